Source: an optimization exercise on an open RTL-to-GDS flow (aim: small area, a short achievable clock period and few clock cycles per item). Production flows keep margins and buffers that such runs may drop.
Where RTL was checked, it was by simulation tests only, not by an equivalence proof against the original.
Runs are listed by start time; runs that overlapped did not see each other's results, and the first one shown may already differ from the original design.
Not every run is shown, and edits may drop behaviour that the tests do not exercise.
Function not checked in runs 2, 3, 6 to 13, 17 to 24, 29 to 31 and 36: the RTL went through the layout flow alone.
Power figures rest on the tool's default switching activity, not on a simulated workload.

==> run.sh <==
#!/bin/bash
# synth_recipe.tcl (not shown) runs the flow's synth.tcl, then flattens the netlist and writes it again
# the make line also repeats each setting of config.mk as NAME=value (left out here)
make -C /OpenROAD-flow-scripts/flow DESIGN_CONFIG=/design/flow/config.mk WORK_HOME=/design/flow/orfs CLKGATE_MAP_FILE= SYNTH_SCRIPT=/design/flow/synth_recipe.tcl finish
==> constraint.sdc <==
create_clock -name core_clock -period 5.0 [get_ports {clk}]
set_input_delay 1.0000 -clock core_clock [delete_from_list [all_inputs] [get_ports {clk}]]
set_output_delay 1.0000 -clock core_clock [all_outputs]
set_load 0.01 [all_outputs]
==> design.v <==
module div(
    input                               clk,
    input                               resetn,
    input                               signed_div_i,
    input   [31:0]                   operand1_i,
    input   [31:0]                   operand2_i,
    input                               start_i,
    input                               annul_i,
    output  reg[63:0]          result_o,
    output  reg                         ready_o
);
wire[32:0] div_temp;
reg[64:0] dividend;
reg[5:0] cnt;
reg[1:0] state;
reg[31:0] divisor;
assign div_temp = {1'b0, dividend[63:32]} - {1'b0, divisor};
always @(posedge clk) begin
    if (resetn == 1'b0) begin
        state <= 2'b00;
        ready_o <= 1'b0;
        result_o <= {32'd0, 32'd0};
    end else begin
        case (state)
            2'b00: begin
                if ((start_i == 1'b1) && (annul_i == 1'b0)) begin
                    if (operand2_i == 32'd0) begin
                        state <= 2'b01;
                    end else begin
                        state <= 2'b10;
                        cnt <= 6'b000000;
                        dividend[63:33] <= 31'b0;
                        dividend[0] <= 1'b0;
                        if ((signed_div_i == 1'b1) && (operand1_i[31] == 1'b1)) begin
                            dividend[32:1] <= ~operand1_i + 1;
                        end else begin
                            dividend[32:1] <= operand1_i;
                        end
                        if ((signed_div_i == 1'b1) && (operand2_i[31] == 1'b1)) begin
                            divisor <= ~operand2_i + 1;
                        end else begin
                            divisor <= operand2_i;
                        end
                    end
                end else begin
                    ready_o <= 1'b0;
                    result_o <= {32'd0, 32'd0};
                end
            end
            2'b01: begin
                dividend <= {32'd0, 32'd0};
                state <= 2'b11;
            end
            2'b10: begin
                if (annul_i == 1'b0) begin
                    if (cnt != 6'b100000) begin
                        if (div_temp[32] == 1'b1) begin
                            dividend <= {dividend[63:0], 1'b0};
                        end else begin
                            dividend <= {div_temp[31:0], dividend[31:0], 1'b1};
                        end
                        cnt <= cnt + 1;
                    end else begin
                        if ((signed_div_i == 1'b1) && ((operand1_i[31] ^ operand2_i[31]) == 1'b1)) begin
                            dividend[31:0] <= (~dividend[31:0] + 1);
                        end
                        if ((signed_div_i == 1'b1) && ((operand1_i[31] ^ dividend[64]) == 1'b1)) begin
                            dividend[64:33] <= (~dividend[64:33] + 1);
                        end
                        state <= 2'b11;
                        cnt <= 6'b000000;
                    end
                end else begin
                    state <= 2'b00;
                end
            end
            2'b11: begin
                result_o <= {dividend[64:33], dividend[31:0]};
                ready_o <= 1'b1;
                if (start_i == 1'b0) begin
                    state <= 2'b00;
                    ready_o <= 1'b0;
                    result_o <= {32'd0, 32'd0};
                end
            end
        endcase
    end
end
endmodule
==> config.mk <==
export PLATFORM = sky130hd
export DESIGN_NAME = div
export DESIGN_NICKNAME = div
export VERILOG_FILES = /design/flow/design.v
export SDC_FILE = /design/flow/constraint.sdc
export NUM_CORES = 8
export LEC_CHECK = 0
export CAP_MARGIN = 20
export CORE_MARGIN = 2
export CORE_UTILIZATION = 40
export SLEW_MARGIN = 20
==> reports/results.tsv, run 1 <==
stage	metric	value	unit
setup_path	CP Cell Sequence	clkdlybuf4s50_1 -> inv_1 -> ha_1 -> and4bb_2 -> nand4_1 -> o21ai_0 -> a21oi_1 -> nor2_1 -> or3b_2 -> a21oi_2 -> buf_4	
layout	Final Util	48.2	%
timing	Final Max Tran Viols	0	
global_route	GRT Util Overall	21.6	%
setup_path	r2r endpoint	dividend[54]	
synth	ys async rst share	0	%
setup_path	CP endpoint kind	flop	
timing	worst clock skew	13.6	ps
clock_network	CTS max path bufs	2	
layout	Area Growth Syn to Fin	18.9	%
timing	final setup vio count	0	
synth	dominant cell by count in the synthesized netlist	edfxtp_1	
clock_network	# resized after CTS	0	
die	Starting Density	40.5	%
die	DIE HEIGHT	175	µm
worst_hold_path	Hold Path Stages	2	
route	Avg WL per Cell	18.6	µm
route	DRT iter0 DRCs	778	
setup_path	worst r2r src	dividend[33]	
timing	final-report hold violation count	0	
clock_network	# H-tree levels	4	
setup_path	critical path launch point type	input port	
synth	top cell type by total area after synthesis	edfxtp_1	
die	Die Wd	175	µm
place	routability congestion estimate	0.914	
setup_path	Worst Setup SP	operand2_i[0]	
synth	Mapped Cells	1266	
clock_network	clock insertion delay at the later pin of the skew report	450	ps
setup_path	signal arrival time at the worst endpoint	3870	ps
route	first-pass detailed-route iteration total	6	
global_route	initial antenna violation count	5	
setup_path	crit path kind	input port to flop	
route	via count	9974	
die	core region area	28700	µm²
setup_path	max incr delay on CP	550	ps
route	DR vias/cell	5.65	
timing	fin worst setup slack	1220	ps
synth	Yosys top cell area share	26.6	%
timing	setup TNS	0	ps
pwr	Total Power	5.94	mW
place	dpl hpwl	24200	µm
die	Ports	134	
synth	EDFF count, synth	103	
setup_path	Crit Path Max Fanout	31	
run	MaxCap Viol Count	0	
layout	layout cells sized above 1	6.25	%
timing	Max Clk Rate	264	MHz
layout	number of nets in the final layout	1476	
pwr	leakage power	4.72	nW
layout	Multi-input gate area	6680	µm²
global_route	GRT overflow	0	
setup_path	Worst EP required	5090	ps
synth	Seq/Total Area, Yosys	38.1	%
timing	RSZ-0062 raised after global routing	false	
layout	Storage cell area	4430	µm²
clock_network	clk slew on worst S/H paths	70	ps
global_route	largest net degree at the start of global routing	66	
timing	period utilisation layout	75.7	%
place	I/O Buffers	133	
clock_network	# Post-CTS Setup Buffers	0	
setup_path	cell family with most CP delay	simple AND/OR/NAND/NOR gates	
outcome	outcome	finished clean	
setup_path	Critical path buffers and inverters	3	
pwr	Peak supply drop	0.264	mV
global_route	first-pass GRT wire length	52100	µm
clock_network	# hold bufs at CTS	0	
worst_hold_path	Hold Path Class	flop to flop	
place	DP Area	13200	µm²
setup_path	total stage count of the critical path	11	
synth	Synth Register Bits	170	
synth	Netlist cell types	87	
synth	Post-Syn Area	11600	µm²
clock_network	CTS tree	done	
route	DRC violations left	0	
route	final antenna-violating net count	0	
synth	ranking of synthesized cells by area	edfxtp_1 27%, dfxtp_1 12%, xor2_1 4.8%, a22oi_1 4.7%, xnor2_1 4.6%	
setup_path	Worst R2R Path Depth	10	
synth	dominant synthesized flop cell	edfxtp_1	
global_route	number of global-route vias before repair	9659	
clock_network	CTS root buffer	clkbuf_16	
pwr	power per cell area	429	nW/µm²
route	final WL	32900	µm
setup_path	Max stage delay cell, worst path	clkdlybuf4s50_1	
timing	slew of the pin with the lowest slew margin	1100	ps
setup_path	R2R setup slack	1320	ps
synth	Syn Area/Cell	9.19	µm²
layout	Fillers	2754	
die	full die area	30500	µm²
synth	synthesized netlist net count	1378	
place	Setup WS pre-CTS	771	ps
synth	Synth Warn #	1	
clock_network	CTS Sinks	170	
timing	Rel. slew slack	26.5	%
clock_network	Num CTS Buffers	17	
timing	min cycle time layout	3780	ps
setup_path	worst setup path endpoint	dividend[61]	
layout	Finished Cell Area	13800	µm²
synth	Commonest cells post-synth	103 x edfxtp_1, 91 x nor2_1, 82 x nand2_1	
die	Rows	62	
layer usage:
| layer | wire [µm] | vias to the layer above | share of wire (%) | track usage (%) |
|---|---|---|---|---|
| li1 | - | 4929 | - | - |
| met1 | 14400 | 4736 | 44 | 27.6 |
| met2 | 15900 | 269 | 48 | 37.1 |
| met3 | 1900 | 40 | 5.8 | 4.07 |
| met4 | 626 | 0 | 1.9 | 6.39 |
| met5 | 0 | - | 0 | 0 |
power by group:
part | total, mW | switching, mW | leakage [nW] | internal, mW
sequential | 2.19 | 0.355 | 1.51 | 1.84
combinational | 2.36 | 1.48 | 2.92 | 0.880
clock | 1.38 | 0.666 | 0.292 | 0.717
flip-flops by register name (all words and copies together) (netlist names):
signal and flops:
dividend 65, divisor 32, cnt 6, state 2, ready_o 1, result_o 64
layout by cell type (no fill, tap or decap), drive strengths merged, types with 10 or more instances in the layout:
cell type / n
clkbuf: 17
nor2b: 70
a21oi: 72
nor2: 92
nand2b: 12
dfxtp: 67
o21ai: 64
or4: 17
xor2: 64
and3: 11
a31oi: 11
and2: 13
nand3: 26
inv: 63
mux2i: 20
edfxtp: 103
ha: 42
o31ai: 12
o41ai: 10
nand2: 85
o22ai: 32
clkdlybuf4s50: 132
a211oi: 11
nor4: 22
a22oi: 73
xnor2: 61
buf: 13
nor3: 36
how the worst min path moves through the flow:
stage                     startpoint        to  slack [ps]
after floorplan             state[0]  state[0]         460
after global placement      state[0]  state[0]         490
after detailed placement    state[0]  state[0]         490
after CTS                   state[0]  state[0]         500
after global routing        state[0]  state[0]         540
final                       state[0]  state[0]         510
area by class of cell:
class / instances / area share, %
Antenna cell: 5 / 0.0904
Clock buffer: 17 / 3.07
Inverter: 56 / 1.52
Multi-Input combinational cell: 974 / 48.3
Clock inverter: 15 / 1.29
Sequential cell: 170 / 32.0
Tap cell: 384 / 3.47
Timing Repair Buffer: 145 / 10.2
cells by family (layout without fill, tap and decap cells):
group | Yosys count | count (layout) | share of synthesized area (%)
AND/OR/NAND/NOR | 421 | 421 | 20.2
multiplexers | 21 | 21 | 1.82
adder cells (fa/ha/maj) | 43 | 43 | 4.69
AO/OA/AOI/OAI | 364 | 364 | 21.2
buffers and inverters | 122 | 233 | 4.61
flip-flops | 170 | 170 | 38.1
other | 0 | 5 | 0
XOR/XNOR | 125 | 125 | 9.41
worst register-to-register path, stage by stage, from the launching register on:
cell and delay (ps):
edfxtp_1 530, inv_1 140, fa_1 470, nand2b_1 190
a21o_1 200, a31oi_1 340, o21a_1 260, a31oi_4 200
nor2_8 450, nand2_1 380, o21ai_0 330
stage by stage:
step | hold slack, ps | cells
2_1_floorplan | 465 | 1266
3_3_place_gp | 489 | 1729
3_5_place_dp | 490 | 1729
4_1_cts | 505 | 1761
5_1_grt | 538 | 1762
6_report | 510 | 1766
==> run 2, diff against run 1 <==
==> design.v (replaced) <==
module div(
    input                               clk,
    input                               resetn,
    input                               signed_div_i,
    input   [31:0]                   operand1_i,
    input   [31:0]                   operand2_i,
    input                               start_i,
    input                               annul_i,
    output  reg[63:0]          result_o,
    output  reg                         ready_o
);
localparam S_IDLE = 3'd0;
localparam S_NEG  = 3'd1;
localparam S_NORM = 3'd2;
localparam S_ITER = 3'd3;
localparam S_DONE = 3'd4;
reg [2:0]  state;
reg [32:0] rem;
reg [32:0] dsr;
reg [31:0] quo;
reg [4:0]  cnt;
wire sa_in = signed_div_i & operand1_i[31];
wire sb_in = signed_div_i & operand2_i[31];
reg  sa;       
reg  neg_q;    
wire b_zero = ~|operand2_i;
wire [32:0] a_ext = {sa_in, operand1_i};
wire [32:0] b_ext = {sb_in, operand2_i};
wire sd = dsr[32];
wire do_add = ~sa & sd;
wire [33:0] x = {rem[32], rem};
wire [33:0] y = do_add ? {dsr[32], dsr} : ~{dsr[32], dsr};
wire [33:0] sum = x + y + {33'd0, ~do_add};
wire eq = (rem == dsr);
wire take = sa ? (sum[33] | eq) : ~sum[33];
function [5:0] lzc32;
    input [31:0] v;
    reg [15:0] v16;
    reg [7:0]  v8;
    reg [3:0]  v4;
    reg [1:0]  v2;
    reg [4:0]  n;
    begin
        n[4] = ~|v[31:16];
        v16  = n[4] ? v[15:0] : v[31:16];
        n[3] = ~|v16[15:8];
        v8   = n[3] ? v16[7:0] : v16[15:8];
        n[2] = ~|v8[7:4];
        v4   = n[2] ? v8[3:0] : v8[7:4];
        n[1] = ~|v4[3:2];
        v2   = n[1] ? v4[1:0] : v4[3:2];
        n[0] = ~v2[1];
        lzc32 = {~|v, n & {5{|v}}};
    end
endfunction
wire [5:0] lz_r = lzc32(rem[31:0] ^ {32{sa}});
wire [5:0] lz_d = lzc32((dsr[31:0] ^ {32{sd}}) | 32'd1);
wire [5:0] first = lz_d - lz_r + {5'd0, sa};
always @(*) begin
    result_o = {rem[31:0], quo};
end
always @(posedge clk) begin
    if (resetn == 1'b0) begin
        state   <= S_IDLE;
        ready_o <= 1'b0;
    end else begin
        case (state)
            S_IDLE: begin
                ready_o <= 1'b0;
                quo     <= 32'd0;
                dsr     <= b_ext;
                sa      <= sa_in;
                neg_q   <= sa_in ^ sb_in;
                if (sa_in & ~sb_in | b_zero) rem <= 33'd0;
                else                   rem <= a_ext;
                if (start_i && !annul_i) begin
                    if (b_zero) begin
                        state   <= S_DONE;
                        ready_o <= 1'b1;
                    end else if (sa_in & ~sb_in) begin
                        state <= S_NEG;
                    end else begin
                        state <= S_NORM;
                    end
                end
            end
            S_NEG: begin
                rem <= a_ext;
                dsr <= sum[32:0];
                state <= annul_i ? S_IDLE : S_NORM;
            end
            S_NORM: begin
                if (annul_i) begin
                    state <= S_IDLE;
                end else if (!take) begin
                    state   <= S_DONE;
                    ready_o <= 1'b1;
                end else begin
                    if (neg_q) rem <= sum[32:0];
                    quo   <= {32{neg_q}};
                    dsr   <= dsr << first[4:0];
                    cnt   <= first[4:0];
                    state <= S_ITER;
                end
            end
            S_ITER: begin
                if (annul_i) begin
                    state <= S_IDLE;
                end else begin
                    if (take) rem <= sum[32:0];
                    quo <= {quo[30:0], take ^ neg_q};
                    dsr <= {dsr[32], dsr[32:1]};
                    cnt <= cnt - 5'd1;
                    if (cnt == 5'd0) begin
                        state   <= S_DONE;
                        ready_o <= 1'b1;
                    end
                end
            end
            default: begin
                state   <= S_IDLE;
                ready_o <= 1'b0;
            end
        endcase
    end
end
endmodule
==> reports/results.tsv, run 2 <==
stage	metric	value	unit	change
setup_path	Crit Path Max Fanout	7		-77%
synth	Yosys top cell area share	27.8	%	+1.2 points
setup_path	max incr delay on CP	630	ps	+80 ps
global_route	initial antenna violation count	0		-5
synth	Post-Syn Area	11300	µm²	-2.6%
synth	Synth Warn #	1		unchanged
setup_path	critical path launch point type	flop		
global_route	GRT Util Overall	33.5	%	+12 points
setup_path	cell family with most CP delay	compound AO/OA/AOI/OAI gates		
synth	Commonest cells post-synth	138 x nand2_1, 105 x edfxtp_1, 89 x o21ai_0		
place	dpl hpwl	38700	µm	+60%
timing	Final Max Tran Viols	0		unchanged
synth	EDFF count, synth	105		+1.9%
synth	Syn Area/Cell	8.55	µm²	-7.0%
timing	final setup vio count	34		+34
setup_path	CP endpoint kind	flop		
timing	fin worst setup slack	-908	ps	-2120 ps
timing	RSZ-0062 raised after global routing	true		
layout	commonest non-fill, non-tap cell in the layout	buf_4		
timing	Max Clk Rate	169	MHz	-36%
synth	ranking of synthesized cells by area	edfxtp_1 28%, xnor2_1 5.5%, ha_1 4.7%, nand2_1 4.6%, mux2i_1 4.1%		
route	DR vias/cell	6.10		+8.0%
die	core region area	27900	µm²	-2.9%
clock_network	CTS tree	done		
place	routability congestion estimate	1.01		+11%
clock_network	clock insertion delay at the later pin of the skew report	380	ps	-70 ps
global_route	first-pass GRT wire length	73100	µm	+40%
run	MaxCap Viol Count	0		unchanged
global_route	GRT overflow	0		unchanged
setup_path	crit path kind	flop to flop		
route	DRT iter0 DRCs	1341		+72%
synth	dominant cell by count in the synthesized netlist	nand2_1		
layout	Fillers	2505		-9.0%
die	DIE HEIGHT	172	µm	-1.3%
setup_path	Worst EP required	5210	ps	+120 ps
layout	number of nets in the final layout	1770		+20%
setup_path	signal arrival time at the worst endpoint	6120	ps	+2250 ps
clock_network	CTS Sinks	109		-36%
route	Avg WL per Cell	24.8	µm	+33%
timing	worst clock skew	14.6	ps	+1.04 ps
clock_network	CTS root buffer	clkbuf_16		
layout	most frequent cells in the layout	285 x buf_4, 133 x clkdlybuf4s50_1, 126 x nand2_1		
layout	Final Util	59.0	%	+11 points
route	final WL	50600	µm	+54%
layout	Top Registers	dsr x33, rem x33, quo x32		
setup_path	CP most frequent cell	buf_6		
timing	period utilisation layout	118	%	+42 points
layout	Post-Layout Cell Count	2039		+15%
clock_network	CTS max path bufs	2		unchanged
die	Starting Density	40.7	%	+0.14 points
die	Ports	134		unchanged
synth	Synth Register Bits	109		-36%
global_route	largest net degree at the start of global routing	43		-35%
clock_network	clk slew on worst S/H paths	100	ps	+30 ps
synth	post-synthesis simple-gate area fraction	17.1	%	-3.1 points
timing	final-report hold violation count	0		unchanged
clock_network	# H-tree levels	3		-1
synth	Netlist cell types	89		+2.3%
synth	largest family of logic cells by synthesized area	compound AO/OA/AOI/OAI gates		
worst_hold_path	Hold Path Class	flop to flop		
global_route	number of global-route vias before repair	11600		+20%
synth	complex-gate fraction of the synthesized area	26.3	%	+5.1 points
synth	Post-Synth Adder-Cell Area	5.10	%	+0.41 points
synth	dominant synthesized flop cell	edfxtp_1		
route	via count	12400		+25%
layout	n_diodes	0		-5
outcome	Failing Checks	negative setup slack		
place	Cells after DPL	1973		+14%
timing	min cycle time layout	5910	ps	+2120 ps
setup_path	Max stage delay cell, worst path	fa_2		
layout	Storage cell area	3230	µm²	-27%
synth	synthesized netlist net count	1440		+4.5%
synth	top cell type by total area after synthesis	edfxtp_1		
timing	slew of the pin with the lowest slew margin	814	ps	-288 ps
die	Rows	61		-1.6%
synth	multiplexer share of the synthesized area	7.34	%	+5.5 points
route	first-pass detailed-route iteration total	5		-1
layout	layout cells sized above 1	31.7	%	+25 points
place	I/O Buffers	133		unchanged
clock_network	Num CTS Buffers	9		-8
die	full die area	29700	µm²	-2.6%
route	final antenna-violating net count	0		unchanged
die	Die Wd	172	µm	-1.3%
timing	Rel. slew slack	45.5	%	+19 points
synth	ys async rst share	0	%	unchanged
route	DRC violations left	0		unchanged
layout	Multi-input gate area	8210	µm²	+23%
outcome	outcome	complete, but fails checks		
synth	Mapped Cells	1326		+4.7%
synth	Seq/Total Area, Yosys	28.5	%	-9.6 points
timing	Hold Worst Slack	533	ps	+22.9 ps
layout	Area Growth Syn to Fin	45.1	%	
synth	Post-Synth XOR/XNOR Area	8.58	%	-0.83 points
setup_path	Critical path buffers and inverters	11		+8
[run 2: layout make-up]
cell class	count	area share, %
timing repair buffer	458	24.8
multi-input combinational	1048	49.9
inverter	30	0.746
clock inverter	7	0.586
clock buffer	9	1.37
tap	378	2.88
sequential	109	19.7
[run 2: path summary, 6_finish.rpt]
check,depth (start not counted),slack (ps),startpoint,endpoint
setup / recovery,30,-910,sa,dsr[30]
hold / removal,1,530,ready_o,ready_o
setup reg to reg,30,-910,sa,dsr[30]
hold reg to reg,1,530,ready_o,ready_o
[run 2: metal layers]
layer / global-route usage, % / routed length (µm)
met5: 0 / 0
met4: 14.2 / 2360
met3: 4.67 / 4480
met2: 51.2 / 22200
met1: 47.2 / 21500
[run 2: metrics by stage]
| stage | TNS [ps] | area [µm²] | setup WS [ps] |
|---|---|---|---|
| after floorplan | -24690 | 11500 | -562 |
| after global routing | -32750 | 16400 | -1130 |
| final | -23690 | 16400 | -908 |
| after detailed placement | -29810 | 14900 | -1140 |
| after global placement | -28220 | 14900 | -1120 |
| after CTS | -24870 | 15800 | -889 |
[run 2: worst reg2reg max path, delay by kind of cell, from the launching register on]
family	cells	cell delay (ps)
mux	1	150
buf+inv	11	1250
simple gates	6	530
compound gates	9	2350
flops	1	470
fa+ha+maj	3	1010
[run 2: logic make-up (layout without fill, tap and decap cells)]
family / count (synthesis) / in the layout
simple gates: 391 / 392
mux: 68 / 68
flops: 109 / 109
compound gates: 432 / 432
xor+xnor: 111 / 111
fa+ha+maj: 45 / 45
buf+inv: 170 / 504
[run 2: repair_timing]
action	in CTS	in global routing
pin swaps	48	70
buffers inserted	31	23
resized for setup	80	122
cloned	2	0
endpoints found under the setup margin	35	134
hold buffers	0	0
Power of run 2 is left out: the tool's default activity adds up to more than one toggle a clock period on the data nets, which glitch-free logic cannot reach.
==> run 3, diff against run 2 <==
--- a/design.v
+++ b/design.v
@@ -19,20 +19,15 @@
 reg [32:0] dsr;
 reg [31:0] quo;
 reg [4:0]  cnt;
+reg [5:0]  lz_a;      
+reg [5:0]  lz_b;      
+reg        sa;        
+reg        neg_q;     
 wire sa_in = signed_div_i & operand1_i[31];
 wire sb_in = signed_div_i & operand2_i[31];
-reg  sa;       
-reg  neg_q;    
 wire b_zero = ~|operand2_i;
 wire [32:0] a_ext = {sa_in, operand1_i};
 wire [32:0] b_ext = {sb_in, operand2_i};
-wire sd = dsr[32];
-wire do_add = ~sa & sd;
-wire [33:0] x = {rem[32], rem};
-wire [33:0] y = do_add ? {dsr[32], dsr} : ~{dsr[32], dsr};
-wire [33:0] sum = x + y + {33'd0, ~do_add};
-wire eq = (rem == dsr);
-wire take = sa ? (sum[33] | eq) : ~sum[33];
 function [5:0] lzc32;
     input [31:0] v;
     reg [15:0] v16;
@@ -53,9 +48,40 @@
         lzc32 = {~|v, n & {5{|v}}};
     end
 endfunction
-wire [5:0] lz_r = lzc32(rem[31:0] ^ {32{sa}});
-wire [5:0] lz_d = lzc32((dsr[31:0] ^ {32{sd}}) | 32'd1);
-wire [5:0] first = lz_d - lz_r + {5'd0, sa};
+wire [5:0] lz_a_in = lzc32(operand1_i ^ {32{sa_in}});
+wire [5:0] lz_b_in = lzc32((operand2_i ^ {32{sb_in}}) | 32'd1);
+wire small_in = (lz_b_in + {5'd0, sa_in}) < lz_a_in;
+wire sd = dsr[32];
+wire sub = sa | ~sd;
+wire [33:0] x = {rem[32], rem};
+wire [33:0] y = {dsr[32], dsr} ^ {34{sub}};
+wire [33:0] g0 = x & y;
+wire [33:0] p0 = x ^ y;
+wire [33:0] gg [0:6];
+wire [33:0] pp [0:6];
+assign gg[0] = g0;
+assign pp[0] = p0;
+genvar k, i;
+generate
+    for (k = 0; k < 6; k = k + 1) begin : ks
+        for (i = 0; i < 34; i = i + 1) begin : kb
+            if (i >= (1 << k)) begin : comb
+                assign gg[k+1][i] = gg[k][i] | (pp[k][i] & gg[k][i - (1 << k)]);
+                assign pp[k+1][i] = pp[k][i] & pp[k][i - (1 << k)];
+            end else begin : pass
+                assign gg[k+1][i] = gg[k][i];
+                assign pp[k+1][i] = pp[k][i];
+            end
+        end
+    end
+endgenerate
+wire [33:0] gt = gg[6];
+wire [33:0] pt = pp[6];
+wire [33:0] carry = {gt[32:0] | (pt[32:0] & {33{sub}}), sub};
+wire [33:0] sum = p0 ^ carry;
+wire neg_le = p0[33] ^ gt[32];
+wire take = sa ? neg_le : ~sum[33];
+wire [5:0] first = lz_b - lz_a + {5'd0, sa};
 always @(*) begin
     result_o = {rem[31:0], quo};
 end
@@ -69,12 +95,14 @@
                 ready_o <= 1'b0;
                 quo     <= 32'd0;
                 dsr     <= b_ext;
+                lz_a    <= lz_a_in;
+                lz_b    <= lz_b_in;
                 sa      <= sa_in;
                 neg_q   <= sa_in ^ sb_in;
-                if (sa_in & ~sb_in | b_zero) rem <= 33'd0;
-                else                   rem <= a_ext;
+                if (b_zero | ~small_in & sa_in & ~sb_in) rem <= 33'd0;
+                else                                    rem <= a_ext;
                 if (start_i && !annul_i) begin
-                    if (b_zero) begin
+                    if (b_zero | small_in) begin
                         state   <= S_DONE;
                         ready_o <= 1'b1;
                     end else if (sa_in & ~sb_in) begin
==> reports/results.tsv, run 3 <==
stage	metric	value	unit	change
outcome	outcome	complete, but fails checks		
outcome	Failing Checks	negative setup slack		
synth	Mapped Cells	1263		-4.8%
die	Die Wd	171	µm	-0.91%
route	final WL	43700	µm	-14%
timing	min cycle time layout	5590	ps	-316 ps
place	routability congestion estimate	0.996		-1.9%
route	via count	11400		-8.3%
timing	Max Clk Rate	179	MHz	+5.7%
pwr	Peak supply drop	0.241	mV	
global_route	met1 GRT Util	41.0	%	-6.2 points
global_route	GRT Util Overall	29.9	%	-3.6 points
synth	top cell type by total area after synthesis	edfxtp_1		
pwr	power per cell area	484	nW/µm²	
die	full die area	29200	µm²	-1.8%
place	dpl hpwl	33300	µm	-14%
synth	Synth Register Bits	119		+9.2%
route	final antenna-violating net count	0		unchanged
global_route	number of global-route vias before repair	11000		-5.4%
clock_network	CTS root buffer	clkbuf_16		
die	Ports	134		unchanged
synth	ranking of synthesized cells by area	edfxtp_1 31%, ha_1 5.7%, xnor2_1 5.1%, mux2i_1 4.3%, a21oi_1 4.2%		
pwr	switch share	47.7	%	
die	core region area	27600	µm²	-1.1%
clock_network	# hold bufs at CTS	0		unchanged
layout	number of nets in the final layout	1625		-8.2%
timing	RSZ-0062 raised after global routing	true		
timing	Hold Worst Slack	542	ps	+9.34 ps
setup_path	CP most frequent cell	buf_12		
timing	slew of the pin with the lowest slew margin	1080	ps	+268 ps
layout	Area Growth Syn to Fin	35.5	%	
timing	Rel. slew slack	27.7	%	-18 points
pwr	clock share of power	17.6	%	
place	I/O Buffers	133		unchanged
synth	ys async rst share	0	%	unchanged
synth	Seq/Total Area, Yosys	31.8	%	+3.2 points
clock_network	clk slew on worst S/H paths	70	ps	-30 ps
synth	synthesized netlist net count	1384		-3.9%
synth	Syn Area/Cell	8.81	µm²	+3.1%
global_route	GRT overflow	0		unchanged
setup_path	crit path kind	input port to flop		
layout	n_diodes	0		unchanged
die	DIE HEIGHT	171	µm	-0.91%
setup_path	Crit Path Max Fanout	8		+1
route	DRC violations left	0		unchanged
route	DR vias/cell	6.02		-1.3%
timing	final setup vio count	37		+8.8%
synth	Yosys top cell area share	31.0	%	+3.2 points
clock_network	CTS max path bufs	2		unchanged
setup_path	signal arrival time at the worst endpoint	5870	ps	-250 ps
pwr	sequential share of power	20.7	%	
layout	most frequent cells in the layout	186 x buf_4, 116 x clkdlybuf4s50_1, 115 x edfxtp_1		
synth	EDFF count, synth	115		+9.5%
die	Rows	61		unchanged
synth	Netlist cell types	83		-6.7%
synth	Post-Syn Area	11100	µm²	-1.8%
global_route	met2 GRT Util	47.6	%	-3.6 points
global_route	initial antenna violation count	0		unchanged
synth	dominant cell by count in the synthesized netlist	edfxtp_1		
clock_network	CTS Sinks	119		+9.2%
layout	Top Registers	dsr x33, rem x33, quo x32		
synth	dominant synthesized flop cell	edfxtp_1		
route	first-pass detailed-route iteration total	7		+2
clock_network	Num CTS Buffers	17		+8
pwr	Total Power	7.29	mW	
global_route	most used routing layer	met2		
pwr	Psw	3.48	mW	
global_route	GR Util met3	4.49	%	-0.18 points
timing	fin worst setup slack	-592	ps	+316 ps
pwr	internal power	3.81	mW	
run	MaxCap Viol Count	0		unchanged
pwr	Comb pwr share	61.7	%	
timing	Final Max Tran Viols	0		unchanged
setup_path	CP endpoint kind	flop		
setup_path	max incr delay on CP	540	ps	-90 ps
timing	final-report hold violation count	0		unchanged
layout	layout cells sized above 1	22.8	%	-8.9 points
setup_path	Worst EP required	5280	ps	+70 ps
route	Avg WL per Cell	23.1	µm	-6.9%
clock_network	# H-tree levels	4		+1
synth	Commonest cells post-synth	115 x edfxtp_1, 112 x nand2_1, 105 x nor2_1		
clock_network	clock insertion delay at the later pin of the skew report	440	ps	+60 ps
clock_network	CTS tree	done		
setup_path	Max stage delay cell, worst path	or4_4		
layout	commonest non-fill, non-tap cell in the layout	buf_4		
global_route	first-pass GRT wire length	65700	µm	-10%
setup_path	critical path launch point type	input port		
die	Starting Density	40.4	%	-0.31 points
route	DRT iter0 DRCs	1220		-9.0%
timing	period utilisation layout	112	%	-6.3 points
global_route	largest net degree at the start of global routing	47		+9.3%
worst_hold_path	Hold Path Class	flop to flop		
timing	worst clock skew	15.9	ps	+1.28 ps
synth	Synth Warn #	1		unchanged
pwr	leakage power	6.25	nW	
## run 3: cell count changes after synthesis, sizes merged, moves of 19 or more
cell,previous run,this run
o21ai,103,68
nor2,76,105
clkbuf,80,54
nand2,138,113
o2bb2ai,0,25
nand3,19,38
## run 3: logic make-up after synthesis
| group | after synthesis | share of synthesized area, % |
|---|---|---|
| multiplexers | 63 | 6.45 |
| adder cells (fa/ha/maj) | 52 | 5.92 |
| AO/OA/AOI/OAI | 428 | 27.1 |
| flip-flops | 119 | 31.8 |
| AND/OR/NAND/NOR | 365 | 15.4 |
| buffers and inverters | 147 | 6.45 |
| XOR/XNOR | 89 | 7.01 |
## run 3: per-layer routing
| layer | wire length, µm | part of all wire [%] |
|---|---|---|
| met1 | 18200 | 42 |
| met2 | 20200 | 46 |
| met3 | 3760 | 8.6 |
| met4 | 1550 | 3.5 |
| met5 | 0 | 0 |
## run 3: layout make-up
| type | instances | area, µm² |
|---|---|---|
| fillers | 2569 | 12500 |
| clock buffers | 17 | 425 |
| flip-flops and latches | 119 | 3530 |
| inverters | 34 | 133 |
| repair buffers | 335 | 2980 |
| multi-input cells | 997 | 7350 |
| clock inverters | 15 | 175 |
| well taps | 378 | 473 |
## run 3: per-stage QoR
step / instances / cell area (µm²) / setup WS, ps / utilization, % / TNS (ps)
after floorplan: 1263 / 11300 / -448 / - / -15290
after CTS: 1894 / 15000 / -542 / 54.3 / -16590
after detailed placement: 1841 / 13900 / -1280 / 50.6 / -45650
after global placement: 1841 / 13900 / -1160 / 50.6 / -41490
after global routing: 1895 / 15100 / -776 / 54.7 / -26740
final: 1895 / 15100 / -592 / 54.7 / -19630
## run 3: path summary, 6_finish.rpt
path,slack (ps),startpoint,endpoint,cells after the start
hold reg to reg,540,quo[13],quo[14],1
setup / recovery,-590,operand2_i[26],rem[16],26
hold / removal,540,quo[13],quo[14],1
setup reg to reg,360,dsr[32],dsr[2],14
## run 3: what timing repair did
action / CTS / global route
buffers inserted: 22 / 4
gates resized for setup: 87 / 27
pin swaps: 24 / 29
setup endpoints to repair: 37 / 37
gates cloned: 3 / 0
## run 3: power by group through the flow
stage	combinational (mW)	sequential [mW]	clock, mW
6_report	4.50	1.51	1.28
3_5_place_dp	4.22	1.52	0
3_3_place_gp	4.21	1.52	0
2_1_floorplan	2.85	1.46	0
5_1_grt	4.83	1.52	1.33
4_1_cts	4.36	1.50	1.29
## run 3: worst max-delay path: cells and delay by family
family | cells | cell delay (ps)
AOI/OAI and AO/OA | 15 | 2780
adders and majority gates | 2 | 500
buffers and inverters | 5 | 660
and+or+nand+nor | 4 | 920
==> run 4, diff against run 3 <==
==> design.v (replaced) <==
module div(
    input                               clk,
    input                               resetn,
    input                               signed_div_i,
    input   [31:0]                   operand1_i,
    input   [31:0]                   operand2_i,
    input                               start_i,
    input                               annul_i,
    output  reg[63:0]          result_o,
    output  reg                         ready_o
);
localparam S_IDLE = 3'd0;
localparam S_NEG  = 3'd1;
localparam S_NORM = 3'd2;
localparam S_ITER = 3'd3;
localparam S_DONE = 3'd4;
reg [2:0]  state;
reg [32:0] rem;
reg [32:0] dsr;       
reg [31:0] quo;
reg [4:0]  cnt;
reg [5:0]  lz_a;      
reg [5:0]  lz_b;      
reg        sa;        
reg        sub;       
reg        neg_q;     
reg        is_small;     
wire sa_in = signed_div_i & operand1_i[31];
wire sb_in = signed_div_i & operand2_i[31];
wire b_zero = ~|operand2_i;
wire [32:0] a_ext = {sa_in, operand1_i};
wire [32:0] b_ext = {sb_in, operand2_i};
wire neg_first = sa_in & ~sb_in;      
wire [31:0] ua = operand1_i ^ {32{sa_in}};
wire [31:0] ub = (operand2_i ^ {32{sb_in}}) | 32'd1;
wire [7:0] nz_a, nz_b;
genvar k, i;
generate
    for (k = 0; k < 8; k = k + 1) begin : nib
        assign nz_a[k] = |ua[4*k+3:4*k];
        assign nz_b[k] = |ub[4*k+3:4*k];
    end
endgenerate
function [5:0] lzc32;
    input [31:0] v;
    input [7:0]  nz;
    reg [2:0] hn;
    reg [3:0] nb;
    begin
        casez (nz)
            8'b1???????: hn = 3'd0;
            8'b01??????: hn = 3'd1;
            8'b001?????: hn = 3'd2;
            8'b0001????: hn = 3'd3;
            8'b00001???: hn = 3'd4;
            8'b000001??: hn = 3'd5;
            8'b0000001?: hn = 3'd6;
            default:     hn = 3'd7;
        endcase
        nb = v[31 - 4*hn -: 4];
        casez (nb)
            4'b1???: lzc32 = {1'b0, hn, 2'd0};
            4'b01??: lzc32 = {1'b0, hn, 2'd1};
            4'b001?: lzc32 = {1'b0, hn, 2'd2};
            4'b0001: lzc32 = {1'b0, hn, 2'd3};
            default: lzc32 = 6'd32;
        endcase
    end
endfunction
wire [7:0] nz_b_above;    
assign nz_b_above[7] = 1'b0;
generate
    for (k = 0; k < 7; k = k + 1) begin : above
        assign nz_b_above[k] = |nz_b[7:k+1];
    end
endgenerate
wire small_in = ~sa_in & ~|(nz_a & ~nz_b_above);
wire [33:0] x = {rem[32], rem};
wire [33:0] y = {dsr[32], dsr};
wire [33:0] g0 = x & y;
wire [33:0] p0 = x ^ y;
wire [33:0] gg [0:6];
wire [33:0] pp [0:6];
assign gg[0] = g0;
assign pp[0] = p0;
generate
    for (k = 0; k < 6; k = k + 1) begin : ks
        for (i = 0; i < 34; i = i + 1) begin : kb
            if (i >= (1 << k)) begin : comb
                assign gg[k+1][i] = gg[k][i] | (pp[k][i] & gg[k][i - (1 << k)]);
                assign pp[k+1][i] = pp[k][i] & pp[k][i - (1 << k)];
            end else begin : pass
                assign gg[k+1][i] = gg[k][i];
                assign pp[k+1][i] = pp[k][i];
            end
        end
    end
endgenerate
wire [33:0] gt = gg[6];
wire [33:0] pt = pp[6];
wire [33:0] carry = {gt[32:0] | (pt[32:0] & {33{sub}}), sub};
wire [33:0] sum = p0 ^ carry;
wire neg_le = p0[33] ^ gt[32];
wire take = sa ? neg_le : ~sum[33];
wire [5:0] first = lz_b - lz_a + {5'd0, sa};
always @(*) begin
    result_o = {rem[31:0], quo};
end
always @(posedge clk) begin
    if (resetn == 1'b0) begin
        state   <= S_IDLE;
        ready_o <= 1'b0;
    end else begin
        case (state)
            S_IDLE: begin
                ready_o <= 1'b0;
                quo     <= 32'd0;
                dsr     <= b_ext ^ {33{sa_in | ~sb_in}};
                lz_a    <= lzc32(ua, nz_a);
                lz_b    <= lzc32(ub, nz_b);
                sa      <= sa_in;
                sub     <= sa_in | ~sb_in;
                neg_q   <= sa_in ^ sb_in;
                is_small   <= small_in;
                if (b_zero | neg_first) rem <= 33'd0;
                else                    rem <= a_ext;
                if (start_i && !annul_i) begin
                    if (b_zero | small_in) begin
                        state   <= S_DONE;
                        ready_o <= 1'b1;
                    end else if (neg_first) begin
                        state <= S_NEG;
                    end else begin
                        state <= S_NORM;
                    end
                end
            end
            S_NEG: begin
                rem   <= a_ext;
                dsr   <= ~sum[32:0];
                state <= annul_i ? S_IDLE : S_NORM;
            end
            S_NORM: begin
                dsr <= (dsr << first[4:0]) | ~({33{1'b1}} << first[4:0]) & {33{sub}};
                cnt <= first[4:0];
                quo <= {32{neg_q & take}};
                if (take & neg_q) rem <= sum[32:0];
                if (annul_i) begin
                    state <= S_IDLE;
                end else if (!take) begin
                    state   <= S_DONE;
                    ready_o <= 1'b1;
                end else begin
                    state <= S_ITER;
                end
            end
            S_ITER: begin
                if (take) rem <= sum[32:0];
                quo <= {quo[30:0], take ^ neg_q};
                dsr <= {dsr[32], dsr[32:1]};
                cnt <= cnt - 5'd1;
                if (annul_i) begin
                    state <= S_IDLE;
                end else if (cnt == 5'd0) begin
                    state   <= S_DONE;
                    ready_o <= 1'b1;
                end
            end
            default: begin
                state   <= S_IDLE;
                ready_o <= 1'b0;
            end
        endcase
    end
end
endmodule
==> reports/results.tsv, run 4 <==
stage	metric	value	unit	change
place	dpl hpwl	32500	µm	-2.2%
timing	RSZ-0062 raised after global routing	false		
synth	EDFF count, synth	116		+0.87%
die	core region area	28000	µm²	+1.7%
clock_network	Num CTS Buffers	17		unchanged
outcome	outcome	finished clean		
synth	Mapped Cells	1270		+0.55%
layout	Final Util	50.2	%	-4.5 points
pwr	Total Power	5.83	mW	-20%
synth	Post-Syn Area	11500	µm²	+3.0%
route	Avg WL per Cell	23.6	µm	+2.1%
layout	n_diodes	0		unchanged
timing	final-report hold violation count	0		unchanged
timing	Hold Worst Slack	545	ps	+2.53 ps
timing	setup TNS	0	ps	+19,630 ps
route	DR vias/cell	6.15		+2.2%
route	DRT iter0 DRCs	1225		+0.41%
timing	fin worst setup slack	426	ps	+1020 ps
die	Die Wd	173	µm	+1.4%
global_route	largest net degree at the start of global routing	42		-11%
synth	Yosys top cell area share	30.4	%	-0.63 points
layout	commonest non-fill, non-tap cell in the layout	clkdlybuf4s50_1		
setup_path	max incr delay on CP	490	ps	-50 ps
run	MaxCap Viol Count	0		unchanged
clock_network	# H-tree levels	4		unchanged
place	Setup WS pre-CTS	95.1	ps	+1380 ps
pwr	leakage power	5.76	nW	-7.8%
timing	period utilisation layout	91.5	%	-20 points
pwr	Peak supply drop	0.254	mV	+5.1%
timing	slew of the pin with the lowest slew margin	1100	ps	+20.7 ps
synth	Seq/Total Area, Yosys	31.1	%	-0.65 points
setup_path	crit path kind	input port to flop		
setup_path	CP Cell Sequence	clkdlybuf4s50_1 -> nor4_1 -> mux2i_1 -> or2_2 -> o211ai_1 -> ha_1 -> buf_4 -> inv_1 -> nor2_1 -> nand3_1 -> mux2i_1 -> a2111oi_4 -> o221ai_1 -> a21oi_2 -> a21oi_1		
clock_network	# hold bufs at CTS	0		unchanged
layout	most frequent cells in the layout	133 x clkdlybuf4s50_1, 118 x nand2_1, 116 x edfxtp_1		
pwr	power per cell area	414	nW/µm²	-14%
route	final WL	41900	µm	-4.2%
clock_network	CTS max path bufs	2		unchanged
place	routability congestion estimate	1.01		+1.4%
clock_network	CTS root buffer	clkbuf_16		
setup_path	CP most frequent cell	mux2i_1		
clock_network	CTS tree	done		
global_route	number of global-route vias before repair	10400		-4.9%
timing	min cycle time layout	4570	ps	-1020 ps
setup_path	CP endpoint kind	flop		
synth	synthesized netlist net count	1390		+0.43%
clock_network	clk slew on worst S/H paths	60	ps	about the same
route	first-pass detailed-route iteration total	5		-2
timing	Final Max Tran Viols	0		unchanged
timing	Max Clk Rate	219	MHz	+22%
synth	Synth Warn #	1		unchanged
synth	Syn Area/Cell	9.02	µm²	+2.4%
synth	dominant cell by count in the synthesized netlist	nand2_1		
clock_network	# Post-CTS Setup Buffers	0		-100%
clock_network	CTS Sinks	120		+0.84%
synth	Netlist cell types	97		+17%
global_route	GRT overflow	0		unchanged
setup_path	critical path launch point type	input port		
layout	Finished Cell Area	14100	µm²	-6.7%
layout	Post-Layout Cell Count	1778		-6.2%
clock_network	clock insertion delay at the later pin of the skew report	430	ps	about the same
die	Ports	134		unchanged
die	full die area	30000	µm²	+2.9%
place	Cells after DPL	1746		-5.2%
die	DIE HEIGHT	173	µm	+1.4%
clock_network	# resized after CTS	0		-100%
synth	ys async rst share	0	%	unchanged
timing	worst clock skew	9.52	ps	-6.39 ps
setup_path	signal arrival time at the worst endpoint	4750	ps	-1120 ps
layout	layout cells sized above 1	12.6	%	-10 points
worst_hold_path	Hold Path Class	flop to flop		
die	Rows	61		unchanged
die	Starting Density	40.9	%	+0.52 points
setup_path	Crit Path Max Fanout	11		+3
layout	Top Registers	dsr x33, rem x33, quo x32		
route	DRC violations left	0		unchanged
setup_path	Max stage delay cell, worst path	clkdlybuf4s50_1		
synth	dominant synthesized flop cell	edfxtp_1		
global_route	first-pass GRT wire length	63300	µm	-3.6%
layout	number of nets in the final layout	1507		-7.3%
synth	ranking of synthesized cells by area	edfxtp_1 30%, mux2i_1 6.5%, ha_1 5.4%, xnor2_1 4.9%, a21oi_1 4.3%		
route	final antenna-violating net count	0		unchanged
layout	Storage cell area	3560	µm²	+0.85%
setup_path	Worst EP required	5170	ps	-110 ps
layout	Fillers	2686		+4.6%
place	I/O Buffers	133		unchanged
synth	Commonest cells post-synth	118 x nand2_1, 116 x edfxtp_1, 99 x a21oi_1		
timing	Rel. slew slack	26.4	%	-1.3 points
place	DP Area	13400	µm²	-3.9%
global_route	initial antenna violation count	0		unchanged
synth	Synth Register Bits	120		+0.84%
timing	final setup vio count	0		-100%
layout	Area Growth Syn to Fin	22.8	%	
layout	Multi-input gate area	7280	µm²	-0.92%
route	via count	10900		-4.1%
global_route	GRT Util Overall	27.6	%	-2.4 points
synth	top cell type by total area after synthesis	edfxtp_1		
run 4: kinds of logic (layout without fill, tap and decap cells):
family / Yosys count / in the layout / share of synthesized area (%)
adder cells (fa/ha/maj): 51 / 51 / 5.70
buffers and inverters: 145 / 275 / 6.23
AO/OA/AOI/OAI: 421 / 421 / 24.8
AND/OR/NAND/NOR: 334 / 334 / 14.1
XOR/XNOR: 98 / 98 / 7.49
multiplexers: 101 / 101 / 10.6
flip-flops: 120 / 120 / 31.1
run 4: path summary, 6_finish.rpt:
check                                    start      end  slack (ps)  depth (start not counted)
worst max register to register          dsr[1]   rem[2]         740                         13
worst max-delay path            operand1_i[23]  lz_a[3]         430                         15
worst min register to register         quo[12]  quo[13]         540                          1
worst min-delay path                   quo[12]  quo[13]         540                          1
run 4: critical path, delay by kind of cell:
kind / cells / cell delay, ps
AO/OA/AOI/OAI: 5 / 1310
adder cells (fa/ha/maj): 1 / 290
buffers and inverters: 3 / 860
AND/OR/NAND/NOR: 4 / 960
multiplexers: 2 / 320
run 4: cell type report:
type	count	area share [%]
multi-input cells	1005	51.8
clock inverters	13	1.53
well taps	378	3.36
inverters	31	0.828
flip-flops and latches	120	25.3
clock buffers	19	3.22
repair buffers	212	13.9
run 4: where the power goes:
group	leakage, nW	switching, mW	internal, mW
Clock	0.325	0.505	0.917
Sequential	1.18	0.106	1.24
Combinational	4.26	1.90	1.15
Total	5.76	2.51	3.31
run 4: per-layer routing:
layer	GRT usage [%]	vias up	share of wire (%)
met4	11.5	0	3.9
met1	37.6	5244	42
met5	0	-	0
met3	5.34	91	9.1
met2	42.8	561	45
li1	-	5042	-
Testbench counts for the RTL of run 4, summed over its fixed seeds: cycles 72,428, divisions 8,000.
==> run 5, diff against run 4 <==
--- a/config.mk
+++ b/config.mk
@@ -8,4 +8,5 @@
 export CAP_MARGIN = 20
 export CORE_MARGIN = 2
 export CORE_UTILIZATION = 40
+export SETUP_SLACK_MARGIN = 2.0
 export SLEW_MARGIN = 20
==> reports/results.tsv, run 5 <==
stage	metric	value	unit	change
pwr	power per cell area	440	nW/µm²	+6.1%
layout	Area Growth Syn to Fin	56.2	%	
global_route	initial antenna violation count	2		+2
clock_network	CTS max path bufs	2		unchanged
place	DP Area	13500	µm²	+1.1%
setup_path	CP most frequent cell	buf_6		
timing	final setup vio count	0		unchanged
timing	setup TNS	0	ps	unchanged
clock_network	Num CTS Buffers	17		unchanged
timing	Final Max Tran Viols	0		unchanged
timing	Hold Worst Slack	552	ps	+7.15 ps
clock_network	clk slew on worst S/H paths	60	ps	about the same
timing	period utilisation layout	80.1	%	-11 points
synth	dominant cell by count in the synthesized netlist	nand2_1		
layout	Finished Cell Area	17900	µm²	+27%
run	MaxCap Viol Count	0		unchanged
synth	Post-Syn Area	11500	µm²	unchanged
clock_network	# H-tree levels	4		unchanged
route	Avg WL per Cell	26.2	µm	+11%
setup_path	Max stage delay cell, worst path	or4_4		
clock_network	CTS root buffer	clkbuf_16		
timing	Max Clk Rate	250	MHz	+14%
timing	RSZ-0062 raised after global routing	true		
layout	Top Registers	dsr x33, rem x33, quo x32		
synth	Commonest cells post-synth	118 x nand2_1, 116 x edfxtp_1, 99 x a21oi_1		
synth	synthesized netlist net count	1390		unchanged
synth	EDFF count, synth	116		unchanged
synth	ranking of synthesized cells by area	edfxtp_1 30%, mux2i_1 6.5%, ha_1 5.4%, xnor2_1 4.9%, a21oi_1 4.3%		
timing	final-report hold violation count	0		unchanged
layout	commonest non-fill, non-tap cell in the layout	buf_4		
place	routability congestion estimate	0.942		-6.7%
timing	worst clock skew	11.3	ps	+1.75 ps
setup_path	crit path kind	input port to flop		
route	DRT iter0 DRCs	1774		+45%
die	core region area	28000	µm²	unchanged
route	final antenna-violating net count	0		unchanged
route	first-pass detailed-route iteration total	8		+3
synth	dominant synthesized flop cell	edfxtp_1		
setup_path	CP Cell Sequence	buf_8 -> or4_4 -> mux2_4 -> or2_4 -> o21ai_4 -> ha_4 -> buf_6 -> buf_6 -> a311o_2 -> a211o_1 -> nor3_4 -> o221ai_4 -> a21oi_4 -> a21oi_2		
route	DR vias/cell	6.37		+3.6%
clock_network	clock insertion delay at the later pin of the skew report	440	ps	about the same
layout	Multi-input gate area	9190	µm²	+26%
synth	ys async rst share	0	%	unchanged
die	Ports	134		unchanged
layout	most frequent cells in the layout	198 x buf_4, 116 x edfxtp_1, 95 x nand2_1		
die	DIE HEIGHT	173	µm	unchanged
synth	Synth Warn #	1		unchanged
synth	Synth Register Bits	120		unchanged
die	Die Wd	173	µm	unchanged
worst_hold_path	Hold Path Class	flop to flop		
timing	Rel. slew slack	20.5	%	-5.9 points
setup_path	critical path launch point type	input port		
layout	Fillers	2181		-19%
place	I/O Buffers	133		unchanged
setup_path	CP endpoint kind	flop		
setup_path	max incr delay on CP	520	ps	+30 ps
layout	Storage cell area	3560	µm²	unchanged
global_route	GRT Util Overall	32.2	%	+4.6 points
timing	min cycle time layout	4010	ps	-568 ps
global_route	number of global-route vias before repair	11700		+13%
pwr	Peak supply drop	0.341	mV	+34%
global_route	first-pass GRT wire length	73700	µm	+16%
pwr	leakage power	7.22	nW	+25%
outcome	outcome	finished clean		
die	Rows	61		unchanged
synth	Mapped Cells	1270		unchanged
route	via count	12600		+15%
route	final WL	51800	µm	+24%
clock_network	CTS tree	done		
place	dpl hpwl	32700	µm	+0.64%
die	Starting Density	40.9	%	unchanged
setup_path	Worst EP required	5180	ps	about the same
die	full die area	30000	µm²	unchanged
layout	number of nets in the final layout	1706		+13%
setup_path	signal arrival time at the worst endpoint	4180	ps	-570 ps
synth	Seq/Total Area, Yosys	31.1	%	unchanged
synth	Netlist cell types	97		unchanged
route	DRC violations left	0		unchanged
synth	top cell type by total area after synthesis	edfxtp_1		
clock_network	CTS Sinks	120		unchanged
global_route	largest net degree at the start of global routing	51		+21%
global_route	GRT overflow	0		unchanged
synth	Syn Area/Cell	9.02	µm²	unchanged
timing	slew of the pin with the lowest slew margin	1180	ps	+80.9 ps
setup_path	Crit Path Max Fanout	7		-4
synth	Yosys top cell area share	30.4	%	unchanged
layout	layout cells sized above 1	41.4	%	+29 points
layout	n_diodes	0		unchanged
==> run 5: what timing repair did <==
action | 4_1_cts | 5_1_grt
setup endpoints to repair | 151 | 129
cloned | 17 | 0
resized for setup | 446 | 196
hold buffers | 0 | 0
pin swaps | 150 | 155
buffers inserted | 135 | 55
==> run 5: final cells by class <==
| cell class | instances | area share [%] |
|---|---|---|
| tap | 378 | 2.64 |
| clock inverter | 15 | 0.790 |
| timing repair buffer | 407 | 22.0 |
| multi-input combinational | 1008 | 51.3 |
| inverter | 31 | 0.832 |
| sequential | 120 | 19.9 |
| timing repair inverter | 1 | 0.0490 |
| clock buffer | 17 | 2.38 |
==> run 5: layer usage <==
metal	wire (µm)	share of wire, %	GRT usage (%)	up-vias
li1	-	-	-	5455
met1	19700	38	42.1	6106
met3	5280	10	6.84	220
met4	3290	6.4	15.5	2
met2	23500	45	50.8	812
met5	13	0.025	0	-
==> run 5: where the power goes <==
group          switching (mW)  internal, mW  total [mW]
Combinational            2.88          2.40        5.28
Clock                   0.539         0.693        1.23
Sequential              0.106          1.24        1.35
Total                    3.53          4.34        7.87
==> run 5: path summary, 6_finish.rpt <==
path | slack (ps) | startpoint | cells after the start | end
setup / recovery | 990 | operand1_i[26] | 14 | lz_a[2]
hold / removal | 550 | quo[4] | 1 | quo[5]
setup reg to reg | 1200 | dsr[30] | 16 | rem[19]
hold reg to reg | 550 | quo[4] | 1 | quo[5]
==> run 5: logic make-up (layout without fill, tap and decap cells) <==
logic type	after synthesis	after routing	share of synthesized area, %
buf+inv	145	471	6.23
simple gates	334	335	14.1
xor+xnor	98	100	7.49
flops	120	120	31.1
fa+ha+maj	51	51	5.70
compound gates	421	421	24.8
mux	101	101	10.6
==> run 5: worst max-delay path, delay by kind of cell <==
| family | cells | cell delay [ps] |
|---|---|---|
| AOI/OAI and AO/OA | 6 | 1290 |
| buffers and inverters | 3 | 320 |
| and+or+nand+nor | 3 | 1050 |
| muxes | 1 | 270 |
| adders and majority gates | 1 | 240 |
==> run 5: through the flow <==
stage / util, % / cells / total power, mW / worst slack [ps]
after floorplan: - / 1270 / 3.46 / 666
after global placement: 48.3 / 1737 / 4.40 / 204
after detailed placement: 48.3 / 1737 / 4.40 / 139
after CTS: 59.8 / 1921 / 7.10 / 966
after global routing: 63.9 / 1977 / 8.13 / 901
final: 63.9 / 1977 / 7.87 / 994
==> run 6, diff against run 5 <==
==> design.v (replaced) <==
module div(
    input                               clk,
    input                               resetn,
    input                               signed_div_i,
    input   [31:0]                   operand1_i,
    input   [31:0]                   operand2_i,
    input                               start_i,
    input                               annul_i,
    output  reg[63:0]          result_o,
    output  reg                         ready_o
);
localparam S_IDLE = 3'd0;
localparam S_NEG  = 3'd1;
localparam S_NORM = 3'd2;
localparam S_ITER = 3'd3;
localparam S_DONE = 3'd4;
reg [2:0]  state;
reg [32:0] rem;
reg [32:0] dsr;       
reg [31:0] quo;
reg [4:0]  cnt;
reg [5:0]  lz_a;      
reg [5:0]  lz_b;      
reg        sa;        
reg        sub;       
reg        neg_q;     
wire sa_in = signed_div_i & operand1_i[31];
wire sb_in = signed_div_i & operand2_i[31];
wire b_zero = ~|operand2_i;
wire [32:0] a_ext = {sa_in, operand1_i};
wire [32:0] b_ext = {sb_in, operand2_i};
wire neg_first = sa_in & ~sb_in;      
wire [31:0] ua = operand1_i ^ {32{sa_in}};
wire [31:0] ub = (operand2_i ^ {32{sb_in}}) | 32'd1;
genvar k, i;
function [5:0] lzc32;
    input [31:0] v;
    reg [7:0] nz;
    reg [7:0] oh;
    reg [1:0] lo;
    reg [2:0] hi;
    integer n;
    begin
        for (n = 0; n < 8; n = n + 1)
            nz[n] = |v[4*n +: 4];
        for (n = 0; n < 8; n = n + 1)
            oh[n] = nz[n] & ~|(nz >> (n + 1));
        lo = 2'd0;
        hi = 3'd0;
        for (n = 0; n < 8; n = n + 1) begin
            lo = lo | ({2{oh[n]}} & {~v[4*n+3] & ~v[4*n+2],
                                     ~v[4*n+3] & (v[4*n+2] | ~v[4*n+1])});
            hi = hi | ({3{oh[n]}} & (3'd7 - n[2:0]));
        end
        lzc32 = {~|nz, hi, lo};
    end
endfunction
wire [7:0] nz_a, nz_b, nz_b_above;
generate
    for (k = 0; k < 8; k = k + 1) begin : nib
        assign nz_a[k] = |ua[4*k+3:4*k];
        assign nz_b[k] = |ub[4*k+3:4*k];
        if (k == 7) begin : top
            assign nz_b_above[k] = 1'b0;
        end else begin : below
            assign nz_b_above[k] = |nz_b[7:k+1];
        end
    end
endgenerate
wire small_in = ~sa_in & ~|(nz_a & ~nz_b_above);
wire [33:0] x = {rem[32], rem};
wire [33:0] y = {dsr[32], dsr};
wire [33:0] g0 = x & y;
wire [33:0] p0 = x ^ y;
wire [33:0] gg [0:6];
wire [33:0] pp [0:6];
assign gg[0] = g0;
assign pp[0] = p0;
generate
    for (k = 0; k < 6; k = k + 1) begin : ks
        for (i = 0; i < 34; i = i + 1) begin : kb
            if (i >= (1 << k)) begin : comb
                assign gg[k+1][i] = gg[k][i] | (pp[k][i] & gg[k][i - (1 << k)]);
                assign pp[k+1][i] = pp[k][i] & pp[k][i - (1 << k)];
            end else begin : pass
                assign gg[k+1][i] = gg[k][i];
                assign pp[k+1][i] = pp[k][i];
            end
        end
    end
endgenerate
wire [33:0] gt = gg[6];
wire [33:0] pt = pp[6];
wire [33:0] carry = {gt[32:0] | (pt[32:0] & {33{sub}}), sub};
wire [33:0] sum = p0 ^ carry;
wire neg_le = p0[33] ^ gt[32];
wire take = sa ? neg_le : ~sum[33];
wire [5:0] first = lz_b - lz_a + {5'd0, sa};
always @(*) begin
    result_o = {rem[31:0], quo};
    ready_o  = (state == S_DONE);
end
always @(posedge clk) begin
    lz_a  <= lzc32(ua);
    lz_b  <= lzc32(ub);
    sa    <= sa_in;
    sub   <= sa_in | ~sb_in;
    neg_q <= sa_in ^ sb_in;
    case (state)
        S_IDLE:  dsr <= b_ext ^ {33{sa_in | ~sb_in}};
        S_NEG:   dsr <= ~sum[32:0];     
        S_NORM:  dsr <= (dsr << first[4:0]) | ~({33{1'b1}} << first[4:0]) & {33{sub}};
        default: dsr <= {dsr[32], dsr[32:1]};
    endcase
    if (state == S_NORM) cnt <= first[4:0];
    else                 cnt <= cnt - 5'd1;
    case (state)
        S_IDLE:  quo <= 32'd0;
        S_NEG:   quo <= 32'd0;
        S_NORM:  quo <= {32{neg_q & take}};
        default: quo <= {quo[30:0], take ^ neg_q};
    endcase
    case (state)
        S_IDLE:  rem <= (b_zero | neg_first) ? 33'd0 : a_ext;
        S_NEG:   rem <= a_ext;
        S_NORM:  if (take & neg_q) rem <= sum[32:0];
        S_ITER:  if (take) rem <= sum[32:0];
        default: ;
    endcase
    if (resetn == 1'b0) begin
        state <= S_IDLE;
    end else begin
        case (state)
            S_IDLE: begin
                if (start_i && !annul_i) begin
                    if (b_zero | small_in) state <= S_DONE;
                    else if (neg_first)    state <= S_NEG;
                    else                   state <= S_NORM;
                end
            end
            S_NEG:  state <= annul_i ? S_IDLE : S_NORM;
            S_NORM: begin
                if (annul_i)    state <= S_IDLE;
                else if (!take) state <= S_DONE;     
                else            state <= S_ITER;
            end
            S_ITER: begin
                if (annul_i)           state <= S_IDLE;
                else if (cnt == 5'd0)  state <= S_DONE;
            end
            default: state <= S_IDLE;
        endcase
    end
end
endmodule
--- a/config.mk
+++ b/config.mk
@@ -8,5 +8,4 @@
 export CAP_MARGIN = 20
 export CORE_MARGIN = 2
 export CORE_UTILIZATION = 40
-export SETUP_SLACK_MARGIN = 2.0
 export SLEW_MARGIN = 20
==> reports/results.tsv, run 6 <==
stage	metric	value	unit	change
outcome	outcome	finished clean		
timing	setup TNS	0	ps	unchanged
global_route	number of global-route vias before repair	9904		-16%
layout	Area Growth Syn to Fin	19.7	%	
route	final WL	41100	µm	-21%
synth	Seq/Total Area, Yosys	26.4	%	-4.7 points
route	final antenna-violating net count	0		unchanged
layout	Top Registers	dsr x33, rem x33, quo x32		
setup_path	Max stage delay cell, worst path	fa_2		
synth	top cell type by total area after synthesis	dfxtp_1		
global_route	first-pass GRT wire length	60800	µm	-18%
clock_network	# Post-CTS Setup Buffers	0		-100%
clock_network	clk slew on worst S/H paths	60	ps	about the same
clock_network	# resized after CTS	0		-100%
setup_path	Critical path buffers and inverters	2		-1
layout	Multi-input gate area	6940	µm²	-24%
die	Ports	134		unchanged
synth	ranking of synthesized cells by area	dfxtp_1 16%, edfxtp_1 9.9%, nand2_1 6.6%, ha_1 5.6%, mux2i_1 4.6%		
layout	number of nets in the final layout	1477		-13%
setup_path	cell family with most CP delay	adder cells		
clock_network	CTS tree	done		
synth	EDFF count, synth	34		-71%
clock_network	# hold bufs at CTS	0		unchanged
setup_path	Worst EP required	5290	ps	+110 ps
layout	Storage cell area	2720	µm²	-24%
worst_hold_path	Hold Path Stages	2		+1
synth	Commonest cells post-synth	182 x nand2_1, 85 x dfxtp_1, 83 x a21oi_1		
timing	final setup vio count	0		unchanged
synth	Post-Syn Area	10300	µm²	-9.9%
clock_network	CTS Sinks	119		-0.83%
die	core region area	25300	µm²	-9.8%
worst_hold_path	Hold Path Class	flop to flop		
run	MaxCap Viol Count	0		unchanged
die	full die area	27100	µm²	-9.7%
timing	period utilisation layout	80.2	%	+0.097 points
clock_network	# H-tree levels	4		unchanged
route	DRC violations left	0		unchanged
route	Avg WL per Cell	24.1	µm	-7.8%
setup_path	max incr delay on CP	1080	ps	+560 ps
synth	Mapped Cells	1284		+1.1%
route	first-pass detailed-route iteration total	7		-1
timing	final-report hold violation count	0		unchanged
timing	Final Max Tran Viols	0		unchanged
synth	Synth Warn #	1		unchanged
global_route	GRT overflow	0		unchanged
pwr	power per cell area	517	nW/µm²	+17%
setup_path	Crit Path Max Fanout	30		+23
route	via count	10700		-15%
timing	RSZ-0062 raised after global routing	false		
setup_path	crit path kind	flop to flop		
place	dpl hpwl	32200	µm	-1.6%
timing	min cycle time layout	4010	ps	+4.87 ps
global_route	GRT Util Overall	30.3	%	-2.0 points
pwr	Total Power	6.38	mW	-19%
synth	Syn Area/Cell	8.04	µm²	-11%
clock_network	clock insertion delay at the later pin of the skew report	430	ps	about the same
place	routability congestion estimate	0.990		+5.1%
synth	Yosys top cell area share	16.5	%	-14 points
setup_path	Worst R2R Path Depth	12		-4
timing	worst clock skew	14.9	ps	+3.66 ps
pwr	leakage power	4.89	nW	-32%
synth	dominant synthesized flop cell	dfxtp_1		
setup_path	signal arrival time at the worst endpoint	4300	ps	+120 ps
setup_path	CP endpoint kind	flop		
die	Starting Density	40.9	%	about the same
synth	Netlist cell types	84		-13%
die	DIE HEIGHT	165	µm	-5.0%
synth	Synth Register Bits	119		-0.83%
layout	Finished Cell Area	12400	µm²	-31%
route	DRT iter0 DRCs	1104		-38%
layout	commonest non-fill, non-tap cell in the layout	nand2_1		
place	DP Area	11800	µm²	-13%
clock_network	Num CTS Buffers	17		unchanged
global_route	largest net degree at the start of global routing	59		+16%
layout	layout cells sized above 1	8.45	%	-33 points
synth	ys async rst share	0	%	unchanged
global_route	initial antenna violation count	0		-2
synth	dominant cell by count in the synthesized netlist	nand2_1		
timing	Rel. slew slack	39.9	%	+19 points
layout	most frequent cells in the layout	181 x nand2_1, 133 x clkdlybuf4s50_1, 85 x dfxtp_1		
layout	Fillers	2483		+14%
synth	synthesized netlist net count	1401		+0.79%
die	Rows	58		-4.9%
pwr	Peak supply drop	0.219	mV	-36%
setup_path	CP Cell Sequence	inv_1 -> ha_1 -> inv_1 -> ha_2 -> fa_2 -> mux4_2 -> nand2_1 -> a21oi_1 -> o31ai_1 -> o21ai_0 -> nor3_1 -> a21oi_1		
timing	slew of the pin with the lowest slew margin	892	ps	-292 ps
route	DR vias/cell	6.29		-1.2%
setup_path	critical path launch point type	flop		
die	Die Wd	165	µm	-5.0%
setup_path	total stage count of the critical path	12		-2
clock_network	CTS max path bufs	2		unchanged
clock_network	CTS root buffer	clkbuf_16		
place	I/O Buffers	133		unchanged
timing	Max Clk Rate	249	MHz	-0.12%
## run 6: cell types whose count changed in the layout (fill, tap and decap cells not counted), sizes merged, moves of 28 or more
cell	change
a21o	-48
mux2i	-28
buf	-271
nand2	+63
edfxtp	-82
dfxtp	+81
clkdlybuf4s50	+55
## run 6: per-stage QoR
stage	instances	hold WS, ps	worst slack (ps)	util (%)
finish	1704	432	989	48.9
global route	1703	445	797	48.9
CTS	1702	432	1050	48.8
detailed placement	1670	432	654	46.6
global placement	1670	428	613	46.6
floorplan	1284	429	684	-
## run 6: area by class of cell
cell class	instances	area share [%]
timing repair buffer	160	12.5
tap	330	3.34
multi-input combinational	1017	56.2
clock buffer	19	3.85
antenna	1	0.0202
inverter	45	1.37
sequential	119	22.0
clock inverter	13	0.769
## run 6: worst paths after layout
check,start,endpoint,slack (ps)
min reg2reg,quo[25],quo[26],430
max,sa,dsr[27],990
min,quo[25],quo[26],430
max reg2reg,sa,dsr[27],990
## run 6: tightest hold or removal path: cells and delay by family, from the launching register on
family	cells	cell delay, ps
flops	1	310
simple gates	2	90
## run 6: cell families after synthesis
| kind of cell | after synthesis | synth area share [%] |
|---|---|---|
| adders and majority gates | 48 | 5.96 |
| and+or+nand+nor | 438 | 19.7 |
| muxes | 69 | 8.70 |
| buffers and inverters | 148 | 6.98 |
| xor gates and xnor gates | 67 | 5.83 |
| DFF | 119 | 26.4 |
| AOI/OAI and AO/OA | 395 | 26.4 |
## run 6: power breakdown
part	leakage [nW]	switching, mW	internal [mW]
Sequential	1.07	0.275	1.23
Clock	0.272	0.505	0.694
Combinational	3.55	2.25	1.43
## run 6: routing by layer
layer	global-route usage (%)	vias to the layer above	share of wire [%]
li1	-	4961	-
met1	41.4	5093	43
met2	44.6	584	43
met3	7.96	87	9.9
met4	13.5	0	3.9
met5	0	-	0
==> run 7, diff against run 6 <==
--- a/config.mk
+++ b/config.mk
@@ -8,4 +8,5 @@
 export CAP_MARGIN = 20
 export CORE_MARGIN = 2
 export CORE_UTILIZATION = 40
+export SETUP_SLACK_MARGIN = 0.6
 export SLEW_MARGIN = 20
==> reports/results.tsv, run 7 <==
stage	metric	value	unit	change
die	Die Wd	165	µm	unchanged
place	Setup WS pre-CTS	654	ps	unchanged
synth	Netlist cell types	84		unchanged
synth	Seq/Total Area, Yosys	26.4	%	unchanged
outcome	outcome	finished clean		
pwr	switch share	47.5	%	unchanged
timing	worst clock skew	14.9	ps	unchanged
clock_network	# resized after CTS	0		unchanged
place	I/O Buffers	133		unchanged
die	Rows	58		unchanged
pwr	clock share of power	18.8	%	about the same
setup_path	critical path launch point type	flop		
layout	Top Registers	dsr x33, rem x33, quo x32		
die	Starting Density	40.9	%	unchanged
die	core region area	25300	µm²	unchanged
route	Avg WL per Cell	24.1	µm	unchanged
global_route	initial antenna violation count	0		unchanged
timing	Final Max Tran Viols	0		unchanged
place	routability congestion estimate	0.990		unchanged
synth	dominant cell by count in the synthesized netlist	nand2_1		
run	MaxCap Viol Count	0		unchanged
synth	Mapped Cells	1284		unchanged
clock_network	CTS max path bufs	2		unchanged
timing	slew of the pin with the lowest slew margin	892	ps	unchanged
global_route	met2 GRT Util	44.6	%	unchanged
layout	layout cells sized above 1	8.45	%	unchanged
pwr	sequential share of power	23.5	%	about the same
global_route	number of global-route vias before repair	9904		unchanged
clock_network	clk slew on worst S/H paths	60	ps	about the same
die	Ports	134		unchanged
timing	setup TNS	0	ps	unchanged
layout	most frequent cells in the layout	181 x nand2_1, 133 x clkdlybuf4s50_1, 85 x dfxtp_1		
layout	number of nets in the final layout	1477		unchanged
timing	period utilisation layout	80.2	%	unchanged
timing	min cycle time layout	4010	ps	unchanged
pwr	Psw	3.03	mW	unchanged
timing	final setup vio count	0		unchanged
route	final WL	41100	µm	unchanged
clock_network	# hold bufs at CTS	0		unchanged
clock_network	# Post-CTS Setup Buffers	0		unchanged
timing	Hold Worst Slack	432	ps	unchanged
setup_path	CP endpoint kind	flop		
die	full die area	27100	µm²	unchanged
setup_path	Crit Path Max Fanout	30		unchanged
layout	commonest non-fill, non-tap cell in the layout	nand2_1		
clock_network	# H-tree levels	4		unchanged
place	dpl hpwl	32200	µm	unchanged
global_route	GRT Util Overall	30.3	%	unchanged
timing	RSZ-0062 raised after global routing	false		
synth	Syn Area/Cell	8.04	µm²	unchanged
clock_network	clock insertion delay at the later pin of the skew report	430	ps	about the same
synth	EDFF count, synth	34		unchanged
die	DIE HEIGHT	165	µm	unchanged
timing	Rel. slew slack	39.9	%	unchanged
clock_network	Num CTS Buffers	17		unchanged
timing	fin worst setup slack	989	ps	unchanged
timing	final-report hold violation count	0		unchanged
layout	Area Growth Syn to Fin	19.7	%	unchanged
route	DRC violations left	0		unchanged
pwr	Peak supply drop	0.219	mV	unchanged
synth	dominant synthesized flop cell	dfxtp_1		
synth	Yosys top cell area share	16.5	%	unchanged
global_route	most used routing layer	met2		
synth	Post-Syn Area	10300	µm²	unchanged
setup_path	R2R setup slack	990	ps	about the same
route	final antenna-violating net count	0		unchanged
clock_network	CTS Sinks	119		unchanged
route	first-pass detailed-route iteration total	7		unchanged
timing	Max Clk Rate	249	MHz	unchanged
synth	ranking of synthesized cells by area	dfxtp_1 16%, edfxtp_1 9.9%, nand2_1 6.6%, ha_1 5.6%, mux2i_1 4.6%		
pwr	Comb pwr share	57.7	%	about the same
route	DR vias/cell	6.29		unchanged
global_route	GR Util met3	7.96	%	unchanged
global_route	largest net degree at the start of global routing	59		unchanged
synth	ys async rst share	0	%	unchanged
setup_path	crit path kind	flop to flop		
setup_path	signal arrival time at the worst endpoint	4300	ps	about the same
global_route	GRT overflow	0		unchanged
route	via count	10700		unchanged
synth	synthesized netlist net count	1401		unchanged
layout	Fillers	2483		unchanged
global_route	first-pass GRT wire length	60800	µm	unchanged
pwr	power per cell area	517	nW/µm²	unchanged
synth	Synth Register Bits	119		unchanged
clock_network	CTS tree	done		
pwr	internal power	3.35	mW	unchanged
synth	Synth Warn #	1		unchanged
synth	Commonest cells post-synth	182 x nand2_1, 85 x dfxtp_1, 83 x a21oi_1		
worst_hold_path	Hold Path Class	flop to flop		
pwr	leakage power	4.89	nW	unchanged
clock_network	CTS root buffer	clkbuf_16		
synth	top cell type by total area after synthesis	dfxtp_1		
setup_path	Worst EP required	5290	ps	about the same
global_route	met1 GRT Util	41.4	%	unchanged
route	DRT iter0 DRCs	1104		unchanged
==> run 7: layer usage <==
layer,vias to the layer above,share of wire (%)
met5,-,0
li1,4961,-
met4,0,3.9
met3,87,9.9
met1,5093,43
met2,584,43
==> run 7: final timing paths <==
kind                               from  endpoint  depth (start not counted)
worst max-delay path                 sa   dsr[27]                         12
worst min-delay path            quo[25]   quo[26]                          2
worst max register to register       sa   dsr[27]                         12
worst min register to register  quo[25]   quo[26]                          2
==> run 7: metrics by stage <==
stage	cells	total power [mW]	utilization [%]	instance area (µm²)
finish	1704	6.38	48.9	12400
floorplan	1284	3.91	-	10300
global placement	1670	5.08	46.6	11800
detailed placement	1670	5.09	46.6	11800
global route	1703	6.70	48.9	12400
CTS	1702	6.30	48.8	12300
==> run 7: power groups by stage <==
stage | logic [mW] | clock network, mW | registers, mW
2_1_floorplan | 2.54 | 0 | 1.38
3_3_place_gp | 3.57 | 0 | 1.51
6_report | 3.68 | 1.20 | 1.50
3_5_place_dp | 3.58 | 0 | 1.51
4_1_cts | 3.60 | 1.21 | 1.49
5_1_grt | 3.93 | 1.26 | 1.51
==> run 7: kinds of logic after synthesis <==
| group | after synthesis | share of synthesized area [%] |
|---|---|---|
| multiplexers | 69 | 8.70 |
| buffers and inverters | 148 | 6.98 |
| AO/OA/AOI/OAI | 395 | 26.4 |
| adder cells (fa/ha/maj) | 48 | 5.96 |
| flip-flops | 119 | 26.4 |
| XOR/XNOR | 67 | 5.83 |
| AND/OR/NAND/NOR | 438 | 19.7 |
==> run 7: critical path, cell delays in order, from the launching register on <==
cell     delay [ps]
dfxtp_1         370
inv_1            70
ha_1            330
inv_1            60
ha_2            180
fa_2           1080
mux4_2          620
nand2_1         110
a21oi_1          70
o31ai_1         470
o21ai_0         250
nor3_1          170
a21oi_1          90
==> run 7: layout make-up <==
type	instances	area, µm²	area share [%]
Multi-Input combinational cell	1017	6940	56.2
Sequential cell	119	2720	22.0
Timing Repair Buffer	160	1540	12.5
Clock buffer	19	475	3.85
Tap cell	330	413	3.34
Inverter	45	169	1.37
Clock inverter	13	95.1	0.769
Antenna cell	1	2.50	0.0202
==> run 8, diff against run 7 <==
--- a/config.mk
+++ b/config.mk
@@ -8,5 +8,5 @@
 export CAP_MARGIN = 20
 export CORE_MARGIN = 2
 export CORE_UTILIZATION = 40
-export SETUP_SLACK_MARGIN = 0.6
+export SETUP_SLACK_MARGIN = 1.2
 export SLEW_MARGIN = 20
==> reports/results.tsv, run 8 <==
stage	metric	value	unit	change
setup_path	CP endpoint kind	output pin		
layout	n_diodes	0		-1
route	final antenna-violating net count	0		unchanged
setup_path	cell family with most CP delay	buffers and inverters		
timing	setup TNS	0	ps	unchanged
synth	Post-Synth Adder-Cell Area	5.96	%	unchanged
route	Avg WL per Cell	24.7	µm	+2.1%
place	I/O Buffers	133		unchanged
route	DR vias/cell	6.36		+1.1%
setup_path	max incr delay on CP	770	ps	-310 ps
route	DRT iter0 DRCs	1276		+16%
place	dpl hpwl	32500	µm	+0.77%
clock_network	clk slew on worst S/H paths	70	ps	about the same
timing	Rel. slew slack	27.7	%	-12 points
global_route	initial antenna violation count	1		+1
synth	dominant synthesized flop cell	dfxtp_1		
pwr	power per cell area	524	nW/µm²	+1.4%
timing	Max Clk Rate	271	MHz	+8.7%
layout	most frequent cells in the layout	181 x nand2_1, 131 x clkdlybuf4s50_1, 85 x dfxtp_1		
layout	Area Growth Syn to Fin	21.2	%	
die	full die area	27100	µm²	unchanged
layout	Final Util	49.5	%	+0.60 points
synth	multiplexer share of the synthesized area	8.70	%	unchanged
synth	ys async rst share	0	%	unchanged
route	DRC violations left	0		unchanged
timing	Final Max Tran Viols	0		unchanged
layout	layout cells sized above 1	9.49	%	+1.0 points
die	Die Wd	165	µm	unchanged
layout	commonest non-fill, non-tap cell in the layout	nand2_1		
setup_path	Crit Path Max Fanout	12		-60%
global_route	number of global-route vias before repair	9966		+0.63%
clock_network	clock insertion delay at the later pin of the skew report	440	ps	about the same
setup_path	Worst EP required	4000	ps	-1290 ps
run	MaxCap Viol Count	0		unchanged
die	Starting Density	40.9	%	unchanged
synth	dominant cell by count in the synthesized netlist	nand2_1		
synth	Syn Area/Cell	8.04	µm²	unchanged
outcome	outcome	finished clean		
timing	final setup vio count	0		unchanged
synth	ranking of synthesized cells by area	dfxtp_1 16%, edfxtp_1 9.9%, nand2_1 6.6%, ha_1 5.6%, mux2i_1 4.6%		
clock_network	# H-tree levels	4		unchanged
setup_path	Max stage delay cell, worst path	dfxtp_1		
global_route	first-pass GRT wire length	61900	µm	+1.8%
pwr	Peak supply drop	0.247	mV	+13%
route	final WL	42200	µm	+2.5%
place	routability congestion estimate	0.989		about the same
synth	Synth Warn #	1		unchanged
clock_network	CTS Sinks	119		unchanged
clock_network	CTS tree	done		
synth	Synth Register Bits	119		unchanged
timing	period utilisation layout	73.8	%	-6.5 points
synth	top cell type by total area after synthesis	dfxtp_1		
synth	Post-Synth XOR/XNOR Area	5.83	%	unchanged
clock_network	# hold bufs at CTS	0		unchanged
clock_network	CTS max path bufs	2		unchanged
timing	RSZ-0062 raised after global routing	false		
global_route	largest net degree at the start of global routing	59		unchanged
timing	min cycle time layout	3690	ps	-323 ps
die	Ports	134		unchanged
setup_path	CP Cell Sequence	clkinv_1 -> nor3_1 -> clkdlybuf4s50_1		
synth	EDFF count, synth	34		unchanged
setup_path	critical path launch point type	flop		
timing	final-report hold violation count	0		unchanged
timing	worst clock skew	16.2	ps	+1.28 ps
clock_network	Num CTS Buffers	17		unchanged
synth	post-synthesis simple-gate area fraction	19.7	%	unchanged
timing	slew of the pin with the lowest slew margin	1080	ps	+191 ps
die	DIE HEIGHT	165	µm	unchanged
synth	largest family of logic cells by synthesized area	compound AO/OA/AOI/OAI gates		
setup_path	signal arrival time at the worst endpoint	2690	ps	-1610 ps
global_route	GRT overflow	0		unchanged
synth	complex-gate fraction of the synthesized area	26.4	%	unchanged
synth	Post-Syn Area	10300	µm²	unchanged
synth	synthesized netlist net count	1401		unchanged
clock_network	CTS root buffer	clkbuf_16		
synth	Commonest cells post-synth	182 x nand2_1, 85 x dfxtp_1, 83 x a21oi_1		
synth	Mapped Cells	1284		unchanged
pwr	leakage power	4.94	nW	+1.2%
setup_path	Critical path buffers and inverters	2		unchanged
synth	Yosys top cell area share	16.5	%	unchanged
route	first-pass detailed-route iteration total	7		unchanged
synth	Seq/Total Area, Yosys	26.4	%	unchanged
route	via count	10900		+1.4%
die	Rows	58		unchanged
setup_path	R2R setup slack	1350	ps	+360 ps
global_route	GRT Util Overall	30.9	%	+0.67 points
worst_hold_path	Hold Path Class	flop to flop		
setup_path	crit path kind	flop to output pin		
die	core region area	25300	µm²	unchanged
layout	Top Registers	dsr x33, rem x33, quo x32		
synth	Netlist cell types	84		unchanged
layout	number of nets in the final layout	1484		+0.47%
-- run 8: repair_timing --
action | 4_1_cts | 5_1_grt
gates resized for setup | 2 | 17
buffers inserted | 1 | 8
cloned | 0 | 0
pin swaps | 1 | 3
endpoints found under the setup margin | 42 | 52
-- run 8: power by group --
part           internal (mW)  leakage [nW]  total (mW)  switching, mW
clock                  0.693         0.276        1.21          0.521
combinational           1.49          3.60        3.84           2.34
sequential              1.23          1.07        1.51          0.279
total                   3.41          4.94        6.56           3.14
-- run 8: worst register-to-register path, stage by stage (launching register included) --
cell and delay (ps):
dfxtp_1 370, inv_1 70, ha_1 270, inv_1 90
ha_4 180, fa_2 460, xnor2_4 480, buf_12 250
mux2i_1 380, mux2i_1 170, a311oi_1 260, a21oi_1 140
a222oi_1 240, o21ai_1 110
-- run 8: stage by stage --
stage          cells  power (mW)  area, µm²  hold slack [ps]  setup slack, ps
6_report        1710        6.56      12500              436             1310
5_1_grt         1710        6.85      12500              451             1200
4_1_cts         1702        6.36      12400              440             1220
3_5_place_dp    1669        5.12      11800              437              794
3_3_place_gp    1669        5.13      11800              429              839
2_1_floorplan   1284        3.91      10300              429             1390
-- run 8: area by class of cell --
class	count	area [µm²]
Fill cell	2425	12700
Sequential cell	119	2720
Clock inverter	15	141
Tap cell	330	413
Timing Repair Buffer	167	1630
Multi-Input combinational cell	1017	7000
Inverter	45	176
Clock buffer	17	425
-- run 8: worst paths after layout --
kind              startpoint  cells after the start  endpoint
setup / recovery    state[2]                      3   ready_o
hold / removal       quo[30]                      2   quo[31]
setup reg to reg          sa                     13   dsr[30]
hold reg to reg      quo[30]                      2   quo[31]
-- run 8: layer usage --
metal  vias to the layer above  global-route usage [%]  wire length [µm]
li1                       4981                       -                 -
met3                       112                    7.58              4470
met1                      5129                    42.3             17700
met4                         2                    13.0              1750
met2                       652                    46.4             18300
met5                         -                       0                13
-- run 8: cells by family (layout without fill, tap and decap cells) --
logic type / Yosys count / in the layout
muxes: 69 / 69
xor gates and xnor gates: 67 / 67
DFF: 119 / 119
AOI/OAI and AO/OA: 395 / 395
adders and majority gates: 48 / 48
and+or+nand+nor: 438 / 438
buffers and inverters: 148 / 244
==> run 9, diff against run 8 <==
--- a/config.mk
+++ b/config.mk
@@ -8,5 +8,5 @@
 export CAP_MARGIN = 20
 export CORE_MARGIN = 2
 export CORE_UTILIZATION = 40
-export SETUP_SLACK_MARGIN = 1.2
+export SETUP_SLACK_MARGIN = 1.6
 export SLEW_MARGIN = 20
==> reports/results.tsv, run 9 <==
stage	metric	value	unit	change
route	final antenna-violating net count	0		unchanged
synth	Yosys top cell area share	16.5	%	unchanged
layout	Fillers	2391		-1.4%
clock_network	# H-tree levels	4		unchanged
pwr	Peak supply drop	0.201	mV	-19%
worst_hold_path	Endpoint, Worst Hold	quo[13]		
place	dpl hpwl	31700	µm	-2.2%
die	Rows	58		unchanged
layout	Final Util	52.8	%	+3.3 points
route	DRC violations left	0		unchanged
synth	ys async rst share	0	%	unchanged
synth	EDFF count, synth	34		unchanged
die	core region area	25300	µm²	unchanged
synth	Synth Register Bits	119		unchanged
setup_path	signal arrival time at the worst endpoint	3720	ps	+1030 ps
synth	Netlist cell types	84		unchanged
clock_network	CTS tree	done		
place	I/O Buffers	133		unchanged
clock_network	clk slew on worst S/H paths	70	ps	about the same
die	Die Wd	165	µm	unchanged
clock_network	CTS root buffer	clkbuf_16		
timing	Rel. slew slack	22.4	%	-5.2 points
synth	Synth Warn #	1		unchanged
global_route	GRT Util Overall	30.8	%	-0.087 points
die	DIE HEIGHT	165	µm	unchanged
setup_path	R2R setup slack	1590	ps	+240 ps
timing	worst clock skew	11.3	ps	-4.92 ps
route	via count	11300		+3.7%
timing	period utilisation layout	68.3	%	-5.5 points
route	Avg WL per Cell	24.8	µm	+0.60%
place	DP Area	11700	µm²	-0.23%
layout	Area Growth Syn to Fin	29.2	%	
clock_network	# hold bufs at CTS	0		unchanged
global_route	initial antenna violation count	1		unchanged
timing	final-report hold violation count	0		unchanged
setup_path	critical path launch point type	flop		
die	Starting Density	40.9	%	unchanged
layout	Finished Cell Area	13300	µm²	+6.6%
layout	Storage cell area	2740	µm²	+0.55%
synth	ranking of synthesized cells by area	dfxtp_1 16%, edfxtp_1 9.9%, nand2_1 6.6%, ha_1 5.6%, mux2i_1 4.6%		
clock_network	CTS Sinks	119		unchanged
timing	slew of the pin with the lowest slew margin	1130	ps	+51.9 ps
synth	Commonest cells post-synth	182 x nand2_1, 85 x dfxtp_1, 83 x a21oi_1		
synth	dominant synthesized flop cell	dfxtp_1		
timing	final setup vio count	0		unchanged
timing	min cycle time layout	3410	ps	-274 ps
setup_path	crit path kind	flop to flop		
layout	Top Registers	dsr x33, rem x33, quo x32		
route	DRT iter0 DRCs	1324		+3.8%
timing	Final Max Tran Viols	0		unchanged
setup_path	worst r2r src	sa		
layout	most frequent cells in the layout	180 x nand2_1, 129 x clkdlybuf4s50_1, 79 x nor2_1		
layout	Multi-input gate area	7410	µm²	+5.9%
timing	RSZ-0062 raised after global routing	true		
timing	setup TNS	0	ps	unchanged
run	MaxCap Viol Count	0		unchanged
route	first-pass detailed-route iteration total	9		+2
route	DR vias/cell	6.47		+1.8%
timing	fin worst setup slack	1590	ps	+274 ps
setup_path	CP endpoint kind	flop		
outcome	outcome	finished clean		
synth	Mapped Cells	1284		unchanged
route	final WL	43200	µm	+2.5%
synth	Seq/Total Area, Yosys	26.4	%	unchanged
setup_path	Worst EP required	5300	ps	+1300 ps
place	routability congestion estimate	1.04		+5.1%
place	Setup WS pre-CTS	735	ps	-59.1 ps
die	Ports	134		unchanged
clock_network	CTS max path bufs	2		unchanged
synth	synthesized netlist net count	1401		unchanged
layout	layout cells sized above 1	15.4	%	+5.9 points
setup_path	Worst R2R Path Depth	12		-1
pwr	leakage power	5.22	nW	+5.6%
global_route	largest net degree at the start of global routing	59		unchanged
timing	Max Clk Rate	293	MHz	+8.0%
setup_path	r2r endpoint	dsr[23]		
clock_network	clock insertion delay at the later pin of the skew report	440	ps	about the same
setup_path	Crit Path Max Fanout	6		-6
worst_hold_path	min-delay src	quo[12]		
synth	dominant cell by count in the synthesized netlist	nand2_1		
synth	top cell type by total area after synthesis	dfxtp_1		
synth	Post-Syn Area	10300	µm²	unchanged
global_route	number of global-route vias before repair	10100		+1.4%
synth	Syn Area/Cell	8.04	µm²	unchanged
clock_network	Num CTS Buffers	17		unchanged
pwr	power per cell area	535	nW/µm²	+2.1%
layout	number of nets in the final layout	1515		+2.1%
global_route	GRT overflow	0		unchanged
global_route	first-pass GRT wire length	62400	µm	+0.74%
worst_hold_path	Hold Path Class	flop to flop		
die	full die area	27100	µm²	unchanged
worst_hold_path	Hold Path Stages	2		unchanged
layout	commonest non-fill, non-tap cell in the layout	nand2_1		
[run 9: cell families (layout without fill, tap and decap cells)]
family	Yosys count	count (layout)	share of synthesized area, %
XOR/XNOR	67	68	5.83
other	0	1	0
flip-flops	119	119	26.4
AND/OR/NAND/NOR	438	438	19.7
adder cells (fa/ha/maj)	48	48	5.96
multiplexers	69	69	8.70
buffers and inverters	148	274	6.98
AO/OA/AOI/OAI	395	395	26.4
[run 9: final cells by class]
cell class              instances  area share (%)
well taps                     330            3.10
clock inverters                12            1.21
clock buffers                  20            3.67
repair inverters                2          0.0938
flip-flops and latches        119            20.5
repair buffers                195            14.5
diodes                          1          0.0188
inverters                      45            1.36
multi-input cells            1018            55.6
[run 9: worst max path at each step]
stage | from | end | cells after the start
floorplan | sa | dsr[32] | 11
global placement | operand1_i[31] | state[1] | 10
detailed placement | operand1_i[31] | state[1] | 10
CTS | sa | dsr[32] | 11
global route | sa | dsr[23] | 12
finish | sa | dsr[23] | 12
[run 9: power breakdown]
group          total [mW]  switching (mW)  internal, mW
combinational        4.25            2.51          1.74
clock                1.36           0.501         0.862
sequential           1.53           0.294          1.23
[run 9: routing by layer]
layer,vias up,wire (µm),track usage [%],share of wire (%)
met3,160,4920,7.31,11
met4,2,2380,14.9,5.5
li1,5021,-,-,-
met1,5323,17500,42.5,41
met5,-,11,0,0.025
met2,773,18400,45.2,43
[run 9: critical path, stage by stage (launching register included)]
cell,delay (ps)
dfxtp_4,370
inv_4,50
ha_4,260
inv_2,40
ha_4,160
fa_2,650
buf_6,180
mux4_2,520
nand2_1,90
nand2_1,70
mux4_2,460
a222oi_1,300
o21ai_1,110
[run 9: through the flow]
stage | total power, mW | hold WS [ps] | cells
3_5_place_dp | 5.09 | 432 | 1667
2_1_floorplan | 3.91 | 429 | 1284
6_report | 7.13 | 431 | 1742
3_3_place_gp | 5.09 | 427 | 1667
5_1_grt | 7.43 | 448 | 1741
4_1_cts | 6.61 | 435 | 1710
[run 9: what timing repair did]
item                                   in CTS  in global routing
setup buffers                               9                 26
cloned                                      2                  5
resized for setup                          44                 87
pin swaps                                   5                 16
endpoints found under the hold margin       0                  0
setup endpoints to repair                 133                125
==> run 10, diff against run 9 <==
--- a/config.mk
+++ b/config.mk
@@ -8,5 +8,5 @@
 export CAP_MARGIN = 20
 export CORE_MARGIN = 2
 export CORE_UTILIZATION = 40
-export SETUP_SLACK_MARGIN = 1.6
+export SETUP_SLACK_MARGIN = 2.0
 export SLEW_MARGIN = 20
==> reports/results.tsv, run 10 <==
stage	metric	value	unit	change
route	DRC violations left	0		unchanged
global_route	initial antenna violation count	0		-1
pwr	leakage power	5.66	nW	+8.4%
layout	Area Growth Syn to Fin	37.5	%	
global_route	GRT overflow	0		unchanged
pwr	Total Power	7.56	mW	+6.0%
synth	ranking of synthesized cells by area	dfxtp_1 16%, edfxtp_1 9.9%, nand2_1 6.6%, ha_1 5.6%, mux2i_1 4.6%		
route	via count	11300		+0.23%
setup_path	CP endpoint kind	flop		
setup_path	Worst R2R Path Depth	17		+5
synth	Syn Area/Cell	8.04	µm²	unchanged
synth	ys async rst share	0	%	unchanged
synth	Synth Warn #	1		unchanged
setup_path	CP Cell Sequence	inv_4 -> ha_4 -> inv_2 -> ha_4 -> fa_2 -> buf_12 -> buf_8 -> buf_4 -> buf_4 -> nand2_1 -> o22ai_2 -> mux2i_1 -> mux2i_1 -> a311oi_1 -> a21oi_2 -> a222oi_1 -> o21ai_1		
setup_path	worst r2r src	sa		
die	Die Wd	165	µm	unchanged
pwr	power per cell area	533	nW/µm²	-0.39%
worst_hold_path	Hold Path Class	flop to flop		
layout	Fillers	2319		-3.0%
outcome	outcome	finished clean		
die	Starting Density	40.9	%	unchanged
synth	EDFF count, synth	34		unchanged
place	DP Area	11900	µm²	+1.5%
timing	final-report hold violation count	0		unchanged
timing	RSZ-0062 raised after global routing	true		
clock_network	CTS root buffer	clkbuf_16		
timing	min cycle time layout	3460	ps	+50.1 ps
timing	Max Clk Rate	289	MHz	-1.4%
clock_network	clock insertion delay at the later pin of the skew report	440	ps	about the same
layout	Top Registers	dsr x33, rem x33, quo x32		
layout	layout cells sized above 1	22.9	%	+7.5 points
layout	number of nets in the final layout	1539		+1.6%
synth	synthesized netlist net count	1401		unchanged
synth	post-synthesis simple-gate area fraction	19.7	%	unchanged
route	final antenna-violating net count	0		unchanged
setup_path	critical path launch point type	flop		
synth	Post-Synth XOR/XNOR Area	5.83	%	unchanged
synth	top cell type by total area after synthesis	dfxtp_1		
clock_network	# H-tree levels	4		unchanged
die	full die area	27100	µm²	unchanged
synth	dominant synthesized flop cell	dfxtp_1		
die	Ports	134		unchanged
worst_hold_path	Hold Path Stages	2		unchanged
run	MaxCap Viol Count	0		unchanged
setup_path	Critical path buffers and inverters	6		+3
synth	Seq/Total Area, Yosys	26.4	%	unchanged
route	final WL	44100	µm	+2.1%
setup_path	crit path kind	flop to flop		
synth	Netlist cell types	84		unchanged
setup_path	r2r endpoint	dsr[30]		
timing	worst clock skew	11.9	ps	+0.556 ps
place	dpl hpwl	31700	µm	-0.21%
global_route	GRT Util Overall	31.9	%	+1.1 points
synth	Post-Synth Adder-Cell Area	5.96	%	unchanged
clock_network	clk slew on worst S/H paths	70	ps	about the same
global_route	number of global-route vias before repair	10500		+4.1%
setup_path	Max stage delay cell, worst path	fa_2		
synth	largest family of logic cells by synthesized area	compound AO/OA/AOI/OAI gates		
synth	Mapped Cells	1284		unchanged
setup_path	cell family with most CP delay	compound AO/OA/AOI/OAI gates		
worst_hold_path	Endpoint, Worst Hold	quo[26]		
layout	commonest non-fill, non-tap cell in the layout	nand2_1		
timing	Rel. slew slack	47.5	%	+25 points
route	DRT iter0 DRCs	1563		+18%
synth	complex-gate fraction of the synthesized area	26.4	%	unchanged
worst_hold_path	min-delay src	quo[25]		
layout	most frequent cells in the layout	166 x nand2_1, 103 x clkdlybuf4s50_1, 73 x nor2_1		
route	DR vias/cell	6.41		-1.1%
timing	period utilisation layout	69.3	%	+1.0 points
clock_network	CTS max path bufs	2		unchanged
die	Rows	58		unchanged
global_route	largest net degree at the start of global routing	59		unchanged
timing	setup TNS	0	ps	unchanged
route	Avg WL per Cell	25.0	µm	+0.79%
synth	multiplexer share of the synthesized area	8.70	%	unchanged
layout	n_diodes	0		-1
place	I/O Buffers	133		unchanged
clock_network	CTS Sinks	119		unchanged
timing	final setup vio count	0		unchanged
setup_path	Worst EP required	5310	ps	about the same
setup_path	signal arrival time at the worst endpoint	3780	ps	+60 ps
die	DIE HEIGHT	165	µm	unchanged
synth	Post-Syn Area	10300	µm²	unchanged
timing	slew of the pin with the lowest slew margin	780	ps	-355 ps
pwr	Peak supply drop	0.224	mV	+12%
clock_network	CTS tree	done		
setup_path	R2R setup slack	1540	ps	-50 ps
timing	Final Max Tran Viols	0		unchanged
place	routability congestion estimate	0.965		-7.2%
global_route	first-pass GRT wire length	64300	µm	+3.0%
synth	Commonest cells post-synth	182 x nand2_1, 85 x dfxtp_1, 83 x a21oi_1		
synth	Yosys top cell area share	16.5	%	unchanged
setup_path	Crit Path Max Fanout	6		unchanged
clock_network	Num CTS Buffers	17		unchanged
synth	Synth Register Bits	119		unchanged
route	first-pass detailed-route iteration total	8		-1
layout	Finished Cell Area	14200	µm²	+6.4%
synth	dominant cell by count in the synthesized netlist	nand2_1		
setup_path	max incr delay on CP	440	ps	-210 ps
die	core region area	25300	µm²	unchanged
run 10: timing repair:
item                       in CTS  in global routing
hold buffers                    0                  0
buffers inserted               40                 24
setup endpoints to repair     144                135
resized for setup             153                120
pin swaps                      40                 43
gates cloned                    4                  1
run 10: worst min-delay path: cells and delay by family, from the launching register on:
family           cells  cell delay, ps
flip-flops           1             310
AND/OR/NAND/NOR      2              90
run 10: power breakdown:
group          internal [mW]  switching, mW  total, mW
Combinational           2.07           2.73       4.81
Sequential              1.23          0.298       1.53
Clock                  0.689          0.535       1.22
run 10: cells by family (layout without fill, tap and decap cells):
group	after synthesis	in the layout
xor+xnor	67	67
compound gates	395	395
fa+ha+maj	48	48
simple gates	438	439
buf+inv	148	298
mux	69	69
flops	119	119
run 10: worst max path at each step:
stage            startpoint      end  slack [ps]  depth (start not counted)
2_1_floorplan       rem[24]   rem[0]        1980                          9
3_3_place_gp   signed_div_i  lz_a[1]         800                         10
3_5_place_dp   signed_div_i  lz_a[1]         670                         10
4_1_cts                  sa  dsr[23]        1720                         13
5_1_grt                  sa  dsr[30]        1480                         16
6_report                 sa  dsr[30]        1540                         17
run 10: final cells by class:
type | count | area, µm² | share of cell area, %
Inverter | 45 | 181 | 1.28
Timing Repair Buffer | 220 | 2300 | 16.2
Timing Repair inverter | 1 | 7.51 | 0.0529
Clock inverter | 13 | 106 | 0.749
Multi-Input combinational cell | 1018 | 7980 | 56.2
Tap cell | 330 | 413 | 2.91
Sequential cell | 119 | 2750 | 19.3
Clock buffer | 19 | 464 | 3.27
run 10: metal layers:
layer	up-vias	GRT usage (%)	share of wire, %
li1	5082	-	-
met1	5353	43.6	41
met2	728	47.5	43
met3	142	6.81	11
met4	0	15.8	5.4
met5	-	0	0
run 10: stage by stage:
stage	hold slack, ps	setup slack [ps]	std cells	util, %
4_1_cts	441	1720	1740	53.5
6_report	436	1540	1765	56.2
3_3_place_gp	427	797	1664	47.2
2_1_floorplan	429	1980	1284	-
5_1_grt	453	1480	1765	56.2
3_5_place_dp	432	674	1664	47.2
==> run 11, diff against run 10 <==
==> flow/run.sh (new file) <==
#!/bin/bash
# The standard layout, with the ports buffered by buf_2 cells.
set -euo pipefail
bash standard.sh "BUFFER_PORTS_ARGS=-buffer_cell sky130_fd_sc_hd__buf_2" finish > standard_flow.log 2>&1
==> standard.sh (new file) <==
#!/bin/bash
# synth_recipe.tcl (not shown) runs the flow's synth.tcl, then flattens the netlist and writes it again
# the make line also repeats each setting of config.mk as NAME=value (left out here)
make -C /OpenROAD-flow-scripts/flow DESIGN_CONFIG=/design/flow/config.mk WORK_HOME=/design/flow/orfs CLKGATE_MAP_FILE= SYNTH_SCRIPT=/design/flow/synth_recipe.tcl "${@:-finish}"
--- a/config.mk
+++ b/config.mk
@@ -8,5 +8,5 @@
 export CAP_MARGIN = 20
 export CORE_MARGIN = 2
 export CORE_UTILIZATION = 40
-export SETUP_SLACK_MARGIN = 2.0
+export SETUP_SLACK_MARGIN = 1.2
 export SLEW_MARGIN = 20
removed: run.sh
==> reports/results.tsv, run 11 <==
stage	metric	value	unit	change
synth	Yosys top cell area share	16.5	%	unchanged
setup_path	r2r endpoint	dsr[8]		
route	first-pass detailed-route iteration total	6		-2
layout	most frequent cells in the layout	181 x nand2_1, 133 x buf_2, 85 x dfxtp_1		
setup_path	Worst Setup SP	lz_a[1]		
die	Starting Density	40.9	%	unchanged
synth	Seq/Total Area, Yosys	26.4	%	unchanged
global_route	GRT overflow	0		unchanged
global_route	GRT Util Overall	30.2	%	-1.7 points
timing	min cycle time layout	3710	ps	+249 ps
setup_path	Worst R2R Path Depth	12		-5
global_route	first-pass GRT wire length	61200	µm	-4.7%
pwr	power per cell area	543	nW/µm²	+1.9%
route	DRC violations left	0		unchanged
synth	Synth Register Bits	119		unchanged
setup_path	CP endpoint kind	flop		
timing	slew of the pin with the lowest slew margin	918	ps	+138 ps
setup_path	Crit Path Max Fanout	11		+5
synth	Synth Warn #	1		unchanged
worst_hold_path	Hold Path Stages	2		unchanged
clock_network	Num CTS Buffers	17		unchanged
setup_path	CP Cell Sequence	inv_1 -> ha_1 -> ha_1 -> a21o_1 -> a21oi_2 -> xor2_2 -> buf_4 -> nand2_1 -> nand3_1 -> a31oi_1 -> a211oi_1 -> a21oi_1		
synth	ys async rst share	0	%	unchanged
pwr	switch share	48.6	%	+1.5 points
route	DR vias/cell	6.38		-0.35%
layout	n_diodes	0		unchanged
layout	layout cells sized above 1	18.6	%	-4.2 points
timing	period utilisation layout	74.2	%	+5.0 points
synth	dominant synthesized flop cell	dfxtp_1		
clock_network	CTS Sinks	119		unchanged
clock_network	clock insertion delay at the later pin of the skew report	440	ps	about the same
global_route	met1 GRT Util	41.8	%	-1.8 points
outcome	outcome	finished clean		
pwr	Comb pwr share	57.1	%	-6.4 points
place	I/O Buffers	133		unchanged
timing	Rel. slew slack	38.6	%	-8.9 points
route	via count	10900		-3.5%
clock_network	CTS max path bufs	2		unchanged
clock_network	CTS root buffer	clkbuf_16		
layout	Fillers	2555		+10%
global_route	GR Util met3	5.50	%	-1.3 points
global_route	number of global-route vias before repair	9916		-5.7%
route	DRT iter0 DRCs	1469		-6.0%
place	dpl hpwl	31500	µm	-0.43%
route	final antenna-violating net count	0		unchanged
route	Avg WL per Cell	24.1	µm	-3.7%
worst_hold_path	min-delay src	quo[28]		
die	Ports	134		unchanged
setup_path	max incr delay on CP	550	ps	+110 ps
timing	final setup vio count	0		unchanged
setup_path	Worst EP required	5300	ps	about the same
synth	Netlist cell types	84		unchanged
timing	Max Clk Rate	269	MHz	-6.7%
die	Die Wd	165	µm	unchanged
layout	number of nets in the final layout	1484		-3.6%
timing	Final Max Tran Viols	0		unchanged
synth	top cell type by total area after synthesis	dfxtp_1		
timing	worst clock skew	15.9	ps	+4.05 ps
pwr	clock share of power	19.3	%	+3.1 points
pwr	internal power	3.29	mW	-18%
pwr	sequential share of power	23.6	%	+3.3 points
timing	setup TNS	0	ps	unchanged
layout	Top Registers	dsr x33, rem x33, quo x32		
die	full die area	27100	µm²	unchanged
clock_network	CTS tree	done		
pwr	Peak supply drop	0.251	mV	+12%
synth	synthesized netlist net count	1401		unchanged
timing	RSZ-0062 raised after global routing	false		
synth	ranking of synthesized cells by area	dfxtp_1 16%, edfxtp_1 9.9%, nand2_1 6.6%, ha_1 5.6%, mux2i_1 4.6%		
setup_path	R2R setup slack	1290	ps	-250 ps
route	final WL	41200	µm	-6.7%
synth	dominant cell by count in the synthesized netlist	nand2_1		
place	routability congestion estimate	0.985		+2.1%
setup_path	CP most frequent cell	ha_1		
setup_path	worst setup path endpoint	dsr[8]		
setup_path	Max stage delay cell, worst path	xor2_2		
global_route	initial antenna violation count	0		unchanged
setup_path	crit path kind	flop to flop		
synth	Post-Syn Area	10300	µm²	unchanged
timing	Hold Worst Slack	434	ps	-1.91 ps
global_route	largest net degree at the start of global routing	59		unchanged
synth	Mapped Cells	1284		unchanged
layout	commonest non-fill, non-tap cell in the layout	nand2_1		
setup_path	worst r2r src	lz_a[1]		
pwr	Psw	3.11	mW	-13%
worst_hold_path	Hold Path Class	flop to flop		
synth	EDFF count, synth	34		unchanged
die	Rows	58		unchanged
clock_network	# H-tree levels	4		unchanged
die	DIE HEIGHT	165	µm	unchanged
global_route	met2 GRT Util	45.7	%	-1.9 points
synth	Syn Area/Cell	8.04	µm²	unchanged
run	MaxCap Viol Count	0		unchanged
synth	Commonest cells post-synth	182 x nand2_1, 85 x dfxtp_1, 83 x a21oi_1		
pwr	leakage power	5.02	nW	-11%
timing	final-report hold violation count	0		unchanged
setup_path	critical path launch point type	flop		
setup_path	signal arrival time at the worst endpoint	4010	ps	+230 ps
layout	Area Growth Syn to Fin	14.2	%	
die	core region area	25300	µm²	unchanged
clock_network	clk slew on worst S/H paths	70	ps	about the same
global_route	most used routing layer	met2		
-- run 11: worst min path at each step --
stage	end	slack (ps)
3_3_place_gp	quo[26]	420
6_report	quo[29]	430
2_1_floorplan	cnt[0]	430
3_5_place_dp	quo[17]	430
4_1_cts	quo[17]	440
5_1_grt	quo[17]	450
-- run 11: what timing repair did --
item / 4_1_cts / 5_1_grt
gates resized for setup: 2 / 3
pin swaps: 1 / 2
hold buffers: 0 / 0
buffers inserted: 1 / 10
setup endpoints to repair: 31 / 37
-- run 11: cells by family after synthesis --
logic type / Yosys count / share of synthesized area, %
AND/OR/NAND/NOR: 438 / 19.7
AO/OA/AOI/OAI: 395 / 26.4
buffers and inverters: 148 / 6.98
flip-flops: 119 / 26.4
multiplexers: 69 / 8.70
XOR/XNOR: 67 / 5.83
adder cells (fa/ha/maj): 48 / 5.96
-- run 11: worst max-delay path: cells and delay by family, from the launching register on --
kind | cells | cell delay [ps]
xor gates and xnor gates | 1 | 550
buffers and inverters | 2 | 390
AOI/OAI and AO/OA | 5 | 1150
adders and majority gates | 2 | 660
and+or+nand+nor | 2 | 510
DFF | 1 | 310
-- run 11: layer usage --
layer / wire length (µm) / up-vias
li1: - / 4972
met1: 17500 / 5163
met2: 17900 / 665
met3: 3860 / 114
met4: 1870 / 0
met5: 0 / -
-- run 11: layout make-up --
class                   instances  area (µm²)  share of cell area [%]
clock buffers                  19         475                    4.03
clock inverters                13         111                   0.945
inverters                      45         169                    1.43
multi-input cells            1017        6960                    59.1
flip-flops and latches        119        2720                    23.1
well taps                     330         413                    3.50
repair buffers                167         928                    7.88
-- run 11: through the flow --
step	cell area [µm²]	std cells	power (mW)	utilization, %	setup slack, ps
final	11800	1710	6.40	46.7	1290
after floorplan	10300	1284	3.91	-	1390
after global placement	11100	1667	4.98	43.9	1170
after detailed placement	11100	1667	4.97	43.9	1050
after global routing	11800	1710	6.70	46.7	1230
after CTS	11700	1700	6.24	46.3	1240
-- run 11: power by group through the flow --
stage	logic [mW]	clock network [mW]	registers, mW
6_report	3.65	1.24	1.51
5_1_grt	3.90	1.28	1.52
4_1_cts	3.50	1.25	1.50
3_5_place_dp	3.46	0	1.52
3_3_place_gp	3.47	0	1.52
2_1_floorplan	2.54	0	1.37
==> run 12, diff against run 11 <==
--- a/design.v
+++ b/design.v
@@ -19,8 +19,7 @@
 reg [32:0] dsr;       
 reg [31:0] quo;
 reg [4:0]  cnt;
-reg [5:0]  lz_a;      
-reg [5:0]  lz_b;      
+reg [4:0]  first;     
 reg        sa;        
 reg        sub;       
 reg        neg_q;     
@@ -30,36 +29,41 @@
 wire [32:0] a_ext = {sa_in, operand1_i};
 wire [32:0] b_ext = {sb_in, operand2_i};
 wire neg_first = sa_in & ~sb_in;      
-wire [31:0] ua = operand1_i ^ {32{sa_in}};
-wire [31:0] ub = (operand2_i ^ {32{sb_in}}) | 32'd1;
 genvar k, i;
 function [5:0] lzc32;
     input [31:0] v;
+    input        s;
     reg [7:0] nz;
     reg [7:0] oh;
-    reg [1:0] lo;
+    reg [3:0] nb;
     reg [2:0] hi;
     integer n;
     begin
         for (n = 0; n < 8; n = n + 1)
-            nz[n] = |v[4*n +: 4];
+            nz[n] = s ? ~&v[4*n +: 4] : |v[4*n +: 4];
         for (n = 0; n < 8; n = n + 1)
             oh[n] = nz[n] & ~|(nz >> (n + 1));
-        lo = 2'd0;
+        nb = 4'd0;
         hi = 3'd0;
         for (n = 0; n < 8; n = n + 1) begin
-            lo = lo | ({2{oh[n]}} & {~v[4*n+3] & ~v[4*n+2],
-                                     ~v[4*n+3] & (v[4*n+2] | ~v[4*n+1])});
+            nb = nb | ({4{oh[n]}} & v[4*n +: 4]);
             hi = hi | ({3{oh[n]}} & (3'd7 - n[2:0]));
         end
-        lzc32 = {~|nz, hi, lo};
+        nb = nb ^ {4{s}};
+        lzc32 = {~|nz, hi, ~nb[3] & ~nb[2], ~nb[3] & (nb[2] | ~nb[1])};
     end
 endfunction
+wire [5:0] lz_a = lzc32(operand1_i, sa_in);
+wire [5:0] lz_b = lzc32({operand2_i[31:1], ~sb_in}, sb_in);
 wire [7:0] nz_a, nz_b, nz_b_above;
 generate
     for (k = 0; k < 8; k = k + 1) begin : nib
-        assign nz_a[k] = |ua[4*k+3:4*k];
-        assign nz_b[k] = |ub[4*k+3:4*k];
+        assign nz_a[k] = |operand1_i[4*k+3:4*k];
+        if (k == 0) begin : low
+            assign nz_b[k] = 1'b1;
+        end else begin : high
+            assign nz_b[k] = sb_in ? ~&operand2_i[4*k+3:4*k] : |operand2_i[4*k+3:4*k];
+        end
         if (k == 7) begin : top
             assign nz_b_above[k] = 1'b0;
         end else begin : below
@@ -95,24 +99,22 @@
 wire [33:0] sum = p0 ^ carry;
 wire neg_le = p0[33] ^ gt[32];
 wire take = sa ? neg_le : ~sum[33];
-wire [5:0] first = lz_b - lz_a + {5'd0, sa};
 always @(*) begin
     result_o = {rem[31:0], quo};
     ready_o  = (state == S_DONE);
 end
 always @(posedge clk) begin
-    lz_a  <= lzc32(ua);
-    lz_b  <= lzc32(ub);
+    first <= lz_b[4:0] - lz_a[4:0] + {4'd0, sa_in};
     sa    <= sa_in;
     sub   <= sa_in | ~sb_in;
     neg_q <= sa_in ^ sb_in;
     case (state)
         S_IDLE:  dsr <= b_ext ^ {33{sa_in | ~sb_in}};
         S_NEG:   dsr <= ~sum[32:0];     
-        S_NORM:  dsr <= (dsr << first[4:0]) | ~({33{1'b1}} << first[4:0]) & {33{sub}};
+        S_NORM:  dsr <= (dsr << first) | ~({33{1'b1}} << first) & {33{sub}};
         default: dsr <= {dsr[32], dsr[32:1]};
     endcase
-    if (state == S_NORM) cnt <= first[4:0];
+    if (state == S_NORM) cnt <= first;
     else                 cnt <= cnt - 5'd1;
     case (state)
         S_IDLE:  quo <= 32'd0;
==> reports/results.tsv, run 12 <==
stage	metric	value	unit	change
global_route	number of global-route vias before repair	9142		-7.8%
die	Ports	134		unchanged
setup_path	cell family with most CP delay	simple AND/OR/NAND/NOR gates		
timing	worst clock skew	8.65	ps	-7.26 ps
global_route	GRT overflow	0		unchanged
route	DRT iter0 DRCs	1067		-27%
global_route	initial antenna violation count	0		unchanged
place	I/O Buffers	133		unchanged
clock_network	# H-tree levels	4		unchanged
die	Die Wd	161	µm	-2.0%
die	full die area	26000	µm²	-4.0%
synth	Syn Area/Cell	8.57	µm²	+6.6%
clock_network	# hold bufs at CTS	0		unchanged
route	first-pass detailed-route iteration total	8		+2
worst_hold_path	Hold Path Class	flop to flop		
setup_path	Max stage delay cell, worst path	or4_4		
clock_network	CTS root buffer	clkbuf_16		
layout	n_diodes	0		unchanged
place	Setup WS pre-CTS	-0.193	ps	-1050 ps
layout	commonest non-fill, non-tap cell in the layout	buf_2		
global_route	GRT Util Overall	27.9	%	-2.2 points
route	via count	9829		-9.9%
setup_path	worst setup path endpoint	first[4]		
timing	final setup vio count	0		unchanged
global_route	largest net degree at the start of global routing	58		-1.7%
clock_network	clk slew on worst S/H paths	50	ps	-20 ps
synth	EDFF count, synth	34		unchanged
layout	most frequent cells in the layout	129 x buf_2, 92 x nand2_1, 81 x nor2_1		
synth	dominant cell by count in the synthesized netlist	nand2_1		
setup_path	CP most frequent cell	xnor2_1		
setup_path	CP Cell Sequence	buf_8 -> or4_4 -> mux2_4 -> nor4_4 -> buf_4 -> buf_4 -> and3_1 -> nand2_1 -> nand4_1 -> xnor2_1 -> a21boi_2 -> ha_1 -> inv_1 -> ha_2 -> inv_2 -> fa_2 -> inv_2 -> a21o_1 -> a21oi_2 -> xor2_1 -> xnor2_1 -> xnor2_1		
setup_path	critical path launch point type	input port		
timing	Rel. slew slack	39.1	%	+0.53 points
synth	dominant synthesized flop cell	dfxtp_1		
clock_network	Num CTS Buffers	17		unchanged
pwr	clock share of power	16.2	%	-3.1 points
pwr	leakage power	5.11	nW	+1.7%
clock_network	CTS tree	done		
setup_path	Crit Path Max Fanout	4		-7
pwr	Peak supply drop	0.217	mV	-13%
clock_network	CTS Sinks	114		-4.2%
setup_path	R2R setup slack	1380	ps	+90 ps
global_route	first-pass GRT wire length	55400	µm	-9.6%
setup_path	total stage count of the critical path	22		+10
route	final WL	36800	µm	-11%
timing	Max Clk Rate	223	MHz	-17%
route	DR vias/cell	6.19		-3.1%
pwr	power per cell area	617	nW/µm²	+14%
timing	min cycle time layout	4490	ps	+778 ps
layout	layout cells sized above 1	23.8	%	+5.2 points
timing	fin worst setup slack	510	ps	-778 ps
pwr	Psw	3.47	mW	+12%
die	core region area	24300	µm²	-3.7%
place	DP Area	10800	µm²	-2.9%
setup_path	Worst EP required	5280	ps	-20 ps
synth	Commonest cells post-synth	93 x nand2_1, 81 x nor2_1, 80 x dfxtp_1		
die	Starting Density	40.7	%	-0.16 points
layout	Finished Cell Area	11500	µm²	-2.1%
synth	ranking of synthesized cells by area	dfxtp_1 16%, edfxtp_1 10%, ha_1 5.9%, mux4_2 5.2%, mux2i_1 4.0%		
route	DRC violations left	0		unchanged
setup_path	r2r endpoint	rem[9]		
synth	ys async rst share	0	%	unchanged
pwr	Comb pwr share	60.5	%	+3.4 points
pwr	switch share	48.8	%	+0.11 points
place	Cells after DPL	1544		-7.4%
timing	slew of the pin with the lowest slew margin	890	ps	-27.6 ps
timing	final-report hold violation count	0		unchanged
setup_path	max incr delay on CP	530	ps	-20 ps
place	routability congestion estimate	0.940		-4.6%
setup_path	signal arrival time at the worst endpoint	4770	ps	+760 ps
synth	synthesized netlist net count	1273		-9.1%
synth	Synth Register Bits	114		-4.2%
pwr	sequential share of power	23.3	%	-0.3 points
setup_path	Worst R2R Path Depth	14		+2
timing	Final Max Tran Viols	0		unchanged
setup_path	CP endpoint kind	flop		
setup_path	worst r2r src	dsr[8]		
layout	Area Growth Syn to Fin	16.6	%	
synth	Yosys top cell area share	16.2	%	-0.31 points
die	DIE HEIGHT	161	µm	-2.0%
synth	Post-Syn Area	9900	µm²	-4.1%
setup_path	crit path kind	input port to flop		
setup_path	Critical path buffers and inverters	6		+4
run	MaxCap Viol Count	0		unchanged
clock_network	clock insertion delay at the later pin of the skew report	420	ps	-20 ps
synth	top cell type by total area after synthesis	dfxtp_1		
synth	Netlist cell types	73		-13%
timing	RSZ-0062 raised after global routing	true		
setup_path	Worst Setup SP	operand1_i[24]		
timing	period utilisation layout	89.8	%	+16 points
synth	Mapped Cells	1155		-10%
pwr	internal power	3.65	mW	+11%
route	Avg WL per Cell	23.2	µm	-3.7%
die	Rows	57		-1.7%
layout	number of nets in the final layout	1370		-7.7%
synth	Synth Warn #	1		unchanged
layout	Top Registers	dsr x33, rem x33, quo x32		
route	final antenna-violating net count	0		unchanged
clock_network	CTS max path bufs	2		unchanged
synth	Seq/Total Area, Yosys	26.5	%	+0.11 points
outcome	outcome	finished clean		
place	dpl hpwl	28400	µm	-9.9%
layout	Post-Layout Cell Count	1589		-7.1%
==> run 12: cell count changes in the layout (fill, tap and decap cells not counted), moves of 15 or more <==
cell / before / now
nor3_1: 37 / 17
mux2_2: 6 / 21
o21ai_0: 76 / 53
a21o_1: 9 / 49
o21ai_1: 4 / 23
nand2_1: 181 / 92
a31oi_1: 30 / 13
==> run 12: metrics by stage <==
| stage | setup TNS, ps | power [mW] | hold WS [ps] | util (%) |
|---|---|---|---|---|
| finish | 0 | 7.12 | 441 | 47.5 |
| global route | 0 | 7.51 | 460 | 47.5 |
| CTS | 0 | 6.99 | 443 | 46.9 |
| detailed placement | -0.193 | 5.80 | 430 | 44.2 |
| global placement | 0 | 5.78 | 427 | 44.2 |
| floorplan | 0 | 4.59 | 429 | - |
==> run 12: worst min path at each step <==
| stage | startpoint | end | slack [ps] | cells past startpoint |
|---|---|---|---|---|
| 6_report | quo[21] | quo[22] | 440 | 1 |
| 5_1_grt | quo[30] | quo[31] | 460 | 1 |
| 4_1_cts | quo[21] | quo[22] | 440 | 1 |
| 3_5_place_dp | quo[21] | quo[22] | 430 | 1 |
| 3_3_place_gp | quo[16] | quo[17] | 430 | 1 |
| 2_1_floorplan | cnt[0] | cnt[0] | 430 | 1 |
==> run 12: layer usage <==
layer | track usage [%] | vias to the layer above | part of all wire (%)
li1 | - | 4545 | -
met1 | 38.9 | 4697 | 43
met2 | 42.7 | 517 | 44
met3 | 5.65 | 70 | 9.5
met4 | 10.5 | 0 | 3.8
met5 | 0 | - | 0
==> run 12: area by class of cell <==
cell class,count,area (µm²)
fill,2398,12800
clock buffer,20,478
timing repair buffer,181,1070
multi-input combinational,900,6740
sequential,114,2630
tap,324,405
inverter,38,143
clock inverter,12,75.1
==> run 12: power by group through the flow <==
stage	sequential (mW)	clock (mW)	combinational (mW)
after floorplan	1.44	0	3.15
final	1.66	1.15	4.31
after global placement	1.66	0	4.12
after detailed placement	1.66	0	4.13
after global routing	1.69	1.20	4.61
after CTS	1.65	1.16	4.18
==> run 12: logic make-up (layout without fill, tap and decap cells) <==
logic type | Yosys count | count (layout) | synth area share (%)
multiplexers | 88 | 88 | 12.2
XOR/XNOR | 69 | 69 | 6.10
AO/OA/AOI/OAI | 372 | 372 | 25.6
adder cells (fa/ha/maj) | 49 | 49 | 6.34
buffers and inverters | 141 | 251 | 6.76
AND/OR/NAND/NOR | 322 | 322 | 16.5
flip-flops | 114 | 114 | 26.5
==> run 12: repair_timing <==
action,CTS,global route
pin swaps,12,12
gates resized for setup,15,19
setup endpoints to repair,69,69
setup buffers,6,7
==> run 13, diff against run 12 <==
--- a/config.mk
+++ b/config.mk
@@ -8,5 +8,5 @@
 export CAP_MARGIN = 20
 export CORE_MARGIN = 2
 export CORE_UTILIZATION = 40
-export SETUP_SLACK_MARGIN = 1.2
+export SETUP_SLACK_MARGIN = 1.6
 export SLEW_MARGIN = 20
==> reports/results.tsv, run 13 <==
stage	metric	value	unit	change
outcome	outcome	finished clean		
synth	Post-Syn Area	9900	µm²	unchanged
clock_network	Num CTS Buffers	17		unchanged
place	routability congestion estimate	0.946		+0.69%
layout	number of nets in the final layout	1391		+1.5%
clock_network	CTS tree	done		
die	DIE HEIGHT	161	µm	unchanged
setup_path	crit path kind	input port to flop		
place	dpl hpwl	28200	µm	-0.92%
clock_network	clock insertion delay at the later pin of the skew report	440	ps	+20 ps
timing	final setup vio count	0		unchanged
layout	Finished Cell Area	12200	µm²	+5.8%
timing	Final Max Tran Viols	0		unchanged
worst_hold_path	Hold Path Class	flop to flop		
setup_path	r2r endpoint	rem[29]		
clock_network	CTS Sinks	114		unchanged
synth	Yosys top cell area share	16.2	%	unchanged
timing	Rel. slew slack	34.6	%	-4.5 points
route	first-pass detailed-route iteration total	5		-3
global_route	GRT overflow	0		unchanged
synth	top cell type by total area after synthesis	dfxtp_1		
setup_path	CP endpoint kind	flop		
clock_network	CTS max path bufs	2		unchanged
pwr	leakage power	5.31	nW	+4.1%
route	DRT iter0 DRCs	1215		+14%
setup_path	worst setup path endpoint	first[4]		
synth	EDFF count, synth	34		unchanged
layout	n_diodes	0		unchanged
clock_network	CTS root buffer	clkbuf_16		
route	Avg WL per Cell	24.1	µm	+4.0%
die	Ports	134		unchanged
setup_path	Worst R2R Path Depth	16		+2
global_route	first-pass GRT wire length	57000	µm	+2.9%
clock_network	clk slew on worst S/H paths	70	ps	+20 ps
synth	dominant synthesized flop cell	dfxtp_1		
timing	min cycle time layout	4430	ps	-58.0 ps
route	DR vias/cell	6.29		+1.7%
setup_path	critical path launch point type	input port		
setup_path	Crit Path Max Fanout	5		+1
layout	most frequent cells in the layout	128 x buf_2, 90 x nand2_1, 80 x nor2_1		
pwr	power per cell area	636	nW/µm²	+3.1%
setup_path	Worst Setup SP	operand1_i[24]		
synth	dominant cell by count in the synthesized netlist	nand2_1		
synth	Commonest cells post-synth	93 x nand2_1, 81 x nor2_1, 80 x dfxtp_1		
route	final WL	38800	µm	+5.3%
synth	Seq/Total Area, Yosys	26.5	%	unchanged
timing	slew of the pin with the lowest slew margin	979	ps	+88.2 ps
die	full die area	26000	µm²	unchanged
synth	Synth Register Bits	114		unchanged
place	I/O Buffers	133		unchanged
die	Die Wd	161	µm	unchanged
timing	final-report hold violation count	0		unchanged
synth	ys async rst share	0	%	unchanged
layout	layout cells sized above 1	27.9	%	+4.1 points
global_route	initial antenna violation count	1		+1
synth	ranking of synthesized cells by area	dfxtp_1 16%, edfxtp_1 10%, ha_1 5.9%, mux4_2 5.2%, mux2i_1 4.0%		
layout	Post-Layout Cell Count	1610		+1.3%
global_route	largest net degree at the start of global routing	58		unchanged
die	core region area	24300	µm²	unchanged
route	via count	10100		+3.0%
synth	Syn Area/Cell	8.57	µm²	unchanged
global_route	number of global-route vias before repair	9537		+4.3%
route	final antenna-violating net count	0		unchanged
pwr	Peak supply drop	0.230	mV	+6.1%
setup_path	worst r2r src	rem[7]		
timing	setup TNS	0	ps	unchanged
timing	RSZ-0062 raised after global routing	true		
global_route	GRT Util Overall	28.9	%	+0.94 points
route	DRC violations left	0		unchanged
synth	Netlist cell types	73		unchanged
synth	Synth Warn #	1		unchanged
clock_network	# hold bufs at CTS	0		unchanged
setup_path	Worst EP required	5300	ps	+20 ps
place	DP Area	10700	µm²	-0.14%
synth	synthesized netlist net count	1273		unchanged
setup_path	signal arrival time at the worst endpoint	4730	ps	-40 ps
clock_network	# H-tree levels	4		unchanged
layout	Top Registers	dsr x33, rem x33, quo x32		
run	MaxCap Viol Count	0		unchanged
die	Starting Density	40.7	%	unchanged
setup_path	R2R setup slack	1490	ps	+110 ps
die	Rows	57		unchanged
layout	commonest non-fill, non-tap cell in the layout	buf_2		
timing	worst clock skew	13.8	ps	+5.13 ps
layout	Area Growth Syn to Fin	23.3	%	
place	Cells after DPL	1539		-0.32%
timing	Max Clk Rate	226	MHz	+1.3%
synth	Mapped Cells	1155		unchanged
timing	period utilisation layout	88.6	%	-1.2 points
[run 13: final cells by class]
| class | instances | area (µm²) |
|---|---|---|
| clock buffer | 18 | 450 |
| clock inverter | 14 | 164 |
| fill | 2323 | 12100 |
| inverter | 38 | 145 |
| multi-input combinational | 903 | 7090 |
| sequential | 114 | 2630 |
| tap | 324 | 405 |
| timing repair buffer | 199 | 1320 |
[run 13: what timing repair did]
action	CTS	global route
gates cloned	4	3
resized for setup	58	38
pin swaps	29	11
setup buffers	24	8
endpoints found under the setup margin	70	49
[run 13: metal layers]
layer | routed length [µm] | vias up | global-route usage [%]
met3 | 3810 | 97 | 6.81
met2 | 17300 | 566 | 44.2
met1 | 16000 | 4830 | 38.8
met4 | 1660 | 2 | 12.6
met5 | 16 | - | 0
li1 | - | 4630 | -
[run 13: worst min path at each step]
stage                     endpoint  slack [ps]     from  cells after the start
after floorplan             cnt[0]         430   cnt[0]                      1
after global placement     quo[22]         430  quo[21]                      1
after detailed placement   quo[24]         430  quo[23]                      1
after CTS                  quo[24]         450  quo[23]                      1
after global routing       quo[11]         460  quo[10]                      1
final                       quo[4]         440   quo[3]                      1
[run 13: where the power goes]
part           switching, mW  leakage (nW)  total (mW)  internal [mW]
Clock                  0.527         0.301        1.31          0.780
Combinational           2.78          3.99        4.76           1.99
Sequential             0.436          1.03        1.70           1.26
Total                   3.74          5.31        7.77           4.03
[run 13: stage by stage]
stage	utilization (%)	hold WS, ps	setup WS [ps]	power [mW]
2_1_floorplan	-	429	399	4.62
3_3_place_gp	44.2	426	102	5.78
3_5_place_dp	44.2	432	60.2	5.79
4_1_cts	48.9	446	601	7.40
5_1_grt	50.2	461	424	8.16
6_report	50.2	444	568	7.77
[run 13: worst max-delay path, cell delays in order]
cell and delay, ps:
buf_6 90, or4_4 530, mux2_4 310, nor4_4 390, buf_4 190, and3_4 200
nand2_1 60, nand4_1 150, xnor2_2 150, a21boi_2 80, ha_1 310, inv_2 70
ha_4 130, inv_2 40, fa_2 380, inv_1 60, a21o_1 120, a21oi_2 50
xor2_1 150, xnor2_1 190, xnor2_1 90
[run 13: cells by family after synthesis]
logic type / count (synthesis) / share of synthesized area [%]
AOI/OAI and AO/OA: 372 / 25.6
xor gates and xnor gates: 69 / 6.10
adders and majority gates: 49 / 6.34
buffers and inverters: 141 / 6.76
DFF: 114 / 26.5
muxes: 88 / 12.2
and+or+nand+nor: 322 / 16.5
==> run 14, diff against run 13 <==
--- a/design.v
+++ b/design.v
@@ -19,7 +19,8 @@
 reg [32:0] dsr;       
 reg [31:0] quo;
 reg [4:0]  cnt;
-reg [4:0]  first;     
+reg [4:0]  lz_a;      
+reg [4:0]  lz_b;      
 reg        sa;        
 reg        sub;       
 reg        neg_q;     
@@ -30,7 +31,7 @@
 wire [32:0] b_ext = {sb_in, operand2_i};
 wire neg_first = sa_in & ~sb_in;      
 genvar k, i;
-function [5:0] lzc32;
+function [4:0] lzc32;
     input [31:0] v;
     input        s;
     reg [7:0] nz;
@@ -50,20 +51,16 @@
             hi = hi | ({3{oh[n]}} & (3'd7 - n[2:0]));
         end
         nb = nb ^ {4{s}};
-        lzc32 = {~|nz, hi, ~nb[3] & ~nb[2], ~nb[3] & (nb[2] | ~nb[1])};
+        lzc32 = {hi, ~nb[3] & ~nb[2], ~nb[3] & (nb[2] | ~nb[1])};
     end
 endfunction
-wire [5:0] lz_a = lzc32(operand1_i, sa_in);
-wire [5:0] lz_b = lzc32({operand2_i[31:1], ~sb_in}, sb_in);
+wire [31:0] wa = sa_in ? {~operand1_i[30:0], 1'b1} : operand1_i;
+wire [31:0] wb = {operand2_i[31:1], ~sb_in};
 wire [7:0] nz_a, nz_b, nz_b_above;
 generate
     for (k = 0; k < 8; k = k + 1) begin : nib
         assign nz_a[k] = |operand1_i[4*k+3:4*k];
-        if (k == 0) begin : low
-            assign nz_b[k] = 1'b1;
-        end else begin : high
-            assign nz_b[k] = sb_in ? ~&operand2_i[4*k+3:4*k] : |operand2_i[4*k+3:4*k];
-        end
+        assign nz_b[k] = sb_in ? ~&wb[4*k+3:4*k] : |wb[4*k+3:4*k];
         if (k == 7) begin : top
             assign nz_b_above[k] = 1'b0;
         end else begin : below
@@ -72,10 +69,20 @@
     end
 endgenerate
 wire small_in = ~sa_in & ~|(nz_a & ~nz_b_above);
+wire [4:0] sg = lz_b & ~lz_a;
+wire [4:0] sp = lz_b | ~lz_a;
+wire [4:0] sc;      
+assign sc[0] = 1'b1;
+assign sc[1] = sg[0] | sp[0];
+assign sc[2] = sg[1] | sp[1] & (sg[0] | sp[0]);
+assign sc[3] = sg[2] | sp[2] & sg[1] | sp[2] & sp[1] & (sg[0] | sp[0]);
+assign sc[4] = sg[3] | sp[3] & sg[2] | sp[3] & sp[2] & sg[1]
+             | sp[3] & sp[2] & sp[1] & (sg[0] | sp[0]);
+wire [4:0] first = (lz_b ^ sc) ^ ~lz_a;
 wire [33:0] x = {rem[32], rem};
 wire [33:0] y = {dsr[32], dsr};
 wire [33:0] g0 = x & y;
-wire [33:0] p0 = x ^ y;
+wire [33:0] p0 = x | y;
 wire [33:0] gg [0:6];
 wire [33:0] pp [0:6];
 assign gg[0] = g0;
@@ -96,15 +103,16 @@
 wire [33:0] gt = gg[6];
 wire [33:0] pt = pp[6];
 wire [33:0] carry = {gt[32:0] | (pt[32:0] & {33{sub}}), sub};
-wire [33:0] sum = p0 ^ carry;
-wire neg_le = p0[33] ^ gt[32];
+wire [33:0] sum = (x ^ carry) ^ y;
+wire neg_le = (x[33] ^ gt[32]) ^ y[33];
 wire take = sa ? neg_le : ~sum[33];
 always @(*) begin
     result_o = {rem[31:0], quo};
     ready_o  = (state == S_DONE);
 end
 always @(posedge clk) begin
-    first <= lz_b[4:0] - lz_a[4:0] + {4'd0, sa_in};
+    lz_a  <= lzc32(wa, 1'b0);
+    lz_b  <= lzc32(wb, sb_in);
     sa    <= sa_in;
     sub   <= sa_in | ~sb_in;
     neg_q <= sa_in ^ sb_in;
==> reports/results.tsv, run 14 <==
stage	metric	value	unit	change
synth	ranking of synthesized cells by area	dfxtp_1 17%, edfxtp_1 10%, xnor2_1 7.9%, nand2_1 7.3%, a21oi_1 4.9%		
synth	Mapped Cells	1339		+16%
clock_network	Num CTS Buffers	17		unchanged
layout	Post-Layout Cell Count	1775		+10%
route	final antenna-violating net count	0		unchanged
layout	Area Growth Syn to Fin	20.9	%	
worst_hold_path	min-delay src	quo[1]		
route	Avg WL per Cell	22.5	µm	-6.5%
synth	Netlist cell types	79		+8.2%
run	MaxCap Viol Count	0		unchanged
synth	Yosys top cell area share	16.7	%	+0.55 points
worst_hold_path	Hold Path Class	flop to flop		
place	Setup WS pre-CTS	1020	ps	+960 ps
setup_path	critical path launch point type	flop		
pwr	Comb pwr share	57.6	%	-3.7 points
setup_path	cell family with most CP delay	compound AO/OA/AOI/OAI gates		
global_route	most used routing layer	met2		
timing	period utilisation layout	67.9	%	-21 points
route	via count	11000		+8.2%
synth	Syn Area/Cell	7.60	µm²	-11%
pwr	leakage power	4.94	nW	-7.1%
setup_path	Crit Path Max Fanout	8		+3
layout	n_diodes	0		unchanged
synth	Seq/Total Area, Yosys	26.8	%	+0.28 points
global_route	first-pass GRT wire length	58500	µm	+2.7%
setup_path	Worst EP required	5200	ps	-100 ps
route	final WL	40000	µm	+3.1%
global_route	initial antenna violation count	0		-1
setup_path	Max stage delay cell, worst path	or3_4		
setup_path	worst r2r src	rem[15]		
synth	Synth Warn #	1		unchanged
setup_path	R2R setup slack	1610	ps	+120 ps
layout	number of nets in the final layout	1509		+8.5%
setup_path	Critical path buffers and inverters	0		-5
route	DR vias/cell	6.17		-1.9%
global_route	GR Util met3	7.97	%	+1.2 points
timing	Hold Worst Slack	433	ps	-11.1 ps
pwr	power per cell area	566	nW/µm²	-11%
layout	most frequent cells in the layout	195 x nand2_1, 134 x buf_2, 105 x nor2_1		
die	DIE HEIGHT	163	µm	+1.3%
setup_path	signal arrival time at the worst endpoint	3590	ps	-1140 ps
die	Starting Density	40.5	%	-0.20 points
global_route	met2 GRT Util	45.0	%	+0.76 points
place	I/O Buffers	133		unchanged
place	dpl hpwl	29500	µm	+4.7%
setup_path	CP Cell Sequence	o22ai_1 -> nor4_2 -> nand3_2 -> or3_4 -> a221oi_4 -> a2111oi_4 -> o31ai_2 -> maj3_2 -> xnor2_2 -> a22o_1		
timing	min cycle time layout	3390	ps	-1040 ps
timing	Final Max Tran Viols	0		unchanged
die	Rows	58		+1.8%
synth	ys async rst share	0	%	unchanged
timing	final-report hold violation count	0		unchanged
setup_path	CP endpoint kind	flop		
layout	Final Util	49.0	%	-1.2 points
pwr	Psw	3.27	mW	-13%
synth	Post-Syn Area	10200	µm²	+2.7%
timing	final setup vio count	0		unchanged
die	Ports	134		unchanged
clock_network	clk slew on worst S/H paths	70	ps	about the same
pwr	switch share	46.9	%	-1.2 points
timing	fin worst setup slack	1610	ps	+1040 ps
route	DRC violations left	0		unchanged
timing	worst clock skew	18.4	ps	+4.59 ps
synth	dominant cell by count in the synthesized netlist	nand2_1		
global_route	GRT Util Overall	29.0	%	+0.16 points
layout	Top Registers	dsr x33, rem x33, quo x32		
die	Die Wd	163	µm	+1.3%
timing	setup TNS	0	ps	unchanged
setup_path	crit path kind	flop to flop		
pwr	clock share of power	17.8	%	+1.0 points
route	DRT iter0 DRCs	1386		+14%
timing	Rel. slew slack	37.3	%	+2.7 points
synth	dominant synthesized flop cell	dfxtp_1		
place	routability congestion estimate	0.991		+4.7%
setup_path	Worst Setup SP	rem[15]		
synth	Synth Register Bits	119		+4.4%
clock_network	CTS tree	done		
die	full die area	26700	µm²	+2.7%
pwr	internal power	3.69	mW	-8.3%
global_route	GRT overflow	0		unchanged
global_route	met1 GRT Util	37.9	%	-0.91 points
pwr	Peak supply drop	0.230	mV	about the same
outcome	outcome	finished clean		
route	first-pass detailed-route iteration total	8		+3
layout	commonest non-fill, non-tap cell in the layout	nand2_1		
clock_network	CTS Sinks	119		+4.4%
synth	Commonest cells post-synth	199 x nand2_1, 112 x nor2_1, 99 x a21oi_1		
pwr	sequential share of power	24.6	%	+2.7 points
clock_network	# H-tree levels	4		unchanged
synth	top cell type by total area after synthesis	dfxtp_1		
timing	RSZ-0062 raised after global routing	true		
layout	layout cells sized above 1	25.4	%	-2.5 points
clock_network	CTS root buffer	clkbuf_16		
clock_network	# hold bufs at CTS	0		unchanged
synth	synthesized netlist net count	1416		+11%
die	core region area	25100	µm²	+3.2%
global_route	number of global-route vias before repair	9857		+3.4%
timing	Max Clk Rate	295	MHz	+31%
setup_path	max incr delay on CP	510	ps	-20 ps
clock_network	CTS max path bufs	2		unchanged
clock_network	clock insertion delay at the later pin of the skew report	440	ps	about the same
synth	EDFF count, synth	34		unchanged
timing	slew of the pin with the lowest slew margin	937	ps	-42.0 ps
global_route	largest net degree at the start of global routing	42		-28%
place	Cells after DPL	1683		+9.4%
[run 14: repair_timing]
action                                  4_1_cts  5_1_grt
buffers inserted                             22       35
pin swaps                                    16       37
resized for setup                            29       68
gates cloned                                  2        1
endpoints found under the setup margin       60      104
[run 14: final cells by class]
type                       count  area (µm²)
timing repair buffer         215        1380
clock inverter                12         105
timing repair inverter         1        7.51
fill                        2536       12800
sequential                   119        2750
tap                          330         413
inverter                      43         169
clock buffer                  20         479
multi-input combinational   1035        6990
[run 14: kinds of logic (layout without fill, tap and decap cells)]
| group | Yosys count | in the layout | share of synthesized area (%) |
|---|---|---|---|
| AOI/OAI and AO/OA | 425 | 425 | 28.4 |
| buffers and inverters | 185 | 291 | 8.38 |
| xor gates and xnor gates | 108 | 108 | 9.37 |
| and+or+nand+nor | 426 | 426 | 18.2 |
| adders and majority gates | 31 | 31 | 3.47 |
| DFF | 119 | 119 | 26.8 |
| muxes | 45 | 45 | 5.38 |
[run 14: metrics by stage]
stage | total power [mW] | cell area (µm²)
final | 6.96 | 12300
after detailed placement | 5.09 | 10800
after global routing | 7.35 | 12300
after floorplan | 4.19 | 10200
after global placement | 5.07 | 10800
after CTS | 6.56 | 11700
[run 14: worst paths after layout]
| kind | cells after the start | end |
|---|---|---|
| hold reg to reg | 2 | quo[2] |
| setup reg to reg | 10 | rem[32] |
| hold / removal | 2 | quo[2] |
| setup / recovery | 10 | rem[32] |
[run 14: worst reg2reg max path, cell delays in order, from the launching register on]
cell and delay, ps:
edfxtp_1 500, o22ai_1 190, nor4_2 400, nand3_2 240, or3_4 510, a221oi_4 340, a2111oi_4 90, o31ai_2 330
maj3_2 260, xnor2_2 80, a22o_1 210
[run 14: layer usage]
layer	up-vias	wire, µm
li1	5053	-
met1	5259	16800
met2	531	17800
met3	110	3640
met4	0	1760
met5	-	0
[run 14: power groups by stage]
stage	logic (mW)	clock network (mW)	registers, mW
2_1_floorplan	2.74	0	1.45
3_3_place_gp	3.37	0	1.71
3_5_place_dp	3.36	0	1.72
4_1_cts	3.61	1.26	1.70
5_1_grt	4.30	1.29	1.76
6_report	4.01	1.24	1.71
Testbench counts for the RTL of run 14, summed over its fixed seeds: cycles 72,428, divisions 8,000.
==> run 15, diff against run 14 <==
--- a/config.mk
+++ b/config.mk
@@ -8,5 +8,5 @@
 export CAP_MARGIN = 20
 export CORE_MARGIN = 2
 export CORE_UTILIZATION = 40
-export SETUP_SLACK_MARGIN = 1.6
+export SETUP_SLACK_MARGIN = 1.2
 export SLEW_MARGIN = 20
==> reports/results.tsv, run 15 <==
stage	metric	value	unit	change
synth	Post-Syn Area	10200	µm²	unchanged
synth	dominant cell by count in the synthesized netlist	nand2_1		
clock_network	CTS root buffer	clkbuf_16		
clock_network	CTS tree	done		
global_route	GRT overflow	0		unchanged
place	Setup WS pre-CTS	879	ps	-142 ps
layout	Storage cell area	2730	µm²	-0.82%
synth	Synth Warn #	1		unchanged
die	Ports	134		unchanged
synth	synthesized netlist net count	1416		unchanged
setup_path	Max stage delay cell, worst path	edfxtp_1		
timing	Max Clk Rate	277	MHz	-6.1%
timing	setup TNS	0	ps	unchanged
die	DIE HEIGHT	163	µm	unchanged
setup_path	max incr delay on CP	470	ps	-40 ps
pwr	power per cell area	568	nW/µm²	+0.25%
setup_path	cell family with most CP delay	compound AO/OA/AOI/OAI gates		
layout	Area Growth Syn to Fin	13.4	%	
synth	dominant synthesized flop cell	dfxtp_1		
synth	EDFF count, synth	34		unchanged
die	Starting Density	40.5	%	unchanged
clock_network	# H-tree levels	4		unchanged
synth	Mapped Cells	1339		unchanged
global_route	number of global-route vias before repair	9804		-0.54%
die	Rows	58		unchanged
timing	Rel. slew slack	30.3	%	-7.0 points
setup_path	signal arrival time at the worst endpoint	3750	ps	+160 ps
synth	Yosys top cell area share	16.7	%	unchanged
setup_path	CP endpoint kind	flop		
route	final WL	39700	µm	-0.68%
layout	Multi-input gate area	6710	µm²	-4.1%
timing	fin worst setup slack	1390	ps	-220 ps
synth	Commonest cells post-synth	199 x nand2_1, 112 x nor2_1, 99 x a21oi_1		
layout	commonest non-fill, non-tap cell in the layout	nand2_1		
timing	min cycle time layout	3610	ps	+220 ps
route	final antenna-violating net count	0		unchanged
clock_network	CTS max path bufs	2		unchanged
die	Die Wd	163	µm	unchanged
synth	Seq/Total Area, Yosys	26.8	%	unchanged
route	Avg WL per Cell	23.1	µm	+2.6%
route	DR vias/cell	6.22		+0.87%
synth	ys async rst share	0	%	unchanged
route	DRT iter0 DRCs	1177		-15%
timing	worst clock skew	14.5	ps	-3.91 ps
layout	Post-Layout Cell Count	1718		-3.2%
clock_network	clk slew on worst S/H paths	60	ps	about the same
layout	number of nets in the final layout	1452		-3.8%
clock_network	# hold bufs at CTS	0		unchanged
outcome	outcome	finished clean		
place	I/O Buffers	133		unchanged
timing	period utilisation layout	72.3	%	+4.4 points
clock_network	clock insertion delay at the later pin of the skew report	440	ps	about the same
timing	slew of the pin with the lowest slew margin	1040	ps	+108 ps
setup_path	CP Cell Sequence	and2_1 -> maj3_1 -> a21o_1 -> o211a_1 -> o31ai_1 -> a311oi_2 -> o31a_1 -> nor3_4 -> xnor2_2 -> o21ai_1 -> a21oi_4 -> clkbuf_16		
setup_path	Worst EP required	5140	ps	-60 ps
pwr	leakage power	4.63	nW	-6.3%
clock_network	Num CTS Buffers	17		unchanged
synth	Syn Area/Cell	7.60	µm²	unchanged
layout	Fillers	2557		+0.83%
synth	ranking of synthesized cells by area	dfxtp_1 17%, edfxtp_1 10%, xnor2_1 7.9%, nand2_1 7.3%, a21oi_1 4.9%		
setup_path	Crit Path Max Fanout	16		+8
synth	Synth Register Bits	119		unchanged
setup_path	crit path kind	flop to flop		
run	MaxCap Viol Count	0		unchanged
global_route	initial antenna violation count	0		unchanged
global_route	largest net degree at the start of global routing	41		-2.4%
setup_path	Critical path buffers and inverters	1		+1
route	DRC violations left	0		unchanged
layout	n_diodes	0		unchanged
clock_network	CTS Sinks	119		unchanged
place	dpl hpwl	30000	µm	+1.7%
worst_hold_path	Hold Path Class	flop to flop		
global_route	GRT Util Overall	29.5	%	+0.44 points
timing	RSZ-0062 raised after global routing	false		
place	routability congestion estimate	0.973		-1.8%
die	full die area	26700	µm²	unchanged
pwr	Total Power	6.55	mW	-5.9%
layout	layout cells sized above 1	18.2	%	-7.2 points
timing	Final Max Tran Viols	0		unchanged
die	core region area	25100	µm²	unchanged
global_route	first-pass GRT wire length	59200	µm	+1.2%
timing	final-report hold violation count	0		unchanged
timing	final setup vio count	0		unchanged
setup_path	critical path launch point type	flop		
layout	most frequent cells in the layout	198 x nand2_1, 133 x buf_2, 110 x nor2_1		
layout	Top Registers	dsr x33, rem x33, quo x32		
place	Cells after DPL	1683		unchanged
synth	top cell type by total area after synthesis	dfxtp_1		
route	via count	10700		-2.4%
pwr	Peak supply drop	0.223	mV	-3.1%
synth	Netlist cell types	79		unchanged
route	first-pass detailed-route iteration total	6		-2
timing	Hold Worst Slack	432	ps	-0.681 ps
run 15: cell counts after synthesis:
Identical to the previous run, type by type.
run 15: kinds of logic (layout without fill, tap and decap cells):
kind of cell | count (synthesis) | in the layout | synth area share (%)
AOI/OAI and AO/OA | 425 | 425 | 28.4
xor gates and xnor gates | 108 | 108 | 9.37
adders and majority gates | 31 | 31 | 3.47
buffers and inverters | 185 | 234 | 8.38
DFF | 119 | 119 | 26.8
muxes | 45 | 45 | 5.38
and+or+nand+nor | 426 | 426 | 18.2
run 15: worst paths after layout:
path | from | endpoint | slack (ps) | cells past startpoint
worst max-delay path | rem[9] | rem[14] | 1390 | 12
worst max register to register | rem[9] | rem[14] | 1390 | 12
worst min-delay path | quo[2] | quo[3] | 430 | 2
worst min register to register | quo[2] | quo[3] | 430 | 2
run 15: stage by stage:
step	area [µm²]	utilization, %
after floorplan	10200	-
after global placement	10800	43.0
after detailed placement	10800	43.0
after CTS	11500	45.6
after global routing	11500	45.9
final	11500	45.9
run 15: tightest hold or removal path: stages, from the launching register on:
cell and delay [ps]:
dfxtp_1 300, nand2_1 50, nand2_1 40
run 15: cell type report:
class	count	area share, %
clock buffer	22	4.68
clock inverter	10	0.846
inverter	43	1.40
multi-input combinational	1035	58.1
sequential	119	23.6
tap	330	3.58
timing repair buffer	159	7.72
run 15: report_power, final:
group          internal [mW]  switching [mW]  total [mW]
Combinational           1.38            2.11        3.49
Clock                  0.823           0.505        1.33
Sequential              1.27           0.460        1.73
Total                   3.47            3.08        6.55
run 15: layer usage:
| metal | GRT usage (%) | part of all wire (%) | up-vias | wire length, µm |
|---|---|---|---|---|
| met5 | 0 | 0 | - | 0 |
| met4 | 11.6 | 3.8 | 0 | 1520 |
| met3 | 11.6 | 13 | 88 | 5180 |
| met2 | 43.1 | 42 | 577 | 16800 |
| met1 | 38.8 | 41 | 5107 | 16300 |
| li1 | - | - | 4922 | - |
run 15: timing repair:
action                     4_1_cts  5_1_grt
setup buffers                    0        2
setup endpoints to repair       33       38
resized for setup                5        9
gates cloned                     0        1
pin swaps                        0        2
==> run 16, diff against run 15 <==
--- a/config.mk
+++ b/config.mk
@@ -8,5 +8,6 @@
 export CAP_MARGIN = 20
 export CORE_MARGIN = 2
 export CORE_UTILIZATION = 40
+export CTS_BUF_LIST = sky130_fd_sc_hd__clkbuf_4 sky130_fd_sc_hd__clkbuf_8
 export SETUP_SLACK_MARGIN = 1.2
 export SLEW_MARGIN = 20
==> reports/results.tsv, run 16 <==
stage	metric	value	unit	change
timing	Rel. slew slack	28.3	%	-2.0 points
die	Die Wd	163	µm	unchanged
synth	Commonest cells post-synth	199 x nand2_1, 112 x nor2_1, 99 x a21oi_1		
layout	Post-Layout Cell Count	1722		+0.23%
setup_path	critical path launch point type	flop		
route	via count	10700		-0.14%
run	MaxCap Viol Count	0		unchanged
setup_path	signal arrival time at the worst endpoint	3870	ps	+120 ps
route	DRC violations left	0		unchanged
clock_network	CTS tree	done		
place	Setup WS pre-CTS	879	ps	unchanged
route	Avg WL per Cell	23.2	µm	+0.16%
clock_network	Num CTS Buffers	17		unchanged
clock_network	clock insertion delay at the later pin of the skew report	470	ps	+30 ps
layout	Fillers	2579		+0.86%
global_route	number of global-route vias before repair	9810		+0.061%
pwr	clock share of power	17.1	%	-3.2 points
die	DIE HEIGHT	163	µm	unchanged
clock_network	# H-tree levels	4		unchanged
synth	Netlist cell types	79		unchanged
pwr	switch share	48.1	%	+1.2 points
die	Rows	58		unchanged
synth	synthesized netlist net count	1416		unchanged
layout	layout cells sized above 1	18.5	%	+0.38 points
setup_path	Worst EP required	5170	ps	+30 ps
synth	Mapped Cells	1339		unchanged
pwr	internal power	3.27	mW	-5.8%
timing	min cycle time layout	3700	ps	+82.6 ps
layout	most frequent cells in the layout	198 x nand2_1, 133 x buf_2, 110 x nor2_1		
layout	Top Registers	dsr x33, rem x33, quo x32		
synth	dominant synthesized flop cell	dfxtp_1		
place	routability congestion estimate	0.973		unchanged
synth	Yosys top cell area share	16.7	%	unchanged
setup_path	Worst R2R Path Depth	12		unchanged
layout	number of nets in the final layout	1456		+0.28%
synth	Seq/Total Area, Yosys	26.8	%	unchanged
global_route	initial antenna violation count	0		unchanged
timing	slew of the pin with the lowest slew margin	1070	ps	+29.7 ps
setup_path	r2r endpoint	rem[28]		
die	Ports	134		unchanged
timing	worst clock skew	15.2	ps	+0.721 ps
clock_network	CTS max path bufs	2		unchanged
route	DRT iter0 DRCs	1251		+6.3%
die	core region area	25100	µm²	unchanged
timing	Max Clk Rate	271	MHz	-2.2%
clock_network	CTS root buffer	clkbuf_8		
pwr	Comb pwr share	55.6	%	+2.3 points
synth	ranking of synthesized cells by area	dfxtp_1 17%, edfxtp_1 10%, xnor2_1 7.9%, nand2_1 7.3%, a21oi_1 4.9%		
timing	setup TNS	0	ps	unchanged
route	DR vias/cell	6.20		-0.37%
timing	Final Max Tran Viols	0		unchanged
route	final WL	39900	µm	+0.39%
global_route	first-pass GRT wire length	59200	µm	about the same
die	Starting Density	40.5	%	unchanged
clock_network	# hold bufs at CTS	0		unchanged
global_route	largest net degree at the start of global routing	41		unchanged
synth	ys async rst share	0	%	unchanged
worst_hold_path	Hold Path Class	flop to flop		
die	full die area	26700	µm²	unchanged
synth	dominant cell by count in the synthesized netlist	nand2_1		
global_route	GRT Util Overall	29.4	%	about the same
worst_hold_path	Hold Path Stages	2		unchanged
setup_path	Crit Path Max Fanout	16		unchanged
setup_path	crit path kind	flop to flop		
pwr	Peak supply drop	0.222	mV	-0.55%
outcome	outcome	finished clean		
synth	Syn Area/Cell	7.60	µm²	unchanged
setup_path	R2R setup slack	1300	ps	-80 ps
worst_hold_path	min-delay src	quo[2]		
setup_path	worst r2r src	dsr[23]		
pwr	sequential share of power	27.3	%	+0.9 points
pwr	leakage power	4.56	nW	-1.4%
worst_hold_path	Endpoint, Worst Hold	quo[3]		
layout	n_diodes	0		unchanged
synth	Post-Syn Area	10200	µm²	unchanged
pwr	power per cell area	554	nW/µm²	-2.5%
timing	RSZ-0062 raised after global routing	false		
pwr	Total Power	6.30	mW	-3.7%
synth	top cell type by total area after synthesis	dfxtp_1		
timing	period utilisation layout	73.9	%	+1.7 points
clock_network	clk slew on worst S/H paths	80	ps	+20 ps
timing	final setup vio count	0		unchanged
synth	Synth Register Bits	119		unchanged
setup_path	CP endpoint kind	flop		
global_route	GRT overflow	0		unchanged
layout	Area Growth Syn to Fin	11.9	%	
route	final antenna-violating net count	0		unchanged
clock_network	CTS Sinks	119		unchanged
synth	Synth Warn #	1		unchanged
place	dpl hpwl	30000	µm	unchanged
place	I/O Buffers	133		unchanged
route	first-pass detailed-route iteration total	9		+3
synth	EDFF count, synth	34		unchanged
timing	final-report hold violation count	0		unchanged
pwr	Psw	3.03	mW	-1.4%
place	Cells after DPL	1683		unchanged
timing	fin worst setup slack	1300	ps	-82.6 ps
layout	commonest non-fill, non-tap cell in the layout	nand2_1		
[run 16: cell counts after synthesis]
No cell type changed its count.
[run 16: power groups by stage]
stage	Clock, mW	Sequential, mW	Combinational, mW
floorplan	0	1.45	2.72
global placement	0	1.71	3.33
detailed placement	0	1.73	3.33
CTS	1.09	1.71	3.36
global route	1.13	1.77	3.79
finish	1.08	1.72	3.50
[run 16: cell families (layout without fill, tap and decap cells)]
group / Yosys count / in the layout / synth area share, %
AO/OA/AOI/OAI: 425 / 425 / 28.4
XOR/XNOR: 108 / 108 / 9.37
adder cells (fa/ha/maj): 31 / 31 / 3.47
buffers and inverters: 185 / 238 / 8.38
flip-flops: 119 / 119 / 26.8
multiplexers: 45 / 45 / 5.38
AND/OR/NAND/NOR: 426 / 426 / 18.2
[run 16: final cells by class]
class                      count  area, µm²  share of cell area (%)
sequential                   119       2730                    24.0
tap                          330        413                    3.63
clock buffer                  18        248                    2.18
clock inverter                14        218                    1.91
inverter                      43        161                    1.42
timing repair buffer         163        921                    8.09
multi-input combinational   1035       6690                    58.8
[run 16: worst max-delay path by stage]
stage | startpoint | to | depth (start not counted)
2_1_floorplan | operand1_i[31] | dsr[30] | 12
3_3_place_gp | dsr[19] | rem[23] | 12
3_5_place_dp | dsr[19] | rem[23] | 12
4_1_cts | rem[9] | rem[7] | 12
5_1_grt | dsr[11] | rem[4] | 12
6_report | dsr[23] | rem[28] | 12
[run 16: metal layers]
metal | wire length, µm | up-vias | GRT usage [%]
met4 | 1350 | 0 | 11.4
li1 | - | 4941 | -
met3 | 4970 | 84 | 11.0
met1 | 16500 | 5092 | 39.1
met2 | 17000 | 562 | 43.1
met5 | 0 | - | 0
[run 16: timing repair]
item	in CTS	in global routing
gates cloned	0	1
resized for setup	4	11
buffers inserted	0	6
pin swaps	0	2
endpoints found under the setup margin	33	38
[run 16: stage by stage]
step	hold WS [ps]	cell area [µm²]	utilization [%]
after global placement	422	10800	43.0
after CTS	435	11300	44.9
after floorplan	467	10200	-
after detailed placement	428	10800	43.0
final	434	11400	45.3
after global routing	451	11400	45.3
[run 16: worst max-delay path, cell delays in order (launching register included)]
cell,delay [ps]
dfxtp_1,510
nor2_1,160
nor4_4,440
nand3_1,280
nor4_1,500
nand3_1,130
nand3_1,110
nor3_1,60
nor3_2,300
xnor2_2,210
o21ai_1,170
a21oi_4,260
clkbuf_16,250
==> run 17, diff against run 16 <==
--- a/design.v
+++ b/design.v
@@ -59,7 +59,7 @@
 wire [7:0] nz_a, nz_b, nz_b_above;
 generate
     for (k = 0; k < 8; k = k + 1) begin : nib
-        assign nz_a[k] = |operand1_i[4*k+3:4*k];
+        assign nz_a[k] = |wa[4*k+3:4*k];
         assign nz_b[k] = sb_in ? ~&wb[4*k+3:4*k] : |wb[4*k+3:4*k];
         if (k == 7) begin : top
             assign nz_b_above[k] = 1'b0;
@@ -68,7 +68,7 @@
         end
     end
 endgenerate
-wire small_in = ~sa_in & ~|(nz_a & ~nz_b_above);
+wire small_in = ~|(nz_a & ~nz_b_above);
 wire [4:0] sg = lz_b & ~lz_a;
 wire [4:0] sp = lz_b | ~lz_a;
 wire [4:0] sc;      
@@ -143,12 +143,17 @@
         case (state)
             S_IDLE: begin
                 if (start_i && !annul_i) begin
-                    if (b_zero | small_in) state <= S_DONE;
-                    else if (neg_first)    state <= S_NEG;
+                    if (b_zero)         state <= S_DONE;
+                    else if (neg_first) state <= S_NEG;
+                    else if (small_in)  state <= S_DONE;
                     else                   state <= S_NORM;
                 end
             end
-            S_NEG:  state <= annul_i ? S_IDLE : S_NORM;
+            S_NEG: begin
+                if (annul_i)       state <= S_IDLE;
+                else if (small_in) state <= S_DONE;     
+                else               state <= S_NORM;
+            end
             S_NORM: begin
                 if (annul_i)    state <= S_IDLE;
                 else if (!take) state <= S_DONE;     
--- a/config.mk
+++ b/config.mk
@@ -8,6 +8,5 @@
 export CAP_MARGIN = 20
 export CORE_MARGIN = 2
 export CORE_UTILIZATION = 40
-export CTS_BUF_LIST = sky130_fd_sc_hd__clkbuf_4 sky130_fd_sc_hd__clkbuf_8
 export SETUP_SLACK_MARGIN = 1.2
 export SLEW_MARGIN = 20
==> reports/results.tsv, run 17 <==
stage	metric	value	unit	change
synth	Post-Syn Area	10300	µm²	+0.87%
timing	setup TNS	0	ps	unchanged
clock_network	# H-tree levels	4		unchanged
place	I/O Buffers	133		unchanged
die	Starting Density	40.7	%	+0.24 points
setup_path	signal arrival time at the worst endpoint	3750	ps	-120 ps
timing	fin worst setup slack	1400	ps	+93.1 ps
synth	Seq/Total Area, Yosys	26.5	%	-0.23 points
synth	synthesized netlist net count	1419		+0.21%
clock_network	Num CTS Buffers	17		unchanged
die	Ports	134		unchanged
global_route	number of global-route vias before repair	9756		-0.55%
pwr	leakage power	4.68	nW	+2.7%
route	final WL	39700	µm	-0.56%
layout	most frequent cells in the layout	177 x nand2_1, 133 x buf_2, 118 x nor2_1		
clock_network	clk slew on worst S/H paths	70	ps	about the same
layout	Post-Layout Cell Count	1731		+0.52%
synth	Mapped Cells	1342		+0.22%
setup_path	CP Cell Sequence	o22ai_1 -> or2_1 -> nor3_2 -> o2111ai_1 -> o311a_1 -> o2111ai_1 -> mux2i_1 -> xor2_2 -> o21ai_1 -> a21oi_4 -> buf_12		
setup_path	Max stage delay cell, worst path	edfxtp_1		
die	Rows	58		unchanged
global_route	GRT overflow	0		unchanged
layout	Final Util	46.2	%	+0.84 points
synth	ys async rst share	0	%	unchanged
pwr	Total Power	6.13	mW	-2.7%
synth	EDFF count, synth	34		unchanged
synth	Synth Register Bits	119		unchanged
synth	Commonest cells post-synth	178 x nand2_1, 119 x nor2_1, 96 x a21oi_1		
layout	Multi-input gate area	6820	µm²	+1.9%
timing	Hold Worst Slack	437	ps	+2.19 ps
pwr	Peak supply drop	0.212	mV	-4.4%
timing	Max Clk Rate	278	MHz	+2.6%
route	DR vias/cell	6.23		+0.52%
timing	worst clock skew	14.0	ps	-1.13 ps
clock_network	CTS max path bufs	2		unchanged
pwr	power per cell area	527	nW/µm²	-4.8%
place	Cells after DPL	1691		+0.48%
place	routability congestion estimate	1.03		+5.7%
setup_path	CP most frequent cell	o2111ai_1		
timing	RSZ-0062 raised after global routing	false		
synth	Netlist cell types	83		+5.1%
synth	dominant cell by count in the synthesized netlist	nand2_1		
timing	Final Max Tran Viols	0		unchanged
worst_hold_path	Hold Path Class	flop to flop		
timing	final setup vio count	0		unchanged
global_route	largest net degree at the start of global routing	46		+12%
timing	final-report hold violation count	0		unchanged
timing	period utilisation layout	72.1	%	-1.9 points
die	full die area	26900	µm²	+0.85%
layout	Finished Cell Area	11600	µm²	+2.1%
clock_network	CTS root buffer	clkbuf_16		
place	DP Area	10900	µm²	+1.3%
run	MaxCap Viol Count	0		unchanged
timing	min cycle time layout	3600	ps	-93.1 ps
outcome	outcome	finished clean		
setup_path	crit path kind	flop to flop		
layout	Storage cell area	2730	µm²	about the same
route	first-pass detailed-route iteration total	9		unchanged
layout	n_diodes	0		unchanged
die	Die Wd	164	µm	+0.43%
setup_path	Worst EP required	5140	ps	-30 ps
route	via count	10800		+1.0%
layout	commonest non-fill, non-tap cell in the layout	nand2_1		
synth	dominant synthesized flop cell	dfxtp_1		
global_route	first-pass GRT wire length	59400	µm	+0.36%
timing	slew of the pin with the lowest slew margin	932	ps	-142 ps
layout	number of nets in the final layout	1465		+0.62%
die	core region area	25200	µm²	+0.29%
synth	ranking of synthesized cells by area	dfxtp_1 17%, edfxtp_1 10%, xnor2_1 7.3%, nand2_1 6.5%, a21oi_1 4.7%		
layout	Top Registers	dsr x33, rem x33, quo x32		
clock_network	CTS tree	done		
synth	Synth Warn #	1		unchanged
global_route	GRT Util Overall	29.3	%	-0.15 points
place	dpl hpwl	30000	µm	about the same
setup_path	max incr delay on CP	490	ps	-20 ps
setup_path	Crit Path Max Fanout	16		unchanged
setup_path	CP endpoint kind	flop		
clock_network	clock insertion delay at the later pin of the skew report	440	ps	-30 ps
layout	layout cells sized above 1	18.2	%	-0.33 points
synth	Yosys top cell area share	16.6	%	-0.14 points
setup_path	critical path launch point type	flop		
layout	Fillers	2588		+0.35%
route	DRC violations left	0		unchanged
synth	top cell type by total area after synthesis	dfxtp_1		
route	Avg WL per Cell	22.9	µm	-1.1%
layout	Area Growth Syn to Fin	13.3	%	
timing	Rel. slew slack	37.9	%	+9.5 points
clock_network	CTS Sinks	119		unchanged
route	DRT iter0 DRCs	1231		-1.6%
global_route	initial antenna violation count	0		unchanged
route	final antenna-violating net count	0		unchanged
place	Setup WS pre-CTS	706	ps	-173 ps
die	DIE HEIGHT	164	µm	+0.43%
synth	Syn Area/Cell	7.65	µm²	+0.65%
==> run 17: logic make-up (layout without fill, tap and decap cells) <==
group	after synthesis	count (layout)	synth area share, %
simple gates	435	435	19.2
compound gates	424	424	27.6
buf+inv	174	233	7.98
flops	119	119	26.5
xor+xnor	106	106	9.05
mux	55	55	6.30
fa+ha+maj	29	29	3.26
==> run 17: where the power goes <==
part,switching [mW],internal (mW),total [mW],leakage (nW)
clock,0.580,0.668,1.25,0.281
sequential,0.385,1.23,1.61,1.07
combinational,1.98,1.29,3.27,3.34
total,2.95,3.18,6.13,4.68
==> run 17: worst max-delay path, delay by kind of cell, from the launching register on <==
family / cells / cell delay, ps
AOI/OAI and AO/OA: 6 / 1400
and+or+nand+nor: 2 / 600
DFF: 1 / 490
muxes: 1 / 340
xor gates and xnor gates: 1 / 250
buffers and inverters: 1 / 210
==> run 17: final timing paths <==
| path | from | end | slack [ps] | depth (start not counted) |
|---|---|---|---|---|
| setup / recovery | rem[13] | rem[19] | 1400 | 11 |
| hold / removal | quo[29] | quo[30] | 440 | 2 |
| setup reg to reg | rem[13] | rem[19] | 1400 | 11 |
| hold reg to reg | quo[29] | quo[30] | 440 | 2 |
==> run 17: metal layers <==
metal / GRT usage (%) / up-vias / wire length, µm
li1: - / 5000 / -
met1: 41.4 / 5172 / 17100
met4: 8.33 / 0 / 913
met5: 0 / - / 0
met3: 5.43 / 71 / 3740
met2: 45.4 / 548 / 17900
==> run 17: cell type report <==
class / instances / share of cell area, %
Multi-Input combinational cell: 1049 / 58.7
Sequential cell: 119 / 23.5
Timing Repair Buffer: 168 / 8.31
Clock buffer: 17 / 3.66
Tap cell: 330 / 3.55
Clock inverter: 15 / 1.28
Inverter: 33 / 1.07
==> run 17: repair_timing <==
action / CTS / global route
hold buffers: 0 / 0
pin swaps: 1 / 0
setup buffers: 1 / 7
gates resized for setup: 1 / 9
endpoints found under the setup margin: 33 / 38
==> run 18, diff against run 17 <==
--- a/config.mk
+++ b/config.mk
@@ -7,6 +7,6 @@
 export LEC_CHECK = 0
 export CAP_MARGIN = 20
 export CORE_MARGIN = 2
-export CORE_UTILIZATION = 40
+export CORE_UTILIZATION = 60
 export SETUP_SLACK_MARGIN = 1.2
 export SLEW_MARGIN = 20
==> reports/results.tsv, run 18 <==
stage	metric	value	unit	change
die	full die area	18200	µm²	-33%
timing	slew of the pin with the lowest slew margin	1040	ps	+104 ps
global_route	largest net degree at the start of global routing	41		-11%
layout	number of nets in the final layout	1452		-0.89%
layout	Top Registers	dsr x33, rem x33, quo x32		
place	routability congestion estimate	1.03		+0.51%
clock_network	clock insertion delay at the later pin of the skew report	440	ps	about the same
clock_network	CTS max path bufs	2		unchanged
die	core region area	16600	µm²	-34%
die	Ports	134		unchanged
synth	dominant synthesized flop cell	dfxtp_1		
pwr	Comb pwr share	52.4	%	-1.0 points
clock_network	CTS Sinks	119		unchanged
synth	Yosys top cell area share	16.6	%	unchanged
die	Starting Density	61.6	%	+21 points
clock_network	# H-tree levels	4		unchanged
synth	Synth Register Bits	119		unchanged
synth	post-synthesis simple-gate area fraction	19.2	%	unchanged
route	Avg WL per Cell	23.2	µm	+1.3%
timing	final-report hold violation count	0		unchanged
setup_path	R2R setup slack	1280	ps	-110 ps
place	DP Area	10700	µm²	-1.8%
pwr	power per cell area	532	nW/µm²	+0.84%
setup_path	critical path launch point type	flop		
global_route	initial antenna violation count	0		unchanged
pwr	switch share	47.6	%	-0.50 points
synth	Syn Area/Cell	7.65	µm²	unchanged
clock_network	clk slew on worst S/H paths	60	ps	about the same
layout	Finished Cell Area	11400	µm²	-2.1%
die	Die Wd	135	µm	-18%
setup_path	CP endpoint kind	flop		
clock_network	CTS root buffer	clkbuf_16		
pwr	sequential share of power	27.2	%	+0.9 points
pwr	internal power	3.17	mW	-0.30%
synth	complex-gate fraction of the synthesized area	27.6	%	unchanged
layout	most frequent cells in the layout	177 x nand2_1, 133 x buf_2, 118 x nor2_1		
synth	top cell type by total area after synthesis	dfxtp_1		
die	Rows	47		-19%
global_route	first-pass GRT wire length	56900	µm	-4.2%
synth	Synth Warn #	1		unchanged
global_route	GRT Util Overall	41.1	%	+12 points
timing	min cycle time layout	3720	ps	+114 ps
route	via count	10900		+0.81%
timing	final setup vio count	0		unchanged
setup_path	Crit Path Max Fanout	9		-7
layout	commonest non-fill, non-tap cell in the layout	nand2_1		
run	MaxCap Viol Count	0		unchanged
synth	dominant cell by count in the synthesized netlist	nand2_1		
setup_path	worst r2r src	rem[10]		
route	DRC violations left	0		unchanged
layout	Area Growth Syn to Fin	11.0	%	
timing	worst clock skew	10.3	ps	-3.73 ps
route	final WL	37300	µm	-5.9%
layout	n_diodes	0		unchanged
synth	Netlist cell types	83		unchanged
layout	Storage cell area	2730	µm²	about the same
synth	Post-Synth Adder-Cell Area	3.26	%	unchanged
timing	RSZ-0062 raised after global routing	false		
clock_network	CTS tree	done		
synth	Mapped Cells	1342		unchanged
pwr	leakage power	4.61	nW	-1.5%
route	first-pass detailed-route iteration total	7		-2
die	DIE HEIGHT	135	µm	-18%
setup_path	crit path kind	flop to flop		
synth	Seq/Total Area, Yosys	26.5	%	unchanged
setup_path	worst setup path endpoint	dsr[32]		
place	dpl hpwl	27800	µm	-7.2%
worst_hold_path	Hold Path Class	flop to flop		
route	final antenna-violating net count	0		unchanged
setup_path	Worst Setup SP	rem[10]		
synth	synthesized netlist net count	1419		unchanged
setup_path	Worst EP required	5170	ps	+30 ps
setup_path	r2r endpoint	dsr[32]		
synth	largest family of logic cells by synthesized area	compound AO/OA/AOI/OAI gates		
setup_path	signal arrival time at the worst endpoint	3880	ps	+130 ps
timing	Max Clk Rate	269	MHz	-3.1%
synth	Commonest cells post-synth	178 x nand2_1, 119 x nor2_1, 96 x a21oi_1		
outcome	outcome	finished clean		
synth	multiplexer share of the synthesized area	6.30	%	unchanged
layout	Multi-input gate area	6830	µm²	+0.15%
global_route	GRT overflow	0		unchanged
pwr	clock share of power	20.4	%	about the same
pwr	Peak supply drop	0.316	mV	+49%
route	DR vias/cell	6.76		+8.5%
clock_network	Num CTS Buffers	17		unchanged
layout	layout cells sized above 1	17.6	%	-0.62 points
layout	Fillers	1432		-45%
setup_path	Worst R2R Path Depth	11		unchanged
clock_network	# hold bufs at CTS	0		unchanged
global_route	number of global-route vias before repair	9824		+0.70%
timing	Rel. slew slack	30.5	%	-7.3 points
timing	Final Max Tran Viols	0		unchanged
pwr	Psw	2.88	mW	-2.3%
timing	period utilisation layout	74.3	%	+2.3 points
synth	EDFF count, synth	34		unchanged
synth	ranking of synthesized cells by area	dfxtp_1 17%, edfxtp_1 10%, xnor2_1 7.3%, nand2_1 6.5%, a21oi_1 4.7%		
synth	Post-Synth XOR/XNOR Area	9.05	%	unchanged
synth	Post-Syn Area	10300	µm²	unchanged
place	I/O Buffers	133		unchanged
route	DRT iter0 DRCs	1463		+19%
synth	ys async rst share	0	%	unchanged
timing	setup TNS	0	ps	unchanged
==> run 18: metrics by stage <==
stage / utilization [%] / setup slack, ps / power (mW) / std cells / hold WS (ps)
floorplan: - / 1270 / 3.88 / 1342 / 438
global route: 68.4 / 1210 / 6.38 / 1608 / 461
detailed placement: 64.6 / 881 / 4.67 / 1575 / 430
global placement: 64.6 / 977 / 4.64 / 1575 / 426
CTS: 68.1 / 1220 / 5.93 / 1608 / 440
finish: 68.4 / 1280 / 6.05 / 1608 / 440
==> run 18: routing by layer <==
metal / up-vias / GRT usage (%) / routed length, µm
met5: - / 0 / 0
met4: 0 / 16.2 / 1310
met3: 96 / 14.2 / 4820
met2: 727 / 60.0 / 15900
met1: 5084 / 55.8 / 15300
li1: 4971 / - / -
==> run 18: worst min path at each step <==
stage	endpoint	depth (start not counted)	from	slack, ps
final	quo[29]	2	quo[28]	440
after global routing	quo[4]	2	quo[3]	460
after CTS	quo[29]	2	quo[28]	440
after detailed placement	quo[20]	2	quo[19]	430
after global placement	quo[16]	2	quo[15]	430
after floorplan	cnt[0]	1	cnt[0]	440
==> run 18: kinds of logic after synthesis <==
group                    Yosys count
AO/OA/AOI/OAI                    424
adder cells (fa/ha/maj)           29
buffers and inverters            174
XOR/XNOR                         106
flip-flops                       119
multiplexers                      55
AND/OR/NAND/NOR                  435
==> run 18: repair_timing <==
| item | in CTS | in global routing |
|---|---|---|
| resized for setup | 1 | 11 |
| endpoints found under the setup margin | 51 | 81 |
| pin swaps | 1 | 0 |
| setup buffers | 1 | 0 |
==> run 18: cell type report <==
| cell class | instances | area share (%) |
|---|---|---|
| Sequential cell | 119 | 24.0 |
| Inverter | 33 | 1.09 |
| Clock inverter | 15 | 1.37 |
| Tap cell | 220 | 2.42 |
| Timing Repair Buffer | 155 | 7.41 |
| Clock buffer | 17 | 3.74 |
| Multi-Input combinational cell | 1049 | 60.0 |
==> run 18: power groups by stage <==
stage / Combinational [mW] / Clock [mW] / Sequential [mW]
after global routing: 3.42 / 1.28 / 1.68
final: 3.17 / 1.24 / 1.64
after floorplan: 2.50 / 0 / 1.38
after detailed placement: 3.03 / 0 / 1.64
after CTS: 3.07 / 1.24 / 1.62
after global placement: 3.02 / 0 / 1.62
==> run 18: critical path: stages, from the launching register on <==
cell and delay, ps:
edfxtp_1 560, o22ai_1 360, buf_4 220, nor4_1 70, a211oi_1 410, o211ai_1 310
nand4_1 220, a21oi_1 150, o2111ai_1 300, nand2_1 130, nor4b_1 170, or4_1 560
==> run 19, diff against run 18 <==
--- a/design.v
+++ b/design.v
@@ -15,19 +15,17 @@
 localparam S_ITER = 3'd3;
 localparam S_DONE = 3'd4;
 reg [2:0]  state;
-reg [32:0] rem;
+reg [31:0] rem;       
 reg [32:0] dsr;       
 reg [31:0] quo;
 reg [4:0]  cnt;
 reg [4:0]  lz_a;      
 reg [4:0]  lz_b;      
 reg        sa;        
-reg        sub;       
-reg        neg_q;     
+reg        sb;        
 wire sa_in = signed_div_i & operand1_i[31];
 wire sb_in = signed_div_i & operand2_i[31];
 wire b_zero = ~|operand2_i;
-wire [32:0] a_ext = {sa_in, operand1_i};
 wire [32:0] b_ext = {sb_in, operand2_i};
 wire neg_first = sa_in & ~sb_in;      
 genvar k, i;
@@ -79,7 +77,10 @@
 assign sc[4] = sg[3] | sp[3] & sg[2] | sp[3] & sp[2] & sg[1]
              | sp[3] & sp[2] & sp[1] & (sg[0] | sp[0]);
 wire [4:0] first = (lz_b ^ sc) ^ ~lz_a;
-wire [33:0] x = {rem[32], rem};
+wire        sub = sa | ~sb;      
+wire        neg_q = sa ^ sb;     
+wire        rem_s = sa & rem[31];
+wire [33:0] x = {rem_s, rem_s, rem};
 wire [33:0] y = {dsr[32], dsr};
 wire [33:0] g0 = x & y;
 wire [33:0] p0 = x | y;
@@ -114,8 +115,7 @@
     lz_a  <= lzc32(wa, 1'b0);
     lz_b  <= lzc32(wb, sb_in);
     sa    <= sa_in;
-    sub   <= sa_in | ~sb_in;
-    neg_q <= sa_in ^ sb_in;
+    sb    <= sb_in;
     case (state)
         S_IDLE:  dsr <= b_ext ^ {33{sa_in | ~sb_in}};
         S_NEG:   dsr <= ~sum[32:0];     
@@ -131,10 +131,10 @@
         default: quo <= {quo[30:0], take ^ neg_q};
     endcase
     case (state)
-        S_IDLE:  rem <= (b_zero | neg_first) ? 33'd0 : a_ext;
-        S_NEG:   rem <= a_ext;
-        S_NORM:  if (take & neg_q) rem <= sum[32:0];
-        S_ITER:  if (take) rem <= sum[32:0];
+        S_IDLE:  rem <= (b_zero | neg_first) ? 32'd0 : operand1_i;
+        S_NEG:   rem <= operand1_i;
+        S_NORM:  if (take & neg_q) rem <= sum[31:0];
+        S_ITER:  if (take) rem <= sum[31:0];
         default: ;
     endcase
     if (resetn == 1'b0) begin
--- a/config.mk
+++ b/config.mk
@@ -7,6 +7,8 @@
 export LEC_CHECK = 0
 export CAP_MARGIN = 20
 export CORE_MARGIN = 2
-export CORE_UTILIZATION = 60
+export CORE_UTILIZATION = 40
+export CTS_CLUSTER_DIAMETER = 150
+export CTS_CLUSTER_SIZE = 60
 export SETUP_SLACK_MARGIN = 1.2
 export SLEW_MARGIN = 20
==> reports/results.tsv, run 19 <==
stage	metric	value	unit	change
outcome	outcome	finished clean		
synth	Netlist cell types	85		+2.4%
clock_network	CTS Sinks	117		-1.7%
route	Avg WL per Cell	23.9	µm	+2.8%
synth	Seq/Total Area, Yosys	26.1	%	-0.48 points
layout	Finished Cell Area	12000	µm²	+5.6%
setup_path	CP endpoint kind	flop		
synth	Syn Area/Cell	7.60	µm²	-0.56%
route	DRC violations left	0		unchanged
timing	Hold Worst Slack	436	ps	-4.13 ps
setup_path	max incr delay on CP	650	ps	+90 ps
timing	worst clock skew	13.4	ps	+3.14 ps
clock_network	Num CTS Buffers	17		unchanged
clock_network	clk slew on worst S/H paths	60	ps	about the same
worst_hold_path	Endpoint, Worst Hold	quo[2]		
layout	layout cells sized above 1	20.2	%	+2.6 points
clock_network	clock insertion delay at the later pin of the skew report	430	ps	about the same
clock_network	# H-tree levels	4		unchanged
layout	Top Registers	dsr x33, quo x32, rem x32		
route	DRT iter0 DRCs	1218		-17%
place	Setup WS pre-CTS	794	ps	-86.6 ps
setup_path	Critical path buffers and inverters	0		-1
clock_network	CTS root buffer	clkbuf_16		
global_route	initial antenna violation count	1		+1
setup_path	crit path kind	flop to flop		
timing	Final Max Tran Viols	0		unchanged
place	dpl hpwl	31300	µm	+13%
synth	Mapped Cells	1349		+0.52%
pwr	power per cell area	564	nW/µm²	+6.2%
timing	final setup vio count	0		unchanged
timing	min cycle time layout	3770	ps	+56.2 ps
place	I/O Buffers	133		unchanged
synth	Post-Syn Area	10300	µm²	about the same
timing	final-report hold violation count	0		unchanged
synth	synthesized netlist net count	1424		+0.35%
layout	most frequent cells in the layout	193 x nand2_1, 133 x buf_2, 111 x nor2_1		
synth	dominant synthesized flop cell	dfxtp_1		
layout	Final Util	47.7	%	-21 points
die	Ports	134		unchanged
layout	commonest non-fill, non-tap cell in the layout	nand2_1		
setup_path	CP Cell Sequence	o22ai_1 -> nor2_1 -> a31oi_1 -> o21ai_1 -> a32oi_1 -> a21oi_2 -> o311ai_0 -> nand3b_1 -> o31ai_1 -> o22a_1 -> o32a_1		
synth	EDFF count, synth	33		-2.9%
timing	Rel. slew slack	38.2	%	+7.7 points
layout	Post-Layout Cell Count	1770		+10%
worst_hold_path	min-delay src	quo[1]		
run	MaxCap Viol Count	0		unchanged
synth	ranking of synthesized cells by area	dfxtp_1 16%, edfxtp_1 9.7%, xnor2_1 7.6%, nand2_1 7.1%, a21oi_1 5.2%		
route	first-pass detailed-route iteration total	9		+2
layout	number of nets in the final layout	1502		+3.4%
worst_hold_path	Hold Path Class	flop to flop		
route	final antenna-violating net count	0		unchanged
timing	fin worst setup slack	1230	ps	-56.2 ps
synth	top cell type by total area after synthesis	dfxtp_1		
setup_path	Worst R2R Path Depth	11		unchanged
clock_network	CTS tree	done		
die	full die area	26900	µm²	+48%
clock_network	# hold bufs at CTS	0		unchanged
die	Starting Density	40.7	%	-21 points
route	DR vias/cell	6.29		-7.0%
worst_hold_path	Hold Path Stages	2		unchanged
setup_path	critical path launch point type	flop		
timing	slew of the pin with the lowest slew margin	925	ps	-111 ps
layout	max reg flops	33		
pwr	leakage power	4.72	nW	+2.4%
pwr	Peak supply drop	0.229	mV	-27%
global_route	number of global-route vias before repair	10200		+4.2%
synth	ys async rst share	0	%	unchanged
route	via count	11100		+2.3%
setup_path	r2r endpoint	dsr[32]		
die	core region area	25200	µm²	+51%
die	Rows	58		+23%
setup_path	signal arrival time at the worst endpoint	3950	ps	+70 ps
setup_path	cell family with most CP delay	compound AO/OA/AOI/OAI gates		
layout	Area Growth Syn to Fin	17.2	%	
synth	Synth Register Bits	117		-1.7%
setup_path	Worst EP required	5180	ps	about the same
synth	Yosys top cell area share	16.4	%	-0.19 points
synth	Commonest cells post-synth	194 x nand2_1, 114 x nor2_1, 107 x a21oi_1		
setup_path	R2R setup slack	1230	ps	-60 ps
place	DP Area	11200	µm²	+4.0%
setup_path	Max stage delay cell, worst path	dfxtp_1		
timing	Max Clk Rate	265	MHz	-1.5%
timing	period utilisation layout	75.5	%	+1.1 points
timing	RSZ-0062 raised after global routing	true		
pwr	Total Power	6.79	mW	+12%
place	Cells after DPL	1728		+9.7%
setup_path	Crit Path Max Fanout	14		+5
synth	dominant cell by count in the synthesized netlist	nand2_1		
layout	n_diodes	0		unchanged
timing	setup TNS	0	ps	unchanged
global_route	largest net degree at the start of global routing	58		+41%
layout	Reg with most FFs	dsr		
synth	Synth Warn #	1		unchanged
die	Die Wd	164	µm	+22%
global_route	GRT Util Overall	31.1	%	-10 points
setup_path	worst r2r src	dsr[15]		
global_route	first-pass GRT wire length	62400	µm	+9.7%
global_route	GRT overflow	0		unchanged
place	routability congestion estimate	1.04		+0.50%
clock_network	CTS max path bufs	2		unchanged
route	final WL	42200	µm	+13%
die	DIE HEIGHT	164	µm	+22%
-- run 19: cell families after synthesis --
family	count (synthesis)	synth area share, %
compound gates	457	29.8
xor+xnor	107	9.14
fa+ha+maj	23	2.59
buf+inv	145	5.84
flops	117	26.1
mux	54	7.05
simple gates	446	19.5
-- run 19: cell type report --
class / count / area [µm²]
Multi-Input combinational cell: 1087 / 7180
Fill cell: 2498 / 13200
Sequential cell: 117 / 2680
Tap cell: 330 / 413
Clock buffer: 20 / 500
Timing Repair Buffer: 174 / 1030
Inverter: 30 / 116
Clock inverter: 12 / 101
-- run 19: how the worst max path moves through the flow --
stage / startpoint / end / slack (ps) / cells after the start
floorplan: rem[25] / rem[0] / 1350 / 11
global placement: sa / rem[25] / 870 / 14
detailed placement: sa / rem[25] / 790 / 14
CTS: rem[17] / dsr[32] / 1200 / 11
global route: sa / dsr[32] / 1140 / 15
finish: dsr[15] / dsr[32] / 1230 / 11
-- run 19: worst reg2reg max path, stage by stage, from the launching register on --
cell	delay, ps
dfxtp_1	650
o22ai_1	170
nor2_1	370
a31oi_1	180
o21ai_1	580
a32oi_1	190
a21oi_2	330
o311ai_0	180
nand3b_1	210
o31ai_1	90
o22a_1	220
o32a_1	340
-- run 19: repair_timing --
| item | 4_1_cts | 5_1_grt |
|---|---|---|
| endpoints found under the setup margin | 47 | 40 |
| gates resized for setup | 16 | 15 |
| pin swaps | 6 | 2 |
| buffers inserted | 10 | 0 |
-- run 19: metal layers --
| layer | up-vias | global-route usage, % | routed length, µm |
|---|---|---|---|
| met5 | - | 0 | 0 |
| met4 | 0 | 15.8 | 2270 |
| met3 | 95 | 9.77 | 4370 |
| met2 | 581 | 45.4 | 17800 |
| met1 | 5294 | 41.2 | 17800 |
| li1 | 5161 | - | - |
-- run 19: report_power, final --
group	switching, mW	total [mW]	internal (mW)	leakage [nW]
registers	0.515	1.75	1.23	1.05
logic	2.25	3.77	1.52	3.38
clock network	0.533	1.27	0.739	0.302
==> run 20, diff against run 19 <==
--- a/config.mk
+++ b/config.mk
@@ -8,7 +8,5 @@
 export CAP_MARGIN = 20
 export CORE_MARGIN = 2
 export CORE_UTILIZATION = 40
-export CTS_CLUSTER_DIAMETER = 150
-export CTS_CLUSTER_SIZE = 60
 export SETUP_SLACK_MARGIN = 1.2
 export SLEW_MARGIN = 20
==> reports/results.tsv, run 20 <==
stage	metric	value	unit	change
route	DR vias/cell	6.29		unchanged
layout	n_diodes	0		unchanged
synth	complex-gate fraction of the synthesized area	29.8	%	unchanged
place	DP Area	11200	µm²	unchanged
worst_hold_path	Hold Path Class	flop to flop		
route	via count	11100		unchanged
synth	Yosys top cell area share	16.4	%	unchanged
die	full die area	26900	µm²	unchanged
clock_network	# hold bufs at CTS	0		unchanged
setup_path	Worst EP required	5180	ps	about the same
setup_path	CP Cell Sequence	o22ai_1 -> nor2_1 -> a31oi_1 -> o21ai_1 -> a32oi_1 -> a21oi_2 -> o311ai_0 -> nand3b_1 -> o31ai_1 -> o22a_1 -> o32a_1		
setup_path	Critical path buffers and inverters	0		unchanged
pwr	leakage power	4.72	nW	unchanged
setup_path	critical path launch point type	flop		
setup_path	max incr delay on CP	650	ps	about the same
synth	Commonest cells post-synth	194 x nand2_1, 114 x nor2_1, 107 x a21oi_1		
outcome	outcome	finished clean		
route	DRT iter0 DRCs	1218		unchanged
synth	Mapped Cells	1349		unchanged
timing	Max Clk Rate	265	MHz	unchanged
synth	dominant synthesized flop cell	dfxtp_1		
route	DRC violations left	0		unchanged
timing	Final Max Tran Viols	0		unchanged
die	core region area	25200	µm²	unchanged
clock_network	CTS max path bufs	2		unchanged
synth	post-synthesis simple-gate area fraction	19.5	%	unchanged
timing	min cycle time layout	3770	ps	unchanged
timing	Rel. slew slack	38.2	%	unchanged
clock_network	CTS Sinks	117		unchanged
synth	EDFF count, synth	33		unchanged
clock_network	clock insertion delay at the later pin of the skew report	430	ps	about the same
die	Die Wd	164	µm	unchanged
synth	ranking of synthesized cells by area	dfxtp_1 16%, edfxtp_1 9.7%, xnor2_1 7.6%, nand2_1 7.1%, a21oi_1 5.2%		
synth	multiplexer share of the synthesized area	7.05	%	unchanged
place	routability congestion estimate	1.04		unchanged
timing	slew of the pin with the lowest slew margin	925	ps	unchanged
setup_path	CP endpoint kind	flop		
global_route	first-pass GRT wire length	62400	µm	unchanged
setup_path	Crit Path Max Fanout	14		unchanged
setup_path	signal arrival time at the worst endpoint	3950	ps	about the same
global_route	GRT overflow	0		unchanged
route	Avg WL per Cell	23.9	µm	unchanged
global_route	largest net degree at the start of global routing	58		unchanged
layout	layout cells sized above 1	20.2	%	unchanged
pwr	Peak supply drop	0.229	mV	unchanged
timing	RSZ-0062 raised after global routing	true		
layout	most frequent cells in the layout	193 x nand2_1, 133 x buf_2, 111 x nor2_1		
layout	commonest non-fill, non-tap cell in the layout	nand2_1		
synth	Seq/Total Area, Yosys	26.1	%	unchanged
route	final antenna-violating net count	0		unchanged
die	Starting Density	40.7	%	unchanged
setup_path	Max stage delay cell, worst path	dfxtp_1		
global_route	number of global-route vias before repair	10200		unchanged
setup_path	cell family with most CP delay	compound AO/OA/AOI/OAI gates		
timing	final-report hold violation count	0		unchanged
die	DIE HEIGHT	164	µm	unchanged
die	Ports	134		unchanged
layout	max reg flops	33		unchanged
pwr	power per cell area	564	nW/µm²	unchanged
run	MaxCap Viol Count	0		unchanged
timing	worst clock skew	13.4	ps	unchanged
layout	Top Registers	dsr x33, quo x32, rem x32		
clock_network	clk slew on worst S/H paths	60	ps	about the same
synth	Post-Syn Area	10300	µm²	unchanged
timing	final setup vio count	0		unchanged
clock_network	CTS tree	done		
layout	Reg with most FFs	dsr		
clock_network	Num CTS Buffers	17		unchanged
place	I/O Buffers	133		unchanged
synth	Synth Register Bits	117		unchanged
setup_path	crit path kind	flop to flop		
synth	ys async rst share	0	%	unchanged
timing	period utilisation layout	75.5	%	unchanged
synth	Post-Synth XOR/XNOR Area	9.14	%	unchanged
synth	Syn Area/Cell	7.60	µm²	unchanged
timing	setup TNS	0	ps	unchanged
synth	dominant cell by count in the synthesized netlist	nand2_1		
synth	Synth Warn #	1		unchanged
layout	Area Growth Syn to Fin	17.2	%	unchanged
layout	number of nets in the final layout	1502		unchanged
synth	synthesized netlist net count	1424		unchanged
route	final WL	42200	µm	unchanged
global_route	initial antenna violation count	1		unchanged
layout	Finished Cell Area	12000	µm²	unchanged
synth	top cell type by total area after synthesis	dfxtp_1		
synth	largest family of logic cells by synthesized area	compound AO/OA/AOI/OAI gates		
clock_network	# H-tree levels	4		unchanged
clock_network	CTS root buffer	clkbuf_16		
die	Rows	58		unchanged
synth	Post-Synth Adder-Cell Area	2.59	%	unchanged
synth	Netlist cell types	85		unchanged
route	first-pass detailed-route iteration total	9		unchanged
global_route	GRT Util Overall	31.1	%	unchanged
place	dpl hpwl	31300	µm	unchanged
==> run 20: cell counts in the layout (fill, tap and decap cells not counted) <==
No cell type changed its count.
==> run 20: path summary, 6_finish.rpt <==
kind         slack [ps]  cells after the start      end  startpoint
max                1230                     11  dsr[32]     dsr[15]
min                 440                      2   quo[2]      quo[1]
max reg2reg        1230                     11  dsr[32]     dsr[15]
min reg2reg         440                      2   quo[2]      quo[1]
==> run 20: worst reg2reg max path, delay by kind of cell, from the launching register on <==
| kind | cells | cell delay [ps] |
|---|---|---|
| AOI/OAI and AO/OA | 9 | 2280 |
| DFF | 1 | 650 |
| and+or+nand+nor | 2 | 580 |
==> run 20: layer usage <==
| metal | part of all wire (%) | track usage [%] |
|---|---|---|
| met5 | 0 | 0 |
| met4 | 5.4 | 15.8 |
| met3 | 10 | 9.77 |
| met2 | 42 | 45.4 |
| met1 | 42 | 41.2 |
==> run 20: cell families (layout without fill, tap and decap cells) <==
group,after synthesis,count (layout)
flops,117,117
simple gates,446,446
fa+ha+maj,23,23
compound gates,457,457
xor+xnor,107,107
buf+inv,145,236
mux,54,54
==> run 20: power breakdown <==
group	internal, mW	switching (mW)	leakage (nW)
combinational	1.52	2.25	3.38
sequential	1.23	0.515	1.05
clock	0.739	0.533	0.302
total	3.49	3.30	4.72
==> run 20: final cells by class <==
class,count,area [µm²]
clock inverters,12,101
fillers,2498,13200
well taps,330,413
multi-input cells,1087,7180
inverters,30,116
flip-flops and latches,117,2680
repair buffers,174,1030
clock buffers,20,500
==> run 20: per-stage QoR <==
step                setup slack, ps  total power [mW]  hold WS, ps  std cells  util [%]
finish                         1230              6.79          436       1770      47.7
global route                   1140              7.16          445       1770      47.7
CTS                            1200              6.66          433       1770      47.5
detailed placement              794              5.21          428       1728      44.4
global placement                872              5.21          425       1728      44.4
floorplan                      1350              4.12          467       1349         -
==> run 20: timing repair <==
item,in CTS,in global routing
pin swaps,6,2
buffers inserted,10,0
setup endpoints to repair,47,40
resized for setup,16,15
==> run 21, diff against run 20 <==
--- a/design.v
+++ b/design.v
@@ -107,6 +107,13 @@
 wire [33:0] sum = (x ^ carry) ^ y;
 wire neg_le = (x[33] ^ gt[32]) ^ y[33];
 wire take = sa ? neg_le : ~sum[33];
+wire [32:0] sh [0:5];
+assign sh[0] = dsr;
+generate
+    for (k = 0; k < 5; k = k + 1) begin : shs
+        assign sh[k+1] = first[k] ? {sh[k][32 - (1 << k):0], {(1 << k){sub}}} : sh[k];
+    end
+endgenerate
 always @(*) begin
     result_o = {rem[31:0], quo};
     ready_o  = (state == S_DONE);
@@ -119,7 +126,7 @@
     case (state)
         S_IDLE:  dsr <= b_ext ^ {33{sa_in | ~sb_in}};
         S_NEG:   dsr <= ~sum[32:0];     
-        S_NORM:  dsr <= (dsr << first) | ~({33{1'b1}} << first) & {33{sub}};
+        S_NORM:  dsr <= sh[5];
         default: dsr <= {dsr[32], dsr[32:1]};
     endcase
     if (state == S_NORM) cnt <= first;
==> reports/results.tsv, run 21 <==
stage	metric	value	unit	change
synth	Post-Synth Adder-Cell Area	3.28	%	+0.69 points
synth	Seq/Total Area, Yosys	27.2	%	+1.2 points
clock_network	clk slew on worst S/H paths	60	ps	about the same
clock_network	CTS root buffer	clkbuf_16		
synth	Syn Area/Cell	8.02	µm²	+5.6%
synth	Post-Syn Area	9850	µm²	-3.9%
global_route	largest net degree at the start of global routing	44		-24%
clock_network	# H-tree levels	4		unchanged
pwr	sequential share of power	27.5	%	+1.8 points
global_route	GRT Util Overall	28.7	%	-2.5 points
place	routability congestion estimate	0.964		-7.2%
worst_hold_path	Hold Path Class	flop to flop		
timing	min cycle time layout	3670	ps	-105 ps
die	DIE HEIGHT	161	µm	-1.9%
die	full die area	25900	µm²	-3.8%
run	MaxCap Viol Count	0		unchanged
global_route	GRT overflow	0		unchanged
synth	synthesized netlist net count	1303		-8.5%
route	via count	10100		-9.1%
route	final WL	37400	µm	-11%
synth	Yosys top cell area share	16.9	%	+0.47 points
synth	ranking of synthesized cells by area	dfxtp_1 17%, edfxtp_1 10%, xnor2_1 7.6%, o21ai_0 4.7%, mux4_2 4.6%		
timing	fin worst setup slack	1330	ps	+105 ps
die	Rows	57		-1.7%
synth	largest family of logic cells by synthesized area	compound AO/OA/AOI/OAI gates		
clock_network	# hold bufs at CTS	0		unchanged
timing	worst clock skew	14.2	ps	+0.722 ps
setup_path	Crit Path Max Fanout	8		-6
timing	final setup vio count	0		unchanged
route	DRC violations left	0		unchanged
setup_path	CP endpoint kind	flop		
layout	most frequent cells in the layout	133 x buf_2, 117 x nand2_1, 112 x nor2_1		
route	DRT iter0 DRCs	925		-24%
die	core region area	24200	µm²	-3.7%
place	dpl hpwl	28400	µm	-9.5%
synth	ys async rst share	0	%	unchanged
timing	Rel. slew slack	33.5	%	-4.8 points
setup_path	Worst Setup SP	sa		
layout	number of nets in the final layout	1378		-8.3%
place	Cells after DPL	1605		-7.1%
synth	dominant cell by count in the synthesized netlist	nand2_1		
layout	layout cells sized above 1	18.8	%	-1.4 points
setup_path	signal arrival time at the worst endpoint	3850	ps	-100 ps
die	Starting Density	40.6	%	-0.089 points
layout	Area Growth Syn to Fin	15.7	%	
timing	RSZ-0062 raised after global routing	false		
layout	max reg flops	33		unchanged
layout	Multi-input gate area	6740	µm²	-6.1%
pwr	clock share of power	17.5	%	-1.3 points
synth	top cell type by total area after synthesis	dfxtp_1		
synth	Synth Warn #	1		unchanged
timing	period utilisation layout	73.4	%	-2.1 points
die	Die Wd	161	µm	-1.9%
pwr	internal power	3.43	mW	-1.7%
pwr	Comb pwr share	55.1	%	-0.4 points
timing	Final Max Tran Viols	0		unchanged
global_route	number of global-route vias before repair	9374		-8.4%
setup_path	R2R setup slack	1330	ps	+110 ps
synth	EDFF count, synth	34		+3.0%
setup_path	critical path launch point type	flop		
synth	Commonest cells post-synth	117 x nand2_1, 114 x nor2_1, 92 x o21ai_0		
route	Avg WL per Cell	22.8	µm	-4.6%
synth	Post-Synth XOR/XNOR Area	9.33	%	+0.19 points
setup_path	Worst EP required	5180	ps	about the same
clock_network	CTS tree	done		
pwr	Psw	3.13	mW	-5.0%
pwr	power per cell area	575	nW/µm²	+1.9%
layout	Reg with most FFs	dsr		
clock_network	Num CTS Buffers	17		unchanged
synth	Synth Register Bits	117		unchanged
layout	Post-Layout Cell Count	1642		-7.2%
outcome	outcome	finished clean		
synth	Mapped Cells	1228		-9.0%
place	Setup WS pre-CTS	1080	ps	+281 ps
layout	Final Util	47.0	%	-0.72 points
clock_network	CTS Sinks	117		unchanged
pwr	Peak supply drop	0.194	mV	-15%
global_route	initial antenna violation count	2		+1
synth	multiplexer share of the synthesized area	9.47	%	+2.4 points
worst_hold_path	min-delay src	quo[11]		
layout	Top Registers	dsr x33, quo x32, rem x32		
layout	commonest non-fill, non-tap cell in the layout	buf_2		
timing	Max Clk Rate	273	MHz	+2.9%
route	DR vias/cell	6.16		-2.0%
place	I/O Buffers	133		unchanged
pwr	leakage power	4.69	nW	-0.81%
timing	final-report hold violation count	0		unchanged
route	first-pass detailed-route iteration total	5		-4
clock_network	CTS max path bufs	2		unchanged
timing	setup TNS	0	ps	unchanged
setup_path	worst r2r src	sa		
layout	Fillers	2428		-2.8%
clock_network	clock insertion delay at the later pin of the skew report	430	ps	about the same
die	Ports	134		unchanged
synth	complex-gate fraction of the synthesized area	28.0	%	-1.8 points
pwr	switch share	47.7	%	-0.86 points
synth	Netlist cell types	80		-5.9%
synth	post-synthesis simple-gate area fraction	17.2	%	-2.3 points
layout	Storage cell area	2690	µm²	+0.28%
synth	dominant synthesized flop cell	dfxtp_1		
route	final antenna-violating net count	0		unchanged
global_route	first-pass GRT wire length	56700	µm	-9.2%
timing	slew of the pin with the lowest slew margin	998	ps	+72.7 ps
setup_path	crit path kind	flop to flop		
## run 21: cell count changes in the layout (fill, tap and decap cells not counted), moves of 7 or more
cell      change
a21o_1       +33
a21oi_1      -34
a221oi_1      +9
a222oi_1     -17
a22oi_1       +9
a31oi_1       +7
buf_4        -12
inv_1         +7
maj3_1        +8
nand2_1      -76
o21ai_1      -17
o311ai_0      -7
or2_2         -9
## run 21: routing by layer
layer | vias to the layer above | wire, µm | GRT usage (%)
li1 | 4734 | - | -
met1 | 4796 | 16400 | 40.4
met2 | 515 | 16200 | 42.5
met3 | 71 | 3510 | 6.64
met4 | 0 | 1290 | 11.3
met5 | - | 0 | 0
## run 21: power by group through the flow
stage	combinational (mW)	sequential [mW]	clock (mW)
detailed placement	3.46	1.80	0
global route	3.91	1.85	1.20
finish	3.61	1.80	1.15
global placement	3.46	1.80	0
CTS	3.50	1.79	1.15
floorplan	2.64	1.54	0
## run 21: final timing paths
path | endpoint | cells past startpoint
hold / removal | quo[12] | 1
setup reg to reg | rem[29] | 13
hold reg to reg | quo[12] | 1
setup / recovery | rem[29] | 13
## run 21: cell type report
class | count | area share (%)
Antenna cell | 2 | 0.0439
Clock buffer | 19 | 3.88
Clock inverter | 13 | 0.867
Inverter | 34 | 1.12
Multi-Input combinational cell | 973 | 59.1
Sequential cell | 117 | 23.5
Tap cell | 324 | 3.55
Timing Repair Buffer | 160 | 7.86
## run 21: logic make-up (layout without fill, tap and decap cells)
logic type / Yosys count / count (layout)
flip-flops: 117 / 117
other: 0 / 2
multiplexers: 63 / 63
AND/OR/NAND/NOR: 363 / 363
AO/OA/AOI/OAI: 413 / 413
XOR/XNOR: 105 / 105
adder cells (fa/ha/maj): 29 / 29
buffers and inverters: 138 / 226
## run 21: what timing repair did
item / in CTS / in global routing
gates resized for setup: 3 / 9
setup buffers: 0 / 3
pin swaps: 0 / 1
endpoints found under the setup margin: 33 / 71
## run 21: critical path: stages, from the launching register on
cell       delay [ps]
dfxtp_2           400
inv_1              80
ha_1              270
nor2b_1           160
o211ai_1          190
a21o_1            210
o2bb2ai_1         250
a211oi_2          200
o41ai_2           470
buf_4             210
o211a_2           240
nor3_2            100
or3_1             380
a32o_1            250
## run 21: through the flow
stage | total power, mW | hold WS, ps | instance area, µm²
2_1_floorplan | 4.18 | 438 | 9870
3_3_place_gp | 5.26 | 426 | 10800
3_5_place_dp | 5.26 | 432 | 10800
4_1_cts | 6.44 | 444 | 11300
5_1_grt | 6.96 | 460 | 11400
6_report | 6.56 | 441 | 11400
==> run 22, diff against run 21 <==
--- a/config.mk
+++ b/config.mk
@@ -8,5 +8,5 @@
 export CAP_MARGIN = 20
 export CORE_MARGIN = 2
 export CORE_UTILIZATION = 40
-export SETUP_SLACK_MARGIN = 1.2
+export SETUP_SLACK_MARGIN = 1.6
 export SLEW_MARGIN = 20
==> reports/results.tsv, run 22 <==
stage	metric	value	unit	change
setup_path	Critical path buffers and inverters	0		-2
worst_hold_path	min-delay src	quo[0]		
layout	Fillers	2412		-0.66%
synth	ranking of synthesized cells by area	dfxtp_1 17%, edfxtp_1 10%, xnor2_1 7.6%, o21ai_0 4.7%, mux4_2 4.6%		
setup_path	critical path launch point type	flop		
die	DIE HEIGHT	161	µm	unchanged
synth	Post-Syn Area	9850	µm²	unchanged
die	Die Wd	161	µm	unchanged
worst_hold_path	Endpoint, Worst Hold	quo[1]		
layout	Area Growth Syn to Fin	22.5	%	
place	DP Area	10800	µm²	+0.43%
die	full die area	25900	µm²	unchanged
clock_network	CTS tree	done		
global_route	number of global-route vias before repair	9662		+3.1%
route	DR vias/cell	6.32		+2.6%
setup_path	Max stage delay cell, worst path	edfxtp_1		
timing	Rel. slew slack	37.3	%	+3.8 points
run	MaxCap Viol Count	0		unchanged
timing	RSZ-0062 raised after global routing	true		
die	Rows	57		unchanged
clock_network	# H-tree levels	4		unchanged
setup_path	signal arrival time at the worst endpoint	3790	ps	-60 ps
layout	Finished Cell Area	12100	µm²	+5.9%
die	core region area	24200	µm²	unchanged
synth	EDFF count, synth	34		unchanged
layout	Reg with most FFs	dsr		
layout	max reg flops	33		unchanged
timing	final setup vio count	0		unchanged
die	Ports	134		unchanged
clock_network	CTS root buffer	clkbuf_16		
route	first-pass detailed-route iteration total	6		+1
die	Starting Density	40.6	%	unchanged
global_route	largest net degree at the start of global routing	41		-6.8%
outcome	outcome	finished clean		
setup_path	crit path kind	flop to flop		
synth	top cell type by total area after synthesis	dfxtp_1		
timing	setup TNS	0	ps	unchanged
synth	Yosys top cell area share	16.9	%	unchanged
layout	layout cells sized above 1	24.8	%	+6.0 points
synth	Syn Area/Cell	8.02	µm²	unchanged
synth	Commonest cells post-synth	117 x nand2_1, 114 x nor2_1, 92 x o21ai_0		
synth	Synth Register Bits	117		unchanged
place	I/O Buffers	133		unchanged
pwr	Peak supply drop	0.239	mV	+23%
setup_path	CP most frequent cell	maj3_2		
timing	min cycle time layout	3440	ps	-228 ps
global_route	initial antenna violation count	1		-1
route	Avg WL per Cell	23.4	µm	+2.9%
setup_path	max incr delay on CP	550	ps	+80 ps
route	DRC violations left	0		unchanged
setup_path	r2r endpoint	dsr[27]		
synth	Netlist cell types	80		unchanged
global_route	GRT Util Overall	29.2	%	+0.53 points
clock_network	# hold bufs at CTS	0		unchanged
worst_hold_path	Hold Path Class	flop to flop		
place	routability congestion estimate	0.958		-0.64%
setup_path	CP endpoint kind	flop		
setup_path	worst r2r src	rem[1]		
setup_path	Worst EP required	5350	ps	+170 ps
place	dpl hpwl	28800	µm	+1.6%
pwr	power per cell area	588	nW/µm²	+2.1%
clock_network	clock insertion delay at the later pin of the skew report	440	ps	about the same
pwr	leakage power	4.95	nW	+5.7%
setup_path	CP Cell Sequence	o22ai_2 -> o21ai_2 -> o21a_1 -> or2_4 -> a311o_1 -> maj3_2 -> maj3_2 -> or4_1 -> a31oi_1		
setup_path	cell family with most CP delay	compound AO/OA/AOI/OAI gates		
synth	dominant synthesized flop cell	dfxtp_1		
clock_network	CTS max path bufs	2		unchanged
layout	Top Registers	dsr x33, quo x32, rem x32		
setup_path	R2R setup slack	1560	ps	+230 ps
timing	final-report hold violation count	0		unchanged
route	via count	10600		+4.7%
synth	dominant cell by count in the synthesized netlist	nand2_1		
synth	Mapped Cells	1228		unchanged
timing	worst clock skew	15.2	ps	+1.04 ps
clock_network	CTS Sinks	117		unchanged
setup_path	Crit Path Max Fanout	6		-2
route	DRT iter0 DRCs	1270		+37%
layout	most frequent cells in the layout	133 x buf_2, 116 x nand2_1, 110 x nor2_1		
layout	number of nets in the final layout	1412		+2.5%
synth	ys async rst share	0	%	unchanged
global_route	first-pass GRT wire length	57800	µm	+1.9%
global_route	GRT overflow	0		unchanged
clock_network	Num CTS Buffers	17		unchanged
setup_path	Worst R2R Path Depth	9		-4
clock_network	clk slew on worst S/H paths	60	ps	about the same
timing	Final Max Tran Viols	0		unchanged
route	final antenna-violating net count	0		unchanged
synth	Seq/Total Area, Yosys	27.2	%	unchanged
layout	commonest non-fill, non-tap cell in the layout	buf_2		
synth	Synth Warn #	1		unchanged
route	final WL	39200	µm	+5.0%
timing	period utilisation layout	68.8	%	-4.6 points
synth	synthesized netlist net count	1303		unchanged
worst_hold_path	Hold Path Stages	1		unchanged
timing	slew of the pin with the lowest slew margin	940	ps	-58.3 ps
timing	Max Clk Rate	291	MHz	+6.6%
run 22: cell count changes in the layout (fill, tap and decap cells not counted), moves of 4 or more:
cell     change
buf_4       +28
dfxtp_1     -12
dfxtp_2     +11
buf_6        +6
a21oi_1      -4
a21oi_2      +4
inv_8        +4
xnor2_1      -4
xnor2_4      +4
run 22: kinds of logic (layout without fill, tap and decap cells):
group | Yosys count | count (layout) | synth area share, %
other | 0 | 1 | 0
XOR/XNOR | 105 | 105 | 9.33
AO/OA/AOI/OAI | 413 | 413 | 28.0
AND/OR/NAND/NOR | 363 | 363 | 17.2
buffers and inverters | 138 | 260 | 5.47
adder cells (fa/ha/maj) | 29 | 29 | 3.28
flip-flops | 117 | 117 | 27.2
multiplexers | 63 | 63 | 9.47
run 22: report_power, final:
part           internal [mW]  switching (mW)
clock network          0.664           0.563
logic                   1.78            2.28
registers               1.28           0.525
total                   3.72            3.37
run 22: per-stage QoR:
stage	worst slack, ps	power [mW]	hold slack (ps)	util, %	instances
after global routing	1490	7.47	460	49.8	1674
after detailed placement	1070	5.28	434	44.6	1605
final	1560	7.09	445	49.8	1675
after global placement	1030	5.26	426	44.6	1605
after CTS	1520	6.62	447	47.6	1647
after floorplan	1530	4.22	438	-	1228
run 22: worst max path at each step:
stage | startpoint | to | slack (ps) | cells past startpoint
floorplan | rem[26] | rem[0] | 1530 | 9
global placement | sa | rem[29] | 1030 | 14
detailed placement | sa | rem[29] | 1070 | 14
CTS | rem[10] | rem[29] | 1520 | 11
global route | rem[10] | rem[29] | 1490 | 11
finish | rem[1] | dsr[27] | 1560 | 9
run 22: routing by layer:
metal	track usage (%)	part of all wire, %	wire [µm]	vias up
met5	0	0	0	-
met4	11.3	2.9	1150	0
met3	7.36	10	3990	79
met2	44.6	45	17600	635
met1	39.8	42	16500	5075
li1	-	-	-	4798
run 22: layout make-up:
class | count | area (µm²) | area share, %
multi-input combinational | 973 | 7070 | 58.6
clock buffer | 17 | 425 | 3.52
tap | 324 | 405 | 3.36
timing repair buffer | 194 | 1180 | 9.80
antenna | 1 | 2.50 | 0.0207
clock inverter | 15 | 153 | 1.26
sequential | 117 | 2700 | 22.4
inverter | 34 | 131 | 1.09
run 22: timing repair:
| action | CTS | global route |
|---|---|---|
| gates cloned | 0 | 1 |
| pin swaps | 6 | 17 |
| setup buffers | 10 | 26 |
| setup endpoints to repair | 92 | 93 |
| gates resized for setup | 17 | 65 |
==> run 23, diff against run 22 <==
--- a/config.mk
+++ b/config.mk
@@ -8,5 +8,5 @@
 export CAP_MARGIN = 20
 export CORE_MARGIN = 2
 export CORE_UTILIZATION = 40
-export SETUP_SLACK_MARGIN = 1.6
+export SETUP_SLACK_MARGIN = 1.4
 export SLEW_MARGIN = 20
==> reports/results.tsv, run 23 <==
stage	metric	value	unit	change
clock_network	clk slew on worst S/H paths	70	ps	about the same
timing	period utilisation layout	71.4	%	+2.6 points
synth	Synth Register Bits	117		unchanged
synth	dominant cell by count in the synthesized netlist	nand2_1		
setup_path	Critical path buffers and inverters	2		+2
setup_path	crit path kind	flop to flop		
die	DIE HEIGHT	161	µm	unchanged
clock_network	# H-tree levels	4		unchanged
clock_network	CTS root buffer	clkbuf_16		
synth	ys async rst share	0	%	unchanged
layout	max reg flops	33		unchanged
worst_hold_path	Hold Path Class	flop to flop		
layout	n_diodes	0		-1
pwr	power per cell area	583	nW/µm²	-0.76%
pwr	Psw	3.21	mW	-4.9%
setup_path	CP Cell Sequence	inv_1 -> ha_1 -> buf_6 -> a21boi_1 -> o21ai_2 -> o21a_1 -> or2_4 -> a311o_1 -> maj3_2 -> a211o_2 -> o21ai_1 -> o41ai_1 -> a211o_1		
synth	Mapped Cells	1228		unchanged
pwr	internal power	3.54	mW	-4.9%
setup_path	CP endpoint kind	flop		
synth	synthesized netlist net count	1303		unchanged
timing	min cycle time layout	3570	ps	+132 ps
pwr	Peak supply drop	0.188	mV	-21%
pwr	clock share of power	18.2	%	+0.9 points
timing	Final Max Tran Viols	0		unchanged
route	DR vias/cell	6.23		-1.5%
pwr	Total Power	6.75	mW	-4.9%
timing	RSZ-0062 raised after global routing	true		
die	Starting Density	40.6	%	unchanged
place	Cells after DPL	1605		unchanged
layout	Area Growth Syn to Fin	17.4	%	
route	final antenna-violating net count	0		unchanged
setup_path	signal arrival time at the worst endpoint	3750	ps	-40 ps
synth	Post-Syn Area	9850	µm²	unchanged
pwr	sequential share of power	26.6	%	+1.1 points
die	full die area	25900	µm²	unchanged
global_route	GRT overflow	0		unchanged
route	M1 WL	16400	µm	-0.25%
synth	Commonest cells post-synth	117 x nand2_1, 114 x nor2_1, 92 x o21ai_0		
die	Die Wd	161	µm	unchanged
layout	commonest non-fill, non-tap cell in the layout	buf_2		
setup_path	critical path launch point type	flop		
synth	Yosys top cell area share	16.9	%	unchanged
layout	Post-Layout Cell Count	1647		-1.7%
setup_path	Crit Path Max Fanout	12		+6
global_route	first-pass GRT wire length	56600	µm	-2.1%
clock_network	Num CTS Buffers	17		unchanged
clock_network	CTS Sinks	117		unchanged
global_route	GRT Util Overall	28.5	%	-0.75 points
timing	worst clock skew	14.5	ps	-0.684 ps
place	I/O Buffers	133		unchanged
synth	Netlist cell types	80		unchanged
timing	slew of the pin with the lowest slew margin	1000	ps	+60.4 ps
layout	number of nets in the final layout	1385		-1.9%
timing	final-report hold violation count	0		unchanged
setup_path	max incr delay on CP	400	ps	-150 ps
global_route	number of global-route vias before repair	9474		-1.9%
pwr	Comb pwr share	55.2	%	-2.0 points
route	first-pass detailed-route iteration total	7		+1
timing	Rel. slew slack	33.3	%	-3.9 points
die	Ports	134		unchanged
setup_path	Worst EP required	5180	ps	-170 ps
global_route	initial antenna violation count	0		-1
layout	Top Registers	dsr x33, quo x32, rem x32		
synth	EDFF count, synth	34		unchanged
route	Avg WL per Cell	22.7	µm	-3.2%
setup_path	cell family with most CP delay	compound AO/OA/AOI/OAI gates		
timing	setup TNS	0	ps	unchanged
route	DRC violations left	0		unchanged
clock_network	clock insertion delay at the later pin of the skew report	440	ps	about the same
route	DR WL met3	3260	µm	-18%
place	routability congestion estimate	0.964		+0.69%
die	core region area	24200	µm²	unchanged
pwr	leakage power	4.77	nW	-3.6%
pwr	switch share	47.5	%	about the same
clock_network	CTS max path bufs	2		unchanged
synth	Synth Warn #	1		unchanged
die	Rows	57		unchanged
route	Met2 Wirelength	16800	µm	-4.9%
synth	dominant synthesized flop cell	dfxtp_1		
route	final WL	37300	µm	-4.8%
route	via count	10300		-3.1%
synth	ranking of synthesized cells by area	dfxtp_1 17%, edfxtp_1 10%, xnor2_1 7.6%, o21ai_0 4.7%, mux4_2 4.6%		
setup_path	Max stage delay cell, worst path	a311o_1		
synth	Syn Area/Cell	8.02	µm²	unchanged
layout	most frequent cells in the layout	133 x buf_2, 117 x nand2_1, 112 x nor2_1		
synth	Seq/Total Area, Yosys	27.2	%	unchanged
outcome	outcome	finished clean		
synth	top cell type by total area after synthesis	dfxtp_1		
timing	Max Clk Rate	280	MHz	-3.7%
layout	layout cells sized above 1	20.4	%	-4.4 points
route	Highest Signal Layer	met4		
route	DRT iter0 DRCs	1148		-9.6%
layout	Reg with most FFs	dsr		
clock_network	CTS tree	done		
global_route	largest net degree at the start of global routing	47		+15%
run	MaxCap Viol Count	0		unchanged
place	dpl hpwl	28100	µm	-2.5%
timing	final setup vio count	0		unchanged
run 23: kinds of logic (layout without fill, tap and decap cells):
family | after synthesis | in the layout | share of synthesized area (%)
AO/OA/AOI/OAI | 413 | 413 | 28.0
XOR/XNOR | 105 | 105 | 9.33
adder cells (fa/ha/maj) | 29 | 29 | 3.28
buffers and inverters | 138 | 233 | 5.47
flip-flops | 117 | 117 | 27.2
multiplexers | 63 | 63 | 9.47
AND/OR/NAND/NOR | 363 | 363 | 17.2
run 23: metal layers:
layer / global-route usage (%) / vias to the layer above
met2: 43.7 / 538
met5: 0 / -
met4: 9.42 / 0
li1: - / 4741
met3: 4.21 / 64
met1: 41.0 / 4914
run 23: area by class of cell:
type	count	area [µm²]
Fill cell	2447	12700
Multi-Input combinational cell	973	6820
Sequential cell	117	2700
Timing Repair Buffer	167	943
Clock buffer	18	450
Tap cell	324	405
Inverter	34	128
Clock inverter	14	123
run 23: final timing paths:
path           start  endpoint  slack [ps]  depth (start not counted)
min          quo[24]   quo[25]         450                          1
max               sa   dsr[32]        1430                         13
min reg2reg  quo[24]   quo[25]         450                          1
max reg2reg       sa   dsr[32]        1430                         13
run 23: power groups by stage:
stage	clock network [mW]	logic (mW)	registers [mW]
floorplan	0	2.64	1.54
global placement	0	3.44	1.79
detailed placement	0	3.44	1.80
CTS	1.23	3.54	1.78
global route	1.28	4.00	1.84
finish	1.23	3.73	1.79
run 23: repair_timing:
| action | 4_1_cts | 5_1_grt |
|---|---|---|
| cloned | 0 | 0 |
| gates resized for setup | 12 | 22 |
| buffers inserted | 5 | 5 |
| pin swaps | 4 | 5 |
| setup endpoints to repair | 79 | 44 |
| hold buffers | 0 | 0 |
run 23: per-stage QoR:
stage	area, µm²	utilization, %	setup slack [ps]	hold WS, ps
3_3_place_gp	10800	44.4	711	425
3_5_place_dp	10800	44.4	708	431
4_1_cts	11400	47.2	1400	449
5_1_grt	11600	47.7	1340	466
6_report	11600	47.7	1430	447
2_1_floorplan	9880	-	1400	438
==> run 24, diff against run 23 <==
--- a/config.mk
+++ b/config.mk
@@ -8,5 +8,6 @@
 export CAP_MARGIN = 20
 export CORE_MARGIN = 2
 export CORE_UTILIZATION = 40
+export CTS_BUF_LIST = sky130_fd_sc_hd__clkbuf_8
 export SETUP_SLACK_MARGIN = 1.4
 export SLEW_MARGIN = 20
==> reports/results.tsv, run 24 <==
stage	metric	value	unit	change
synth	ys async rst share	0	%	unchanged
pwr	power per cell area	562	nW/µm²	-3.6%
setup_path	Worst R2R Path Depth	9		-4
pwr	Peak supply drop	0.253	mV	+34%
pwr	switch share	49.2	%	+1.6 points
route	first-pass detailed-route iteration total	5		-2
layout	n_diodes	0		unchanged
timing	Rel. slew slack	36.1	%	+2.8 points
global_route	number of global-route vias before repair	9456		-0.19%
synth	EDFF count, synth	34		unchanged
clock_network	CTS Sinks	117		unchanged
clock_network	clk slew on worst S/H paths	90	ps	+20 ps
layout	max reg flops	33		unchanged
synth	Synth Register Bits	117		unchanged
timing	final-report hold violation count	0		unchanged
pwr	internal power	3.25	mW	-8.1%
timing	setup TNS	0	ps	unchanged
setup_path	max incr delay on CP	670	ps	+270 ps
global_route	first-pass GRT wire length	56200	µm	-0.61%
route	DRC violations left	0		unchanged
global_route	GRT overflow	0		unchanged
worst_hold_path	Hold Path Stages	1		unchanged
pwr	Psw	3.15	mW	-1.9%
layout	number of nets in the final layout	1387		+0.14%
pwr	Comb pwr share	57.7	%	+2.5 points
synth	Syn Area/Cell	8.02	µm²	unchanged
timing	slew of the pin with the lowest slew margin	959	ps	-41.3 ps
die	Rows	57		unchanged
synth	Synth Warn #	1		unchanged
timing	worst clock skew	16.8	ps	+2.29 ps
outcome	outcome	finished clean		
setup_path	R2R setup slack	1420	ps	about the same
setup_path	worst r2r src	dsr[29]		
synth	Post-Syn Area	9850	µm²	unchanged
layout	Area Growth Syn to Fin	15.6	%	
die	Ports	134		unchanged
setup_path	Max stage delay cell, worst path	or4_1		
layout	Top Registers	dsr x33, quo x32, rem x32		
timing	period utilisation layout	71.6	%	+0.22 points
layout	Fillers	2475		+1.1%
worst_hold_path	min-delay src	quo[11]		
setup_path	Worst EP required	5170	ps	about the same
route	Avg WL per Cell	22.7	µm	+0.19%
synth	Netlist cell types	80		unchanged
global_route	initial antenna violation count	0		unchanged
pwr	leakage power	4.68	nW	-1.9%
setup_path	Crit Path Max Fanout	19		+7
setup_path	CP Cell Sequence	o22ai_1 -> or4_1 -> nor4_4 -> nand4_1 -> o21a_1 -> a31oi_1 -> xnor2_2 -> a221oi_4 -> buf_8		
run	MaxCap Viol Count	0		unchanged
synth	Seq/Total Area, Yosys	27.2	%	unchanged
setup_path	critical path launch point type	flop		
synth	Mapped Cells	1228		unchanged
synth	Post-Synth XOR/XNOR Area	9.33	%	unchanged
route	via count	10200		-0.35%
global_route	largest net degree at the start of global routing	47		unchanged
synth	post-synthesis simple-gate area fraction	17.2	%	unchanged
synth	Commonest cells post-synth	117 x nand2_1, 114 x nor2_1, 92 x o21ai_0		
clock_network	CTS root buffer	clkbuf_8		
route	final WL	37500	µm	+0.31%
setup_path	Worst Setup SP	dsr[29]		
timing	Final Max Tran Viols	0		unchanged
route	DRT iter0 DRCs	1063		-7.4%
timing	Max Clk Rate	279	MHz	-0.31%
clock_network	Num CTS Buffers	17		unchanged
timing	final setup vio count	0		unchanged
global_route	GRT Util Overall	28.2	%	-0.27 points
die	Starting Density	40.6	%	unchanged
synth	Post-Synth Adder-Cell Area	3.28	%	unchanged
timing	min cycle time layout	3580	ps	+11.2 ps
layout	Final Util	47.0	%	-0.74 points
place	dpl hpwl	28100	µm	unchanged
place	routability congestion estimate	0.964		unchanged
synth	dominant cell by count in the synthesized netlist	nand2_1		
synth	top cell type by total area after synthesis	dfxtp_1		
die	core region area	24200	µm²	unchanged
synth	ranking of synthesized cells by area	dfxtp_1 17%, edfxtp_1 10%, xnor2_1 7.6%, o21ai_0 4.7%, mux4_2 4.6%		
clock_network	# H-tree levels	4		unchanged
setup_path	CP endpoint kind	flop		
setup_path	signal arrival time at the worst endpoint	3750	ps	about the same
layout	Reg with most FFs	dsr		
setup_path	r2r endpoint	rem[16]		
layout	commonest non-fill, non-tap cell in the layout	buf_2		
clock_network	CTS max path bufs	2		unchanged
worst_hold_path	Hold Path Class	flop to flop		
setup_path	crit path kind	flop to flop		
die	Die Wd	161	µm	unchanged
layout	most frequent cells in the layout	134 x buf_2, 117 x nand2_1, 111 x nor2_1		
synth	multiplexer share of the synthesized area	9.47	%	unchanged
clock_network	CTS tree	done		
route	final antenna-violating net count	0		unchanged
pwr	sequential share of power	28.0	%	+1.4 points
synth	synthesized netlist net count	1303		unchanged
synth	largest family of logic cells by synthesized area	compound AO/OA/AOI/OAI gates		
die	full die area	25900	µm²	unchanged
synth	complex-gate fraction of the synthesized area	28.0	%	unchanged
die	DIE HEIGHT	161	µm	unchanged
setup_path	cell family with most CP delay	simple AND/OR/NAND/NOR gates		
route	DR vias/cell	6.20		-0.47%
layout	layout cells sized above 1	20.6	%	+0.20 points
worst_hold_path	Endpoint, Worst Hold	quo[12]		
clock_network	clock insertion delay at the later pin of the skew report	480	ps	+40 ps
setup_path	Critical path buffers and inverters	1		-1
synth	Yosys top cell area share	16.9	%	unchanged
timing	RSZ-0062 raised after global routing	true		
synth	dominant synthesized flop cell	dfxtp_1		
pwr	clock share of power	14.2	%	-4.0 points
place	I/O Buffers	133		unchanged
==> run 24: layout make-up <==
type	count	area [µm²]	share of cell area (%)
inverters	34	128	1.12
well taps	324	405	3.56
repair buffers	169	952	8.36
clock buffers	17	234	2.05
clock inverters	15	153	1.34
multi-input cells	973	6820	59.9
flip-flops and latches	117	2700	23.7
==> run 24: layer usage <==
layer	share of wire (%)	up-vias	track usage [%]
met4	2.3	0	8.64
li1	-	4745	-
met5	0	-	0
met2	45	508	43.6
met3	8.3	58	3.69
met1	45	4910	41.0
==> run 24: timing repair <==
action                                  4_1_cts  5_1_grt
pin swaps                                     1        5
setup buffers                                 4        7
endpoints found under the setup margin       81       45
hold buffers                                  0        0
gates resized for setup                      11       22
gates cloned                                  0        1
==> run 24: worst reg2reg max path, cell delays in order (launching register included) <==
cell and delay, ps:
dfxtp_2 490, o22ai_1 140, or4_1 670, nor4_4 340, nand4_1 260, o21a_1 260
a31oi_1 270, xnor2_2 220, a221oi_4 370, buf_8 240
==> run 24: metrics by stage <==
step	area [µm²]	instances	power, mW	hold WS [ps]	worst slack, ps
floorplan	9880	1228	4.18	438	1400
finish	11400	1649	6.40	452	1420
global route	11400	1649	6.78	473	1310
global placement	10800	1605	5.23	425	711
detailed placement	10800	1605	5.24	431	708
CTS	11200	1641	6.22	455	1410
==> run 24: power by group through the flow <==
stage	logic, mW	clock network, mW	registers (mW)
after global routing	3.98	0.961	1.84
after CTS	3.53	0.914	1.78
after global placement	3.44	0	1.79
after detailed placement	3.44	0	1.80
after floorplan	2.64	0	1.54
final	3.70	0.910	1.80
==> run 24: worst max-delay path by stage <==
stage                   end  slack [ps]  depth (start not counted)
floorplan            rem[0]        1400                          9
global placement    rem[13]         710                          9
detailed placement  rem[13]         710                          9
CTS                 dsr[32]        1410                         13
global route        rem[29]        1310                         14
finish              rem[16]        1420                          9
==> run 24: cell families after synthesis <==
| kind of cell | Yosys count |
|---|---|
| AO/OA/AOI/OAI | 413 |
| AND/OR/NAND/NOR | 363 |
| buffers and inverters | 138 |
| flip-flops | 117 |
| XOR/XNOR | 105 |
| multiplexers | 63 |
| adder cells (fa/ha/maj) | 29 |
==> run 25, diff against run 24 <==
--- a/design.v
+++ b/design.v
@@ -27,7 +27,7 @@
 wire sb_in = signed_div_i & operand2_i[31];
 wire b_zero = ~|operand2_i;
 wire [32:0] b_ext = {sb_in, operand2_i};
-wire neg_first = sa_in & ~sb_in;      
+wire neg_in = sa_in ^ sb_in;          
 genvar k, i;
 function [4:0] lzc32;
     input [31:0] v;
@@ -77,11 +77,10 @@
 assign sc[4] = sg[3] | sp[3] & sg[2] | sp[3] & sp[2] & sg[1]
              | sp[3] & sp[2] & sp[1] & (sg[0] | sp[0]);
 wire [4:0] first = (lz_b ^ sc) ^ ~lz_a;
-wire        sub = sa | ~sb;      
 wire        neg_q = sa ^ sb;     
 wire        rem_s = sa & rem[31];
 wire [33:0] x = {rem_s, rem_s, rem};
-wire [33:0] y = {dsr[32], dsr};
+wire [33:0] y = ~{dsr[32], dsr};
 wire [33:0] g0 = x & y;
 wire [33:0] p0 = x | y;
 wire [33:0] gg [0:6];
@@ -103,7 +102,7 @@
 endgenerate
 wire [33:0] gt = gg[6];
 wire [33:0] pt = pp[6];
-wire [33:0] carry = {gt[32:0] | (pt[32:0] & {33{sub}}), sub};
+wire [33:0] carry = {gt[32:0] | pt[32:0], 1'b1};
 wire [33:0] sum = (x ^ carry) ^ y;
 wire neg_le = (x[33] ^ gt[32]) ^ y[33];
 wire take = sa ? neg_le : ~sum[33];
@@ -111,7 +110,7 @@
 assign sh[0] = dsr;
 generate
     for (k = 0; k < 5; k = k + 1) begin : shs
-        assign sh[k+1] = first[k] ? {sh[k][32 - (1 << k):0], {(1 << k){sub}}} : sh[k];
+        assign sh[k+1] = first[k] ? {sh[k][32 - (1 << k):0], {(1 << k){1'b0}}} : sh[k];
     end
 endgenerate
 always @(*) begin
@@ -124,8 +123,8 @@
     sa    <= sa_in;
     sb    <= sb_in;
     case (state)
-        S_IDLE:  dsr <= b_ext ^ {33{sa_in | ~sb_in}};
-        S_NEG:   dsr <= ~sum[32:0];     
+        S_IDLE:  dsr <= b_ext;
+        S_NEG:   dsr <= sum[32:0];      
         S_NORM:  dsr <= sh[5];
         default: dsr <= {dsr[32], dsr[32:1]};
     endcase
@@ -138,7 +137,7 @@
         default: quo <= {quo[30:0], take ^ neg_q};
     endcase
     case (state)
-        S_IDLE:  rem <= (b_zero | neg_first) ? 32'd0 : operand1_i;
+        S_IDLE:  rem <= (b_zero | neg_in & ~small_in) ? 32'd0 : operand1_i;
         S_NEG:   rem <= operand1_i;
         S_NORM:  if (take & neg_q) rem <= sum[31:0];
         S_ITER:  if (take) rem <= sum[31:0];
@@ -150,17 +149,12 @@
         case (state)
             S_IDLE: begin
                 if (start_i && !annul_i) begin
-                    if (b_zero)         state <= S_DONE;
-                    else if (neg_first) state <= S_NEG;
-                    else if (small_in)  state <= S_DONE;
+                    if (b_zero | small_in) state <= S_DONE;
+                    else if (neg_in)       state <= S_NEG;
                     else                   state <= S_NORM;
                 end
             end
-            S_NEG: begin
-                if (annul_i)       state <= S_IDLE;
-                else if (small_in) state <= S_DONE;     
-                else               state <= S_NORM;
-            end
+            S_NEG:  state <= annul_i ? S_IDLE : S_NORM;
             S_NORM: begin
                 if (annul_i)    state <= S_IDLE;
                 else if (!take) state <= S_DONE;     
--- a/config.mk
+++ b/config.mk
@@ -9,5 +9,5 @@
 export CORE_MARGIN = 2
 export CORE_UTILIZATION = 40
 export CTS_BUF_LIST = sky130_fd_sc_hd__clkbuf_8
-export SETUP_SLACK_MARGIN = 1.4
+export SETUP_SLACK_MARGIN = 1.2
 export SLEW_MARGIN = 20
==> reports/results.tsv, run 25 <==
stage	metric	value	unit	change
outcome	outcome	finished clean		
synth	largest family of logic cells by synthesized area	compound AO/OA/AOI/OAI gates		
synth	ys async rst share	0	%	unchanged
pwr	power per cell area	557	nW/µm²	-0.91%
layout	Reg with most FFs	dsr		
setup_path	Worst EP required	5170	ps	about the same
layout	Finished Cell Area	10900	µm²	-4.4%
global_route	GRT overflow	0		unchanged
die	Rows	55		-3.5%
global_route	first-pass GRT wire length	52400	µm	-6.7%
synth	Netlist cell types	82		+2.5%
clock_network	clock insertion delay at the later pin of the skew report	480	ps	about the same
timing	Max Clk Rate	268	MHz	-3.9%
setup_path	crit path kind	flop to flop		
setup_path	critical path launch point type	flop		
setup_path	cell family with most CP delay	compound AO/OA/AOI/OAI gates		
setup_path	CP most frequent cell	maj3_2		
pwr	Peak supply drop	0.189	mV	-25%
layout	most frequent cells in the layout	133 x buf_2, 114 x nand2_1, 96 x nor2_1		
die	core region area	22800	µm²	-6.1%
layout	Post-Layout Cell Count	1582		-4.1%
setup_path	CP Cell Sequence	nor2b_2 -> maj3_2 -> maj3_2 -> maj3_2 -> o21bai_1 -> a211oi_2 -> o211ai_2 -> mux2i_1 -> xnor2_2 -> o21bai_2 -> a21oi_4 -> buf_6		
route	DR vias/cell	6.02		-2.9%
route	DRT iter0 DRCs	1106		+4.0%
run	MaxCap Viol Count	0		unchanged
die	Starting Density	41.0	%	+0.31 points
route	final antenna-violating net count	0		unchanged
synth	EDFF count, synth	34		unchanged
setup_path	max incr delay on CP	550	ps	-120 ps
clock_network	Num CTS Buffers	17		unchanged
timing	fin worst setup slack	1270	ps	-147 ps
timing	worst clock skew	21.8	ps	+4.96 ps
global_route	number of global-route vias before repair	8815		-6.8%
clock_network	CTS Sinks	117		unchanged
synth	top cell type by total area after synthesis	dfxtp_1		
synth	Post-Syn Area	9330	µm²	-5.3%
synth	Syn Area/Cell	8.25	µm²	+2.8%
setup_path	Crit Path Max Fanout	15		-4
clock_network	# hold bufs at CTS	0		unchanged
layout	n_diodes	0		unchanged
layout	Final Util	47.8	%	+0.83 points
synth	complex-gate fraction of the synthesized area	25.8	%	-2.2 points
route	DRC violations left	0		unchanged
global_route	GRT Util Overall	28.6	%	+0.41 points
synth	dominant cell by count in the synthesized netlist	nand2_1		
synth	Post-Synth XOR/XNOR Area	5.04	%	-4.3 points
die	Die Wd	157	µm	-2.6%
synth	Yosys top cell area share	17.8	%	+0.95 points
layout	max reg flops	33		unchanged
setup_path	Max stage delay cell, worst path	dfxtp_1		
place	DP Area	10300	µm²	-4.4%
layout	layout cells sized above 1	23.2	%	+2.6 points
route	via count	9526		-6.8%
place	I/O Buffers	133		unchanged
clock_network	CTS tree	done		
timing	slew of the pin with the lowest slew margin	987	ps	+27.9 ps
synth	ranking of synthesized cells by area	dfxtp_1 18%, edfxtp_1 11%, mux2i_1 4.7%, nand2_1 4.6%, a21oi_1 4.2%		
pwr	leakage power	4.59	nW	-1.8%
synth	Synth Warn #	1		unchanged
synth	Seq/Total Area, Yosys	28.8	%	+1.5 points
place	Cells after DPL	1539		-4.1%
die	full die area	24600	µm²	-5.2%
global_route	largest net degree at the start of global routing	49		+4.3%
synth	dominant synthesized flop cell	dfxtp_1		
die	Ports	134		unchanged
synth	Mapped Cells	1131		-7.9%
place	routability congestion estimate	0.992		+2.9%
synth	post-synthesis simple-gate area fraction	21.0	%	+3.8 points
synth	multiplexer share of the synthesized area	9.63	%	+0.16 points
worst_hold_path	Hold Path Class	flop to flop		
timing	RSZ-0062 raised after global routing	true		
timing	Hold Worst Slack	451	ps	-0.966 ps
synth	Post-Synth Adder-Cell Area	4.52	%	+1.2 points
synth	synthesized netlist net count	1206		-7.4%
timing	min cycle time layout	3730	ps	+147 ps
synth	Synth Register Bits	117		unchanged
setup_path	CP endpoint kind	flop		
timing	setup TNS	0	ps	unchanged
timing	Final Max Tran Viols	0		unchanged
timing	period utilisation layout	74.6	%	+2.9 points
place	dpl hpwl	27400	µm	-2.5%
die	DIE HEIGHT	157	µm	-2.6%
setup_path	signal arrival time at the worst endpoint	3900	ps	+150 ps
route	first-pass detailed-route iteration total	8		+3
layout	number of nets in the final layout	1331		-4.0%
clock_network	CTS max path bufs	2		unchanged
pwr	Total Power	6.06	mW	-5.3%
clock_network	CTS root buffer	clkbuf_8		
synth	Commonest cells post-synth	114 x nand2_1, 97 x nor2_1, 83 x dfxtp_1		
route	final WL	35600	µm	-5.0%
clock_network	# H-tree levels	4		unchanged
timing	final setup vio count	0		unchanged
route	Avg WL per Cell	22.5	µm	-0.97%
timing	final-report hold violation count	0		unchanged
place	Setup WS pre-CTS	817	ps	+109 ps
layout	Area Growth Syn to Fin	16.7	%	
layout	commonest non-fill, non-tap cell in the layout	buf_2		
timing	Rel. slew slack	34.2	%	-1.9 points
global_route	initial antenna violation count	0		unchanged
layout	Top Registers	dsr x33, quo x32, rem x32		
clock_network	clk slew on worst S/H paths	100	ps	about the same
setup_path	Critical path buffers and inverters	1		unchanged
[run 25: changes by cell type in the layout (fill, tap and decap cells not counted), sizes merged, moves of 16 or more]
| cell | previous run | this run |
|---|---|---|
| a31oi | 32 | 14 |
| inv | 46 | 64 |
| nand2b | 15 | 33 |
| nor2 | 114 | 98 |
| nor2b | 8 | 46 |
| o21ai | 99 | 67 |
| xnor2 | 86 | 36 |
[run 25: area by class of cell]
class / count / area, µm²
Sequential cell: 117 / 2680
Fill cell: 2306 / 11900
Timing Repair Buffer: 165 / 942
Multi-Input combinational cell: 901 / 6260
Clock inverter: 15 / 175
Clock buffer: 17 / 234
Tap cell: 313 / 392
Inverter: 54 / 203
[run 25: worst paths after layout]
check | from | end | slack [ps] | cells after the start
max | dsr[5] | rem[5] | 1270 | 12
min | quo[0] | quo[1] | 450 | 1
max reg2reg | dsr[5] | rem[5] | 1270 | 12
min reg2reg | quo[0] | quo[1] | 450 | 1
[run 25: where the power goes]
group,internal [mW],total (mW),switching [mW]
registers,1.26,1.61,0.350
clock network,0.386,0.929,0.543
logic,1.47,3.53,2.05
[run 25: kinds of logic after synthesis]
logic type / count (synthesis)
XOR/XNOR: 52
flip-flops: 117
AND/OR/NAND/NOR: 397
adder cells (fa/ha/maj): 39
AO/OA/AOI/OAI: 345
multiplexers: 68
buffers and inverters: 113
[run 25: what timing repair did]
action                                  4_1_cts  5_1_grt
pin swaps                                     3        3
buffers inserted                              2        9
resized for setup                             8       13
endpoints found under the setup margin       64      103
endpoints found under the hold margin         0        0
[run 25: layer usage]
metal / vias up / GRT usage, % / part of all wire, % / wire (µm)
met5: - / 0 / 0 / 0
met4: 0 / 12.1 / 4.0 / 1440
met3: 86 / 8.58 / 11 / 3750
met2: 472 / 43.2 / 44 / 15500
met1: 4512 / 37.9 / 42 / 14900
li1: 4456 / - / - / -
[run 25: worst reg2reg max path, stage by stage (launching register included)]
cell,delay [ps]
dfxtp_1,550
nor2b_2,110
maj3_2,320
maj3_2,310
maj3_2,300
o21bai_1,180
a211oi_2,420
o211ai_2,130
mux2i_1,250
xnor2_2,150
o21bai_2,250
a21oi_4,250
buf_6,230
Testbench counts for the RTL of run 25, summed over its fixed seeds: cycles 71,722, divisions 8,000.
==> run 26, diff against run 25 <==
--- a/config.mk
+++ b/config.mk
@@ -9,5 +9,5 @@
 export CORE_MARGIN = 2
 export CORE_UTILIZATION = 40
 export CTS_BUF_LIST = sky130_fd_sc_hd__clkbuf_8
-export SETUP_SLACK_MARGIN = 1.2
+export SETUP_SLACK_MARGIN = 1.5
 export SLEW_MARGIN = 20
==> reports/results.tsv, run 26 <==
stage	metric	value	unit	change
route	final WL	36100	µm	+1.6%
layout	n_diodes	0		unchanged
layout	most frequent cells in the layout	133 x buf_2, 113 x nand2_1, 95 x nor2_1		
clock_network	# hold bufs at CTS	0		unchanged
setup_path	max incr delay on CP	410	ps	-140 ps
setup_path	CP endpoint kind	flop		
synth	Commonest cells post-synth	114 x nand2_1, 97 x nor2_1, 83 x dfxtp_1		
setup_path	signal arrival time at the worst endpoint	3720	ps	-180 ps
layout	max reg flops	33		unchanged
die	Die Wd	157	µm	unchanged
die	full die area	24600	µm²	unchanged
synth	EDFF count, synth	34		unchanged
layout	number of nets in the final layout	1344		+0.98%
die	core region area	22800	µm²	unchanged
global_route	number of global-route vias before repair	9226		+4.7%
pwr	leakage power	4.69	nW	+2.2%
clock_network	clk slew on worst S/H paths	90	ps	about the same
timing	min cycle time layout	3520	ps	-206 ps
timing	Final Max Tran Viols	0		unchanged
layout	Fillers	2260		-2.0%
timing	setup TNS	0	ps	unchanged
timing	RSZ-0062 raised after global routing	true		
timing	Max Clk Rate	284	MHz	+5.8%
clock_network	clock insertion delay at the later pin of the skew report	480	ps	about the same
clock_network	CTS Sinks	117		unchanged
timing	worst clock skew	21.5	ps	-0.293 ps
route	via count	9780		+2.7%
timing	slew of the pin with the lowest slew margin	895	ps	-92.1 ps
die	Rows	55		unchanged
route	final antenna-violating net count	0		unchanged
synth	dominant synthesized flop cell	dfxtp_1		
timing	period utilisation layout	70.4	%	-4.1 points
layout	Finished Cell Area	11200	µm²	+3.1%
die	Ports	134		unchanged
layout	Area Growth Syn to Fin	20.3	%	
setup_path	r2r endpoint	rem[21]		
setup_path	Worst R2R Path Depth	13		+1
run	MaxCap Viol Count	0		unchanged
layout	layout cells sized above 1	26.4	%	+3.2 points
setup_path	worst r2r src	rem[5]		
synth	Synth Warn #	1		unchanged
worst_hold_path	Endpoint, Worst Hold	quo[30]		
layout	commonest non-fill, non-tap cell in the layout	buf_2		
synth	synthesized netlist net count	1206		unchanged
timing	final-report hold violation count	0		unchanged
synth	Netlist cell types	82		unchanged
setup_path	Crit Path Max Fanout	9		-6
setup_path	crit path kind	flop to flop		
place	I/O Buffers	133		unchanged
place	DP Area	10300	µm²	+0.12%
place	routability congestion estimate	0.985		-0.69%
route	first-pass detailed-route iteration total	9		+1
synth	Post-Syn Area	9330	µm²	unchanged
setup_path	CP most frequent cell	maj3_2		
synth	dominant cell by count in the synthesized netlist	nand2_1		
route	DRC violations left	0		unchanged
worst_hold_path	Hold Path Class	flop to flop		
timing	final setup vio count	0		unchanged
global_route	GRT Util Overall	29.0	%	+0.37 points
outcome	outcome	finished clean		
setup_path	R2R setup slack	1480	ps	+210 ps
worst_hold_path	min-delay src	quo[29]		
global_route	GRT overflow	0		unchanged
layout	Top Registers	dsr x33, quo x32, rem x32		
synth	Syn Area/Cell	8.25	µm²	unchanged
synth	Seq/Total Area, Yosys	28.8	%	unchanged
place	dpl hpwl	27500	µm	+0.19%
synth	Mapped Cells	1131		unchanged
synth	Yosys top cell area share	17.8	%	unchanged
synth	ranking of synthesized cells by area	dfxtp_1 18%, edfxtp_1 11%, mux2i_1 4.7%, nand2_1 4.6%, a21oi_1 4.2%		
pwr	power per cell area	564	nW/µm²	+1.2%
synth	ys async rst share	0	%	unchanged
die	Starting Density	41.0	%	unchanged
timing	Rel. slew slack	40.3	%	+6.1 points
clock_network	CTS root buffer	clkbuf_8		
global_route	first-pass GRT wire length	53600	µm	+2.3%
setup_path	Worst EP required	5190	ps	+20 ps
route	DRT iter0 DRCs	1100		-0.54%
setup_path	CP Cell Sequence	nor2b_4 -> maj3_2 -> maj3_2 -> maj3_2 -> o21bai_1 -> a211oi_2 -> o211ai_2 -> mux2i_2 -> xnor2_2 -> o21bai_4 -> a21oi_4 -> buf_6 -> clkbuf_16		
setup_path	Max stage delay cell, worst path	edfxtp_1		
clock_network	CTS tree	done		
clock_network	Num CTS Buffers	17		unchanged
global_route	largest net degree at the start of global routing	40		-18%
global_route	initial antenna violation count	0		unchanged
pwr	Peak supply drop	0.196	mV	+3.9%
synth	Synth Register Bits	117		unchanged
die	DIE HEIGHT	157	µm	unchanged
worst_hold_path	Hold Path Stages	1		unchanged
route	Avg WL per Cell	22.7	µm	+0.74%
synth	top cell type by total area after synthesis	dfxtp_1		
clock_network	# H-tree levels	4		unchanged
clock_network	CTS max path bufs	2		unchanged
route	DR vias/cell	6.13		+1.8%
setup_path	critical path launch point type	flop		
layout	Reg with most FFs	dsr		
==> run 26: cell counts after synthesis <==
No cell type changed its count.
==> run 26: worst max-delay path: cells and delay by family (launching register included) <==
family                     cells  cell delay (ps)
AOI/OAI and AO/OA              5             1070
adders and majority gates      3              930
DFF                            1              410
buffers and inverters          2              320
muxes                          1              240
and+or+nand+nor                1              150
xor gates and xnor gates       1              110
==> run 26: worst max path at each step <==
| stage | from | to | slack, ps | cells past startpoint |
|---|---|---|---|---|
| finish | rem[5] | rem[21] | 1480 | 13 |
| global placement | signed_div_i | rem[28] | 760 | 12 |
| global route | rem[5] | rem[21] | 1400 | 13 |
| detailed placement | operand2_i[31] | rem[27] | 690 | 13 |
| CTS | lz_b[0] | dsr[21] | 1470 | 12 |
| floorplan | rem[5] | rem[0] | 1430 | 11 |
==> run 26: per-stage QoR <==
step / hold slack, ps / power [mW] / worst slack, ps / std cells / util, %
2_1_floorplan: 435 / 3.97 / 1430 / 1131 / -
3_3_place_gp: 429 / 4.97 / 760 / 1539 / 45.3
3_5_place_dp: 439 / 4.99 / 692 / 1539 / 45.3
4_1_cts: 463 / 6.03 / 1470 / 1582 / 48.0
5_1_grt: 465 / 6.67 / 1400 / 1595 / 49.3
6_report: 452 / 6.33 / 1480 / 1595 / 49.3
==> run 26: layout make-up <==
cell class	count	area [µm²]	area share (%)
Multi-Input combinational cell	902	6460	57.6
Timing Repair Buffer	177	1080	9.65
Sequential cell	117	2690	24.0
Clock buffer	17	234	2.08
Clock inverter	15	159	1.42
Inverter	54	205	1.83
Tap cell	313	392	3.49
==> run 26: timing repair <==
action	CTS	global route
setup endpoints to repair	95	111
pin swaps	6	15
buffers inserted	11	10
gates resized for setup	32	38
gates cloned	0	3
==> run 26: logic make-up after synthesis <==
group	count (synthesis)	share of synthesized area, %
adders and majority gates	39	4.52
muxes	68	9.63
AOI/OAI and AO/OA	345	25.8
xor gates and xnor gates	52	5.04
DFF	117	28.8
and+or+nand+nor	397	21.0
buffers and inverters	113	5.24
==> run 26: where the power goes <==
group,internal (mW),total (mW),switching [mW]
clock,0.415,0.901,0.486
sequential,1.26,1.60,0.344
combinational,1.60,3.82,2.22
==> run 26: per-layer routing <==
metal / routed length [µm] / GRT usage, % / vias to the layer above
met2: 16000 / 44.4 / 518
met1: 15200 / 38.9 / 4699
li1: - / - / 4487
met3: 3790 / 8.31 / 76
met4: 1150 / 10.2 / 0
met5: 0 / 0 / -
==> run 27, diff against run 26 <==
--- a/config.mk
+++ b/config.mk
@@ -9,5 +9,5 @@
 export CORE_MARGIN = 2
 export CORE_UTILIZATION = 40
 export CTS_BUF_LIST = sky130_fd_sc_hd__clkbuf_8
-export SETUP_SLACK_MARGIN = 1.5
+export SETUP_SLACK_MARGIN = 1.8
 export SLEW_MARGIN = 20
==> reports/results.tsv, run 27 <==
stage	metric	value	unit	change
worst_hold_path	Hold Path Class	flop to flop		
synth	Seq/Total Area, Yosys	28.8	%	unchanged
clock_network	CTS max path bufs	2		unchanged
route	DRT iter0 DRCs	1192		+8.4%
timing	worst clock skew	15.1	ps	-6.36 ps
global_route	GR Util met3	5.07	%	-3.2 points
layout	Reg with most FFs	dsr		
timing	RSZ-0062 raised after global routing	true		
route	DR vias/cell	6.21		+1.3%
layout	Fillers	2125		-6.0%
setup_path	Worst EP required	5180	ps	about the same
setup_path	r2r endpoint	rem[30]		
timing	final-report hold violation count	0		unchanged
global_route	met2 GRT Util	45.5	%	+1.1 points
route	first-pass detailed-route iteration total	8		-1
global_route	number of global-route vias before repair	9308		+0.89%
setup_path	R2R setup slack	1510	ps	+40 ps
timing	setup TNS	0	ps	unchanged
die	core region area	22800	µm²	unchanged
run	MaxCap Viol Count	0		unchanged
clock_network	clock insertion delay at the later pin of the skew report	460	ps	-20 ps
die	Rows	55		unchanged
synth	top cell type by total area after synthesis	dfxtp_1		
clock_network	CTS Sinks	117		unchanged
setup_path	critical path launch point type	flop		
route	Avg WL per Cell	22.7	µm	about the same
setup_path	max incr delay on CP	430	ps	+20 ps
global_route	first-pass GRT wire length	55100	µm	+2.7%
synth	Netlist cell types	82		unchanged
global_route	GRT overflow	0		unchanged
synth	dominant synthesized flop cell	dfxtp_1		
layout	layout cells sized above 1	34.9	%	+8.5 points
setup_path	signal arrival time at the worst endpoint	3670	ps	-50 ps
setup_path	Max stage delay cell, worst path	edfxtp_1		
global_route	most used routing layer	met2		
die	Ports	134		unchanged
clock_network	clk slew on worst S/H paths	90	ps	about the same
synth	Mapped Cells	1131		unchanged
pwr	leakage power	5.15	nW	+9.7%
die	DIE HEIGHT	157	µm	unchanged
setup_path	CP Cell Sequence	nor2b_4 -> maj3_1 -> maj3_2 -> o211ai_1 -> a21oi_2 -> o21ai_2 -> o211ai_2 -> mux2i_2 -> xnor2_2 -> o21bai_4 -> a21oi_4 -> buf_12 -> clkbuf_16		
clock_network	CTS root buffer	clkbuf_8		
layout	Storage cell area	2700	µm²	+0.33%
setup_path	worst r2r src	rem[17]		
layout	Top Registers	dsr x33, quo x32, rem x32		
global_route	met1 GRT Util	41.4	%	+2.4 points
pwr	Total Power	7.07	mW	+12%
synth	Commonest cells post-synth	114 x nand2_1, 97 x nor2_1, 83 x dfxtp_1		
synth	Synth Register Bits	117		unchanged
outcome	outcome	finished clean		
synth	Yosys top cell area share	17.8	%	unchanged
worst_hold_path	Endpoint, Worst Hold	quo[18]		
worst_hold_path	Hold Path Stages	1		unchanged
setup_path	Critical path buffers and inverters	2		unchanged
worst_hold_path	min-delay src	quo[17]		
setup_path	cell family with most CP delay	compound AO/OA/AOI/OAI gates		
synth	Synth Warn #	1		unchanged
layout	Post-Layout Cell Count	1655		+3.8%
synth	Syn Area/Cell	8.25	µm²	unchanged
place	routability congestion estimate	0.993		+0.80%
timing	Final Max Tran Viols	0		unchanged
setup_path	CP endpoint kind	flop		
place	Cells after DPL	1537		-0.13%
timing	slew of the pin with the lowest slew margin	1040	ps	+141 ps
die	full die area	24600	µm²	unchanged
route	final antenna-violating net count	0		unchanged
layout	max reg flops	33		unchanged
place	I/O Buffers	133		unchanged
global_route	initial antenna violation count	1		+1
global_route	largest net degree at the start of global routing	45		+13%
timing	Rel. slew slack	30.9	%	-9.4 points
layout	Multi-input gate area	7030	µm²	+8.8%
global_route	GRT Util Overall	29.6	%	+0.60 points
layout	most frequent cells in the layout	133 x buf_2, 111 x nand2_1, 92 x nor2_1		
timing	Max Clk Rate	287	MHz	+1.1%
setup_path	Worst R2R Path Depth	13		unchanged
setup_path	Crit Path Max Fanout	8		-1
synth	dominant cell by count in the synthesized netlist	nand2_1		
clock_network	Num CTS Buffers	17		unchanged
layout	Area Growth Syn to Fin	33.2	%	
timing	min cycle time layout	3490	ps	-36.8 ps
die	Starting Density	41.0	%	unchanged
synth	Post-Syn Area	9330	µm²	unchanged
layout	commonest non-fill, non-tap cell in the layout	buf_2		
route	final WL	37500	µm	+3.8%
pwr	Peak supply drop	0.263	mV	+34%
synth	synthesized netlist net count	1206		unchanged
timing	final setup vio count	0		unchanged
die	Die Wd	157	µm	unchanged
timing	Hold Worst Slack	452	ps	+0.533 ps
synth	EDFF count, synth	34		unchanged
synth	ranking of synthesized cells by area	dfxtp_1 18%, edfxtp_1 11%, mux2i_1 4.7%, nand2_1 4.6%, a21oi_1 4.2%		
clock_network	# H-tree levels	4		unchanged
setup_path	crit path kind	flop to flop		
route	DRC violations left	0		unchanged
timing	period utilisation layout	69.7	%	-0.74 points
synth	ys async rst share	0	%	unchanged
place	dpl hpwl	27100	µm	-1.3%
route	via count	10300		+5.1%
clock_network	CTS tree	done		
pwr	power per cell area	569	nW/µm²	+0.87%
layout	number of nets in the final layout	1403		+4.4%
## run 27: changes by cell type in the layout (fill, tap and decap cells not counted), moves of 5 or more
cell / change
dfxtp_1: -9
mux2i_1: -8
o21ai_0: -11
maj3_1: -9
mux2i_4: +5
maj3_2: +9
buf_4: +44
o21ai_1: +6
a21o_2: -15
nor2b_1: -5
buf_12: +7
dfxtp_2: +10
a21o_4: +15
a21oi_1: -5
## run 27: worst max path at each step
stage               depth (start not counted)  startpoint  slack, ps       to
floorplan                                  11      rem[5]       1430   rem[0]
global placement                           11     rem[31]        890  rem[24]
detailed placement                         11     rem[31]        830  rem[23]
CTS                                        13     rem[17]       1570  rem[28]
global route                               13      rem[5]       1480  rem[31]
finish                                     13     rem[17]       1510  rem[30]
## run 27: per-stage QoR
step | setup slack (ps) | util (%) | cell area (µm²)
2_1_floorplan | 1430 | - | 9370
3_3_place_gp | 886 | 45.4 | 10300
3_5_place_dp | 828 | 45.4 | 10300
4_1_cts | 1570 | 50.3 | 11500
5_1_grt | 1480 | 54.6 | 12400
6_report | 1510 | 54.6 | 12400
## run 27: what timing repair did
item | CTS | global route
pin swaps | 20 | 57
hold buffers | 0 | 0
endpoints found under the hold margin | 0 | 0
buffers inserted | 33 | 44
gates cloned | 4 | 4
gates resized for setup | 87 | 113
endpoints found under the setup margin | 131 | 127
## run 27: worst register-to-register path: cells and delay by family (launching register included)
family	cells	cell delay, ps
muxes	1	250
and+or+nand+nor	1	170
xor gates and xnor gates	1	120
AOI/OAI and AO/OA	6	1180
DFF	1	430
buffers and inverters	2	350
adders and majority gates	2	720
## run 27: where the power goes
| part | internal (mW) | leakage, nW | switching [mW] |
|---|---|---|---|
| Sequential | 1.26 | 1.06 | 0.342 |
| Clock | 0.416 | 0.199 | 0.498 |
| Combinational | 2.04 | 3.89 | 2.50 |
## run 27: layer usage
metal | vias to the layer above | wire length [µm]
li1 | 4609 | -
met1 | 4912 | 15500
met2 | 650 | 16700
met3 | 107 | 3780
met4 | 0 | 1550
met5 | - | 0
## run 27: logic make-up (layout without fill, tap and decap cells)
logic type                 count (synthesis)  after routing  share of synthesized area [%]
muxes                                     68             68                           9.63
and+or+nand+nor                          397            399                           21.0
other                                      0              1                              0
buffers and inverters                    113            321                           5.24
xor gates and xnor gates                  52             52                           5.04
DFF                                      117            117                           28.8
adders and majority gates                 39             39                           4.52
AOI/OAI and AO/OA                        345            345                           25.8
## run 27: layout make-up
type / instances / share of cell area [%]
inverters: 54 / 1.68
flip-flops and latches: 117 / 21.7
well taps: 313 / 3.15
clock inverters: 15 / 1.28
multi-input cells: 903 / 56.5
repair buffers: 235 / 13.7
clock buffers: 17 / 1.88
diodes: 1 / 0.0201
==> run 28, diff against run 27 <==
--- a/config.mk
+++ b/config.mk
@@ -7,7 +7,7 @@
 export LEC_CHECK = 0
 export CAP_MARGIN = 20
 export CORE_MARGIN = 2
-export CORE_UTILIZATION = 40
+export CORE_UTILIZATION = 55
 export CTS_BUF_LIST = sky130_fd_sc_hd__clkbuf_8
-export SETUP_SLACK_MARGIN = 1.8
+export SETUP_SLACK_MARGIN = 1.5
 export SLEW_MARGIN = 20
==> reports/results.tsv, run 28 <==
stage	metric	value	unit	change
synth	Syn Area/Cell	8.25	µm²	unchanged
route	DR vias/cell	6.56		+5.6%
layout	Multi-input gate area	6390	µm²	-9.1%
timing	min cycle time layout	3430	ps	-51.3 ps
die	Rows	47		-15%
synth	dominant cell by count in the synthesized netlist	nand2_1		
setup_path	Crit Path Max Fanout	16		+8
timing	final-report hold violation count	0		unchanged
worst_hold_path	Hold Path Class	flop to flop		
synth	ys async rst share	0	%	unchanged
die	Die Wd	134	µm	-14%
setup_path	CP Cell Sequence	inv_1 -> maj3_2 -> maj3_2 -> maj3_2 -> o21bai_1 -> a211oi_2 -> o211ai_2 -> mux2i_2 -> xnor2_2 -> o21bai_4 -> a21oi_4 -> buf_12 -> buf_16		
timing	Max Clk Rate	291	MHz	+1.5%
clock_network	CTS max path bufs	2		unchanged
pwr	switch share	46.9	%	-0.37 points
place	DP Area	10200	µm²	-1.5%
setup_path	total stage count of the critical path	13		unchanged
setup_path	signal arrival time at the worst endpoint	3610	ps	-60 ps
pwr	clock share of power	15.2	%	+2.3 points
timing	worst clock skew	16.8	ps	+1.68 ps
global_route	first-pass GRT wire length	52100	µm	-5.5%
pwr	power per cell area	567	nW/µm²	-0.24%
timing	period utilisation layout	68.7	%	-1.0 points
place	routability congestion estimate	1.00		+0.89%
synth	Seq/Total Area, Yosys	28.8	%	unchanged
global_route	GRT Util Overall	38.0	%	+8.4 points
clock_network	clock insertion delay at the later pin of the skew report	460	ps	about the same
setup_path	CP endpoint kind	flop		
pwr	Total Power	6.24	mW	-12%
timing	Final Max Tran Viols	0		unchanged
place	dpl hpwl	26000	µm	-4.0%
clock_network	CTS tree	done		
timing	setup TNS	0	ps	unchanged
layout	Area Growth Syn to Fin	17.9	%	
route	DRT iter0 DRCs	1124		-5.7%
clock_network	clk slew on worst S/H paths	80	ps	about the same
synth	synthesized netlist net count	1206		unchanged
global_route	number of global-route vias before repair	9138		-1.8%
global_route	GRT overflow	0		unchanged
setup_path	cell family with most CP delay	compound AO/OA/AOI/OAI gates		
pwr	sequential share of power	25.6	%	+2.9 points
route	DRC violations left	0		unchanged
layout	commonest non-fill, non-tap cell in the layout	buf_2		
route	via count	9799		-4.7%
setup_path	Worst EP required	5170	ps	about the same
setup_path	Max stage delay cell, worst path	dfxtp_2		
die	DIE HEIGHT	134	µm	-14%
route	final WL	34800	µm	-7.3%
layout	Reg with most FFs	dsr		
place	Cells after DPL	1442		-6.2%
pwr	internal power	3.31	mW	-11%
pwr	Peak supply drop	0.309	mV	+17%
synth	Mapped Cells	1131		unchanged
layout	Top Registers	dsr x33, quo x32, rem x32		
clock_network	Num CTS Buffers	17		unchanged
setup_path	worst setup path endpoint	rem[9]		
setup_path	R2R setup slack	1570	ps	+50 ps
synth	Commonest cells post-synth	114 x nand2_1, 97 x nor2_1, 83 x dfxtp_1		
setup_path	critical path launch point type	flop		
synth	EDFF count, synth	34		unchanged
setup_path	r2r endpoint	rem[9]		
timing	slew of the pin with the lowest slew margin	925	ps	-111 ps
die	core region area	16600	µm²	-27%
die	Ports	134		unchanged
pwr	Psw	2.93	mW	-12%
synth	Netlist cell types	82		unchanged
layout	Storage cell area	2690	µm²	-0.46%
route	Avg WL per Cell	23.3	µm	+2.7%
clock_network	CTS Sinks	117		unchanged
layout	Fillers	1474		-31%
setup_path	Worst R2R Path Depth	13		unchanged
setup_path	crit path kind	flop to flop		
outcome	outcome	finished clean		
layout	max reg flops	33		unchanged
pwr	leakage power	4.67	nW	-9.3%
layout	layout cells sized above 1	24.7	%	-10 points
synth	Synth Warn #	1		unchanged
layout	most frequent cells in the layout	133 x buf_2, 113 x nand2_1, 96 x nor2_1		
global_route	largest net degree at the start of global routing	49		+8.9%
clock_network	CTS root buffer	clkbuf_8		
layout	Post-Layout Cell Count	1494		-9.7%
route	first-pass detailed-route iteration total	7		-1
layout	n_diodes	0		-1
setup_path	max incr delay on CP	420	ps	about the same
timing	Rel. slew slack	38.3	%	+7.4 points
synth	top cell type by total area after synthesis	dfxtp_1		
setup_path	Worst Setup SP	dsr[6]		
synth	Synth Register Bits	117		unchanged
die	Starting Density	56.2	%	+15 points
timing	RSZ-0062 raised after global routing	true		
synth	Post-Syn Area	9330	µm²	unchanged
setup_path	Critical path buffers and inverters	3		+1
route	final antenna-violating net count	0		unchanged
setup_path	worst r2r src	dsr[6]		
die	full die area	18000	µm²	-27%
run	MaxCap Viol Count	0		unchanged
place	I/O Buffers	133		unchanged
timing	final setup vio count	0		unchanged
synth	dominant synthesized flop cell	dfxtp_1		
layout	Finished Cell Area	11000	µm²	-12%
global_route	initial antenna violation count	1		unchanged
synth	ranking of synthesized cells by area	dfxtp_1 18%, edfxtp_1 11%, mux2i_1 4.7%, nand2_1 4.6%, a21oi_1 4.2%		
setup_path	CP most frequent cell	maj3_2		
clock_network	# H-tree levels	4		unchanged
layout	number of nets in the final layout	1336		-4.8%
synth	Yosys top cell area share	17.8	%	unchanged
pwr	Comb pwr share	59.2	%	-5.1 points
-- run 28: cell counts after synthesis --
Identical to the previous run, type by type.
-- run 28: worst min path at each step --
stage,from,endpoint,slack (ps),cells past startpoint
after global placement,quo[20],quo[21],430,1
after floorplan,cnt[0],cnt[0],440,1
after global routing,quo[17],quo[18],470,1
after detailed placement,quo[20],quo[21],430,1
final,quo[20],quo[21],450,1
after CTS,quo[20],quo[21],450,1
-- run 28: layout make-up --
class / count / share of cell area, %
multi-input cells: 902 / 58.1
clock buffers: 17 / 2.13
clock inverters: 15 / 1.72
inverters: 54 / 1.87
repair buffers: 169 / 9.26
well taps: 220 / 2.50
flip-flops and latches: 117 / 24.4
-- run 28: timing repair --
action,CTS,global route
gates resized for setup,17,33
buffers inserted,4,13
pin swaps,5,16
cloned,1,2
setup endpoints to repair,76,117
hold buffers,0,0
-- run 28: power groups by stage --
stage          combinational (mW)  sequential (mW)  clock (mW)
2_1_floorplan                2.44             1.53           0
3_3_place_gp                 3.33             1.59           0
3_5_place_dp                 3.34             1.60           0
4_1_cts                      3.45             1.58       0.954
5_1_grt                      3.95             1.63       0.990
6_report                     3.69             1.60       0.948
-- run 28: logic make-up after synthesis --
kind of cell | share of synthesized area [%]
AO/OA/AOI/OAI | 25.8
XOR/XNOR | 5.04
adder cells (fa/ha/maj) | 4.52
buffers and inverters | 5.24
flip-flops | 28.8
multiplexers | 9.63
AND/OR/NAND/NOR | 21.0
-- run 28: per-stage QoR --
step / worst slack (ps) / hold WS, ps / util, %
detailed placement: 1070 / 435 / 61.5
CTS: 1500 / 454 / 64.7
finish: 1570 / 451 / 66.3
floorplan: 1430 / 435 / -
global placement: 1120 / 428 / 61.4
global route: 1480 / 470 / 66.3
-- run 28: layer usage --
| layer | routed length [µm] | track usage (%) |
|---|---|---|
| met5 | 10 | 0 |
| met4 | 1330 | 15.5 |
| met3 | 4060 | 10.1 |
| met2 | 15200 | 57.7 |
| met1 | 14200 | 51.5 |
==> run 29, diff against run 28 <==
--- a/design.v
+++ b/design.v
@@ -80,32 +80,9 @@
 wire        neg_q = sa ^ sb;     
 wire        rem_s = sa & rem[31];
 wire [33:0] x = {rem_s, rem_s, rem};
-wire [33:0] y = ~{dsr[32], dsr};
-wire [33:0] g0 = x & y;
-wire [33:0] p0 = x | y;
-wire [33:0] gg [0:6];
-wire [33:0] pp [0:6];
-assign gg[0] = g0;
-assign pp[0] = p0;
-generate
-    for (k = 0; k < 6; k = k + 1) begin : ks
-        for (i = 0; i < 34; i = i + 1) begin : kb
-            if (i >= (1 << k)) begin : comb
-                assign gg[k+1][i] = gg[k][i] | (pp[k][i] & gg[k][i - (1 << k)]);
-                assign pp[k+1][i] = pp[k][i] & pp[k][i - (1 << k)];
-            end else begin : pass
-                assign gg[k+1][i] = gg[k][i];
-                assign pp[k+1][i] = pp[k][i];
-            end
-        end
-    end
-endgenerate
-wire [33:0] gt = gg[6];
-wire [33:0] pt = pp[6];
-wire [33:0] carry = {gt[32:0] | pt[32:0], 1'b1};
-wire [33:0] sum = (x ^ carry) ^ y;
-wire neg_le = (x[33] ^ gt[32]) ^ y[33];
-wire take = sa ? neg_le : ~sum[33];
+wire [33:0] y = {dsr[32], dsr};
+wire [33:0] sum = x - y;
+wire take = sa ? ($signed(x) <= $signed(y)) : ($signed(x) >= $signed(y));
 wire [32:0] sh [0:5];
 assign sh[0] = dsr;
 generate
==> reports/results.tsv, run 29 <==
stage	metric	value	unit	change
timing	final setup vio count	0		unchanged
global_route	number of global-route vias before repair	9090		-0.53%
layout	layout cells sized above 1	25.3	%	+0.62 points
clock_network	# hold bufs at CTS	0		unchanged
timing	Max Clk Rate	284	MHz	-2.3%
layout	number of nets in the final layout	1330		-0.45%
layout	Storage cell area	2700	µm²	+0.37%
setup_path	worst r2r src	dsr[15]		
setup_path	crit path kind	flop to flop		
setup_path	critical path launch point type	flop		
global_route	GRT overflow	0		unchanged
timing	setup TNS	0	ps	unchanged
synth	Seq/Total Area, Yosys	28.7	%	-0.10 points
place	I/O Buffers	133		unchanged
clock_network	Num CTS Buffers	17		unchanged
setup_path	CP Cell Sequence	inv_1 -> ha_2 -> nand2_1 -> o211ai_1 -> a21oi_1 -> or2_2 -> nor4_4 -> o211a_1 -> nor2_2 -> ha_2 -> nor3b_2 -> nor2_2 -> buf_4 -> o21a_4 -> buf_4		
route	DR vias/cell	6.75		+2.9%
route	via count	9823		+0.24%
setup_path	Max stage delay cell, worst path	dfxtp_4		
global_route	GRT Util Overall	39.1	%	+1.1 points
layout	commonest non-fill, non-tap cell in the layout	buf_2		
layout	most frequent cells in the layout	133 x buf_2, 100 x nand2_1, 77 x a21oi_1		
pwr	Peak supply drop	0.273	mV	-12%
synth	top cell type by total area after synthesis	dfxtp_1		
layout	max reg flops	33		unchanged
synth	ys async rst share	0	%	unchanged
timing	worst clock skew	18.8	ps	+1.99 ps
layout	Reg with most FFs	dsr		
pwr	power per cell area	530	nW/µm²	-6.6%
synth	Synth Register Bits	117		unchanged
setup_path	CP endpoint kind	flop		
timing	Final Max Tran Viols	0		unchanged
route	DRT iter0 DRCs	1246		+11%
synth	dominant cell by count in the synthesized netlist	nand2_1		
synth	Mapped Cells	1105		-2.3%
synth	EDFF count, synth	34		unchanged
pwr	Total Power	5.84	mW	-6.4%
layout	n_diodes	0		unchanged
worst_hold_path	Hold Path Class	flop to flop		
route	final antenna-violating net count	0		unchanged
clock_network	CTS max path bufs	2		unchanged
setup_path	Worst EP required	5250	ps	+80 ps
synth	Yosys top cell area share	17.7	%	-0.064 points
route	DRC violations left	0		unchanged
place	routability congestion estimate	0.980		-2.2%
timing	Rel. slew slack	28.1	%	-10 points
timing	RSZ-0062 raised after global routing	true		
die	Die Wd	134	µm	+0.18%
synth	Netlist cell types	83		+1.2%
route	Avg WL per Cell	24.6	µm	+5.8%
die	Ports	134		unchanged
outcome	outcome	finished clean		
synth	ranking of synthesized cells by area	dfxtp_1 18%, edfxtp_1 11%, mux2i_1 6.4%, ha_1 4.9%, a21oi_1 4.3%		
timing	final-report hold violation count	0		unchanged
layout	Fillers	1450		-1.6%
clock_network	clk slew on worst S/H paths	100	ps	+20 ps
route	final WL	35800	µm	+3.0%
worst_hold_path	min-delay src	quo[20]		
die	Starting Density	56.5	%	+0.20 points
synth	Syn Area/Cell	8.47	µm²	+2.7%
die	core region area	16600	µm²	unchanged
setup_path	Crit Path Max Fanout	7		-9
setup_path	signal arrival time at the worst endpoint	3760	ps	+150 ps
synth	Commonest cells post-synth	102 x nand2_1, 83 x dfxtp_1, 80 x a21oi_1		
synth	dominant synthesized flop cell	dfxtp_1		
layout	Top Registers	dsr x33, quo x32, rem x32		
layout	Multi-input gate area	6490	µm²	+1.6%
die	full die area	18100	µm²	+0.35%
clock_network	CTS Sinks	117		unchanged
layout	Area Growth Syn to Fin	17.7	%	
die	DIE HEIGHT	134	µm	+0.18%
timing	period utilisation layout	70.3	%	+1.6 points
route	first-pass detailed-route iteration total	8		+1
place	dpl hpwl	27200	µm	+4.6%
clock_network	# H-tree levels	4		unchanged
clock_network	clock insertion delay at the later pin of the skew report	480	ps	+20 ps
global_route	initial antenna violation count	0		-1
synth	synthesized netlist net count	1213		+0.58%
pwr	leakage power	4.96	nW	+6.2%
run	MaxCap Viol Count	0		unchanged
timing	slew of the pin with the lowest slew margin	1080	ps	+153 ps
synth	Synth Warn #	1		unchanged
synth	Post-Syn Area	9360	µm²	+0.36%
clock_network	CTS root buffer	clkbuf_8		
setup_path	Worst Setup SP	dsr[15]		
global_route	largest net degree at the start of global routing	51		+4.1%
clock_network	CTS tree	done		
layout	Final Util	66.4	%	+0.14 points
global_route	first-pass GRT wire length	53100	µm	+2.0%
setup_path	max incr delay on CP	400	ps	-20 ps
timing	min cycle time layout	3520	ps	+81.4 ps
die	Rows	47		unchanged
[run 29: changes by cell type after synthesis, moves of 19 or more]
cell / delta
a21o_1: +39
nor2b_1: -33
ha_1: +32
nor2_1: -28
a21o_2: -26
maj3_1: -26
a22o_2: +21
a22o_1: -19
nand2b_1: -19
[run 29: worst paths after layout]
| kind | end | slack [ps] | depth (start not counted) |
|---|---|---|---|
| worst max-delay path | rem[16] | 1480 | 15 |
| worst min-delay path | quo[21] | 440 | 1 |
| worst max register to register | rem[16] | 1480 | 15 |
| worst min register to register | quo[21] | 440 | 1 |
[run 29: metal layers]
metal / track usage [%] / vias up / share of wire [%]
li1: - / 4457 / -
met1: 53.6 / 4593 / 39
met2: 58.8 / 662 / 44
met3: 9.05 / 111 / 12
met4: 17.9 / 0 / 4.7
met5: 0 / - / 0
[run 29: worst max-delay path, delay by kind of cell (launching register included)]
family	cells	cell delay (ps)
AOI/OAI and AO/OA	4	770
DFF	1	400
buffers and inverters	3	410
and+or+nand+nor	6	1110
adders and majority gates	2	600
[run 29: repair_timing]
action | CTS | global route
cloned | 2 | 0
resized for setup | 30 | 33
buffers inserted | 9 | 10
pin swaps | 7 | 8
endpoints found under the setup margin | 78 | 76
[run 29: kinds of logic (layout without fill, tap and decap cells)]
logic type               after synthesis  in the layout  synth area share [%]
XOR/XNOR                              36             36                  3.52
multiplexers                          81             81                  10.6
AND/OR/NAND/NOR                      332            332                  17.7
adder cells (fa/ha/maj)               39             39                  5.37
flip-flops                           117            117                  28.7
AO/OA/AOI/OAI                        375            377                  28.8
buffers and inverters                125            253                  5.37
[run 29: layout make-up]
cell class / instances / share of cell area, %
inverters: 55 / 1.87
repair buffers: 166 / 8.52
clock buffers: 17 / 2.12
well taps: 220 / 2.50
flip-flops and latches: 117 / 24.5
multi-input cells: 865 / 58.9
clock inverters: 15 / 1.65
[run 29: through the flow]
step	cell area (µm²)	worst slack [ps]	hold slack (ps)	cells
after global placement	10100	887	425	1402
after global routing	11000	1350	472	1455
after floorplan	9370	1560	439	1105
after CTS	10800	1500	452	1445
after detailed placement	10100	720	429	1402
final	11000	1480	445	1455
[run 29: power by group]
group	leakage [nW]	switching, mW	internal [mW]	total, mW
clock network	0.211	0.539	0.388	0.927
logic	3.70	2.14	1.36	3.51
registers	1.06	0.190	1.21	1.40
==> run 30, diff against run 29 <==
--- a/config.mk
+++ b/config.mk
@@ -9,5 +9,5 @@
 export CORE_MARGIN = 2
 export CORE_UTILIZATION = 55
 export CTS_BUF_LIST = sky130_fd_sc_hd__clkbuf_8
-export SETUP_SLACK_MARGIN = 1.5
+export SETUP_SLACK_MARGIN = 1.8
 export SLEW_MARGIN = 20
==> reports/results.tsv, run 30 <==
stage	metric	value	unit	change
clock_network	CTS root buffer	clkbuf_8		
pwr	clock share of power	15.0	%	-0.9 points
worst_hold_path	Hold Path Class	flop to flop		
clock_network	CTS tree	done		
timing	Max Clk Rate	298	MHz	+4.7%
setup_path	R2R setup slack	1640	ps	+160 ps
route	Highest Signal Layer	met4		
synth	Synth Register Bits	117		unchanged
synth	Commonest cells post-synth	102 x nand2_1, 83 x dfxtp_1, 80 x a21oi_1		
route	via count	10100		+3.2%
setup_path	crit path kind	flop to flop		
synth	Yosys top cell area share	17.7	%	unchanged
worst_hold_path	min-delay src	quo[20]		
synth	Synth Warn #	1		unchanged
synth	ranking of synthesized cells by area	dfxtp_1 18%, edfxtp_1 11%, mux2i_1 6.4%, ha_1 4.9%, a21oi_1 4.3%		
synth	Post-Synth XOR/XNOR Area	3.52	%	unchanged
place	Cells after DPL	1400		-0.14%
pwr	internal power	3.24	mW	+9.4%
setup_path	Crit Path Max Fanout	8		+1
die	core region area	16600	µm²	unchanged
clock_network	# hold bufs at CTS	0		unchanged
pwr	power per cell area	538	nW/µm²	+1.6%
setup_path	worst r2r src	dsr[16]		
synth	Post-Syn Area	9360	µm²	unchanged
synth	EDFF count, synth	34		unchanged
setup_path	signal arrival time at the worst endpoint	3560	ps	-200 ps
global_route	GRT overflow	0		unchanged
timing	RSZ-0062 raised after global routing	true		
layout	layout cells sized above 1	30.6	%	+5.3 points
synth	post-synthesis simple-gate area fraction	17.7	%	unchanged
route	first-pass detailed-route iteration total	9		+1
layout	Multi-input gate area	6890	µm²	+6.2%
layout	most frequent cells in the layout	131 x buf_2, 97 x nand2_1, 75 x a21oi_1		
die	full die area	18100	µm²	unchanged
clock_network	clock insertion delay at the later pin of the skew report	470	ps	about the same
timing	final-report hold violation count	0		unchanged
timing	min cycle time layout	3360	ps	-157 ps
setup_path	CP endpoint kind	flop		
setup_path	Worst EP required	5210	ps	-40 ps
timing	Hold Worst Slack	450	ps	+5.55 ps
route	Avg WL per Cell	25.2	µm	+2.3%
layout	Finished Cell Area	11600	µm²	+5.7%
die	Ports	134		unchanged
place	DP Area	10200	µm²	+0.47%
layout	Post-Layout Cell Count	1474		+1.3%
pwr	switch share	48.3	%	-0.98 points
die	Rows	47		unchanged
pwr	leakage power	5.10	nW	+2.8%
synth	dominant synthesized flop cell	dfxtp_1		
route	final WL	37100	µm	+3.7%
route	DR WL met3	4780	µm	+10%
synth	top cell type by total area after synthesis	dfxtp_1		
layout	Storage cell area	2710	µm²	+0.32%
setup_path	critical path launch point type	flop		
route	DRT iter0 DRCs	1336		+7.2%
layout	max reg flops	33		unchanged
clock_network	CTS max path bufs	2		unchanged
synth	multiplexer share of the synthesized area	10.6	%	unchanged
place	I/O Buffers	133		unchanged
layout	commonest non-fill, non-tap cell in the layout	buf_2		
layout	number of nets in the final layout	1348		+1.4%
pwr	Psw	3.02	mW	+5.2%
worst_hold_path	Endpoint, Worst Hold	quo[21]		
layout	Reg with most FFs	dsr		
worst_hold_path	Hold Path Stages	1		unchanged
synth	Post-Synth Adder-Cell Area	5.37	%	unchanged
clock_network	clk slew on worst S/H paths	100	ps	about the same
run	MaxCap Viol Count	0		unchanged
clock_network	# H-tree levels	4		unchanged
setup_path	r2r endpoint	rem[26]		
synth	Seq/Total Area, Yosys	28.7	%	unchanged
synth	Syn Area/Cell	8.47	µm²	unchanged
synth	largest family of logic cells by synthesized area	compound AO/OA/AOI/OAI gates		
global_route	largest net degree at the start of global routing	44		-14%
route	DRC violations left	0		unchanged
timing	worst clock skew	17.7	ps	-1.12 ps
global_route	GRT Util Overall	39.4	%	+0.30 points
synth	dominant cell by count in the synthesized netlist	nand2_1		
global_route	number of global-route vias before repair	9221		+1.4%
die	DIE HEIGHT	134	µm	unchanged
outcome	outcome	finished clean		
timing	period utilisation layout	67.2	%	-3.1 points
die	Die Wd	134	µm	unchanged
pwr	sequential share of power	22.8	%	-1.2 points
pwr	Comb pwr share	62.2	%	+2.1 points
global_route	first-pass GRT wire length	53800	µm	+1.4%
pwr	Peak supply drop	0.334	mV	+22%
die	Starting Density	56.5	%	unchanged
route	Met2 Wirelength	15900	µm	+1.3%
timing	slew of the pin with the lowest slew margin	1130	ps	+47.0 ps
synth	Mapped Cells	1105		unchanged
synth	synthesized netlist net count	1213		unchanged
timing	Final Max Tran Viols	0		unchanged
synth	Netlist cell types	83		unchanged
route	M1 WL	14300	µm	+1.2%
synth	complex-gate fraction of the synthesized area	28.8	%	unchanged
clock_network	CTS Sinks	117		unchanged
place	dpl hpwl	26900	µm	-1.3%
timing	Rel. slew slack	24.4	%	-3.7 points
layout	Area Growth Syn to Fin	24.4	%	
route	DR vias/cell	6.88		+1.9%
timing	final setup vio count	0		unchanged
layout	Fillers	1363		-6.0%
layout	Top Registers	dsr x33, quo x32, rem x32		
place	routability congestion estimate	1.00		+2.6%
clock_network	Num CTS Buffers	17		unchanged
route	final antenna-violating net count	0		unchanged
timing	setup TNS	0	ps	unchanged
global_route	initial antenna violation count	0		unchanged
setup_path	Worst R2R Path Depth	15		unchanged
synth	ys async rst share	0	%	unchanged
run 30: metrics by stage:
stage	total power [mW]	setup slack, ps	util, %
4_1_cts	5.71	1680	66.3
3_3_place_gp	4.52	1220	61.4
2_1_floorplan	3.60	1650	-
5_1_grt	6.54	1540	70.2
3_5_place_dp	4.54	1170	61.4
6_report	6.26	1640	70.2
run 30: power groups by stage:
stage               logic (mW)  registers, mW  clock network (mW)
floorplan                 2.21           1.39                   0
global placement          3.11           1.41                   0
detailed placement        3.13           1.41                   0
CTS                       3.36           1.40               0.942
global route              4.12           1.45               0.980
finish                    3.89           1.43               0.941
run 30: worst max-delay path, stage by stage (launching register included):
cell and delay (ps):
dfxtp_2 370, inv_1 110, ha_4 340, nand4_1 190, o211ai_1 140, a21oi_1 120, or2_2 340, nor4_4 270
buf_4 190, o211a_4 180, nor2_4 40, ha_2 190, nor3b_2 200, nor2_2 50, buf_6 170, o21a_4 180
run 30: cells by family after synthesis:
family,Yosys count
multiplexers,81
AND/OR/NAND/NOR,332
XOR/XNOR,36
AO/OA/AOI/OAI,375
flip-flops,117
buffers and inverters,125
adder cells (fa/ha/maj),39
run 30: worst max path at each step:
stage                              start      end  slack [ps]  depth (start not counted)
after detailed placement  operand2_i[31]   rem[7]        1170                         10
after global placement    operand1_i[31]  rem[31]        1220                         11
after global routing              dsr[6]  rem[19]        1540                         15
after floorplan            operand1_i[4]  rem[24]        1650                          9
after CTS                         rem[1]  rem[25]        1680                         14
final                            dsr[16]  rem[26]        1640                         15
run 30: area by class of cell:
cell class	instances	share of cell area [%]
clock inverter	15	1.53
clock buffer	17	2.01
inverter	55	1.77
antenna	1	0.0215
timing repair buffer	183	9.90
multi-input combinational	866	59.2
sequential	117	23.2
tap	220	2.36
run 30: metal layers:
metal | up-vias | global-route usage [%]
met5 | - | 0
met4 | 0 | 21.6
met3 | 161 | 9.83
met2 | 785 | 58.4
met1 | 4677 | 52.7
li1 | 4514 | -
run 30: timing repair:
action,4_1_cts,5_1_grt
buffers inserted,12,23
setup endpoints to repair,122,117
gates resized for setup,61,89
pin swaps,12,25
gates cloned,3,3
==> run 31, diff against run 30 <==
--- a/design.v
+++ b/design.v
@@ -77,12 +77,36 @@
 assign sc[4] = sg[3] | sp[3] & sg[2] | sp[3] & sp[2] & sg[1]
              | sp[3] & sp[2] & sp[1] & (sg[0] | sp[0]);
 wire [4:0] first = (lz_b ^ sc) ^ ~lz_a;
+wire       first0 = (lz_b == lz_a);     
 wire        neg_q = sa ^ sb;     
 wire        rem_s = sa & rem[31];
 wire [33:0] x = {rem_s, rem_s, rem};
-wire [33:0] y = {dsr[32], dsr};
-wire [33:0] sum = x - y;
-wire take = sa ? ($signed(x) <= $signed(y)) : ($signed(x) >= $signed(y));
+wire [33:0] y = ~{dsr[32], dsr};
+wire [33:0] g0 = x & y;
+wire [33:0] p0 = x | y;
+wire [33:0] gg [0:6];
+wire [33:0] pp [0:6];
+assign gg[0] = g0;
+assign pp[0] = p0;
+generate
+    for (k = 0; k < 6; k = k + 1) begin : ks
+        for (i = 0; i < 34; i = i + 1) begin : kb
+            if (i >= (1 << k)) begin : comb
+                assign gg[k+1][i] = gg[k][i] | (pp[k][i] & gg[k][i - (1 << k)]);
+                assign pp[k+1][i] = pp[k][i] & pp[k][i - (1 << k)];
+            end else begin : pass
+                assign gg[k+1][i] = gg[k][i];
+                assign pp[k+1][i] = pp[k][i];
+            end
+        end
+    end
+endgenerate
+wire [33:0] gt = gg[6];
+wire [33:0] pt = pp[6];
+wire [33:0] carry = {gt[32:0] | pt[32:0], 1'b1};
+wire [33:0] sum = (x ^ carry) ^ y;
+wire neg_le = (x[33] ^ gt[32]) ^ y[33];
+wire take = sa ? neg_le : ~sum[33];
 wire [32:0] sh [0:5];
 assign sh[0] = dsr;
 generate
@@ -110,13 +134,13 @@
     case (state)
         S_IDLE:  quo <= 32'd0;
         S_NEG:   quo <= 32'd0;
-        S_NORM:  quo <= {32{neg_q & take}};
+        S_NORM:  quo <= {{31{neg_q & take}}, take & (neg_q | first0)};
         default: quo <= {quo[30:0], take ^ neg_q};
     endcase
     case (state)
         S_IDLE:  rem <= (b_zero | neg_in & ~small_in) ? 32'd0 : operand1_i;
         S_NEG:   rem <= operand1_i;
-        S_NORM:  if (take & neg_q) rem <= sum[31:0];
+        S_NORM:  if (take & (neg_q | first0)) rem <= sum[31:0];
         S_ITER:  if (take) rem <= sum[31:0];
         default: ;
     endcase
@@ -135,6 +159,7 @@
             S_NORM: begin
                 if (annul_i)    state <= S_IDLE;
                 else if (!take) state <= S_DONE;     
+                else if (first0) state <= S_DONE;    
                 else            state <= S_ITER;
             end
             S_ITER: begin
--- a/config.mk
+++ b/config.mk
@@ -9,5 +9,5 @@
 export CORE_MARGIN = 2
 export CORE_UTILIZATION = 55
 export CTS_BUF_LIST = sky130_fd_sc_hd__clkbuf_8
-export SETUP_SLACK_MARGIN = 1.8
+export SETUP_SLACK_MARGIN = 1.5
 export SLEW_MARGIN = 20
==> reports/results.tsv, run 31 <==
stage	metric	value	unit	change
synth	ys async rst share	0	%	unchanged
pwr	power per cell area	539	nW/µm²	+0.22%
timing	Rel. slew slack	27.4	%	+3.0 points
die	full die area	17800	µm²	-1.6%
timing	Max Clk Rate	264	MHz	-11%
route	DR vias/cell	6.68		-2.9%
global_route	GRT Util Overall	39.3	%	-0.13 points
setup_path	max incr delay on CP	500	ps	+130 ps
clock_network	CTS tree	done		
route	Met2 Wirelength	15900	µm	+0.16%
clock_network	CTS max path bufs	2		unchanged
global_route	first-pass GRT wire length	53200	µm	-1.2%
synth	ranking of synthesized cells by area	dfxtp_1 18%, edfxtp_1 11%, nand2_1 5.3%, nor2_1 5.2%, a21oi_1 4.6%		
layout	Reg with most FFs	dsr		
place	DP Area	10100	µm²	-0.86%
layout	commonest non-fill, non-tap cell in the layout	buf_2		
place	dpl hpwl	26300	µm	-2.2%
timing	Hold Worst Slack	448	ps	-2.61 ps
route	final antenna-violating net count	0		unchanged
synth	Syn Area/Cell	7.89	µm²	-6.8%
route	DR WL met3	4570	µm	-4.3%
setup_path	worst r2r src	dsr[6]		
die	DIE HEIGHT	133	µm	-0.81%
clock_network	clk slew on worst S/H paths	80	ps	-20 ps
setup_path	total stage count of the critical path	12		-3
layout	layout cells sized above 1	25.1	%	-5.6 points
timing	min cycle time layout	3790	ps	+434 ps
place	routability congestion estimate	0.994		-1.0%
setup_path	worst setup path endpoint	rem[20]		
route	M1 WL	14000	µm	-2.0%
timing	slew of the pin with the lowest slew margin	1080	ps	-45.0 ps
worst_hold_path	Hold Path Class	flop to flop		
setup_path	Worst EP required	5220	ps	about the same
timing	Final Max Tran Viols	0		unchanged
layout	max reg flops	33		unchanged
global_route	number of global-route vias before repair	9245		+0.26%
setup_path	CP Cell Sequence	nor2b_1 -> or4_4 -> or3_4 -> o2111ai_4 -> nand4_1 -> and2_4 -> maj3_2 -> maj3_2 -> o22ai_4 -> maj3_2 -> xnor2_2 -> o21ai_2		
pwr	Peak supply drop	0.298	mV	-11%
die	Rows	47		unchanged
setup_path	Crit Path Max Fanout	8		unchanged
synth	top cell type by total area after synthesis	dfxtp_1		
route	first-pass detailed-route iteration total	9		unchanged
layout	Area Growth Syn to Fin	23.2	%	
pwr	Total Power	6.11	mW	-2.4%
setup_path	CP most frequent cell	maj3_2		
synth	synthesized netlist net count	1248		+2.9%
die	Die Wd	133	µm	-0.81%
setup_path	R2R setup slack	1210	ps	-430 ps
layout	most frequent cells in the layout	133 x buf_2, 130 x nand2_1, 123 x nor2_1		
route	via count	10400		+2.6%
route	Avg WL per Cell	23.3	µm	-7.5%
synth	Synth Register Bits	117		unchanged
synth	Yosys top cell area share	18.1	%	+0.30 points
setup_path	crit path kind	flop to flop		
synth	Post-Syn Area	9210	µm²	-1.7%
clock_network	clock insertion delay at the later pin of the skew report	480	ps	about the same
route	final WL	36300	µm	-2.3%
global_route	GRT overflow	0		unchanged
setup_path	Worst Setup SP	dsr[6]		
die	core region area	16500	µm²	-0.71%
synth	dominant cell by count in the synthesized netlist	nand2_1		
synth	Synth Warn #	1		unchanged
layout	number of nets in the final layout	1406		+4.3%
synth	Commonest cells post-synth	130 x nand2_1, 127 x nor2_1, 85 x a21oi_1		
global_route	initial antenna violation count	1		+1
timing	final-report hold violation count	0		unchanged
clock_network	Num CTS Buffers	17		unchanged
timing	setup TNS	0	ps	unchanged
global_route	largest net degree at the start of global routing	45		+2.3%
setup_path	r2r endpoint	rem[20]		
synth	Netlist cell types	74		-11%
pwr	leakage power	4.93	nW	-3.4%
run	MaxCap Viol Count	0		unchanged
setup_path	Critical path buffers and inverters	0		-3
layout	Finished Cell Area	11300	µm²	-2.6%
timing	RSZ-0062 raised after global routing	true		
synth	Mapped Cells	1166		+5.5%
timing	final setup vio count	0		unchanged
route	DRT iter0 DRCs	1502		+12%
setup_path	critical path launch point type	flop		
synth	dominant synthesized flop cell	dfxtp_1		
setup_path	CP endpoint kind	flop		
setup_path	Worst R2R Path Depth	12		-3
clock_network	# H-tree levels	4		unchanged
layout	n_diodes	0		-1
timing	worst clock skew	16.9	ps	-0.752 ps
synth	Seq/Total Area, Yosys	29.1	%	+0.49 points
die	Starting Density	55.9	%	-0.55 points
setup_path	cell family with most CP delay	simple AND/OR/NAND/NOR gates		
timing	period utilisation layout	75.8	%	+8.7 points
setup_path	signal arrival time at the worst endpoint	4010	ps	+450 ps
die	Ports	134		unchanged
route	DRC violations left	0		unchanged
outcome	outcome	finished clean		
clock_network	CTS root buffer	clkbuf_8		
clock_network	CTS Sinks	117		unchanged
clock_network	# hold bufs at CTS	0		unchanged
synth	EDFF count, synth	34		unchanged
setup_path	Max stage delay cell, worst path	or4_4		
layout	Top Registers	dsr x33, quo x32, rem x32		
route	Highest Signal Layer	met4		
place	I/O Buffers	133		unchanged
run 31: cell count changes after synthesis, sizes merged, moves of 25 or more:
cell / delta
nor2: +57
mux2i: -29
ha: -25
nand2: +28
maj3: +29
nor2b: +25
run 31: kinds of logic (layout without fill, tap and decap cells):
| kind of cell | after synthesis | after routing | share of synthesized area [%] |
|---|---|---|---|
| adder cells (fa/ha/maj) | 42 | 42 | 5.03 |
| buffers and inverters | 121 | 292 | 5.02 |
| flip-flops | 117 | 117 | 29.1 |
| XOR/XNOR | 55 | 55 | 5.23 |
| multiplexers | 42 | 42 | 6.06 |
| AND/OR/NAND/NOR | 408 | 408 | 20.9 |
| AO/OA/AOI/OAI | 381 | 381 | 28.6 |
run 31: per-stage QoR:
step                      util (%)  cells  worst slack, ps
after floorplan                  -   1166             1500
after global placement        61.4   1471              877
after detailed placement      61.4   1471              754
after CTS                     66.1   1527             1290
after global routing          68.9   1557             1140
final                         68.9   1557             1210
run 31: final cells by class:
cell class	count	area, µm²
fill	1392	5130
tap	220	275
timing repair buffer	206	1330
sequential	117	2700
inverter	54	203
multi-input combinational	928	6410
clock buffer	17	234
clock inverter	15	185
run 31: timing repair:
action | in CTS | in global routing
pin swaps | 23 | 44
setup endpoints to repair | 95 | 109
resized for setup | 41 | 53
gates cloned | 2 | 1
setup buffers | 22 | 29
run 31: layer usage:
metal | global-route usage (%) | up-vias
li1 | - | 4632
met1 | 52.1 | 4869
met2 | 59.8 | 739
met3 | 10.6 | 158
met4 | 18.3 | 0
met5 | 0 | -
run 31: report_power, final:
part           switching [mW]  leakage [nW]  internal, mW
Sequential              0.272          1.06          1.22
Combinational            2.13          3.66          1.54
Clock                   0.489         0.212         0.468
Total                    2.89          4.93          3.23
run 31: worst register-to-register path, stage by stage (launching register included):
cell and delay, ps:
dfxtp_2 380, nor2b_1 180, or4_4 500, or3_4 380
o2111ai_4 210, nand4_1 310, and2_4 280, maj3_2 310
maj3_2 350, o22ai_4 210, maj3_2 260, xnor2_2 120
o21ai_2 60
run 31: worst min path at each step:
stage,start,endpoint,slack (ps),depth (start not counted)
detailed placement,quo[5],quo[6],430,1
global placement,quo[3],quo[4],420,1
finish,quo[9],quo[10],450,1
floorplan,dsr[18],dsr[17],480,2
CTS,quo[7],quo[8],450,1
global route,quo[9],quo[10],460,1
==> run 32, diff against run 31 <==
--- a/design.v
+++ b/design.v
@@ -77,7 +77,6 @@
 assign sc[4] = sg[3] | sp[3] & sg[2] | sp[3] & sp[2] & sg[1]
              | sp[3] & sp[2] & sp[1] & (sg[0] | sp[0]);
 wire [4:0] first = (lz_b ^ sc) ^ ~lz_a;
-wire       first0 = (lz_b == lz_a);     
 wire        neg_q = sa ^ sb;     
 wire        rem_s = sa & rem[31];
 wire [33:0] x = {rem_s, rem_s, rem};
@@ -134,13 +133,13 @@
     case (state)
         S_IDLE:  quo <= 32'd0;
         S_NEG:   quo <= 32'd0;
-        S_NORM:  quo <= {{31{neg_q & take}}, take & (neg_q | first0)};
+        S_NORM:  quo <= {32{neg_q & take}};
         default: quo <= {quo[30:0], take ^ neg_q};
     endcase
     case (state)
         S_IDLE:  rem <= (b_zero | neg_in & ~small_in) ? 32'd0 : operand1_i;
         S_NEG:   rem <= operand1_i;
-        S_NORM:  if (take & (neg_q | first0)) rem <= sum[31:0];
+        S_NORM:  if (take & neg_q) rem <= sum[31:0];
         S_ITER:  if (take) rem <= sum[31:0];
         default: ;
     endcase
@@ -159,7 +158,6 @@
             S_NORM: begin
                 if (annul_i)    state <= S_IDLE;
                 else if (!take) state <= S_DONE;     
-                else if (first0) state <= S_DONE;    
                 else            state <= S_ITER;
             end
             S_ITER: begin
==> flow/run.sh (replaced) <==
#!/bin/bash
# The standard layout, with the ports buffered by buf_1 cells.
set -euo pipefail
bash standard.sh "BUFFER_PORTS_ARGS=-buffer_cell sky130_fd_sc_hd__buf_1" finish > standard_flow.log 2>&1
==> reports/results.tsv, run 32 <==
stage	metric	value	unit	change
route	via count	9966		-4.2%
place	routability congestion estimate	1.03		+3.8%
worst_hold_path	Hold Path Class	flop to flop		
global_route	first-pass GRT wire length	52600	µm	-1.2%
route	final antenna-violating net count	0		unchanged
timing	slew of the pin with the lowest slew margin	952	ps	-128 ps
die	Ports	134		unchanged
synth	synthesized netlist net count	1206		-3.4%
die	core region area	16600	µm²	+0.71%
layout	layout cells sized above 1	15.5	%	-9.6 points
clock_network	clock insertion delay at the later pin of the skew report	460	ps	-20 ps
setup_path	crit path kind	flop to flop		
synth	Seq/Total Area, Yosys	28.8	%	-0.38 points
setup_path	Max stage delay cell, worst path	dfxtp_2		
route	Highest Signal Layer	met4		
clock_network	clk slew on worst S/H paths	80	ps	about the same
route	first-pass detailed-route iteration total	8		-1
global_route	number of global-route vias before repair	9054		-2.1%
setup_path	signal arrival time at the worst endpoint	3630	ps	-380 ps
pwr	Peak supply drop	0.276	mV	-7.3%
layout	commonest non-fill, non-tap cell in the layout	buf_1		
timing	Rel. slew slack	36.2	%	+8.8 points
synth	top cell type by total area after synthesis	dfxtp_1		
route	DR WL met3	4010	µm	-12%
route	Met2 Wirelength	15800	µm	-0.66%
timing	Max Clk Rate	289	MHz	+9.4%
synth	dominant synthesized flop cell	dfxtp_1		
setup_path	Worst EP required	5160	ps	-60 ps
route	DR vias/cell	6.65		-0.38%
pwr	power per cell area	573	nW/µm²	+6.2%
timing	worst clock skew	16.9	ps	-0.0160 ps
layout	number of nets in the final layout	1340		-4.7%
timing	Final Max Tran Viols	0		unchanged
route	DRC violations left	0		unchanged
place	I/O Buffers	133		unchanged
die	Rows	47		unchanged
synth	Netlist cell types	82		+11%
layout	n_diodes	0		unchanged
layout	Area Growth Syn to Fin	16.7	%	
die	Starting Density	56.2	%	+0.34 points
timing	min cycle time layout	3470	ps	-326 ps
clock_network	CTS max path bufs	2		unchanged
timing	setup TNS	0	ps	unchanged
setup_path	cell family with most CP delay	adder cells		
timing	RSZ-0062 raised after global routing	true		
synth	dominant cell by count in the synthesized netlist	nand2_1		
setup_path	max incr delay on CP	420	ps	-80 ps
setup_path	CP endpoint kind	flop		
synth	Post-Syn Area	9330	µm²	+1.3%
setup_path	Critical path buffers and inverters	3		+3
route	M1 WL	14400	µm	+2.8%
layout	Top Registers	dsr x33, quo x32, rem x32		
layout	max reg flops	33		unchanged
pwr	Total Power	6.23	mW	+2.0%
clock_network	CTS tree	done		
place	Cells after DPL	1445		-1.8%
synth	ranking of synthesized cells by area	dfxtp_1 18%, edfxtp_1 11%, mux2i_1 4.7%, nand2_1 4.6%, a21oi_1 4.2%		
synth	Synth Warn #	1		unchanged
die	DIE HEIGHT	134	µm	+0.64%
synth	Commonest cells post-synth	114 x nand2_1, 97 x nor2_1, 83 x dfxtp_1		
clock_network	Num CTS Buffers	17		unchanged
synth	ys async rst share	0	%	unchanged
run	MaxCap Viol Count	0		unchanged
synth	Syn Area/Cell	8.25	µm²	+4.5%
synth	Yosys top cell area share	17.8	%	-0.24 points
clock_network	# H-tree levels	4		unchanged
clock_network	# hold bufs at CTS	0		unchanged
global_route	initial antenna violation count	0		-1
place	dpl hpwl	26500	µm	+0.76%
timing	final setup vio count	0		unchanged
global_route	GRT overflow	0		unchanged
route	final WL	35700	µm	-1.7%
die	full die area	18000	µm²	+1.3%
global_route	largest net degree at the start of global routing	39		-13%
setup_path	CP most frequent cell	maj3_2		
synth	Synth Register Bits	117		unchanged
layout	Finished Cell Area	10900	µm²	-4.0%
timing	period utilisation layout	69.3	%	-6.5 points
die	Die Wd	134	µm	+0.64%
layout	Post-Layout Cell Count	1498		-3.8%
layout	Reg with most FFs	dsr		
place	DP Area	10000	µm²	-0.76%
timing	final-report hold violation count	0		unchanged
route	DRT iter0 DRCs	1114		-26%
setup_path	Crit Path Max Fanout	8		unchanged
route	Avg WL per Cell	23.8	µm	+2.2%
outcome	outcome	finished clean		
global_route	GRT Util Overall	38.8	%	-0.43 points
setup_path	critical path launch point type	flop		
pwr	leakage power	4.26	nW	-14%
layout	most frequent cells in the layout	132 x buf_1, 113 x nand2_1, 95 x nor2_1		
synth	EDFF count, synth	34		unchanged
setup_path	CP Cell Sequence	inv_1 -> maj3_2 -> maj3_2 -> maj3_2 -> o21bai_4 -> a211oi_4 -> o211ai_2 -> mux2i_2 -> xnor2_2 -> o21bai_4 -> a21oi_4 -> buf_6 -> buf_12		
clock_network	CTS Sinks	117		unchanged
clock_network	CTS root buffer	clkbuf_8		
synth	Mapped Cells	1131		-3.0%
## run 32: changes by cell type in the layout (fill, tap and decap cells not counted), sizes merged, moves of 7 or more
cell    previous run  this run
ha                12         5
buf              205       172
nand2            130       114
mux2               0         8
nand2b            24        33
nor2b             37        46
o21ai             76        67
o211ai            30        15
mux2i             31        44
nor2             127        99
## run 32: final timing paths
check | slack [ps] | start | depth (start not counted) | endpoint
max reg2reg | 1530 | dsr[6] | 13 | rem[18]
min reg2reg | 450 | quo[22] | 1 | quo[23]
max | 1530 | dsr[6] | 13 | rem[18]
min | 450 | quo[22] | 1 | quo[23]
## run 32: final cells by class
class | instances | area (µm²)
clock buffers | 17 | 234
clock inverters | 15 | 163
fillers | 1499 | 5700
inverters | 54 | 206
multi-input cells | 902 | 6420
flip-flops and latches | 117 | 2690
well taps | 220 | 275
repair buffers | 173 | 893
## run 32: what timing repair did
item                                    CTS  global route
pin swaps                                 7            15
gates resized for setup                  23            43
endpoints found under the setup margin  102           102
cloned                                    3             0
setup buffers                             6            12
## run 32: metrics by stage
step	utilization [%]	hold WS (ps)	worst slack, ps
2_1_floorplan	-	435	1430
3_3_place_gp	60.5	432	1040
3_5_place_dp	60.5	437	947
4_1_cts	64.0	459	1490
5_1_grt	65.6	473	1440
6_report	65.6	453	1530
## run 32: logic make-up after synthesis
family | count (synthesis) | share of synthesized area (%)
buffers and inverters | 113 | 5.24
multiplexers | 68 | 9.63
adder cells (fa/ha/maj) | 39 | 4.52
AND/OR/NAND/NOR | 397 | 21.0
flip-flops | 117 | 28.8
AO/OA/AOI/OAI | 345 | 25.8
XOR/XNOR | 52 | 5.04
## run 32: metal layers
layer  vias to the layer above  global-route usage (%)
met5                         -                       0
met4                         0                    15.8
met3                       104                    11.1
met2                       612                    59.3
met1                      4775                    51.9
li1                       4475                       -
## run 32: where the power goes
| group | internal [mW] | total (mW) | switching (mW) |
|---|---|---|---|
| sequential | 1.26 | 1.60 | 0.342 |
| clock | 0.454 | 0.907 | 0.453 |
| combinational | 1.52 | 3.72 | 2.20 |
Testbench counts for the RTL of run 32, summed over its fixed seeds: cycles 71,722, divisions 8,000.
==> run 33, diff against run 32 <==
==> flow/run.sh (replaced) <==
#!/bin/bash
# The standard layout, with the ports buffered by buf_2 cells.
set -euo pipefail
bash standard.sh "BUFFER_PORTS_ARGS=-buffer_cell sky130_fd_sc_hd__buf_2" finish > standard_flow.log 2>&1
--- a/config.mk
+++ b/config.mk
@@ -9,5 +9,6 @@
 export CORE_MARGIN = 2
 export CORE_UTILIZATION = 55
 export CTS_BUF_LIST = sky130_fd_sc_hd__clkbuf_8
+export PLACE_DENSITY = 0.75
 export SETUP_SLACK_MARGIN = 1.5
 export SLEW_MARGIN = 20
==> reports/results.tsv, run 33 <==
stage	metric	value	unit	change
outcome	outcome	finished clean		
worst_hold_path	min-delay src	quo[28]		
route	first-pass detailed-route iteration total	9		+1
layout	most frequent cells in the layout	133 x buf_2, 113 x nand2_1, 96 x nor2_1		
clock_network	clock insertion delay at the later pin of the skew report	470	ps	about the same
place	Cells after DPL	1442		-0.21%
pwr	Psw	3.04	mW	+1.6%
layout	Post-Layout Cell Count	1495		-0.20%
synth	Yosys top cell area share	17.8	%	unchanged
layout	number of nets in the final layout	1337		-0.22%
setup_path	max incr delay on CP	400	ps	-20 ps
setup_path	crit path kind	flop to flop		
clock_network	CTS tree	done		
synth	Syn Area/Cell	8.25	µm²	unchanged
clock_network	# H-tree levels	4		unchanged
worst_hold_path	Hold Path Class	flop to flop		
global_route	number of global-route vias before repair	9235		+2.0%
pwr	Comb pwr share	60.3	%	+0.6 points
layout	Reg with most FFs	dsr		
global_route	GRT Util Overall	37.6	%	-1.3 points
synth	Post-Syn Area	9330	µm²	unchanged
pwr	Peak supply drop	0.263	mV	-5.0%
setup_path	CP endpoint kind	flop		
clock_network	clk slew on worst S/H paths	100	ps	+20 ps
timing	Rel. slew slack	37.5	%	+1.2 points
setup_path	Worst EP required	5180	ps	+20 ps
pwr	switch share	48.5	%	+0.46 points
clock_network	Num CTS Buffers	17		unchanged
synth	ys async rst share	0	%	unchanged
synth	EDFF count, synth	34		unchanged
setup_path	Worst Setup SP	dsr[1]		
layout	Area Growth Syn to Fin	18.0	%	
die	Ports	134		unchanged
synth	top cell type by total area after synthesis	dfxtp_1		
timing	Final Max Tran Viols	0		unchanged
place	DP Area	10200	µm²	+1.5%
route	DR vias/cell	6.75		+1.5%
pwr	clock share of power	14.1	%	-0.5 points
layout	Storage cell area	2690	µm²	-0.23%
die	Starting Density	56.2	%	unchanged
setup_path	CP most frequent cell	maj3_1		
synth	Synth Register Bits	117		unchanged
timing	final-report hold violation count	0		unchanged
layout	Fillers	1418		-5.4%
setup_path	worst r2r src	dsr[1]		
route	final WL	34500	µm	-3.3%
place	I/O Buffers	133		unchanged
timing	setup TNS	0	ps	unchanged
global_route	first-pass GRT wire length	51700	µm	-1.8%
global_route	largest net degree at the start of global routing	53		+36%
synth	Netlist cell types	82		unchanged
place	routability congestion estimate	1.01		-2.4%
die	Die Wd	134	µm	unchanged
timing	slew of the pin with the lowest slew margin	938	ps	-13.9 ps
route	Highest Signal Layer	met5		
layout	commonest non-fill, non-tap cell in the layout	buf_2		
synth	synthesized netlist net count	1206		unchanged
synth	ranking of synthesized cells by area	dfxtp_1 18%, edfxtp_1 11%, mux2i_1 4.7%, nand2_1 4.6%, a21oi_1 4.2%		
run	MaxCap Viol Count	0		unchanged
timing	min cycle time layout	3460	ps	-8.55 ps
route	DR WL met3	4840	µm	+21%
pwr	leakage power	4.64	nW	+8.9%
synth	dominant synthesized flop cell	dfxtp_1		
timing	period utilisation layout	69.1	%	-0.17 points
layout	layout cells sized above 1	25.4	%	+9.9 points
die	Rows	47		unchanged
setup_path	critical path launch point type	flop		
route	via count	10100		+1.3%
timing	worst clock skew	14.4	ps	-2.52 ps
route	final antenna-violating net count	0		unchanged
layout	n_diodes	0		unchanged
setup_path	Max stage delay cell, worst path	dfxtp_1		
pwr	sequential share of power	25.6	%	about the same
route	Avg WL per Cell	23.1	µm	-3.1%
synth	Mapped Cells	1131		unchanged
timing	Max Clk Rate	289	MHz	+0.25%
setup_path	signal arrival time at the worst endpoint	3630	ps	about the same
layout	Top Registers	dsr x33, quo x32, rem x32		
timing	final setup vio count	0		unchanged
die	full die area	18000	µm²	unchanged
timing	RSZ-0062 raised after global routing	true		
route	M1 WL	13100	µm	-9.1%
layout	Final Util	66.3	%	+0.71 points
clock_network	CTS max path bufs	2		unchanged
synth	dominant cell by count in the synthesized netlist	nand2_1		
synth	Commonest cells post-synth	114 x nand2_1, 97 x nor2_1, 83 x dfxtp_1		
layout	max reg flops	33		unchanged
global_route	GRT overflow	0		unchanged
clock_network	# hold bufs at CTS	0		unchanged
layout	Multi-input gate area	6440	µm²	+0.29%
synth	Seq/Total Area, Yosys	28.8	%	unchanged
pwr	internal power	3.23	mW	-0.27%
setup_path	CP Cell Sequence	nand2b_4 -> maj3_1 -> o21ba_2 -> maj3_1 -> o21bai_1 -> a211oi_2 -> o211ai_2 -> mux2i_2 -> xnor2_2 -> o21bai_4 -> a21oi_4 -> buf_4 -> buf_16		
pwr	power per cell area	570	nW/µm²	-0.46%
clock_network	CTS Sinks	117		unchanged
synth	Synth Warn #	1		unchanged
route	DRT iter0 DRCs	1190		+6.8%
route	Met2 Wirelength	15100	µm	-4.5%
place	dpl hpwl	25100	µm	-5.4%
clock_network	CTS root buffer	clkbuf_8		
setup_path	Crit Path Max Fanout	16		+8
die	DIE HEIGHT	134	µm	unchanged
layout	Finished Cell Area	11000	µm²	+1.1%
route	DRC violations left	0		unchanged
global_route	initial antenna violation count	0		unchanged
die	core region area	16600	µm²	unchanged
-- run 33: cell count changes in the layout (fill, tap and decap cells not counted), moves of 4 or more --
| cell | change |
|---|---|
| buf_2 | +133 |
| buf_1 | -132 |
| mux2i_1 | -8 |
| inv_8 | +7 |
| dfxtp_1 | +5 |
| dfxtp_2 | -5 |
| inv_6 | -4 |
| mux2i_2 | +4 |
| mux2i_4 | +4 |
| nor4_1 | +4 |
-- run 33: cells by family (layout without fill, tap and decap cells) --
kind of cell	after synthesis	in the layout	synth area share, %
fa+ha+maj	39	39	4.52
compound gates	345	345	25.8
buf+inv	113	256	5.24
flops	117	117	28.8
mux	68	68	9.63
simple gates	397	398	21.0
xor+xnor	52	52	5.04
-- run 33: critical path, delay by kind of cell (launching register included) --
kind            cells  cell delay [ps]
simple gates        1              190
flops               1              400
fa+ha+maj           2              720
xor+xnor            1              110
compound gates      6             1110
mux                 1              280
buf+inv             2              350
-- run 33: timing repair --
action / CTS / global route
endpoints found under the setup margin: 109 / 112
pin swaps: 2 / 13
buffers inserted: 11 / 8
cloned: 1 / 1
resized for setup: 19 / 42
-- run 33: layer usage --
layer	track usage, %	vias up
met5	0	-
met4	15.6	3
met3	10.8	130
met2	56.9	755
met1	50.3	4742
li1	-	4464
-- run 33: final cells by class --
type	count	area share, %
clock inverter	15	1.36
inverter	54	1.86
sequential	117	24.4
clock buffer	17	2.13
multi-input combinational	902	58.5
timing repair buffer	170	9.20
tap	220	2.50
-- run 33: through the flow --
| stage | power [mW] | worst slack, ps | hold slack (ps) |
|---|---|---|---|
| after global routing | 6.59 | 1400 | 474 |
| after detailed placement | 4.90 | 951 | 439 |
| final | 6.27 | 1540 | 449 |
| after CTS | 5.94 | 1450 | 454 |
| after global placement | 4.85 | 929 | 425 |
| after floorplan | 3.97 | 1430 | 435 |
-- run 33: power by group through the flow --
stage | clock, mW | sequential (mW) | combinational (mW)
final | 0.886 | 1.61 | 3.78
after global routing | 0.924 | 1.65 | 4.02
after CTS | 0.886 | 1.59 | 3.47
after detailed placement | 0 | 1.61 | 3.29
after global placement | 0 | 1.59 | 3.26
after floorplan | 0 | 1.53 | 2.44
-- run 33: worst paths after layout --
path                   to  slack (ps)  depth (start not counted)
setup / recovery  rem[26]        1540                         13
hold / removal    quo[29]         450                          1
setup reg to reg  rem[26]        1540                         13
hold reg to reg   quo[29]         450                          1
==> run 34, diff against run 33 <==
--- a/config.mk
+++ b/config.mk
@@ -5,10 +5,10 @@
 export SDC_FILE = /design/flow/constraint.sdc
 export NUM_CORES = 8
 export LEC_CHECK = 0
+export ABC_AREA = 1
 export CAP_MARGIN = 20
 export CORE_MARGIN = 2
 export CORE_UTILIZATION = 55
 export CTS_BUF_LIST = sky130_fd_sc_hd__clkbuf_8
-export PLACE_DENSITY = 0.75
 export SETUP_SLACK_MARGIN = 1.5
 export SLEW_MARGIN = 20
==> reports/results.tsv, run 34 <==
stage	metric	value	unit	change
synth	Synth Register Bits	117		unchanged
route	DR vias/cell	5.77		-15%
synth	Yosys top cell area share	23.8	%	+6.0 points
synth	Post-Syn Area	9980	µm²	+7.0%
timing	slew of the pin with the lowest slew margin	984	ps	+45.8 ps
clock_network	# H-tree levels	4		unchanged
setup_path	CP endpoint kind	flop		
synth	dominant cell by count in the synthesized netlist	nand2_1		
run	MaxCap Viol Count	0		unchanged
place	I/O Buffers	133		unchanged
synth	Netlist cell types	52		-37%
setup_path	critical path launch point type	flop		
die	Ports	134		unchanged
layout	most frequent cells in the layout	633 x nand2_1, 206 x inv_1, 160 x nor2_1		
timing	final setup vio count	0		unchanged
pwr	Peak supply drop	0.320	mV	+22%
timing	worst clock skew	12.1	ps	-2.26 ps
worst_hold_path	min-delay src	quo[16]		
synth	EDFF count, synth	34		unchanged
setup_path	worst r2r src	rem[15]		
pwr	power per cell area	505	nW/µm²	-11%
setup_path	cell family with most CP delay	simple AND/OR/NAND/NOR gates		
synth	Commonest cells post-synth	633 x nand2_1, 207 x inv_1, 162 x nor2_1		
place	routability congestion estimate	1.08		+7.0%
synth	dominant synthesized flop cell	dfxtp_1		
layout	number of nets in the final layout	1905		+42%
die	Starting Density	55.7	%	-0.51 points
layout	Reg with most FFs	dsr		
timing	Final Max Tran Viols	0		unchanged
synth	top cell type by total area after synthesis	nand2_1		
route	via count	12000		+18%
setup_path	Worst R2R Path Depth	14		+1
global_route	GRT Util Overall	38.8	%	+1.3 points
layout	commonest non-fill, non-tap cell in the layout	nand2_1		
synth	Syn Area/Cell	5.81	µm²	-30%
die	core region area	17900	µm²	+8.0%
setup_path	crit path kind	flop to flop		
place	dpl hpwl	30400	µm	+21%
layout	Final Util	63.0	%	-3.4 points
setup_path	r2r endpoint	rem[17]		
synth	ranking of synthesized cells by area	nand2_1 24%, dfxtp_1 17%, edfxtp_1 10%, o21ai_0 8.0%, inv_1 7.8%		
timing	RSZ-0062 raised after global routing	false		
pwr	leakage power	5.82	nW	+26%
worst_hold_path	Endpoint, Worst Hold	quo[17]		
timing	Rel. slew slack	34.4	%	-3.1 points
synth	Post-Synth XOR/XNOR Area	2.55	%	-2.5 points
worst_hold_path	Hold Path Stages	2		+1
clock_network	Num CTS Buffers	17		unchanged
route	Avg WL per Cell	18.4	µm	-20%
clock_network	CTS root buffer	clkbuf_8		
synth	multiplexer share of the synthesized area	0	%	-9.6 points
clock_network	clock insertion delay at the later pin of the skew report	470	ps	about the same
die	Die Wd	139	µm	+3.3%
worst_hold_path	Hold Path Class	flop to flop		
die	full die area	19200	µm²	+6.8%
clock_network	# Post-CTS Setup Buffers	0		-11
synth	Synth Warn #	1		unchanged
global_route	initial antenna violation count	1		+1
timing	Max Clk Rate	300	MHz	+3.7%
layout	max reg flops	33		unchanged
setup_path	Worst EP required	5090	ps	-90 ps
timing	setup TNS	0	ps	unchanged
die	Rows	49		+4.3%
clock_network	CTS Sinks	117		unchanged
global_route	GRT overflow	0		unchanged
setup_path	CP most frequent cell	nand2_1		
route	DRT iter0 DRCs	1240		+4.2%
setup_path	R2R setup slack	1670	ps	+120 ps
synth	post-synthesis simple-gate area fraction	40.0	%	+19 points
clock_network	CTS max path bufs	2		unchanged
global_route	largest net degree at the start of global routing	52		-1.9%
route	first-pass detailed-route iteration total	8		-1
layout	Area Growth Syn to Fin	13.0	%	
synth	synthesized netlist net count	1793		+49%
setup_path	max incr delay on CP	820	ps	+420 ps
timing	min cycle time layout	3330	ps	-124 ps
layout	Top Registers	dsr x33, quo x32, rem x32		
timing	final-report hold violation count	0		unchanged
layout	n_diodes	0		unchanged
setup_path	Crit Path Max Fanout	16		unchanged
timing	Hold Worst Slack	450	ps	+0.218 ps
route	final WL	38100	µm	+10%
setup_path	Max stage delay cell, worst path	o21ai_2		
synth	Seq/Total Area, Yosys	26.9	%	-1.9 points
synth	largest family of logic cells by synthesized area	simple AND/OR/NAND/NOR gates		
setup_path	signal arrival time at the worst endpoint	3420	ps	-210 ps
clock_network	clk slew on worst S/H paths	80	ps	-20 ps
setup_path	Critical path buffers and inverters	3		+1
route	final antenna-violating net count	0		unchanged
synth	Mapped Cells	1718		+52%
outcome	outcome	finished clean		
global_route	first-pass GRT wire length	58500	µm	+13%
clock_network	CTS tree	done		
global_route	number of global-route vias before repair	11100		+21%
setup_path	total stage count of the critical path	14		+1
synth	complex-gate fraction of the synthesized area	18.7	%	-7.1 points
die	DIE HEIGHT	139	µm	+3.3%
timing	period utilisation layout	66.7	%	-2.5 points
setup_path	CP Cell Sequence	inv_1 -> nand2_1 -> nand2_1 -> nor2_1 -> nand2_1 -> nor2_1 -> nand3_1 -> nand2_1 -> inv_1 -> nand3_1 -> nand3_1 -> nand2_1 -> inv_1 -> o21ai_2		
synth	ys async rst share	0	%	unchanged
synth	Post-Synth Adder-Cell Area	0.828	%	-3.7 points
route	DRC violations left	0		unchanged
layout	layout cells sized above 1	13.7	%	-12 points
pwr	Total Power	5.70	mW	-9.1%
run 34: cell count changes in the layout (fill, tap and decap cells not counted), sizes merged, moves of 27 or more:
| cell | delta |
|---|---|
| mux2i | -44 |
| nand2 | +535 |
| nor2b | -45 |
| a22o | -27 |
| a21o | -34 |
| maj3 | -33 |
| o21ai | +126 |
| nand2b | -33 |
| nor2 | +77 |
| nand3 | +71 |
| inv | +153 |
run 34: layout make-up:
class | count | area (µm²)
clock buffers | 17 | 234
clock inverters | 15 | 243
fillers | 1830 | 6630
inverters | 219 | 832
multi-input cells | 1327 | 6220
flip-flops and latches | 117 | 2680
well taps | 229 | 287
repair buffers | 146 | 763
repair inverters | 2 | 12.5
run 34: timing repair:
item,in CTS,in global routing
endpoints found under the setup margin,0,57
hold buffers,0,0
hold endpoints to repair,0,0
gates resized for setup,0,3
run 34: worst max-delay path by stage:
stage,from,end,slack (ps)
after detailed placement,operand1_i[31],rem[18],1410
after floorplan,rem[23],rem[0],2090
after CTS,lz_b[0],dsr[25],1500
final,rem[15],rem[17],1670
after global placement,operand1_i[31],rem[18],1490
after global routing,rem[24],rem[17],1490
run 34: routing by layer:
metal	routed length [µm]	GRT usage, %
met5	0	0
met4	1540	14.7
met3	4860	11.3
met2	16400	60.9
met1	15300	50.9
run 34: cell families (layout without fill, tap and decap cells):
logic type / after synthesis / after routing
adder cells (fa/ha/maj): 6 / 6
AO/OA/AOI/OAI: 323 / 324
XOR/XNOR: 29 / 29
buffers and inverters: 275 / 399
flip-flops: 117 / 117
AND/OR/NAND/NOR: 968 / 968
run 34: power breakdown:
part | internal [mW] | switching, mW
Combinational | 0.923 | 2.33
Sequential | 1.21 | 0.181
Clock | 0.609 | 0.448
Total | 2.74 | 2.96
run 34: metrics by stage:
stage	worst slack (ps)	std cells	cell area, µm²
finish	1670	2072	11300
detailed placement	1410	2037	10800
CTS	1500	2069	11200
floorplan	2090	1718	9980
global route	1490	2072	11300
global placement	1490	2037	10800
run 34: worst reg2reg max path, cell delays in order (launching register included):
cell and delay, ps:
edfxtp_1 390, inv_1 50, nand2_1 140, nand2_1 90, nor2_1 270, nand2_1 110, nor2_1 240, nand3_1 110
nand2_1 90, inv_1 50, nand3_1 70, nand3_1 80, nand2_1 230, inv_1 210, o21ai_2 820
==> run 35, diff against run 34 <==
==> flow/run.sh (replaced) <==
#!/bin/bash
# The standard layout, with the ports buffered by buf_2 cells and a clock tree
# without dummy loads.
set -euo pipefail
bash standard.sh "BUFFER_PORTS_ARGS=-buffer_cell sky130_fd_sc_hd__buf_2" \
  "CTS_ARGS=-sink_clustering_enable -repair_clock_nets -dont_use_dummy_load -buf_list sky130_fd_sc_hd__clkbuf_8" \
  finish > standard_flow.log 2>&1
--- a/config.mk
+++ b/config.mk
@@ -5,7 +5,6 @@
 export SDC_FILE = /design/flow/constraint.sdc
 export NUM_CORES = 8
 export LEC_CHECK = 0
-export ABC_AREA = 1
 export CAP_MARGIN = 20
 export CORE_MARGIN = 2
 export CORE_UTILIZATION = 55
==> reports/results.tsv, run 35 <==
stage	metric	value	unit	change
outcome	outcome	finished clean		
worst_hold_path	min-delay src	quo[17]		
die	Starting Density	56.2	%	+0.51 points
layout	n_diodes	0		unchanged
route	Avg WL per Cell	23.4	µm	+27%
timing	slew of the pin with the lowest slew margin	952	ps	-31.5 ps
synth	Mapped Cells	1131		-34%
pwr	Peak supply drop	0.272	mV	-15%
layout	layout cells sized above 1	24.3	%	+11 points
layout	Area Growth Syn to Fin	16.2	%	
timing	Final Max Tran Viols	0		unchanged
setup_path	cell family with most CP delay	compound AO/OA/AOI/OAI gates		
pwr	clock share of power	10.5	%	-8.0 points
setup_path	Critical path buffers and inverters	2		-1
pwr	Comb pwr share	62.6	%	+5.5 points
clock_network	clk slew on worst S/H paths	80	ps	about the same
timing	final setup vio count	0		unchanged
pwr	leakage power	4.59	nW	-21%
global_route	initial antenna violation count	0		-1
layout	number of nets in the final layout	1336		-30%
layout	Fillers	1496		-18%
setup_path	CP Cell Sequence	nor2b_4 -> maj3_2 -> maj3_2 -> maj3_2 -> o21bai_4 -> a211oi_4 -> o211ai_2 -> mux2i_2 -> xnor2_2 -> o21bai_4 -> a21oi_4 -> buf_6 -> buf_16		
synth	Yosys top cell area share	17.8	%	-6.0 points
setup_path	Max stage delay cell, worst path	edfxtp_1		
synth	Synth Register Bits	117		unchanged
synth	Post-Synth Adder-Cell Area	4.52	%	+3.7 points
synth	ranking of synthesized cells by area	dfxtp_1 18%, edfxtp_1 11%, mux2i_1 4.7%, nand2_1 4.6%, a21oi_1 4.2%		
route	final antenna-violating net count	0		unchanged
layout	max reg flops	33		unchanged
place	DP Area	10200	µm²	-5.3%
layout	Finished Cell Area	10800	µm²	-3.9%
layout	most frequent cells in the layout	133 x buf_2, 113 x nand2_1, 96 x nor2_1		
worst_hold_path	Hold Path Stages	1		-1
global_route	number of global-route vias before repair	9092		-18%
die	Ports	134		unchanged
synth	Post-Syn Area	9330	µm²	-6.5%
synth	ys async rst share	0	%	unchanged
synth	dominant cell by count in the synthesized netlist	nand2_1		
run	MaxCap Viol Count	0		unchanged
clock_network	CTS tree	done		
pwr	sequential share of power	26.9	%	+2.6 points
pwr	power per cell area	548	nW/µm²	+8.5%
timing	Max Clk Rate	285	MHz	-4.9%
setup_path	CP most frequent cell	maj3_2		
die	Die Wd	134	µm	-3.2%
pwr	Total Power	5.95	mW	+4.3%
synth	Seq/Total Area, Yosys	28.8	%	+1.9 points
pwr	internal power	3.13	mW	+14%
layout	Top Registers	dsr x33, quo x32, rem x32		
pwr	Psw	2.82	mW	-4.8%
synth	Synth Warn #	1		unchanged
timing	Rel. slew slack	36.5	%	+2.1 points
layout	Multi-input gate area	6400	µm²	+2.9%
place	I/O Buffers	133		unchanged
timing	min cycle time layout	3510	ps	+173 ps
worst_hold_path	Hold Path Class	flop to flop		
route	DR vias/cell	6.59		+14%
clock_network	CTS root buffer	clkbuf_8		
setup_path	max incr delay on CP	390	ps	-430 ps
setup_path	Crit Path Max Fanout	8		-8
route	DRC violations left	0		unchanged
synth	Netlist cell types	82		+58%
synth	synthesized netlist net count	1206		-33%
synth	top cell type by total area after synthesis	dfxtp_1		
die	DIE HEIGHT	134	µm	-3.2%
synth	dominant synthesized flop cell	dfxtp_1		
worst_hold_path	Endpoint, Worst Hold	quo[18]		
timing	setup TNS	0	ps	unchanged
clock_network	clock insertion delay at the later pin of the skew report	450	ps	-20 ps
layout	commonest non-fill, non-tap cell in the layout	buf_2		
timing	fin worst setup slack	1490	ps	-173 ps
synth	complex-gate fraction of the synthesized area	25.8	%	+7.1 points
clock_network	CTS max path bufs	2		unchanged
setup_path	Worst EP required	5140	ps	+50 ps
global_route	largest net degree at the start of global routing	49		-5.8%
setup_path	signal arrival time at the worst endpoint	3650	ps	+230 ps
die	Rows	47		-4.1%
synth	Syn Area/Cell	8.25	µm²	+42%
setup_path	R2R setup slack	1490	ps	-170 ps
layout	Reg with most FFs	dsr		
synth	Commonest cells post-synth	114 x nand2_1, 97 x nor2_1, 83 x dfxtp_1		
pwr	switch share	47.4	%	-4.5 points
setup_path	critical path launch point type	flop		
clock_network	Num CTS Buffers	17		unchanged
place	Setup WS pre-CTS	1070	ps	-335 ps
timing	period utilisation layout	70.1	%	+3.5 points
setup_path	Worst R2R Path Depth	13		-1
route	via count	9742		-19%
route	final WL	34600	µm	-9.1%
setup_path	r2r endpoint	rem[1]		
synth	largest family of logic cells by synthesized area	compound AO/OA/AOI/OAI gates		
layout	Final Util	65.4	%	+2.4 points
global_route	first-pass GRT wire length	51900	µm	-11%
timing	worst clock skew	32.3	ps	+20.2 ps
timing	RSZ-0062 raised after global routing	true		
timing	final-report hold violation count	0		unchanged
synth	post-synthesis simple-gate area fraction	21.0	%	-19 points
place	dpl hpwl	26000	µm	-14%
global_route	GRT overflow	0		unchanged
synth	Post-Synth XOR/XNOR Area	5.04	%	+2.5 points
route	first-pass detailed-route iteration total	7		-1
synth	EDFF count, synth	34		unchanged
setup_path	worst r2r src	rem[5]		
die	core region area	16600	µm²	-7.4%
clock_network	CTS Sinks	117		unchanged
layout	Storage cell area	2690	µm²	+0.23%
clock_network	# H-tree levels	4		unchanged
synth	multiplexer share of the synthesized area	9.63	%	+9.6 points
setup_path	CP endpoint kind	flop		
place	routability congestion estimate	1.00		-7.1%
die	full die area	18000	µm²	-6.3%
route	DRT iter0 DRCs	1097		-12%
setup_path	crit path kind	flop to flop		
global_route	GRT Util Overall	38.0	%	-0.83 points
run 35: cell count changes in the layout (fill, tap and decap cells not counted), sizes merged, moves of 34 or more:
cell	change
nand3	-71
nand2	-535
mux2i	+44
a21o	+34
nor2	-78
nor2b	+45
inv	-165
o21ai	-126
run 35: metrics by stage:
step	hold slack, ps	instances
2_1_floorplan	435	1131
3_3_place_gp	428	1442
4_1_cts	451	1466
6_report	449	1479
5_1_grt	470	1479
3_5_place_dp	435	1442
run 35: final cells by class:
class	instances	share of cell area, %
clock buffer	17	2.16
inverter	54	1.89
multi-input combinational	901	59.1
tap	220	2.54
sequential	117	24.8
timing repair buffer	170	9.56
run 35: timing repair:
action                     in CTS  in global routing
buffers inserted                5                 13
pin swaps                       2                 20
gates cloned                    2                  0
resized for setup              16                 44
hold buffers                    0                  0
setup endpoints to repair      76                120
run 35: kinds of logic after synthesis:
kind of cell	count (synthesis)
flops	117
compound gates	345
buf+inv	113
xor+xnor	52
mux	68
fa+ha+maj	39
simple gates	397
run 35: how the worst max path moves through the flow:
stage | from | to | slack [ps] | depth (start not counted)
after detailed placement | operand1_i[31] | rem[25] | 1070 | 14
after CTS | rem[0] | rem[20] | 1510 | 12
after floorplan | rem[5] | rem[0] | 1430 | 11
final | rem[5] | rem[1] | 1490 | 13
after global placement | operand1_i[31] | rem[31] | 1120 | 14
after global routing | dsr[12] | rem[1] | 1410 | 13
run 35: routing by layer:
| metal | up-vias | GRT usage (%) | share of wire (%) |
|---|---|---|---|
| met5 | - | 0 | 0 |
| met4 | 0 | 16.2 | 4.1 |
| met3 | 99 | 10.4 | 11 |
| met2 | 599 | 57.6 | 44 |
| met1 | 4586 | 51.0 | 41 |
| li1 | 4458 | - | - |
run 35: power by group through the flow:
stage | sequential (mW) | combinational, mW | clock, mW
6_report | 1.60 | 3.72 | 0.623
5_1_grt | 1.64 | 3.98 | 0.665
4_1_cts | 1.58 | 3.47 | 0.629
3_5_place_dp | 1.60 | 3.34 | 0
3_3_place_gp | 1.59 | 3.33 | 0
2_1_floorplan | 1.53 | 2.44 | 0
==> run 36, diff against run 35 <==
--- a/design.v
+++ b/design.v
@@ -21,8 +21,6 @@
 reg [4:0]  cnt;
 reg [4:0]  lz_a;      
 reg [4:0]  lz_b;      
-reg        sa;        
-reg        sb;        
 wire sa_in = signed_div_i & operand1_i[31];
 wire sb_in = signed_div_i & operand2_i[31];
 wire b_zero = ~|operand2_i;
@@ -77,7 +75,8 @@
 assign sc[4] = sg[3] | sp[3] & sg[2] | sp[3] & sp[2] & sg[1]
              | sp[3] & sp[2] & sp[1] & (sg[0] | sp[0]);
 wire [4:0] first = (lz_b ^ sc) ^ ~lz_a;
-wire        neg_q = sa ^ sb;     
+wire        sa = sa_in;          
+wire        neg_q = neg_in;      
 wire        rem_s = sa & rem[31];
 wire [33:0] x = {rem_s, rem_s, rem};
 wire [33:0] y = ~{dsr[32], dsr};
@@ -120,8 +119,6 @@
 always @(posedge clk) begin
     lz_a  <= lzc32(wa, 1'b0);
     lz_b  <= lzc32(wb, sb_in);
-    sa    <= sa_in;
-    sb    <= sb_in;
     case (state)
         S_IDLE:  dsr <= b_ext;
         S_NEG:   dsr <= sum[32:0];      
==> flow/run.sh (replaced) <==
#!/bin/bash
# The standard layout, with the ports buffered by buf_2 cells.
set -euo pipefail
bash standard.sh "BUFFER_PORTS_ARGS=-buffer_cell sky130_fd_sc_hd__buf_2" finish > standard_flow.log 2>&1
==> reports/results.tsv, run 36 <==
stage	metric	value	unit	change
pwr	switch share	48.9	%	+1.5 points
clock_network	CTS max path bufs	2		unchanged
worst_hold_path	Hold Path Stages	1		unchanged
timing	final setup vio count	0		unchanged
setup_path	Worst EP required	5250	ps	+110 ps
route	final WL	37100	µm	+7.2%
setup_path	Worst R2R Path Depth	10		-3
synth	ys async rst share	0	%	unchanged
synth	EDFF count, synth	34		unchanged
clock_network	Num CTS Buffers	17		unchanged
synth	ranking of synthesized cells by area	dfxtp_1 17%, edfxtp_1 11%, nand2_1 5.2%, mux2i_1 4.7%, o21ai_0 4.3%		
setup_path	Max stage delay cell, worst path	maj3_1		
setup_path	R2R setup slack	1530	ps	+30 ps
clock_network	CTS tree	done		
layout	Post-Layout Cell Count	1566		+5.9%
place	I/O Buffers	133		unchanged
setup_path	CP Cell Sequence	inv_1 -> ha_4 -> maj3_1 -> maj3_1 -> maj3_1 -> xnor2_2 -> nand2b_1 -> nor2_1 -> nand4b_1 -> and2_1		
layout	n_diodes	0		unchanged
setup_path	crit path kind	flop to flop		
layout	most frequent cells in the layout	131 x buf_2, 130 x nand2_1, 97 x nor2_1		
synth	Post-Syn Area	9600	µm²	+2.9%
synth	Synth Warn #	1		unchanged
synth	dominant synthesized flop cell	dfxtp_1		
timing	Rel. slew slack	42.6	%	+6.1 points
clock_network	CTS root buffer	clkbuf_8		
layout	layout cells sized above 1	27.8	%	+3.5 points
worst_hold_path	Endpoint, Worst Hold	quo[24]		
die	Ports	134		unchanged
pwr	power per cell area	578	nW/µm²	+5.4%
synth	Netlist cell types	100		+22%
global_route	GRT overflow	0		unchanged
setup_path	CP endpoint kind	flop		
clock_network	CTS Sinks	115		-1.7%
synth	top cell type by total area after synthesis	dfxtp_1		
setup_path	r2r endpoint	dsr[32]		
layout	Area Growth Syn to Fin	21.9	%	
die	core region area	17200	µm²	+3.6%
setup_path	worst r2r src	lz_b[0]		
timing	setup TNS	0	ps	unchanged
timing	min cycle time layout	3470	ps	-34.3 ps
pwr	clock share of power	13.6	%	+3.1 points
setup_path	critical path launch point type	flop		
pwr	leakage power	5.00	nW	+8.9%
timing	final-report hold violation count	0		unchanged
global_route	initial antenna violation count	1		+1
synth	synthesized netlist net count	1249		+3.6%
clock_network	# H-tree levels	4		unchanged
route	Avg WL per Cell	23.7	µm	+1.2%
synth	Commonest cells post-synth	132 x nand2_1, 100 x nor2_1, 83 x o21ai_0		
place	Setup WS pre-CTS	922	ps	-151 ps
setup_path	signal arrival time at the worst endpoint	3720	ps	+70 ps
route	DRC violations left	0		unchanged
synth	Seq/Total Area, Yosys	27.5	%	-1.2 points
setup_path	CP most frequent cell	maj3_1		
timing	slew of the pin with the lowest slew margin	859	ps	-93.0 ps
global_route	largest net degree at the start of global routing	45		-8.2%
pwr	Peak supply drop	0.306	mV	+13%
route	via count	10500		+7.7%
worst_hold_path	Hold Path Class	flop to flop		
die	DIE HEIGHT	136	µm	+1.4%
timing	worst clock skew	15.8	ps	-16.5 ps
global_route	GRT Util Overall	39.5	%	+1.6 points
pwr	Psw	3.31	mW	+17%
layout	max reg flops	33		unchanged
layout	Final Util	68.1	%	+2.7 points
die	full die area	18500	µm²	+2.8%
layout	Top Registers	dsr x33, quo x32, rem x32		
route	final antenna-violating net count	0		unchanged
synth	Mapped Cells	1173		+3.7%
layout	commonest non-fill, non-tap cell in the layout	buf_2		
timing	fin worst setup slack	1530	ps	+34.3 ps
die	Die Wd	136	µm	+1.4%
global_route	number of global-route vias before repair	9492		+4.4%
route	DR vias/cell	6.70		+1.7%
setup_path	Crit Path Max Fanout	9		+1
clock_network	clock insertion delay at the later pin of the skew report	470	ps	+20 ps
setup_path	max incr delay on CP	460	ps	+70 ps
synth	Syn Area/Cell	8.18	µm²	-0.77%
place	Cells after DPL	1487		+3.1%
pwr	Comb pwr share	63.1	%	+0.5 points
pwr	sequential share of power	23.3	%	-3.6 points
layout	number of nets in the final layout	1404		+5.1%
timing	period utilisation layout	69.4	%	-0.69 points
layout	Finished Cell Area	11700	µm²	+7.9%
timing	Final Max Tran Viols	0		unchanged
place	routability congestion estimate	1.05		+4.7%
setup_path	Critical path buffers and inverters	1		-1
timing	RSZ-0062 raised after global routing	true		
global_route	first-pass GRT wire length	54800	µm	+5.4%
outcome	outcome	finished clean		
layout	Reg with most FFs	dsr		
die	Starting Density	55.9	%	-0.36 points
pwr	internal power	3.45	mW	+11%
synth	Yosys top cell area share	16.9	%	-0.92 points
run	MaxCap Viol Count	0		unchanged
synth	dominant cell by count in the synthesized netlist	nand2_1		
die	Rows	48		+2.1%
synth	Synth Register Bits	115		-1.7%
route	first-pass detailed-route iteration total	6		-1
setup_path	Worst Setup SP	lz_b[0]		
place	dpl hpwl	27400	µm	+5.2%
timing	Max Clk Rate	288	MHz	+0.99%
route	DRT iter0 DRCs	1490		+36%
setup_path	cell family with most CP delay	adder cells		
clock_network	clk slew on worst S/H paths	100	ps	+20 ps
place	DP Area	10500	µm²	+2.8%
worst_hold_path	min-delay src	quo[23]		
[run 36: cell types whose count changed after synthesis, moves of 6 or more]
cell       change
o2111ai_1      +6
nand2b_1      -10
nor3_1         +8
a21o_1        +26
and3_1         -7
a21oi_1       -14
or4_1          +7
nor2b_1        -8
o21ai_0       +21
nand2_1       +18
clkbuf_1      +13
a21o_2        -26
[run 36: worst max-delay path by stage]
stage,end,slack [ps],cells past startpoint
detailed placement,rem[16],920,14
global placement,rem[16],1030,14
floorplan,rem[0],980,14
CTS,rem[21],1510,15
finish,dsr[32],1530,10
global route,rem[20],1450,16
[run 36: logic make-up after synthesis]
kind of cell,Yosys count,share of synthesized area (%)
compound gates,360,26.5
flops,115,27.5
simple gates,427,22.2
xor+xnor,51,4.65
mux,71,10.1
fa+ha+maj,32,3.64
buf+inv,117,5.34
[run 36: through the flow]
stage	hold WS [ps]	total power [mW]
2_1_floorplan	439	4.11
3_3_place_gp	425	5.10
3_5_place_dp	432	5.13
4_1_cts	452	6.42
5_1_grt	467	7.11
6_report	444	6.76
[run 36: final cells by class]
class	instances	area, µm²
inverter	48	180
sequential	115	2670
tap	225	282
multi-input combinational	941	6850
clock inverter	15	176
clock buffer	17	234
fill	1467	5480
timing repair buffer	205	1310
[run 36: power groups by stage]
stage	logic (mW)	registers, mW	clock network (mW)
finish	4.27	1.58	0.919
global route	4.54	1.61	0.964
CTS	3.95	1.56	0.920
detailed placement	3.53	1.59	0
global placement	3.52	1.58	0
floorplan	2.59	1.52	0
[run 36: what timing repair did]
item                       4_1_cts  5_1_grt
setup buffers                   31       14
cloned                           1        1
setup endpoints to repair       72       78
hold buffers                     0        0
pin swaps                       17       14
resized for setup               74       37
[run 36: per-layer routing]
metal | routed length [µm] | global-route usage (%)
met1 | 14800 | 53.2
met3 | 4770 | 12.0
met5 | 13 | 0
met4 | 1580 | 16.3
met2 | 16000 | 59.0
==> run 37, diff against run 36 <==
--- a/design.v
+++ b/design.v
@@ -21,6 +21,8 @@
 reg [4:0]  cnt;
 reg [4:0]  lz_a;      
 reg [4:0]  lz_b;      
+reg        sa;        
+reg        sb;        
 wire sa_in = signed_div_i & operand1_i[31];
 wire sb_in = signed_div_i & operand2_i[31];
 wire b_zero = ~|operand2_i;
@@ -75,8 +77,7 @@
 assign sc[4] = sg[3] | sp[3] & sg[2] | sp[3] & sp[2] & sg[1]
              | sp[3] & sp[2] & sp[1] & (sg[0] | sp[0]);
 wire [4:0] first = (lz_b ^ sc) ^ ~lz_a;
-wire        sa = sa_in;          
-wire        neg_q = neg_in;      
+wire        neg_q = sa ^ sb;     
 wire        rem_s = sa & rem[31];
 wire [33:0] x = {rem_s, rem_s, rem};
 wire [33:0] y = ~{dsr[32], dsr};
@@ -119,6 +120,8 @@
 always @(posedge clk) begin
     lz_a  <= lzc32(wa, 1'b0);
     lz_b  <= lzc32(wb, sb_in);
+    sa    <= sa_in;
+    sb    <= sb_in;
     case (state)
         S_IDLE:  dsr <= b_ext;
         S_NEG:   dsr <= sum[32:0];      
--- a/config.mk
+++ b/config.mk
@@ -7,7 +7,7 @@
 export LEC_CHECK = 0
 export CAP_MARGIN = 20
 export CORE_MARGIN = 2
-export CORE_UTILIZATION = 55
+export CORE_UTILIZATION = 54
 export CTS_BUF_LIST = sky130_fd_sc_hd__clkbuf_8
 export SETUP_SLACK_MARGIN = 1.5
 export SLEW_MARGIN = 20
==> reports/results.tsv, run 37 <==
stage	metric	value	unit	change
setup_path	worst r2r src	rem[17]		
outcome	outcome	finished clean		
synth	synthesized netlist net count	1206		-3.4%
synth	Commonest cells post-synth	114 x nand2_1, 97 x nor2_1, 83 x dfxtp_1		
route	first-pass detailed-route iteration total	7		+1
setup_path	CP endpoint kind	flop		
clock_network	Num CTS Buffers	17		unchanged
pwr	Peak supply drop	0.308	mV	+0.87%
synth	dominant cell by count in the synthesized netlist	nand2_1		
setup_path	Max stage delay cell, worst path	edfxtp_1		
setup_path	Worst EP required	5180	ps	-70 ps
layout	Finished Cell Area	11200	µm²	-4.5%
route	DRT iter0 DRCs	1105		-26%
timing	Rel. slew slack	43.1	%	+0.44 points
setup_path	crit path kind	flop to flop		
clock_network	clock insertion delay at the later pin of the skew report	460	ps	about the same
global_route	GRT Util Overall	38.3	%	-1.2 points
setup_path	max incr delay on CP	420	ps	-40 ps
die	full die area	18300	µm²	-1.0%
pwr	power per cell area	569	nW/µm²	-1.6%
route	Avg WL per Cell	23.6	µm	-0.52%
worst_hold_path	Hold Path Stages	1		unchanged
global_route	largest net degree at the start of global routing	43		-4.4%
setup_path	total stage count of the critical path	13		+3
layout	Area Growth Syn to Fin	19.7	%	
layout	commonest non-fill, non-tap cell in the layout	buf_2		
pwr	leakage power	4.70	nW	-6.2%
synth	Post-Syn Area	9330	µm²	-2.8%
timing	min cycle time layout	3520	ps	+44.8 ps
route	via count	9953		-5.1%
setup_path	Worst R2R Path Depth	13		+3
layout	Fillers	1536		+4.7%
setup_path	r2r endpoint	rem[6]		
run	MaxCap Viol Count	0		unchanged
timing	worst clock skew	16.2	ps	+0.404 ps
global_route	number of global-route vias before repair	9116		-4.0%
timing	RSZ-0062 raised after global routing	true		
clock_network	clk slew on worst S/H paths	90	ps	about the same
timing	setup TNS	0	ps	unchanged
setup_path	Crit Path Max Fanout	8		-1
clock_network	# H-tree levels	4		unchanged
global_route	initial antenna violation count	1		unchanged
place	routability congestion estimate	0.984		-6.2%
synth	Synth Warn #	1		unchanged
place	dpl hpwl	26300	µm	-4.1%
route	final WL	35400	µm	-4.6%
worst_hold_path	Endpoint, Worst Hold	quo[24]		
global_route	GRT overflow	0		unchanged
route	DR vias/cell	6.63		-1.1%
synth	Netlist cell types	82		-18%
setup_path	Critical path buffers and inverters	2		+1
die	Starting Density	54.5	%	-1.4 points
layout	n_diodes	0		unchanged
synth	ys async rst share	0	%	unchanged
synth	dominant synthesized flop cell	dfxtp_1		
timing	final-report hold violation count	0		unchanged
synth	EDFF count, synth	34		unchanged
place	DP Area	10200	µm²	-3.0%
global_route	first-pass GRT wire length	52500	µm	-4.1%
worst_hold_path	min-delay src	quo[23]		
synth	Mapped Cells	1131		-3.6%
timing	Max Clk Rate	284	MHz	-1.3%
timing	final setup vio count	0		unchanged
worst_hold_path	Hold Path Class	flop to flop		
die	Ports	134		unchanged
die	Rows	48		unchanged
die	core region area	17100	µm²	-0.35%
timing	slew of the pin with the lowest slew margin	845	ps	-14.3 ps
synth	ranking of synthesized cells by area	dfxtp_1 18%, edfxtp_1 11%, mux2i_1 4.7%, nand2_1 4.6%, a21oi_1 4.2%		
clock_network	CTS Sinks	117		+1.7%
synth	Yosys top cell area share	17.8	%	+0.92 points
layout	number of nets in the final layout	1339		-4.6%
clock_network	CTS tree	done		
synth	top cell type by total area after synthesis	dfxtp_1		
die	DIE HEIGHT	135	µm	-0.50%
layout	max reg flops	33		unchanged
setup_path	CP Cell Sequence	nor2b_4 -> maj3_1 -> maj3_1 -> o211ai_1 -> a21oi_2 -> o21ai_2 -> o211ai_2 -> mux2i_2 -> xnor2_2 -> o21bai_4 -> a21oi_4 -> buf_12 -> clkbuf_16		
setup_path	cell family with most CP delay	compound AO/OA/AOI/OAI gates		
layout	Top Registers	dsr x33, quo x32, rem x32		
setup_path	signal arrival time at the worst endpoint	3690	ps	-30 ps
layout	Reg with most FFs	dsr		
timing	Final Max Tran Viols	0		unchanged
synth	Synth Register Bits	117		+1.7%
route	final antenna-violating net count	0		unchanged
synth	Seq/Total Area, Yosys	28.8	%	+1.2 points
layout	layout cells sized above 1	27.3	%	-0.49 points
setup_path	critical path launch point type	flop		
route	DRC violations left	0		unchanged
clock_network	CTS root buffer	clkbuf_8		
synth	Syn Area/Cell	8.25	µm²	+0.78%
place	I/O Buffers	133		unchanged
layout	most frequent cells in the layout	133 x buf_2, 113 x nand2_1, 95 x nor2_1		
setup_path	CP most frequent cell	maj3_1		
timing	period utilisation layout	70.3	%	+0.90 points
clock_network	CTS max path bufs	2		unchanged
setup_path	R2R setup slack	1480	ps	-40 ps
die	Die Wd	135	µm	-0.50%
## run 37: timing repair
item                       in CTS  in global routing
buffers inserted               12                  8
hold endpoints to repair        0                  0
gates cloned                    1                  3
pin swaps                       3                 21
hold buffers                    0                  0
setup endpoints to repair     117                118
resized for setup              30                 64
## run 37: area by class of cell
cell class	count	area (µm²)	area share (%)
multi-input cells	902	6530	58.4
flip-flops and latches	117	2700	24.1
repair buffers	172	1070	9.58
well taps	225	282	2.52
clock inverters	15	156	1.40
clock buffers	17	234	2.10
inverters	54	205	1.84
## run 37: how the worst max path moves through the flow
stage	startpoint	endpoint	slack, ps
after global routing	rem[11]	rem[6]	1400
after detailed placement	rem[31]	rem[13]	720
after floorplan	rem[5]	rem[0]	1430
after CTS	rem[17]	rem[17]	1470
final	rem[17]	rem[6]	1480
after global placement	rem[31]	rem[14]	670
## run 37: per-stage QoR
stage	hold slack (ps)	worst slack (ps)	total power, mW	cells	util, %
after floorplan	435	1430	3.97	1131	-
after global placement	430	671	4.92	1446	59.4
after detailed placement	436	725	4.94	1446	59.4
after CTS	451	1470	6.00	1491	63.1
after global routing	479	1400	6.68	1502	65.2
final	454	1480	6.35	1502	65.2
## run 37: worst register-to-register path, cell delays in order, from the launching register on
cell	delay [ps]
edfxtp_1	420
nor2b_4	170
maj3_1	380
maj3_1	390
o211ai_1	320
a21oi_2	110
o21ai_2	200
o211ai_2	140
mux2i_2	240
xnor2_2	110
o21bai_4	210
a21oi_4	190
buf_12	160
clkbuf_16	190
## run 37: per-layer routing
metal,up-vias,global-route usage (%),share of wire (%)
li1,4474,-,-
met1,4711,51.3,41
met2,649,57.1,43
met3,117,12.1,12
met4,2,16.6,4.0
met5,-,0,0.037
## run 37: cells by family after synthesis
logic type / share of synthesized area (%)
fa+ha+maj: 4.52
buf+inv: 5.24
simple gates: 21.0
xor+xnor: 5.04
mux: 9.63
compound gates: 25.8
flops: 28.8
## run 37: report_power, final
part / switching, mW / total [mW] / internal, mW
sequential: 0.355 / 1.62 / 1.26
clock: 0.478 / 0.892 / 0.414
combinational: 2.23 / 3.84 / 1.62
Testbench counts for the RTL of run 37, summed over its fixed seeds: cycles 71,722, divisions 8,000.
==> run 38, diff against run 37 <==
--- a/config.mk
+++ b/config.mk
@@ -7,7 +7,7 @@
 export LEC_CHECK = 0
 export CAP_MARGIN = 20
 export CORE_MARGIN = 2
-export CORE_UTILIZATION = 54
+export CORE_UTILIZATION = 56
 export CTS_BUF_LIST = sky130_fd_sc_hd__clkbuf_8
 export SETUP_SLACK_MARGIN = 1.5
 export SLEW_MARGIN = 20
==> reports/results.tsv, run 38 <==
stage	metric	value	unit	change
outcome	outcome	finished clean		
pwr	power per cell area	567	nW/µm²	-0.35%
synth	ys async rst share	0	%	unchanged
clock_network	clk slew on worst S/H paths	80	ps	about the same
worst_hold_path	Endpoint, Worst Hold	quo[20]		
layout	Fillers	1390		-9.5%
worst_hold_path	min-delay src	quo[19]		
setup_path	signal arrival time at the worst endpoint	3700	ps	about the same
layout	most frequent cells in the layout	133 x buf_2, 113 x nand2_1, 97 x nor2_1		
timing	final setup vio count	0		unchanged
global_route	GRT overflow	0		unchanged
layout	Final Util	68.5	%	+3.2 points
global_route	first-pass GRT wire length	51800	µm	-1.4%
synth	Syn Area/Cell	8.25	µm²	unchanged
synth	Mapped Cells	1131		unchanged
timing	Max Clk Rate	282	MHz	-0.73%
global_route	GRT Util Overall	38.4	%	+0.049 points
setup_path	Crit Path Max Fanout	8		unchanged
timing	Rel. slew slack	36.2	%	-6.8 points
setup_path	R2R setup slack	1460	ps	-30 ps
setup_path	CP most frequent cell	maj3_1		
route	first-pass detailed-route iteration total	6		-1
layout	layout cells sized above 1	26.9	%	-0.40 points
clock_network	CTS tree	done		
setup_path	worst r2r src	rem[17]		
layout	commonest non-fill, non-tap cell in the layout	buf_2		
synth	EDFF count, synth	34		unchanged
synth	ranking of synthesized cells by area	dfxtp_1 18%, edfxtp_1 11%, mux2i_1 4.7%, nand2_1 4.6%, a21oi_1 4.2%		
route	DRC violations left	0		unchanged
synth	Commonest cells post-synth	114 x nand2_1, 97 x nor2_1, 83 x dfxtp_1		
synth	dominant synthesized flop cell	dfxtp_1		
clock_network	Num CTS Buffers	17		unchanged
layout	number of nets in the final layout	1347		+0.60%
place	dpl hpwl	25700	µm	-2.3%
route	DR vias/cell	6.48		-2.2%
layout	max reg flops	33		unchanged
die	Rows	47		-2.1%
clock_network	clock insertion delay at the later pin of the skew report	460	ps	about the same
synth	dominant cell by count in the synthesized netlist	nand2_1		
setup_path	Max stage delay cell, worst path	edfxtp_1		
place	I/O Buffers	133		unchanged
setup_path	crit path kind	flop to flop		
timing	final-report hold violation count	0		unchanged
die	Starting Density	56.9	%	+2.4 points
layout	Top Registers	dsr x33, quo x32, rem x32		
global_route	number of global-route vias before repair	8929		-2.1%
timing	RSZ-0062 raised after global routing	true		
timing	min cycle time layout	3540	ps	+25.8 ps
pwr	Peak supply drop	0.261	mV	-15%
clock_network	CTS max path bufs	2		unchanged
setup_path	Worst Setup SP	rem[17]		
synth	Yosys top cell area share	17.8	%	unchanged
pwr	leakage power	4.72	nW	+0.44%
setup_path	r2r endpoint	rem[17]		
die	DIE HEIGHT	133	µm	-1.7%
clock_network	CTS Sinks	117		unchanged
setup_path	Worst EP required	5160	ps	-20 ps
die	full die area	17700	µm²	-3.5%
synth	Synth Warn #	1		unchanged
timing	slew of the pin with the lowest slew margin	951	ps	+106 ps
timing	Final Max Tran Viols	0		unchanged
worst_hold_path	Hold Path Stages	1		unchanged
setup_path	Worst R2R Path Depth	14		+1
die	Die Wd	133	µm	-1.7%
synth	Synth Register Bits	117		unchanged
synth	Post-Syn Area	9330	µm²	unchanged
clock_network	# H-tree levels	4		unchanged
layout	Reg with most FFs	dsr		
run	MaxCap Viol Count	0		unchanged
synth	top cell type by total area after synthesis	dfxtp_1		
synth	Netlist cell types	82		unchanged
worst_hold_path	Hold Path Class	flop to flop		
die	Ports	134		unchanged
timing	period utilisation layout	70.8	%	+0.52 points
clock_network	CTS root buffer	clkbuf_8		
synth	Seq/Total Area, Yosys	28.8	%	unchanged
route	final WL	34300	µm	-3.1%
global_route	largest net degree at the start of global routing	41		-4.7%
timing	setup TNS	0	ps	unchanged
route	DRT iter0 DRCs	971		-12%
setup_path	critical path launch point type	flop		
setup_path	max incr delay on CP	430	ps	about the same
die	core region area	16400	µm²	-4.1%
route	final antenna-violating net count	0		unchanged
setup_path	CP Cell Sequence	nor2b_4 -> maj3_1 -> maj3_1 -> o211ai_1 -> a21oi_2 -> o21ai_2 -> o211ai_2 -> mux2i_2 -> xnor2_2 -> o21bai_4 -> a21oi_4 -> buf_6 -> buf_8 -> buf_12		
route	via count	9757		-2.0%
timing	worst clock skew	17.8	ps	+1.62 ps
route	Avg WL per Cell	22.8	µm	-3.4%
global_route	initial antenna violation count	0		-1
place	routability congestion estimate	0.974		-1.0%
setup_path	CP endpoint kind	flop		
synth	synthesized netlist net count	1206		unchanged
layout	Area Growth Syn to Fin	20.5	%	
-- run 38: cell counts after synthesis --
Identical to the previous run, type by type.
-- run 38: power breakdown --
group,internal [mW],switching (mW),total (mW),leakage (nW)
logic,1.65,2.21,3.85,3.45
clock network,0.471,0.449,0.919,0.212
registers,1.26,0.339,1.60,1.06
total,3.38,2.99,6.37,4.72
-- run 38: critical path: cells and delay by family, from the launching register on --
family / cells / cell delay [ps]
xor gates and xnor gates: 1 / 130
buffers and inverters: 3 / 400
and+or+nand+nor: 1 / 170
DFF: 1 / 430
adders and majority gates: 2 / 740
muxes: 1 / 260
AOI/OAI and AO/OA: 6 / 1110
-- run 38: layer usage --
metal / GRT usage (%) / vias up / wire length [µm]
met3: 8.77 / 79 / 3700
met5: 0 / - / 0
met2: 58.0 / 616 / 14900
met1: 53.1 / 4563 / 14300
li1: - / 4499 / -
met4: 15.7 / 0 / 1360
-- run 38: layout make-up --
cell class / count / area [µm²] / share of cell area (%)
sequential: 117 / 2690 / 23.9
inverter: 54 / 205 / 1.83
multi-input combinational: 902 / 6550 / 58.3
antenna: 1 / 2.50 / 0.0223
timing repair buffer: 180 / 1100 / 9.82
tap: 220 / 275 / 2.45
clock inverter: 14 / 161 / 1.44
clock buffer: 18 / 248 / 2.20
-- run 38: worst max path at each step --
stage | endpoint | depth (start not counted)
after floorplan | rem[0] | 11
after global placement | rem[14] | 10
after detailed placement | rem[14] | 10
after CTS | rem[17] | 14
after global routing | rem[17] | 15
final | rem[17] | 14
-- run 38: repair_timing --
action / CTS / global route
buffers inserted: 15 / 11
gates cloned: 2 / 1
pin swaps: 12 / 20
hold buffers: 0 / 0
resized for setup: 38 / 51
endpoints found under the setup margin: 107 / 104
-- run 38: logic make-up after synthesis --
kind of cell    count (synthesis)  share of synthesized area, %
simple gates                  397                          21.0
flops                         117                          28.8
mux                            68                          9.63
buf+inv                       113                          5.24
compound gates                345                          25.8
fa+ha+maj                      39                          4.52
xor+xnor                       52                          5.04
-- run 38: through the flow --
step / std cells / hold WS, ps / setup WS, ps / power [mW] / cell area, µm²
global placement: 1444 / 427 / 601 / 4.91 / 10200
global route: 1505 / 477 / 1380 / 6.73 / 11200
CTS: 1493 / 457 / 1460 / 6.06 / 10900
detailed placement: 1444 / 439 / 611 / 4.93 / 10200
floorplan: 1131 / 435 / 1430 / 3.97 / 9360
finish: 1506 / 455 / 1460 / 6.37 / 11200
==> run 39, diff against run 38 <==
--- a/design.v
+++ b/design.v
@@ -77,19 +77,20 @@
 assign sc[4] = sg[3] | sp[3] & sg[2] | sp[3] & sp[2] & sg[1]
              | sp[3] & sp[2] & sp[1] & (sg[0] | sp[0]);
 wire [4:0] first = (lz_b ^ sc) ^ ~lz_a;
+wire       first0 = (lz_b == lz_a);     
 wire        neg_q = sa ^ sb;     
 wire        rem_s = sa & rem[31];
-wire [33:0] x = {rem_s, rem_s, rem};
-wire [33:0] y = ~{dsr[32], dsr};
-wire [33:0] g0 = x & y;
-wire [33:0] p0 = x | y;
-wire [33:0] gg [0:6];
-wire [33:0] pp [0:6];
+wire [32:0] x = {rem_s, rem};
+wire [32:0] y = ~dsr;
+wire [32:0] g0 = x & y;
+wire [32:0] p0 = x | y;
+wire [32:0] gg [0:6];
+wire [32:0] pp [0:6];
 assign gg[0] = g0;
 assign pp[0] = p0;
 generate
     for (k = 0; k < 6; k = k + 1) begin : ks
-        for (i = 0; i < 34; i = i + 1) begin : kb
+        for (i = 0; i < 33; i = i + 1) begin : kb
             if (i >= (1 << k)) begin : comb
                 assign gg[k+1][i] = gg[k][i] | (pp[k][i] & gg[k][i - (1 << k)]);
                 assign pp[k+1][i] = pp[k][i] & pp[k][i - (1 << k)];
@@ -100,12 +101,12 @@
         end
     end
 endgenerate
-wire [33:0] gt = gg[6];
-wire [33:0] pt = pp[6];
-wire [33:0] carry = {gt[32:0] | pt[32:0], 1'b1};
-wire [33:0] sum = (x ^ carry) ^ y;
-wire neg_le = (x[33] ^ gt[32]) ^ y[33];
-wire take = sa ? neg_le : ~sum[33];
+wire [32:0] gt = gg[6];
+wire [32:0] pt = pp[6];
+wire [32:0] carry = {gt[31:0] | pt[31:0], 1'b1};
+wire [32:0] sum = (x ^ carry) ^ y;
+wire neg_le = (x[32] ^ gt[31]) ^ y[32];
+wire take = sa ? neg_le : ~sum[32];
 wire [32:0] sh [0:5];
 assign sh[0] = dsr;
 generate
@@ -133,13 +134,13 @@
     case (state)
         S_IDLE:  quo <= 32'd0;
         S_NEG:   quo <= 32'd0;
-        S_NORM:  quo <= {32{neg_q & take}};
+        S_NORM:  quo <= {{31{neg_q & take}}, take & (neg_q | first0)};
         default: quo <= {quo[30:0], take ^ neg_q};
     endcase
     case (state)
         S_IDLE:  rem <= (b_zero | neg_in & ~small_in) ? 32'd0 : operand1_i;
         S_NEG:   rem <= operand1_i;
-        S_NORM:  if (take & neg_q) rem <= sum[31:0];
+        S_NORM:  if (take & (neg_q | first0)) rem <= sum[31:0];
         S_ITER:  if (take) rem <= sum[31:0];
         default: ;
     endcase
@@ -158,6 +159,7 @@
             S_NORM: begin
                 if (annul_i)    state <= S_IDLE;
                 else if (!take) state <= S_DONE;     
+                else if (first0) state <= S_DONE;    
                 else            state <= S_ITER;
             end
             S_ITER: begin
==> flow/run.sh (replaced) <==
#!/bin/bash
# The standard layout, with the ports buffered by buf_2 cells and a clock tree
# without dummy loads.
set -euo pipefail
bash standard.sh "BUFFER_PORTS_ARGS=-buffer_cell sky130_fd_sc_hd__buf_2" \
  "CTS_ARGS=-sink_clustering_enable -repair_clock_nets -dont_use_dummy_load -buf_list sky130_fd_sc_hd__clkbuf_8" \
  finish > standard_flow.log 2>&1
--- a/config.mk
+++ b/config.mk
@@ -7,7 +7,6 @@
 export LEC_CHECK = 0
 export CAP_MARGIN = 20
 export CORE_MARGIN = 2
-export CORE_UTILIZATION = 56
-export CTS_BUF_LIST = sky130_fd_sc_hd__clkbuf_8
+export CORE_UTILIZATION = 50
 export SETUP_SLACK_MARGIN = 1.5
 export SLEW_MARGIN = 20
==> reports/results.tsv, run 39 <==
stage	metric	value	unit	change
timing	Max Clk Rate	293	MHz	+3.8%
die	Rows	51		+8.5%
synth	synthesized netlist net count	1328		+10%
setup_path	Max stage delay cell, worst path	mux2_2		
layout	commonest non-fill, non-tap cell in the layout	buf_2		
setup_path	cell family with most CP delay	compound AO/OA/AOI/OAI gates		
clock_network	CTS Sinks	117		unchanged
synth	Seq/Total Area, Yosys	27.5	%	-1.3 points
timing	Rel. slew slack	37.7	%	+1.5 points
clock_network	clk slew on worst S/H paths	90	ps	about the same
clock_network	# H-tree levels	4		unchanged
global_route	initial antenna violation count	0		unchanged
layout	Area Growth Syn to Fin	13.9	%	
synth	Synth Warn #	1		unchanged
synth	dominant synthesized flop cell	dfxtp_1		
setup_path	max incr delay on CP	390	ps	-40 ps
setup_path	CP endpoint kind	flop		
route	via count	10300		+5.7%
die	Die Wd	144	µm	+8.0%
setup_path	CP Cell Sequence	buf_2 -> nand2_2 -> inv_2 -> mux2_2 -> nand4_1 -> inv_1 -> and4_1 -> a221o_1 -> a21bo_2 -> a21oi_4 -> buf_4 -> nand2_1 -> o31ai_1		
die	Ports	134		unchanged
timing	worst clock skew	45.3	ps	+27.4 ps
run	MaxCap Viol Count	0		unchanged
setup_path	crit path kind	input port to flop		
synth	Synth Register Bits	117		unchanged
place	DP Area	10700	µm²	+5.0%
synth	Commonest cells post-synth	128 x nand2_1, 115 x nor2_1, 83 x dfxtp_1		
synth	EDFF count, synth	34		unchanged
synth	Post-Syn Area	9750	µm²	+4.5%
clock_network	# hold bufs at CTS	0		unchanged
place	dpl hpwl	29700	µm	+16%
timing	Final Max Tran Viols	0		unchanged
worst_hold_path	Hold Path Stages	1		unchanged
layout	Storage cell area	2680	µm²	-0.14%
place	routability congestion estimate	1.03		+5.6%
clock_network	Num CTS Buffers	17		unchanged
setup_path	Worst R2R Path Depth	13		-1
route	DR vias/cell	6.31		-2.6%
layout	most frequent cells in the layout	133 x buf_2, 128 x nand2_1, 114 x nor2_1		
clock_network	clock insertion delay at the later pin of the skew report	470	ps	about the same
route	Avg WL per Cell	23.1	µm	+1.3%
synth	Netlist cell types	94		+15%
timing	slew of the pin with the lowest slew margin	933	ps	-18.2 ps
die	DIE HEIGHT	144	µm	+8.0%
pwr	power per cell area	563	nW/µm²	-0.66%
layout	Finished Cell Area	11100	µm²	-1.2%
layout	n_diodes	0		-1
layout	layout cells sized above 1	17.7	%	-9.3 points
timing	RSZ-0062 raised after global routing	false		
route	DRC violations left	0		unchanged
setup_path	total stage count of the critical path	13		-1
layout	number of nets in the final layout	1454		+7.9%
layout	max reg flops	33		unchanged
route	DRT iter0 DRCs	984		+1.3%
setup_path	signal arrival time at the worst endpoint	3680	ps	-20 ps
clock_network	CTS root buffer	clkbuf_8		
die	full die area	20600	µm²	+17%
timing	setup TNS	0	ps	unchanged
layout	Reg with most FFs	dsr		
synth	ranking of synthesized cells by area	dfxtp_1 17%, edfxtp_1 10%, mux2i_1 7.0%, nand2_1 4.9%, nor2_1 4.4%		
place	I/O Buffers	133		unchanged
global_route	GRT Util Overall	36.5	%	-1.9 points
route	first-pass detailed-route iteration total	8		+2
pwr	leakage power	4.89	nW	+3.7%
global_route	first-pass GRT wire length	56300	µm	+8.7%
global_route	largest net degree at the start of global routing	56		+37%
synth	dominant cell by count in the synthesized netlist	nand2_1		
setup_path	Crit Path Max Fanout	13		+5
route	final antenna-violating net count	0		unchanged
global_route	GRT overflow	0		unchanged
outcome	outcome	finished clean		
pwr	Peak supply drop	0.214	mV	-18%
clock_network	CTS tree	done		
worst_hold_path	Hold Path Class	flop to flop		
layout	Fillers	1929		+39%
die	Starting Density	50.6	%	-6.2 points
synth	ys async rst share	0	%	unchanged
timing	final-report hold violation count	0		unchanged
setup_path	Worst EP required	5270	ps	+110 ps
synth	Mapped Cells	1246		+10%
synth	top cell type by total area after synthesis	dfxtp_1		
setup_path	Critical path buffers and inverters	4		+1
timing	period utilisation layout	68.2	%	-2.6 points
route	final WL	37700	µm	+10%
layout	Multi-input gate area	6680	µm²	+1.9%
global_route	number of global-route vias before repair	9459		+5.9%
die	core region area	19300	µm²	+17%
synth	Yosys top cell area share	17.0	%	-0.77 points
synth	Syn Area/Cell	7.83	µm²	-5.1%
layout	Top Registers	dsr x33, quo x32, rem x32		
clock_network	CTS max path bufs	2		unchanged
setup_path	critical path launch point type	input port		
timing	min cycle time layout	3410	ps	-131 ps
timing	final setup vio count	0		unchanged
-- run 39: changes by cell type after synthesis, sizes merged, moves of 10 or more --
cell,delta
mux2i,+25
nor2,+18
o21ai,+17
mux4,-15
or4,+10
a22o,-17
nand2,+15
-- run 39: power by group --
| part | total [mW] | switching (mW) | internal (mW) |
|---|---|---|---|
| combinational | 3.95 | 2.43 | 1.52 |
| sequential | 1.64 | 0.363 | 1.28 |
| clock | 0.662 | 0.364 | 0.298 |
-- run 39: worst register-to-register path, stage by stage (launching register included) --
cell      delay [ps]
dfxtp_1          290
inv_1             50
ha_2             190
inv_1             70
fa_2             730
inv_1             90
buf_6            190
mux2i_1          170
mux2i_1          240
mux2i_1          170
a221oi_2         290
o21a_1           230
or4b_1           440
and3_1           160
-- run 39: cell families (layout without fill, tap and decap cells) --
kind of cell | after synthesis | after routing | share of synthesized area, %
simple gates | 463 | 463 | 23.6
compound gates | 374 | 374 | 26.1
buf+inv | 121 | 245 | 5.06
flops | 117 | 117 | 27.5
mux | 81 | 81 | 8.71
xor+xnor | 51 | 51 | 4.58
fa+ha+maj | 39 | 39 | 4.43
-- run 39: worst paths after layout --
| path | from | slack (ps) | end |
|---|---|---|---|
| hold / removal | quo[20] | 420 | quo[21] |
| setup / recovery | signed_div_i | 1590 | rem[25] |
| hold reg to reg | quo[20] | 420 | quo[21] |
| setup reg to reg | lz_b[0] | 1610 | dsr[27] |
-- run 39: timing repair --
item / 4_1_cts / 5_1_grt
setup buffers: 4 / 10
pin swaps: 3 / 5
gates resized for setup: 8 / 12
endpoints found under the setup margin: 83 / 81
-- run 39: metal layers --
| layer | part of all wire, % | track usage (%) |
|---|---|---|
| met5 | 0 | 0 |
| met4 | 3.3 | 12.7 |
| met3 | 10 | 9.30 |
| met2 | 44 | 56.2 |
| met1 | 42 | 49.6 |
-- run 39: cell type report --
| class | count | share of cell area [%] |
|---|---|---|
| multi-input cells | 1008 | 60.1 |
| flip-flops and latches | 117 | 24.2 |
| repair buffers | 169 | 8.61 |
| well taps | 265 | 2.99 |
| clock buffers | 17 | 2.11 |
| inverters | 59 | 1.99 |
-- run 39: metrics by stage --
step / hold WS, ps / setup WS, ps / std cells / power (mW) / util [%]
CTS: 428 / 1510 / 1625 / 6.08 / 57.0
floorplan: 438 / 1520 / 1246 / 4.17 / -
finish: 424 / 1590 / 1635 / 6.25 / 57.6
global route: 437 / 1500 / 1635 / 6.65 / 57.6
global placement: 427 / 948 / 1604 / 5.34 / 55.5
detailed placement: 432 / 877 / 1604 / 5.34 / 55.5
Testbench counts for the RTL of run 39, summed over its fixed seeds: cycles 71,183, divisions 8,000.
==> run 40, diff against run 39 <==
--- a/config.mk
+++ b/config.mk
@@ -7,6 +7,6 @@
 export LEC_CHECK = 0
 export CAP_MARGIN = 20
 export CORE_MARGIN = 2
-export CORE_UTILIZATION = 50
+export CORE_UTILIZATION = 55
 export SETUP_SLACK_MARGIN = 1.5
 export SLEW_MARGIN = 20
==> reports/results.tsv, run 40 <==
stage	metric	value	unit	change
outcome	outcome	finished clean		
setup_path	Crit Path Max Fanout	4		-9
route	DRC violations left	0		unchanged
global_route	largest net degree at the start of global routing	47		-16%
pwr	power per cell area	565	nW/µm²	+0.34%
synth	Synth Register Bits	117		unchanged
layout	Fillers	1593		-17%
route	first-pass detailed-route iteration total	7		-1
timing	final setup vio count	0		unchanged
setup_path	critical path launch point type	flop		
clock_network	clk slew on worst S/H paths	90	ps	about the same
global_route	GRT Util Overall	38.4	%	+1.9 points
timing	setup TNS	0	ps	unchanged
global_route	first-pass GRT wire length	53400	µm	-5.2%
run	MaxCap Viol Count	0		unchanged
synth	largest family of logic cells by synthesized area	compound AO/OA/AOI/OAI gates		
route	DRT iter0 DRCs	1283		+30%
synth	dominant synthesized flop cell	dfxtp_1		
clock_network	# H-tree levels	4		unchanged
die	Rows	48		-5.9%
setup_path	crit path kind	flop to flop		
synth	multiplexer share of the synthesized area	8.71	%	unchanged
layout	most frequent cells in the layout	133 x buf_2, 128 x nand2_1, 115 x nor2_1		
clock_network	CTS root buffer	clkbuf_8		
route	final WL	36400	µm	-3.6%
pwr	sequential share of power	26.3	%	about the same
synth	Post-Synth XOR/XNOR Area	4.58	%	unchanged
place	I/O Buffers	133		unchanged
synth	post-synthesis simple-gate area fraction	23.6	%	unchanged
layout	Top Registers	dsr x33, quo x32, rem x32		
setup_path	Worst EP required	5270	ps	about the same
synth	synthesized netlist net count	1328		unchanged
pwr	Peak supply drop	0.362	mV	+69%
synth	Synth Warn #	1		unchanged
pwr	switch share	50.9	%	+0.50 points
timing	Max Clk Rate	294	MHz	+0.17%
setup_path	R2R setup slack	1590	ps	-20 ps
synth	dominant cell by count in the synthesized netlist	nand2_1		
global_route	GRT overflow	0		unchanged
setup_path	worst r2r src	rem[0]		
synth	EDFF count, synth	34		unchanged
die	core region area	17300	µm²	-10%
die	Starting Density	56.4	%	+5.8 points
timing	min cycle time layout	3410	ps	-5.95 ps
clock_network	clock insertion delay at the later pin of the skew report	470	ps	about the same
layout	Multi-input gate area	6730	µm²	+0.73%
synth	Commonest cells post-synth	128 x nand2_1, 115 x nor2_1, 83 x dfxtp_1		
timing	worst clock skew	44.5	ps	-0.790 ps
pwr	leakage power	4.90	nW	about the same
worst_hold_path	min-delay src	quo[28]		
synth	Post-Synth Adder-Cell Area	4.43	%	unchanged
setup_path	r2r endpoint	rem[24]		
synth	Seq/Total Area, Yosys	27.5	%	unchanged
timing	Hold Worst Slack	435	ps	+11.2 ps
synth	top cell type by total area after synthesis	dfxtp_1		
setup_path	Worst R2R Path Depth	11		-2
timing	period utilisation layout	68.1	%	-0.12 points
clock_network	Num CTS Buffers	17		unchanged
layout	number of nets in the final layout	1453		-0.069%
timing	final-report hold violation count	0		unchanged
pwr	internal power	3.08	mW	-0.71%
pwr	clock share of power	10.2	%	-0.4 points
timing	RSZ-0062 raised after global routing	true		
worst_hold_path	Hold Path Class	flop to flop		
pwr	Comb pwr share	63.5	%	+0.4 points
layout	layout cells sized above 1	17.8	%	+0.086 points
synth	Syn Area/Cell	7.83	µm²	unchanged
route	Avg WL per Cell	22.8	µm	-1.1%
setup_path	signal arrival time at the worst endpoint	3680	ps	about the same
route	via count	10300		-0.039%
layout	max reg flops	33		unchanged
layout	Storage cell area	2690	µm²	about the same
clock_network	CTS tree	done		
timing	Rel. slew slack	40.2	%	+2.5 points
synth	Yosys top cell area share	17.0	%	unchanged
route	DR vias/cell	6.47		+2.5%
layout	Area Growth Syn to Fin	13.8	%	about the same
route	final antenna-violating net count	0		unchanged
layout	commonest non-fill, non-tap cell in the layout	buf_2		
clock_network	CTS max path bufs	2		unchanged
die	Ports	134		unchanged
die	full die area	18800	µm²	-8.8%
place	routability congestion estimate	1.02		-1.1%
place	dpl hpwl	28400	µm	-4.4%
die	DIE HEIGHT	137	µm	-4.5%
global_route	initial antenna violation count	2		+2
global_route	number of global-route vias before repair	9157		-3.2%
synth	Mapped Cells	1246		unchanged
pwr	Psw	3.19	mW	+1.3%
synth	ys async rst share	0	%	unchanged
setup_path	CP endpoint kind	flop		
worst_hold_path	Endpoint, Worst Hold	quo[29]		
layout	n_diodes	0		unchanged
synth	complex-gate fraction of the synthesized area	26.1	%	unchanged
synth	Post-Syn Area	9750	µm²	unchanged
synth	ranking of synthesized cells by area	dfxtp_1 17%, edfxtp_1 10%, mux2i_1 7.0%, nand2_1 4.9%, nor2_1 4.4%		
layout	Reg with most FFs	dsr		
synth	Netlist cell types	94		unchanged
timing	Final Max Tran Viols	0		unchanged
clock_network	CTS Sinks	117		unchanged
timing	slew of the pin with the lowest slew margin	896	ps	-36.8 ps
worst_hold_path	Hold Path Stages	1		unchanged
die	Die Wd	137	µm	-4.5%
[run 40: worst max-delay path by stage]
stage	start	endpoint	slack [ps]	cells after the start
6_report	rem[0]	rem[24]	1590	11
5_1_grt	lz_a[0]	dsr[31]	1410	11
4_1_cts	dsr[0]	rem[24]	1510	11
3_5_place_dp	operand1_i[31]	rem[8]	970	12
3_3_place_gp	operand1_i[31]	rem[16]	1030	11
2_1_floorplan	rem[28]	rem[0]	1520	9
[run 40: cell families after synthesis]
group                    Yosys count
buffers and inverters            121
AO/OA/AOI/OAI                    374
multiplexers                      81
AND/OR/NAND/NOR                  463
flip-flops                       117
adder cells (fa/ha/maj)           39
XOR/XNOR                          51
[run 40: critical path, stage by stage (launching register included)]
cell,delay (ps)
edfxtp_1,410
ha_1,240
nand2b_1,190
maj3_1,420
o211ai_1,220
nand4_1,140
buf_4,190
a211oi_4,330
a21oi_1,200
nor2_1,210
xnor2_1,350
a22o_1,330
[run 40: power by group through the flow]
stage	Combinational [mW]	Clock [mW]	Sequential [mW]
detailed placement	3.70	0	1.65
floorplan	2.58	0	1.59
global placement	3.69	0	1.64
finish	3.99	0.640	1.65
CTS	3.77	0.639	1.63
global route	4.26	0.677	1.68
[run 40: through the flow]
| step | total power [mW] | setup slack [ps] | std cells | utilization [%] | instance area (µm²) |
|---|---|---|---|---|---|
| after floorplan | 4.17 | 1520 | 1246 | - | 9770 |
| after global placement | 5.34 | 1030 | 1563 | 61.5 | 10600 |
| after detailed placement | 5.35 | 967 | 1563 | 61.5 | 10600 |
| after CTS | 6.04 | 1510 | 1582 | 63.1 | 10900 |
| after global routing | 6.61 | 1410 | 1594 | 64.2 | 11100 |
| final | 6.27 | 1590 | 1594 | 64.2 | 11100 |
[run 40: metal layers]
layer	track usage, %	wire (µm)	up-vias
met2	58.4	15800	609
met1	53.6	15400	4801
met5	0	23	-
met3	9.78	4290	65
li1	-	-	4835
met4	10.9	883	4
[run 40: layout make-up]
class | count | share of cell area [%]
Multi-Input combinational cell | 1008 | 60.6
Sequential cell | 117 | 24.2
Timing Repair Buffer | 168 | 8.54
Tap cell | 225 | 2.54
Clock buffer | 17 | 2.11
Inverter | 59 | 2.03
[run 40: what timing repair did]
action                     CTS  global route
buffers inserted             2            12
setup endpoints to repair   86            97
hold buffers                 0             0
pin swaps                    5             8
gates resized for setup      7            19
==> run 41, diff against run 40 <==
--- a/config.mk
+++ b/config.mk
@@ -8,5 +8,5 @@
 export CAP_MARGIN = 20
 export CORE_MARGIN = 2
 export CORE_UTILIZATION = 55
-export SETUP_SLACK_MARGIN = 1.5
+export SETUP_SLACK_MARGIN = 1.7
 export SLEW_MARGIN = 20
==> reports/results.tsv, run 41 <==
stage	metric	value	unit	change
timing	Rel. slew slack	36.9	%	-3.4 points
pwr	sequential share of power	25.8	%	-0.5 points
pwr	Psw	3.25	mW	+1.8%
synth	Seq/Total Area, Yosys	27.5	%	unchanged
place	Setup WS pre-CTS	1120	ps	+149 ps
timing	setup TNS	0	ps	unchanged
pwr	switch share	50.8	%	-0.13 points
outcome	outcome	finished clean		
clock_network	# H-tree levels	4		unchanged
setup_path	crit path kind	flop to flop		
synth	Post-Syn Area	9750	µm²	unchanged
setup_path	Crit Path Max Fanout	6		+2
layout	Post-Layout Cell Count	1598		+0.25%
place	dpl hpwl	29000	µm	+2.0%
synth	synthesized netlist net count	1328		unchanged
global_route	first-pass GRT wire length	54800	µm	+2.7%
global_route	largest net degree at the start of global routing	39		-17%
global_route	GRT overflow	0		unchanged
pwr	leakage power	4.94	nW	+0.86%
synth	ranking of synthesized cells by area	dfxtp_1 17%, edfxtp_1 10%, mux2i_1 7.0%, nand2_1 4.9%, nor2_1 4.4%		
die	Die Wd	137	µm	unchanged
timing	final-report hold violation count	0		unchanged
synth	top cell type by total area after synthesis	dfxtp_1		
worst_hold_path	Hold Path Stages	1		unchanged
timing	worst clock skew	47.3	ps	+2.84 ps
layout	n_diodes	0		unchanged
synth	Mapped Cells	1246		unchanged
setup_path	Worst R2R Path Depth	8		-3
synth	Post-Synth XOR/XNOR Area	4.58	%	unchanged
synth	dominant synthesized flop cell	dfxtp_1		
die	full die area	18800	µm²	unchanged
synth	complex-gate fraction of the synthesized area	26.1	%	unchanged
route	first-pass detailed-route iteration total	6		-1
pwr	Peak supply drop	0.326	mV	-10%
setup_path	worst r2r src	rem[8]		
run	MaxCap Viol Count	0		unchanged
route	Avg WL per Cell	23.2	µm	+1.8%
synth	dominant cell by count in the synthesized netlist	nand2_1		
die	core region area	17300	µm²	unchanged
layout	Multi-input gate area	6770	µm²	+0.71%
clock_network	# hold bufs at CTS	0		unchanged
layout	layout cells sized above 1	19.2	%	+1.4 points
pwr	Comb pwr share	64.0	%	+0.5 points
clock_network	CTS root buffer	clkbuf_8		
layout	commonest non-fill, non-tap cell in the layout	buf_2		
timing	Max Clk Rate	306	MHz	+4.1%
layout	Fillers	1590		-0.19%
die	Starting Density	56.4	%	unchanged
synth	Synth Warn #	1		unchanged
route	DRT iter0 DRCs	1282		-0.078%
setup_path	signal arrival time at the worst endpoint	3470	ps	-210 ps
clock_network	clock insertion delay at the later pin of the skew report	480	ps	about the same
synth	Syn Area/Cell	7.83	µm²	unchanged
layout	Area Growth Syn to Fin	14.8	%	
place	routability congestion estimate	1.03		+1.4%
worst_hold_path	Endpoint, Worst Hold	quo[12]		
timing	RSZ-0062 raised after global routing	false		
setup_path	Worst EP required	5200	ps	-70 ps
timing	min cycle time layout	3270	ps	-133 ps
synth	post-synthesis simple-gate area fraction	23.6	%	unchanged
clock_network	CTS tree	done		
global_route	number of global-route vias before repair	9504		+3.8%
route	DRC violations left	0		unchanged
clock_network	Num CTS Buffers	17		unchanged
timing	period utilisation layout	65.4	%	-2.7 points
timing	slew of the pin with the lowest slew margin	938	ps	+41.7 ps
place	Cells after DPL	1565		+0.13%
place	I/O Buffers	133		unchanged
die	Ports	134		unchanged
synth	ys async rst share	0	%	unchanged
clock_network	CTS max path bufs	2		unchanged
synth	Post-Synth Adder-Cell Area	4.43	%	unchanged
route	final antenna-violating net count	0		unchanged
layout	most frequent cells in the layout	132 x buf_2, 127 x nand2_1, 115 x nor2_1		
pwr	power per cell area	572	nW/µm²	+1.2%
setup_path	CP endpoint kind	flop		
synth	Synth Register Bits	117		unchanged
die	DIE HEIGHT	137	µm	unchanged
layout	Top Registers	dsr x33, quo x32, rem x32		
synth	Yosys top cell area share	17.0	%	unchanged
layout	number of nets in the final layout	1457		+0.28%
worst_hold_path	min-delay src	quo[11]		
synth	largest family of logic cells by synthesized area	compound AO/OA/AOI/OAI gates		
worst_hold_path	Hold Path Class	flop to flop		
pwr	internal power	3.15	mW	+2.3%
setup_path	r2r endpoint	rem[30]		
clock_network	clk slew on worst S/H paths	100	ps	about the same
layout	Reg with most FFs	dsr		
global_route	initial antenna violation count	0		-2
route	final WL	37100	µm	+2.1%
layout	Storage cell area	2690	µm²	unchanged
route	DR vias/cell	6.66		+2.9%
synth	Commonest cells post-synth	128 x nand2_1, 115 x nor2_1, 83 x dfxtp_1		
layout	max reg flops	33		unchanged
global_route	GRT Util Overall	39.2	%	+0.87 points
timing	Final Max Tran Viols	0		unchanged
timing	fin worst setup slack	1730	ps	+133 ps
setup_path	R2R setup slack	1730	ps	+130 ps
die	Rows	48		unchanged
synth	multiplexer share of the synthesized area	8.71	%	unchanged
synth	EDFF count, synth	34		unchanged
setup_path	critical path launch point type	flop		
clock_network	CTS Sinks	117		unchanged
synth	Netlist cell types	94		unchanged
route	via count	10600		+3.1%
pwr	clock share of power	10.2	%	about the same
timing	final setup vio count	0		unchanged
## run 41: power groups by stage
| stage | logic [mW] | registers (mW) | clock network [mW] |
|---|---|---|---|
| floorplan | 2.60 | 1.59 | 0 |
| global placement | 3.71 | 1.65 | 0 |
| detailed placement | 3.73 | 1.66 | 0 |
| CTS | 3.89 | 1.63 | 0.651 |
| global route | 4.38 | 1.69 | 0.687 |
| finish | 4.10 | 1.65 | 0.651 |
## run 41: cells by family after synthesis
group,count (synthesis)
adders and majority gates,39
AOI/OAI and AO/OA,374
DFF,117
and+or+nand+nor,463
muxes,81
buffers and inverters,121
xor gates and xnor gates,51
## run 41: stage by stage
stage               hold WS, ps  cell area, µm²  total power, mW  util, %
finish                      435           11200             6.40     64.7
global route                465           11200             6.75     64.7
CTS                         442           11000             6.17     63.8
detailed placement          430           10700             5.39     61.7
global placement            427           10700             5.36     61.7
floorplan                   438            9800             4.19        -
## run 41: layout make-up
type,instances,share of cell area (%)
multi-input combinational,1008,60.5
sequential,117,24.0
timing repair buffer,172,8.87
tap,225,2.52
clock buffer,17,2.09
inverter,59,2.00
## run 41: layer usage
layer  track usage [%]  vias up  share of wire (%)
met5                 0        -                  0
met4              16.6        0                4.5
met3              10.1      128                 12
met2              58.9      692                 43
met1              53.3     4973                 41
li1                  -     4845                  -
## run 41: worst max path at each step
stage | slack, ps | from | endpoint | cells past startpoint
5_1_grt | 1690 | rem[14] | rem[5] | 12
3_3_place_gp | 1160 | operand1_i[31] | rem[29] | 12
2_1_floorplan | 1700 | rem[23] | rem[0] | 9
6_report | 1730 | rem[8] | rem[30] | 8
3_5_place_dp | 1120 | operand1_i[31] | rem[29] | 12
4_1_cts | 1720 | lz_a[1] | dsr[27] | 11
## run 41: worst max-delay path, stage by stage (launching register included)
cell	delay (ps)
edfxtp_1	480
nor2b_1	180
maj3_2	350
or4_1	650
o21a_1	280
o21ai_0	390
and3_1	310
xor2_1	290
o21ai_1	100
## run 41: timing repair
| item | CTS | global route |
|---|---|---|
| pin swaps | 6 | 4 |
| resized for setup | 11 | 29 |
| setup buffers | 11 | 5 |
| endpoints found under the setup margin | 102 | 102 |
==> run 42, diff against run 41 <==
--- a/config.mk
+++ b/config.mk
@@ -8,5 +8,5 @@
 export CAP_MARGIN = 20
 export CORE_MARGIN = 2
 export CORE_UTILIZATION = 55
-export SETUP_SLACK_MARGIN = 1.7
+export SETUP_SLACK_MARGIN = 1.9
 export SLEW_MARGIN = 20
==> reports/results.tsv, run 42 <==
stage	metric	value	unit	change
worst_hold_path	Hold Path Class	flop to flop		
clock_network	CTS Sinks	117		unchanged
layout	Reg with most FFs	dsr		
setup_path	worst r2r src	rem[0]		
timing	Hold Worst Slack	447	ps	+12.3 ps
pwr	Peak supply drop	0.459	mV	+41%
outcome	outcome	finished clean		
global_route	largest net degree at the start of global routing	51		+31%
timing	setup TNS	0	ps	unchanged
timing	worst clock skew	30.0	ps	-17.3 ps
synth	Synth Warn #	1		unchanged
clock_network	clock insertion delay at the later pin of the skew report	450	ps	-30 ps
timing	Rel. slew slack	26.6	%	-10 points
clock_network	clk slew on worst S/H paths	80	ps	-20 ps
place	dpl hpwl	28100	µm	-2.8%
layout	number of nets in the final layout	1493		+2.5%
clock_network	# H-tree levels	4		unchanged
setup_path	max incr delay on CP	460	ps	-190 ps
layout	Top Registers	dsr x33, quo x32, rem x32		
synth	Syn Area/Cell	7.83	µm²	unchanged
synth	Mapped Cells	1246		unchanged
global_route	GRT overflow	0		unchanged
route	DRT iter0 DRCs	1195		-6.8%
synth	Netlist cell types	94		unchanged
synth	ys async rst share	0	%	unchanged
setup_path	Worst Setup SP	rem[0]		
layout	Area Growth Syn to Fin	24.9	%	
die	Die Wd	137	µm	unchanged
timing	min cycle time layout	3210	ps	-58.3 ps
route	Avg WL per Cell	23.8	µm	+2.5%
route	DR WL met3	4950	µm	+13%
synth	top cell type by total area after synthesis	dfxtp_1		
setup_path	Max stage delay cell, worst path	edfxtp_1		
synth	Yosys top cell area share	17.0	%	unchanged
global_route	first-pass GRT wire length	55500	µm	+1.3%
layout	Fillers	1478		-7.0%
timing	fin worst setup slack	1790	ps	+58.3 ps
route	Met2 Wirelength	16900	µm	+6.7%
worst_hold_path	min-delay src	quo[27]		
layout	Multi-input gate area	7240	µm²	+6.9%
setup_path	signal arrival time at the worst endpoint	3540	ps	+70 ps
timing	period utilisation layout	64.3	%	-1.2 points
pwr	power per cell area	565	nW/µm²	-1.2%
clock_network	CTS tree	done		
timing	final setup vio count	0		unchanged
synth	Post-Syn Area	9750	µm²	unchanged
route	final WL	38900	µm	+4.8%
setup_path	CP endpoint kind	flop		
synth	synthesized netlist net count	1328		unchanged
setup_path	Worst EP required	5330	ps	+130 ps
setup_path	crit path kind	flop to flop		
route	final antenna-violating net count	0		unchanged
layout	Final Util	70.4	%	+5.7 points
setup_path	critical path launch point type	flop		
setup_path	CP Cell Sequence	ha_4 -> nor2_2 -> o41ai_2 -> maj3_2 -> a211oi_4 -> o221ai_4 -> a221oi_2 -> nor2_1 -> nand4_1 -> buf_4 -> inv_2 -> ha_2 -> and2_4 -> buf_12 -> a21o_1		
timing	Max Clk Rate	311	MHz	+1.8%
place	routability congestion estimate	1.02		-1.1%
die	full die area	18800	µm²	unchanged
layout	most frequent cells in the layout	127 x buf_2, 112 x nor2_1, 111 x nand2_1		
place	DP Area	10700	µm²	+0.39%
run	MaxCap Viol Count	0		unchanged
route	Highest Signal Layer	met4		
route	DRC violations left	0		unchanged
die	Rows	48		unchanged
die	DIE HEIGHT	137	µm	unchanged
layout	Post-Layout Cell Count	1634		+2.3%
synth	ranking of synthesized cells by area	dfxtp_1 17%, edfxtp_1 10%, mux2i_1 7.0%, nand2_1 4.9%, nor2_1 4.4%		
synth	dominant synthesized flop cell	dfxtp_1		
clock_network	CTS max path bufs	2		unchanged
synth	Seq/Total Area, Yosys	27.5	%	unchanged
global_route	initial antenna violation count	0		unchanged
layout	Finished Cell Area	12200	µm²	+8.8%
layout	commonest non-fill, non-tap cell in the layout	buf_2		
route	DR vias/cell	6.66		about the same
layout	max reg flops	33		unchanged
route	first-pass detailed-route iteration total	8		+2
setup_path	worst setup path endpoint	quo[16]		
synth	EDFF count, synth	34		unchanged
place	I/O Buffers	133		unchanged
timing	final-report hold violation count	0		unchanged
timing	slew of the pin with the lowest slew margin	1100	ps	+163 ps
die	Ports	134		unchanged
place	Setup WS pre-CTS	906	ps	-209 ps
synth	dominant cell by count in the synthesized netlist	nand2_1		
clock_network	CTS root buffer	clkbuf_8		
setup_path	r2r endpoint	quo[16]		
setup_path	Worst R2R Path Depth	15		+7
die	core region area	17300	µm²	unchanged
timing	Final Max Tran Viols	0		unchanged
global_route	GRT Util Overall	39.6	%	+0.37 points
synth	Synth Register Bits	117		unchanged
die	Starting Density	56.4	%	unchanged
synth	Commonest cells post-synth	128 x nand2_1, 115 x nor2_1, 83 x dfxtp_1		
global_route	number of global-route vias before repair	9831		+3.4%
route	M1 WL	15100	µm	-1.0%
clock_network	# hold bufs at CTS	0		unchanged
pwr	leakage power	5.33	nW	+7.9%
setup_path	Crit Path Max Fanout	16		+10
pwr	Total Power	6.88	mW	+7.5%
clock_network	Num CTS Buffers	17		unchanged
layout	Storage cell area	2690	µm²	+0.14%
timing	RSZ-0062 raised after global routing	true		
layout	layout cells sized above 1	26.5	%	+7.3 points
layout	n_diodes	0		unchanged
route	via count	10900		+2.2%
place	Cells after DPL	1564		-0.064%
setup_path	R2R setup slack	1790	ps	+60 ps
## run 42: routing by layer
layer  GRT usage (%)  up-vias
li1                -     4912
met1            53.0     5079
met2            60.9      743
met3            10.1      143
met4            15.7        0
met5               0        -
## run 42: final cells by class
cell class	count	share of cell area, %
Clock buffer	17	1.92
Inverter	59	1.89
Multi-Input combinational cell	1008	59.4
Sequential cell	117	22.1
Tap cell	225	2.31
Timing Repair Buffer	208	12.4
## run 42: worst min-delay path by stage
stage,endpoint,slack [ps],depth (start not counted)
4_1_cts,quo[24],450,1
5_1_grt,quo[8],460,1
2_1_floorplan,cnt[0],440,1
3_5_place_dp,quo[27],430,1
3_3_place_gp,quo[12],430,1
6_report,quo[28],450,1
## run 42: logic make-up after synthesis
group | synth area share (%)
XOR/XNOR | 4.58
AO/OA/AOI/OAI | 26.1
adder cells (fa/ha/maj) | 4.43
buffers and inverters | 5.06
multiplexers | 8.71
flip-flops | 27.5
AND/OR/NAND/NOR | 23.6
## run 42: power breakdown
part | internal (mW) | leakage (nW) | switching, mW
Sequential | 1.28 | 1.06 | 0.366
Clock | 0.298 | 0.122 | 0.339
Combinational | 1.86 | 4.15 | 2.74
Total | 3.44 | 5.33 | 3.44
## run 42: worst max-delay path: cells and delay by family, from the launching register on
kind / cells / cell delay [ps]
AO/OA/AOI/OAI: 5 / 1000
AND/OR/NAND/NOR: 4 / 550
buffers and inverters: 3 / 360
flip-flops: 1 / 460
adder cells (fa/ha/maj): 3 / 740
## run 42: timing repair
item,4_1_cts,5_1_grt
setup buffers,30,15
endpoints found under the setup margin,106,113
cloned,3,5
pin swaps,16,19
resized for setup,61,107
==> run 43, diff against run 42 <==
--- a/config.mk
+++ b/config.mk
@@ -8,5 +8,5 @@
 export CAP_MARGIN = 20
 export CORE_MARGIN = 2
 export CORE_UTILIZATION = 55
-export SETUP_SLACK_MARGIN = 1.9
+export SETUP_SLACK_MARGIN = 1.8
 export SLEW_MARGIN = 20
==> reports/results.tsv, run 43 <==
stage	metric	value	unit	change
layout	Final Util	69.0	%	-1.4 points
route	DR vias/cell	6.66		about the same
layout	Multi-input gate area	7070	µm²	-2.3%
route	DRT iter0 DRCs	1267		+6.0%
layout	Storage cell area	2690	µm²	unchanged
pwr	Comb pwr share	66.0	%	-0.8 points
setup_path	r2r endpoint	rem[0]		
synth	synthesized netlist net count	1328		unchanged
layout	number of nets in the final layout	1491		-0.13%
pwr	sequential share of power	24.5	%	+0.5 points
timing	period utilisation layout	65.0	%	+0.70 points
synth	Synth Register Bits	117		unchanged
route	Avg WL per Cell	23.7	µm	-0.62%
die	Starting Density	56.4	%	unchanged
pwr	Psw	3.38	mW	-1.9%
timing	worst clock skew	39.0	ps	+8.98 ps
synth	top cell type by total area after synthesis	dfxtp_1		
pwr	Peak supply drop	0.349	mV	-24%
clock_network	CTS tree	done		
synth	Synth Warn #	1		unchanged
route	via count	10900		-0.037%
place	Cells after DPL	1563		-0.064%
global_route	GRT overflow	0		unchanged
setup_path	crit path kind	flop to flop		
route	first-pass detailed-route iteration total	9		+1
timing	final setup vio count	0		unchanged
die	Ports	134		unchanged
pwr	switch share	50.3	%	+0.24 points
setup_path	CP endpoint kind	flop		
timing	RSZ-0062 raised after global routing	true		
timing	Max Clk Rate	308	MHz	-1.1%
clock_network	clk slew on worst S/H paths	90	ps	about the same
pwr	leakage power	5.22	nW	-1.9%
route	Met2 Wirelength	17000	µm	+0.83%
clock_network	# hold bufs at CTS	0		unchanged
global_route	initial antenna violation count	0		unchanged
timing	Final Max Tran Viols	0		unchanged
synth	Netlist cell types	94		unchanged
setup_path	R2R setup slack	1750	ps	-40 ps
place	routability congestion estimate	1.02		-0.44%
die	core region area	17300	µm²	unchanged
clock_network	CTS max path bufs	2		unchanged
place	I/O Buffers	133		unchanged
synth	Post-Syn Area	9750	µm²	unchanged
timing	final-report hold violation count	0		unchanged
synth	ys async rst share	0	%	unchanged
layout	n_diodes	0		unchanged
setup_path	Worst EP required	5150	ps	-180 ps
layout	Fillers	1492		+0.95%
setup_path	worst setup path endpoint	rem[0]		
route	DRC violations left	0		unchanged
clock_network	CTS Sinks	117		unchanged
layout	most frequent cells in the layout	129 x buf_2, 127 x nand2_1, 113 x nor2_1		
global_route	first-pass GRT wire length	54700	µm	-1.4%
die	DIE HEIGHT	137	µm	unchanged
synth	dominant cell by count in the synthesized netlist	nand2_1		
synth	dominant synthesized flop cell	dfxtp_1		
setup_path	Crit Path Max Fanout	8		-8
layout	layout cells sized above 1	24.0	%	-2.5 points
timing	min cycle time layout	3250	ps	+35.0 ps
clock_network	clock insertion delay at the later pin of the skew report	460	ps	about the same
timing	slew of the pin with the lowest slew margin	1150	ps	+49.0 ps
synth	Commonest cells post-synth	128 x nand2_1, 115 x nor2_1, 83 x dfxtp_1		
worst_hold_path	Hold Path Class	flop to flop		
synth	Yosys top cell area share	17.0	%	unchanged
layout	Reg with most FFs	dsr		
synth	Syn Area/Cell	7.83	µm²	unchanged
route	Highest Signal Layer	met4		
global_route	number of global-route vias before repair	9527		-3.1%
setup_path	Worst R2R Path Depth	12		-3
global_route	largest net degree at the start of global routing	52		+2.0%
pwr	internal power	3.34	mW	-2.8%
clock_network	# H-tree levels	4		unchanged
synth	EDFF count, synth	34		unchanged
die	Rows	48		unchanged
layout	max reg flops	33		unchanged
setup_path	worst r2r src	rem[4]		
die	Die Wd	137	µm	unchanged
timing	Rel. slew slack	23.3	%	-3.3 points
global_route	GRT Util Overall	39.0	%	-0.64 points
outcome	outcome	finished clean		
layout	Area Growth Syn to Fin	22.4	%	
clock_network	CTS root buffer	clkbuf_8		
setup_path	Worst Setup SP	rem[4]		
route	M1 WL	15100	µm	+0.21%
synth	ranking of synthesized cells by area	dfxtp_1 17%, edfxtp_1 10%, mux2i_1 7.0%, nand2_1 4.9%, nor2_1 4.4%		
route	final antenna-violating net count	0		unchanged
clock_network	Num CTS Buffers	17		unchanged
synth	Mapped Cells	1246		unchanged
pwr	power per cell area	563	nW/µm²	-0.38%
setup_path	critical path launch point type	flop		
die	full die area	18800	µm²	unchanged
synth	Seq/Total Area, Yosys	27.5	%	unchanged
pwr	clock share of power	9.5	%	+0.2 points
layout	Top Registers	dsr x33, quo x32, rem x32		
layout	Post-Layout Cell Count	1632		-0.12%
run	MaxCap Viol Count	0		unchanged
route	final WL	38600	µm	-0.74%
timing	setup TNS	0	ps	unchanged
place	dpl hpwl	28000	µm	-0.49%
layout	commonest non-fill, non-tap cell in the layout	buf_2		
setup_path	signal arrival time at the worst endpoint	3400	ps	-140 ps
route	DR WL met3	4960	µm	+0.20%
run 43: cell count changes in the layout (fill, tap and decap cells not counted), moves of 3 or more:
| cell | change |
|---|---|
| nand2_1 | +16 |
| buf_12 | -3 |
| mux2i_2 | +3 |
| nand2_4 | -7 |
| nand2_2 | -9 |
| dfxtp_2 | -3 |
| o21ai_1 | +8 |
| inv_2 | -3 |
| maj3_1 | +3 |
| o21ai_2 | -7 |
| maj3_2 | -3 |
| buf_6 | -3 |
run 43: worst min-delay path by stage:
stage / cells past startpoint / slack (ps) / from / to
6_report: 1 / 430 / quo[18] / quo[19]
5_1_grt: 1 / 450 / quo[18] / quo[19]
4_1_cts: 1 / 430 / quo[18] / quo[19]
3_5_place_dp: 1 / 430 / quo[26] / quo[27]
3_3_place_gp: 1 / 430 / quo[7] / quo[8]
2_1_floorplan: 1 / 440 / cnt[0] / cnt[0]
run 43: what timing repair did:
item / 4_1_cts / 5_1_grt
setup buffers: 21 / 23
setup endpoints to repair: 108 / 111
pin swaps: 9 / 16
cloned: 2 / 6
gates resized for setup: 30 / 84
run 43: power by group through the flow:
stage          Combinational, mW  Clock, mW  Sequential [mW]
3_5_place_dp                3.69          0             1.65
6_report                    4.43      0.638             1.65
2_1_floorplan               2.62          0             1.59
3_3_place_gp                3.68          0             1.65
5_1_grt                     4.71      0.677             1.68
4_1_cts                     3.94      0.637             1.62
run 43: logic make-up (layout without fill, tap and decap cells):
kind of cell             after synthesis  count (layout)  synth area share (%)
AO/OA/AOI/OAI                        374             374                  26.1
flip-flops                           117             117                  27.5
adder cells (fa/ha/maj)               39              39                  4.43
AND/OR/NAND/NOR                      463             463                  23.6
buffers and inverters                121             282                  5.06
multiplexers                          81              81                  8.71
XOR/XNOR                              51              51                  4.58
run 43: cell type report:
type | instances | area share, %
Clock buffer | 17 | 1.96
Multi-Input combinational cell | 1008 | 59.3
Inverter | 59 | 1.96
Timing Repair Buffer | 206 | 11.9
Tap cell | 225 | 2.36
Sequential cell | 117 | 22.5
run 43: routing by layer:
layer | track usage [%] | vias to the layer above
met2 | 60.5 | 755
li1 | - | 4916
met4 | 12.9 | 0
met3 | 9.89 | 113
met1 | 52.8 | 5089
met5 | 0 | -
run 43: worst max-delay path, cell delays in order (launching register included):
cell	delay, ps
edfxtp_1	440
nor2b_2	240
nor2_1	110
nor4_1	450
nor3_2	130
a21bo_4	270
a21boi_4	170
or4_1	130
nand4_1	180
buf_4	210
a211oi_4	270
buf_6	180
clkbuf_16	170
run 43: stage by stage:
| step | hold slack, ps | total power, mW | instance area, µm² | worst slack [ps] |
|---|---|---|---|---|
| final | 433 | 6.72 | 11900 | 1750 |
| after global routing | 454 | 7.07 | 11900 | 1620 |
| after CTS | 432 | 6.20 | 11300 | 1800 |
| after detailed placement | 432 | 5.34 | 10700 | 941 |
| after global placement | 427 | 5.32 | 10700 | 975 |
| after floorplan | 438 | 4.21 | 9850 | 1720 |
==> run 44, diff against run 43 <==
--- a/config.mk
+++ b/config.mk
@@ -7,6 +7,6 @@
 export LEC_CHECK = 0
 export CAP_MARGIN = 20
 export CORE_MARGIN = 2
-export CORE_UTILIZATION = 55
-export SETUP_SLACK_MARGIN = 1.8
+export CORE_UTILIZATION = 60
+export SETUP_SLACK_MARGIN = 1.7
 export SLEW_MARGIN = 20
==> reports/results.tsv, run 44 <==
stage	metric	value	unit	change
outcome	outcome	finished clean		
timing	Rel. slew slack	43.9	%	+21 points
pwr	leakage power	4.99	nW	-4.5%
setup_path	Worst R2R Path Depth	13		+1
setup_path	critical path launch point type	input port		
timing	Max Clk Rate	302	MHz	-2.0%
timing	final-report hold violation count	0		unchanged
timing	min cycle time layout	3320	ps	+66.4 ps
route	Highest Signal Layer	met5		
setup_path	cell family with most CP delay	simple AND/OR/NAND/NOR gates		
die	Ports	134		unchanged
die	Die Wd	131	µm	-4.1%
place	I/O Buffers	133		unchanged
clock_network	clk slew on worst S/H paths	90	ps	about the same
layout	Storage cell area	2690	µm²	about the same
synth	EDFF count, synth	34		unchanged
timing	period utilisation layout	66.3	%	+1.3 points
worst_hold_path	min-delay src	quo[27]		
synth	Yosys top cell area share	17.0	%	unchanged
setup_path	worst r2r src	rem[8]		
layout	Top Registers	dsr x33, quo x32, rem x32		
timing	final setup vio count	0		unchanged
synth	Seq/Total Area, Yosys	27.5	%	unchanged
layout	max reg flops	33		unchanged
layout	most frequent cells in the layout	131 x buf_2, 127 x nand2_1, 114 x nor2_1		
setup_path	max incr delay on CP	570	ps	+120 ps
synth	Synth Register Bits	117		unchanged
setup_path	total stage count of the critical path	11		-1
route	Met2 Wirelength	15400	µm	-9.7%
timing	slew of the pin with the lowest slew margin	833	ps	-317 ps
synth	Syn Area/Cell	7.83	µm²	unchanged
setup_path	Max stage delay cell, worst path	or4_4		
pwr	Peak supply drop	0.308	mV	-12%
setup_path	R2R setup slack	1740	ps	about the same
synth	Commonest cells post-synth	128 x nand2_1, 115 x nor2_1, 83 x dfxtp_1		
setup_path	Crit Path Max Fanout	4		-4
synth	ranking of synthesized cells by area	dfxtp_1 17%, edfxtp_1 10%, mux2i_1 7.0%, nand2_1 4.9%, nor2_1 4.4%		
worst_hold_path	Endpoint, Worst Hold	quo[28]		
route	Avg WL per Cell	22.6	µm	-4.7%
synth	dominant cell by count in the synthesized netlist	nand2_1		
place	dpl hpwl	27200	µm	-3.1%
layout	number of nets in the final layout	1462		-1.9%
setup_path	Critical path buffers and inverters	2		-1
timing	worst clock skew	37.6	ps	-1.44 ps
setup_path	CP Cell Sequence	buf_2 -> or4_4 -> mux2i_4 -> a2111oi_4 -> or3_1 -> a221o_1 -> a21bo_2 -> a21oi_4 -> buf_4 -> nand2_1 -> o21ai_1		
clock_network	# H-tree levels	4		unchanged
die	full die area	17300	µm²	-8.1%
setup_path	Worst Setup SP	operand1_i[24]		
die	Starting Density	61.4	%	+5.0 points
route	DRT iter0 DRCs	1234		-2.6%
clock_network	CTS tree	done		
global_route	first-pass GRT wire length	53100	µm	-2.9%
layout	commonest non-fill, non-tap cell in the layout	buf_2		
timing	RSZ-0062 raised after global routing	true		
timing	Final Max Tran Viols	0		unchanged
clock_network	Num CTS Buffers	17		unchanged
route	first-pass detailed-route iteration total	9		unchanged
layout	Reg with most FFs	dsr		
layout	layout cells sized above 1	20.4	%	-3.6 points
synth	Mapped Cells	1246		unchanged
pwr	power per cell area	553	nW/µm²	-1.7%
synth	dominant synthesized flop cell	dfxtp_1		
pwr	Total Power	6.29	mW	-6.3%
synth	Synth Warn #	1		unchanged
synth	Post-Syn Area	9750	µm²	unchanged
route	DR WL met3	4600	µm	-7.2%
setup_path	CP endpoint kind	flop		
die	DIE HEIGHT	131	µm	-4.1%
setup_path	signal arrival time at the worst endpoint	3620	ps	+220 ps
route	DRC violations left	0		unchanged
place	routability congestion estimate	1.03		+1.9%
global_route	GRT overflow	0		unchanged
clock_network	clock insertion delay at the later pin of the skew report	470	ps	about the same
route	DR vias/cell	6.64		-0.38%
route	final WL	36000	µm	-6.9%
route	via count	10600		-2.6%
clock_network	CTS max path bufs	2		unchanged
setup_path	r2r endpoint	quo[16]		
route	final antenna-violating net count	0		unchanged
global_route	largest net degree at the start of global routing	45		-13%
setup_path	crit path kind	input port to flop		
synth	synthesized netlist net count	1328		unchanged
layout	Multi-input gate area	6860	µm²	-3.0%
die	Rows	46		-4.2%
synth	top cell type by total area after synthesis	dfxtp_1		
layout	Area Growth Syn to Fin	16.5	%	
setup_path	Worst EP required	5300	ps	+150 ps
clock_network	# hold bufs at CTS	0		unchanged
synth	ys async rst share	0	%	unchanged
layout	Fillers	1337		-10%
global_route	number of global-route vias before repair	9552		+0.26%
global_route	initial antenna violation count	2		+2
clock_network	CTS Sinks	117		unchanged
die	core region area	15900	µm²	-8.2%
clock_network	CTS root buffer	clkbuf_8		
worst_hold_path	Hold Path Stages	1		unchanged
run	MaxCap Viol Count	0		unchanged
worst_hold_path	Hold Path Class	flop to flop		
global_route	GRT Util Overall	39.5	%	+0.57 points
timing	setup TNS	0	ps	unchanged
route	M1 WL	14300	µm	-5.6%
synth	Netlist cell types	94		unchanged
-- run 44: cell counts after synthesis --
Identical to the previous run, type by type.
-- run 44: per-layer routing --
layer,global-route usage [%],up-vias
li1,-,4848
met1,52.5,4901
met2,59.7,704
met3,12.1,131
met4,16.5,2
met5,0,-
-- run 44: how the worst max path moves through the flow --
stage	endpoint	slack [ps]
global route	rem[25]	1650
finish	rem[21]	1680
CTS	rem[15]	1700
detailed placement	rem[17]	710
global placement	rem[16]	770
floorplan	rem[0]	1700
-- run 44: cells by family after synthesis --
logic type,synth area share (%)
adder cells (fa/ha/maj),4.43
multiplexers,8.71
AND/OR/NAND/NOR,23.6
buffers and inverters,5.06
XOR/XNOR,4.58
AO/OA/AOI/OAI,26.1
flip-flops,27.5
-- run 44: repair_timing --
action	CTS	global route
resized for setup	15	48
endpoints found under the setup margin	105	113
cloned	1	2
endpoints found under the hold margin	0	0
buffers inserted	8	14
pin swaps	3	11
-- run 44: area by class of cell --
cell class / count / share of cell area (%)
clock buffer: 17 / 2.06
timing repair buffer: 176 / 9.44
timing repair inverter: 1 / 0.0661
antenna: 1 / 0.0220
inverter: 59 / 2.03
tap: 216 / 2.38
sequential: 117 / 23.6
multi-input combinational: 1008 / 60.4
-- run 44: stage by stage --
step	worst slack [ps]	instances	instance area [µm²]	hold WS (ps)	utilization, %
2_1_floorplan	1700	1246	9800	438	-
3_3_place_gp	773	1552	10600	425	66.9
3_5_place_dp	707	1552	10600	430	66.9
4_1_cts	1700	1578	11000	436	69.3
5_1_grt	1650	1594	11400	455	71.5
6_report	1680	1595	11400	442	71.5
-- run 44: report_power, final --
group / total, mW / switching, mW / internal [mW]
Clock: 0.647 / 0.350 / 0.298
Sequential: 1.64 / 0.354 / 1.28
Combinational: 4.01 / 2.43 / 1.58
Total: 6.29 / 3.13 / 3.16
==> run 45, diff against run 44 <==
--- a/config.mk
+++ b/config.mk
@@ -7,6 +7,7 @@
 export LEC_CHECK = 0
 export CAP_MARGIN = 20
 export CORE_MARGIN = 2
-export CORE_UTILIZATION = 60
+export CORE_UTILIZATION = 55
+export GPL_ROUTABILITY_DRIVEN = 0
 export SETUP_SLACK_MARGIN = 1.7
 export SLEW_MARGIN = 20
==> reports/results.tsv, run 45 <==
stage	metric	value	unit	change
outcome	outcome	finished clean		
timing	RSZ-0062 raised after global routing	true		
setup_path	Worst R2R Path Depth	12		-1
timing	final setup vio count	0		unchanged
clock_network	CTS tree	done		
timing	worst clock skew	33.5	ps	-4.08 ps
setup_path	critical path launch point type	flop		
synth	ys async rst share	0	%	unchanged
synth	Syn Area/Cell	7.83	µm²	unchanged
die	Rows	48		+4.3%
pwr	power per cell area	568	nW/µm²	+2.6%
timing	period utilisation layout	65.1	%	-1.3 points
clock_network	clock insertion delay at the later pin of the skew report	460	ps	about the same
layout	max reg flops	33		unchanged
route	final WL	36300	µm	+0.93%
clock_network	CTS max path bufs	2		unchanged
layout	Top Registers	dsr x33, quo x32, rem x32		
die	DIE HEIGHT	137	µm	+4.3%
timing	Max Clk Rate	307	MHz	+1.9%
place	DP Area	10700	µm²	+0.25%
timing	final-report hold violation count	0		unchanged
synth	Seq/Total Area, Yosys	27.5	%	unchanged
layout	n_diodes	0		-1
synth	Yosys top cell area share	17.0	%	unchanged
die	Ports	134		unchanged
route	first-pass detailed-route iteration total	6		-3
route	DRT iter0 DRCs	1264		+2.4%
synth	Mapped Cells	1246		unchanged
layout	Area Growth Syn to Fin	16.5	%	about the same
synth	top cell type by total area after synthesis	dfxtp_1		
setup_path	signal arrival time at the worst endpoint	3600	ps	-20 ps
pwr	Peak supply drop	0.318	mV	+3.2%
worst_hold_path	Hold Path Class	flop to flop		
layout	commonest non-fill, non-tap cell in the layout	buf_2		
route	DRC violations left	0		unchanged
synth	Synth Register Bits	117		unchanged
worst_hold_path	Hold Path Stages	1		unchanged
synth	EDFF count, synth	34		unchanged
synth	Post-Synth Adder-Cell Area	4.43	%	unchanged
setup_path	CP endpoint kind	flop		
global_route	number of global-route vias before repair	9241		-3.3%
synth	Commonest cells post-synth	128 x nand2_1, 115 x nor2_1, 83 x dfxtp_1		
pwr	leakage power	5.02	nW	+0.55%
synth	dominant cell by count in the synthesized netlist	nand2_1		
synth	Post-Synth XOR/XNOR Area	4.58	%	unchanged
run	MaxCap Viol Count	0		unchanged
clock_network	CTS root buffer	clkbuf_8		
die	Die Wd	137	µm	+4.3%
layout	Reg with most FFs	dsr		
timing	setup TNS	0	ps	unchanged
route	DR vias/cell	6.55		-1.4%
layout	most frequent cells in the layout	132 x buf_2, 127 x nand2_1, 115 x nor2_1		
setup_path	Worst EP required	5340	ps	+40 ps
global_route	largest net degree at the start of global routing	44		-2.2%
setup_path	crit path kind	flop to flop		
route	via count	10500		-0.69%
timing	min cycle time layout	3250	ps	-62.6 ps
global_route	first-pass GRT wire length	52300	µm	-1.4%
synth	Synth Warn #	1		unchanged
clock_network	Num CTS Buffers	17		unchanged
synth	Post-Syn Area	9750	µm²	unchanged
synth	synthesized netlist net count	1328		unchanged
global_route	GRT overflow	0		unchanged
timing	slew of the pin with the lowest slew margin	1040	ps	+207 ps
clock_network	# H-tree levels	4		unchanged
synth	ranking of synthesized cells by area	dfxtp_1 17%, edfxtp_1 10%, mux2i_1 7.0%, nand2_1 4.9%, nor2_1 4.4%		
die	full die area	18800	µm²	+8.8%
synth	multiplexer share of the synthesized area	8.71	%	unchanged
global_route	GRT Util Overall	37.5	%	-2.1 points
clock_network	CTS Sinks	117		unchanged
synth	dominant synthesized flop cell	dfxtp_1		
place	I/O Buffers	133		unchanged
die	Starting Density	56.4	%	-5.0 points
layout	Finished Cell Area	11400	µm²	about the same
place	dpl hpwl	27800	µm	+2.4%
global_route	initial antenna violation count	0		-2
synth	Netlist cell types	94		unchanged
layout	number of nets in the final layout	1465		+0.21%
timing	Final Max Tran Viols	0		unchanged
synth	largest family of logic cells by synthesized area	compound AO/OA/AOI/OAI gates		
layout	Fillers	1584		+18%
layout	layout cells sized above 1	20.5	%	+0.10 points
route	final antenna-violating net count	0		unchanged
route	Avg WL per Cell	22.6	µm	+0.24%
synth	post-synthesis simple-gate area fraction	23.6	%	unchanged
timing	Rel. slew slack	30.7	%	-13 points
setup_path	Crit Path Max Fanout	15		+11
synth	complex-gate fraction of the synthesized area	26.1	%	unchanged
clock_network	clk slew on worst S/H paths	90	ps	about the same
die	core region area	17300	µm²	+8.9%
==> run 45: critical path, stage by stage, from the launching register on <==
cell	delay, ps
edfxtp_1	520
nor2b_4	200
a211oi_2	220
a211oi_1	110
o31ai_2	440
nand3_2	170
or4_1	480
nand4_1	260
inv_2	80
ha_1	210
and2_4	160
clkbuf_16	170
a21o_1	150
==> run 45: cells by family (layout without fill, tap and decap cells) <==
group / Yosys count / after routing
simple gates: 463 / 463
buf+inv: 121 / 256
fa+ha+maj: 39 / 39
mux: 81 / 81
xor+xnor: 51 / 51
compound gates: 374 / 374
flops: 117 / 117
==> run 45: path summary, 6_finish.rpt <==
kind            from  slack [ps]  endpoint
max          rem[20]        1750   quo[23]
min          quo[28]         440   quo[29]
max reg2reg  rem[20]        1750   quo[23]
min reg2reg  quo[28]         440   quo[29]
==> run 45: layout make-up <==
cell class              instances  area, µm²  area share (%)
well taps                     225        282            2.48
repair buffers                180       1080            9.53
flip-flops and latches        117       2690            23.6
clock buffers                  17        234            2.06
multi-input cells            1008       6850            60.3
inverters                      59        226            1.99
==> run 45: through the flow <==
step	utilization (%)	power [mW]	hold WS [ps]	worst slack, ps	std cells
2_1_floorplan	-	4.19	438	1700	1246
3_3_place_gp	61.6	5.30	428	1060	1563
3_5_place_dp	61.6	5.33	430	1020	1563
4_1_cts	63.6	6.07	435	1700	1588
5_1_grt	65.7	6.84	464	1640	1606
6_report	65.7	6.45	441	1750	1606
==> run 45: what timing repair did <==
item                       in CTS  in global routing
cloned                          0                  1
resized for setup              11                 47
setup endpoints to repair      98                100
buffers inserted                8                 17
hold buffers                    0                  0
pin swaps                       4                 12
==> run 45: per-layer routing <==
layer  track usage, %  share of wire (%)  vias up
li1                 -                  -     4867
met1             51.8                 40     4892
met2             55.7                 43      672
met3             10.3                 13       82
met4             13.9                3.5        0
met5                0                  0        -
==> run 45: report_power, final <==
| group | switching, mW | internal [mW] |
|---|---|---|
| registers | 0.357 | 1.28 |
| clock network | 0.340 | 0.298 |
| logic | 2.52 | 1.65 |
| total | 3.22 | 3.23 |
==> run 46, diff against run 45 <==
--- a/config.mk
+++ b/config.mk
@@ -7,7 +7,6 @@
 export LEC_CHECK = 0
 export CAP_MARGIN = 20
 export CORE_MARGIN = 2
-export CORE_UTILIZATION = 55
-export GPL_ROUTABILITY_DRIVEN = 0
+export CORE_UTILIZATION = 52
 export SETUP_SLACK_MARGIN = 1.7
 export SLEW_MARGIN = 20
==> reports/results.tsv, run 46 <==
stage	metric	value	unit	change
setup_path	Worst EP required	5110	ps	-230 ps
global_route	GRT overflow	0		unchanged
setup_path	Crit Path Max Fanout	32		+17
synth	ys async rst share	0	%	unchanged
die	Die Wd	141	µm	+2.8%
clock_network	# H-tree levels	4		unchanged
clock_network	CTS root buffer	clkbuf_8		
clock_network	CTS max path bufs	2		unchanged
place	DP Area	10600	µm²	about the same
layout	max reg flops	33		unchanged
timing	Rel. slew slack	35.1	%	+4.4 points
layout	Fillers	1768		+12%
setup_path	r2r endpoint	rem[10]		
setup_path	R2R setup slack	1720	ps	-30 ps
synth	EDFF count, synth	34		unchanged
run	MaxCap Viol Count	0		unchanged
synth	Mapped Cells	1246		unchanged
global_route	largest net degree at the start of global routing	38		-14%
timing	final-report hold violation count	0		unchanged
setup_path	worst setup path endpoint	rem[10]		
clock_network	clk slew on worst S/H paths	90	ps	about the same
die	DIE HEIGHT	141	µm	+2.8%
timing	setup TNS	0	ps	unchanged
pwr	Peak supply drop	0.208	mV	-35%
synth	Synth Register Bits	117		unchanged
global_route	initial antenna violation count	1		+1
synth	synthesized netlist net count	1328		unchanged
layout	Finished Cell Area	11500	µm²	+1.4%
timing	final setup vio count	0		unchanged
clock_network	# hold bufs at CTS	0		unchanged
die	Ports	134		unchanged
layout	layout cells sized above 1	21.6	%	+1.1 points
route	DRC violations left	0		unchanged
layout	Area Growth Syn to Fin	18.2	%	
route	final WL	37500	µm	+3.4%
die	Rows	50		+4.2%
synth	Post-Syn Area	9750	µm²	unchanged
setup_path	Worst Setup SP	dsr[24]		
layout	commonest non-fill, non-tap cell in the layout	buf_2		
setup_path	critical path launch point type	flop		
place	routability congestion estimate	1.00		
timing	min cycle time layout	3280	ps	+31.7 ps
timing	Hold Worst Slack	436	ps	-4.85 ps
setup_path	CP endpoint kind	flop		
synth	ranking of synthesized cells by area	dfxtp_1 17%, edfxtp_1 10%, mux2i_1 7.0%, nand2_1 4.9%, nor2_1 4.4%		
layout	most frequent cells in the layout	133 x buf_2, 125 x nand2_1, 114 x nor2_1		
timing	fin worst setup slack	1720	ps	-31.7 ps
global_route	number of global-route vias before repair	9492		+2.7%
layout	Top Registers	dsr x33, quo x32, rem x32		
die	full die area	19900	µm²	+5.6%
place	Setup WS pre-CTS	812	ps	-205 ps
setup_path	worst r2r src	dsr[24]		
setup_path	CP Cell Sequence	nor2b_1 -> a21oi_1 -> nand3_1 -> or2_2 -> nor3_2 -> a21boi_2 -> or4_1 -> nand4_1 -> buf_4 -> a211oi_4 -> buf_12		
synth	Seq/Total Area, Yosys	27.5	%	unchanged
synth	dominant synthesized flop cell	dfxtp_1		
die	core region area	18600	µm²	+7.4%
setup_path	Max stage delay cell, worst path	dfxtp_1		
timing	slew of the pin with the lowest slew margin	965	ps	-75.6 ps
timing	worst clock skew	40.9	ps	+7.43 ps
clock_network	CTS Sinks	117		unchanged
synth	Synth Warn #	1		unchanged
timing	period utilisation layout	65.7	%	+0.63 points
clock_network	CTS tree	done		
synth	top cell type by total area after synthesis	dfxtp_1		
pwr	Total Power	6.51	mW	+0.94%
setup_path	signal arrival time at the worst endpoint	3390	ps	-210 ps
clock_network	Num CTS Buffers	17		unchanged
layout	Post-Layout Cell Count	1628		+1.4%
outcome	outcome	finished clean		
clock_network	clock insertion delay at the later pin of the skew report	450	ps	about the same
layout	n_diodes	0		unchanged
route	Avg WL per Cell	23.1	µm	+2.0%
global_route	first-pass GRT wire length	55200	µm	+5.6%
timing	Max Clk Rate	304	MHz	-0.97%
global_route	GRT Util Overall	36.6	%	-0.84 points
route	final antenna-violating net count	0		unchanged
route	first-pass detailed-route iteration total	6		unchanged
synth	Yosys top cell area share	17.0	%	unchanged
timing	RSZ-0062 raised after global routing	true		
synth	Netlist cell types	94		unchanged
place	Cells after DPL	1570		+0.45%
route	via count	10500		-0.019%
setup_path	crit path kind	flop to flop		
synth	Commonest cells post-synth	128 x nand2_1, 115 x nor2_1, 83 x dfxtp_1		
place	I/O Buffers	133		unchanged
place	dpl hpwl	28500	µm	+2.4%
layout	Reg with most FFs	dsr		
layout	Final Util	62.0	%	-3.7 points
die	Starting Density	52.5	%	-3.9 points
setup_path	Worst R2R Path Depth	11		-1
pwr	leakage power	5.06	nW	+0.79%
layout	number of nets in the final layout	1478		+0.89%
worst_hold_path	Hold Path Class	flop to flop		
pwr	power per cell area	565	nW/µm²	-0.49%
synth	dominant cell by count in the synthesized netlist	nand2_1		
setup_path	max incr delay on CP	360	ps	-160 ps
route	DR vias/cell	6.46		-1.4%
synth	Syn Area/Cell	7.83	µm²	unchanged
timing	Final Max Tran Viols	0		unchanged
route	DRT iter0 DRCs	1079		-15%
run 46: routing by layer:
layer / part of all wire, % / track usage (%) / up-vias
li1: - / - / 4881
met1: 42 / 49.7 / 4975
met2: 43 / 55.2 / 564
met3: 11 / 10.8 / 89
met4: 3.7 / 14.1 / 2
met5: 0.035 / 0 / -
run 46: layout make-up:
cell class,count,area (µm²),share of cell area [%]
Clock buffer,17,234,2.03
Sequential cell,117,2690,23.3
Multi-Input combinational cell,1008,6860,59.5
Timing Repair inverter,1,7.51,0.0651
Inverter,59,230,2.00
Timing Repair Buffer,192,1220,10.6
Tap cell,234,293,2.54
run 46: how the worst min path moves through the flow:
stage          slack (ps)  cells after the start  endpoint  startpoint
6_report              440                      1   quo[19]     quo[18]
5_1_grt               460                      1   quo[17]     quo[16]
4_1_cts               440                      1   quo[19]     quo[18]
3_5_place_dp          430                      1   quo[14]     quo[13]
3_3_place_gp          430                      1    quo[8]      quo[7]
2_1_floorplan         440                      1    cnt[0]      cnt[0]
run 46: critical path: cells and delay by family, from the launching register on:
family | cells | cell delay (ps)
compound gates | 3 | 730
buf+inv | 2 | 470
flops | 1 | 360
simple gates | 6 | 1350
run 46: where the power goes:
group | switching [mW] | internal [mW] | total [mW]
clock network | 0.349 | 0.298 | 0.648
logic | 2.53 | 1.69 | 4.22
registers | 0.361 | 1.28 | 1.64
run 46: timing repair:
| item | CTS | global route |
|---|---|---|
| setup endpoints to repair | 111 | 106 |
| setup buffers | 11 | 26 |
| cloned | 1 | 3 |
| gates resized for setup | 19 | 43 |
| pin swaps | 5 | 14 |
run 46: cell families (layout without fill, tap and decap cells):
kind of cell	after synthesis	in the layout	synth area share [%]
buffers and inverters	121	269	5.06
muxes	81	81	8.71
DFF	117	117	27.5
and+or+nand+nor	463	463	23.6
xor gates and xnor gates	51	51	4.58
adders and majority gates	39	39	4.43
AOI/OAI and AO/OA	374	374	26.1

what the ideal ports hide:
The flow's constraints put no driver on any port. The routed layouts listed below were extracted and timed again, unchanged, in two steps. Step 1 assumes that a clkbuf_16 drives the clock port and a buf_2 every other input. Step 2 adds t to the input delays and takes it off the output delays; t is the mean of the earliest and latest rising clock arrival at the registers after step 1. Input paths then give back, and output paths get back, about the clock's delay inside the block. Three values: no drivers, after step 1, after step 2; two values: the first two.
run	t, ns	slack for setup (ns)	worst setup path after step 2
run 1	0.488	1.217 / 1.228 / 0.740	input to register
run 2	0.421	-0.908 / -0.908 / -0.908	register to register
run 3	0.481	-0.592 / -0.578 / -1.059	input to register
run 4	0.477	0.426 / 0.447 / -0.030	input to register
run 5	0.487	0.994 / 1.010 / 0.523	input to register
run 6	0.469	0.989 / 0.989 / 0.666	input to register
run 7	0.469	0.989 / 0.989 / 0.666	input to register
run 8	0.484	1.312 / 1.260 / 1.073	input to register
run 9	0.478	1.586 / 1.586 / 1.201	input to register
run 10	0.475	1.536 / 1.536 / 1.536	register to register
run 11	0.483	1.288 / 1.288 / 0.970	input to register
run 12	0.467	0.510 / 0.500 / 0.033	input to register
run 13	0.483	0.568 / 0.580 / 0.097	input to register
run 14	0.478	1.607 / 1.607 / 1.338	input to register
run 15	0.476	1.387 / 1.387 / 0.964	input to register
run 16	0.506	1.304 / 1.304 / 0.931	input to register
run 17	0.484	1.397 / 1.397 / 1.076	input to register
run 18	0.479	1.284 / 1.284 / 1.171	input to register
run 19	0.478	1.227 / 1.227 / 1.187	input to register
run 20	0.478	1.227 / 1.227 / 1.187	input to register
run 21	0.477	1.332 / 1.332 / 1.103	input to register
run 22	0.483	1.561 / 1.561 / 1.256	input to register
run 23	0.487	1.429 / 1.429 / 1.274	input to register
run 24	0.516	1.418 / 1.418 / 1.292	input to register
run 25	0.514	1.272 / 1.272 / 1.002	input to register
run 26	0.512	1.478 / 1.478 / 1.143	input to register
run 27	0.496	1.514 / 1.514 / 1.454	input to register
run 28	0.495	1.566 / 1.566 / 1.259	input to register
run 29	0.510	1.484 / 1.484 / 1.129	input to register
run 30	0.499	1.642 / 1.642 / 1.305	input to register
run 31	0.511	1.208 / 1.208 / 1.048	input to register
run 32	0.489	1.534 / 1.534 / 1.257	input to register
run 33	0.506	1.543 / 1.543 / 1.163	input to register
run 34	0.502	1.667 / 1.667 / 1.343	input to register
run 35	0.471	1.494 / 1.495 / 1.282	input to register
run 36	0.506	1.529 / 1.529 / 1.092	input to register
run 37	0.497	1.484 / 1.484 / 1.255	input to register
run 38	0.490	1.458 / 1.458 / 1.227	input to register
run 39	0.491	1.589 / 1.601 / 1.109	input to register
run 40	0.496	1.595 / 1.595 / 1.147	input to register
run 41	0.498	1.728 / 1.728 / 1.294	input to register
run 42	0.472	1.786 / 1.786 / 1.340	input to register
run 43	0.488	1.751 / 1.751 / 1.316	input to register
run 44	0.488	1.685 / 1.704 / 1.216	input to register
run 45	0.485	1.747 / 1.747 / 1.294	input to register
run 46	0.475	1.716 / 1.716 / 1.277	input to register
With both steps, setup timing fails in run 4, where it was met with ideal ports. For run 39, which loses most, drivers alone change the setup slack by +0.012 ns; drivers and shift together by -0.480 ns.
